This is an optimization exercise on Yosys and OpenROAD, whose aim is small area, not a production implementation.
Where RTL was checked, it was by simulation tests only, not by an equivalence proof against the original.
Runs are listed by start time; runs that overlapped did not see each other's results, and the first one shown may already differ from the original design.
Not every run is shown, and edits may drop behaviour that the tests do not exercise.
The RTL of runs 10 and 15 was laid out without a check of its function.
No driver is modelled on the clock port, so clocking that relies on it looks cheaper here than on a real chip.
Power is estimated from default activity; no workload was simulated.

## flow/config.mk

```make
export PLATFORM = sky130hd
export DESIGN_NAME = ALU_top
export DESIGN_NICKNAME = ALU_top
export VERILOG_FILES = /design/flow/design.v
export SDC_FILE = /design/flow/constraint.sdc
export NUM_CORES = 4
export LEC_CHECK = 0
export CAP_MARGIN = 20
export CORE_MARGIN = 2
export CORE_UTILIZATION = 40
export SLEW_MARGIN = 20
```

## flow/constraint.sdc

```tcl
create_clock -name core_clock -period 4.5 [get_ports {clk}]
set_input_delay 0.9000 -clock core_clock [delete_from_list [all_inputs] [get_ports {clk}]]
set_output_delay 0.9000 -clock core_clock [all_outputs]
set_load 0.01 [all_outputs]
```

## flow/run.sh

```bash
#!/bin/bash
# synth_recipe.tcl (not shown) runs the flow's synth.tcl, then flattens the netlist and writes it again
# the make line also repeats each setting of config.mk as NAME=value (left out here)
make -C /OpenROAD-flow-scripts/flow DESIGN_CONFIG=/design/flow/config.mk WORK_HOME=/design/flow/orfs CLKGATE_MAP_FILE= SYNTH_SCRIPT=/design/flow/synth_recipe.tcl finish
```

## flow/design.v

```verilog
`timescale 1ns / 1ps
module ALU_top(
    input clk,
    input [31:0] a,
    input [31:0] b,
    input [3:0] f,
    output reg [31:0] y,
    output reg [3:0] zero
    );
    reg  [31:0] a_r, b_r;
    reg  [3:0]  f_r;
    wire [31:0] y_c;
    wire [3:0]  zero_c;
    ALU u_alu(.a(a_r), .b(b_r), .f(f_r), .y(y_c), .zero(zero_c));
    always @(posedge clk) begin
        a_r  <= a;
        b_r  <= b;
        f_r  <= f;
        y    <= y_c;
        zero <= zero_c;
    end
endmodule

`timescale 1ns / 1ps
module ALU(
   input signed [31:0] a, b,
   input [3:0] f,
   output signed [31:0] y,
   output [3:0] zero
   );
   reg signed [31:0] result;
   always @ (*)
   case (f)
   0: result = a & b;
   1: result = a | b;
   2: result = a + b;
   3: result = a ^ b;
   4: result = a & ~b;
   5: result = a | ~b;
   6: result = a + ~b + 1;
   7: result = (a < b) ? 1 : 0;
   default: result = 0;
   endcase
   assign zero = (y == 0) ? 1 : 0;
   assign y = result;
endmodule
```

==> impl_metrics.json, run 1 <==
{
  "synth_edf_count": 0,
  "critPathKind": "reg2reg",
  "slew_violations": 0,
  "ys_async_sr_fraction_pct": 0,
  "htree_num_levels": 3,
  "dp_hpwl_um": 19000,
  "cts_sinks": 101,
  "setup_violations": 0,
  "min_period_ns": 3.92,
  "overflow": 0,
  "ant_nets": 0,
  "ys_types": 89,
  "port_buffers": 101,
  "end_kind": "register",
  "drt_iter0_markers": 673,
  "first_pass_iters": 7,
  "synth_top_area_share_pct": 26.9,
  "cts-root-buf": "clkbuf_16",
  "chipWidth_um": 141,
  "track_usage_pct": 25.5,
  "clock_skew_ns": 0.0109,
  "ys_ff_latch": 101,
  "clock_path_buffers": 2,
  "final_area_mm2": 0.00900,
  "synth_most_common_cell": "dfxtp_1",
  "num_rows": 50,
  "slew_headroom_pct": 47.4,
  "syn-cell-area_mm2": 0.00753,
  "cap_violations": 0,
  "cp_data_required_time_ns": 4.79,
  "ios": 105,
  "die-area_mm2": 0.0199,
  "vias_per_cell": 6.03,
  "tns_ns": 0,
  "r2r_slack_ns": 0.58,
  "vias": 7525,
  "final.period_utilization_pct": 87.0,
  "yosys-top-cells-count": "dfxtp_1, a21oi_1, nand2_1, nor2_1, ha_1",
  "clk_latency_ns": 0.37,
  "nets": 1143,
  "leakage_nw": 3.69,
  "avgSynthCellArea_um2": 8.03,
  "powerDensity_mw_per_mm2": 300,
  "initial_core_util_pct": 40.5,
  "critPathMaxFanout": 6,
  "synth.area.top_cells": "dfxtp_1, ha_1, a21oi_1, nand2_1, nor2_1",
  "rsz0062_at_grt": "false",
  "utilization_pct": 48.4,
  "post_cts_resized": 0,
  "tritoncts": "done",
  "hold_path_class": "reg2reg",
  "avgRoutedWirePerCell_um": 20.2,
  "syn2layout_area_growth_pct": 19.5,
  "clk_transition_reported_paths_ns": 0.08,
  "remaining_drc_errors": 0,
  "peakVddDrop_mv": 0.184,
  "post-cts-setup-buffers": 0,
  "outcome": "no timing/DRC/antenna violations",
  "globalplace.congestion": 0.942,
  "place_area_mm2": 0.00869,
  "post-synth-top-area-cell": "dfxtp_1",
  "layout-drive-gt1-share_pct": 6.80,
  "fp.dieH_um": 141,
  "cts_hold_buf": 0,
  "yosys_warnings": 2,
  "drt_wl_total_um": 25200,
  "numCtsBuffers": 9,
  "grt_first_pass_wirelength_um": 39600,
  "start_kind": "register",
  "worst_slew_pin_slew_ns": 0.788,
  "hold_viol": 0,
  "n_antenna_cell": 0,
  "grt_antenna_before_repair": 0,
  "ys.flop_type": "dfxtp_1",
  "ys_seq_area_share_pct": 26.9,
  "grt_pass1_vias": 7241,
  "fmax_mhz": 255,
  "grt_max_degree": 50,
  "totalPowerFinal_mw": 2.70,
  "synth_cells": 937,
  "holdWs_ns": 0.699,
  "arrival_ns": 4.20,
  "fp.coreArea_mm2": 0.0186
}
-- critical path, cell delays in order, from the launching register on --
cell       delay, ns
dfxtp_1         0.34
inv_1           0.07
ha_1            0.23
fa_1            0.38
and2b_1         0.26
o2111ai_1       0.27
a211oi_2        0.51
o21a_1          0.29
xnor2_1         0.14
o221ai_1        0.23
nor4_2          0.19
nand4b_1        0.14
nor4b_2         0.42
nand4_1         0.19
nor4_2          0.15
-- worst paths after layout --
| kind | start | endpoint | depth (start not counted) |
|---|---|---|---|
| setup / recovery | a_r[0] | zero[0] | 14 |
| hold / removal | a_r[3] | y[3] | 2 |
| setup reg to reg | a_r[0] | zero[0] | 14 |
| hold reg to reg | a_r[3] | y[3] | 2 |
-- state kept, by name (all words and copies together), names as in the netlist --
name  count
b_r      32
y        32
zero      1
a_r      32
f_r       4
-- logic make-up after synthesis --
family	synth area share, %
and+or+nand+nor	18.2
DFF	26.9
AOI/OAI and AO/OA	28.3
adders and majority gates	14.1
other	0.0498
muxes	1.06
xor gates and xnor gates	4.66
buffers and inverters	6.80
-- stage by stage --
step                worst slack (ns)  std cells
CTS                            0.644       1248
detailed placement             0.685       1232
finish                         0.584       1248
floorplan                       1.35        939
global route                   0.301       1248
global placement               0.656       1232
-- per-layer routing --
metal,GRT usage [%],vias to the layer above,routed length (µm)
li1,-,3546,-
met1,33.2,3549,11100
met2,40.4,355,11400
met3,5.60,75,1900
met4,11.3,0,877
met5,0,-,0
-- placed cells by master (no fill, tap or decap), types with 9 or more instances in the layout --
| master | instances |
|---|---|
| nor2_1 | 69 |
| nor3_1 | 19 |
| nand2_1 | 85 |
| nor2b_1 | 12 |
| nor4_1 | 9 |
| o211ai_1 | 15 |
| a31oi_1 | 14 |
| buf_4 | 14 |
| maj3_1 | 23 |
| o21ai_0 | 43 |
| xnor2_1 | 12 |
| clkdlybuf4s50_1 | 101 |
| nand2b_1 | 13 |
| o31ai_1 | 11 |
| a21o_1 | 12 |
| o21a_1 | 11 |
| ha_1 | 63 |
| xor2_1 | 28 |
| dfxtp_1 | 99 |
| a21oi_1 | 86 |
| nand4_1 | 11 |
| o21bai_1 | 9 |
| inv_1 | 59 |
| clkbuf_16 | 9 |
| nand3_1 | 19 |
-- area by class of cell --
cell class              instances  area, µm²
flip-flops and latches        101       2020
multi-input cells             719       5000
fillers                      1817       9580
inverters                      62        233
repair buffers                116       1140
clock inverters                 6       68.8
well taps                     234        293
clock buffers                  10        239
-- where the power goes --
group          internal, mW  switching [mW]
sequential            0.964          0.0481
clock                 0.407           0.388
combinational         0.375           0.515
total                  1.75           0.951
==> inputs of run 2 (changes only) <==
==> flow/design.v (replaced) <==
`timescale 1ns / 1ps
module ALU_top(
    input clk,
    input [31:0] a,
    input [31:0] b,
    input [3:0] f,
    output reg [31:0] y,
    output reg [3:0] zero
    );
    reg  [31:0] a_r, b_r;
    reg  [3:0]  f_r;
    wire [31:0] y_c;
    wire [3:0]  zero_c;
    ALU u_alu(.a(a_r), .b(b_r), .f(f_r), .y(y_c), .zero(zero_c));
    always @(posedge clk) begin
        a_r  <= a;
        b_r  <= b;
        f_r  <= f;
        y    <= y_c;
        zero <= zero_c;
    end
endmodule

`timescale 1ns / 1ps
module ALU(
   input signed [31:0] a, b,
   input [3:0] f,
   output signed [31:0] y,
   output [3:0] zero
   );
   wire bb0, p0, g0, bb1, pn1, gn1, bb2, p2, g2, bb3, pn3, gn3, bb4, p4, g4, bb5, pn5, gn5, sn0, ln0, yb0, cn1, s1, l1, y1, c2, sn2, ln2, y2, cn3, s3, l3, y3, c4, sn4, ln4, y4, cn5, s5, l5, y5, c6, bb6, p6, g6, bb7, pn7, gn7, bb8, p8, g8, bb9, pn9, gn9, bb10, p10, g10, bb11, pn11, gn11, bb12, p12, g12, bb13, pn13, gn13, sn6, ln6, y6, cn7, s7, l7, y7, c8, sn8, ln8, y8, cn9, s9, l9, y9, c10, sn10, ln10, y10, cn11, s11, l11, y11, c12, sn12, ln12, y12, cn13, s13, l13, y13, gx6, G6_7, Gn6_8, G6_9, Gn6_10, G6_11, Gn6_12, G6_13, Px6, Pw6, P6, Cn14, bb14, pn14, gn14, bb15, p15, g15, bb16, pn16, gn16, bb17, p17, g17, bb18, pn18, gn18, bb19, p19, g19, s14, l14, y14, c15, sn15, ln15, y15, cn16, s16, l16, y16, c17, sn17, ln17, y17, cn18, s18, l18, y18, c19, sn19, ln19, y19, gx14, Gn14_15, G14_16, Gn14_17, G14_18, Gn14_19, Px14, Pw14, Pn14, C20, bb20, p20, g20, bb21, pn21, gn21, bb22, p22, g22, bb23, pn23, gn23, bb24, p24, g24, sn20, ln20, y20, cn21, s21, l21, y21, c22, sn22, ln22, y22, cn23, s23, l23, y23, c24, sn24, ln24, y24, gx20, G20_21, Gn20_22, G20_23, Gn20_24, Px20, Pw20, P20, Cn25, bb25, pn25, gn25, bb26, p26, g26, bb27, pn27, gn27, bb28, p28, g28, s25, l25, y25, c26, sn26, ln26, y26, cn27, s27, l27, y27, c28, sn28, ln28, y28, gx25, Gn25_26, G25_27, Gn25_28, Px25, Pw25, Pn25, C29, bb29, p29, g29, bb30, pn30, gn30, bb31, p31, g31, sn29, ln29, y29, cn30, s30, l30, y30, c31, sn31, ln31, y31, cn32, slt, y0, z0, z1, z2, z3, z4, z5, z6, z7, m1, m2, zr;
   wire nkill, f0n, F1, F1n, F1b, F1nb, S7;
   alu_ctrl u_ctrl (.f(f), .nkill(nkill), .f0n(f0n), .F1(F1), .F1n(F1n), .F1b(F1b), .F1nb(F1nb), .S7(S7));
   g_xor2 u_bb0 (.a(b[0]), .b(f[2]), .y(bb0));
   g_xor2 u_p0 (.a(a[0]), .b(bb0), .y(p0));
   g_and3 u_g0 (.a(a[0]), .b(bb0), .c(nkill), .y(g0));
   g_xor2 u_bb1 (.a(b[1]), .b(f[2]), .y(bb1));
   g_xnor2 u_pn1 (.a(a[1]), .b(bb1), .y(pn1));
   g_nand3 u_gn1 (.a(a[1]), .b(bb1), .c(nkill), .y(gn1));
   g_xor2 u_bb2 (.a(b[2]), .b(f[2]), .y(bb2));
   g_xor2 u_p2 (.a(a[2]), .b(bb2), .y(p2));
   g_and3 u_g2 (.a(a[2]), .b(bb2), .c(nkill), .y(g2));
   g_xor2 u_bb3 (.a(b[3]), .b(f[2]), .y(bb3));
   g_xnor2 u_pn3 (.a(a[3]), .b(bb3), .y(pn3));
   g_nand3 u_gn3 (.a(a[3]), .b(bb3), .c(nkill), .y(gn3));
   g_xor2 u_bb4 (.a(b[4]), .b(f[2]), .y(bb4));
   g_xor2 u_p4 (.a(a[4]), .b(bb4), .y(p4));
   g_and3 u_g4 (.a(a[4]), .b(bb4), .c(nkill), .y(g4));
   g_xor2 u_bb5 (.a(b[5]), .b(f[2]), .y(bb5));
   g_xnor2 u_pn5 (.a(a[5]), .b(bb5), .y(pn5));
   g_nand3 u_gn5 (.a(a[5]), .b(bb5), .c(nkill), .y(gn5));
   g_xnor2 u_sn0 (.a(p0), .b(f[2]), .y(sn0));
   g_a21oi u_ln0 (.a1(f[0]), .a2(p0), .b1(g0), .y(ln0));
   g_o22ai u_yb0 (.a1(F1b), .a2(sn0), .b1(F1nb), .b2(ln0), .y(yb0));
   g_a21oi u_cn1 (.a1(p0), .a2(f[2]), .b1(g0), .y(cn1));
   g_xor2 u_s1 (.a(pn1), .b(cn1), .y(s1));
   g_o21ai u_l1 (.a1(f0n), .a2(pn1), .b1(gn1), .y(l1));
   g_a22o u_y1 (.a1(F1), .a2(s1), .b1(F1n), .b2(l1), .y(y1));
   g_o21ai u_c2 (.a1(pn1), .a2(cn1), .b1(gn1), .y(c2));
   g_xnor2 u_sn2 (.a(p2), .b(c2), .y(sn2));
   g_a21oi u_ln2 (.a1(f[0]), .a2(p2), .b1(g2), .y(ln2));
   g_o22ai u_y2 (.a1(F1b), .a2(sn2), .b1(F1nb), .b2(ln2), .y(y2));
   g_a21oi u_cn3 (.a1(p2), .a2(c2), .b1(g2), .y(cn3));
   g_xor2 u_s3 (.a(pn3), .b(cn3), .y(s3));
   g_o21ai u_l3 (.a1(f0n), .a2(pn3), .b1(gn3), .y(l3));
   g_a22o u_y3 (.a1(F1), .a2(s3), .b1(F1n), .b2(l3), .y(y3));
   g_o21ai u_c4 (.a1(pn3), .a2(cn3), .b1(gn3), .y(c4));
   g_xnor2 u_sn4 (.a(p4), .b(c4), .y(sn4));
   g_a21oi u_ln4 (.a1(f[0]), .a2(p4), .b1(g4), .y(ln4));
   g_o22ai u_y4 (.a1(F1b), .a2(sn4), .b1(F1nb), .b2(ln4), .y(y4));
   g_a21oi u_cn5 (.a1(p4), .a2(c4), .b1(g4), .y(cn5));
   g_xor2 u_s5 (.a(pn5), .b(cn5), .y(s5));
   g_o21ai u_l5 (.a1(f0n), .a2(pn5), .b1(gn5), .y(l5));
   g_a22o u_y5 (.a1(F1), .a2(s5), .b1(F1n), .b2(l5), .y(y5));
   g_o21ai u_c6 (.a1(pn5), .a2(cn5), .b1(gn5), .y(c6));
   g_xor2 u_bb6 (.a(b[6]), .b(f[2]), .y(bb6));
   g_xor2 u_p6 (.a(a[6]), .b(bb6), .y(p6));
   g_and3 u_g6 (.a(a[6]), .b(bb6), .c(nkill), .y(g6));
   g_xor2 u_bb7 (.a(b[7]), .b(f[2]), .y(bb7));
   g_xnor2 u_pn7 (.a(a[7]), .b(bb7), .y(pn7));
   g_nand3 u_gn7 (.a(a[7]), .b(bb7), .c(nkill), .y(gn7));
   g_xor2 u_bb8 (.a(b[8]), .b(f[2]), .y(bb8));
   g_xor2 u_p8 (.a(a[8]), .b(bb8), .y(p8));
   g_and3 u_g8 (.a(a[8]), .b(bb8), .c(nkill), .y(g8));
   g_xor2 u_bb9 (.a(b[9]), .b(f[2]), .y(bb9));
   g_xnor2 u_pn9 (.a(a[9]), .b(bb9), .y(pn9));
   g_nand3 u_gn9 (.a(a[9]), .b(bb9), .c(nkill), .y(gn9));
   g_xor2 u_bb10 (.a(b[10]), .b(f[2]), .y(bb10));
   g_xor2 u_p10 (.a(a[10]), .b(bb10), .y(p10));
   g_and3 u_g10 (.a(a[10]), .b(bb10), .c(nkill), .y(g10));
   g_xor2 u_bb11 (.a(b[11]), .b(f[2]), .y(bb11));
   g_xnor2 u_pn11 (.a(a[11]), .b(bb11), .y(pn11));
   g_nand3 u_gn11 (.a(a[11]), .b(bb11), .c(nkill), .y(gn11));
   g_xor2 u_bb12 (.a(b[12]), .b(f[2]), .y(bb12));
   g_xor2 u_p12 (.a(a[12]), .b(bb12), .y(p12));
   g_and3 u_g12 (.a(a[12]), .b(bb12), .c(nkill), .y(g12));
   g_xor2 u_bb13 (.a(b[13]), .b(f[2]), .y(bb13));
   g_xnor2 u_pn13 (.a(a[13]), .b(bb13), .y(pn13));
   g_nand3 u_gn13 (.a(a[13]), .b(bb13), .c(nkill), .y(gn13));
   g_xnor2 u_sn6 (.a(p6), .b(c6), .y(sn6));
   g_a21oi u_ln6 (.a1(f[0]), .a2(p6), .b1(g6), .y(ln6));
   g_o22ai u_y6 (.a1(F1b), .a2(sn6), .b1(F1nb), .b2(ln6), .y(y6));
   g_a21oi u_cn7 (.a1(p6), .a2(c6), .b1(g6), .y(cn7));
   g_xor2 u_s7 (.a(pn7), .b(cn7), .y(s7));
   g_o21ai u_l7 (.a1(f0n), .a2(pn7), .b1(gn7), .y(l7));
   g_a22o u_y7 (.a1(F1), .a2(s7), .b1(F1n), .b2(l7), .y(y7));
   g_o21ai u_c8 (.a1(pn7), .a2(cn7), .b1(gn7), .y(c8));
   g_xnor2 u_sn8 (.a(p8), .b(c8), .y(sn8));
   g_a21oi u_ln8 (.a1(f[0]), .a2(p8), .b1(g8), .y(ln8));
   g_o22ai u_y8 (.a1(F1b), .a2(sn8), .b1(F1nb), .b2(ln8), .y(y8));
   g_a21oi u_cn9 (.a1(p8), .a2(c8), .b1(g8), .y(cn9));
   g_xor2 u_s9 (.a(pn9), .b(cn9), .y(s9));
   g_o21ai u_l9 (.a1(f0n), .a2(pn9), .b1(gn9), .y(l9));
   g_a22o u_y9 (.a1(F1), .a2(s9), .b1(F1n), .b2(l9), .y(y9));
   g_o21ai u_c10 (.a1(pn9), .a2(cn9), .b1(gn9), .y(c10));
   g_xnor2 u_sn10 (.a(p10), .b(c10), .y(sn10));
   g_a21oi u_ln10 (.a1(f[0]), .a2(p10), .b1(g10), .y(ln10));
   g_o22ai u_y10 (.a1(F1b), .a2(sn10), .b1(F1nb), .b2(ln10), .y(y10));
   g_a21oi u_cn11 (.a1(p10), .a2(c10), .b1(g10), .y(cn11));
   g_xor2 u_s11 (.a(pn11), .b(cn11), .y(s11));
   g_o21ai u_l11 (.a1(f0n), .a2(pn11), .b1(gn11), .y(l11));
   g_a22o u_y11 (.a1(F1), .a2(s11), .b1(F1n), .b2(l11), .y(y11));
   g_o21ai u_c12 (.a1(pn11), .a2(cn11), .b1(gn11), .y(c12));
   g_xnor2 u_sn12 (.a(p12), .b(c12), .y(sn12));
   g_a21oi u_ln12 (.a1(f[0]), .a2(p12), .b1(g12), .y(ln12));
   g_o22ai u_y12 (.a1(F1b), .a2(sn12), .b1(F1nb), .b2(ln12), .y(y12));
   g_a21oi u_cn13 (.a1(p12), .a2(c12), .b1(g12), .y(cn13));
   g_xor2 u_s13 (.a(pn13), .b(cn13), .y(s13));
   g_o21ai u_l13 (.a1(f0n), .a2(pn13), .b1(gn13), .y(l13));
   g_a22o u_y13 (.a1(F1), .a2(s13), .b1(F1n), .b2(l13), .y(y13));
   g_nand3 u_gx6 (.a(a[6]), .b(bb6), .c(nkill), .y(gx6));
   g_o21ai u_G6_7 (.a1(pn7), .a2(gx6), .b1(gn7), .y(G6_7));
   g_a21oi u_Gn6_8 (.a1(p8), .a2(G6_7), .b1(g8), .y(Gn6_8));
   g_o21ai u_G6_9 (.a1(pn9), .a2(Gn6_8), .b1(gn9), .y(G6_9));
   g_a21oi u_Gn6_10 (.a1(p10), .a2(G6_9), .b1(g10), .y(Gn6_10));
   g_o21ai u_G6_11 (.a1(pn11), .a2(Gn6_10), .b1(gn11), .y(G6_11));
   g_a21oi u_Gn6_12 (.a1(p12), .a2(G6_11), .b1(g12), .y(Gn6_12));
   g_o21ai u_G6_13 (.a1(pn13), .a2(Gn6_12), .b1(gn13), .y(G6_13));
   g_nand4 u_Px6 (.a(p6), .b(p8), .c(p10), .d(p12), .y(Px6));
   g_nor4 u_Pw6 (.a(pn7), .b(pn9), .c(pn11), .d(pn13), .y(Pw6));
   g_nor2b u_P6 (.a(Px6), .bn(Pw6), .y(P6));
   g_a21oi u_Cn14 (.a1(P6), .a2(c6), .b1(G6_13), .y(Cn14));
   g_xor2 u_bb14 (.a(b[14]), .b(f[2]), .y(bb14));
   g_xnor2 u_pn14 (.a(a[14]), .b(bb14), .y(pn14));
   g_nand3 u_gn14 (.a(a[14]), .b(bb14), .c(nkill), .y(gn14));
   g_xor2 u_bb15 (.a(b[15]), .b(f[2]), .y(bb15));
   g_xor2 u_p15 (.a(a[15]), .b(bb15), .y(p15));
   g_and3 u_g15 (.a(a[15]), .b(bb15), .c(nkill), .y(g15));
   g_xor2 u_bb16 (.a(b[16]), .b(f[2]), .y(bb16));
   g_xnor2 u_pn16 (.a(a[16]), .b(bb16), .y(pn16));
   g_nand3 u_gn16 (.a(a[16]), .b(bb16), .c(nkill), .y(gn16));
   g_xor2 u_bb17 (.a(b[17]), .b(f[2]), .y(bb17));
   g_xor2 u_p17 (.a(a[17]), .b(bb17), .y(p17));
   g_and3 u_g17 (.a(a[17]), .b(bb17), .c(nkill), .y(g17));
   g_xor2 u_bb18 (.a(b[18]), .b(f[2]), .y(bb18));
   g_xnor2 u_pn18 (.a(a[18]), .b(bb18), .y(pn18));
   g_nand3 u_gn18 (.a(a[18]), .b(bb18), .c(nkill), .y(gn18));
   g_xor2 u_bb19 (.a(b[19]), .b(f[2]), .y(bb19));
   g_xor2 u_p19 (.a(a[19]), .b(bb19), .y(p19));
   g_and3 u_g19 (.a(a[19]), .b(bb19), .c(nkill), .y(g19));
   g_xor2 u_s14 (.a(pn14), .b(Cn14), .y(s14));
   g_o21ai u_l14 (.a1(f0n), .a2(pn14), .b1(gn14), .y(l14));
   g_a22o u_y14 (.a1(F1), .a2(s14), .b1(F1n), .b2(l14), .y(y14));
   g_o21ai u_c15 (.a1(pn14), .a2(Cn14), .b1(gn14), .y(c15));
   g_xnor2 u_sn15 (.a(p15), .b(c15), .y(sn15));
   g_a21oi u_ln15 (.a1(f[0]), .a2(p15), .b1(g15), .y(ln15));
   g_o22ai u_y15 (.a1(F1b), .a2(sn15), .b1(F1nb), .b2(ln15), .y(y15));
   g_a21oi u_cn16 (.a1(p15), .a2(c15), .b1(g15), .y(cn16));
   g_xor2 u_s16 (.a(pn16), .b(cn16), .y(s16));
   g_o21ai u_l16 (.a1(f0n), .a2(pn16), .b1(gn16), .y(l16));
   g_a22o u_y16 (.a1(F1), .a2(s16), .b1(F1n), .b2(l16), .y(y16));
   g_o21ai u_c17 (.a1(pn16), .a2(cn16), .b1(gn16), .y(c17));
   g_xnor2 u_sn17 (.a(p17), .b(c17), .y(sn17));
   g_a21oi u_ln17 (.a1(f[0]), .a2(p17), .b1(g17), .y(ln17));
   g_o22ai u_y17 (.a1(F1b), .a2(sn17), .b1(F1nb), .b2(ln17), .y(y17));
   g_a21oi u_cn18 (.a1(p17), .a2(c17), .b1(g17), .y(cn18));
   g_xor2 u_s18 (.a(pn18), .b(cn18), .y(s18));
   g_o21ai u_l18 (.a1(f0n), .a2(pn18), .b1(gn18), .y(l18));
   g_a22o u_y18 (.a1(F1), .a2(s18), .b1(F1n), .b2(l18), .y(y18));
   g_o21ai u_c19 (.a1(pn18), .a2(cn18), .b1(gn18), .y(c19));
   g_xnor2 u_sn19 (.a(p19), .b(c19), .y(sn19));
   g_a21oi u_ln19 (.a1(f[0]), .a2(p19), .b1(g19), .y(ln19));
   g_o22ai u_y19 (.a1(F1b), .a2(sn19), .b1(F1nb), .b2(ln19), .y(y19));
   g_and3 u_gx14 (.a(a[14]), .b(bb14), .c(nkill), .y(gx14));
   g_a21oi u_Gn14_15 (.a1(p15), .a2(gx14), .b1(g15), .y(Gn14_15));
   g_o21ai u_G14_16 (.a1(pn16), .a2(Gn14_15), .b1(gn16), .y(G14_16));
   g_a21oi u_Gn14_17 (.a1(p17), .a2(G14_16), .b1(g17), .y(Gn14_17));
   g_o21ai u_G14_18 (.a1(pn18), .a2(Gn14_17), .b1(gn18), .y(G14_18));
   g_a21oi u_Gn14_19 (.a1(p19), .a2(G14_18), .b1(g19), .y(Gn14_19));
   g_nand3 u_Px14 (.a(p15), .b(p17), .c(p19), .y(Px14));
   g_nor3 u_Pw14 (.a(pn14), .b(pn16), .c(pn18), .y(Pw14));
   g_nand2b u_Pn14 (.an(Px14), .b(Pw14), .y(Pn14));
   g_o21ai u_C20 (.a1(Pn14), .a2(Cn14), .b1(Gn14_19), .y(C20));
   g_xor2 u_bb20 (.a(b[20]), .b(f[2]), .y(bb20));
   g_xor2 u_p20 (.a(a[20]), .b(bb20), .y(p20));
   g_and3 u_g20 (.a(a[20]), .b(bb20), .c(nkill), .y(g20));
   g_xor2 u_bb21 (.a(b[21]), .b(f[2]), .y(bb21));
   g_xnor2 u_pn21 (.a(a[21]), .b(bb21), .y(pn21));
   g_nand3 u_gn21 (.a(a[21]), .b(bb21), .c(nkill), .y(gn21));
   g_xor2 u_bb22 (.a(b[22]), .b(f[2]), .y(bb22));
   g_xor2 u_p22 (.a(a[22]), .b(bb22), .y(p22));
   g_and3 u_g22 (.a(a[22]), .b(bb22), .c(nkill), .y(g22));
   g_xor2 u_bb23 (.a(b[23]), .b(f[2]), .y(bb23));
   g_xnor2 u_pn23 (.a(a[23]), .b(bb23), .y(pn23));
   g_nand3 u_gn23 (.a(a[23]), .b(bb23), .c(nkill), .y(gn23));
   g_xor2 u_bb24 (.a(b[24]), .b(f[2]), .y(bb24));
   g_xor2 u_p24 (.a(a[24]), .b(bb24), .y(p24));
   g_and3 u_g24 (.a(a[24]), .b(bb24), .c(nkill), .y(g24));
   g_xnor2 u_sn20 (.a(p20), .b(C20), .y(sn20));
   g_a21oi u_ln20 (.a1(f[0]), .a2(p20), .b1(g20), .y(ln20));
   g_o22ai u_y20 (.a1(F1b), .a2(sn20), .b1(F1nb), .b2(ln20), .y(y20));
   g_a21oi u_cn21 (.a1(p20), .a2(C20), .b1(g20), .y(cn21));
   g_xor2 u_s21 (.a(pn21), .b(cn21), .y(s21));
   g_o21ai u_l21 (.a1(f0n), .a2(pn21), .b1(gn21), .y(l21));
   g_a22o u_y21 (.a1(F1), .a2(s21), .b1(F1n), .b2(l21), .y(y21));
   g_o21ai u_c22 (.a1(pn21), .a2(cn21), .b1(gn21), .y(c22));
   g_xnor2 u_sn22 (.a(p22), .b(c22), .y(sn22));
   g_a21oi u_ln22 (.a1(f[0]), .a2(p22), .b1(g22), .y(ln22));
   g_o22ai u_y22 (.a1(F1b), .a2(sn22), .b1(F1nb), .b2(ln22), .y(y22));
   g_a21oi u_cn23 (.a1(p22), .a2(c22), .b1(g22), .y(cn23));
   g_xor2 u_s23 (.a(pn23), .b(cn23), .y(s23));
   g_o21ai u_l23 (.a1(f0n), .a2(pn23), .b1(gn23), .y(l23));
   g_a22o u_y23 (.a1(F1), .a2(s23), .b1(F1n), .b2(l23), .y(y23));
   g_o21ai u_c24 (.a1(pn23), .a2(cn23), .b1(gn23), .y(c24));
   g_xnor2 u_sn24 (.a(p24), .b(c24), .y(sn24));
   g_a21oi u_ln24 (.a1(f[0]), .a2(p24), .b1(g24), .y(ln24));
   g_o22ai u_y24 (.a1(F1b), .a2(sn24), .b1(F1nb), .b2(ln24), .y(y24));
   g_nand3 u_gx20 (.a(a[20]), .b(bb20), .c(nkill), .y(gx20));
   g_o21ai u_G20_21 (.a1(pn21), .a2(gx20), .b1(gn21), .y(G20_21));
   g_a21oi u_Gn20_22 (.a1(p22), .a2(G20_21), .b1(g22), .y(Gn20_22));
   g_o21ai u_G20_23 (.a1(pn23), .a2(Gn20_22), .b1(gn23), .y(G20_23));
   g_a21oi u_Gn20_24 (.a1(p24), .a2(G20_23), .b1(g24), .y(Gn20_24));
   g_nand3 u_Px20 (.a(p20), .b(p22), .c(p24), .y(Px20));
   g_nor2 u_Pw20 (.a(pn21), .b(pn23), .y(Pw20));
   g_nor2b u_P20 (.a(Px20), .bn(Pw20), .y(P20));
   g_a21boi u_Cn25 (.a1(P20), .a2(C20), .b1n(Gn20_24), .y(Cn25));
   g_xor2 u_bb25 (.a(b[25]), .b(f[2]), .y(bb25));
   g_xnor2 u_pn25 (.a(a[25]), .b(bb25), .y(pn25));
   g_nand3 u_gn25 (.a(a[25]), .b(bb25), .c(nkill), .y(gn25));
   g_xor2 u_bb26 (.a(b[26]), .b(f[2]), .y(bb26));
   g_xor2 u_p26 (.a(a[26]), .b(bb26), .y(p26));
   g_and3 u_g26 (.a(a[26]), .b(bb26), .c(nkill), .y(g26));
   g_xor2 u_bb27 (.a(b[27]), .b(f[2]), .y(bb27));
   g_xnor2 u_pn27 (.a(a[27]), .b(bb27), .y(pn27));
   g_nand3 u_gn27 (.a(a[27]), .b(bb27), .c(nkill), .y(gn27));
   g_xor2 u_bb28 (.a(b[28]), .b(f[2]), .y(bb28));
   g_xor2 u_p28 (.a(a[28]), .b(bb28), .y(p28));
   g_and3 u_g28 (.a(a[28]), .b(bb28), .c(nkill), .y(g28));
   g_xor2 u_s25 (.a(pn25), .b(Cn25), .y(s25));
   g_o21ai u_l25 (.a1(f0n), .a2(pn25), .b1(gn25), .y(l25));
   g_a22o u_y25 (.a1(F1), .a2(s25), .b1(F1n), .b2(l25), .y(y25));
   g_o21ai u_c26 (.a1(pn25), .a2(Cn25), .b1(gn25), .y(c26));
   g_xnor2 u_sn26 (.a(p26), .b(c26), .y(sn26));
   g_a21oi u_ln26 (.a1(f[0]), .a2(p26), .b1(g26), .y(ln26));
   g_o22ai u_y26 (.a1(F1b), .a2(sn26), .b1(F1nb), .b2(ln26), .y(y26));
   g_a21oi u_cn27 (.a1(p26), .a2(c26), .b1(g26), .y(cn27));
   g_xor2 u_s27 (.a(pn27), .b(cn27), .y(s27));
   g_o21ai u_l27 (.a1(f0n), .a2(pn27), .b1(gn27), .y(l27));
   g_a22o u_y27 (.a1(F1), .a2(s27), .b1(F1n), .b2(l27), .y(y27));
   g_o21ai u_c28 (.a1(pn27), .a2(cn27), .b1(gn27), .y(c28));
   g_xnor2 u_sn28 (.a(p28), .b(c28), .y(sn28));
   g_a21oi u_ln28 (.a1(f[0]), .a2(p28), .b1(g28), .y(ln28));
   g_o22ai u_y28 (.a1(F1b), .a2(sn28), .b1(F1nb), .b2(ln28), .y(y28));
   g_and3 u_gx25 (.a(a[25]), .b(bb25), .c(nkill), .y(gx25));
   g_a21oi u_Gn25_26 (.a1(p26), .a2(gx25), .b1(g26), .y(Gn25_26));
   g_o21ai u_G25_27 (.a1(pn27), .a2(Gn25_26), .b1(gn27), .y(G25_27));
   g_a21oi u_Gn25_28 (.a1(p28), .a2(G25_27), .b1(g28), .y(Gn25_28));
   g_nand2 u_Px25 (.a(p26), .b(p28), .y(Px25));
   g_nor2 u_Pw25 (.a(pn25), .b(pn27), .y(Pw25));
   g_nand2b u_Pn25 (.an(Px25), .b(Pw25), .y(Pn25));
   g_o21ai u_C29 (.a1(Pn25), .a2(Cn25), .b1(Gn25_28), .y(C29));
   g_xor2 u_bb29 (.a(b[29]), .b(f[2]), .y(bb29));
   g_xor2 u_p29 (.a(a[29]), .b(bb29), .y(p29));
   g_and3 u_g29 (.a(a[29]), .b(bb29), .c(nkill), .y(g29));
   g_xor2 u_bb30 (.a(b[30]), .b(f[2]), .y(bb30));
   g_xnor2 u_pn30 (.a(a[30]), .b(bb30), .y(pn30));
   g_nand3 u_gn30 (.a(a[30]), .b(bb30), .c(nkill), .y(gn30));
   g_xor2 u_bb31 (.a(b[31]), .b(f[2]), .y(bb31));
   g_xor2 u_p31 (.a(a[31]), .b(bb31), .y(p31));
   g_and3 u_g31 (.a(a[31]), .b(bb31), .c(nkill), .y(g31));
   g_xnor2 u_sn29 (.a(p29), .b(C29), .y(sn29));
   g_a21oi u_ln29 (.a1(f[0]), .a2(p29), .b1(g29), .y(ln29));
   g_o22ai u_y29 (.a1(F1b), .a2(sn29), .b1(F1nb), .b2(ln29), .y(y29));
   g_a21oi u_cn30 (.a1(p29), .a2(C29), .b1(g29), .y(cn30));
   g_xor2 u_s30 (.a(pn30), .b(cn30), .y(s30));
   g_o21ai u_l30 (.a1(f0n), .a2(pn30), .b1(gn30), .y(l30));
   g_a22o u_y30 (.a1(F1), .a2(s30), .b1(F1n), .b2(l30), .y(y30));
   g_o21ai u_c31 (.a1(pn30), .a2(cn30), .b1(gn30), .y(c31));
   g_xnor2 u_sn31 (.a(p31), .b(c31), .y(sn31));
   g_a21oi u_ln31 (.a1(f[0]), .a2(p31), .b1(g31), .y(ln31));
   g_o22ai u_y31 (.a1(F1b), .a2(sn31), .b1(F1nb), .b2(ln31), .y(y31));
   g_a21oi u_cn32 (.a1(p31), .a2(c31), .b1(g31), .y(cn32));
   g_xnor2 u_slt (.a(p31), .b(cn32), .y(slt));
   g_a21o u_y0 (.a1(S7), .a2(slt), .b1(yb0), .y(y0));
   g_nor4 u_z0 (.a(y1), .b(y2), .c(y3), .d(y4), .y(z0));
   g_nor4 u_z1 (.a(y5), .b(y6), .c(y7), .d(y8), .y(z1));
   g_nor4 u_z2 (.a(y9), .b(y10), .c(y11), .d(y12), .y(z2));
   g_nor4 u_z3 (.a(y13), .b(y14), .c(y15), .d(y16), .y(z3));
   g_nor4 u_z4 (.a(y17), .b(y18), .c(y19), .d(y20), .y(z4));
   g_nor4 u_z5 (.a(y21), .b(y22), .c(y23), .d(y24), .y(z5));
   g_nor4 u_z6 (.a(y25), .b(y26), .c(y27), .d(y28), .y(z6));
   g_nor2 u_z7 (.a(y29), .b(y30), .y(z7));
   g_nand4 u_m1 (.a(z0), .b(z1), .c(z2), .d(z3), .y(m1));
   g_nand4 u_m2 (.a(z4), .b(z5), .c(z6), .d(z7), .y(m2));
   g_nor4 u_zr (.a(m1), .b(m2), .c(y31), .d(y0), .y(zr));
   assign y = {y31, y30, y29, y28, y27, y26, y25, y24, y23, y22, y21, y20, y19, y18, y17, y16, y15, y14, y13, y12, y11, y10, y9, y8, y7, y6, y5, y4, y3, y2, y1, y0};
   assign zero = {3'b000, zr};
endmodule
module alu_ctrl(input [3:0] f, output nkill, f0n, F1, F1n, F1b, F1nb, S7);
   wire en = ~f[3] & ~(f[2] & f[1] & f[0]);
   assign nkill = ~(~f[2] & f[1] & f[0]);
   assign f0n = ~f[0];
   assign F1 = f[1] & en;
   assign F1n = ~f[1] & en;
   assign F1b = ~(f[1] & en);
   assign F1nb = ~(~f[1] & en);
   assign S7 = ~f[3] & f[2] & f[1] & f[0];
endmodule
module g_a21boi(input a1, a2, b1n, output y);
   assign y = ~((a1 & a2) | ~b1n);
endmodule
module g_a21o(input a1, a2, b1, output y);
   assign y = (a1 & a2) | b1;
endmodule
module g_a21oi(input a1, a2, b1, output y);
   assign y = ~((a1 & a2) | b1);
endmodule
module g_a22o(input a1, a2, b1, b2, output y);
   assign y = (a1 & a2) | (b1 & b2);
endmodule
module g_and3(input a, b, c, output y);
   assign y = ~(~a | ~b | ~c);
endmodule
module g_nand2(input a, b, output y);
   assign y = ~(a & b);
endmodule
module g_nand2b(input an, b, output y);
   assign y = ~(~an & b);
endmodule
module g_nand3(input a, b, c, output y);
   assign y = ~(a & b & c);
endmodule
module g_nand4(input a, b, c, d, output y);
   assign y = ~(a & b & c & d);
endmodule
module g_nor2(input a, b, output y);
   assign y = ~(a | b);
endmodule
module g_nor2b(input a, bn, output y);
   assign y = ~(a | ~bn);
endmodule
module g_nor3(input a, b, c, output y);
   assign y = ~(a | b | c);
endmodule
module g_nor4(input a, b, c, d, output y);
   assign y = ~(a | b | c | d);
endmodule
module g_o21ai(input a1, a2, b1, output y);
   assign y = ~((a1 | a2) & b1);
endmodule
module g_o22ai(input a1, a2, b1, b2, output y);
   assign y = ~((a1 | a2) & (b1 | b2));
endmodule
module g_xnor2(input a, b, output y);
   assign y = (a & b) | (~a & ~b);
endmodule
module g_xor2(input a, b, output y);
   assign y = (a & ~b) | (~a & b);
endmodule
--- a/flow/config.mk
+++ b/flow/config.mk
@@ -9,3 +9,5 @@
 export CORE_MARGIN = 2
 export CORE_UTILIZATION = 40
 export SLEW_MARGIN = 20
+export SYNTH_HIERARCHICAL = 1
+export SYNTH_MINIMUM_KEEP_SIZE = 1
==> run 2 against run 1 <==
Effect of this change:
- still clean
- combinational power down about 30%
- final cell count down 48%
- clock-buffer cell count unchanged
- critical path depth up 6
- non-clock buffer count down 5
- critical path type unchanged
==> impl_metrics.json, run 2 <==
{
  "outcome": "no timing/DRC/antenna violations",
  "gr-usage-met2_pct": 29.8,
  "grt_first_pass_wirelength_um": 15700,
  "synth.area.top_cells": "dfxtp_1, xor2_1, a21oi_2, xnor2_1, o21ai_1",
  "grt_antenna_before_repair": 0,
  "multi_input_area_mm2": 0.00219,
  "cap_violations": 0,
  "switching_share_pct": 30.2,
  "globalplace.congestion": 0.862,
  "path_common_cell": "a21oi_2",
  "track_usage_pct": 17.8,
  "clk_transition_reported_paths_ns": 0.10,
  "cp_data_required_time_ns": 4.79,
  "cts_sinks": 101,
  "vias": 3189,
  "worst_slew_pin_slew_ns": 0.791,
  "leakage_nw": 2.16,
  "tritoncts": "done",
  "vias_per_cell": 4.92,
  "layout_commonest_cell": "clkdlybuf4s50_1",
  "layout-drive-gt1-share_pct": 18.8,
  "peakVddDrop_mv": 0.201,
  "busiest_layer": "met2",
  "start_kind": "register",
  "pwr-share-comb_pct": 28.0,
  "post-synth-top-area-cell": "dfxtp_1",
  "synth_edf_count": 0,
  "critPathKind": "reg2reg",
  "final_cell_mix": "clkdlybuf4s50_1, dfxtp_1, xor2_1",
  "setup_violations": 0,
  "path_buf_inv": 1,
  "grt_pass1_vias": 3217,
  "ys_seq_area_share_pct": 48.4,
  "numCtsBuffers": 9,
  "ff2ff_path_depth": 20,
  "crit_family": "compound AO/OA/AOI/OAI gates",
  "ys_async_sr_fraction_pct": 0,
  "first_pass_iters": 4,
  "r2r_slack_ns": 0.31,
  "clk_latency_ns": 0.37,
  "slew_headroom_pct": 47.2,
  "chipWidth_um": 106,
  "min_path_cells": 3,
  "clock_skew_ns": 0.0122,
  "utilization_pct": 55.7,
  "clock_path_buffers": 2,
  "overflow": 0,
  "syn2layout_area_growth_pct": 36.2,
  "final.period_utilization_pct": 93.1,
  "tns_ns": 0,
  "cp_slowest_cell": "dfxtp_4",
  "clock_power_share_pct": 27.3,
  "htree_num_levels": 3,
  "crit_end": "zero[0]",
  "cp.depth": 20,
  "fp.coreArea_mm2": 0.0102,
  "slew_violations": 0,
  "port_buffers": 101,
  "synth_most_common_cell": "dfxtp_1",
  "cp_slowest_stage_delay_ns": 0.46,
  "cts-root-buf": "clkbuf_8",
  "ios": 105,
  "synth_cells": 386,
  "r2r_end": "zero[0]",
  "intPower_mw": 1.56,
  "num_rows": 37,
  "r2r_start": "f_r[2]",
  "hold_path_class": "reg2reg",
  "drt_iter0_markers": 84,
  "drt_wl_total_um": 9750,
  "n_antenna_cell": 0,
  "grt_max_degree": 21,
  "ys.flop_type": "dfxtp_1",
  "nets": 576,
  "yosys-top-cells-count": "dfxtp_1, xor2_1, a21oi_2, o21ai_1, xnor2_1",
  "arrival_ns": 4.48,
  "ys_types": 25,
  "ys_ff_latch": 101,
  "p_seq_share_pct": 44.7,
  "dp_hpwl_um": 7270,
  "fp.dieH_um": 106,
  "reg.largest.list": "a_r x32, b_r x32, y x32",
  "fillers": 917,
  "hold_viol": 0,
  "remaining_drc_errors": 0,
  "end_kind": "register",
  "die-area_mm2": 0.0113,
  "fmax_mhz": 239,
  "grtUsageMet1_pct": 23.0,
  "avgSynthCellArea_um2": 10.8,
  "avgRoutedWirePerCell_um": 15.1,
  "powerDensity_mw_per_mm2": 391,
  "seq_area_mm2": 0.00203,
  "p_sw_uw": 673,
  "ant_nets": 0,
  "synth_top_area_share_pct": 48.4,
  "critPathMaxFanout": 11,
  "yosys_warnings": 7,
  "grt_util_met3_pct": 3.86,
  "syn-cell-area_mm2": 0.00418,
  "rsz0062_at_grt": "false",
  "crit_chain": "buf_4 > xor2_1 > xnor2_1 > o21ai_2 > a21oi_2 > o21ai_1 > a21oi_2 > o21ai_2 > a21oi_2 > o21ai_2 > a21oi_2 > o21ai_2 > a21oi_2 > o21ai_2 > a21oi_2 > xor2_1 > a22o_1 > nor4_2 > nand4_1 > nor4_2",
  "startpoint": "f_r[2]",
  "min_period_ns": 4.19,
  "initial_core_util_pct": 40.9
}
## run 2: cell types whose count changed after synthesis, sizes merged, moves of 18 or more
cell / change
maj3: -23
nor2: -66
nand2: -83
ha: -63
nor3: -18
inv: -59
buf: -29
a21oi: -46
clkbuf: -25
xnor2: +21
xor2: +36
## run 2: power by group through the flow
stage | logic [mW] | registers (mW) | clock network (mW)
2_1_floorplan | 0.379 | 1.04 | 0
3_3_place_gp | 0.611 | 1.02 | 0
3_5_place_dp | 0.615 | 1.02 | 0
6_report | 0.624 | 0.996 | 0.608
4_1_cts | 0.618 | 0.997 | 0.628
5_1_grt | 0.679 | 1.00 | 0.658
## run 2: worst register-to-register path: stages (launching register included)
cell and delay [ns]:
dfxtp_4 0.46, buf_4 0.21, xor2_1 0.22, xnor2_1 0.17, o21ai_2 0.19, a21oi_2 0.09, o21ai_1 0.25, a21oi_2 0.11
o21ai_2 0.24, a21oi_2 0.11, o21ai_2 0.20, a21oi_2 0.09, o21ai_2 0.22, a21oi_2 0.10, o21ai_2 0.20, a21oi_2 0.08
xor2_1 0.18, a22o_1 0.25, nor4_2 0.26, nand4_1 0.20, nor4_2 0.28
## run 2: timing repair
| item | CTS | global route |
|---|---|---|
| gates resized for setup | 0 | 6 |
| endpoints found under the setup margin | 0 | 1 |
| buffers inserted | 0 | 2 |
| hold buffers | 0 | 0 |
## run 2: worst min-delay path by stage
stage / slack [ns] / endpoint / start
finish: 0.75 / y[30] / a_r[30]
global route: 0.79 / y[30] / a_r[30]
CTS: 0.74 / y[30] / a_r[30]
detailed placement: 0.70 / y[30] / a_r[30]
global placement: 0.71 / y[30] / a_r[30]
floorplan: 0.64 / y[30] / a_r[30]
## run 2: logic make-up after synthesis
group | after synthesis | share of synthesized area [%]
AND/OR/NAND/NOR | 65 | 10.7
AO/OA/AOI/OAI | 117 | 19.8
buffers and inverters | 5 | 0.718
XOR/XNOR | 97 | 20.3
flip-flops | 101 | 48.4
other | 1 | 0.0897
## run 2: final cells by class
class	instances	area share (%)
multi-input combinational	282	38.5
timing repair buffer	111	19.1
clock buffer	10	2.42
clock inverter	6	1.34
sequential	101	35.6
tap	136	2.99
inverter	2	0.132
## run 2: routing by layer
metal | up-vias | share of wire, %
met5 | - | 0
met4 | 0 | 1.1
met3 | 9 | 4.0
met2 | 84 | 47
met1 | 1480 | 48
li1 | 1616 | -
## run 2: through the flow
stage               setup slack, ns  power (mW)  std cells  hold slack, ns  area, µm²
global route                 0.0106        2.34        648           0.791       5700
floorplan                    0.0287        1.42        388           0.641       4210
global placement              0.358        1.63        630           0.707       5430
detailed placement            0.172        1.63        630           0.697       5430
finish                        0.309        2.23        648           0.745       5700
CTS                           0.160        2.24        646           0.735       5650
## run 2: Yosys stat by module, one instance, submodules excluded, a selection
module    times used  cell area [µm²]  flops+latches
g_a21boi           1             11.3              0
g_xnor2           33             8.76              0
g_a21o             1             7.51              0
g_nor2b            2             13.8              0
g_o22ai           17             6.26              0
ALU_top            1             2050            101
g_xor2            64             8.76              0
g_nand2b           2             6.26              0
==> inputs of run 3 (changes only) <==
==> flow/design.v (replaced) <==
`timescale 1ns / 1ps
module ALU_top(
    input clk,
    input [31:0] a,
    input [31:0] b,
    input [3:0] f,
    output reg [31:0] y,
    output reg [3:0] zero
    );
    reg  [31:0] a_r, b_r;
    reg  [3:0]  f_r;
    wire [31:0] y_c;
    wire [3:0]  zero_c;
    ALU u_alu(.a(a_r), .b(b_r), .f(f_r), .y(y_c), .zero(zero_c));
    always @(posedge clk) begin
        a_r  <= a;
        b_r  <= b;
        f_r  <= f;
        y    <= y_c;
        zero <= zero_c;
    end
endmodule

`timescale 1ns / 1ps
module ALU(
   input signed [31:0] a, b,
   input [3:0] f,
   output signed [31:0] y,
   output [3:0] zero
   );
   wire bb0, p0, g0, bb1, pn1, gn1, bb2, p2, g2, bb3, pn3, gn3, bb4, p4, g4, bb5, pn5, gn5, qn0, yb0, cn1, l1, q1, y1, c2, qn2, y2, cn3, l3, q3, y3, c4, qn4, y4, cn5, l5, q5, y5, c6, bb6, p6, g6, bb7, pn7, gn7, bb8, p8, g8, bb9, pn9, gn9, bb10, p10, g10, bb11, pn11, gn11, bb12, p12, g12, bb13, pn13, gn13, qn6, y6, cn7, l7, q7, y7, c8, qn8, y8, cn9, l9, q9, y9, c10, qn10, y10, cn11, l11, q11, y11, c12, qn12, y12, cn13, l13, q13, y13, gx6, G6_7, Gn6_8, G6_9, Gn6_10, G6_11, Gn6_12, G6_13, Px6, Pw6, P6, Cn14, bb14, pn14, gn14, bb15, p15, g15, bb16, pn16, gn16, bb17, p17, g17, bb18, pn18, gn18, bb19, p19, g19, l14, q14, y14, c15, qn15, y15, cn16, l16, q16, y16, c17, qn17, y17, cn18, l18, q18, y18, c19, qn19, y19, gx14, Gn14_15, G14_16, Gn14_17, G14_18, Gn14_19, Px14, Pw14, Pn14, C20, bb20, p20, g20, bb21, pn21, gn21, bb22, p22, g22, bb23, pn23, gn23, bb24, p24, g24, qn20, y20, cn21, l21, q21, y21, c22, qn22, y22, cn23, l23, q23, y23, c24, qn24, y24, gx20, G20_21, Gn20_22, G20_23, Gn20_24, Px20, Pw20, P20, Cn25, bb25, pn25, gn25, bb26, p26, g26, bb27, pn27, gn27, bb28, p28, g28, l25, q25, y25, c26, qn26, y26, cn27, l27, q27, y27, c28, qn28, y28, gx25, Gn25_26, G25_27, Gn25_28, Px25, Pw25, Pn25, C29, bb29, p29, g29, bb30, pn30, gn30, bb31, p31, g31, qn29, y29, cn30, l30, q30, y30, c31, qn31, y31, cn32, slt, y0, z0, z1, z2, z3, z4, z5, z6, z7, m1, m2, zr;
   wire K1, K2, K3, K1n, K2n, K3n, S7;
   alu_ctrl u_ctrl (.f(f), .K1(K1), .K2(K2), .K3(K3), .K1n(K1n), .K2n(K2n), .K3n(K3n), .S7(S7));
   g_xor2 u_bb0 (.a(b[0]), .b(f[2]), .y(bb0));
   g_xor2 u_p0 (.a(a[0]), .b(bb0), .y(p0));
   g_and2 u_g0 (.a(a[0]), .b(bb0), .y(g0));
   g_xor2 u_bb1 (.a(b[1]), .b(f[2]), .y(bb1));
   g_xnor2 u_pn1 (.a(a[1]), .b(bb1), .y(pn1));
   g_nand2 u_gn1 (.a(a[1]), .b(bb1), .y(gn1));
   g_xor2 u_bb2 (.a(b[2]), .b(f[2]), .y(bb2));
   g_xor2 u_p2 (.a(a[2]), .b(bb2), .y(p2));
   g_and2 u_g2 (.a(a[2]), .b(bb2), .y(g2));
   g_xor2 u_bb3 (.a(b[3]), .b(f[2]), .y(bb3));
   g_xnor2 u_pn3 (.a(a[3]), .b(bb3), .y(pn3));
   g_nand2 u_gn3 (.a(a[3]), .b(bb3), .y(gn3));
   g_xor2 u_bb4 (.a(b[4]), .b(f[2]), .y(bb4));
   g_xor2 u_p4 (.a(a[4]), .b(bb4), .y(p4));
   g_and2 u_g4 (.a(a[4]), .b(bb4), .y(g4));
   g_xor2 u_bb5 (.a(b[5]), .b(f[2]), .y(bb5));
   g_xnor2 u_pn5 (.a(a[5]), .b(bb5), .y(pn5));
   g_nand2 u_gn5 (.a(a[5]), .b(bb5), .y(gn5));
   g_a222oi u_qn0 (.a1(K1), .a2(f[2]), .b1(K2), .b2(g0), .c1(K3), .c2(p0), .y(qn0));
   g_xnor2 u_yb0 (.a(p0), .b(qn0), .y(yb0));
   g_a21oi u_cn1 (.a1(p0), .a2(f[2]), .b1(g0), .y(cn1));
   g_o22ai u_l1 (.a1(K2n), .a2(gn1), .b1(K3n), .b2(pn1), .y(l1));
   g_o21bai u_q1 (.a1(K1n), .a2(cn1), .b1n(l1), .y(q1));
   g_xnor2 u_y1 (.a(pn1), .b(q1), .y(y1));
   g_o21ai u_c2 (.a1(pn1), .a2(cn1), .b1(gn1), .y(c2));
   g_a222oi u_qn2 (.a1(K1), .a2(c2), .b1(K2), .b2(g2), .c1(K3), .c2(p2), .y(qn2));
   g_xnor2 u_y2 (.a(p2), .b(qn2), .y(y2));
   g_a21oi u_cn3 (.a1(p2), .a2(c2), .b1(g2), .y(cn3));
   g_o22ai u_l3 (.a1(K2n), .a2(gn3), .b1(K3n), .b2(pn3), .y(l3));
   g_o21bai u_q3 (.a1(K1n), .a2(cn3), .b1n(l3), .y(q3));
   g_xnor2 u_y3 (.a(pn3), .b(q3), .y(y3));
   g_o21ai u_c4 (.a1(pn3), .a2(cn3), .b1(gn3), .y(c4));
   g_a222oi u_qn4 (.a1(K1), .a2(c4), .b1(K2), .b2(g4), .c1(K3), .c2(p4), .y(qn4));
   g_xnor2 u_y4 (.a(p4), .b(qn4), .y(y4));
   g_a21oi u_cn5 (.a1(p4), .a2(c4), .b1(g4), .y(cn5));
   g_o22ai u_l5 (.a1(K2n), .a2(gn5), .b1(K3n), .b2(pn5), .y(l5));
   g_o21bai u_q5 (.a1(K1n), .a2(cn5), .b1n(l5), .y(q5));
   g_xnor2 u_y5 (.a(pn5), .b(q5), .y(y5));
   g_o21ai u_c6 (.a1(pn5), .a2(cn5), .b1(gn5), .y(c6));
   g_xor2 u_bb6 (.a(b[6]), .b(f[2]), .y(bb6));
   g_xor2 u_p6 (.a(a[6]), .b(bb6), .y(p6));
   g_and2 u_g6 (.a(a[6]), .b(bb6), .y(g6));
   g_xor2 u_bb7 (.a(b[7]), .b(f[2]), .y(bb7));
   g_xnor2 u_pn7 (.a(a[7]), .b(bb7), .y(pn7));
   g_nand2 u_gn7 (.a(a[7]), .b(bb7), .y(gn7));
   g_xor2 u_bb8 (.a(b[8]), .b(f[2]), .y(bb8));
   g_xor2 u_p8 (.a(a[8]), .b(bb8), .y(p8));
   g_and2 u_g8 (.a(a[8]), .b(bb8), .y(g8));
   g_xor2 u_bb9 (.a(b[9]), .b(f[2]), .y(bb9));
   g_xnor2 u_pn9 (.a(a[9]), .b(bb9), .y(pn9));
   g_nand2 u_gn9 (.a(a[9]), .b(bb9), .y(gn9));
   g_xor2 u_bb10 (.a(b[10]), .b(f[2]), .y(bb10));
   g_xor2 u_p10 (.a(a[10]), .b(bb10), .y(p10));
   g_and2 u_g10 (.a(a[10]), .b(bb10), .y(g10));
   g_xor2 u_bb11 (.a(b[11]), .b(f[2]), .y(bb11));
   g_xnor2 u_pn11 (.a(a[11]), .b(bb11), .y(pn11));
   g_nand2 u_gn11 (.a(a[11]), .b(bb11), .y(gn11));
   g_xor2 u_bb12 (.a(b[12]), .b(f[2]), .y(bb12));
   g_xor2 u_p12 (.a(a[12]), .b(bb12), .y(p12));
   g_and2 u_g12 (.a(a[12]), .b(bb12), .y(g12));
   g_xor2 u_bb13 (.a(b[13]), .b(f[2]), .y(bb13));
   g_xnor2 u_pn13 (.a(a[13]), .b(bb13), .y(pn13));
   g_nand2 u_gn13 (.a(a[13]), .b(bb13), .y(gn13));
   g_a222oi u_qn6 (.a1(K1), .a2(c6), .b1(K2), .b2(g6), .c1(K3), .c2(p6), .y(qn6));
   g_xnor2 u_y6 (.a(p6), .b(qn6), .y(y6));
   g_a21oi u_cn7 (.a1(p6), .a2(c6), .b1(g6), .y(cn7));
   g_o22ai u_l7 (.a1(K2n), .a2(gn7), .b1(K3n), .b2(pn7), .y(l7));
   g_o21bai u_q7 (.a1(K1n), .a2(cn7), .b1n(l7), .y(q7));
   g_xnor2 u_y7 (.a(pn7), .b(q7), .y(y7));
   g_o21ai u_c8 (.a1(pn7), .a2(cn7), .b1(gn7), .y(c8));
   g_a222oi u_qn8 (.a1(K1), .a2(c8), .b1(K2), .b2(g8), .c1(K3), .c2(p8), .y(qn8));
   g_xnor2 u_y8 (.a(p8), .b(qn8), .y(y8));
   g_a21oi u_cn9 (.a1(p8), .a2(c8), .b1(g8), .y(cn9));
   g_o22ai u_l9 (.a1(K2n), .a2(gn9), .b1(K3n), .b2(pn9), .y(l9));
   g_o21bai u_q9 (.a1(K1n), .a2(cn9), .b1n(l9), .y(q9));
   g_xnor2 u_y9 (.a(pn9), .b(q9), .y(y9));
   g_o21ai u_c10 (.a1(pn9), .a2(cn9), .b1(gn9), .y(c10));
   g_a222oi u_qn10 (.a1(K1), .a2(c10), .b1(K2), .b2(g10), .c1(K3), .c2(p10), .y(qn10));
   g_xnor2 u_y10 (.a(p10), .b(qn10), .y(y10));
   g_a21oi u_cn11 (.a1(p10), .a2(c10), .b1(g10), .y(cn11));
   g_o22ai u_l11 (.a1(K2n), .a2(gn11), .b1(K3n), .b2(pn11), .y(l11));
   g_o21bai u_q11 (.a1(K1n), .a2(cn11), .b1n(l11), .y(q11));
   g_xnor2 u_y11 (.a(pn11), .b(q11), .y(y11));
   g_o21ai u_c12 (.a1(pn11), .a2(cn11), .b1(gn11), .y(c12));
   g_a222oi u_qn12 (.a1(K1), .a2(c12), .b1(K2), .b2(g12), .c1(K3), .c2(p12), .y(qn12));
   g_xnor2 u_y12 (.a(p12), .b(qn12), .y(y12));
   g_a21oi u_cn13 (.a1(p12), .a2(c12), .b1(g12), .y(cn13));
   g_o22ai u_l13 (.a1(K2n), .a2(gn13), .b1(K3n), .b2(pn13), .y(l13));
   g_o21bai u_q13 (.a1(K1n), .a2(cn13), .b1n(l13), .y(q13));
   g_xnor2 u_y13 (.a(pn13), .b(q13), .y(y13));
   g_nand2 u_gx6 (.a(a[6]), .b(bb6), .y(gx6));
   g_o21ai u_G6_7 (.a1(pn7), .a2(gx6), .b1(gn7), .y(G6_7));
   g_a21oi u_Gn6_8 (.a1(p8), .a2(G6_7), .b1(g8), .y(Gn6_8));
   g_o21ai u_G6_9 (.a1(pn9), .a2(Gn6_8), .b1(gn9), .y(G6_9));
   g_a21oi u_Gn6_10 (.a1(p10), .a2(G6_9), .b1(g10), .y(Gn6_10));
   g_o21ai u_G6_11 (.a1(pn11), .a2(Gn6_10), .b1(gn11), .y(G6_11));
   g_a21oi u_Gn6_12 (.a1(p12), .a2(G6_11), .b1(g12), .y(Gn6_12));
   g_o21ai u_G6_13 (.a1(pn13), .a2(Gn6_12), .b1(gn13), .y(G6_13));
   g_nand4 u_Px6 (.a(p6), .b(p8), .c(p10), .d(p12), .y(Px6));
   g_nor4 u_Pw6 (.a(pn7), .b(pn9), .c(pn11), .d(pn13), .y(Pw6));
   g_nor2b u_P6 (.a(Px6), .bn(Pw6), .y(P6));
   g_a21oi u_Cn14 (.a1(P6), .a2(c6), .b1(G6_13), .y(Cn14));
   g_xor2 u_bb14 (.a(b[14]), .b(f[2]), .y(bb14));
   g_xnor2 u_pn14 (.a(a[14]), .b(bb14), .y(pn14));
   g_nand2 u_gn14 (.a(a[14]), .b(bb14), .y(gn14));
   g_xor2 u_bb15 (.a(b[15]), .b(f[2]), .y(bb15));
   g_xor2 u_p15 (.a(a[15]), .b(bb15), .y(p15));
   g_and2 u_g15 (.a(a[15]), .b(bb15), .y(g15));
   g_xor2 u_bb16 (.a(b[16]), .b(f[2]), .y(bb16));
   g_xnor2 u_pn16 (.a(a[16]), .b(bb16), .y(pn16));
   g_nand2 u_gn16 (.a(a[16]), .b(bb16), .y(gn16));
   g_xor2 u_bb17 (.a(b[17]), .b(f[2]), .y(bb17));
   g_xor2 u_p17 (.a(a[17]), .b(bb17), .y(p17));
   g_and2 u_g17 (.a(a[17]), .b(bb17), .y(g17));
   g_xor2 u_bb18 (.a(b[18]), .b(f[2]), .y(bb18));
   g_xnor2 u_pn18 (.a(a[18]), .b(bb18), .y(pn18));
   g_nand2 u_gn18 (.a(a[18]), .b(bb18), .y(gn18));
   g_xor2 u_bb19 (.a(b[19]), .b(f[2]), .y(bb19));
   g_xor2 u_p19 (.a(a[19]), .b(bb19), .y(p19));
   g_and2 u_g19 (.a(a[19]), .b(bb19), .y(g19));
   g_o22ai u_l14 (.a1(K2n), .a2(gn14), .b1(K3n), .b2(pn14), .y(l14));
   g_o21bai u_q14 (.a1(K1n), .a2(Cn14), .b1n(l14), .y(q14));
   g_xnor2 u_y14 (.a(pn14), .b(q14), .y(y14));
   g_o21ai u_c15 (.a1(pn14), .a2(Cn14), .b1(gn14), .y(c15));
   g_a222oi u_qn15 (.a1(K1), .a2(c15), .b1(K2), .b2(g15), .c1(K3), .c2(p15), .y(qn15));
   g_xnor2 u_y15 (.a(p15), .b(qn15), .y(y15));
   g_a21oi u_cn16 (.a1(p15), .a2(c15), .b1(g15), .y(cn16));
   g_o22ai u_l16 (.a1(K2n), .a2(gn16), .b1(K3n), .b2(pn16), .y(l16));
   g_o21bai u_q16 (.a1(K1n), .a2(cn16), .b1n(l16), .y(q16));
   g_xnor2 u_y16 (.a(pn16), .b(q16), .y(y16));
   g_o21ai u_c17 (.a1(pn16), .a2(cn16), .b1(gn16), .y(c17));
   g_a222oi u_qn17 (.a1(K1), .a2(c17), .b1(K2), .b2(g17), .c1(K3), .c2(p17), .y(qn17));
   g_xnor2 u_y17 (.a(p17), .b(qn17), .y(y17));
   g_a21oi u_cn18 (.a1(p17), .a2(c17), .b1(g17), .y(cn18));
   g_o22ai u_l18 (.a1(K2n), .a2(gn18), .b1(K3n), .b2(pn18), .y(l18));
   g_o21bai u_q18 (.a1(K1n), .a2(cn18), .b1n(l18), .y(q18));
   g_xnor2 u_y18 (.a(pn18), .b(q18), .y(y18));
   g_o21ai u_c19 (.a1(pn18), .a2(cn18), .b1(gn18), .y(c19));
   g_a222oi u_qn19 (.a1(K1), .a2(c19), .b1(K2), .b2(g19), .c1(K3), .c2(p19), .y(qn19));
   g_xnor2 u_y19 (.a(p19), .b(qn19), .y(y19));
   g_and2 u_gx14 (.a(a[14]), .b(bb14), .y(gx14));
   g_a21oi u_Gn14_15 (.a1(p15), .a2(gx14), .b1(g15), .y(Gn14_15));
   g_o21ai u_G14_16 (.a1(pn16), .a2(Gn14_15), .b1(gn16), .y(G14_16));
   g_a21oi u_Gn14_17 (.a1(p17), .a2(G14_16), .b1(g17), .y(Gn14_17));
   g_o21ai u_G14_18 (.a1(pn18), .a2(Gn14_17), .b1(gn18), .y(G14_18));
   g_a21oi u_Gn14_19 (.a1(p19), .a2(G14_18), .b1(g19), .y(Gn14_19));
   g_nand3 u_Px14 (.a(p15), .b(p17), .c(p19), .y(Px14));
   g_nor3 u_Pw14 (.a(pn14), .b(pn16), .c(pn18), .y(Pw14));
   g_nand2b u_Pn14 (.an(Px14), .b(Pw14), .y(Pn14));
   g_o21ai u_C20 (.a1(Pn14), .a2(Cn14), .b1(Gn14_19), .y(C20));
   g_xor2 u_bb20 (.a(b[20]), .b(f[2]), .y(bb20));
   g_xor2 u_p20 (.a(a[20]), .b(bb20), .y(p20));
   g_and2 u_g20 (.a(a[20]), .b(bb20), .y(g20));
   g_xor2 u_bb21 (.a(b[21]), .b(f[2]), .y(bb21));
   g_xnor2 u_pn21 (.a(a[21]), .b(bb21), .y(pn21));
   g_nand2 u_gn21 (.a(a[21]), .b(bb21), .y(gn21));
   g_xor2 u_bb22 (.a(b[22]), .b(f[2]), .y(bb22));
   g_xor2 u_p22 (.a(a[22]), .b(bb22), .y(p22));
   g_and2 u_g22 (.a(a[22]), .b(bb22), .y(g22));
   g_xor2 u_bb23 (.a(b[23]), .b(f[2]), .y(bb23));
   g_xnor2 u_pn23 (.a(a[23]), .b(bb23), .y(pn23));
   g_nand2 u_gn23 (.a(a[23]), .b(bb23), .y(gn23));
   g_xor2 u_bb24 (.a(b[24]), .b(f[2]), .y(bb24));
   g_xor2 u_p24 (.a(a[24]), .b(bb24), .y(p24));
   g_and2 u_g24 (.a(a[24]), .b(bb24), .y(g24));
   g_a222oi u_qn20 (.a1(K1), .a2(C20), .b1(K2), .b2(g20), .c1(K3), .c2(p20), .y(qn20));
   g_xnor2 u_y20 (.a(p20), .b(qn20), .y(y20));
   g_a21oi u_cn21 (.a1(p20), .a2(C20), .b1(g20), .y(cn21));
   g_o22ai u_l21 (.a1(K2n), .a2(gn21), .b1(K3n), .b2(pn21), .y(l21));
   g_o21bai u_q21 (.a1(K1n), .a2(cn21), .b1n(l21), .y(q21));
   g_xnor2 u_y21 (.a(pn21), .b(q21), .y(y21));
   g_o21ai u_c22 (.a1(pn21), .a2(cn21), .b1(gn21), .y(c22));
   g_a222oi u_qn22 (.a1(K1), .a2(c22), .b1(K2), .b2(g22), .c1(K3), .c2(p22), .y(qn22));
   g_xnor2 u_y22 (.a(p22), .b(qn22), .y(y22));
   g_a21oi u_cn23 (.a1(p22), .a2(c22), .b1(g22), .y(cn23));
   g_o22ai u_l23 (.a1(K2n), .a2(gn23), .b1(K3n), .b2(pn23), .y(l23));
   g_o21bai u_q23 (.a1(K1n), .a2(cn23), .b1n(l23), .y(q23));
   g_xnor2 u_y23 (.a(pn23), .b(q23), .y(y23));
   g_o21ai u_c24 (.a1(pn23), .a2(cn23), .b1(gn23), .y(c24));
   g_a222oi u_qn24 (.a1(K1), .a2(c24), .b1(K2), .b2(g24), .c1(K3), .c2(p24), .y(qn24));
   g_xnor2 u_y24 (.a(p24), .b(qn24), .y(y24));
   g_nand2 u_gx20 (.a(a[20]), .b(bb20), .y(gx20));
   g_o21ai u_G20_21 (.a1(pn21), .a2(gx20), .b1(gn21), .y(G20_21));
   g_a21oi u_Gn20_22 (.a1(p22), .a2(G20_21), .b1(g22), .y(Gn20_22));
   g_o21ai u_G20_23 (.a1(pn23), .a2(Gn20_22), .b1(gn23), .y(G20_23));
   g_a21oi u_Gn20_24 (.a1(p24), .a2(G20_23), .b1(g24), .y(Gn20_24));
   g_nand3 u_Px20 (.a(p20), .b(p22), .c(p24), .y(Px20));
   g_nor2 u_Pw20 (.a(pn21), .b(pn23), .y(Pw20));
   g_nor2b u_P20 (.a(Px20), .bn(Pw20), .y(P20));
   g_a21boi u_Cn25 (.a1(P20), .a2(C20), .b1n(Gn20_24), .y(Cn25));
   g_xor2 u_bb25 (.a(b[25]), .b(f[2]), .y(bb25));
   g_xnor2 u_pn25 (.a(a[25]), .b(bb25), .y(pn25));
   g_nand2 u_gn25 (.a(a[25]), .b(bb25), .y(gn25));
   g_xor2 u_bb26 (.a(b[26]), .b(f[2]), .y(bb26));
   g_xor2 u_p26 (.a(a[26]), .b(bb26), .y(p26));
   g_and2 u_g26 (.a(a[26]), .b(bb26), .y(g26));
   g_xor2 u_bb27 (.a(b[27]), .b(f[2]), .y(bb27));
   g_xnor2 u_pn27 (.a(a[27]), .b(bb27), .y(pn27));
   g_nand2 u_gn27 (.a(a[27]), .b(bb27), .y(gn27));
   g_xor2 u_bb28 (.a(b[28]), .b(f[2]), .y(bb28));
   g_xor2 u_p28 (.a(a[28]), .b(bb28), .y(p28));
   g_and2 u_g28 (.a(a[28]), .b(bb28), .y(g28));
   g_o22ai u_l25 (.a1(K2n), .a2(gn25), .b1(K3n), .b2(pn25), .y(l25));
   g_o21bai u_q25 (.a1(K1n), .a2(Cn25), .b1n(l25), .y(q25));
   g_xnor2 u_y25 (.a(pn25), .b(q25), .y(y25));
   g_o21ai u_c26 (.a1(pn25), .a2(Cn25), .b1(gn25), .y(c26));
   g_a222oi u_qn26 (.a1(K1), .a2(c26), .b1(K2), .b2(g26), .c1(K3), .c2(p26), .y(qn26));
   g_xnor2 u_y26 (.a(p26), .b(qn26), .y(y26));
   g_a21oi u_cn27 (.a1(p26), .a2(c26), .b1(g26), .y(cn27));
   g_o22ai u_l27 (.a1(K2n), .a2(gn27), .b1(K3n), .b2(pn27), .y(l27));
   g_o21bai u_q27 (.a1(K1n), .a2(cn27), .b1n(l27), .y(q27));
   g_xnor2 u_y27 (.a(pn27), .b(q27), .y(y27));
   g_o21ai u_c28 (.a1(pn27), .a2(cn27), .b1(gn27), .y(c28));
   g_a222oi u_qn28 (.a1(K1), .a2(c28), .b1(K2), .b2(g28), .c1(K3), .c2(p28), .y(qn28));
   g_xnor2 u_y28 (.a(p28), .b(qn28), .y(y28));
   g_and2 u_gx25 (.a(a[25]), .b(bb25), .y(gx25));
   g_a21oi u_Gn25_26 (.a1(p26), .a2(gx25), .b1(g26), .y(Gn25_26));
   g_o21ai u_G25_27 (.a1(pn27), .a2(Gn25_26), .b1(gn27), .y(G25_27));
   g_a21oi u_Gn25_28 (.a1(p28), .a2(G25_27), .b1(g28), .y(Gn25_28));
   g_nand2 u_Px25 (.a(p26), .b(p28), .y(Px25));
   g_nor2 u_Pw25 (.a(pn25), .b(pn27), .y(Pw25));
   g_nand2b u_Pn25 (.an(Px25), .b(Pw25), .y(Pn25));
   g_o21ai u_C29 (.a1(Pn25), .a2(Cn25), .b1(Gn25_28), .y(C29));
   g_xor2 u_bb29 (.a(b[29]), .b(f[2]), .y(bb29));
   g_xor2 u_p29 (.a(a[29]), .b(bb29), .y(p29));
   g_and2 u_g29 (.a(a[29]), .b(bb29), .y(g29));
   g_xor2 u_bb30 (.a(b[30]), .b(f[2]), .y(bb30));
   g_xnor2 u_pn30 (.a(a[30]), .b(bb30), .y(pn30));
   g_nand2 u_gn30 (.a(a[30]), .b(bb30), .y(gn30));
   g_xor2 u_bb31 (.a(b[31]), .b(f[2]), .y(bb31));
   g_xor2 u_p31 (.a(a[31]), .b(bb31), .y(p31));
   g_and2 u_g31 (.a(a[31]), .b(bb31), .y(g31));
   g_a222oi u_qn29 (.a1(K1), .a2(C29), .b1(K2), .b2(g29), .c1(K3), .c2(p29), .y(qn29));
   g_xnor2 u_y29 (.a(p29), .b(qn29), .y(y29));
   g_a21oi u_cn30 (.a1(p29), .a2(C29), .b1(g29), .y(cn30));
   g_o22ai u_l30 (.a1(K2n), .a2(gn30), .b1(K3n), .b2(pn30), .y(l30));
   g_o21bai u_q30 (.a1(K1n), .a2(cn30), .b1n(l30), .y(q30));
   g_xnor2 u_y30 (.a(pn30), .b(q30), .y(y30));
   g_o21ai u_c31 (.a1(pn30), .a2(cn30), .b1(gn30), .y(c31));
   g_a222oi u_qn31 (.a1(K1), .a2(c31), .b1(K2), .b2(g31), .c1(K3), .c2(p31), .y(qn31));
   g_xnor2 u_y31 (.a(p31), .b(qn31), .y(y31));
   g_a21oi u_cn32 (.a1(p31), .a2(c31), .b1(g31), .y(cn32));
   g_xnor2 u_slt (.a(p31), .b(cn32), .y(slt));
   g_a21o u_y0 (.a1(S7), .a2(slt), .b1(yb0), .y(y0));
   g_nor4 u_z0 (.a(y1), .b(y2), .c(y3), .d(y4), .y(z0));
   g_nor4 u_z1 (.a(y5), .b(y6), .c(y7), .d(y8), .y(z1));
   g_nor4 u_z2 (.a(y9), .b(y10), .c(y11), .d(y12), .y(z2));
   g_nor4 u_z3 (.a(y13), .b(y14), .c(y15), .d(y16), .y(z3));
   g_nor4 u_z4 (.a(y17), .b(y18), .c(y19), .d(y20), .y(z4));
   g_nor4 u_z5 (.a(y21), .b(y22), .c(y23), .d(y24), .y(z5));
   g_nor4 u_z6 (.a(y25), .b(y26), .c(y27), .d(y28), .y(z6));
   g_nor2 u_z7 (.a(y29), .b(y30), .y(z7));
   g_nand4 u_m1 (.a(z0), .b(z1), .c(z2), .d(z3), .y(m1));
   g_nand4 u_m2 (.a(z4), .b(z5), .c(z6), .d(z7), .y(m2));
   g_nor4 u_zr (.a(m1), .b(m2), .c(y31), .d(y0), .y(zr));
   assign y = {y31, y30, y29, y28, y27, y26, y25, y24, y23, y22, y21, y20, y19, y18, y17, y16, y15, y14, y13, y12, y11, y10, y9, y8, y7, y6, y5, y4, y3, y2, y1, y0};
   assign zero = {3'b000, zr};
endmodule
module alu_ctrl(input [3:0] f, output K1, K2, K3, K1n, K2n, K3n, S7);
   assign K1 = ~f[3] & f[1] & ~f[0];
   assign K2 = ~f[3] & ~f[1];
   assign K3 = f[3] | (~f[1] & ~f[0]) | (f[2] & f[1] & f[0]);
   assign K1n = ~(~f[3] & f[1] & ~f[0]);
   assign K2n = ~(~f[3] & ~f[1]);
   assign K3n = ~(f[3] | (~f[1] & ~f[0]) | (f[2] & f[1] & f[0]));
   assign S7 = ~f[3] & f[2] & f[1] & f[0];
endmodule
module g_a21boi(input a1, a2, b1n, output y);
   assign y = ~((a1 & a2) | ~b1n);
endmodule
module g_a21o(input a1, a2, b1, output y);
   assign y = (a1 & a2) | b1;
endmodule
module g_a21oi(input a1, a2, b1, output y);
   assign y = ~((a1 & a2) | b1);
endmodule
module g_a222oi(input a1, a2, b1, b2, c1, c2, output y);
   assign y = ~((a1 & a2) | (b1 & b2) | (c1 & c2));
endmodule
module g_and2(input a, b, output y);
   assign y = ~(~a | ~b);
endmodule
module g_nand2(input a, b, output y);
   assign y = ~(a & b);
endmodule
module g_nand2b(input an, b, output y);
   assign y = ~(~an & b);
endmodule
module g_nand3(input a, b, c, output y);
   assign y = ~(a & b & c);
endmodule
module g_nand4(input a, b, c, d, output y);
   assign y = ~(a & b & c & d);
endmodule
module g_nor2(input a, b, output y);
   assign y = ~(a | b);
endmodule
module g_nor2b(input a, bn, output y);
   assign y = ~(a | ~bn);
endmodule
module g_nor3(input a, b, c, output y);
   assign y = ~(a | b | c);
endmodule
module g_nor4(input a, b, c, d, output y);
   assign y = ~(a | b | c | d);
endmodule
module g_o21ai(input a1, a2, b1, output y);
   assign y = ~((a1 | a2) & b1);
endmodule
module g_o21bai(input a1, a2, b1n, output y);
   assign y = ~((a1 | a2) & ~b1n);
endmodule
module g_o22ai(input a1, a2, b1, b2, output y);
   assign y = ~((a1 | a2) & (b1 | b2));
endmodule
module g_xnor2(input a, b, output y);
   assign y = (a & b) | (~a & ~b);
endmodule
module g_xor2(input a, b, output y);
   assign y = (a & ~b) | (~a & b);
endmodule
==> flow/flow/run.sh (new file) <==
#!/bin/bash
# The standard layout (standard.sh), with these changes:
#  - synthesis maps to the x1 (or x0) size of every cell: the platform's
#    don't-use list plus the larger sizes (flow/synth_dont_use.txt); ABC
#    otherwise upsizes the one-gate modules for a load they do not have.
#    Placement and timing repair may still use every size;
#  - the port buffers are the smallest buffer cell (buf_1);
#  - clock tree: clkbuf_4 buffers and no dummy loads.
# Each step's output goes to a log file of its own here; ORFS's own logs are
# under orfs/logs.
set -euo pipefail
bash standard.sh synth "DONT_USE_CELLS=$(cat flow/synth_dont_use.txt)" > synth.log 2>&1
export BUFFER_PORTS_ARGS="-buffer_cell sky130_fd_sc_hd__buf_1"
export CTS_ARGS="-sink_clustering_enable -repair_clock_nets -dont_use_dummy_load -buf_list sky130_fd_sc_hd__clkbuf_4"
bash standard.sh > layout.log 2>&1
==> flow/flow/synth_dont_use.txt (new file) <==
sky130_fd_sc_hd__probe_p_8 sky130_fd_sc_hd__probec_p_8 sky130_fd_sc_hd__lpflow_bleeder_1 sky130_fd_sc_hd__lpflow_clkbufkapwr_1 sky130_fd_sc_hd__lpflow_clkbufkapwr_16 sky130_fd_sc_hd__lpflow_clkbufkapwr_2 sky130_fd_sc_hd__lpflow_clkbufkapwr_4 sky130_fd_sc_hd__lpflow_clkbufkapwr_8 sky130_fd_sc_hd__lpflow_clkinvkapwr_1 sky130_fd_sc_hd__lpflow_clkinvkapwr_16 sky130_fd_sc_hd__lpflow_clkinvkapwr_2 sky130_fd_sc_hd__lpflow_clkinvkapwr_4 sky130_fd_sc_hd__lpflow_clkinvkapwr_8 sky130_fd_sc_hd__lpflow_decapkapwr_12 sky130_fd_sc_hd__lpflow_decapkapwr_3 sky130_fd_sc_hd__lpflow_decapkapwr_4 sky130_fd_sc_hd__lpflow_decapkapwr_6 sky130_fd_sc_hd__lpflow_decapkapwr_8 sky130_fd_sc_hd__lpflow_inputiso0n_1 sky130_fd_sc_hd__lpflow_inputiso0p_1 sky130_fd_sc_hd__lpflow_inputiso1n_1 sky130_fd_sc_hd__lpflow_inputiso1p_1 sky130_fd_sc_hd__lpflow_inputisolatch_1 sky130_fd_sc_hd__lpflow_isobufsrc_1 sky130_fd_sc_hd__lpflow_isobufsrc_16 sky130_fd_sc_hd__lpflow_isobufsrc_2 sky130_fd_sc_hd__lpflow_isobufsrc_4 sky130_fd_sc_hd__lpflow_isobufsrc_8 sky130_fd_sc_hd__lpflow_isobufsrckapwr_16 sky130_fd_sc_hd__lpflow_lsbuf_lh_hl_isowell_tap_1 sky130_fd_sc_hd__lpflow_lsbuf_lh_hl_isowell_tap_2 sky130_fd_sc_hd__lpflow_lsbuf_lh_hl_isowell_tap_4 sky130_fd_sc_hd__lpflow_lsbuf_lh_isowell_4 sky130_fd_sc_hd__lpflow_lsbuf_lh_isowell_tap_1 sky130_fd_sc_hd__lpflow_lsbuf_lh_isowell_tap_2 sky130_fd_sc_hd__lpflow_lsbuf_lh_isowell_tap_4 sky130_fd_sc_hd__fill_1 sky130_fd_sc_hd__fill_2 sky130_fd_sc_hd__fill_4 sky130_fd_sc_hd__fill_8 sky130_fd_sc_hd__a2111o_2 sky130_fd_sc_hd__a2111o_4 sky130_fd_sc_hd__a2111oi_2 sky130_fd_sc_hd__a2111oi_4 sky130_fd_sc_hd__a211o_2 sky130_fd_sc_hd__a211o_4 sky130_fd_sc_hd__a211oi_2 sky130_fd_sc_hd__a211oi_4 sky130_fd_sc_hd__a21bo_2 sky130_fd_sc_hd__a21bo_4 sky130_fd_sc_hd__a21boi_2 sky130_fd_sc_hd__a21boi_4 sky130_fd_sc_hd__a21o_2 sky130_fd_sc_hd__a21o_4 sky130_fd_sc_hd__a21oi_2 sky130_fd_sc_hd__a21oi_4 sky130_fd_sc_hd__a221o_2 sky130_fd_sc_hd__a221o_4 sky130_fd_sc_hd__a221oi_2 sky130_fd_sc_hd__a221oi_4 sky130_fd_sc_hd__a22o_2 sky130_fd_sc_hd__a22o_4 sky130_fd_sc_hd__a22oi_2 sky130_fd_sc_hd__a22oi_4 sky130_fd_sc_hd__a2bb2o_2 sky130_fd_sc_hd__a2bb2o_4 sky130_fd_sc_hd__a2bb2oi_2 sky130_fd_sc_hd__a2bb2oi_4 sky130_fd_sc_hd__a311o_2 sky130_fd_sc_hd__a311o_4 sky130_fd_sc_hd__a311oi_2 sky130_fd_sc_hd__a311oi_4 sky130_fd_sc_hd__a31o_2 sky130_fd_sc_hd__a31o_4 sky130_fd_sc_hd__a31oi_2 sky130_fd_sc_hd__a31oi_4 sky130_fd_sc_hd__a32o_2 sky130_fd_sc_hd__a32o_4 sky130_fd_sc_hd__a32oi_2 sky130_fd_sc_hd__a32oi_4 sky130_fd_sc_hd__a41o_2 sky130_fd_sc_hd__a41o_4 sky130_fd_sc_hd__a41oi_2 sky130_fd_sc_hd__a41oi_4 sky130_fd_sc_hd__and2_2 sky130_fd_sc_hd__and2_4 sky130_fd_sc_hd__and2b_2 sky130_fd_sc_hd__and2b_4 sky130_fd_sc_hd__and3_2 sky130_fd_sc_hd__and3_4 sky130_fd_sc_hd__and3b_2 sky130_fd_sc_hd__and3b_4 sky130_fd_sc_hd__and4_2 sky130_fd_sc_hd__and4_4 sky130_fd_sc_hd__and4b_2 sky130_fd_sc_hd__and4b_4 sky130_fd_sc_hd__and4bb_2 sky130_fd_sc_hd__and4bb_4 sky130_fd_sc_hd__buf_12 sky130_fd_sc_hd__buf_16 sky130_fd_sc_hd__buf_2 sky130_fd_sc_hd__buf_4 sky130_fd_sc_hd__buf_6 sky130_fd_sc_hd__buf_8 sky130_fd_sc_hd__bufbuf_16 sky130_fd_sc_hd__bufbuf_8 sky130_fd_sc_hd__bufinv_16 sky130_fd_sc_hd__bufinv_8 sky130_fd_sc_hd__clkbuf_16 sky130_fd_sc_hd__clkbuf_2 sky130_fd_sc_hd__clkbuf_4 sky130_fd_sc_hd__clkbuf_8 sky130_fd_sc_hd__clkdlybuf4s15_2 sky130_fd_sc_hd__clkdlybuf4s18_2 sky130_fd_sc_hd__clkdlybuf4s25_2 sky130_fd_sc_hd__clkdlybuf4s50_2 sky130_fd_sc_hd__clkinv_16 sky130_fd_sc_hd__clkinv_2 sky130_fd_sc_hd__clkinv_4 sky130_fd_sc_hd__clkinv_8 sky130_fd_sc_hd__clkinvlp_2 sky130_fd_sc_hd__clkinvlp_4 sky130_fd_sc_hd__decap_12 sky130_fd_sc_hd__decap_3 sky130_fd_sc_hd__decap_4 sky130_fd_sc_hd__decap_6 sky130_fd_sc_hd__decap_8 sky130_fd_sc_hd__dfbbn_2 sky130_fd_sc_hd__dfrbp_2 sky130_fd_sc_hd__dfrtp_2 sky130_fd_sc_hd__dfrtp_4 sky130_fd_sc_hd__dfsbp_2 sky130_fd_sc_hd__dfstp_2 sky130_fd_sc_hd__dfstp_4 sky130_fd_sc_hd__dfxbp_2 sky130_fd_sc_hd__dfxtp_2 sky130_fd_sc_hd__dfxtp_4 sky130_fd_sc_hd__diode_2 sky130_fd_sc_hd__dlclkp_2 sky130_fd_sc_hd__dlclkp_4 sky130_fd_sc_hd__dlrbn_2 sky130_fd_sc_hd__dlrbp_2 sky130_fd_sc_hd__dlrtn_2 sky130_fd_sc_hd__dlrtn_4 sky130_fd_sc_hd__dlrtp_2 sky130_fd_sc_hd__dlrtp_4 sky130_fd_sc_hd__dlxbn_2 sky130_fd_sc_hd__dlxtn_2 sky130_fd_sc_hd__dlxtn_4 sky130_fd_sc_hd__ebufn_2 sky130_fd_sc_hd__ebufn_4 sky130_fd_sc_hd__ebufn_8 sky130_fd_sc_hd__einvn_2 sky130_fd_sc_hd__einvn_4 sky130_fd_sc_hd__einvn_8 sky130_fd_sc_hd__einvp_2 sky130_fd_sc_hd__einvp_4 sky130_fd_sc_hd__einvp_8 sky130_fd_sc_hd__fa_2 sky130_fd_sc_hd__fa_4 sky130_fd_sc_hd__ha_2 sky130_fd_sc_hd__ha_4 sky130_fd_sc_hd__inv_12 sky130_fd_sc_hd__inv_16 sky130_fd_sc_hd__inv_2 sky130_fd_sc_hd__inv_4 sky130_fd_sc_hd__inv_6 sky130_fd_sc_hd__inv_8 sky130_fd_sc_hd__maj3_2 sky130_fd_sc_hd__maj3_4 sky130_fd_sc_hd__mux2_2 sky130_fd_sc_hd__mux2_4 sky130_fd_sc_hd__mux2_8 sky130_fd_sc_hd__mux2i_2 sky130_fd_sc_hd__mux2i_4 sky130_fd_sc_hd__mux4_2 sky130_fd_sc_hd__mux4_4 sky130_fd_sc_hd__nand2_2 sky130_fd_sc_hd__nand2_4 sky130_fd_sc_hd__nand2_8 sky130_fd_sc_hd__nand2b_2 sky130_fd_sc_hd__nand2b_4 sky130_fd_sc_hd__nand3_2 sky130_fd_sc_hd__nand3_4 sky130_fd_sc_hd__nand3b_2 sky130_fd_sc_hd__nand3b_4 sky130_fd_sc_hd__nand4_2 sky130_fd_sc_hd__nand4_4 sky130_fd_sc_hd__nand4b_2 sky130_fd_sc_hd__nand4b_4 sky130_fd_sc_hd__nand4bb_2 sky130_fd_sc_hd__nand4bb_4 sky130_fd_sc_hd__nor2_2 sky130_fd_sc_hd__nor2_4 sky130_fd_sc_hd__nor2_8 sky130_fd_sc_hd__nor2b_2 sky130_fd_sc_hd__nor2b_4 sky130_fd_sc_hd__nor3_2 sky130_fd_sc_hd__nor3_4 sky130_fd_sc_hd__nor3b_2 sky130_fd_sc_hd__nor3b_4 sky130_fd_sc_hd__nor4_2 sky130_fd_sc_hd__nor4_4 sky130_fd_sc_hd__nor4b_2 sky130_fd_sc_hd__nor4b_4 sky130_fd_sc_hd__nor4bb_2 sky130_fd_sc_hd__nor4bb_4 sky130_fd_sc_hd__o2111a_2 sky130_fd_sc_hd__o2111a_4 sky130_fd_sc_hd__o2111ai_2 sky130_fd_sc_hd__o2111ai_4 sky130_fd_sc_hd__o211a_2 sky130_fd_sc_hd__o211a_4 sky130_fd_sc_hd__o211ai_2 sky130_fd_sc_hd__o211ai_4 sky130_fd_sc_hd__o21a_2 sky130_fd_sc_hd__o21a_4 sky130_fd_sc_hd__o21ai_2 sky130_fd_sc_hd__o21ai_4 sky130_fd_sc_hd__o21ba_2 sky130_fd_sc_hd__o21ba_4 sky130_fd_sc_hd__o21bai_2 sky130_fd_sc_hd__o21bai_4 sky130_fd_sc_hd__o221a_2 sky130_fd_sc_hd__o221a_4 sky130_fd_sc_hd__o221ai_2 sky130_fd_sc_hd__o221ai_4 sky130_fd_sc_hd__o22a_2 sky130_fd_sc_hd__o22a_4 sky130_fd_sc_hd__o22ai_2 sky130_fd_sc_hd__o22ai_4 sky130_fd_sc_hd__o2bb2a_2 sky130_fd_sc_hd__o2bb2a_4 sky130_fd_sc_hd__o2bb2ai_2 sky130_fd_sc_hd__o2bb2ai_4 sky130_fd_sc_hd__o311a_2 sky130_fd_sc_hd__o311a_4 sky130_fd_sc_hd__o311ai_2 sky130_fd_sc_hd__o311ai_4 sky130_fd_sc_hd__o31a_2 sky130_fd_sc_hd__o31a_4 sky130_fd_sc_hd__o31ai_2 sky130_fd_sc_hd__o31ai_4 sky130_fd_sc_hd__o32a_2 sky130_fd_sc_hd__o32a_4 sky130_fd_sc_hd__o32ai_2 sky130_fd_sc_hd__o32ai_4 sky130_fd_sc_hd__o41a_2 sky130_fd_sc_hd__o41a_4 sky130_fd_sc_hd__o41ai_2 sky130_fd_sc_hd__o41ai_4 sky130_fd_sc_hd__or2_2 sky130_fd_sc_hd__or2_4 sky130_fd_sc_hd__or2b_2 sky130_fd_sc_hd__or2b_4 sky130_fd_sc_hd__or3_2 sky130_fd_sc_hd__or3_4 sky130_fd_sc_hd__or3b_2 sky130_fd_sc_hd__or3b_4 sky130_fd_sc_hd__or4_2 sky130_fd_sc_hd__or4_4 sky130_fd_sc_hd__or4b_2 sky130_fd_sc_hd__or4b_4 sky130_fd_sc_hd__or4bb_2 sky130_fd_sc_hd__or4bb_4 sky130_fd_sc_hd__sdfbbn_2 sky130_fd_sc_hd__sdfrbp_2 sky130_fd_sc_hd__sdfrtp_2 sky130_fd_sc_hd__sdfrtp_4 sky130_fd_sc_hd__sdfsbp_2 sky130_fd_sc_hd__sdfstp_2 sky130_fd_sc_hd__sdfstp_4 sky130_fd_sc_hd__sdfxbp_2 sky130_fd_sc_hd__sdfxtp_2 sky130_fd_sc_hd__sdfxtp_4 sky130_fd_sc_hd__sdlclkp_2 sky130_fd_sc_hd__sdlclkp_4 sky130_fd_sc_hd__sedfxbp_2 sky130_fd_sc_hd__sedfxtp_2 sky130_fd_sc_hd__sedfxtp_4 sky130_fd_sc_hd__xnor2_2 sky130_fd_sc_hd__xnor2_4 sky130_fd_sc_hd__xnor3_2 sky130_fd_sc_hd__xnor3_4 sky130_fd_sc_hd__xor2_2 sky130_fd_sc_hd__xor2_4 sky130_fd_sc_hd__xor3_2 sky130_fd_sc_hd__xor3_4
==> flow/standard.sh (new file) <==
#!/bin/bash
# synth_recipe.tcl (not shown) runs the flow's synth.tcl, then flattens the netlist and writes it again
# the make line also repeats each setting of config.mk as NAME=value (left out here)
make -C /OpenROAD-flow-scripts/flow DESIGN_CONFIG=/design/flow/config.mk WORK_HOME=/design/flow/orfs CLKGATE_MAP_FILE= SYNTH_SCRIPT=/design/flow/synth_recipe.tcl "${@:-finish}"
--- a/flow/config.mk
+++ b/flow/config.mk
@@ -7,7 +7,7 @@
 export LEC_CHECK = 0
 export CAP_MARGIN = 20
 export CORE_MARGIN = 2
-export CORE_UTILIZATION = 40
+export CORE_UTILIZATION = 70
 export SLEW_MARGIN = 20
 export SYNTH_HIERARCHICAL = 1
 export SYNTH_MINIMUM_KEEP_SIZE = 1
removed: flow/run.sh
==> run 3 against run 2 <==
Effect of this change:
- the run now fails in synthesis (1_2_yosys)
==> impl_metrics.json, run 3 <==
{
  "outcome": "stopped before the end",
  "haltStage": "synthesis (1_2_yosys)",
  "error": "ERROR: TCL interpreter returned an error: The step that buffers pass-through wires placed cells that are on DONT_USE_CELLS: 3 sky130_fd_sc_hd__buf_4 (a module's cells ...",
  "yosys_warnings": 1
}
==> inputs of run 4 (changes only) <==
==> flow/flow/run.sh (replaced) <==
#!/bin/bash
# The standard layout (standard.sh), with these changes:
#  - synthesis maps to the x1 (or x0) size of every cell: the platform's
#    don't-use list plus the larger sizes (flow/synth_dont_use.txt); ABC
#    otherwise upsizes the one-gate modules for a load they do not have.
#    Placement and timing repair may still use every size;
#  - the port buffers are the smallest buffer cell (buf_1);
#  - clock tree: clkbuf_8 buffers and no dummy loads.
# Each step's output goes to a log file of its own here; ORFS's own logs are
# under orfs/logs.
set -euo pipefail
bash standard.sh synth "DONT_USE_CELLS=$(cat flow/synth_dont_use.txt)" > synth.log 2>&1
export BUFFER_PORTS_ARGS="-buffer_cell sky130_fd_sc_hd__buf_1"
export CTS_ARGS="-sink_clustering_enable -repair_clock_nets -dont_use_dummy_load -buf_list sky130_fd_sc_hd__clkbuf_8"
bash standard.sh > layout.log 2>&1
--- a/flow/config.mk
+++ b/flow/config.mk
@@ -7,7 +7,7 @@
 export LEC_CHECK = 0
 export CAP_MARGIN = 20
 export CORE_MARGIN = 2
-export CORE_UTILIZATION = 70
+export CORE_UTILIZATION = 40
 export SLEW_MARGIN = 20
 export SYNTH_HIERARCHICAL = 1
 export SYNTH_MINIMUM_KEEP_SIZE = 1
==> run 4 against run 3 <==
Effect of this change:
- the flow again stops in synthesis (1_2_yosys)
==> impl_metrics.json, run 4 <==
{
  "outcome": "stopped before the end",
  "yosys_warnings": 1,
  "error": "ERROR: TCL interpreter returned an error: The step that buffers pass-through wires placed cells that are on DONT_USE_CELLS: 3 sky130_fd_sc_hd__buf_4 (a module's cells ...",
  "haltStage": "synthesis (1_2_yosys)"
}
==> inputs of run 5 (changes only) <==
==> flow/flow/synth_dont_use.txt (replaced) <==
sky130_fd_sc_hd__probe_p_8 sky130_fd_sc_hd__probec_p_8 sky130_fd_sc_hd__lpflow_bleeder_1 sky130_fd_sc_hd__lpflow_clkbufkapwr_1 sky130_fd_sc_hd__lpflow_clkbufkapwr_16 sky130_fd_sc_hd__lpflow_clkbufkapwr_2 sky130_fd_sc_hd__lpflow_clkbufkapwr_4 sky130_fd_sc_hd__lpflow_clkbufkapwr_8 sky130_fd_sc_hd__lpflow_clkinvkapwr_1 sky130_fd_sc_hd__lpflow_clkinvkapwr_16 sky130_fd_sc_hd__lpflow_clkinvkapwr_2 sky130_fd_sc_hd__lpflow_clkinvkapwr_4 sky130_fd_sc_hd__lpflow_clkinvkapwr_8 sky130_fd_sc_hd__lpflow_decapkapwr_12 sky130_fd_sc_hd__lpflow_decapkapwr_3 sky130_fd_sc_hd__lpflow_decapkapwr_4 sky130_fd_sc_hd__lpflow_decapkapwr_6 sky130_fd_sc_hd__lpflow_decapkapwr_8 sky130_fd_sc_hd__lpflow_inputiso0n_1 sky130_fd_sc_hd__lpflow_inputiso0p_1 sky130_fd_sc_hd__lpflow_inputiso1n_1 sky130_fd_sc_hd__lpflow_inputiso1p_1 sky130_fd_sc_hd__lpflow_inputisolatch_1 sky130_fd_sc_hd__lpflow_isobufsrc_1 sky130_fd_sc_hd__lpflow_isobufsrc_16 sky130_fd_sc_hd__lpflow_isobufsrc_2 sky130_fd_sc_hd__lpflow_isobufsrc_4 sky130_fd_sc_hd__lpflow_isobufsrc_8 sky130_fd_sc_hd__lpflow_isobufsrckapwr_16 sky130_fd_sc_hd__lpflow_lsbuf_lh_hl_isowell_tap_1 sky130_fd_sc_hd__lpflow_lsbuf_lh_hl_isowell_tap_2 sky130_fd_sc_hd__lpflow_lsbuf_lh_hl_isowell_tap_4 sky130_fd_sc_hd__lpflow_lsbuf_lh_isowell_4 sky130_fd_sc_hd__lpflow_lsbuf_lh_isowell_tap_1 sky130_fd_sc_hd__lpflow_lsbuf_lh_isowell_tap_2 sky130_fd_sc_hd__lpflow_lsbuf_lh_isowell_tap_4 sky130_fd_sc_hd__a2111o_2 sky130_fd_sc_hd__a2111o_4 sky130_fd_sc_hd__a2111oi_2 sky130_fd_sc_hd__a2111oi_4 sky130_fd_sc_hd__a211o_2 sky130_fd_sc_hd__a211o_4 sky130_fd_sc_hd__a211oi_2 sky130_fd_sc_hd__a211oi_4 sky130_fd_sc_hd__a21bo_2 sky130_fd_sc_hd__a21bo_4 sky130_fd_sc_hd__a21boi_2 sky130_fd_sc_hd__a21boi_4 sky130_fd_sc_hd__a21o_2 sky130_fd_sc_hd__a21o_4 sky130_fd_sc_hd__a21oi_2 sky130_fd_sc_hd__a21oi_4 sky130_fd_sc_hd__a221o_2 sky130_fd_sc_hd__a221o_4 sky130_fd_sc_hd__a221oi_2 sky130_fd_sc_hd__a221oi_4 sky130_fd_sc_hd__a22o_2 sky130_fd_sc_hd__a22o_4 sky130_fd_sc_hd__a22oi_2 sky130_fd_sc_hd__a22oi_4 sky130_fd_sc_hd__a2bb2o_2 sky130_fd_sc_hd__a2bb2o_4 sky130_fd_sc_hd__a2bb2oi_2 sky130_fd_sc_hd__a2bb2oi_4 sky130_fd_sc_hd__a311o_2 sky130_fd_sc_hd__a311o_4 sky130_fd_sc_hd__a311oi_2 sky130_fd_sc_hd__a311oi_4 sky130_fd_sc_hd__a31o_2 sky130_fd_sc_hd__a31o_4 sky130_fd_sc_hd__a31oi_2 sky130_fd_sc_hd__a31oi_4 sky130_fd_sc_hd__a32o_2 sky130_fd_sc_hd__a32o_4 sky130_fd_sc_hd__a32oi_2 sky130_fd_sc_hd__a32oi_4 sky130_fd_sc_hd__a41o_2 sky130_fd_sc_hd__a41o_4 sky130_fd_sc_hd__a41oi_2 sky130_fd_sc_hd__a41oi_4 sky130_fd_sc_hd__and2_2 sky130_fd_sc_hd__and2_4 sky130_fd_sc_hd__and2b_2 sky130_fd_sc_hd__and2b_4 sky130_fd_sc_hd__and3_2 sky130_fd_sc_hd__and3_4 sky130_fd_sc_hd__and3b_2 sky130_fd_sc_hd__and3b_4 sky130_fd_sc_hd__and4_2 sky130_fd_sc_hd__and4_4 sky130_fd_sc_hd__and4b_2 sky130_fd_sc_hd__and4b_4 sky130_fd_sc_hd__and4bb_2 sky130_fd_sc_hd__and4bb_4 sky130_fd_sc_hd__buf_12 sky130_fd_sc_hd__buf_16 sky130_fd_sc_hd__buf_2 sky130_fd_sc_hd__buf_6 sky130_fd_sc_hd__buf_8 sky130_fd_sc_hd__bufbuf_16 sky130_fd_sc_hd__bufbuf_8 sky130_fd_sc_hd__bufinv_16 sky130_fd_sc_hd__bufinv_8 sky130_fd_sc_hd__clkbuf_16 sky130_fd_sc_hd__clkbuf_2 sky130_fd_sc_hd__clkbuf_4 sky130_fd_sc_hd__clkbuf_8 sky130_fd_sc_hd__clkdlybuf4s15_2 sky130_fd_sc_hd__clkdlybuf4s18_2 sky130_fd_sc_hd__clkdlybuf4s25_2 sky130_fd_sc_hd__clkdlybuf4s50_2 sky130_fd_sc_hd__clkinv_16 sky130_fd_sc_hd__clkinv_2 sky130_fd_sc_hd__clkinv_4 sky130_fd_sc_hd__clkinv_8 sky130_fd_sc_hd__clkinvlp_2 sky130_fd_sc_hd__clkinvlp_4 sky130_fd_sc_hd__decap_12 sky130_fd_sc_hd__decap_3 sky130_fd_sc_hd__decap_4 sky130_fd_sc_hd__decap_6 sky130_fd_sc_hd__decap_8 sky130_fd_sc_hd__dfbbn_2 sky130_fd_sc_hd__dfrbp_2 sky130_fd_sc_hd__dfrtp_2 sky130_fd_sc_hd__dfrtp_4 sky130_fd_sc_hd__dfsbp_2 sky130_fd_sc_hd__dfstp_2 sky130_fd_sc_hd__dfstp_4 sky130_fd_sc_hd__dfxbp_2 sky130_fd_sc_hd__dfxtp_2 sky130_fd_sc_hd__dfxtp_4 sky130_fd_sc_hd__diode_2 sky130_fd_sc_hd__dlclkp_2 sky130_fd_sc_hd__dlclkp_4 sky130_fd_sc_hd__dlrbn_2 sky130_fd_sc_hd__dlrbp_2 sky130_fd_sc_hd__dlrtn_2 sky130_fd_sc_hd__dlrtn_4 sky130_fd_sc_hd__dlrtp_2 sky130_fd_sc_hd__dlrtp_4 sky130_fd_sc_hd__dlxbn_2 sky130_fd_sc_hd__dlxtn_2 sky130_fd_sc_hd__dlxtn_4 sky130_fd_sc_hd__ebufn_2 sky130_fd_sc_hd__ebufn_4 sky130_fd_sc_hd__ebufn_8 sky130_fd_sc_hd__einvn_2 sky130_fd_sc_hd__einvn_4 sky130_fd_sc_hd__einvn_8 sky130_fd_sc_hd__einvp_2 sky130_fd_sc_hd__einvp_4 sky130_fd_sc_hd__einvp_8 sky130_fd_sc_hd__fa_2 sky130_fd_sc_hd__fa_4 sky130_fd_sc_hd__ha_2 sky130_fd_sc_hd__ha_4 sky130_fd_sc_hd__inv_12 sky130_fd_sc_hd__inv_16 sky130_fd_sc_hd__inv_2 sky130_fd_sc_hd__inv_4 sky130_fd_sc_hd__inv_6 sky130_fd_sc_hd__inv_8 sky130_fd_sc_hd__maj3_2 sky130_fd_sc_hd__maj3_4 sky130_fd_sc_hd__mux2_2 sky130_fd_sc_hd__mux2_4 sky130_fd_sc_hd__mux2_8 sky130_fd_sc_hd__mux2i_2 sky130_fd_sc_hd__mux2i_4 sky130_fd_sc_hd__mux4_2 sky130_fd_sc_hd__mux4_4 sky130_fd_sc_hd__nand2_2 sky130_fd_sc_hd__nand2_4 sky130_fd_sc_hd__nand2_8 sky130_fd_sc_hd__nand2b_2 sky130_fd_sc_hd__nand2b_4 sky130_fd_sc_hd__nand3_2 sky130_fd_sc_hd__nand3_4 sky130_fd_sc_hd__nand3b_2 sky130_fd_sc_hd__nand3b_4 sky130_fd_sc_hd__nand4_2 sky130_fd_sc_hd__nand4_4 sky130_fd_sc_hd__nand4b_2 sky130_fd_sc_hd__nand4b_4 sky130_fd_sc_hd__nand4bb_2 sky130_fd_sc_hd__nand4bb_4 sky130_fd_sc_hd__nor2_2 sky130_fd_sc_hd__nor2_4 sky130_fd_sc_hd__nor2_8 sky130_fd_sc_hd__nor2b_2 sky130_fd_sc_hd__nor2b_4 sky130_fd_sc_hd__nor3_2 sky130_fd_sc_hd__nor3_4 sky130_fd_sc_hd__nor3b_2 sky130_fd_sc_hd__nor3b_4 sky130_fd_sc_hd__nor4_2 sky130_fd_sc_hd__nor4_4 sky130_fd_sc_hd__nor4b_2 sky130_fd_sc_hd__nor4b_4 sky130_fd_sc_hd__nor4bb_2 sky130_fd_sc_hd__nor4bb_4 sky130_fd_sc_hd__o2111a_2 sky130_fd_sc_hd__o2111a_4 sky130_fd_sc_hd__o2111ai_2 sky130_fd_sc_hd__o2111ai_4 sky130_fd_sc_hd__o211a_2 sky130_fd_sc_hd__o211a_4 sky130_fd_sc_hd__o211ai_2 sky130_fd_sc_hd__o211ai_4 sky130_fd_sc_hd__o21a_2 sky130_fd_sc_hd__o21a_4 sky130_fd_sc_hd__o21ai_2 sky130_fd_sc_hd__o21ai_4 sky130_fd_sc_hd__o21ba_2 sky130_fd_sc_hd__o21ba_4 sky130_fd_sc_hd__o21bai_2 sky130_fd_sc_hd__o21bai_4 sky130_fd_sc_hd__o221a_2 sky130_fd_sc_hd__o221a_4 sky130_fd_sc_hd__o221ai_2 sky130_fd_sc_hd__o221ai_4 sky130_fd_sc_hd__o22a_2 sky130_fd_sc_hd__o22a_4 sky130_fd_sc_hd__o22ai_2 sky130_fd_sc_hd__o22ai_4 sky130_fd_sc_hd__o2bb2a_2 sky130_fd_sc_hd__o2bb2a_4 sky130_fd_sc_hd__o2bb2ai_2 sky130_fd_sc_hd__o2bb2ai_4 sky130_fd_sc_hd__o311a_2 sky130_fd_sc_hd__o311a_4 sky130_fd_sc_hd__o311ai_2 sky130_fd_sc_hd__o311ai_4 sky130_fd_sc_hd__o31a_2 sky130_fd_sc_hd__o31a_4 sky130_fd_sc_hd__o31ai_2 sky130_fd_sc_hd__o31ai_4 sky130_fd_sc_hd__o32a_2 sky130_fd_sc_hd__o32a_4 sky130_fd_sc_hd__o32ai_2 sky130_fd_sc_hd__o32ai_4 sky130_fd_sc_hd__o41a_2 sky130_fd_sc_hd__o41a_4 sky130_fd_sc_hd__o41ai_2 sky130_fd_sc_hd__o41ai_4 sky130_fd_sc_hd__or2_2 sky130_fd_sc_hd__or2_4 sky130_fd_sc_hd__or2b_2 sky130_fd_sc_hd__or2b_4 sky130_fd_sc_hd__or3_2 sky130_fd_sc_hd__or3_4 sky130_fd_sc_hd__or3b_2 sky130_fd_sc_hd__or3b_4 sky130_fd_sc_hd__or4_2 sky130_fd_sc_hd__or4_4 sky130_fd_sc_hd__or4b_2 sky130_fd_sc_hd__or4b_4 sky130_fd_sc_hd__or4bb_2 sky130_fd_sc_hd__or4bb_4 sky130_fd_sc_hd__sdfbbn_2 sky130_fd_sc_hd__sdfrbp_2 sky130_fd_sc_hd__sdfrtp_2 sky130_fd_sc_hd__sdfrtp_4 sky130_fd_sc_hd__sdfsbp_2 sky130_fd_sc_hd__sdfstp_2 sky130_fd_sc_hd__sdfstp_4 sky130_fd_sc_hd__sdfxbp_2 sky130_fd_sc_hd__sdfxtp_2 sky130_fd_sc_hd__sdfxtp_4 sky130_fd_sc_hd__sdlclkp_2 sky130_fd_sc_hd__sdlclkp_4 sky130_fd_sc_hd__sedfxbp_2 sky130_fd_sc_hd__sedfxtp_2 sky130_fd_sc_hd__sedfxtp_4 sky130_fd_sc_hd__xnor2_2 sky130_fd_sc_hd__xnor2_4 sky130_fd_sc_hd__xnor3_2 sky130_fd_sc_hd__xnor3_4 sky130_fd_sc_hd__xor2_2 sky130_fd_sc_hd__xor2_4 sky130_fd_sc_hd__xor3_2 sky130_fd_sc_hd__xor3_4
==> run 5 against run 4 <==
Effect of this change:
- the run now finishes clean
==> impl_metrics.json, run 5 <==
{
  "outcome": "no timing/DRC/antenna violations",
  "grt_first_pass_wirelength_um": 12800,
  "clock_path_buffers": 2,
  "layout_commonest_cell": "buf_1",
  "ys_types": 27,
  "avgRoutedWirePerCell_um": 14.2,
  "tritoncts": "done",
  "fillers": 945,
  "yosys_warnings": 7,
  "setup_violations": 0,
  "hold_path_class": "in2reg",
  "r2r_start": "f_r[2]",
  "post-synth-top-area-cell": "dfxtp_1",
  "yosys-top-cells-count": "dfxtp_1, xor2_1, xnor2_1, a21oi_1, o21ai_1",
  "overflow": 0,
  "clk_latency_ns": 0.36,
  "wl_met3_um": 596,
  "cts_sinks": 101,
  "worst_slew_pin_slew_ns": 0.733,
  "tns_ns": 0,
  "drt_wl_total_um": 8720,
  "post-cts-setup-buffers": 0,
  "grt_max_degree": 20,
  "syn2layout_area_growth_pct": 19.1,
  "dp_hpwl_um": 6360,
  "end_kind": "register",
  "cap_violations": 0,
  "synth_cells": 369,
  "globalplace.congestion": 0.848,
  "layout-drive-gt1-share_pct": 4.76,
  "clk_transition_reported_paths_ns": 0.09,
  "die-area_mm2": 0.0106,
  "startpoint": "f_r[2]",
  "leakage_nw": 1.69,
  "wl_met1_um": 3960,
  "crit_end": "zero[0]",
  "grt_antenna_before_repair": 0,
  "remaining_drc_errors": 0,
  "first_pass_iters": 8,
  "avgSynthCellArea_um2": 10.6,
  "place_area_mm2": 0.00448,
  "critPathKind": "reg2reg",
  "pre_cts_slack_ns": 0.164,
  "fmax_mhz": 244,
  "num_rows": 36,
  "slew_violations": 0,
  "vias_per_cell": 5.01,
  "track_usage_pct": 15.9,
  "ys_ff_latch": 101,
  "powerDensity_mw_per_mm2": 443,
  "numCtsBuffers": 9,
  "final_cell_mix": "buf_1, dfxtp_1, xor2_1",
  "top_layer": "met4",
  "slew_headroom_pct": 51.1,
  "min_path_cells": 1,
  "nets": 554,
  "ys.flop_type": "dfxtp_1",
  "fp.coreArea_mm2": 0.00964,
  "htree_num_levels": 3,
  "critPathMaxFanout": 9,
  "rsz0062_at_grt": "false",
  "grt_pass1_vias": 2790,
  "fin_ws_ns": 0.399,
  "chipWidth_um": 103,
  "ys_seq_area_share_pct": 51.8,
  "synth.area.top_cells": "dfxtp_1, xor2_1, xnor2_1, a222oi_1, a21oi_1",
  "reg.largest.list": "a_r x32, b_r x32, y x32",
  "wl_met2_um": 4090,
  "hold_start": "a[30]",
  "n_antenna_cell": 0,
  "synth_edf_count": 0,
  "synth_top_area_share_pct": 51.8,
  "port_buffers": 101,
  "syn-cell-area_mm2": 0.00390,
  "final_area_mm2": 0.00465,
  "clock_skew_ns": 0.0287,
  "start_kind": "register",
  "fp.dieH_um": 103,
  "hold_viol": 0,
  "vias": 3086,
  "ant_nets": 0,
  "min_period_ns": 4.10,
  "ys_async_sr_fraction_pct": 0,
  "ios": 105,
  "arrival_ns": 4.37,
  "utilization_pct": 48.3,
  "r2r_end": "zero[0]",
  "final.period_utilization_pct": 91.1,
  "cp_data_required_time_ns": 4.77,
  "r2r_slack_ns": 0.40,
  "synth_most_common_cell": "dfxtp_1",
  "initial_core_util_pct": 40.5,
  "ff2ff_path_depth": 19,
  "cts-root-buf": "clkbuf_8",
  "drt_iter0_markers": 213,
  "peakVddDrop_mv": 0.194
}
run 5: cell type report:
cell class              instances  area, µm²  share of cell area [%]
well taps                     133        166                    3.58
inverters                       2       7.51                   0.161
flip-flops and latches        101       2030                    43.5
clock buffers                   9        124                    2.66
repair buffers                106        420                    9.04
multi-input cells             265       1910                    41.0
run 5: critical path, cell delays in order, from the launching register on:
cell and delay [ns]:
dfxtp_4 0.39, xor2_1 0.18, xor2_1 0.20, a21oi_1 0.21, o21ai_1 0.11, a21oi_1 0.20, o21ai_1 0.11, a21oi_1 0.19
o21ai_1 0.16, a21oi_1 0.20, o21ai_1 0.13, a21oi_1 0.21, o21ai_1 0.12, a21oi_1 0.19, o21ai_1 0.12, a222oi_1 0.44
xnor2_1 0.18, nor4_2 0.24, nand4_1 0.17, nor4_1 0.28
run 5: power by group:
group / total (mW) / internal, mW / switching [mW]
sequential: 1.07 / 1.02 / 0.0451
combinational: 0.564 / 0.227 / 0.337
clock: 0.431 / 0.180 / 0.251
run 5: cells by family (layout without fill, tap and decap cells):
group / Yosys count / count (layout) / share of synthesized area, %
other: 1 / 3 / 0.0960
flip-flops: 101 / 101 / 51.8
AO/OA/AOI/OAI: 99 / 99 / 16.4
buffers and inverters: 5 / 117 / 0.769
AND/OR/NAND/NOR: 66 / 66 / 9.16
XOR/XNOR: 97 / 97 / 21.8
run 5: routing by layer:
layer / global-route usage [%] / up-vias
met5: 0 / -
met4: 4.55 / 0
met2: 26.1 / 115
met1: 20.3 / 1432
met3: 4.75 / 4
li1: - / 1535
run 5: what timing repair did:
item                                   CTS  global route
hold buffers                             0             0
endpoints found under the hold margin    0             0
setup endpoints to repair                0             1
resized for setup                        0             8
run 5: worst min-delay path by stage:
stage	end	slack, ns
4_1_cts	a_r[30]	0.62
5_1_grt	a_r[30]	0.61
6_report	a_r[30]	0.63
2_1_floorplan	y[2]	0.59
3_3_place_gp	y[28]	0.64
3_5_place_dp	y[2]	0.63
run 5: modules after synthesis (local to each module, per instance), excerpt:
module | times used | cell area [µm²]
g_o21ai | 25 | 5.00
g_xor2 | 49 | 8.76
g_a222oi | 17 | 10.0
g_nand2b | 2 | 6.26
g_nand3 | 2 | 5.00
g_nand4 | 3 | 6.26
g_nor2b | 2 | 6.26
ALU_top | 1 | 2050
g_xnor2 | 48 | 8.76
g_and2 | 19 | 6.26
g_nor3 | 1 | 5.00
alu_ctrl | 1 | 52.6
g_nand2 | 18 | 3.75
run 5: stage by stage:
step | std cells | hold slack (ns) | power [mW]
floorplan | 371 | 0.592 | 1.47
global placement | 607 | 0.639 | 1.63
detailed placement | 607 | 0.635 | 1.64
CTS | 616 | 0.617 | 2.07
global route | 616 | 0.607 | 2.18
finish | 616 | 0.626 | 2.06
==> inputs of run 6 (changes only) <==
--- a/flow/config.mk
+++ b/flow/config.mk
@@ -7,7 +7,7 @@
 export LEC_CHECK = 0
 export CAP_MARGIN = 20
 export CORE_MARGIN = 2
-export CORE_UTILIZATION = 40
+export CORE_UTILIZATION = 70
 export SLEW_MARGIN = 20
 export SYNTH_HIERARCHICAL = 1
 export SYNTH_MINIMUM_KEEP_SIZE = 1
==> run 6 against run 5 <==
Effect of this change:
- still clean
- sequential cell count stayed put
- worst hold slack better by 0.0029 ns
- clock-buffer cell count stayed put
- worst setup slack worse by 0.19 ns
- fmax is 4.5% lower
- highest routed layer unchanged
==> impl_metrics.json, run 6 <==
{
  "final_cell_mix": "buf_1, dfxtp_1, xor2_1",
  "ys.flop_type": "dfxtp_1",
  "crit_end": "zero[0]",
  "avgSynthCellArea_um2": 10.6,
  "peakVddDrop_mv": 0.285,
  "totalPowerFinal_mw": 2.08,
  "cts-root-buf": "clkbuf_8",
  "layout-drive-gt1-share_pct": 5.18,
  "tritoncts": "done",
  "ys_types": 27,
  "numCtsBuffers": 9,
  "ys_seq_area_share_pct": 51.8,
  "port_buffers": 101,
  "die-area_mm2": 0.00619,
  "leakage_nw": 1.70,
  "initial_core_util_pct": 71.8,
  "remaining_drc_errors": 0,
  "outcome": "no timing/DRC/antenna violations",
  "num_rows": 27,
  "yosys_warnings": 7,
  "r2r_end": "zero[0]",
  "post_cts_resized": 0,
  "clock_skew_ns": 0.0127,
  "cap_violations": 0,
  "synth_most_common_cell": "dfxtp_1",
  "hold_viol": 0,
  "r2r_slack_ns": 0.21,
  "slew_headroom_pct": 50.8,
  "end_kind": "register",
  "first_pass_iters": 6,
  "startpoint": "f_r[2]",
  "clk_latency_ns": 0.35,
  "htree_num_levels": 3,
  "clk_transition_reported_paths_ns": 0.08,
  "place_area_mm2": 0.00441,
  "drt_iter0_markers": 357,
  "cp_slowest_stage_delay_ns": 0.43,
  "arrival_ns": 4.56,
  "dp_hpwl_um": 6230,
  "layout_commonest_cell": "buf_1",
  "r2r_start": "f_r[2]",
  "avgRoutedWirePerCell_um": 16.2,
  "path_buf_inv": 0,
  "fp.coreArea_mm2": 0.00544,
  "synth_cells": 369,
  "reg.largest.list": "a_r x32, b_r x32, y x32",
  "cp_data_required_time_ns": 4.76,
  "syn-cell-area_mm2": 0.00390,
  "globalplace.congestion": 0.853,
  "yosys-top-cells-count": "dfxtp_1, xor2_1, xnor2_1, a21oi_1, o21ai_1",
  "hold_path_class": "in2reg",
  "post-cts-setup-buffers": 0,
  "ys_async_sr_fraction_pct": 0,
  "track_usage_pct": 29.0,
  "post-synth-top-area-cell": "dfxtp_1",
  "final.period_utilization_pct": 95.4,
  "slew_violations": 0,
  "syn2layout_area_growth_pct": 17.3,
  "nets": 554,
  "crit_chain": "xor2_1 > xor2_1 > a21oi_1 > o21ai_1 > a21oi_1 > o21ai_1 > a21oi_1 > o21ai_2 > a21oi_1 > o21ai_1 > a21oi_1 > o21ai_1 > a21oi_1 > o21ai_1 > a222oi_1 > xnor2_1 > nor4_2 > nand4_1 > nor4_1",
  "worst_slew_pin_slew_ns": 0.733,
  "cts_hold_buf": 0,
  "n_antenna_cell": 0,
  "setup_violations": 0,
  "chipWidth_um": 78.7,
  "crit_family": "compound AO/OA/AOI/OAI gates",
  "fp.dieH_um": 78.7,
  "cp.depth": 19,
  "ff2ff_path_depth": 19,
  "start_kind": "register",
  "grt_first_pass_wirelength_um": 13900,
  "synth_edf_count": 0,
  "vias_per_cell": 5.93,
  "min_period_ns": 4.29,
  "final_area_mm2": 0.00458,
  "path_common_cell": "a21oi_1",
  "ys_ff_latch": 101,
  "cp_slowest_cell": "dfxtp_4",
  "clock_path_buffers": 2,
  "cts_sinks": 101,
  "ios": 105,
  "synth.area.top_cells": "dfxtp_1, xor2_1, xnor2_1, a222oi_1, a21oi_1",
  "grt_antenna_before_repair": 0,
  "powerDensity_mw_per_mm2": 455,
  "synth_top_area_share_pct": 51.8,
  "vias": 3292,
  "ant_nets": 0,
  "grt_max_degree": 19,
  "critPathKind": "reg2reg",
  "drt_wl_total_um": 9010,
  "critPathMaxFanout": 9,
  "overflow": 0,
  "grt_pass1_vias": 3108,
  "fmax_mhz": 233
}
[run 6: cell counts after synthesis]
Identical to the previous run, type by type.
[run 6: logic make-up (layout without fill, tap and decap cells)]
kind of cell	Yosys count	after routing	synth area share, %
xor+xnor	97	97	21.8
simple gates	66	66	9.16
buf+inv	5	117	0.769
compound gates	99	99	16.4
flops	101	101	51.8
other cells	1	3	0.0960
[run 6: area by class of cell]
| cell class | instances | area (µm²) |
|---|---|---|
| Sequential cell | 101 | 2030 |
| Multi-Input combinational cell | 265 | 1920 |
| Fill cell | 334 | 860 |
| Timing Repair Buffer | 106 | 417 |
| Clock buffer | 9 | 124 |
| Tap cell | 72 | 90.1 |
| Inverter | 2 | 7.51 |
[run 6: per-stage QoR]
| stage | std cells | util, % | setup TNS, ns | hold slack [ns] | setup slack [ns] |
|---|---|---|---|---|---|
| 2_1_floorplan | 371 | - | 0 | 0.592 | 0.473 |
| 3_3_place_gp | 546 | 81.0 | 0 | 0.614 | 0.477 |
| 3_5_place_dp | 546 | 81.0 | 0 | 0.637 | 0.279 |
| 4_1_cts | 555 | 83.3 | 0 | 0.616 | 0.172 |
| 5_1_grt | 555 | 84.2 | -0.0861 | 0.607 | -0.0861 |
| 6_report | 555 | 84.2 | 0 | 0.629 | 0.208 |
[run 6: worst register-to-register path: stages, from the launching register on]
cell and delay, ns:
dfxtp_4 0.43, xor2_1 0.20, xor2_1 0.13, a21oi_1 0.23, o21ai_1 0.12, a21oi_1 0.19
o21ai_1 0.13, a21oi_1 0.25, o21ai_2 0.13, a21oi_1 0.19, o21ai_1 0.12, a21oi_1 0.27
o21ai_1 0.16, a21oi_1 0.19, o21ai_1 0.12, a222oi_1 0.42, xnor2_1 0.19, nor4_2 0.33
nand4_1 0.13, nor4_1 0.26
[run 6: routing by layer]
layer / track usage (%) / share of wire (%)
met5: 0 / 0
met4: 10.2 / 2.5
met3: 8.30 / 8.5
met2: 52.0 / 51
met1: 33.0 / 37
[run 6: worst min path at each step]
stage	depth (start not counted)	slack, ns	end	from
6_report	1	0.63	a_r[25]	a[25]
5_1_grt	1	0.61	a_r[27]	a[27]
4_1_cts	1	0.62	a_r[26]	a[26]
3_5_place_dp	2	0.64	y[4]	a_r[4]
3_3_place_gp	2	0.61	y[29]	a_r[29]
2_1_floorplan	2	0.59	y[2]	a_r[2]
[run 6: Yosys stat by module (local to each module, per instance), a selection]
module    copies in the design  area [µm²]
ALU_top                      1        2050
alu_ctrl                     1        52.6
g_a21boi                     1        7.51
g_a222oi                    17        10.0
g_and2                      19        6.26
g_nand2                     18        3.75
g_nand2b                     2        6.26
g_nand4                      3        6.26
g_nor2                       3        3.75
g_nor2b                      2        6.26
g_nor3                       1        5.00
g_nor4                       9        6.26
g_o21ai                     25        5.00
g_o21bai                    15        7.51
g_xnor2                     48        8.76
[run 6: where the power goes]
group	switching (mW)	internal, mW
clock network	0.250	0.180
logic	0.356	0.228
registers	0.0491	1.02
total	0.655	1.43
==> inputs of run 7 (changes only) <==
==> flow/flow/run.sh (replaced) <==
#!/bin/bash
# The standard layout (standard.sh), with these changes:
#  - synthesis maps to the x1 (or x0) size of every cell: the platform's
#    don't-use list plus the larger sizes (flow/synth_dont_use.txt); ABC
#    otherwise upsizes the one-gate modules for a load they do not have.
#    Placement and timing repair may still use every size;
#  - the port buffers are the smallest buffer cell (buf_1);
#  - clock tree: clkbuf_4 buffers and no dummy loads, then each clock buffer
#    is sized to the smallest clkbuf that keeps the slew at the flip-flop
#    clock pins under 120 ps (flow/clk_size.tcl).
# Each step's output goes to a log file of its own here; ORFS's own logs are
# under orfs/logs.
set -euo pipefail
R=orfs/results/sky130hd/ALU_top/base
bash standard.sh synth "DONT_USE_CELLS=$(cat flow/synth_dont_use.txt)" > synth.log 2>&1
export BUFFER_PORTS_ARGS="-buffer_cell sky130_fd_sc_hd__buf_1"
export CTS_ARGS="-sink_clustering_enable -repair_clock_nets -dont_use_dummy_load -buf_list sky130_fd_sc_hd__clkbuf_4"
bash standard.sh cts > place_cts.log 2>&1
ODB_IN=$R/4_cts.odb ODB_OUT=$R/4_cts.odb SDC_IN=$R/4_cts.sdc \
  LIB=$FLOW_HOME/platforms/sky130hd/lib/sky130_fd_sc_hd__tt_025C_1v80.lib \
  PLATFORM_DIR=$FLOW_HOME/platforms/sky130hd CLK_SLEW_TARGET=0.120 CLK_ROOT_SLEW_TARGET=0.25 \
  openroad -no_splash -exit flow/clk_size.tcl > clk_size.log 2>&1
bash standard.sh > route_finish.log 2>&1
==> flow/flow/clk_size.tcl (new file) <==
# Sizes each clock buffer to the smallest clkbuf that keeps the slew at the
# pins it drives under a target, leaves first, then re-legalizes placement.
read_db $::env(ODB_IN)
read_liberty $::env(LIB)
read_sdc $::env(SDC_IN)
source $::env(PLATFORM_DIR)/setRC.tcl
set_propagated_clock [all_clocks]
estimate_parasitics -placement
set target $::env(CLK_SLEW_TARGET)
set sizes {sky130_fd_sc_hd__clkbuf_1 sky130_fd_sc_hd__clkbuf_2 sky130_fd_sc_hd__clkbuf_4 sky130_fd_sc_hd__clkbuf_8 sky130_fd_sc_hd__clkbuf_16}
proc load_slew {inst} {
  set mx 0
  set out [get_pins -of_objects [get_cells $inst] -filter "direction == output"]
  set net [get_nets -of_objects $out]
  foreach p [get_pins -of_objects $net -filter "direction == input"] {
    set s [get_property $p slew_max]
    if {$s > $mx} { set mx $s }
  }
  return $mx
}
proc drives_flops {inst} {
  set out [get_pins -of_objects [get_cells $inst] -filter "direction == output"]
  set net [get_nets -of_objects $out]
  foreach p [get_pins -of_objects $net -filter "direction == input"] {
    if {[string match *CLK [get_full_name $p]]} { return 1 }
  }
  return 0
}
set bufs {}
foreach i [get_cells -hierarchical *] {
  if {[string match *clkbuf* [get_property $i ref_name]]} { lappend bufs [get_full_name $i] }
}
set leaves {}; set others {}
foreach b $bufs { if {[drives_flops $b]} { lappend leaves $b } else { lappend others $b } }
foreach pass {1 2} {
  foreach b [concat $leaves $others] {
    set t [expr {[lsearch $leaves $b] >= 0 ? $target : $::env(CLK_ROOT_SLEW_TARGET)}]
    foreach s $sizes {
      replace_cell [get_cells $b] [get_lib_cells */$s]
      estimate_parasitics -placement
      if {[load_slew $b] <= $t} { break }
    }
    puts "clock buffer $b: [get_property [get_cells $b] ref_name] slew [load_slew $b]"
  }
}
detailed_placement
check_placement
estimate_parasitics -placement
set mx 0
foreach p [get_pins -hierarchical */CLK] { set s [get_property $p slew_max]; if {$s > $mx} {set mx $s} }
puts "max flop clock slew $mx"
write_db $::env(ODB_OUT)
--- a/flow/config.mk
+++ b/flow/config.mk
@@ -7,7 +7,7 @@
 export LEC_CHECK = 0
 export CAP_MARGIN = 20
 export CORE_MARGIN = 2
-export CORE_UTILIZATION = 70
+export CORE_UTILIZATION = 40
 export SLEW_MARGIN = 20
 export SYNTH_HIERARCHICAL = 1
 export SYNTH_MINIMUM_KEEP_SIZE = 1
==> run 7 against run 6 <==
Effect of this change:
- still clean on timing, DRC and antenna
- synthesized area is the same
- register-to-register slack gained 0.13 ns
- combinational power shrank 3%
- worst setup slack gained 0.13 ns
- largest cell class unchanged
- worst hold slack lost 0.068 ns
- critical path depth is the same
- die area grew 71%
- fmax grew 3.1%
- first-iteration DRC count shrank 55%
==> impl_metrics.json, run 7 <==
{
  "outcome": "no timing/DRC/antenna violations",
  "post-cts-setup-buffers": 0,
  "overflow": 0,
  "ys.flop_type": "dfxtp_1",
  "fin_ws_ns": 0.336,
  "hold_start": "b[13]",
  "synth_cells": 369,
  "cts_hold_buf": 0,
  "final_cell_mix": "buf_1, dfxtp_1, xor2_1",
  "drt_wl_total_um": 8730,
  "multi_input_area_mm2": 0.00191,
  "peakVddDrop_mv": 0.184,
  "synth_most_common_cell": "dfxtp_1",
  "hold_end": "b_r[13]",
  "critPathMaxFanout": 9,
  "post-synth-top-area-cell": "dfxtp_1",
  "numCtsBuffers": 9,
  "grt_pass1_vias": 2800,
  "clk_latency_ns": 0.42,
  "arrival_ns": 4.49,
  "fillers": 949,
  "synth_top_area_share_pct": 51.8,
  "n_antenna_cell": 0,
  "die-area_mm2": 0.0106,
  "pwr-share-comb_pct": 28.0,
  "clock_path_buffers": 2,
  "avgSynthCellArea_um2": 10.6,
  "syn-cell-area_mm2": 0.00390,
  "tritoncts": "done",
  "fp.dieH_um": 103,
  "clk_transition_reported_paths_ns": 0.10,
  "chipWidth_um": 103,
  "reg.largest.list": "a_r x32, b_r x32, y x32",
  "hold_viol": 0,
  "grt_first_pass_wirelength_um": 13000,
  "slew_violations": 0,
  "switching_share_pct": 31.2,
  "p_seq_share_pct": 52.8,
  "grt_max_degree": 20,
  "critPathKind": "reg2reg",
  "intPower_mw": 1.39,
  "p_sw_uw": 630,
  "min_path_cells": 1,
  "port_buffers": 101,
  "dp_hpwl_um": 6360,
  "cap_violations": 0,
  "remaining_drc_errors": 0,
  "yosys_warnings": 7,
  "r2r_slack_ns": 0.34,
  "num_rows": 36,
  "first_pass_iters": 6,
  "ant_nets": 0,
  "syn2layout_area_growth_pct": 18.5,
  "ys_seq_area_share_pct": 51.8,
  "globalplace.congestion": 0.848,
  "r2r_start": "f_r[2]",
  "layout_commonest_cell": "buf_1",
  "yosys-top-cells-count": "dfxtp_1, xor2_1, xnor2_1, a21oi_1, o21ai_1",
  "cts_sinks": 101,
  "initial_core_util_pct": 40.5,
  "clock_skew_ns": 0.0302,
  "htree_num_levels": 3,
  "slew_headroom_pct": 51.8,
  "leakage_nw": 1.68,
  "ios": 105,
  "avgRoutedWirePerCell_um": 14.2,
  "ff2ff_path_depth": 19,
  "layout-drive-gt1-share_pct": 4.76,
  "totalPowerFinal_mw": 2.02,
  "synth.area.top_cells": "dfxtp_1, xor2_1, xnor2_1, a222oi_1, a21oi_1",
  "r2r_end": "zero[0]",
  "clock_power_share_pct": 19.2,
  "powerDensity_mw_per_mm2": 436,
  "nets": 554,
  "vias": 3077,
  "hold_path_class": "in2reg",
  "pre_cts_slack_ns": 0.164,
  "setup_violations": 0,
  "cts-root-buf": "clkbuf_4",
  "post_cts_resized": 0,
  "ys_async_sr_fraction_pct": 0,
  "vias_per_cell": 5.00,
  "ys_types": 27,
  "start_kind": "register",
  "seq_area_mm2": 0.00203,
  "final.period_utilization_pct": 92.5,
  "worst_slew_pin_slew_ns": 0.723,
  "fp.coreArea_mm2": 0.00964,
  "ys_ff_latch": 101,
  "min_period_ns": 4.16,
  "cp_data_required_time_ns": 4.82,
  "synth_edf_count": 0,
  "track_usage_pct": 15.9,
  "holdWs_ns": 0.561,
  "tns_ns": 0,
  "end_kind": "register",
  "fmax_mhz": 240,
  "grt_antenna_before_repair": 0,
  "drt_iter0_markers": 161
}
## run 7: cell counts after synthesis
No cell type changed its count.
## run 7: routing by layer
| layer | global-route usage (%) | wire length [µm] |
|---|---|---|
| met5 | 0 | 0 |
| met1 | 20.6 | 3880 |
| met2 | 26.3 | 4050 |
| met4 | 5.36 | 117 |
| met3 | 3.73 | 678 |
## run 7: per-module statistics from Yosys, one instance, submodules excluded, excerpt
module,flip-flops and latches,area [µm²],cells,copies in the design
g_nor4,0,6.26,1,9
g_nand2b,0,6.26,1,2
g_xnor2,0,8.76,1,48
g_o21ai,0,5.00,1,25
g_a21oi,0,5.00,1,25
g_nand3,0,5.00,1,2
alu_ctrl,0,52.6,9,1
g_a21boi,0,7.51,1,1
g_o21bai,0,7.51,1,15
g_and2,0,6.26,1,19
g_nand2,0,3.75,1,18
g_xor2,0,8.76,1,49
g_nor2,0,3.75,1,3
ALU_top,101,2050,105,1
## run 7: kinds of logic (layout without fill, tap and decap cells)
kind of cell | count (synthesis) | in the layout | share of synthesized area [%]
and+or+nand+nor | 66 | 66 | 9.16
AOI/OAI and AO/OA | 99 | 99 | 16.4
DFF | 101 | 101 | 51.8
xor gates and xnor gates | 97 | 97 | 21.8
other | 1 | 3 | 0.0960
buffers and inverters | 5 | 117 | 0.769
## run 7: worst max-delay path by stage
stage / from / endpoint / slack, ns / depth (start not counted)
2_1_floorplan: f_r[2] / zero[0] / 0.47 / 20
3_3_place_gp: f_r[2] / zero[0] / 0.33 / 20
3_5_place_dp: f_r[2] / zero[0] / 0.16 / 20
4_1_cts: f_r[2] / zero[0] / 0.13 / 20
5_1_grt: f_r[2] / zero[0] / -0.003 / 19
6_report: f_r[2] / zero[0] / 0.34 / 19
## run 7: worst max-delay path, stage by stage, from the launching register on
cell	delay (ns)
dfxtp_4	0.39
xor2_1	0.18
xor2_1	0.19
a21oi_1	0.21
o21ai_1	0.11
a21oi_1	0.19
o21ai_1	0.11
a21oi_1	0.20
o21ai_1	0.17
a21oi_2	0.21
o21ai_1	0.13
a21oi_1	0.22
o21ai_1	0.13
a21oi_1	0.20
o21ai_1	0.10
a222oi_1	0.40
xnor2_1	0.16
nor4_2	0.34
nand4_1	0.15
nor4_1	0.28
## run 7: metrics by stage
step                      std cells  cell area [µm²]  util [%]
final                           616             4630      48.0
after global routing            616             4630      48.0
after CTS                       616             4550      47.2
after detailed placement        607             4480      46.5
after global placement          607             4480      46.5
after floorplan                 371             3910         -
## run 7: cell type report
cell class,count,share of cell area (%)
Sequential cell,101,43.8
Multi-Input combinational cell,265,41.2
Timing Repair Buffer,106,9.09
Tap cell,133,3.60
Clock buffer,9,2.14
Inverter,2,0.162
## run 7: power by group through the flow
stage	combinational, mW	clock (mW)	sequential (mW)
final	0.565	0.387	1.07
after floorplan	0.331	0	1.14
after global routing	0.621	0.439	1.08
after global placement	0.547	0	1.09
after detailed placement	0.549	0	1.09
after CTS	0.553	0.353	1.07
==> inputs of run 8 (changes only) <==
--- a/flow/config.mk
+++ b/flow/config.mk
@@ -7,7 +7,7 @@
 export LEC_CHECK = 0
 export CAP_MARGIN = 20
 export CORE_MARGIN = 2
-export CORE_UTILIZATION = 40
+export CORE_UTILIZATION = 70
 export SLEW_MARGIN = 20
 export SYNTH_HIERARCHICAL = 1
 export SYNTH_MINIMUM_KEEP_SIZE = 1
==> run 8 against run 7 <==
Effect of this change:
- cell area decreased by 1.8%
- clock-buffer cell count unchanged
- sequential share of layout area increased by 0.80 points
- worst hold slack worse by 0.020 ns
- still clean on timing, DRC and antenna
- critical endpoint unchanged
- worst setup slack lost 0.021 ns
- largest power group unchanged
- power grew 0.39%
- sequential power barely moved
- die area fell by 41%
==> impl_metrics.json, run 8 <==
{
  "avgSynthCellArea_um2": 10.6,
  "cp_data_required_time_ns": 4.82,
  "outcome": "no timing/DRC/antenna violations",
  "cts_hold_buf": 0,
  "htree_num_levels": 3,
  "cap_violations": 0,
  "port_buffers": 101,
  "leakage_nw": 1.68,
  "first_pass_iters": 6,
  "cts-root-buf": "clkbuf_4",
  "fmax_mhz": 239,
  "cts_sinks": 101,
  "synth.area.top_cells": "dfxtp_1, xor2_1, xnor2_1, a222oi_1, a21oi_1",
  "grt_first_pass_wirelength_um": 13800,
  "hold_viol": 0,
  "chipWidth_um": 78.7,
  "hold_end": "a_r[19]",
  "r2r_start": "f_r[2]",
  "final_cell_mix": "buf_1, dfxtp_1, xor2_1",
  "critPathMaxFanout": 9,
  "ys_seq_area_share_pct": 51.8,
  "synth_most_common_cell": "dfxtp_1",
  "remaining_drc_errors": 0,
  "vias": 3265,
  "ys_ff_latch": 101,
  "numCtsBuffers": 9,
  "slew_violations": 0,
  "tns_ns": 0,
  "fp.dieH_um": 78.7,
  "hold_path_class": "in2reg",
  "syn-cell-area_mm2": 0.00390,
  "powerDensity_mw_per_mm2": 446,
  "grt_antenna_before_repair": 0,
  "final_area_mm2": 0.00454,
  "clk_latency_ns": 0.44,
  "post-synth-top-area-cell": "dfxtp_1",
  "end_kind": "register",
  "critPathKind": "reg2reg",
  "r2r_slack_ns": 0.31,
  "setup_violations": 0,
  "ys_async_sr_fraction_pct": 0,
  "fp.coreArea_mm2": 0.00544,
  "grt_max_degree": 19,
  "dp_hpwl_um": 6230,
  "yosys-top-cells-count": "dfxtp_1, xor2_1, xnor2_1, a21oi_1, o21ai_1",
  "peakVddDrop_mv": 0.327,
  "slew_headroom_pct": 51.5,
  "tritoncts": "done",
  "final.period_utilization_pct": 93.0,
  "ios": 105,
  "track_usage_pct": 28.8,
  "drt_iter0_markers": 321,
  "layout_commonest_cell": "buf_1",
  "r2r_end": "zero[0]",
  "min_path_cells": 1,
  "clock_path_buffers": 2,
  "n_antenna_cell": 0,
  "reg.largest.list": "a_r x32, b_r x32, y x32",
  "ys_types": 27,
  "ff2ff_path_depth": 19,
  "clock_skew_ns": 0.0347,
  "vias_per_cell": 5.88,
  "syn2layout_area_growth_pct": 16.4,
  "yosys_warnings": 7,
  "hold_start": "a[19]",
  "drt_wl_total_um": 8770,
  "clk_transition_reported_paths_ns": 0.11,
  "worst_slew_pin_slew_ns": 0.723,
  "initial_core_util_pct": 71.8,
  "rsz0062_at_grt": "false",
  "synth_edf_count": 0,
  "avgRoutedWirePerCell_um": 15.8,
  "fin_ws_ns": 0.315,
  "synth_top_area_share_pct": 51.8,
  "globalplace.congestion": 0.853,
  "start_kind": "register",
  "pre_cts_slack_ns": 0.279,
  "grt_pass1_vias": 3136,
  "post-cts-setup-buffers": 0,
  "place_area_mm2": 0.00441,
  "ant_nets": 0,
  "arrival_ns": 4.50,
  "min_period_ns": 4.19,
  "layout-drive-gt1-share_pct": 4.97,
  "die-area_mm2": 0.00619,
  "num_rows": 27,
  "synth_cells": 369,
  "overflow": 0,
  "ys.flop_type": "dfxtp_1",
  "utilization_pct": 83.6,
  "nets": 554
}
[run 8: changes by cell type in the layout (fill, tap and decap cells not counted)]
cell      change
a21boi_1      -1
a21boi_2      +1
buf_4         +1
buf_6         -1
clkbuf_4      +1
clkbuf_8      -1
xnor2_1       -1
xnor2_2       +1
xor2_1        +1
xor2_2        -1
[run 8: cell type report]
type	instances	area, µm²
multi-input cells	265	1910
flip-flops and latches	101	2030
fillers	338	895
repair buffers	106	417
well taps	72	90.1
clock buffers	9	92.6
inverters	2	7.51
[run 8: worst max path at each step]
stage | start | to | slack (ns)
finish | f_r[2] | zero[0] | 0.31
global route | f_r[2] | zero[0] | 0.009
CTS | f_r[2] | zero[0] | 0.25
detailed placement | f_r[2] | zero[0] | 0.28
global placement | f_r[2] | zero[0] | 0.48
floorplan | f_r[2] | zero[0] | 0.47
[run 8: layer usage]
layer / up-vias / routed length [µm] / global-route usage, %
li1: 1541 / - / -
met1: 1511 / 3320 / 32.2
met2: 183 / 4530 / 52.1
met3: 30 / 698 / 8.07
met4: 0 / 219 / 10.7
met5: - / 0 / 0
[run 8: logic make-up after synthesis]
logic type | share of synthesized area, %
flops | 51.8
compound gates | 16.4
xor+xnor | 21.8
simple gates | 9.16
buf+inv | 0.769
other cells | 0.0960
[run 8: critical path: stages, from the launching register on]
cell and delay [ns]:
dfxtp_4 0.41, xor2_1 0.18, xor2_1 0.20, a21oi_1 0.23
o21ai_1 0.12, a21oi_1 0.18, o21ai_1 0.12, a21oi_1 0.20
o21ai_1 0.16, a21oi_1 0.20, o21ai_1 0.11, a21oi_1 0.17
o21ai_1 0.13, a21oi_1 0.18, o21ai_1 0.12, a222oi_1 0.40
xnor2_1 0.16, nor4_1 0.38, nand4_1 0.14, nor4_1 0.26
[run 8: timing repair]
action | 4_1_cts | 5_1_grt
setup endpoints to repair | 0 | 1
resized for setup | 0 | 8
hold endpoints to repair | 0 | 0
[run 8: Yosys stat by module (local to each module, per instance), a selection]
module,cells,times used,cell area [µm²]
g_xnor2,1,48,8.76
g_nor2,1,3,3.75
g_nor3,1,1,5.00
g_a21o,1,1,7.51
ALU_top,105,1,2050
g_nand3,1,2,5.00
g_o21ai,1,25,5.00
g_and2,1,19,6.26
g_a222oi,1,17,10.0
g_a21boi,1,1,7.51
alu_ctrl,9,1,52.6
[run 8: through the flow]
stage | hold WS (ns) | std cells | power (mW)
2_1_floorplan | 0.592 | 371 | 1.47
3_3_place_gp | 0.614 | 546 | 1.62
3_5_place_dp | 0.637 | 546 | 1.64
4_1_cts | 0.517 | 555 | 1.97
5_1_grt | 0.501 | 555 | 2.13
6_report | 0.542 | 555 | 2.03
[run 8: report_power, final]
group	leakage [nW]	internal (mW)	total (mW)	switching (mW)
registers	0.852	1.02	1.07	0.0487
clock network	0.0518	0.131	0.379	0.248
logic	0.778	0.228	0.577	0.350
==> inputs of run 9 (changes only) <==
--- a/flow/config.mk
+++ b/flow/config.mk
@@ -5,9 +5,9 @@
 export SDC_FILE = /design/flow/constraint.sdc
 export NUM_CORES = 4
 export LEC_CHECK = 0
-export CAP_MARGIN = 20
+export CAP_MARGIN = 0
 export CORE_MARGIN = 2
 export CORE_UTILIZATION = 70
-export SLEW_MARGIN = 20
+export SLEW_MARGIN = 0
 export SYNTH_HIERARCHICAL = 1
 export SYNTH_MINIMUM_KEEP_SIZE = 1
==> run 9 against run 8 <==
Effect of this change:
- clock skew is the same
- cell area stayed put
- synthesized area unchanged
- die area did not move
- worst hold slack stayed put
==> impl_metrics.json, run 9 <==
{
  "layout_commonest_cell": "buf_1",
  "chipWidth_um": 78.7,
  "grt_pass1_vias": 3136,
  "cp_slowest_stage_delay_ns": 0.41,
  "syn-cell-area_mm2": 0.00390,
  "path_buf_inv": 0,
  "synth.area.top_cells": "dfxtp_1, xor2_1, xnor2_1, a222oi_1, a21oi_1",
  "slew_headroom_pct": 51.5,
  "htree_num_levels": 3,
  "wl_met1_um": 3320,
  "ys_ff_latch": 101,
  "cp_slowest_cell": "dfxtp_4",
  "avgRoutedWirePerCell_um": 15.8,
  "overflow": 0,
  "fillers": 338,
  "dp_hpwl_um": 6230,
  "fp.dieH_um": 78.7,
  "min_period_ns": 4.19,
  "outcome": "no timing/DRC/antenna violations",
  "cp_data_required_time_ns": 4.82,
  "hold_path_class": "in2reg",
  "ys.flop_type": "dfxtp_1",
  "synth_top_area_share_pct": 51.8,
  "final_cell_mix": "buf_1, dfxtp_1, xor2_1",
  "fmax_mhz": 239,
  "cap_violations": 0,
  "layout-drive-gt1-share_pct": 4.97,
  "powerDensity_mw_per_mm2": 446,
  "end_kind": "register",
  "globalplace.congestion": 0.853,
  "peakVddDrop_mv": 0.327,
  "grt_antenna_before_repair": 0,
  "initial_core_util_pct": 71.8,
  "nets": 554,
  "n_antenna_cell": 0,
  "port_buffers": 101,
  "yosys_warnings": 7,
  "leakage_nw": 1.68,
  "clock_path_buffers": 2,
  "fp.coreArea_mm2": 0.00544,
  "rsz0062_at_grt": "false",
  "synth_most_common_cell": "dfxtp_1",
  "vias": 3265,
  "start_kind": "register",
  "numCtsBuffers": 9,
  "syn2layout_area_growth_pct": 16.4,
  "num_rows": 27,
  "top_layer": "met4",
  "cts_hold_buf": 0,
  "grt_first_pass_wirelength_um": 13800,
  "vias_per_cell": 5.88,
  "placedCellCount": 546,
  "crit_chain": "xor2_1 > xor2_1 > a21oi_1 > o21ai_1 > a21oi_1 > o21ai_1 > a21oi_1 > o21ai_1 > a21oi_1 > o21ai_1 > a21oi_1 > o21ai_1 > a21oi_1 > o21ai_1 > a222oi_1 > xnor2_1 > nor4_1 > nand4_1 > nor4_1",
  "utilization_pct": 83.6,
  "hold_viol": 0,
  "pre_cts_slack_ns": 0.279,
  "reg.largest.list": "a_r x32, b_r x32, y x32",
  "fin_ws_ns": 0.315,
  "clk_transition_reported_paths_ns": 0.11,
  "ys_seq_area_share_pct": 51.8,
  "stdcell_count": 555,
  "ys_async_sr_fraction_pct": 0,
  "critPathKind": "reg2reg",
  "clk_latency_ns": 0.44,
  "wl_met2_um": 4530,
  "crit_family": "compound AO/OA/AOI/OAI gates",
  "tritoncts": "done",
  "ant_nets": 0,
  "ys_types": 27,
  "ios": 105,
  "wl_met3_um": 698,
  "post-synth-top-area-cell": "dfxtp_1",
  "clock_skew_ns": 0.0347,
  "final.period_utilization_pct": 93.0,
  "cts-root-buf": "clkbuf_4",
  "slew_violations": 0,
  "synth_edf_count": 0,
  "track_usage_pct": 28.8,
  "synth_cells": 369,
  "arrival_ns": 4.50,
  "grt_max_degree": 19,
  "post-cts-setup-buffers": 0,
  "first_pass_iters": 6,
  "die-area_mm2": 0.00619,
  "cts_sinks": 101,
  "tns_ns": 0,
  "setup_violations": 0,
  "yosys-top-cells-count": "dfxtp_1, xor2_1, xnor2_1, a21oi_1, o21ai_1",
  "remaining_drc_errors": 0,
  "totalPowerFinal_mw": 2.03,
  "drt_iter0_markers": 321,
  "drt_wl_total_um": 8770,
  "worst_slew_pin_slew_ns": 0.723,
  "avgSynthCellArea_um2": 10.6,
  "critPathMaxFanout": 9
}
## run 9: cell counts in the layout (fill, tap and decap cells not counted)
No cell type changed its count.
## run 9: area by class of cell
class	count	area (µm²)	area share, %
inverter	2	7.51	0.165
timing repair buffer	106	417	9.17
multi-input combinational	265	1910	42.1
tap	72	90.1	1.98
sequential	101	2030	44.6
clock buffer	9	92.6	2.04
## run 9: per-module statistics from Yosys, one instance, submodules excluded, a selection
module	cell area, µm²	cells	flip-flops and latches
g_a21o	7.51	1	0
g_o21ai	5.00	1	0
g_xnor2	8.76	1	0
g_o21bai	7.51	1	0
g_a21boi	7.51	1	0
g_and2	6.26	1	0
alu_ctrl	52.6	9	0
g_xor2	8.76	1	0
g_nand2b	6.26	1	0
g_a21oi	5.00	1	0
g_a222oi	10.0	1	0
g_nor4	6.26	1	0
g_nand2	3.75	1	0
g_nor2b	6.26	1	0
g_nand4	6.26	1	0
g_nor2	3.75	1	0
## run 9: what timing repair did
item	in CTS	in global routing
gates resized for setup	0	8
setup endpoints to repair	0	1
endpoints found under the hold margin	0	0
## run 9: cells by family after synthesis
logic type      after synthesis  share of synthesized area (%)
flops                       101                           51.8
simple gates                 66                           9.16
other cells                   1                         0.0960
compound gates               99                           16.4
xor+xnor                     97                           21.8
buf+inv                       5                          0.769
## run 9: stage by stage
| stage | hold slack, ns | cell area [µm²] |
|---|---|---|
| 3_5_place_dp | 0.637 | 4410 |
| 4_1_cts | 0.517 | 4480 |
| 5_1_grt | 0.501 | 4540 |
| 2_1_floorplan | 0.592 | 3910 |
| 6_report | 0.542 | 4540 |
| 3_3_place_gp | 0.614 | 4410 |
## run 9: worst paths after layout
check / start / endpoint / slack, ns / cells past startpoint
worst min register to register: a_r[24] / y[24] / 0.65 / 2
worst max-delay path: f_r[2] / zero[0] / 0.31 / 19
worst min-delay path: a[19] / a_r[19] / 0.54 / 1
worst max register to register: f_r[2] / zero[0] / 0.31 / 19
## run 9: worst reg2reg max path, cell delays in order (launching register included)
cell and delay, ns:
dfxtp_4 0.41, xor2_1 0.18, xor2_1 0.20, a21oi_1 0.23, o21ai_1 0.12, a21oi_1 0.18, o21ai_1 0.12, a21oi_1 0.20
o21ai_1 0.16, a21oi_1 0.20, o21ai_1 0.11, a21oi_1 0.17, o21ai_1 0.13, a21oi_1 0.18, o21ai_1 0.12, a222oi_1 0.41
xnor2_1 0.16, nor4_1 0.38, nand4_1 0.14, nor4_1 0.26
## run 9: power by group
part / internal, mW / leakage [nW] / switching [mW]
Sequential: 1.02 / 0.852 / 0.0487
Clock: 0.131 / 0.0518 / 0.248
Combinational: 0.228 / 0.778 / 0.350
Total: 1.38 / 1.68 / 0.647
## run 9: metal layers
| metal | global-route usage, % | vias to the layer above |
|---|---|---|
| met5 | 0 | - |
| met4 | 10.7 | 0 |
| met3 | 8.07 | 30 |
| met2 | 52.1 | 183 |
| met1 | 32.2 | 1511 |
| li1 | - | 1541 |
==> inputs of run 10 (changes only) <==
==> flow/design.v (replaced) <==
`timescale 1ns / 1ps
module ALU_top(
    input clk,
    input [31:0] a,
    input [31:0] b,
    input [3:0] f,
    output reg [31:0] y,
    output reg [3:0] zero
    );
    reg  [31:0] a_r, b_r;
    reg  [3:0]  f_r;
    wire [31:0] y_c;
    wire [3:0]  zero_c;
    ALU u_alu(.a(a_r), .b(b_r), .f(f_r), .y(y_c), .zero(zero_c));
    always @(posedge clk) begin
        a_r  <= a;
        b_r  <= b;
        f_r  <= f;
        y    <= y_c;
        zero <= zero_c;
    end
endmodule

`timescale 1ns / 1ps
module ALU(
   input signed [31:0] a, b,
   input [3:0] f,
   output signed [31:0] y,
   output [3:0] zero
   );
   wire bb0, p0, g0, bb1, pn1, gn1, bb2, p2, g2, bb3, pn3, gn3, bb4, p4, g4, bb5, pn5, gn5, bb6, p6, g6, qn0, yb0, cn1, l1, q1, y1, c2, qn2, y2, cn3, l3, q3, y3, c4, qn4, y4, cn5, l5, q5, y5, c6, qn6, y6, cn7, bb7, pn7, gn7, bb8, p8, g8, bb9, pn9, gn9, bb10, p10, g10, bb11, pn11, gn11, bb12, p12, g12, bb13, pn13, gn13, bb14, p14, g14, l7, q7, y7, c8, qn8, y8, cn9, l9, q9, y9, c10, qn10, y10, cn11, l11, q11, y11, c12, qn12, y12, cn13, l13, q13, y13, c14, qn14, y14, gx7, Gn7_8, G7_9, Gn7_10, G7_11, Gn7_12, G7_13, Gn7_14, Px7, Pw7, Pn7, C15, bb15, p15, g15, bb16, pn16, gn16, bb17, p17, g17, bb18, pn18, gn18, bb19, p19, g19, bb20, pn20, gn20, bb21, p21, g21, qn15, y15, cn16, l16, q16, y16, c17, qn17, y17, cn18, l18, q18, y18, c19, qn19, y19, cn20, l20, q20, y20, c21, qn21, y21, gx15, G15_16, Gn15_17, G15_18, Gn15_19, G15_20, Gn15_21, Px15, Pw15, P15, Cn22, bb22, pn22, gn22, bb23, p23, g23, bb24, pn24, gn24, bb25, p25, g25, bb26, pn26, gn26, bb27, p27, g27, l22, q22, y22, c23, qn23, y23, cn24, l24, q24, y24, c25, qn25, y25, cn26, l26, q26, y26, c27, qn27, y27, gx22, Gn22_23, G22_24, Gn22_25, G22_26, Gn22_27, Px22, Pw22, Pn22, C28, bb28, p28, g28, bb29, pn29, gn29, bb30, p30, g30, bb31, pn31, gn31, qn28, y28, cn29, l29, q29, y29, c30, qn30, y30, cn31, l31, q31, y31, c32, slt, y0, zf0, zf1, zf2, zf3, zf4, zf5, zf6, zf7, zf8, zf9, zf10, zn0, zn1, zn2, zr;
   wire K1, K2, K3, K1n, K2n, K3n, S7;
   alu_ctrl u_ctrl (.f(f), .K1(K1), .K2(K2), .K3(K3), .K1n(K1n), .K2n(K2n), .K3n(K3n), .S7(S7));
   g_xor2 u_bb0 (.a(b[0]), .b(f[2]), .y(bb0));
   g_xor2 u_p0 (.a(a[0]), .b(bb0), .y(p0));
   g_and2 u_g0 (.a(a[0]), .b(bb0), .y(g0));
   g_xor2 u_bb1 (.a(b[1]), .b(f[2]), .y(bb1));
   g_xnor2 u_pn1 (.a(a[1]), .b(bb1), .y(pn1));
   g_nand2 u_gn1 (.a(a[1]), .b(bb1), .y(gn1));
   g_xor2 u_bb2 (.a(b[2]), .b(f[2]), .y(bb2));
   g_xor2 u_p2 (.a(a[2]), .b(bb2), .y(p2));
   g_and2 u_g2 (.a(a[2]), .b(bb2), .y(g2));
   g_xor2 u_bb3 (.a(b[3]), .b(f[2]), .y(bb3));
   g_xnor2 u_pn3 (.a(a[3]), .b(bb3), .y(pn3));
   g_nand2 u_gn3 (.a(a[3]), .b(bb3), .y(gn3));
   g_xor2 u_bb4 (.a(b[4]), .b(f[2]), .y(bb4));
   g_xor2 u_p4 (.a(a[4]), .b(bb4), .y(p4));
   g_and2 u_g4 (.a(a[4]), .b(bb4), .y(g4));
   g_xor2 u_bb5 (.a(b[5]), .b(f[2]), .y(bb5));
   g_xnor2 u_pn5 (.a(a[5]), .b(bb5), .y(pn5));
   g_nand2 u_gn5 (.a(a[5]), .b(bb5), .y(gn5));
   g_xor2 u_bb6 (.a(b[6]), .b(f[2]), .y(bb6));
   g_xor2 u_p6 (.a(a[6]), .b(bb6), .y(p6));
   g_and2 u_g6 (.a(a[6]), .b(bb6), .y(g6));
   g_a222oi u_qn0 (.a1(K1), .a2(f[2]), .b1(K2), .b2(g0), .c1(K3), .c2(p0), .y(qn0));
   g_xnor2 u_yb0 (.a(p0), .b(qn0), .y(yb0));
   g_a21oi u_cn1 (.a1(p0), .a2(f[2]), .b1(g0), .y(cn1));
   g_o22ai u_l1 (.a1(K2n), .a2(gn1), .b1(K3n), .b2(pn1), .y(l1));
   g_o21bai u_q1 (.a1(K1n), .a2(cn1), .b1n(l1), .y(q1));
   g_xnor2 u_y1 (.a(pn1), .b(q1), .y(y1));
   g_o21ai u_c2 (.a1(pn1), .a2(cn1), .b1(gn1), .y(c2));
   g_a222oi u_qn2 (.a1(K1), .a2(c2), .b1(K2), .b2(g2), .c1(K3), .c2(p2), .y(qn2));
   g_xnor2 u_y2 (.a(p2), .b(qn2), .y(y2));
   g_a21oi u_cn3 (.a1(p2), .a2(c2), .b1(g2), .y(cn3));
   g_o22ai u_l3 (.a1(K2n), .a2(gn3), .b1(K3n), .b2(pn3), .y(l3));
   g_o21bai u_q3 (.a1(K1n), .a2(cn3), .b1n(l3), .y(q3));
   g_xnor2 u_y3 (.a(pn3), .b(q3), .y(y3));
   g_o21ai u_c4 (.a1(pn3), .a2(cn3), .b1(gn3), .y(c4));
   g_a222oi u_qn4 (.a1(K1), .a2(c4), .b1(K2), .b2(g4), .c1(K3), .c2(p4), .y(qn4));
   g_xnor2 u_y4 (.a(p4), .b(qn4), .y(y4));
   g_a21oi u_cn5 (.a1(p4), .a2(c4), .b1(g4), .y(cn5));
   g_o22ai u_l5 (.a1(K2n), .a2(gn5), .b1(K3n), .b2(pn5), .y(l5));
   g_o21bai u_q5 (.a1(K1n), .a2(cn5), .b1n(l5), .y(q5));
   g_xnor2 u_y5 (.a(pn5), .b(q5), .y(y5));
   g_o21ai u_c6 (.a1(pn5), .a2(cn5), .b1(gn5), .y(c6));
   g_a222oi u_qn6 (.a1(K1), .a2(c6), .b1(K2), .b2(g6), .c1(K3), .c2(p6), .y(qn6));
   g_xnor2 u_y6 (.a(p6), .b(qn6), .y(y6));
   g_a21oi u_cn7 (.a1(p6), .a2(c6), .b1(g6), .y(cn7));
   g_xor2 u_bb7 (.a(b[7]), .b(f[2]), .y(bb7));
   g_xnor2 u_pn7 (.a(a[7]), .b(bb7), .y(pn7));
   g_nand2 u_gn7 (.a(a[7]), .b(bb7), .y(gn7));
   g_xor2 u_bb8 (.a(b[8]), .b(f[2]), .y(bb8));
   g_xor2 u_p8 (.a(a[8]), .b(bb8), .y(p8));
   g_and2 u_g8 (.a(a[8]), .b(bb8), .y(g8));
   g_xor2 u_bb9 (.a(b[9]), .b(f[2]), .y(bb9));
   g_xnor2 u_pn9 (.a(a[9]), .b(bb9), .y(pn9));
   g_nand2 u_gn9 (.a(a[9]), .b(bb9), .y(gn9));
   g_xor2 u_bb10 (.a(b[10]), .b(f[2]), .y(bb10));
   g_xor2 u_p10 (.a(a[10]), .b(bb10), .y(p10));
   g_and2 u_g10 (.a(a[10]), .b(bb10), .y(g10));
   g_xor2 u_bb11 (.a(b[11]), .b(f[2]), .y(bb11));
   g_xnor2 u_pn11 (.a(a[11]), .b(bb11), .y(pn11));
   g_nand2 u_gn11 (.a(a[11]), .b(bb11), .y(gn11));
   g_xor2 u_bb12 (.a(b[12]), .b(f[2]), .y(bb12));
   g_xor2 u_p12 (.a(a[12]), .b(bb12), .y(p12));
   g_and2 u_g12 (.a(a[12]), .b(bb12), .y(g12));
   g_xor2 u_bb13 (.a(b[13]), .b(f[2]), .y(bb13));
   g_xnor2 u_pn13 (.a(a[13]), .b(bb13), .y(pn13));
   g_nand2 u_gn13 (.a(a[13]), .b(bb13), .y(gn13));
   g_xor2 u_bb14 (.a(b[14]), .b(f[2]), .y(bb14));
   g_xor2 u_p14 (.a(a[14]), .b(bb14), .y(p14));
   g_and2 u_g14 (.a(a[14]), .b(bb14), .y(g14));
   g_o22ai u_l7 (.a1(K2n), .a2(gn7), .b1(K3n), .b2(pn7), .y(l7));
   g_o21bai u_q7 (.a1(K1n), .a2(cn7), .b1n(l7), .y(q7));
   g_xnor2 u_y7 (.a(pn7), .b(q7), .y(y7));
   g_o21ai u_c8 (.a1(pn7), .a2(cn7), .b1(gn7), .y(c8));
   g_a222oi u_qn8 (.a1(K1), .a2(c8), .b1(K2), .b2(g8), .c1(K3), .c2(p8), .y(qn8));
   g_xnor2 u_y8 (.a(p8), .b(qn8), .y(y8));
   g_a21oi u_cn9 (.a1(p8), .a2(c8), .b1(g8), .y(cn9));
   g_o22ai u_l9 (.a1(K2n), .a2(gn9), .b1(K3n), .b2(pn9), .y(l9));
   g_o21bai u_q9 (.a1(K1n), .a2(cn9), .b1n(l9), .y(q9));
   g_xnor2 u_y9 (.a(pn9), .b(q9), .y(y9));
   g_o21ai u_c10 (.a1(pn9), .a2(cn9), .b1(gn9), .y(c10));
   g_a222oi u_qn10 (.a1(K1), .a2(c10), .b1(K2), .b2(g10), .c1(K3), .c2(p10), .y(qn10));
   g_xnor2 u_y10 (.a(p10), .b(qn10), .y(y10));
   g_a21oi u_cn11 (.a1(p10), .a2(c10), .b1(g10), .y(cn11));
   g_o22ai u_l11 (.a1(K2n), .a2(gn11), .b1(K3n), .b2(pn11), .y(l11));
   g_o21bai u_q11 (.a1(K1n), .a2(cn11), .b1n(l11), .y(q11));
   g_xnor2 u_y11 (.a(pn11), .b(q11), .y(y11));
   g_o21ai u_c12 (.a1(pn11), .a2(cn11), .b1(gn11), .y(c12));
   g_a222oi u_qn12 (.a1(K1), .a2(c12), .b1(K2), .b2(g12), .c1(K3), .c2(p12), .y(qn12));
   g_xnor2 u_y12 (.a(p12), .b(qn12), .y(y12));
   g_a21oi u_cn13 (.a1(p12), .a2(c12), .b1(g12), .y(cn13));
   g_o22ai u_l13 (.a1(K2n), .a2(gn13), .b1(K3n), .b2(pn13), .y(l13));
   g_o21bai u_q13 (.a1(K1n), .a2(cn13), .b1n(l13), .y(q13));
   g_xnor2 u_y13 (.a(pn13), .b(q13), .y(y13));
   g_o21ai u_c14 (.a1(pn13), .a2(cn13), .b1(gn13), .y(c14));
   g_a222oi u_qn14 (.a1(K1), .a2(c14), .b1(K2), .b2(g14), .c1(K3), .c2(p14), .y(qn14));
   g_xnor2 u_y14 (.a(p14), .b(qn14), .y(y14));
   g_and2 u_gx7 (.a(a[7]), .b(bb7), .y(gx7));
   g_a21oi u_Gn7_8 (.a1(p8), .a2(gx7), .b1(g8), .y(Gn7_8));
   g_o21ai u_G7_9 (.a1(pn9), .a2(Gn7_8), .b1(gn9), .y(G7_9));
   g_a21oi u_Gn7_10 (.a1(p10), .a2(G7_9), .b1(g10), .y(Gn7_10));
   g_o21ai u_G7_11 (.a1(pn11), .a2(Gn7_10), .b1(gn11), .y(G7_11));
   g_a21oi u_Gn7_12 (.a1(p12), .a2(G7_11), .b1(g12), .y(Gn7_12));
   g_o21ai u_G7_13 (.a1(pn13), .a2(Gn7_12), .b1(gn13), .y(G7_13));
   g_a21oi u_Gn7_14 (.a1(p14), .a2(G7_13), .b1(g14), .y(Gn7_14));
   g_nand4 u_Px7 (.a(p8), .b(p10), .c(p12), .d(p14), .y(Px7));
   g_nor4 u_Pw7 (.a(pn7), .b(pn9), .c(pn11), .d(pn13), .y(Pw7));
   g_nand2b u_Pn7 (.an(Px7), .b(Pw7), .y(Pn7));
   g_o21ai u_C15 (.a1(Pn7), .a2(cn7), .b1(Gn7_14), .y(C15));
   g_xor2 u_bb15 (.a(b[15]), .b(f[2]), .y(bb15));
   g_xor2 u_p15 (.a(a[15]), .b(bb15), .y(p15));
   g_and2 u_g15 (.a(a[15]), .b(bb15), .y(g15));
   g_xor2 u_bb16 (.a(b[16]), .b(f[2]), .y(bb16));
   g_xnor2 u_pn16 (.a(a[16]), .b(bb16), .y(pn16));
   g_nand2 u_gn16 (.a(a[16]), .b(bb16), .y(gn16));
   g_xor2 u_bb17 (.a(b[17]), .b(f[2]), .y(bb17));
   g_xor2 u_p17 (.a(a[17]), .b(bb17), .y(p17));
   g_and2 u_g17 (.a(a[17]), .b(bb17), .y(g17));
   g_xor2 u_bb18 (.a(b[18]), .b(f[2]), .y(bb18));
   g_xnor2 u_pn18 (.a(a[18]), .b(bb18), .y(pn18));
   g_nand2 u_gn18 (.a(a[18]), .b(bb18), .y(gn18));
   g_xor2 u_bb19 (.a(b[19]), .b(f[2]), .y(bb19));
   g_xor2 u_p19 (.a(a[19]), .b(bb19), .y(p19));
   g_and2 u_g19 (.a(a[19]), .b(bb19), .y(g19));
   g_xor2 u_bb20 (.a(b[20]), .b(f[2]), .y(bb20));
   g_xnor2 u_pn20 (.a(a[20]), .b(bb20), .y(pn20));
   g_nand2 u_gn20 (.a(a[20]), .b(bb20), .y(gn20));
   g_xor2 u_bb21 (.a(b[21]), .b(f[2]), .y(bb21));
   g_xor2 u_p21 (.a(a[21]), .b(bb21), .y(p21));
   g_and2 u_g21 (.a(a[21]), .b(bb21), .y(g21));
   g_a222oi u_qn15 (.a1(K1), .a2(C15), .b1(K2), .b2(g15), .c1(K3), .c2(p15), .y(qn15));
   g_xnor2 u_y15 (.a(p15), .b(qn15), .y(y15));
   g_a21oi u_cn16 (.a1(p15), .a2(C15), .b1(g15), .y(cn16));
   g_o22ai u_l16 (.a1(K2n), .a2(gn16), .b1(K3n), .b2(pn16), .y(l16));
   g_o21bai u_q16 (.a1(K1n), .a2(cn16), .b1n(l16), .y(q16));
   g_xnor2 u_y16 (.a(pn16), .b(q16), .y(y16));
   g_o21ai u_c17 (.a1(pn16), .a2(cn16), .b1(gn16), .y(c17));
   g_a222oi u_qn17 (.a1(K1), .a2(c17), .b1(K2), .b2(g17), .c1(K3), .c2(p17), .y(qn17));
   g_xnor2 u_y17 (.a(p17), .b(qn17), .y(y17));
   g_a21oi u_cn18 (.a1(p17), .a2(c17), .b1(g17), .y(cn18));
   g_o22ai u_l18 (.a1(K2n), .a2(gn18), .b1(K3n), .b2(pn18), .y(l18));
   g_o21bai u_q18 (.a1(K1n), .a2(cn18), .b1n(l18), .y(q18));
   g_xnor2 u_y18 (.a(pn18), .b(q18), .y(y18));
   g_o21ai u_c19 (.a1(pn18), .a2(cn18), .b1(gn18), .y(c19));
   g_a222oi u_qn19 (.a1(K1), .a2(c19), .b1(K2), .b2(g19), .c1(K3), .c2(p19), .y(qn19));
   g_xnor2 u_y19 (.a(p19), .b(qn19), .y(y19));
   g_a21oi u_cn20 (.a1(p19), .a2(c19), .b1(g19), .y(cn20));
   g_o22ai u_l20 (.a1(K2n), .a2(gn20), .b1(K3n), .b2(pn20), .y(l20));
   g_o21bai u_q20 (.a1(K1n), .a2(cn20), .b1n(l20), .y(q20));
   g_xnor2 u_y20 (.a(pn20), .b(q20), .y(y20));
   g_o21ai u_c21 (.a1(pn20), .a2(cn20), .b1(gn20), .y(c21));
   g_a222oi u_qn21 (.a1(K1), .a2(c21), .b1(K2), .b2(g21), .c1(K3), .c2(p21), .y(qn21));
   g_xnor2 u_y21 (.a(p21), .b(qn21), .y(y21));
   g_nand2 u_gx15 (.a(a[15]), .b(bb15), .y(gx15));
   g_o21ai u_G15_16 (.a1(pn16), .a2(gx15), .b1(gn16), .y(G15_16));
   g_a21oi u_Gn15_17 (.a1(p17), .a2(G15_16), .b1(g17), .y(Gn15_17));
   g_o21ai u_G15_18 (.a1(pn18), .a2(Gn15_17), .b1(gn18), .y(G15_18));
   g_a21oi u_Gn15_19 (.a1(p19), .a2(G15_18), .b1(g19), .y(Gn15_19));
   g_o21ai u_G15_20 (.a1(pn20), .a2(Gn15_19), .b1(gn20), .y(G15_20));
   g_a21oi u_Gn15_21 (.a1(p21), .a2(G15_20), .b1(g21), .y(Gn15_21));
   g_nand4 u_Px15 (.a(p15), .b(p17), .c(p19), .d(p21), .y(Px15));
   g_nor3 u_Pw15 (.a(pn16), .b(pn18), .c(pn20), .y(Pw15));
   g_nor2b u_P15 (.a(Px15), .bn(Pw15), .y(P15));
   g_a21boi u_Cn22 (.a1(P15), .a2(C15), .b1n(Gn15_21), .y(Cn22));
   g_xor2 u_bb22 (.a(b[22]), .b(f[2]), .y(bb22));
   g_xnor2 u_pn22 (.a(a[22]), .b(bb22), .y(pn22));
   g_nand2 u_gn22 (.a(a[22]), .b(bb22), .y(gn22));
   g_xor2 u_bb23 (.a(b[23]), .b(f[2]), .y(bb23));
   g_xor2 u_p23 (.a(a[23]), .b(bb23), .y(p23));
   g_and2 u_g23 (.a(a[23]), .b(bb23), .y(g23));
   g_xor2 u_bb24 (.a(b[24]), .b(f[2]), .y(bb24));
   g_xnor2 u_pn24 (.a(a[24]), .b(bb24), .y(pn24));
   g_nand2 u_gn24 (.a(a[24]), .b(bb24), .y(gn24));
   g_xor2 u_bb25 (.a(b[25]), .b(f[2]), .y(bb25));
   g_xor2 u_p25 (.a(a[25]), .b(bb25), .y(p25));
   g_and2 u_g25 (.a(a[25]), .b(bb25), .y(g25));
   g_xor2 u_bb26 (.a(b[26]), .b(f[2]), .y(bb26));
   g_xnor2 u_pn26 (.a(a[26]), .b(bb26), .y(pn26));
   g_nand2 u_gn26 (.a(a[26]), .b(bb26), .y(gn26));
   g_xor2 u_bb27 (.a(b[27]), .b(f[2]), .y(bb27));
   g_xor2 u_p27 (.a(a[27]), .b(bb27), .y(p27));
   g_and2 u_g27 (.a(a[27]), .b(bb27), .y(g27));
   g_o22ai u_l22 (.a1(K2n), .a2(gn22), .b1(K3n), .b2(pn22), .y(l22));
   g_o21bai u_q22 (.a1(K1n), .a2(Cn22), .b1n(l22), .y(q22));
   g_xnor2 u_y22 (.a(pn22), .b(q22), .y(y22));
   g_o21ai u_c23 (.a1(pn22), .a2(Cn22), .b1(gn22), .y(c23));
   g_a222oi u_qn23 (.a1(K1), .a2(c23), .b1(K2), .b2(g23), .c1(K3), .c2(p23), .y(qn23));
   g_xnor2 u_y23 (.a(p23), .b(qn23), .y(y23));
   g_a21oi u_cn24 (.a1(p23), .a2(c23), .b1(g23), .y(cn24));
   g_o22ai u_l24 (.a1(K2n), .a2(gn24), .b1(K3n), .b2(pn24), .y(l24));
   g_o21bai u_q24 (.a1(K1n), .a2(cn24), .b1n(l24), .y(q24));
   g_xnor2 u_y24 (.a(pn24), .b(q24), .y(y24));
   g_o21ai u_c25 (.a1(pn24), .a2(cn24), .b1(gn24), .y(c25));
   g_a222oi u_qn25 (.a1(K1), .a2(c25), .b1(K2), .b2(g25), .c1(K3), .c2(p25), .y(qn25));
   g_xnor2 u_y25 (.a(p25), .b(qn25), .y(y25));
   g_a21oi u_cn26 (.a1(p25), .a2(c25), .b1(g25), .y(cn26));
   g_o22ai u_l26 (.a1(K2n), .a2(gn26), .b1(K3n), .b2(pn26), .y(l26));
   g_o21bai u_q26 (.a1(K1n), .a2(cn26), .b1n(l26), .y(q26));
   g_xnor2 u_y26 (.a(pn26), .b(q26), .y(y26));
   g_o21ai u_c27 (.a1(pn26), .a2(cn26), .b1(gn26), .y(c27));
   g_a222oi u_qn27 (.a1(K1), .a2(c27), .b1(K2), .b2(g27), .c1(K3), .c2(p27), .y(qn27));
   g_xnor2 u_y27 (.a(p27), .b(qn27), .y(y27));
   g_and2 u_gx22 (.a(a[22]), .b(bb22), .y(gx22));
   g_a21oi u_Gn22_23 (.a1(p23), .a2(gx22), .b1(g23), .y(Gn22_23));
   g_o21ai u_G22_24 (.a1(pn24), .a2(Gn22_23), .b1(gn24), .y(G22_24));
   g_a21oi u_Gn22_25 (.a1(p25), .a2(G22_24), .b1(g25), .y(Gn22_25));
   g_o21ai u_G22_26 (.a1(pn26), .a2(Gn22_25), .b1(gn26), .y(G22_26));
   g_a21oi u_Gn22_27 (.a1(p27), .a2(G22_26), .b1(g27), .y(Gn22_27));
   g_nand3 u_Px22 (.a(p23), .b(p25), .c(p27), .y(Px22));
   g_nor3 u_Pw22 (.a(pn22), .b(pn24), .c(pn26), .y(Pw22));
   g_nand2b u_Pn22 (.an(Px22), .b(Pw22), .y(Pn22));
   g_o21ai u_C28 (.a1(Pn22), .a2(Cn22), .b1(Gn22_27), .y(C28));
   g_xor2 u_bb28 (.a(b[28]), .b(f[2]), .y(bb28));
   g_xor2 u_p28 (.a(a[28]), .b(bb28), .y(p28));
   g_and2 u_g28 (.a(a[28]), .b(bb28), .y(g28));
   g_xor2 u_bb29 (.a(b[29]), .b(f[2]), .y(bb29));
   g_xnor2 u_pn29 (.a(a[29]), .b(bb29), .y(pn29));
   g_nand2 u_gn29 (.a(a[29]), .b(bb29), .y(gn29));
   g_xor2 u_bb30 (.a(b[30]), .b(f[2]), .y(bb30));
   g_xor2 u_p30 (.a(a[30]), .b(bb30), .y(p30));
   g_and2 u_g30 (.a(a[30]), .b(bb30), .y(g30));
   g_xor2 u_bb31 (.a(b[31]), .b(f[2]), .y(bb31));
   g_xnor2 u_pn31 (.a(a[31]), .b(bb31), .y(pn31));
   g_nand2 u_gn31 (.a(a[31]), .b(bb31), .y(gn31));
   g_a222oi u_qn28 (.a1(K1), .a2(C28), .b1(K2), .b2(g28), .c1(K3), .c2(p28), .y(qn28));
   g_xnor2 u_y28 (.a(p28), .b(qn28), .y(y28));
   g_a21oi u_cn29 (.a1(p28), .a2(C28), .b1(g28), .y(cn29));
   g_o22ai u_l29 (.a1(K2n), .a2(gn29), .b1(K3n), .b2(pn29), .y(l29));
   g_o21bai u_q29 (.a1(K1n), .a2(cn29), .b1n(l29), .y(q29));
   g_xnor2 u_y29 (.a(pn29), .b(q29), .y(y29));
   g_o21ai u_c30 (.a1(pn29), .a2(cn29), .b1(gn29), .y(c30));
   g_a222oi u_qn30 (.a1(K1), .a2(c30), .b1(K2), .b2(g30), .c1(K3), .c2(p30), .y(qn30));
   g_xnor2 u_y30 (.a(p30), .b(qn30), .y(y30));
   g_a21oi u_cn31 (.a1(p30), .a2(c30), .b1(g30), .y(cn31));
   g_o22ai u_l31 (.a1(K2n), .a2(gn31), .b1(K3n), .b2(pn31), .y(l31));
   g_o21bai u_q31 (.a1(K1n), .a2(cn31), .b1n(l31), .y(q31));
   g_xnor2 u_y31 (.a(pn31), .b(q31), .y(y31));
   g_o21ai u_c32 (.a1(pn31), .a2(cn31), .b1(gn31), .y(c32));
   g_xnor2 u_slt (.a(pn31), .b(c32), .y(slt));
   g_a21o u_y0 (.a1(S7), .a2(slt), .b1(yb0), .y(y0));
   g_nor2 u_zf0 (.a(y21), .b(y27), .y(zf0));
   g_nor2 u_zf1 (.a(y14), .b(y20), .y(zf1));
   g_nor2 u_zf2 (.a(y26), .b(y31), .y(zf2));
   g_nor2 u_zf3 (.a(y13), .b(y19), .y(zf3));
   g_nor2 u_zf4 (.a(y25), .b(y30), .y(zf4));
   g_nor3 u_zf5 (.a(y12), .b(y18), .c(y24), .y(zf5));
   g_nor3 u_zf6 (.a(y29), .b(y11), .c(y17), .y(zf6));
   g_nor3 u_zf7 (.a(y23), .b(y28), .c(y10), .y(zf7));
   g_nor4 u_zf8 (.a(y16), .b(y22), .c(y9), .d(y15), .y(zf8));
   g_nor4 u_zf9 (.a(y8), .b(y7), .c(y6), .d(y5), .y(zf9));
   g_nor4 u_zf10 (.a(y4), .b(y3), .c(y2), .d(y1), .y(zf10));
   g_nand4 u_zn0 (.a(zf0), .b(zf1), .c(zf2), .d(zf3), .y(zn0));
   g_nand4 u_zn1 (.a(zf4), .b(zf5), .c(zf6), .d(zf7), .y(zn1));
   g_nand3 u_zn2 (.a(zf8), .b(zf9), .c(zf10), .y(zn2));
   g_nor4 u_zr (.a(y0), .b(zn0), .c(zn1), .d(zn2), .y(zr));
   assign y = {y31, y30, y29, y28, y27, y26, y25, y24, y23, y22, y21, y20, y19, y18, y17, y16, y15, y14, y13, y12, y11, y10, y9, y8, y7, y6, y5, y4, y3, y2, y1, y0};
   assign zero = {3'b000, zr};
endmodule
module alu_ctrl(input [3:0] f, output K1, K2, K3, K1n, K2n, K3n, S7);
   assign K1 = ~f[3] & f[1] & ~f[0];
   assign K2 = ~f[3] & ~f[1];
   assign K3 = f[3] | (~f[1] & ~f[0]) | (f[2] & f[1] & f[0]);
   assign K1n = ~(~f[3] & f[1] & ~f[0]);
   assign K2n = ~(~f[3] & ~f[1]);
   assign K3n = ~(f[3] | (~f[1] & ~f[0]) | (f[2] & f[1] & f[0]));
   assign S7 = ~f[3] & f[2] & f[1] & f[0];
endmodule
module g_a21boi(input a1, a2, b1n, output y);
   assign y = ~((a1 & a2) | ~b1n);
endmodule
module g_a21o(input a1, a2, b1, output y);
   assign y = (a1 & a2) | b1;
endmodule
module g_a21oi(input a1, a2, b1, output y);
   assign y = ~((a1 & a2) | b1);
endmodule
module g_a222oi(input a1, a2, b1, b2, c1, c2, output y);
   assign y = ~((a1 & a2) | (b1 & b2) | (c1 & c2));
endmodule
module g_and2(input a, b, output y);
   assign y = ~(~a | ~b);
endmodule
module g_nand2(input a, b, output y);
   assign y = ~(a & b);
endmodule
module g_nand2b(input an, b, output y);
   assign y = ~(~an & b);
endmodule
module g_nand3(input a, b, c, output y);
   assign y = ~(a & b & c);
endmodule
module g_nand4(input a, b, c, d, output y);
   assign y = ~(a & b & c & d);
endmodule
module g_nor2(input a, b, output y);
   assign y = ~(a | b);
endmodule
module g_nor2b(input a, bn, output y);
   assign y = ~(a | ~bn);
endmodule
module g_nor3(input a, b, c, output y);
   assign y = ~(a | b | c);
endmodule
module g_nor4(input a, b, c, d, output y);
   assign y = ~(a | b | c | d);
endmodule
module g_o21ai(input a1, a2, b1, output y);
   assign y = ~((a1 | a2) & b1);
endmodule
module g_o21bai(input a1, a2, b1n, output y);
   assign y = ~((a1 | a2) & ~b1n);
endmodule
module g_o22ai(input a1, a2, b1, b2, output y);
   assign y = ~((a1 | a2) & (b1 | b2));
endmodule
module g_xnor2(input a, b, output y);
   assign y = (a & b) | (~a & ~b);
endmodule
module g_xor2(input a, b, output y);
   assign y = (a & ~b) | (~a & b);
endmodule
--- a/flow/config.mk
+++ b/flow/config.mk
@@ -5,9 +5,9 @@
 export SDC_FILE = /design/flow/constraint.sdc
 export NUM_CORES = 4
 export LEC_CHECK = 0
-export CAP_MARGIN = 0
+export CAP_MARGIN = 20
 export CORE_MARGIN = 2
 export CORE_UTILIZATION = 70
-export SLEW_MARGIN = 0
+export SLEW_MARGIN = 20
 export SYNTH_HIERARCHICAL = 1
 export SYNTH_MINIMUM_KEEP_SIZE = 1
==> run 10 against run 9 <==
Effect of this change:
- worst hold slack worse by 0.0054 ns
- non-clock buffer count is 2 lower
- register-to-register slack worse by 0.17 ns
- die area is 0.24% lower
- largest cell class unchanged
- highest routed layer unchanged
==> impl_metrics.json, run 10 <==
{
  "startpoint": "f_r[2]",
  "pwr-share-comb_pct": 28.9,
  "crit_end": "zero[0]",
  "cp_slowest_stage_delay_ns": 0.42,
  "ys_async_sr_fraction_pct": 0,
  "fp.coreArea_mm2": 0.00544,
  "critPathMaxFanout": 5,
  "ys_types": 27,
  "synth.area.top_cells": "dfxtp_1, xor2_1, xnor2_1, a222oi_1, o21ai_1",
  "busiest_layer": "met2",
  "first_pass_iters": 7,
  "tritoncts": "done",
  "holdWs_ns": 0.536,
  "remaining_drc_errors": 0,
  "cp_data_required_time_ns": 4.86,
  "numCtsBuffers": 9,
  "path_common_cell": "o21ai_1",
  "worst_slew_pin_slew_ns": 0.901,
  "port_buffers": 101,
  "cp.depth": 20,
  "arrival_ns": 4.71,
  "syn2layout_area_growth_pct": 18.0,
  "final.period_utilization_pct": 96.7,
  "fmax_mhz": 230,
  "drt_wl_total_um": 9620,
  "ant_nets": 0,
  "grt_pass1_vias": 3195,
  "leakage_nw": 1.68,
  "avgRoutedWirePerCell_um": 17.4,
  "gr-usage-met2_pct": 52.3,
  "fillers": 312,
  "cts_sinks": 101,
  "vias_per_cell": 6.03,
  "synth_cells": 368,
  "avgSynthCellArea_um2": 10.6,
  "intPower_mw": 1.39,
  "r2r_start": "f_r[2]",
  "placedCellCount": 543,
  "final_area_mm2": 0.00460,
  "r2r_end": "zero[0]",
  "grt_util_met3_pct": 8.28,
  "chipWidth_um": 78.6,
  "synth_top_area_share_pct": 51.9,
  "hold_path_class": "in2reg",
  "globalplace.congestion": 0.949,
  "fp.dieH_um": 78.6,
  "slew_headroom_pct": 39.8,
  "min_period_ns": 4.35,
  "n_antenna_cell": 0,
  "crit_family": "compound AO/OA/AOI/OAI gates",
  "ys_seq_area_share_pct": 51.9,
  "powerDensity_mw_per_mm2": 450,
  "syn-cell-area_mm2": 0.00389,
  "path_buf_inv": 0,
  "clock_path_buffers": 2,
  "cts-root-buf": "clkbuf_4",
  "switching_share_pct": 32.6,
  "grt_first_pass_wirelength_um": 14200,
  "grtUsageMet1_pct": 32.9,
  "synth_most_common_cell": "dfxtp_1",
  "hold_viol": 0,
  "pre_cts_slack_ns": 0.235,
  "r2r_slack_ns": 0.15,
  "ys.flop_type": "dfxtp_1",
  "crit_chain": "xor2_1 > xnor2_1 > o21ai_1 > a21oi_2 > o21ai_1 > a21oi_2 > o21ai_1 > a21oi_2 > o21ai_1 > a21oi_2 > o21ai_1 > a21oi_1 > o21ai_1 > a21oi_2 > o21ai_1 > a222oi_1 > xnor2_1 > nor2_1 > nand4_1 > nor4_2",
  "die-area_mm2": 0.00618,
  "start_kind": "register",
  "cap_violations": 0,
  "overflow": 0,
  "clk_transition_reported_paths_ns": 0.11,
  "stdcell_count": 552,
  "initial_core_util_pct": 71.6,
  "dp_hpwl_um": 6720,
  "outcome": "no timing/DRC/antenna violations",
  "setup_violations": 0,
  "ios": 105,
  "min_path_cells": 1,
  "critPathKind": "reg2reg",
  "cp_slowest_cell": "a222oi_1",
  "place_area_mm2": 0.00439,
  "end_kind": "register",
  "track_usage_pct": 30.0,
  "post-cts-setup-buffers": 0,
  "drt_iter0_markers": 345,
  "nets": 551,
  "yosys_warnings": 7,
  "htree_num_levels": 3,
  "tns_ns": 0,
  "clk_latency_ns": 0.44,
  "grt_antenna_before_repair": 0,
  "reg.largest.list": "a_r x32, b_r x32, y x32",
  "slew_violations": 0,
  "layout_commonest_cell": "buf_1",
  "clock_skew_ns": 0.0332,
  "grt_max_degree": 19,
  "totalPowerFinal_mw": 2.07,
  "yosys-top-cells-count": "dfxtp_1, xor2_1, xnor2_1, o21ai_1, a21oi_1",
  "ff2ff_path_depth": 20,
  "utilization_pct": 84.5,
  "synth_edf_count": 0,
  "num_rows": 27,
  "final_cell_mix": "buf_1, dfxtp_1, xnor2_1",
  "clock_power_share_pct": 19.0,
  "vias": 3331,
  "fin_ws_ns": 0.149,
  "ys_ff_latch": 101,
  "p_seq_share_pct": 52.1,
  "p_sw_uw": 675,
  "post-synth-top-area-cell": "dfxtp_1",
  "layout-drive-gt1-share_pct": 6.67,
  "peakVddDrop_mv": 0.347
}
run 10: changes by cell type after synthesis:
cell / change
nor2_1: +2
a21oi_1: -1
nand4_1: +1
nor4_1: -4
nor2b_1: -1
nand2_1: -2
nor3_1: +4
run 10: layout make-up:
class / instances / area (µm²) / share of cell area, %
multi-input cells: 264 / 1970 / 42.8
repair buffers: 104 / 409 / 8.90
flip-flops and latches: 101 / 2020 / 44.0
clock buffers: 9 / 98.8 / 2.15
well taps: 72 / 90.1 / 1.96
inverters: 2 / 7.51 / 0.163
run 10: logic make-up (layout without fill, tap and decap cells):
kind of cell | after synthesis | count (layout) | synth area share, %
buffers and inverters | 5 | 115 | 0.771
other | 1 | 3 | 0.0963
AO/OA/AOI/OAI | 98 | 98 | 16.4
flip-flops | 101 | 101 | 51.9
AND/OR/NAND/NOR | 66 | 66 | 9.06
XOR/XNOR | 97 | 97 | 21.8
run 10: worst min-delay path by stage:
stage	startpoint	end	slack (ns)
after CTS	b[2]	b_r[2]	0.52
after global placement	a_r[30]	y[30]	0.63
final	b[16]	b_r[16]	0.54
after global routing	a[15]	a_r[15]	0.50
after detailed placement	a_r[6]	y[6]	0.63
after floorplan	a_r[2]	y[2]	0.59
run 10: per-module statistics from Yosys, one instance, submodules excluded, excerpt:
module	area [µm²]	cells	flops+latches	copies in the design
g_a21oi	5.00	1	0	24
g_xnor2	8.76	1	0	48
g_o21ai	5.00	1	0	25
g_nand2	3.75	1	0	16
g_a222oi	10.0	1	0	17
alu_ctrl	52.6	9	0	1
ALU_top	2050	105	101	1
g_xor2	8.76	1	0	49
g_nand4	6.26	1	0	4
g_o21bai	7.51	1	0	15
g_nand3	5.00	1	0	2
g_nor4	6.26	1	0	5
g_nor2b	6.26	1	0	1
run 10: timing repair:
| action | 4_1_cts | 5_1_grt |
|---|---|---|
| endpoints found under the setup margin | 0 | 1 |
| hold buffers | 0 | 0 |
| gates resized for setup | 0 | 20 |
| endpoints found under the hold margin | 0 | 0 |
run 10: layer usage:
metal  vias up  wire length [µm]
li1       1521                 -
met1      1546              3470
met2       228              4890
met3        36               976
met4         0               280
met5         -                 0
run 10: power groups by stage:
stage | Clock [mW] | Combinational (mW) | Sequential (mW)
6_report | 0.393 | 0.598 | 1.08
5_1_grt | 0.431 | 0.642 | 1.09
4_1_cts | 0.344 | 0.563 | 1.07
3_5_place_dp | 0 | 0.560 | 1.09
3_3_place_gp | 0 | 0.544 | 1.09
2_1_floorplan | 0 | 0.332 | 1.14
==> inputs of run 11 (changes only) <==
==> flow/design.v (replaced) <==
`timescale 1ns / 1ps
module ALU_top(
    input clk,
    input [31:0] a,
    input [31:0] b,
    input [3:0] f,
    output reg [31:0] y,
    output reg [3:0] zero
    );
    reg  [31:0] a_r, b_r;
    reg  [3:0]  f_r;
    wire [31:0] y_c;
    wire [3:0]  zero_c;
    ALU u_alu(.a(a_r), .b(b_r), .f(f_r), .y(y_c), .zero(zero_c));
    always @(posedge clk) begin
        a_r  <= a;
        b_r  <= b;
        f_r  <= f;
        y    <= y_c;
        zero <= zero_c;
    end
endmodule

`timescale 1ns / 1ps
module ALU(
   input signed [31:0] a, b,
   input [3:0] f,
   output signed [31:0] y,
   output [3:0] zero
   );
   wire bb0, p0, g0, bb1, pn1, gn1, bb2, p2, g2, bb3, pn3, gn3, bb4, p4, g4, bb5, pn5, gn5, qn0, yb0, cn1, l1, q1, y1, c2, qn2, y2, cn3, l3, q3, y3, c4, qn4, y4, cn5, l5, q5, y5, c6, bb6, p6, g6, bb7, pn7, gn7, bb8, p8, g8, bb9, pn9, gn9, bb10, p10, g10, bb11, pn11, gn11, bb12, p12, g12, bb13, pn13, gn13, qn6, y6, cn7, l7, q7, y7, c8, qn8, y8, cn9, l9, q9, y9, c10, qn10, y10, cn11, l11, q11, y11, c12, qn12, y12, cn13, l13, q13, y13, gx6, G6_7, Gn6_8, G6_9, Gn6_10, G6_11, Gn6_12, G6_13, Px6, Pw6, P6, Cn14, bb14, pn14, gn14, bb15, p15, g15, bb16, pn16, gn16, bb17, p17, g17, bb18, pn18, gn18, bb19, p19, g19, l14, q14, y14, c15, qn15, y15, cn16, l16, q16, y16, c17, qn17, y17, cn18, l18, q18, y18, c19, qn19, y19, gx14, Gn14_15, G14_16, Gn14_17, G14_18, Gn14_19, Px14, Pw14, Pn14, C20, bb20, p20, g20, bb21, pn21, gn21, bb22, p22, g22, bb23, pn23, gn23, bb24, p24, g24, qn20, y20, cn21, l21, q21, y21, c22, qn22, y22, cn23, l23, q23, y23, c24, qn24, y24, gx20, G20_21, Gn20_22, G20_23, Gn20_24, Px20, Pw20, P20, Cn25, bb25, pn25, gn25, bb26, p26, g26, bb27, pn27, gn27, bb28, p28, g28, l25, q25, y25, c26, qn26, y26, cn27, l27, q27, y27, c28, qn28, y28, gx25, Gn25_26, G25_27, Gn25_28, Px25, Pw25, Pn25, C29, bb29, p29, g29, bb30, pn30, gn30, bb31, p31, g31, qn29, y29, cn30, l30, q30, y30, c31, qn31, y31, cn32, slt, y0, zf0, zf1, zf2, zf3, zf4, zf5, zf6, zf7, zf8, zf9, zf10, zn0, zn1, zn2, zr;
   wire K1, K2, K3, K1n, K2n, K3n, S7;
   alu_ctrl u_ctrl (.f(f), .K1(K1), .K2(K2), .K3(K3), .K1n(K1n), .K2n(K2n), .K3n(K3n), .S7(S7));
   g_xor2 u_bb0 (.a(b[0]), .b(f[2]), .y(bb0));
   g_xor2 u_p0 (.a(a[0]), .b(bb0), .y(p0));
   g_and2 u_g0 (.a(a[0]), .b(bb0), .y(g0));
   g_xor2 u_bb1 (.a(b[1]), .b(f[2]), .y(bb1));
   g_xnor2 u_pn1 (.a(a[1]), .b(bb1), .y(pn1));
   g_nand2 u_gn1 (.a(a[1]), .b(bb1), .y(gn1));
   g_xor2 u_bb2 (.a(b[2]), .b(f[2]), .y(bb2));
   g_xor2 u_p2 (.a(a[2]), .b(bb2), .y(p2));
   g_and2 u_g2 (.a(a[2]), .b(bb2), .y(g2));
   g_xor2 u_bb3 (.a(b[3]), .b(f[2]), .y(bb3));
   g_xnor2 u_pn3 (.a(a[3]), .b(bb3), .y(pn3));
   g_nand2 u_gn3 (.a(a[3]), .b(bb3), .y(gn3));
   g_xor2 u_bb4 (.a(b[4]), .b(f[2]), .y(bb4));
   g_xor2 u_p4 (.a(a[4]), .b(bb4), .y(p4));
   g_and2 u_g4 (.a(a[4]), .b(bb4), .y(g4));
   g_xor2 u_bb5 (.a(b[5]), .b(f[2]), .y(bb5));
   g_xnor2 u_pn5 (.a(a[5]), .b(bb5), .y(pn5));
   g_nand2 u_gn5 (.a(a[5]), .b(bb5), .y(gn5));
   g_a222oi u_qn0 (.a1(K1), .a2(f[2]), .b1(K2), .b2(g0), .c1(K3), .c2(p0), .y(qn0));
   g_xnor2 u_yb0 (.a(p0), .b(qn0), .y(yb0));
   g_a21oi u_cn1 (.a1(p0), .a2(f[2]), .b1(g0), .y(cn1));
   g_o22ai u_l1 (.a1(K2n), .a2(gn1), .b1(K3n), .b2(pn1), .y(l1));
   g_o21bai u_q1 (.a1(K1n), .a2(cn1), .b1n(l1), .y(q1));
   g_xnor2 u_y1 (.a(pn1), .b(q1), .y(y1));
   g_o21ai u_c2 (.a1(pn1), .a2(cn1), .b1(gn1), .y(c2));
   g_a222oi u_qn2 (.a1(K1), .a2(c2), .b1(K2), .b2(g2), .c1(K3), .c2(p2), .y(qn2));
   g_xnor2 u_y2 (.a(p2), .b(qn2), .y(y2));
   g_a21oi u_cn3 (.a1(p2), .a2(c2), .b1(g2), .y(cn3));
   g_o22ai u_l3 (.a1(K2n), .a2(gn3), .b1(K3n), .b2(pn3), .y(l3));
   g_o21bai u_q3 (.a1(K1n), .a2(cn3), .b1n(l3), .y(q3));
   g_xnor2 u_y3 (.a(pn3), .b(q3), .y(y3));
   g_o21ai u_c4 (.a1(pn3), .a2(cn3), .b1(gn3), .y(c4));
   g_a222oi u_qn4 (.a1(K1), .a2(c4), .b1(K2), .b2(g4), .c1(K3), .c2(p4), .y(qn4));
   g_xnor2 u_y4 (.a(p4), .b(qn4), .y(y4));
   g_a21oi u_cn5 (.a1(p4), .a2(c4), .b1(g4), .y(cn5));
   g_o22ai u_l5 (.a1(K2n), .a2(gn5), .b1(K3n), .b2(pn5), .y(l5));
   g_o21bai u_q5 (.a1(K1n), .a2(cn5), .b1n(l5), .y(q5));
   g_xnor2 u_y5 (.a(pn5), .b(q5), .y(y5));
   g_o21ai u_c6 (.a1(pn5), .a2(cn5), .b1(gn5), .y(c6));
   g_xor2 u_bb6 (.a(b[6]), .b(f[2]), .y(bb6));
   g_xor2 u_p6 (.a(a[6]), .b(bb6), .y(p6));
   g_and2 u_g6 (.a(a[6]), .b(bb6), .y(g6));
   g_xor2 u_bb7 (.a(b[7]), .b(f[2]), .y(bb7));
   g_xnor2 u_pn7 (.a(a[7]), .b(bb7), .y(pn7));
   g_nand2 u_gn7 (.a(a[7]), .b(bb7), .y(gn7));
   g_xor2 u_bb8 (.a(b[8]), .b(f[2]), .y(bb8));
   g_xor2 u_p8 (.a(a[8]), .b(bb8), .y(p8));
   g_and2 u_g8 (.a(a[8]), .b(bb8), .y(g8));
   g_xor2 u_bb9 (.a(b[9]), .b(f[2]), .y(bb9));
   g_xnor2 u_pn9 (.a(a[9]), .b(bb9), .y(pn9));
   g_nand2 u_gn9 (.a(a[9]), .b(bb9), .y(gn9));
   g_xor2 u_bb10 (.a(b[10]), .b(f[2]), .y(bb10));
   g_xor2 u_p10 (.a(a[10]), .b(bb10), .y(p10));
   g_and2 u_g10 (.a(a[10]), .b(bb10), .y(g10));
   g_xor2 u_bb11 (.a(b[11]), .b(f[2]), .y(bb11));
   g_xnor2 u_pn11 (.a(a[11]), .b(bb11), .y(pn11));
   g_nand2 u_gn11 (.a(a[11]), .b(bb11), .y(gn11));
   g_xor2 u_bb12 (.a(b[12]), .b(f[2]), .y(bb12));
   g_xor2 u_p12 (.a(a[12]), .b(bb12), .y(p12));
   g_and2 u_g12 (.a(a[12]), .b(bb12), .y(g12));
   g_xor2 u_bb13 (.a(b[13]), .b(f[2]), .y(bb13));
   g_xnor2 u_pn13 (.a(a[13]), .b(bb13), .y(pn13));
   g_nand2 u_gn13 (.a(a[13]), .b(bb13), .y(gn13));
   g_a222oi u_qn6 (.a1(K1), .a2(c6), .b1(K2), .b2(g6), .c1(K3), .c2(p6), .y(qn6));
   g_xnor2 u_y6 (.a(p6), .b(qn6), .y(y6));
   g_a21oi u_cn7 (.a1(p6), .a2(c6), .b1(g6), .y(cn7));
   g_o22ai u_l7 (.a1(K2n), .a2(gn7), .b1(K3n), .b2(pn7), .y(l7));
   g_o21bai u_q7 (.a1(K1n), .a2(cn7), .b1n(l7), .y(q7));
   g_xnor2 u_y7 (.a(pn7), .b(q7), .y(y7));
   g_o21ai u_c8 (.a1(pn7), .a2(cn7), .b1(gn7), .y(c8));
   g_a222oi u_qn8 (.a1(K1), .a2(c8), .b1(K2), .b2(g8), .c1(K3), .c2(p8), .y(qn8));
   g_xnor2 u_y8 (.a(p8), .b(qn8), .y(y8));
   g_a21oi u_cn9 (.a1(p8), .a2(c8), .b1(g8), .y(cn9));
   g_o22ai u_l9 (.a1(K2n), .a2(gn9), .b1(K3n), .b2(pn9), .y(l9));
   g_o21bai u_q9 (.a1(K1n), .a2(cn9), .b1n(l9), .y(q9));
   g_xnor2 u_y9 (.a(pn9), .b(q9), .y(y9));
   g_o21ai u_c10 (.a1(pn9), .a2(cn9), .b1(gn9), .y(c10));
   g_a222oi u_qn10 (.a1(K1), .a2(c10), .b1(K2), .b2(g10), .c1(K3), .c2(p10), .y(qn10));
   g_xnor2 u_y10 (.a(p10), .b(qn10), .y(y10));
   g_a21oi u_cn11 (.a1(p10), .a2(c10), .b1(g10), .y(cn11));
   g_o22ai u_l11 (.a1(K2n), .a2(gn11), .b1(K3n), .b2(pn11), .y(l11));
   g_o21bai u_q11 (.a1(K1n), .a2(cn11), .b1n(l11), .y(q11));
   g_xnor2 u_y11 (.a(pn11), .b(q11), .y(y11));
   g_o21ai u_c12 (.a1(pn11), .a2(cn11), .b1(gn11), .y(c12));
   g_a222oi u_qn12 (.a1(K1), .a2(c12), .b1(K2), .b2(g12), .c1(K3), .c2(p12), .y(qn12));
   g_xnor2 u_y12 (.a(p12), .b(qn12), .y(y12));
   g_a21oi u_cn13 (.a1(p12), .a2(c12), .b1(g12), .y(cn13));
   g_o22ai u_l13 (.a1(K2n), .a2(gn13), .b1(K3n), .b2(pn13), .y(l13));
   g_o21bai u_q13 (.a1(K1n), .a2(cn13), .b1n(l13), .y(q13));
   g_xnor2 u_y13 (.a(pn13), .b(q13), .y(y13));
   g_nand2 u_gx6 (.a(a[6]), .b(bb6), .y(gx6));
   g_o21ai u_G6_7 (.a1(pn7), .a2(gx6), .b1(gn7), .y(G6_7));
   g_a21oi u_Gn6_8 (.a1(p8), .a2(G6_7), .b1(g8), .y(Gn6_8));
   g_o21ai u_G6_9 (.a1(pn9), .a2(Gn6_8), .b1(gn9), .y(G6_9));
   g_a21oi u_Gn6_10 (.a1(p10), .a2(G6_9), .b1(g10), .y(Gn6_10));
   g_o21ai u_G6_11 (.a1(pn11), .a2(Gn6_10), .b1(gn11), .y(G6_11));
   g_a21oi u_Gn6_12 (.a1(p12), .a2(G6_11), .b1(g12), .y(Gn6_12));
   g_o21ai u_G6_13 (.a1(pn13), .a2(Gn6_12), .b1(gn13), .y(G6_13));
   g_nand4 u_Px6 (.a(p6), .b(p8), .c(p10), .d(p12), .y(Px6));
   g_nor4 u_Pw6 (.a(pn7), .b(pn9), .c(pn11), .d(pn13), .y(Pw6));
   g_nor2b u_P6 (.a(Px6), .bn(Pw6), .y(P6));
   g_a21oi u_Cn14 (.a1(P6), .a2(c6), .b1(G6_13), .y(Cn14));
   g_xor2 u_bb14 (.a(b[14]), .b(f[2]), .y(bb14));
   g_xnor2 u_pn14 (.a(a[14]), .b(bb14), .y(pn14));
   g_nand2 u_gn14 (.a(a[14]), .b(bb14), .y(gn14));
   g_xor2 u_bb15 (.a(b[15]), .b(f[2]), .y(bb15));
   g_xor2 u_p15 (.a(a[15]), .b(bb15), .y(p15));
   g_and2 u_g15 (.a(a[15]), .b(bb15), .y(g15));
   g_xor2 u_bb16 (.a(b[16]), .b(f[2]), .y(bb16));
   g_xnor2 u_pn16 (.a(a[16]), .b(bb16), .y(pn16));
   g_nand2 u_gn16 (.a(a[16]), .b(bb16), .y(gn16));
   g_xor2 u_bb17 (.a(b[17]), .b(f[2]), .y(bb17));
   g_xor2 u_p17 (.a(a[17]), .b(bb17), .y(p17));
   g_and2 u_g17 (.a(a[17]), .b(bb17), .y(g17));
   g_xor2 u_bb18 (.a(b[18]), .b(f[2]), .y(bb18));
   g_xnor2 u_pn18 (.a(a[18]), .b(bb18), .y(pn18));
   g_nand2 u_gn18 (.a(a[18]), .b(bb18), .y(gn18));
   g_xor2 u_bb19 (.a(b[19]), .b(f[2]), .y(bb19));
   g_xor2 u_p19 (.a(a[19]), .b(bb19), .y(p19));
   g_and2 u_g19 (.a(a[19]), .b(bb19), .y(g19));
   g_o22ai u_l14 (.a1(K2n), .a2(gn14), .b1(K3n), .b2(pn14), .y(l14));
   g_o21bai u_q14 (.a1(K1n), .a2(Cn14), .b1n(l14), .y(q14));
   g_xnor2 u_y14 (.a(pn14), .b(q14), .y(y14));
   g_o21ai u_c15 (.a1(pn14), .a2(Cn14), .b1(gn14), .y(c15));
   g_a222oi u_qn15 (.a1(K1), .a2(c15), .b1(K2), .b2(g15), .c1(K3), .c2(p15), .y(qn15));
   g_xnor2 u_y15 (.a(p15), .b(qn15), .y(y15));
   g_a21oi u_cn16 (.a1(p15), .a2(c15), .b1(g15), .y(cn16));
   g_o22ai u_l16 (.a1(K2n), .a2(gn16), .b1(K3n), .b2(pn16), .y(l16));
   g_o21bai u_q16 (.a1(K1n), .a2(cn16), .b1n(l16), .y(q16));
   g_xnor2 u_y16 (.a(pn16), .b(q16), .y(y16));
   g_o21ai u_c17 (.a1(pn16), .a2(cn16), .b1(gn16), .y(c17));
   g_a222oi u_qn17 (.a1(K1), .a2(c17), .b1(K2), .b2(g17), .c1(K3), .c2(p17), .y(qn17));
   g_xnor2 u_y17 (.a(p17), .b(qn17), .y(y17));
   g_a21oi u_cn18 (.a1(p17), .a2(c17), .b1(g17), .y(cn18));
   g_o22ai u_l18 (.a1(K2n), .a2(gn18), .b1(K3n), .b2(pn18), .y(l18));
   g_o21bai u_q18 (.a1(K1n), .a2(cn18), .b1n(l18), .y(q18));
   g_xnor2 u_y18 (.a(pn18), .b(q18), .y(y18));
   g_o21ai u_c19 (.a1(pn18), .a2(cn18), .b1(gn18), .y(c19));
   g_a222oi u_qn19 (.a1(K1), .a2(c19), .b1(K2), .b2(g19), .c1(K3), .c2(p19), .y(qn19));
   g_xnor2 u_y19 (.a(p19), .b(qn19), .y(y19));
   g_and2 u_gx14 (.a(a[14]), .b(bb14), .y(gx14));
   g_a21oi u_Gn14_15 (.a1(p15), .a2(gx14), .b1(g15), .y(Gn14_15));
   g_o21ai u_G14_16 (.a1(pn16), .a2(Gn14_15), .b1(gn16), .y(G14_16));
   g_a21oi u_Gn14_17 (.a1(p17), .a2(G14_16), .b1(g17), .y(Gn14_17));
   g_o21ai u_G14_18 (.a1(pn18), .a2(Gn14_17), .b1(gn18), .y(G14_18));
   g_a21oi u_Gn14_19 (.a1(p19), .a2(G14_18), .b1(g19), .y(Gn14_19));
   g_nand3 u_Px14 (.a(p15), .b(p17), .c(p19), .y(Px14));
   g_nor3 u_Pw14 (.a(pn14), .b(pn16), .c(pn18), .y(Pw14));
   g_nand2b u_Pn14 (.an(Px14), .b(Pw14), .y(Pn14));
   g_o21ai u_C20 (.a1(Pn14), .a2(Cn14), .b1(Gn14_19), .y(C20));
   g_xor2 u_bb20 (.a(b[20]), .b(f[2]), .y(bb20));
   g_xor2 u_p20 (.a(a[20]), .b(bb20), .y(p20));
   g_and2 u_g20 (.a(a[20]), .b(bb20), .y(g20));
   g_xor2 u_bb21 (.a(b[21]), .b(f[2]), .y(bb21));
   g_xnor2 u_pn21 (.a(a[21]), .b(bb21), .y(pn21));
   g_nand2 u_gn21 (.a(a[21]), .b(bb21), .y(gn21));
   g_xor2 u_bb22 (.a(b[22]), .b(f[2]), .y(bb22));
   g_xor2 u_p22 (.a(a[22]), .b(bb22), .y(p22));
   g_and2 u_g22 (.a(a[22]), .b(bb22), .y(g22));
   g_xor2 u_bb23 (.a(b[23]), .b(f[2]), .y(bb23));
   g_xnor2 u_pn23 (.a(a[23]), .b(bb23), .y(pn23));
   g_nand2 u_gn23 (.a(a[23]), .b(bb23), .y(gn23));
   g_xor2 u_bb24 (.a(b[24]), .b(f[2]), .y(bb24));
   g_xor2 u_p24 (.a(a[24]), .b(bb24), .y(p24));
   g_and2 u_g24 (.a(a[24]), .b(bb24), .y(g24));
   g_a222oi u_qn20 (.a1(K1), .a2(C20), .b1(K2), .b2(g20), .c1(K3), .c2(p20), .y(qn20));
   g_xnor2 u_y20 (.a(p20), .b(qn20), .y(y20));
   g_a21oi u_cn21 (.a1(p20), .a2(C20), .b1(g20), .y(cn21));
   g_o22ai u_l21 (.a1(K2n), .a2(gn21), .b1(K3n), .b2(pn21), .y(l21));
   g_o21bai u_q21 (.a1(K1n), .a2(cn21), .b1n(l21), .y(q21));
   g_xnor2 u_y21 (.a(pn21), .b(q21), .y(y21));
   g_o21ai u_c22 (.a1(pn21), .a2(cn21), .b1(gn21), .y(c22));
   g_a222oi u_qn22 (.a1(K1), .a2(c22), .b1(K2), .b2(g22), .c1(K3), .c2(p22), .y(qn22));
   g_xnor2 u_y22 (.a(p22), .b(qn22), .y(y22));
   g_a21oi u_cn23 (.a1(p22), .a2(c22), .b1(g22), .y(cn23));
   g_o22ai u_l23 (.a1(K2n), .a2(gn23), .b1(K3n), .b2(pn23), .y(l23));
   g_o21bai u_q23 (.a1(K1n), .a2(cn23), .b1n(l23), .y(q23));
   g_xnor2 u_y23 (.a(pn23), .b(q23), .y(y23));
   g_o21ai u_c24 (.a1(pn23), .a2(cn23), .b1(gn23), .y(c24));
   g_a222oi u_qn24 (.a1(K1), .a2(c24), .b1(K2), .b2(g24), .c1(K3), .c2(p24), .y(qn24));
   g_xnor2 u_y24 (.a(p24), .b(qn24), .y(y24));
   g_nand2 u_gx20 (.a(a[20]), .b(bb20), .y(gx20));
   g_o21ai u_G20_21 (.a1(pn21), .a2(gx20), .b1(gn21), .y(G20_21));
   g_a21oi u_Gn20_22 (.a1(p22), .a2(G20_21), .b1(g22), .y(Gn20_22));
   g_o21ai u_G20_23 (.a1(pn23), .a2(Gn20_22), .b1(gn23), .y(G20_23));
   g_a21oi u_Gn20_24 (.a1(p24), .a2(G20_23), .b1(g24), .y(Gn20_24));
   g_nand3 u_Px20 (.a(p20), .b(p22), .c(p24), .y(Px20));
   g_nor2 u_Pw20 (.a(pn21), .b(pn23), .y(Pw20));
   g_nor2b u_P20 (.a(Px20), .bn(Pw20), .y(P20));
   g_a21boi u_Cn25 (.a1(P20), .a2(C20), .b1n(Gn20_24), .y(Cn25));
   g_xor2 u_bb25 (.a(b[25]), .b(f[2]), .y(bb25));
   g_xnor2 u_pn25 (.a(a[25]), .b(bb25), .y(pn25));
   g_nand2 u_gn25 (.a(a[25]), .b(bb25), .y(gn25));
   g_xor2 u_bb26 (.a(b[26]), .b(f[2]), .y(bb26));
   g_xor2 u_p26 (.a(a[26]), .b(bb26), .y(p26));
   g_and2 u_g26 (.a(a[26]), .b(bb26), .y(g26));
   g_xor2 u_bb27 (.a(b[27]), .b(f[2]), .y(bb27));
   g_xnor2 u_pn27 (.a(a[27]), .b(bb27), .y(pn27));
   g_nand2 u_gn27 (.a(a[27]), .b(bb27), .y(gn27));
   g_xor2 u_bb28 (.a(b[28]), .b(f[2]), .y(bb28));
   g_xor2 u_p28 (.a(a[28]), .b(bb28), .y(p28));
   g_and2 u_g28 (.a(a[28]), .b(bb28), .y(g28));
   g_o22ai u_l25 (.a1(K2n), .a2(gn25), .b1(K3n), .b2(pn25), .y(l25));
   g_o21bai u_q25 (.a1(K1n), .a2(Cn25), .b1n(l25), .y(q25));
   g_xnor2 u_y25 (.a(pn25), .b(q25), .y(y25));
   g_o21ai u_c26 (.a1(pn25), .a2(Cn25), .b1(gn25), .y(c26));
   g_a222oi u_qn26 (.a1(K1), .a2(c26), .b1(K2), .b2(g26), .c1(K3), .c2(p26), .y(qn26));
   g_xnor2 u_y26 (.a(p26), .b(qn26), .y(y26));
   g_a21oi u_cn27 (.a1(p26), .a2(c26), .b1(g26), .y(cn27));
   g_o22ai u_l27 (.a1(K2n), .a2(gn27), .b1(K3n), .b2(pn27), .y(l27));
   g_o21bai u_q27 (.a1(K1n), .a2(cn27), .b1n(l27), .y(q27));
   g_xnor2 u_y27 (.a(pn27), .b(q27), .y(y27));
   g_o21ai u_c28 (.a1(pn27), .a2(cn27), .b1(gn27), .y(c28));
   g_a222oi u_qn28 (.a1(K1), .a2(c28), .b1(K2), .b2(g28), .c1(K3), .c2(p28), .y(qn28));
   g_xnor2 u_y28 (.a(p28), .b(qn28), .y(y28));
   g_and2 u_gx25 (.a(a[25]), .b(bb25), .y(gx25));
   g_a21oi u_Gn25_26 (.a1(p26), .a2(gx25), .b1(g26), .y(Gn25_26));
   g_o21ai u_G25_27 (.a1(pn27), .a2(Gn25_26), .b1(gn27), .y(G25_27));
   g_a21oi u_Gn25_28 (.a1(p28), .a2(G25_27), .b1(g28), .y(Gn25_28));
   g_nand2 u_Px25 (.a(p26), .b(p28), .y(Px25));
   g_nor2 u_Pw25 (.a(pn25), .b(pn27), .y(Pw25));
   g_nand2b u_Pn25 (.an(Px25), .b(Pw25), .y(Pn25));
   g_o21ai u_C29 (.a1(Pn25), .a2(Cn25), .b1(Gn25_28), .y(C29));
   g_xor2 u_bb29 (.a(b[29]), .b(f[2]), .y(bb29));
   g_xor2 u_p29 (.a(a[29]), .b(bb29), .y(p29));
   g_and2 u_g29 (.a(a[29]), .b(bb29), .y(g29));
   g_xor2 u_bb30 (.a(b[30]), .b(f[2]), .y(bb30));
   g_xnor2 u_pn30 (.a(a[30]), .b(bb30), .y(pn30));
   g_nand2 u_gn30 (.a(a[30]), .b(bb30), .y(gn30));
   g_xor2 u_bb31 (.a(b[31]), .b(f[2]), .y(bb31));
   g_xor2 u_p31 (.a(a[31]), .b(bb31), .y(p31));
   g_and2 u_g31 (.a(a[31]), .b(bb31), .y(g31));
   g_a222oi u_qn29 (.a1(K1), .a2(C29), .b1(K2), .b2(g29), .c1(K3), .c2(p29), .y(qn29));
   g_xnor2 u_y29 (.a(p29), .b(qn29), .y(y29));
   g_a21oi u_cn30 (.a1(p29), .a2(C29), .b1(g29), .y(cn30));
   g_o22ai u_l30 (.a1(K2n), .a2(gn30), .b1(K3n), .b2(pn30), .y(l30));
   g_o21bai u_q30 (.a1(K1n), .a2(cn30), .b1n(l30), .y(q30));
   g_xnor2 u_y30 (.a(pn30), .b(q30), .y(y30));
   g_o21ai u_c31 (.a1(pn30), .a2(cn30), .b1(gn30), .y(c31));
   g_a222oi u_qn31 (.a1(K1), .a2(c31), .b1(K2), .b2(g31), .c1(K3), .c2(p31), .y(qn31));
   g_xnor2 u_y31 (.a(p31), .b(qn31), .y(y31));
   g_a21oi u_cn32 (.a1(p31), .a2(c31), .b1(g31), .y(cn32));
   g_xnor2 u_slt (.a(p31), .b(cn32), .y(slt));
   g_a21o u_y0 (.a1(S7), .a2(slt), .b1(yb0), .y(y0));
   g_nor2 u_zf0 (.a(y19), .b(y24), .y(zf0));
   g_nor2 u_zf1 (.a(y28), .b(y31), .y(zf1));
   g_nor2 u_zf2 (.a(y13), .b(y18), .y(zf2));
   g_nor2 u_zf3 (.a(y23), .b(y27), .y(zf3));
   g_nor2 u_zf4 (.a(y30), .b(y12), .y(zf4));
   g_nor3 u_zf5 (.a(y17), .b(y22), .c(y26), .y(zf5));
   g_nor3 u_zf6 (.a(y29), .b(y11), .c(y16), .y(zf6));
   g_nor3 u_zf7 (.a(y21), .b(y25), .c(y10), .y(zf7));
   g_nor4 u_zf8 (.a(y15), .b(y20), .c(y9), .d(y14), .y(zf8));
   g_nor4 u_zf9 (.a(y8), .b(y7), .c(y6), .d(y5), .y(zf9));
   g_nor4 u_zf10 (.a(y4), .b(y3), .c(y2), .d(y1), .y(zf10));
   g_nand4 u_zn0 (.a(zf0), .b(zf1), .c(zf2), .d(zf3), .y(zn0));
   g_nand4 u_zn1 (.a(zf4), .b(zf5), .c(zf6), .d(zf7), .y(zn1));
   g_nand3 u_zn2 (.a(zf8), .b(zf9), .c(zf10), .y(zn2));
   g_nor4 u_zr (.a(y0), .b(zn0), .c(zn1), .d(zn2), .y(zr));
   assign y = {y31, y30, y29, y28, y27, y26, y25, y24, y23, y22, y21, y20, y19, y18, y17, y16, y15, y14, y13, y12, y11, y10, y9, y8, y7, y6, y5, y4, y3, y2, y1, y0};
   assign zero = {3'b000, zr};
endmodule
module alu_ctrl(input [3:0] f, output K1, K2, K3, K1n, K2n, K3n, S7);
   assign K1 = ~f[3] & f[1] & ~f[0];
   assign K2 = ~f[3] & ~f[1];
   assign K3 = f[3] | (~f[1] & ~f[0]) | (f[2] & f[1] & f[0]);
   assign K1n = ~(~f[3] & f[1] & ~f[0]);
   assign K2n = ~(~f[3] & ~f[1]);
   assign K3n = ~(f[3] | (~f[1] & ~f[0]) | (f[2] & f[1] & f[0]));
   assign S7 = ~f[3] & f[2] & f[1] & f[0];
endmodule
module g_a21boi(input a1, a2, b1n, output y);
   assign y = ~((a1 & a2) | ~b1n);
endmodule
module g_a21o(input a1, a2, b1, output y);
   assign y = (a1 & a2) | b1;
endmodule
module g_a21oi(input a1, a2, b1, output y);
   assign y = ~((a1 & a2) | b1);
endmodule
module g_a222oi(input a1, a2, b1, b2, c1, c2, output y);
   assign y = ~((a1 & a2) | (b1 & b2) | (c1 & c2));
endmodule
module g_and2(input a, b, output y);
   assign y = ~(~a | ~b);
endmodule
module g_nand2(input a, b, output y);
   assign y = ~(a & b);
endmodule
module g_nand2b(input an, b, output y);
   assign y = ~(~an & b);
endmodule
module g_nand3(input a, b, c, output y);
   assign y = ~(a & b & c);
endmodule
module g_nand4(input a, b, c, d, output y);
   assign y = ~(a & b & c & d);
endmodule
module g_nor2(input a, b, output y);
   assign y = ~(a | b);
endmodule
module g_nor2b(input a, bn, output y);
   assign y = ~(a | ~bn);
endmodule
module g_nor3(input a, b, c, output y);
   assign y = ~(a | b | c);
endmodule
module g_nor4(input a, b, c, d, output y);
   assign y = ~(a | b | c | d);
endmodule
module g_o21ai(input a1, a2, b1, output y);
   assign y = ~((a1 | a2) & b1);
endmodule
module g_o21bai(input a1, a2, b1n, output y);
   assign y = ~((a1 | a2) & ~b1n);
endmodule
module g_o22ai(input a1, a2, b1, b2, output y);
   assign y = ~((a1 | a2) & (b1 | b2));
endmodule
module g_xnor2(input a, b, output y);
   assign y = (a & b) | (~a & ~b);
endmodule
module g_xor2(input a, b, output y);
   assign y = (a & ~b) | (~a & b);
endmodule
==> run 11 against run 10 <==
Effect of this change:
- sequential power about the same
- routed wire length is 11% lower
- cell area shrank 1.8%
- worst setup slack better by 0.26 ns
- combinational power down 3.5%
- synthesized area increased by 0.51%
- sequential cell count unchanged
- clock power is 7.4% lower
- clock-buffer cell count unchanged
- largest cell class unchanged
- register-to-register slack gained 0.26 ns
- non-clock buffer count stayed put
==> impl_metrics.json, run 11 <==
{
  "track_usage_pct": 28.2,
  "hold_path_class": "in2reg",
  "overflow": 0,
  "fmax_mhz": 245,
  "hold_start": "b[2]",
  "tritoncts": "done",
  "cts_hold_buf": 0,
  "outcome": "no timing/DRC/antenna violations",
  "hold_end": "b_r[2]",
  "ys_seq_area_share_pct": 51.6,
  "final.period_utilization_pct": 90.8,
  "worst_slew_pin_slew_ns": 1.07,
  "drt_wl_total_um": 8550,
  "post_cts_resized": 0,
  "yosys-top-cells-count": "dfxtp_1, xor2_1, xnor2_1, a21oi_1, o21ai_1",
  "synth_cells": 373,
  "setup_violations": 0,
  "grt_max_degree": 18,
  "clk_transition_reported_paths_ns": 0.12,
  "numCtsBuffers": 9,
  "n_antenna_cell": 0,
  "dp_hpwl_um": 6320,
  "syn2layout_area_growth_pct": 15.3,
  "peakVddDrop_mv": 0.325,
  "synth.area.top_cells": "dfxtp_1, xor2_1, xnor2_1, a222oi_1, a21oi_1",
  "ios": 105,
  "leakage_nw": 1.67,
  "grt_pass1_vias": 3126,
  "r2r_end": "zero[0]",
  "avgRoutedWirePerCell_um": 15.3,
  "placedCellCount": 548,
  "final_cell_mix": "buf_1, dfxtp_1, xnor2_1",
  "ys.flop_type": "dfxtp_1",
  "ys_ff_latch": 101,
  "clock_path_buffers": 2,
  "hold_viol": 0,
  "cts-root-buf": "clkbuf_4",
  "ant_nets": 0,
  "r2r_slack_ns": 0.41,
  "cts_sinks": 101,
  "num_rows": 27,
  "avgSynthCellArea_um2": 10.5,
  "yosys_warnings": 7,
  "critPathMaxFanout": 13,
  "post-synth-top-area-cell": "dfxtp_1",
  "r2r_start": "f_r[2]",
  "fillers": 364,
  "fp.dieH_um": 78.8,
  "slew_violations": 0,
  "drt_iter0_markers": 299,
  "fp.coreArea_mm2": 0.00544,
  "layout-drive-gt1-share_pct": 3.92,
  "syn-cell-area_mm2": 0.00392,
  "initial_core_util_pct": 72.0,
  "layout_commonest_cell": "buf_1",
  "critPathKind": "reg2reg",
  "crit_chain": "xor2_2 > xor2_2 > a21oi_1 > o21ai_1 > a21oi_1 > o21ai_1 > a21oi_1 > o21ai_1 > a21oi_1 > o21ai_1 > a21oi_1 > o21ai_1 > a21oi_1 > o21ai_1 > a222oi_1 > xnor2_1 > nor2_1 > nand4_1 > nor4_1",
  "synth_most_common_cell": "dfxtp_1",
  "pre_cts_slack_ns": 0.338,
  "ys_async_sr_fraction_pct": 0,
  "synth_edf_count": 0,
  "chipWidth_um": 78.8,
  "crit_family": "compound AO/OA/AOI/OAI gates",
  "slew_headroom_pct": 28.6,
  "rsz0062_at_grt": "false",
  "ys_types": 27,
  "powerDensity_mw_per_mm2": 445,
  "vias_per_cell": 5.74,
  "clk_latency_ns": 0.43,
  "cp_slowest_stage_delay_ns": 0.47,
  "utilization_pct": 83.0,
  "cap_violations": 0,
  "first_pass_iters": 7,
  "fin_ws_ns": 0.413,
  "die-area_mm2": 0.00621,
  "ff2ff_path_depth": 19,
  "clock_skew_ns": 0.0343,
  "cp_slowest_cell": "dfxtp_4",
  "path_buf_inv": 0,
  "post-cts-setup-buffers": 0,
  "globalplace.congestion": 0.927,
  "min_period_ns": 4.09,
  "vias": 3197,
  "stdcell_count": 557,
  "start_kind": "register",
  "synth_top_area_share_pct": 51.6,
  "min_path_cells": 1,
  "grt_antenna_before_repair": 0,
  "nets": 556,
  "reg.largest.list": "a_r x32, b_r x32, y x32",
  "htree_num_levels": 3,
  "remaining_drc_errors": 0,
  "tns_ns": 0,
  "port_buffers": 101,
  "grt_first_pass_wirelength_um": 13500,
  "arrival_ns": 4.44,
  "cp_data_required_time_ns": 4.85,
  "end_kind": "register"
}
## run 11: cell types whose count changed after synthesis
cell	delta
nand3_1	+1
a21oi_1	+1
nor3_1	-1
nor2_1	+2
nor2b_1	+1
nand4_1	-1
nand2_1	+2
## run 11: report_power, final
group	switching, mW	total, mW	internal, mW
Clock	0.242	0.364	0.122
Combinational	0.351	0.577	0.226
Sequential	0.0450	1.07	1.02
Total	0.638	2.01	1.37
## run 11: logic make-up after synthesis
kind of cell,Yosys count,share of synthesized area (%)
DFF,101,51.6
other,1,0.0958
buffers and inverters,5,0.767
and+or+nand+nor,70,9.40
AOI/OAI and AO/OA,99,16.4
xor gates and xnor gates,97,21.7
## run 11: per-layer routing
metal  part of all wire, %  vias up  GRT usage (%)  wire length (µm)
li1                      -     1540              -                 -
met1                    38     1446           32.3              3240
met2                    51      183           48.7              4370
met3                   8.3       28           6.14               707
met4                   2.7        0           15.8               232
met5                     0        -              0                 0
## run 11: layout make-up
type                            count  area (µm²)  area share, %
Clock buffer                        9        86.3           1.91
Sequential cell                   101        2030           44.9
Timing Repair Buffer              104         402           8.90
Tap cell                           72        90.1           2.00
Inverter                            2        7.51          0.166
Multi-Input combinational cell    269        1900           42.2
## run 11: worst max-delay path by stage
stage,start,to,cells after the start
3_5_place_dp,f_r[2],zero[0],19
6_report,f_r[2],zero[0],19
3_3_place_gp,f_r[2],zero[0],20
4_1_cts,f_r[2],zero[0],19
5_1_grt,f_r[2],zero[0],19
2_1_floorplan,f_r[2],zero[0],20
## run 11: worst reg2reg max path, delay by kind of cell (launching register included)
| family | cells | cell delay [ns] |
|---|---|---|
| compound gates | 13 | 2.64 |
| flops | 1 | 0.47 |
| simple gates | 3 | 0.40 |
| xor+xnor | 3 | 0.53 |
## run 11: Yosys stat by module (local to each module, per instance), excerpt
module	cell area, µm²	cells inside
g_o21ai	5.00	1
g_nor2b	6.26	1
g_a21oi	5.00	1
g_nor3	5.00	1
g_nand3	5.00	1
g_nor2	3.75	1
ALU_top	2050	105
g_nor4	6.26	1
g_a21boi	7.51	1
## run 11: stage by stage
stage | area [µm²] | total power, mW | hold slack [ns]
after floorplan | 3920 | 1.47 | 0.592
after CTS | 4470 | 1.97 | 0.528
after global routing | 4510 | 2.10 | 0.511
final | 4510 | 2.01 | 0.547
after detailed placement | 4400 | 1.65 | 0.645
after global placement | 4400 | 1.63 | 0.622
==> inputs of run 12 (changes only) <==
--- a/flow/config.mk
+++ b/flow/config.mk
@@ -7,7 +7,7 @@
 export LEC_CHECK = 0
 export CAP_MARGIN = 20
 export CORE_MARGIN = 2
-export CORE_UTILIZATION = 70
+export CORE_UTILIZATION = 80
 export SLEW_MARGIN = 20
 export SYNTH_HIERARCHICAL = 1
 export SYNTH_MINIMUM_KEEP_SIZE = 1
==> run 12 against run 11 <==
Effect of this change:
- synthesized cell count unchanged
- synthesized area unchanged
- the flow now stops in global routing (5_1_grt)
==> impl_metrics.json, run 12 <==
{
  "htree_num_levels": 3,
  "cts-root-buf": "clkbuf_4",
  "syn-cell-area_mm2": 0.00392,
  "dp_hpwl_um": 7650,
  "synth_xor_area_share_pct": 21.7,
  "synth_cells": 373,
  "yosys-top-cells-count": "dfxtp_1, xor2_1, xnor2_1, a21oi_1, o21ai_1",
  "place_area_mm2": 0.00440,
  "numCtsBuffers": 9,
  "synth.area.top_cells": "dfxtp_1, xor2_1, xnor2_1, a222oi_1, a21oi_1",
  "worst_path_end_type": "register data pin",
  "ys_ff_latch": 101,
  "grt_max_degree": 18,
  "ios": 105,
  "outcome": "stopped before the end",
  "globalplace.congestion": 0.905,
  "placedCellCount": 543,
  "synth_compound_area_share_pct": 16.4,
  "ys.flop_type": "dfxtp_1",
  "fp.dieH_um": 74.0,
  "synthMuxAreaShare_pct": 0,
  "chipWidth_um": 74.0,
  "synth_most_common_cell": "dfxtp_1",
  "synth_simple_gate_area_share_pct": 9.40,
  "track_usage_pct": 95.6,
  "ys_types": 27,
  "synth_edf_count": 0,
  "synth_top_area_share_pct": 51.6,
  "num_rows": 25,
  "cts_hold_buf": 0,
  "synthAdderAreaFrac_pct": 0,
  "post-synth-top-area-cell": "dfxtp_1",
  "ys_async_sr_fraction_pct": 0,
  "ys_seq_area_share_pct": 51.6,
  "synth_top_family_by_area": "XOR/XNOR gates",
  "overflow": 446,
  "port_buffers": 101,
  "pre_cts_slack_ns": 0.113,
  "yosys_warnings": 7,
  "cts_sinks": 101,
  "clock_path_buffers": 2,
  "initial_core_util_pct": 82.9,
  "avgSynthCellArea_um2": 10.5,
  "grt-worst-endpoint": "zero[0]$_DFF_P_/D",
  "haltStage": "global routing (5_1_grt)",
  "error": "[ERROR GRT-0232] Routing congestion too high. Check the congestion heatmap in the GUI."
}
-- run 12: logic make-up after synthesis --
logic type	Yosys count
other cells	1
xor+xnor	97
compound gates	99
buf+inv	5
simple gates	70
flops	101
-- run 12: power by group through the flow --
stage	logic [mW]	registers, mW	clock network, mW
after floorplan	0.335	1.14	0
after CTS	0.610	1.08	0.342
after global placement	0.541	1.09	0
after detailed placement	0.572	1.09	0
-- run 12: timing repair --
action                                 in CTS
setup buffers                               3
resized for setup                           3
endpoints found under the hold margin       0
setup endpoints to repair                   1
-- run 12: metrics by stage --
stage	util (%)	total power, mW
after floorplan	-	1.47
after global placement	93.1	1.63
after detailed placement	93.1	1.66
after CTS	95.3	2.03
-- run 12: worst max path at each step --
stage                 from      end  slack, ns  depth (start not counted)
floorplan           f_r[2]  zero[0]       0.12                         20
global placement    f_r[2]  zero[0]       0.57                         19
detailed placement  f_r[2]  zero[0]       0.11                         19
CTS                 f_r[2]  zero[0]      0.007                         19
-- run 12: per-layer routing --
| layer | GRT usage [%] | overflow |
|---|---|---|
| met1 | 84.6 | 3 |
| met2 | 128 | 304 |
| met3 | 65.0 | 8 |
| met4 | 119 | 131 |
| met5 | 8.33 | 0 |
-- run 12: per-module statistics from Yosys (local to each module, per instance), a selection --
module	cell area, µm²	flops+latches	copies in the design
g_o22ai	6.26	0	15
g_xnor2	8.76	0	48
g_nand2b	6.26	0	2
alu_ctrl	52.6	0	1
g_a21o	7.51	0	1
g_nand3	5.00	0	3
g_nor2	3.75	0	7
g_nor2b	6.26	0	2
==> inputs of run 13 (changes only) <==
--- a/flow/config.mk
+++ b/flow/config.mk
@@ -7,7 +7,7 @@
 export LEC_CHECK = 0
 export CAP_MARGIN = 20
 export CORE_MARGIN = 2
-export CORE_UTILIZATION = 80
+export CORE_UTILIZATION = 55
 export SLEW_MARGIN = 20
 export SYNTH_HIERARCHICAL = 1
 export SYNTH_MINIMUM_KEEP_SIZE = 1
==> run 13 against run 12 <==
Effect of this change:
- now clean on timing, DRC and antenna
- synthesized cell count unchanged
- synthesized area unchanged
==> impl_metrics.json, run 13 <==
{
  "ys_async_sr_fraction_pct": 0,
  "cts_sinks": 101,
  "cap_violations": 0,
  "rsz0062_at_grt": "false",
  "startpoint": "f_r[2]",
  "vias_per_cell": 5.39,
  "crit_end": "zero[0]",
  "avgRoutedWirePerCell_um": 14.8,
  "hold_viol": 0,
  "final.period_utilization_pct": 90.5,
  "clock_skew_ns": 0.0350,
  "fmax_mhz": 246,
  "layout-drive-gt1-share_pct": 3.90,
  "nets": 558,
  "cp_slowest_cell": "dfxtp_2",
  "powerDensity_mw_per_mm2": 443,
  "ys_seq_area_share_pct": 51.6,
  "cp_slowest_stage_delay_ns": 0.47,
  "synth.area.top_cells": "dfxtp_1, xor2_1, xnor2_1, a222oi_1, a21oi_1",
  "yosys-top-cells-count": "dfxtp_1, xor2_1, xnor2_1, a21oi_1, o21ai_1",
  "ant_nets": 0,
  "synth_edf_count": 0,
  "r2r_end": "zero[0]",
  "fin_ws_ns": 0.428,
  "arrival_ns": 4.41,
  "synth_top_area_share_pct": 51.6,
  "outcome": "no timing/DRC/antenna violations",
  "layout_commonest_cell": "buf_1",
  "clock_path_buffers": 2,
  "syn-cell-area_mm2": 0.00392,
  "end_kind": "register",
  "holdWs_ns": 0.545,
  "ys_types": 27,
  "fp.coreArea_mm2": 0.00683,
  "critPathMaxFanout": 9,
  "tns_ns": 0,
  "remaining_drc_errors": 0,
  "utilization_pct": 66.6,
  "globalplace.congestion": 0.817,
  "start_kind": "register",
  "syn2layout_area_growth_pct": 16.2,
  "initial_core_util_pct": 57.3,
  "stdcell_count": 583,
  "chipWidth_um": 88.4,
  "worst_slew_pin_slew_ns": 0.756,
  "hold_start": "a[30]",
  "fp.dieH_um": 88.4,
  "dp_hpwl_um": 6330,
  "grt_pass1_vias": 3000,
  "peakVddDrop_mv": 0.248,
  "htree_num_levels": 3,
  "track_usage_pct": 22.8,
  "grt_max_degree": 19,
  "yosys_warnings": 7,
  "final_area_mm2": 0.00455,
  "grt_antenna_before_repair": 0,
  "crit_chain": "xor2_1 > xor2_1 > a21oi_1 > o21ai_1 > a21oi_1 > o21ai_1 > a21oi_1 > o21ai_2 > a21oi_2 > o21ai_1 > a21boi_1 > o21ai_1 > a21oi_1 > o21ai_1 > a222oi_1 > xnor2_1 > nor2_1 > nand4_1 > nor4_1",
  "setup_violations": 0,
  "drt_wl_total_um": 8640,
  "first_pass_iters": 8,
  "r2r_slack_ns": 0.43,
  "tritoncts": "done",
  "n_antenna_cell": 0,
  "post-synth-top-area-cell": "dfxtp_1",
  "min_period_ns": 4.07,
  "ff2ff_path_depth": 19,
  "critPathKind": "reg2reg",
  "drt_iter0_markers": 209,
  "clk_transition_reported_paths_ns": 0.11,
  "slew_violations": 0,
  "port_buffers": 101,
  "final_cell_mix": "buf_1, dfxtp_1, xor2_1",
  "cp_data_required_time_ns": 4.84,
  "grt_first_pass_wirelength_um": 13600,
  "cts-root-buf": "clkbuf_4",
  "leakage_nw": 1.68,
  "vias": 3143,
  "slew_headroom_pct": 49.6,
  "path_common_cell": "o21ai_1",
  "num_rows": 30,
  "totalPowerFinal_mw": 2.02,
  "overflow": 0,
  "synth_most_common_cell": "dfxtp_1",
  "avgSynthCellArea_um2": 10.5,
  "clk_latency_ns": 0.44,
  "place_area_mm2": 0.00445,
  "r2r_start": "f_r[2]",
  "reg.largest.list": "a_r x32, b_r x32, y x32",
  "hold_path_class": "in2reg",
  "pre_cts_slack_ns": 0.409,
  "ios": 105,
  "placedCellCount": 574,
  "numCtsBuffers": 9,
  "fillers": 602,
  "ys_ff_latch": 101,
  "synth_cells": 373,
  "ys.flop_type": "dfxtp_1",
  "die-area_mm2": 0.00781
}
-- run 13: cell counts after synthesis --
Identical to the previous run, type by type.
-- run 13: logic make-up (layout without fill, tap and decap cells) --
logic type,Yosys count,after routing,share of synthesized area (%)
other,1,3,0.0958
AOI/OAI and AO/OA,99,99,16.4
buffers and inverters,5,117,0.767
and+or+nand+nor,70,70,9.40
xor gates and xnor gates,97,97,21.7
DFF,101,101,51.6
-- run 13: routing by layer --
metal / wire length (µm) / global-route usage (%) / up-vias
met5: 0 / 0 / -
met4: 105 / 8.40 / 0
met3: 655 / 6.81 / 9
met2: 4250 / 39.4 / 131
met1: 3630 / 26.7 / 1453
li1: - / - / 1550
-- run 13: area by class of cell --
class	count	area, µm²	area share [%]
Inverter	2	7.51	0.165
Multi-Input combinational cell	269	1890	41.5
Tap cell	96	120	2.64
Clock buffer	9	92.6	2.04
Sequential cell	101	2020	44.5
Timing Repair Buffer	106	417	9.16
-- run 13: worst max-delay path: cells and delay by family, from the launching register on --
| family | cells | cell delay (ns) |
|---|---|---|
| AO/OA/AOI/OAI | 13 | 2.46 |
| XOR/XNOR | 3 | 0.57 |
| AND/OR/NAND/NOR | 3 | 0.47 |
| flip-flops | 1 | 0.47 |
-- run 13: what timing repair did --
action / CTS / global route
gates resized for setup: 0 / 2
hold buffers: 0 / 0
buffers inserted: 0 / 0
endpoints found under the hold margin: 0 / 0
setup endpoints to repair: 0 / 1
-- run 13: where the power goes --
group	internal, mW	switching (mW)
clock network	0.131	0.245
registers	1.02	0.0437
logic	0.226	0.349
-- run 13: worst min-delay path by stage --
stage / to / slack [ns] / cells after the start
after floorplan: y[2] / 0.59 / 2
after global placement: y[4] / 0.64 / 2
after detailed placement: y[4] / 0.64 / 2
after CTS: b_r[7] / 0.51 / 1
after global routing: a_r[25] / 0.50 / 1
final: a_r[30] / 0.55 / 1
-- run 13: Yosys stat by module (local to each module, per instance), excerpt --
module | flops+latches | times used | area (µm²)
g_nor2b | 0 | 2 | 6.26
g_nor3 | 0 | 4 | 5.00
g_o22ai | 0 | 15 | 6.26
g_xnor2 | 0 | 48 | 8.76
g_xor2 | 0 | 49 | 8.76
g_nor2 | 0 | 7 | 3.75
g_a21oi | 0 | 25 | 5.00
g_nand4 | 0 | 3 | 6.26
ALU_top | 101 | 1 | 2050
g_nand3 | 0 | 3 | 5.00
g_nand2b | 0 | 2 | 6.26
g_a21o | 0 | 1 | 7.51
g_nand2 | 0 | 18 | 3.75
g_o21ai | 0 | 25 | 5.00
==> inputs of run 14 (changes only) <==
--- a/flow/design.v
+++ b/flow/design.v
@@ -32,20 +32,17 @@
    wire K1, K2, K3, K1n, K2n, K3n, S7;
    alu_ctrl u_ctrl (.f(f), .K1(K1), .K2(K2), .K3(K3), .K1n(K1n), .K2n(K2n), .K3n(K3n), .S7(S7));
    g_xor2 u_bb0 (.a(b[0]), .b(f[2]), .y(bb0));
-   g_xor2 u_p0 (.a(a[0]), .b(bb0), .y(p0));
-   g_and2 u_g0 (.a(a[0]), .b(bb0), .y(g0));
+   g_ha u_p0 (.a(a[0]), .b(bb0), .s(p0), .c(g0));
    g_xor2 u_bb1 (.a(b[1]), .b(f[2]), .y(bb1));
    g_xnor2 u_pn1 (.a(a[1]), .b(bb1), .y(pn1));
    g_nand2 u_gn1 (.a(a[1]), .b(bb1), .y(gn1));
    g_xor2 u_bb2 (.a(b[2]), .b(f[2]), .y(bb2));
-   g_xor2 u_p2 (.a(a[2]), .b(bb2), .y(p2));
-   g_and2 u_g2 (.a(a[2]), .b(bb2), .y(g2));
+   g_ha u_p2 (.a(a[2]), .b(bb2), .s(p2), .c(g2));
    g_xor2 u_bb3 (.a(b[3]), .b(f[2]), .y(bb3));
    g_xnor2 u_pn3 (.a(a[3]), .b(bb3), .y(pn3));
    g_nand2 u_gn3 (.a(a[3]), .b(bb3), .y(gn3));
    g_xor2 u_bb4 (.a(b[4]), .b(f[2]), .y(bb4));
-   g_xor2 u_p4 (.a(a[4]), .b(bb4), .y(p4));
-   g_and2 u_g4 (.a(a[4]), .b(bb4), .y(g4));
+   g_ha u_p4 (.a(a[4]), .b(bb4), .s(p4), .c(g4));
    g_xor2 u_bb5 (.a(b[5]), .b(f[2]), .y(bb5));
    g_xnor2 u_pn5 (.a(a[5]), .b(bb5), .y(pn5));
    g_nand2 u_gn5 (.a(a[5]), .b(bb5), .y(gn5));
@@ -71,26 +68,22 @@
    g_xnor2 u_y5 (.a(pn5), .b(q5), .y(y5));
    g_o21ai u_c6 (.a1(pn5), .a2(cn5), .b1(gn5), .y(c6));
    g_xor2 u_bb6 (.a(b[6]), .b(f[2]), .y(bb6));
-   g_xor2 u_p6 (.a(a[6]), .b(bb6), .y(p6));
-   g_and2 u_g6 (.a(a[6]), .b(bb6), .y(g6));
+   g_ha u_p6 (.a(a[6]), .b(bb6), .s(p6), .c(g6));
    g_xor2 u_bb7 (.a(b[7]), .b(f[2]), .y(bb7));
    g_xnor2 u_pn7 (.a(a[7]), .b(bb7), .y(pn7));
    g_nand2 u_gn7 (.a(a[7]), .b(bb7), .y(gn7));
    g_xor2 u_bb8 (.a(b[8]), .b(f[2]), .y(bb8));
-   g_xor2 u_p8 (.a(a[8]), .b(bb8), .y(p8));
-   g_and2 u_g8 (.a(a[8]), .b(bb8), .y(g8));
+   g_ha u_p8 (.a(a[8]), .b(bb8), .s(p8), .c(g8));
    g_xor2 u_bb9 (.a(b[9]), .b(f[2]), .y(bb9));
    g_xnor2 u_pn9 (.a(a[9]), .b(bb9), .y(pn9));
    g_nand2 u_gn9 (.a(a[9]), .b(bb9), .y(gn9));
    g_xor2 u_bb10 (.a(b[10]), .b(f[2]), .y(bb10));
-   g_xor2 u_p10 (.a(a[10]), .b(bb10), .y(p10));
-   g_and2 u_g10 (.a(a[10]), .b(bb10), .y(g10));
+   g_ha u_p10 (.a(a[10]), .b(bb10), .s(p10), .c(g10));
    g_xor2 u_bb11 (.a(b[11]), .b(f[2]), .y(bb11));
    g_xnor2 u_pn11 (.a(a[11]), .b(bb11), .y(pn11));
    g_nand2 u_gn11 (.a(a[11]), .b(bb11), .y(gn11));
    g_xor2 u_bb12 (.a(b[12]), .b(f[2]), .y(bb12));
-   g_xor2 u_p12 (.a(a[12]), .b(bb12), .y(p12));
-   g_and2 u_g12 (.a(a[12]), .b(bb12), .y(g12));
+   g_ha u_p12 (.a(a[12]), .b(bb12), .s(p12), .c(g12));
    g_xor2 u_bb13 (.a(b[13]), .b(f[2]), .y(bb13));
    g_xnor2 u_pn13 (.a(a[13]), .b(bb13), .y(pn13));
    g_nand2 u_gn13 (.a(a[13]), .b(bb13), .y(gn13));
@@ -137,20 +130,17 @@
    g_xnor2 u_pn14 (.a(a[14]), .b(bb14), .y(pn14));
    g_nand2 u_gn14 (.a(a[14]), .b(bb14), .y(gn14));
    g_xor2 u_bb15 (.a(b[15]), .b(f[2]), .y(bb15));
-   g_xor2 u_p15 (.a(a[15]), .b(bb15), .y(p15));
-   g_and2 u_g15 (.a(a[15]), .b(bb15), .y(g15));
+   g_ha u_p15 (.a(a[15]), .b(bb15), .s(p15), .c(g15));
    g_xor2 u_bb16 (.a(b[16]), .b(f[2]), .y(bb16));
    g_xnor2 u_pn16 (.a(a[16]), .b(bb16), .y(pn16));
    g_nand2 u_gn16 (.a(a[16]), .b(bb16), .y(gn16));
    g_xor2 u_bb17 (.a(b[17]), .b(f[2]), .y(bb17));
-   g_xor2 u_p17 (.a(a[17]), .b(bb17), .y(p17));
-   g_and2 u_g17 (.a(a[17]), .b(bb17), .y(g17));
+   g_ha u_p17 (.a(a[17]), .b(bb17), .s(p17), .c(g17));
    g_xor2 u_bb18 (.a(b[18]), .b(f[2]), .y(bb18));
    g_xnor2 u_pn18 (.a(a[18]), .b(bb18), .y(pn18));
    g_nand2 u_gn18 (.a(a[18]), .b(bb18), .y(gn18));
    g_xor2 u_bb19 (.a(b[19]), .b(f[2]), .y(bb19));
-   g_xor2 u_p19 (.a(a[19]), .b(bb19), .y(p19));
-   g_and2 u_g19 (.a(a[19]), .b(bb19), .y(g19));
+   g_ha u_p19 (.a(a[19]), .b(bb19), .s(p19), .c(g19));
    g_o22ai u_l14 (.a1(K2n), .a2(gn14), .b1(K3n), .b2(pn14), .y(l14));
    g_o21bai u_q14 (.a1(K1n), .a2(Cn14), .b1n(l14), .y(q14));
    g_xnor2 u_y14 (.a(pn14), .b(q14), .y(y14));
@@ -182,20 +172,17 @@
    g_nand2b u_Pn14 (.an(Px14), .b(Pw14), .y(Pn14));
    g_o21ai u_C20 (.a1(Pn14), .a2(Cn14), .b1(Gn14_19), .y(C20));
    g_xor2 u_bb20 (.a(b[20]), .b(f[2]), .y(bb20));
-   g_xor2 u_p20 (.a(a[20]), .b(bb20), .y(p20));
-   g_and2 u_g20 (.a(a[20]), .b(bb20), .y(g20));
+   g_ha u_p20 (.a(a[20]), .b(bb20), .s(p20), .c(g20));
    g_xor2 u_bb21 (.a(b[21]), .b(f[2]), .y(bb21));
    g_xnor2 u_pn21 (.a(a[21]), .b(bb21), .y(pn21));
    g_nand2 u_gn21 (.a(a[21]), .b(bb21), .y(gn21));
    g_xor2 u_bb22 (.a(b[22]), .b(f[2]), .y(bb22));
-   g_xor2 u_p22 (.a(a[22]), .b(bb22), .y(p22));
-   g_and2 u_g22 (.a(a[22]), .b(bb22), .y(g22));
+   g_ha u_p22 (.a(a[22]), .b(bb22), .s(p22), .c(g22));
    g_xor2 u_bb23 (.a(b[23]), .b(f[2]), .y(bb23));
    g_xnor2 u_pn23 (.a(a[23]), .b(bb23), .y(pn23));
    g_nand2 u_gn23 (.a(a[23]), .b(bb23), .y(gn23));
    g_xor2 u_bb24 (.a(b[24]), .b(f[2]), .y(bb24));
-   g_xor2 u_p24 (.a(a[24]), .b(bb24), .y(p24));
-   g_and2 u_g24 (.a(a[24]), .b(bb24), .y(g24));
+   g_ha u_p24 (.a(a[24]), .b(bb24), .s(p24), .c(g24));
    g_a222oi u_qn20 (.a1(K1), .a2(C20), .b1(K2), .b2(g20), .c1(K3), .c2(p20), .y(qn20));
    g_xnor2 u_y20 (.a(p20), .b(qn20), .y(y20));
    g_a21oi u_cn21 (.a1(p20), .a2(C20), .b1(g20), .y(cn21));
@@ -225,14 +212,12 @@
    g_xnor2 u_pn25 (.a(a[25]), .b(bb25), .y(pn25));
    g_nand2 u_gn25 (.a(a[25]), .b(bb25), .y(gn25));
    g_xor2 u_bb26 (.a(b[26]), .b(f[2]), .y(bb26));
-   g_xor2 u_p26 (.a(a[26]), .b(bb26), .y(p26));
-   g_and2 u_g26 (.a(a[26]), .b(bb26), .y(g26));
+   g_ha u_p26 (.a(a[26]), .b(bb26), .s(p26), .c(g26));
    g_xor2 u_bb27 (.a(b[27]), .b(f[2]), .y(bb27));
    g_xnor2 u_pn27 (.a(a[27]), .b(bb27), .y(pn27));
    g_nand2 u_gn27 (.a(a[27]), .b(bb27), .y(gn27));
    g_xor2 u_bb28 (.a(b[28]), .b(f[2]), .y(bb28));
-   g_xor2 u_p28 (.a(a[28]), .b(bb28), .y(p28));
-   g_and2 u_g28 (.a(a[28]), .b(bb28), .y(g28));
+   g_ha u_p28 (.a(a[28]), .b(bb28), .s(p28), .c(g28));
    g_o22ai u_l25 (.a1(K2n), .a2(gn25), .b1(K3n), .b2(pn25), .y(l25));
    g_o21bai u_q25 (.a1(K1n), .a2(Cn25), .b1n(l25), .y(q25));
    g_xnor2 u_y25 (.a(pn25), .b(q25), .y(y25));
@@ -255,14 +240,12 @@
    g_nand2b u_Pn25 (.an(Px25), .b(Pw25), .y(Pn25));
    g_o21ai u_C29 (.a1(Pn25), .a2(Cn25), .b1(Gn25_28), .y(C29));
    g_xor2 u_bb29 (.a(b[29]), .b(f[2]), .y(bb29));
-   g_xor2 u_p29 (.a(a[29]), .b(bb29), .y(p29));
-   g_and2 u_g29 (.a(a[29]), .b(bb29), .y(g29));
+   g_ha u_p29 (.a(a[29]), .b(bb29), .s(p29), .c(g29));
    g_xor2 u_bb30 (.a(b[30]), .b(f[2]), .y(bb30));
    g_xnor2 u_pn30 (.a(a[30]), .b(bb30), .y(pn30));
    g_nand2 u_gn30 (.a(a[30]), .b(bb30), .y(gn30));
    g_xor2 u_bb31 (.a(b[31]), .b(f[2]), .y(bb31));
-   g_xor2 u_p31 (.a(a[31]), .b(bb31), .y(p31));
-   g_and2 u_g31 (.a(a[31]), .b(bb31), .y(g31));
+   g_ha u_p31 (.a(a[31]), .b(bb31), .s(p31), .c(g31));
    g_a222oi u_qn29 (.a1(K1), .a2(C29), .b1(K2), .b2(g29), .c1(K3), .c2(p29), .y(qn29));
    g_xnor2 u_y29 (.a(p29), .b(qn29), .y(y29));
    g_a21oi u_cn30 (.a1(p29), .a2(C29), .b1(g29), .y(cn30));
@@ -317,6 +300,10 @@
 module g_and2(input a, b, output y);
    assign y = ~(~a | ~b);
 endmodule
+module g_ha(input a, b, output s, c);
+   assign s = a ^ b;
+   assign c = a & b;
+endmodule
 module g_nand2(input a, b, output y);
    assign y = ~(a & b);
 endmodule
--- a/flow/config.mk
+++ b/flow/config.mk
@@ -7,7 +7,7 @@
 export LEC_CHECK = 0
 export CAP_MARGIN = 20
 export CORE_MARGIN = 2
-export CORE_UTILIZATION = 55
+export CORE_UTILIZATION = 70
 export SLEW_MARGIN = 20
 export SYNTH_HIERARCHICAL = 1
 export SYNTH_MINIMUM_KEEP_SIZE = 1
==> run 14 against run 13 <==
Effect of this change:
- core utilization rose by 16 points
- global-route usage rose by 5.5 points
- worst hold slack got worse by 0.0067 ns
- fmax fell by 3.3%
- register-to-register slack got worse by 0.14 ns
- power fell by 0.42%
- non-clock buffer count fell by 1
- first-iteration DRC count rose by 47%
- final cell count fell by 7.2%
- largest cell class unchanged
==> impl_metrics.json, run 14 <==
{
  "clock_path_buffers": 2,
  "drt_wl_total_um": 8670,
  "overflow": 0,
  "crit_chain": "buf_6 > xor2_1 > ha_1 > a21oi_1 > o21ai_1 > a21oi_1 > o21ai_1 > a21oi_1 > o21ai_1 > a21boi_2 > o21ai_1 > a21oi_1 > o21ai_1 > a222oi_1 > xnor2_1 > nor2_1 > nand4_1 > nor4_1",
  "num_rows": 27,
  "remaining_drc_errors": 0,
  "pre_cts_slack_ns": 0.301,
  "ant_nets": 0,
  "grt_antenna_before_repair": 0,
  "synth_edf_count": 0,
  "cts_sinks": 101,
  "cp_slowest_stage_delay_ns": 0.44,
  "slew_violations": 0,
  "worst_slew_pin_slew_ns": 0.698,
  "fp.dieH_um": 78.4,
  "cap_violations": 0,
  "r2r_end": "zero[0]",
  "dp_hpwl_um": 6210,
  "yosys-top-cells-count": "dfxtp_1, xnor2_1, xor2_1, a21oi_1, o21ai_1",
  "vias_per_cell": 6.00,
  "syn-cell-area_mm2": 0.00387,
  "post-cts-setup-buffers": 0,
  "peakVddDrop_mv": 0.325,
  "synth_cells": 356,
  "post-synth-top-area-cell": "dfxtp_1",
  "ys_async_sr_fraction_pct": 0,
  "clk_transition_reported_paths_ns": 0.12,
  "path_common_cell": "o21ai_1",
  "clk_latency_ns": 0.44,
  "hold_end": "b_r[27]",
  "ys_ff_latch": 101,
  "post_cts_resized": 0,
  "die-area_mm2": 0.00614,
  "leakage_nw": 1.69,
  "fp.coreArea_mm2": 0.00544,
  "port_buffers": 101,
  "first_pass_iters": 6,
  "startpoint": "f_r[2]",
  "nets": 557,
  "critPathMaxFanout": 21,
  "layout_commonest_cell": "buf_1",
  "rsz0062_at_grt": "false",
  "ys_types": 28,
  "outcome": "no timing/DRC/antenna violations",
  "fillers": 352,
  "cts_hold_buf": 0,
  "yosys_warnings": 7,
  "hold_path_class": "in2reg",
  "slew_headroom_pct": 53.5,
  "fin_ws_ns": 0.289,
  "min_period_ns": 4.21,
  "synth.area.top_cells": "dfxtp_1, xnor2_1, xor2_1, ha_1, a222oi_1",
  "tns_ns": 0,
  "path_buf_inv": 1,
  "syn2layout_area_growth_pct": 15.4,
  "ios": 105,
  "hold_viol": 0,
  "start_kind": "register",
  "ys.flop_type": "dfxtp_1",
  "cp_slowest_cell": "a222oi_1",
  "clock_skew_ns": 0.0332,
  "fmax_mhz": 237,
  "tritoncts": "done",
  "r2r_start": "f_r[2]",
  "setup_violations": 0,
  "avgSynthCellArea_um2": 10.9,
  "critPathKind": "reg2reg",
  "globalplace.congestion": 0.860,
  "reg.largest.list": "a_r x32, b_r x32, y x32",
  "synth_most_common_cell": "dfxtp_1",
  "cp_data_required_time_ns": 4.84,
  "min_path_cells": 1,
  "n_antenna_cell": 0,
  "ff2ff_path_depth": 18,
  "layout-drive-gt1-share_pct": 3.84,
  "grt_pass1_vias": 2967,
  "powerDensity_mw_per_mm2": 449,
  "r2r_slack_ns": 0.29,
  "ys_seq_area_share_pct": 52.2,
  "track_usage_pct": 28.3,
  "chipWidth_um": 78.4,
  "synth_top_area_share_pct": 52.2,
  "drt_iter0_markers": 308,
  "initial_core_util_pct": 71.2,
  "numCtsBuffers": 9,
  "crit_family": "compound AO/OA/AOI/OAI gates",
  "grt_first_pass_wirelength_um": 13400,
  "grt_max_degree": 22,
  "arrival_ns": 4.55,
  "end_kind": "register",
  "final.period_utilization_pct": 93.6,
  "hold_start": "b[27]",
  "final_cell_mix": "buf_1, dfxtp_1, xnor2_1",
  "htree_num_levels": 3,
  "vias": 3244,
  "avgRoutedWirePerCell_um": 16.0,
  "cts-root-buf": "clkbuf_4"
}
==> run 14: layout make-up <==
class                   count  area [µm²]  area share (%)
multi-input cells         252        1850            41.4
well taps                  72        90.1            2.02
repair buffers            105         413            9.24
clock buffers               9        86.3            1.93
flip-flops and latches    101        2020            45.3
inverters                   2        7.51           0.168
==> run 14: stage by stage <==
step	instance area (µm²)	std cells	utilization [%]	total power [mW]	hold slack (ns)
final	4470	541	82.2	2.01	0.539
after global routing	4470	541	82.2	2.11	0.492
after CTS	4440	541	81.6	1.97	0.521
after detailed placement	4370	532	80.3	1.64	0.647
after global placement	4370	532	80.3	1.63	0.644
after floorplan	3880	358	-	1.47	0.588
==> run 14: worst reg2reg max path: cells and delay by family (launching register included) <==
kind                       cells  cell delay, ns
AOI/OAI and AO/OA             11            2.20
xor gates and xnor gates       2            0.34
and+or+nand+nor                3            0.58
DFF                            1            0.43
adders and majority gates      1            0.29
buffers and inverters          1            0.29
==> run 14: cells by family (layout without fill, tap and decap cells) <==
| kind of cell | count (synthesis) | count (layout) | share of synthesized area [%] |
|---|---|---|---|
| buffers and inverters | 5 | 116 | 0.775 |
| AO/OA/AOI/OAI | 99 | 99 | 16.6 |
| XOR/XNOR | 80 | 80 | 18.1 |
| AND/OR/NAND/NOR | 53 | 53 | 6.75 |
| adder cells (fa/ha/maj) | 17 | 17 | 5.49 |
| flip-flops | 101 | 101 | 52.2 |
| other | 1 | 3 | 0.0968 |
==> run 14: how the worst max path moves through the flow <==
| stage | to | depth (start not counted) | slack, ns |
|---|---|---|---|
| 4_1_cts | zero[0] | 18 | 0.22 |
| 3_5_place_dp | zero[0] | 18 | 0.30 |
| 5_1_grt | zero[0] | 19 | 0.03 |
| 2_1_floorplan | zero[0] | 19 | 0.07 |
| 3_3_place_gp | zero[0] | 18 | 0.56 |
| 6_report | zero[0] | 18 | 0.29 |
==> run 14: Yosys stat by module (local to each module, per instance), a selection <==
module    cells  area, µm²
g_a21boi      1       7.51
g_o21bai      1       7.51
g_nor3        1       5.00
g_nor2b       1       6.26
g_nand4       1       6.26
g_nand2       1       3.75
g_and2        1       6.26
g_a21oi       1       5.00
g_nand2b      1       6.26
g_a21o        1       7.51
alu_ctrl      9       52.6
g_xor2        1       8.76
g_ha          1       12.5
g_nor2        1       3.75
g_nor4        1       6.26
==> run 14: layer usage <==
layer	track usage, %	wire (µm)	up-vias	share of wire (%)
met5	0	0	-	0
met4	11.2	212	0	2.4
met3	7.93	708	28	8.2
met2	48.7	4300	203	50
met1	33.4	3450	1497	40
li1	-	-	1516	-
==> run 14: where the power goes <==
| group | switching (mW) | leakage, nW | internal (mW) |
|---|---|---|---|
| clock | 0.243 | 0.0492 | 0.122 |
| combinational | 0.344 | 0.790 | 0.233 |
| sequential | 0.0449 | 0.852 | 1.02 |
| total | 0.632 | 1.69 | 1.38 |
==> inputs of run 15 (changes only) <==
--- a/flow/design.v
+++ b/flow/design.v
@@ -28,7 +28,7 @@
    output signed [31:0] y,
    output [3:0] zero
    );
-   wire bb0, p0, g0, bb1, pn1, gn1, bb2, p2, g2, bb3, pn3, gn3, bb4, p4, g4, bb5, pn5, gn5, qn0, yb0, cn1, l1, q1, y1, c2, qn2, y2, cn3, l3, q3, y3, c4, qn4, y4, cn5, l5, q5, y5, c6, bb6, p6, g6, bb7, pn7, gn7, bb8, p8, g8, bb9, pn9, gn9, bb10, p10, g10, bb11, pn11, gn11, bb12, p12, g12, bb13, pn13, gn13, qn6, y6, cn7, l7, q7, y7, c8, qn8, y8, cn9, l9, q9, y9, c10, qn10, y10, cn11, l11, q11, y11, c12, qn12, y12, cn13, l13, q13, y13, gx6, G6_7, Gn6_8, G6_9, Gn6_10, G6_11, Gn6_12, G6_13, Px6, Pw6, P6, Cn14, bb14, pn14, gn14, bb15, p15, g15, bb16, pn16, gn16, bb17, p17, g17, bb18, pn18, gn18, bb19, p19, g19, l14, q14, y14, c15, qn15, y15, cn16, l16, q16, y16, c17, qn17, y17, cn18, l18, q18, y18, c19, qn19, y19, gx14, Gn14_15, G14_16, Gn14_17, G14_18, Gn14_19, Px14, Pw14, Pn14, C20, bb20, p20, g20, bb21, pn21, gn21, bb22, p22, g22, bb23, pn23, gn23, bb24, p24, g24, qn20, y20, cn21, l21, q21, y21, c22, qn22, y22, cn23, l23, q23, y23, c24, qn24, y24, gx20, G20_21, Gn20_22, G20_23, Gn20_24, Px20, Pw20, P20, Cn25, bb25, pn25, gn25, bb26, p26, g26, bb27, pn27, gn27, bb28, p28, g28, l25, q25, y25, c26, qn26, y26, cn27, l27, q27, y27, c28, qn28, y28, gx25, Gn25_26, G25_27, Gn25_28, Px25, Pw25, Pn25, C29, bb29, p29, g29, bb30, pn30, gn30, bb31, p31, g31, qn29, y29, cn30, l30, q30, y30, c31, qn31, y31, cn32, slt, y0, zf0, zf1, zf2, zf3, zf4, zf5, zf6, zf7, zf8, zf9, zf10, zn0, zn1, zn2, zr;
+   wire bb0, p0, g0, bb1, pn1, gn1, bb2, p2, g2, bb3, pn3, gn3, bb4, p4, g4, bb5, pn5, gn5, qn0, yb0, cn1, l1, q1, y1, c2, qn2, y2, cn3, l3, q3, y3, c4, qn4, y4, cn5, l5, q5, y5, c6, bb6, p6, g6, bb7, pn7, gn7, bb8, p8, g8, bb9, pn9, gn9, bb10, p10, g10, bb11, pn11, gn11, bb12, p12, g12, qn6, y6, cn7, l7, q7, y7, c8, qn8, y8, cn9, l9, q9, y9, c10, qn10, y10, cn11, l11, q11, y11, c12, qn12, y12, gx6, G6_7, Gn6_8, G6_9, Gn6_10, G6_11, Gn6_12, Px6, Pw6, P6, Cn13, bb13, pn13, gn13, bb14, p14, g14, bb15, pn15, gn15, bb16, p16, g16, bb17, pn17, gn17, bb18, p18, g18, l13, q13, y13, c14, qn14, y14, cn15, l15, q15, y15, c16, qn16, y16, cn17, l17, q17, y17, c18, qn18, y18, gx13, Gn13_14, G13_15, Gn13_16, G13_17, Gn13_18, Px13, Pw13, Pn13, C19, bb19, p19, g19, bb20, pn20, gn20, bb21, p21, g21, bb22, pn22, gn22, bb23, p23, g23, bb24, pn24, gn24, qn19, y19, cn20, l20, q20, y20, c21, qn21, y21, cn22, l22, q22, y22, c23, qn23, y23, cn24, l24, q24, y24, gx19, G19_20, Gn19_21, G19_22, Gn19_23, G19_24, Px19, Pw19, P19, Cn25, bb25, pn25, gn25, bb26, p26, g26, bb27, pn27, gn27, bb28, p28, g28, l25, q25, y25, c26, qn26, y26, cn27, l27, q27, y27, c28, qn28, y28, gx25, Gn25_26, G25_27, Gn25_28, Px25, Pw25, Pn25, C29, bb29, p29, g29, bb30, pn30, gn30, bb31, p31, g31, qn29, y29, cn30, l30, q30, y30, c31, qn31, y31, cn32, slt, y0, zf0, zf1, zf2, zf3, zf4, zf5, zf6, zf7, zf8, zf9, zf10, zn0, zn1, zn2, zr;
    wire K1, K2, K3, K1n, K2n, K3n, S7;
    alu_ctrl u_ctrl (.f(f), .K1(K1), .K2(K2), .K3(K3), .K1n(K1n), .K2n(K2n), .K3n(K3n), .S7(S7));
    g_xor2 u_bb0 (.a(b[0]), .b(f[2]), .y(bb0));
@@ -84,9 +84,6 @@
    g_nand2 u_gn11 (.a(a[11]), .b(bb11), .y(gn11));
    g_xor2 u_bb12 (.a(b[12]), .b(f[2]), .y(bb12));
    g_ha u_p12 (.a(a[12]), .b(bb12), .s(p12), .c(g12));
-   g_xor2 u_bb13 (.a(b[13]), .b(f[2]), .y(bb13));
-   g_xnor2 u_pn13 (.a(a[13]), .b(bb13), .y(pn13));
-   g_nand2 u_gn13 (.a(a[13]), .b(bb13), .y(gn13));
    g_a222oi u_qn6 (.a1(K1), .a2(c6), .b1(K2), .b2(g6), .c1(K3), .c2(p6), .y(qn6));
    g_xnor2 u_y6 (.a(p6), .b(qn6), .y(y6));
    g_a21oi u_cn7 (.a1(p6), .a2(c6), .b1(g6), .y(cn7));
@@ -110,10 +107,6 @@
    g_o21ai u_c12 (.a1(pn11), .a2(cn11), .b1(gn11), .y(c12));
    g_a222oi u_qn12 (.a1(K1), .a2(c12), .b1(K2), .b2(g12), .c1(K3), .c2(p12), .y(qn12));
    g_xnor2 u_y12 (.a(p12), .b(qn12), .y(y12));
-   g_a21oi u_cn13 (.a1(p12), .a2(c12), .b1(g12), .y(cn13));
-   g_o22ai u_l13 (.a1(K2n), .a2(gn13), .b1(K3n), .b2(pn13), .y(l13));
-   g_o21bai u_q13 (.a1(K1n), .a2(cn13), .b1n(l13), .y(q13));
-   g_xnor2 u_y13 (.a(pn13), .b(q13), .y(y13));
    g_nand2 u_gx6 (.a(a[6]), .b(bb6), .y(gx6));
    g_o21ai u_G6_7 (.a1(pn7), .a2(gx6), .b1(gn7), .y(G6_7));
    g_a21oi u_Gn6_8 (.a1(p8), .a2(G6_7), .b1(g8), .y(Gn6_8));
@@ -121,93 +114,100 @@
    g_a21oi u_Gn6_10 (.a1(p10), .a2(G6_9), .b1(g10), .y(Gn6_10));
    g_o21ai u_G6_11 (.a1(pn11), .a2(Gn6_10), .b1(gn11), .y(G6_11));
    g_a21oi u_Gn6_12 (.a1(p12), .a2(G6_11), .b1(g12), .y(Gn6_12));
-   g_o21ai u_G6_13 (.a1(pn13), .a2(Gn6_12), .b1(gn13), .y(G6_13));
    g_nand4 u_Px6 (.a(p6), .b(p8), .c(p10), .d(p12), .y(Px6));
-   g_nor4 u_Pw6 (.a(pn7), .b(pn9), .c(pn11), .d(pn13), .y(Pw6));
+   g_nor3 u_Pw6 (.a(pn7), .b(pn9), .c(pn11), .y(Pw6));
    g_nor2b u_P6 (.a(Px6), .bn(Pw6), .y(P6));
-   g_a21oi u_Cn14 (.a1(P6), .a2(c6), .b1(G6_13), .y(Cn14));
+   g_a21boi u_Cn13 (.a1(P6), .a2(c6), .b1n(Gn6_12), .y(Cn13));
+   g_xor2 u_bb13 (.a(b[13]), .b(f[2]), .y(bb13));
+   g_xnor2 u_pn13 (.a(a[13]), .b(bb13), .y(pn13));
+   g_nand2 u_gn13 (.a(a[13]), .b(bb13), .y(gn13));
    g_xor2 u_bb14 (.a(b[14]), .b(f[2]), .y(bb14));
-   g_xnor2 u_pn14 (.a(a[14]), .b(bb14), .y(pn14));
-   g_nand2 u_gn14 (.a(a[14]), .b(bb14), .y(gn14));
+   g_ha u_p14 (.a(a[14]), .b(bb14), .s(p14), .c(g14));
    g_xor2 u_bb15 (.a(b[15]), .b(f[2]), .y(bb15));
-   g_ha u_p15 (.a(a[15]), .b(bb15), .s(p15), .c(g15));
+   g_xnor2 u_pn15 (.a(a[15]), .b(bb15), .y(pn15));
+   g_nand2 u_gn15 (.a(a[15]), .b(bb15), .y(gn15));
    g_xor2 u_bb16 (.a(b[16]), .b(f[2]), .y(bb16));
-   g_xnor2 u_pn16 (.a(a[16]), .b(bb16), .y(pn16));
-   g_nand2 u_gn16 (.a(a[16]), .b(bb16), .y(gn16));
+   g_ha u_p16 (.a(a[16]), .b(bb16), .s(p16), .c(g16));
    g_xor2 u_bb17 (.a(b[17]), .b(f[2]), .y(bb17));
-   g_ha u_p17 (.a(a[17]), .b(bb17), .s(p17), .c(g17));
+   g_xnor2 u_pn17 (.a(a[17]), .b(bb17), .y(pn17));
+   g_nand2 u_gn17 (.a(a[17]), .b(bb17), .y(gn17));
    g_xor2 u_bb18 (.a(b[18]), .b(f[2]), .y(bb18));
-   g_xnor2 u_pn18 (.a(a[18]), .b(bb18), .y(pn18));
-   g_nand2 u_gn18 (.a(a[18]), .b(bb18), .y(gn18));
+   g_ha u_p18 (.a(a[18]), .b(bb18), .s(p18), .c(g18));
+   g_o22ai u_l13 (.a1(K2n), .a2(gn13), .b1(K3n), .b2(pn13), .y(l13));
+   g_o21bai u_q13 (.a1(K1n), .a2(Cn13), .b1n(l13), .y(q13));
+   g_xnor2 u_y13 (.a(pn13), .b(q13), .y(y13));
+   g_o21ai u_c14 (.a1(pn13), .a2(Cn13), .b1(gn13), .y(c14));
+   g_a222oi u_qn14 (.a1(K1), .a2(c14), .b1(K2), .b2(g14), .c1(K3), .c2(p14), .y(qn14));
+   g_xnor2 u_y14 (.a(p14), .b(qn14), .y(y14));
+   g_a21oi u_cn15 (.a1(p14), .a2(c14), .b1(g14), .y(cn15));
+   g_o22ai u_l15 (.a1(K2n), .a2(gn15), .b1(K3n), .b2(pn15), .y(l15));
+   g_o21bai u_q15 (.a1(K1n), .a2(cn15), .b1n(l15), .y(q15));
+   g_xnor2 u_y15 (.a(pn15), .b(q15), .y(y15));
+   g_o21ai u_c16 (.a1(pn15), .a2(cn15), .b1(gn15), .y(c16));
+   g_a222oi u_qn16 (.a1(K1), .a2(c16), .b1(K2), .b2(g16), .c1(K3), .c2(p16), .y(qn16));
+   g_xnor2 u_y16 (.a(p16), .b(qn16), .y(y16));
+   g_a21oi u_cn17 (.a1(p16), .a2(c16), .b1(g16), .y(cn17));
+   g_o22ai u_l17 (.a1(K2n), .a2(gn17), .b1(K3n), .b2(pn17), .y(l17));
+   g_o21bai u_q17 (.a1(K1n), .a2(cn17), .b1n(l17), .y(q17));
+   g_xnor2 u_y17 (.a(pn17), .b(q17), .y(y17));
+   g_o21ai u_c18 (.a1(pn17), .a2(cn17), .b1(gn17), .y(c18));
+   g_a222oi u_qn18 (.a1(K1), .a2(c18), .b1(K2), .b2(g18), .c1(K3), .c2(p18), .y(qn18));
+   g_xnor2 u_y18 (.a(p18), .b(qn18), .y(y18));
+   g_and2 u_gx13 (.a(a[13]), .b(bb13), .y(gx13));
+   g_a21oi u_Gn13_14 (.a1(p14), .a2(gx13), .b1(g14), .y(Gn13_14));
+   g_o21ai u_G13_15 (.a1(pn15), .a2(Gn13_14), .b1(gn15), .y(G13_15));
+   g_a21oi u_Gn13_16 (.a1(p16), .a2(G13_15), .b1(g16), .y(Gn13_16));
+   g_o21ai u_G13_17 (.a1(pn17), .a2(Gn13_16), .b1(gn17), .y(G13_17));
+   g_a21oi u_Gn13_18 (.a1(p18), .a2(G13_17), .b1(g18), .y(Gn13_18));
+   g_nand3 u_Px13 (.a(p14), .b(p16), .c(p18), .y(Px13));
+   g_nor3 u_Pw13 (.a(pn13), .b(pn15), .c(pn17), .y(Pw13));
+   g_nand2b u_Pn13 (.an(Px13), .b(Pw13), .y(Pn13));
+   g_o21ai u_C19 (.a1(Pn13), .a2(Cn13), .b1(Gn13_18), .y(C19));
    g_xor2 u_bb19 (.a(b[19]), .b(f[2]), .y(bb19));
    g_ha u_p19 (.a(a[19]), .b(bb19), .s(p19), .c(g19));
-   g_o22ai u_l14 (.a1(K2n), .a2(gn14), .b1(K3n), .b2(pn14), .y(l14));
-   g_o21bai u_q14 (.a1(K1n), .a2(Cn14), .b1n(l14), .y(q14));
-   g_xnor2 u_y14 (.a(pn14), .b(q14), .y(y14));
-   g_o21ai u_c15 (.a1(pn14), .a2(Cn14), .b1(gn14), .y(c15));
-   g_a222oi u_qn15 (.a1(K1), .a2(c15), .b1(K2), .b2(g15), .c1(K3), .c2(p15), .y(qn15));
-   g_xnor2 u_y15 (.a(p15), .b(qn15), .y(y15));
-   g_a21oi u_cn16 (.a1(p15), .a2(c15), .b1(g15), .y(cn16));
-   g_o22ai u_l16 (.a1(K2n), .a2(gn16), .b1(K3n), .b2(pn16), .y(l16));
-   g_o21bai u_q16 (.a1(K1n), .a2(cn16), .b1n(l16), .y(q16));
-   g_xnor2 u_y16 (.a(pn16), .b(q16), .y(y16));
-   g_o21ai u_c17 (.a1(pn16), .a2(cn16), .b1(gn16), .y(c17));
-   g_a222oi u_qn17 (.a1(K1), .a2(c17), .b1(K2), .b2(g17), .c1(K3), .c2(p17), .y(qn17));
-   g_xnor2 u_y17 (.a(p17), .b(qn17), .y(y17));
-   g_a21oi u_cn18 (.a1(p17), .a2(c17), .b1(g17), .y(cn18));
-   g_o22ai u_l18 (.a1(K2n), .a2(gn18), .b1(K3n), .b2(pn18), .y(l18));
-   g_o21bai u_q18 (.a1(K1n), .a2(cn18), .b1n(l18), .y(q18));
-   g_xnor2 u_y18 (.a(pn18), .b(q18), .y(y18));
-   g_o21ai u_c19 (.a1(pn18), .a2(cn18), .b1(gn18), .y(c19));
-   g_a222oi u_qn19 (.a1(K1), .a2(c19), .b1(K2), .b2(g19), .c1(K3), .c2(p19), .y(qn19));
-   g_xnor2 u_y19 (.a(p19), .b(qn19), .y(y19));
-   g_and2 u_gx14 (.a(a[14]), .b(bb14), .y(gx14));
-   g_a21oi u_Gn14_15 (.a1(p15), .a2(gx14), .b1(g15), .y(Gn14_15));
-   g_o21ai u_G14_16 (.a1(pn16), .a2(Gn14_15), .b1(gn16), .y(G14_16));
-   g_a21oi u_Gn14_17 (.a1(p17), .a2(G14_16), .b1(g17), .y(Gn14_17));
-   g_o21ai u_G14_18 (.a1(pn18), .a2(Gn14_17), .b1(gn18), .y(G14_18));
-   g_a21oi u_Gn14_19 (.a1(p19), .a2(G14_18), .b1(g19), .y(Gn14_19));
-   g_nand3 u_Px14 (.a(p15), .b(p17), .c(p19), .y(Px14));
-   g_nor3 u_Pw14 (.a(pn14), .b(pn16), .c(pn18), .y(Pw14));
-   g_nand2b u_Pn14 (.an(Px14), .b(Pw14), .y(Pn14));
-   g_o21ai u_C20 (.a1(Pn14), .a2(Cn14), .b1(Gn14_19), .y(C20));
    g_xor2 u_bb20 (.a(b[20]), .b(f[2]), .y(bb20));
-   g_ha u_p20 (.a(a[20]), .b(bb20), .s(p20), .c(g20));
+   g_xnor2 u_pn20 (.a(a[20]), .b(bb20), .y(pn20));
+   g_nand2 u_gn20 (.a(a[20]), .b(bb20), .y(gn20));
    g_xor2 u_bb21 (.a(b[21]), .b(f[2]), .y(bb21));
-   g_xnor2 u_pn21 (.a(a[21]), .b(bb21), .y(pn21));
-   g_nand2 u_gn21 (.a(a[21]), .b(bb21), .y(gn21));
+   g_ha u_p21 (.a(a[21]), .b(bb21), .s(p21), .c(g21));
    g_xor2 u_bb22 (.a(b[22]), .b(f[2]), .y(bb22));
-   g_ha u_p22 (.a(a[22]), .b(bb22), .s(p22), .c(g22));
+   g_xnor2 u_pn22 (.a(a[22]), .b(bb22), .y(pn22));
+   g_nand2 u_gn22 (.a(a[22]), .b(bb22), .y(gn22));
    g_xor2 u_bb23 (.a(b[23]), .b(f[2]), .y(bb23));
-   g_xnor2 u_pn23 (.a(a[23]), .b(bb23), .y(pn23));
-   g_nand2 u_gn23 (.a(a[23]), .b(bb23), .y(gn23));
+   g_ha u_p23 (.a(a[23]), .b(bb23), .s(p23), .c(g23));
    g_xor2 u_bb24 (.a(b[24]), .b(f[2]), .y(bb24));
-   g_ha u_p24 (.a(a[24]), .b(bb24), .s(p24), .c(g24));
-   g_a222oi u_qn20 (.a1(K1), .a2(C20), .b1(K2), .b2(g20), .c1(K3), .c2(p20), .y(qn20));
-   g_xnor2 u_y20 (.a(p20), .b(qn20), .y(y20));
-   g_a21oi u_cn21 (.a1(p20), .a2(C20), .b1(g20), .y(cn21));
-   g_o22ai u_l21 (.a1(K2n), .a2(gn21), .b1(K3n), .b2(pn21), .y(l21));
-   g_o21bai u_q21 (.a1(K1n), .a2(cn21), .b1n(l21), .y(q21));
-   g_xnor2 u_y21 (.a(pn21), .b(q21), .y(y21));
-   g_o21ai u_c22 (.a1(pn21), .a2(cn21), .b1(gn21), .y(c22));
-   g_a222oi u_qn22 (.a1(K1), .a2(c22), .b1(K2), .b2(g22), .c1(K3), .c2(p22), .y(qn22));
-   g_xnor2 u_y22 (.a(p22), .b(qn22), .y(y22));
-   g_a21oi u_cn23 (.a1(p22), .a2(c22), .b1(g22), .y(cn23));
-   g_o22ai u_l23 (.a1(K2n), .a2(gn23), .b1(K3n), .b2(pn23), .y(l23));
-   g_o21bai u_q23 (.a1(K1n), .a2(cn23), .b1n(l23), .y(q23));
-   g_xnor2 u_y23 (.a(pn23), .b(q23), .y(y23));
-   g_o21ai u_c24 (.a1(pn23), .a2(cn23), .b1(gn23), .y(c24));
-   g_a222oi u_qn24 (.a1(K1), .a2(c24), .b1(K2), .b2(g24), .c1(K3), .c2(p24), .y(qn24));
-   g_xnor2 u_y24 (.a(p24), .b(qn24), .y(y24));
-   g_nand2 u_gx20 (.a(a[20]), .b(bb20), .y(gx20));
-   g_o21ai u_G20_21 (.a1(pn21), .a2(gx20), .b1(gn21), .y(G20_21));
-   g_a21oi u_Gn20_22 (.a1(p22), .a2(G20_21), .b1(g22), .y(Gn20_22));
-   g_o21ai u_G20_23 (.a1(pn23), .a2(Gn20_22), .b1(gn23), .y(G20_23));
-   g_a21oi u_Gn20_24 (.a1(p24), .a2(G20_23), .b1(g24), .y(Gn20_24));
-   g_nand3 u_Px20 (.a(p20), .b(p22), .c(p24), .y(Px20));
-   g_nor2 u_Pw20 (.a(pn21), .b(pn23), .y(Pw20));
-   g_nor2b u_P20 (.a(Px20), .bn(Pw20), .y(P20));
-   g_a21boi u_Cn25 (.a1(P20), .a2(C20), .b1n(Gn20_24), .y(Cn25));
+   g_xnor2 u_pn24 (.a(a[24]), .b(bb24), .y(pn24));
+   g_nand2 u_gn24 (.a(a[24]), .b(bb24), .y(gn24));
+   g_a222oi u_qn19 (.a1(K1), .a2(C19), .b1(K2), .b2(g19), .c1(K3), .c2(p19), .y(qn19));
+   g_xnor2 u_y19 (.a(p19), .b(qn19), .y(y19));
+   g_a21oi u_cn20 (.a1(p19), .a2(C19), .b1(g19), .y(cn20));
+   g_o22ai u_l20 (.a1(K2n), .a2(gn20), .b1(K3n), .b2(pn20), .y(l20));
+   g_o21bai u_q20 (.a1(K1n), .a2(cn20), .b1n(l20), .y(q20));
+   g_xnor2 u_y20 (.a(pn20), .b(q20), .y(y20));
+   g_o21ai u_c21 (.a1(pn20), .a2(cn20), .b1(gn20), .y(c21));
+   g_a222oi u_qn21 (.a1(K1), .a2(c21), .b1(K2), .b2(g21), .c1(K3), .c2(p21), .y(qn21));
+   g_xnor2 u_y21 (.a(p21), .b(qn21), .y(y21));
+   g_a21oi u_cn22 (.a1(p21), .a2(c21), .b1(g21), .y(cn22));
+   g_o22ai u_l22 (.a1(K2n), .a2(gn22), .b1(K3n), .b2(pn22), .y(l22));
+   g_o21bai u_q22 (.a1(K1n), .a2(cn22), .b1n(l22), .y(q22));
+   g_xnor2 u_y22 (.a(pn22), .b(q22), .y(y22));
+   g_o21ai u_c23 (.a1(pn22), .a2(cn22), .b1(gn22), .y(c23));
+   g_a222oi u_qn23 (.a1(K1), .a2(c23), .b1(K2), .b2(g23), .c1(K3), .c2(p23), .y(qn23));
+   g_xnor2 u_y23 (.a(p23), .b(qn23), .y(y23));
+   g_a21oi u_cn24 (.a1(p23), .a2(c23), .b1(g23), .y(cn24));
+   g_o22ai u_l24 (.a1(K2n), .a2(gn24), .b1(K3n), .b2(pn24), .y(l24));
+   g_o21bai u_q24 (.a1(K1n), .a2(cn24), .b1n(l24), .y(q24));
+   g_xnor2 u_y24 (.a(pn24), .b(q24), .y(y24));
+   g_nand2 u_gx19 (.a(a[19]), .b(bb19), .y(gx19));
+   g_o21ai u_G19_20 (.a1(pn20), .a2(gx19), .b1(gn20), .y(G19_20));
+   g_a21oi u_Gn19_21 (.a1(p21), .a2(G19_20), .b1(g21), .y(Gn19_21));
+   g_o21ai u_G19_22 (.a1(pn22), .a2(Gn19_21), .b1(gn22), .y(G19_22));
+   g_a21oi u_Gn19_23 (.a1(p23), .a2(G19_22), .b1(g23), .y(Gn19_23));
+   g_o21ai u_G19_24 (.a1(pn24), .a2(Gn19_23), .b1(gn24), .y(G19_24));
+   g_nand3 u_Px19 (.a(p19), .b(p21), .c(p23), .y(Px19));
+   g_nor3 u_Pw19 (.a(pn20), .b(pn22), .c(pn24), .y(Pw19));
+   g_nor2b u_P19 (.a(Px19), .bn(Pw19), .y(P19));
+   g_a21oi u_Cn25 (.a1(P19), .a2(C19), .b1(G19_24), .y(Cn25));
    g_xor2 u_bb25 (.a(b[25]), .b(f[2]), .y(bb25));
    g_xnor2 u_pn25 (.a(a[25]), .b(bb25), .y(pn25));
    g_nand2 u_gn25 (.a(a[25]), .b(bb25), .y(gn25));
@@ -258,16 +258,16 @@
    g_a21oi u_cn32 (.a1(p31), .a2(c31), .b1(g31), .y(cn32));
    g_xnor2 u_slt (.a(p31), .b(cn32), .y(slt));
    g_a21o u_y0 (.a1(S7), .a2(slt), .b1(yb0), .y(y0));
-   g_nor2 u_zf0 (.a(y19), .b(y24), .y(zf0));
-   g_nor2 u_zf1 (.a(y28), .b(y31), .y(zf1));
-   g_nor2 u_zf2 (.a(y13), .b(y18), .y(zf2));
-   g_nor2 u_zf3 (.a(y23), .b(y27), .y(zf3));
-   g_nor2 u_zf4 (.a(y30), .b(y12), .y(zf4));
-   g_nor3 u_zf5 (.a(y17), .b(y22), .c(y26), .y(zf5));
-   g_nor3 u_zf6 (.a(y29), .b(y11), .c(y16), .y(zf6));
-   g_nor3 u_zf7 (.a(y21), .b(y25), .c(y10), .y(zf7));
-   g_nor4 u_zf8 (.a(y15), .b(y20), .c(y9), .d(y14), .y(zf8));
-   g_nor4 u_zf9 (.a(y8), .b(y7), .c(y6), .d(y5), .y(zf9));
+   g_nor2 u_zf0 (.a(y24), .b(y18), .y(zf0));
+   g_nor2 u_zf1 (.a(y23), .b(y28), .y(zf1));
+   g_nor2 u_zf2 (.a(y31), .b(y12), .y(zf2));
+   g_nor2 u_zf3 (.a(y17), .b(y22), .y(zf3));
+   g_nor2 u_zf4 (.a(y27), .b(y30), .y(zf4));
+   g_nor3 u_zf5 (.a(y11), .b(y16), .c(y21), .y(zf5));
+   g_nor3 u_zf6 (.a(y26), .b(y29), .c(y10), .y(zf6));
+   g_nor3 u_zf7 (.a(y15), .b(y20), .c(y25), .y(zf7));
+   g_nor4 u_zf8 (.a(y9), .b(y14), .c(y19), .d(y8), .y(zf8));
+   g_nor4 u_zf9 (.a(y13), .b(y7), .c(y6), .d(y5), .y(zf9));
    g_nor4 u_zf10 (.a(y4), .b(y3), .c(y2), .d(y1), .y(zf10));
    g_nand4 u_zn0 (.a(zf0), .b(zf1), .c(zf2), .d(zf3), .y(zn0));
    g_nand4 u_zn1 (.a(zf4), .b(zf5), .c(zf6), .d(zf7), .y(zn1));
==> run 15 against run 14 <==
Effect of this change:
- still clean
- non-clock buffer count unchanged
- die area unchanged
- cell area up 0.25%
- fmax up 0.74%
- routed wire length up 0.42%
- first-iteration DRC count up 6.8%
- sequential share of layout area down 0.058 points
- global-route usage up 0.90 points
- sequential power about the same
- worst hold slack better by 0.0024 ns
==> impl_metrics.json, run 15 <==
{
  "num_rows": 27,
  "cts-root-buf": "clkbuf_4",
  "start_kind": "register",
  "htree_num_levels": 3,
  "syn2layout_area_growth_pct": 15.7,
  "holdWs_ns": 0.541,
  "place_area_mm2": 0.00437,
  "syn-cell-area_mm2": 0.00387,
  "overflow": 0,
  "remaining_drc_errors": 0,
  "synth_edf_count": 0,
  "ys_ff_latch": 101,
  "yosys-top-cells-count": "dfxtp_1, xnor2_1, xor2_1, a21oi_1, o21ai_1",
  "globalplace.congestion": 0.885,
  "cp_slowest_stage_delay_ns": 0.48,
  "vias": 3206,
  "grt_max_degree": 20,
  "critPathKind": "reg2reg",
  "final_cell_mix": "buf_1, dfxtp_1, xnor2_1",
  "peakVddDrop_mv": 0.358,
  "fin_ws_ns": 0.320,
  "hold_viol": 0,
  "tns_ns": 0,
  "r2r_start": "f_r[2]",
  "drt_wl_total_um": 8710,
  "min_period_ns": 4.18,
  "synth_cells": 356,
  "outcome": "no timing/DRC/antenna violations",
  "avgSynthCellArea_um2": 10.9,
  "avgRoutedWirePerCell_um": 16.1,
  "post-cts-setup-buffers": 0,
  "ios": 105,
  "grt_first_pass_wirelength_um": 13600,
  "ff2ff_path_depth": 19,
  "pre_cts_slack_ns": 0.252,
  "final_area_mm2": 0.00448,
  "fp.coreArea_mm2": 0.00544,
  "tritoncts": "done",
  "yosys_warnings": 7,
  "numCtsBuffers": 9,
  "ys.flop_type": "dfxtp_1",
  "startpoint": "f_r[2]",
  "cp.depth": 19,
  "powerDensity_mw_per_mm2": 452,
  "vias_per_cell": 5.93,
  "ys_seq_area_share_pct": 52.2,
  "arrival_ns": 4.51,
  "layout-drive-gt1-share_pct": 4.26,
  "path_common_cell": "o21ai_1",
  "dp_hpwl_um": 6440,
  "drt_iter0_markers": 329,
  "fmax_mhz": 239,
  "critPathMaxFanout": 10,
  "hold_start": "b[24]",
  "post-synth-top-area-cell": "dfxtp_1",
  "cap_violations": 0,
  "track_usage_pct": 29.2,
  "utilization_pct": 82.4,
  "slew_violations": 0,
  "hold_path_class": "in2reg",
  "cts_sinks": 101,
  "end_kind": "register",
  "cp_data_required_time_ns": 4.83,
  "n_antenna_cell": 0,
  "initial_core_util_pct": 71.2,
  "fillers": 375,
  "die-area_mm2": 0.00614,
  "clk_transition_reported_paths_ns": 0.10,
  "leakage_nw": 1.69,
  "clock_path_buffers": 2,
  "clk_latency_ns": 0.44,
  "worst_slew_pin_slew_ns": 0.698,
  "layout_commonest_cell": "buf_1",
  "synth_most_common_cell": "dfxtp_1",
  "ys_types": 28,
  "synth_top_area_share_pct": 52.2,
  "slew_headroom_pct": 53.5,
  "clock_skew_ns": 0.0246,
  "final.period_utilization_pct": 92.9,
  "reg.largest.list": "a_r x32, b_r x32, y x32",
  "setup_violations": 0,
  "path_buf_inv": 0,
  "grt_pass1_vias": 2990,
  "crit_chain": "xor2_1 > ha_1 > a21oi_2 > o21ai_1 > a21oi_1 > o21ai_1 > a21oi_1 > o21ai_1 > a21boi_2 > o21ai_1 > a21oi_1 > o21ai_1 > a21oi_1 > o21ai_1 > a222oi_1 > xnor2_1 > nor2_1 > nand4_1 > nor4_2",
  "chipWidth_um": 78.4,
  "min_path_cells": 1,
  "nets": 557,
  "synth.area.top_cells": "dfxtp_1, xnor2_1, xor2_1, ha_1, a222oi_1",
  "ys_async_sr_fraction_pct": 0,
  "cts_hold_buf": 0,
  "first_pass_iters": 5,
  "ant_nets": 0,
  "grt_antenna_before_repair": 0,
  "cp_slowest_cell": "a222oi_1",
  "port_buffers": 101,
  "crit_family": "compound AO/OA/AOI/OAI gates",
  "fp.dieH_um": 78.4
}
run 15: cell families after synthesis:
kind of cell               after synthesis  synth area share (%)
AOI/OAI and AO/OA                       99                  16.6
xor gates and xnor gates                80                  18.1
adders and majority gates               17                  5.49
buffers and inverters                    5                 0.775
DFF                                    101                  52.2
other                                    1                0.0968
and+or+nand+nor                         53                  6.75
run 15: through the flow:
step / std cells / power, mW
after floorplan: 358 / 1.47
after global placement: 532 / 1.63
after detailed placement: 532 / 1.65
after CTS: 541 / 1.98
after global routing: 541 / 2.12
final: 541 / 2.03
run 15: area by class of cell:
type | instances | area (µm²) | share of cell area, %
sequential | 101 | 2030 | 45.2
multi-input combinational | 252 | 1860 | 41.4
timing repair buffer | 105 | 409 | 9.13
clock buffer | 9 | 92.6 | 2.07
tap | 72 | 90.1 | 2.01
inverter | 2 | 7.51 | 0.168
run 15: report_power, final:
| part | switching [mW] | internal, mW | leakage, nW |
|---|---|---|---|
| registers | 0.0460 | 1.02 | 0.852 |
| clock network | 0.249 | 0.131 | 0.0518 |
| logic | 0.346 | 0.233 | 0.783 |
| total | 0.641 | 1.39 | 1.69 |
run 15: Yosys stat by module, one instance, submodules excluded, a selection:
module	cells	flip-flops and latches
g_a21boi	1	0
g_nor2b	1	0
g_nor3	1	0
g_nor4	1	0
g_o21ai	1	0
g_o21bai	1	0
g_xor2	1	0
run 15: repair_timing:
action,in CTS,in global routing
hold endpoints to repair,0,0
resized for setup,0,5
endpoints found under the setup margin,0,1
run 15: routing by layer:
layer / vias up / part of all wire (%) / track usage, %
met4: 0 / 2.5 / 13.7
li1: 1510 / - / -
met3: 25 / 9.1 / 7.82
met5: - / 0 / 0
met2: 178 / 48 / 48.2
met1: 1493 / 41 / 35.6
run 15: worst paths after layout:
kind              endpoint  slack [ns]
hold reg to reg      y[31]        0.67
setup reg to reg   zero[0]        0.32
setup / recovery   zero[0]        0.32
hold / removal     b_r[24]        0.54
==> inputs of run 16 (changes only) <==
==> flow/design.v (replaced) <==
`timescale 1ns / 1ps
module ALU_top(
    input clk,
    input [31:0] a,
    input [31:0] b,
    input [3:0] f,
    output reg [31:0] y,
    output reg [3:0] zero
    );
    reg  [31:0] a_r, b_r;
    reg  [3:0]  f_r;
    wire [31:0] y_c;
    wire [3:0]  zero_c;
    ALU u_alu(.a(a_r), .b(b_r), .f(f_r), .y(y_c), .zero(zero_c));
    always @(posedge clk) begin
        a_r  <= a;
        b_r  <= b;
        f_r  <= f;
        y    <= y_c;
        zero <= zero_c;
    end
endmodule

`timescale 1ns / 1ps
module ALU(
   input signed [31:0] a, b,
   input [3:0] f,
   output signed [31:0] y,
   output [3:0] zero
   );
   wire bb0, p0, g0, bb1, pn1, gn1, bb2, p2, g2, bb3, pn3, gn3, bb4, p4, g4, bb5, pn5, gn5, bb6, p6, g6, qn0, yb0, cn1, l1, q1, y1, c2, qn2, y2, cn3, l3, q3, y3, c4, qn4, y4, cn5, l5, q5, y5, c6, qn6, y6, cn7, bb7, pn7, gn7, bb8, p8, g8, bb9, pn9, gn9, bb10, p10, g10, bb11, pn11, gn11, bb12, p12, g12, bb13, pn13, gn13, l7, q7, y7, c8, qn8, y8, cn9, l9, q9, y9, c10, qn10, y10, cn11, l11, q11, y11, c12, qn12, y12, cn13, l13, q13, y13, gx7, Gn7_8, G7_9, Gn7_10, G7_11, Gn7_12, G7_13, Px7, Pw7, Pn7, C14, bb14, p14, g14, bb15, pn15, gn15, bb16, p16, g16, bb17, pn17, gn17, bb18, p18, g18, bb19, pn19, gn19, qn14, y14, cn15, l15, q15, y15, c16, qn16, y16, cn17, l17, q17, y17, c18, qn18, y18, cn19, l19, q19, y19, gx14, G14_15, Gn14_16, G14_17, Gn14_18, G14_19, Px14, Pw14, P14, Cn20, bb20, pn20, gn20, bb21, p21, g21, bb22, pn22, gn22, bb23, p23, g23, bb24, pn24, gn24, l20, q20, y20, c21, qn21, y21, cn22, l22, q22, y22, c23, qn23, y23, cn24, l24, q24, y24, gx20, Gn20_21, G20_22, Gn20_23, G20_24, Px20, Pw20, Pn20, C25, bb25, p25, g25, bb26, pn26, gn26, bb27, p27, g27, bb28, pn28, gn28, qn25, y25, cn26, l26, q26, y26, c27, qn27, y27, cn28, l28, q28, y28, gx25, G25_26, Gn25_27, G25_28, Px25, Pw25, P25, Cn29, bb29, pn29, gn29, bb30, p30, g30, bb31, pn31, gn31, l29, q29, y29, c30, qn30, y30, cn31, l31, q31, y31, c32, slt, y0, zf0, zf1, zf2, zf3, zf4, zf5, zf6, zf7, zf8, zf9, zf10, zn0, zn1, zn2, zr;
   wire K1, K2, K3, K1n, K2n, K3n, S7;
   alu_ctrl u_ctrl (.f(f), .K1(K1), .K2(K2), .K3(K3), .K1n(K1n), .K2n(K2n), .K3n(K3n), .S7(S7));
   g_xor2 u_bb0 (.a(b[0]), .b(f[2]), .y(bb0));
   g_ha u_p0 (.a(a[0]), .b(bb0), .s(p0), .c(g0));
   g_xor2 u_bb1 (.a(b[1]), .b(f[2]), .y(bb1));
   g_xnor2 u_pn1 (.a(a[1]), .b(bb1), .y(pn1));
   g_nand2 u_gn1 (.a(a[1]), .b(bb1), .y(gn1));
   g_xor2 u_bb2 (.a(b[2]), .b(f[2]), .y(bb2));
   g_ha u_p2 (.a(a[2]), .b(bb2), .s(p2), .c(g2));
   g_xor2 u_bb3 (.a(b[3]), .b(f[2]), .y(bb3));
   g_xnor2 u_pn3 (.a(a[3]), .b(bb3), .y(pn3));
   g_nand2 u_gn3 (.a(a[3]), .b(bb3), .y(gn3));
   g_xor2 u_bb4 (.a(b[4]), .b(f[2]), .y(bb4));
   g_ha u_p4 (.a(a[4]), .b(bb4), .s(p4), .c(g4));
   g_xor2 u_bb5 (.a(b[5]), .b(f[2]), .y(bb5));
   g_xnor2 u_pn5 (.a(a[5]), .b(bb5), .y(pn5));
   g_nand2 u_gn5 (.a(a[5]), .b(bb5), .y(gn5));
   g_xor2 u_bb6 (.a(b[6]), .b(f[2]), .y(bb6));
   g_ha u_p6 (.a(a[6]), .b(bb6), .s(p6), .c(g6));
   g_a222oi u_qn0 (.a1(K1), .a2(f[2]), .b1(K2), .b2(g0), .c1(K3), .c2(p0), .y(qn0));
   g_xnor2 u_yb0 (.a(p0), .b(qn0), .y(yb0));
   g_a21oi u_cn1 (.a1(p0), .a2(f[2]), .b1(g0), .y(cn1));
   g_o22ai u_l1 (.a1(K2n), .a2(gn1), .b1(K3n), .b2(pn1), .y(l1));
   g_o21bai u_q1 (.a1(K1n), .a2(cn1), .b1n(l1), .y(q1));
   g_xnor2 u_y1 (.a(pn1), .b(q1), .y(y1));
   g_o21ai u_c2 (.a1(pn1), .a2(cn1), .b1(gn1), .y(c2));
   g_a222oi u_qn2 (.a1(K1), .a2(c2), .b1(K2), .b2(g2), .c1(K3), .c2(p2), .y(qn2));
   g_xnor2 u_y2 (.a(p2), .b(qn2), .y(y2));
   g_a21oi u_cn3 (.a1(p2), .a2(c2), .b1(g2), .y(cn3));
   g_o22ai u_l3 (.a1(K2n), .a2(gn3), .b1(K3n), .b2(pn3), .y(l3));
   g_o21bai u_q3 (.a1(K1n), .a2(cn3), .b1n(l3), .y(q3));
   g_xnor2 u_y3 (.a(pn3), .b(q3), .y(y3));
   g_o21ai u_c4 (.a1(pn3), .a2(cn3), .b1(gn3), .y(c4));
   g_a222oi u_qn4 (.a1(K1), .a2(c4), .b1(K2), .b2(g4), .c1(K3), .c2(p4), .y(qn4));
   g_xnor2 u_y4 (.a(p4), .b(qn4), .y(y4));
   g_a21oi u_cn5 (.a1(p4), .a2(c4), .b1(g4), .y(cn5));
   g_o22ai u_l5 (.a1(K2n), .a2(gn5), .b1(K3n), .b2(pn5), .y(l5));
   g_o21bai u_q5 (.a1(K1n), .a2(cn5), .b1n(l5), .y(q5));
   g_xnor2 u_y5 (.a(pn5), .b(q5), .y(y5));
   g_o21ai u_c6 (.a1(pn5), .a2(cn5), .b1(gn5), .y(c6));
   g_a222oi u_qn6 (.a1(K1), .a2(c6), .b1(K2), .b2(g6), .c1(K3), .c2(p6), .y(qn6));
   g_xnor2 u_y6 (.a(p6), .b(qn6), .y(y6));
   g_a21oi u_cn7 (.a1(p6), .a2(c6), .b1(g6), .y(cn7));
   g_xor2 u_bb7 (.a(b[7]), .b(f[2]), .y(bb7));
   g_xnor2 u_pn7 (.a(a[7]), .b(bb7), .y(pn7));
   g_nand2 u_gn7 (.a(a[7]), .b(bb7), .y(gn7));
   g_xor2 u_bb8 (.a(b[8]), .b(f[2]), .y(bb8));
   g_ha u_p8 (.a(a[8]), .b(bb8), .s(p8), .c(g8));
   g_xor2 u_bb9 (.a(b[9]), .b(f[2]), .y(bb9));
   g_xnor2 u_pn9 (.a(a[9]), .b(bb9), .y(pn9));
   g_nand2 u_gn9 (.a(a[9]), .b(bb9), .y(gn9));
   g_xor2 u_bb10 (.a(b[10]), .b(f[2]), .y(bb10));
   g_ha u_p10 (.a(a[10]), .b(bb10), .s(p10), .c(g10));
   g_xor2 u_bb11 (.a(b[11]), .b(f[2]), .y(bb11));
   g_xnor2 u_pn11 (.a(a[11]), .b(bb11), .y(pn11));
   g_nand2 u_gn11 (.a(a[11]), .b(bb11), .y(gn11));
   g_xor2 u_bb12 (.a(b[12]), .b(f[2]), .y(bb12));
   g_ha u_p12 (.a(a[12]), .b(bb12), .s(p12), .c(g12));
   g_xor2 u_bb13 (.a(b[13]), .b(f[2]), .y(bb13));
   g_xnor2 u_pn13 (.a(a[13]), .b(bb13), .y(pn13));
   g_nand2 u_gn13 (.a(a[13]), .b(bb13), .y(gn13));
   g_o22ai u_l7 (.a1(K2n), .a2(gn7), .b1(K3n), .b2(pn7), .y(l7));
   g_o21bai u_q7 (.a1(K1n), .a2(cn7), .b1n(l7), .y(q7));
   g_xnor2 u_y7 (.a(pn7), .b(q7), .y(y7));
   g_o21ai u_c8 (.a1(pn7), .a2(cn7), .b1(gn7), .y(c8));
   g_a222oi u_qn8 (.a1(K1), .a2(c8), .b1(K2), .b2(g8), .c1(K3), .c2(p8), .y(qn8));
   g_xnor2 u_y8 (.a(p8), .b(qn8), .y(y8));
   g_a21oi u_cn9 (.a1(p8), .a2(c8), .b1(g8), .y(cn9));
   g_o22ai u_l9 (.a1(K2n), .a2(gn9), .b1(K3n), .b2(pn9), .y(l9));
   g_o21bai u_q9 (.a1(K1n), .a2(cn9), .b1n(l9), .y(q9));
   g_xnor2 u_y9 (.a(pn9), .b(q9), .y(y9));
   g_o21ai u_c10 (.a1(pn9), .a2(cn9), .b1(gn9), .y(c10));
   g_a222oi u_qn10 (.a1(K1), .a2(c10), .b1(K2), .b2(g10), .c1(K3), .c2(p10), .y(qn10));
   g_xnor2 u_y10 (.a(p10), .b(qn10), .y(y10));
   g_a21oi u_cn11 (.a1(p10), .a2(c10), .b1(g10), .y(cn11));
   g_o22ai u_l11 (.a1(K2n), .a2(gn11), .b1(K3n), .b2(pn11), .y(l11));
   g_o21bai u_q11 (.a1(K1n), .a2(cn11), .b1n(l11), .y(q11));
   g_xnor2 u_y11 (.a(pn11), .b(q11), .y(y11));
   g_o21ai u_c12 (.a1(pn11), .a2(cn11), .b1(gn11), .y(c12));
   g_a222oi u_qn12 (.a1(K1), .a2(c12), .b1(K2), .b2(g12), .c1(K3), .c2(p12), .y(qn12));
   g_xnor2 u_y12 (.a(p12), .b(qn12), .y(y12));
   g_a21oi u_cn13 (.a1(p12), .a2(c12), .b1(g12), .y(cn13));
   g_o22ai u_l13 (.a1(K2n), .a2(gn13), .b1(K3n), .b2(pn13), .y(l13));
   g_o21bai u_q13 (.a1(K1n), .a2(cn13), .b1n(l13), .y(q13));
   g_xnor2 u_y13 (.a(pn13), .b(q13), .y(y13));
   g_and2 u_gx7 (.a(a[7]), .b(bb7), .y(gx7));
   g_a21oi u_Gn7_8 (.a1(p8), .a2(gx7), .b1(g8), .y(Gn7_8));
   g_o21ai u_G7_9 (.a1(pn9), .a2(Gn7_8), .b1(gn9), .y(G7_9));
   g_a21oi u_Gn7_10 (.a1(p10), .a2(G7_9), .b1(g10), .y(Gn7_10));
   g_o21ai u_G7_11 (.a1(pn11), .a2(Gn7_10), .b1(gn11), .y(G7_11));
   g_a21oi u_Gn7_12 (.a1(p12), .a2(G7_11), .b1(g12), .y(Gn7_12));
   g_o21ai u_G7_13 (.a1(pn13), .a2(Gn7_12), .b1(gn13), .y(G7_13));
   g_nand3 u_Px7 (.a(p8), .b(p10), .c(p12), .y(Px7));
   g_nor4 u_Pw7 (.a(pn7), .b(pn9), .c(pn11), .d(pn13), .y(Pw7));
   g_nand2b u_Pn7 (.an(Px7), .b(Pw7), .y(Pn7));
   g_o21bai u_C14 (.a1(Pn7), .a2(cn7), .b1n(G7_13), .y(C14));
   g_xor2 u_bb14 (.a(b[14]), .b(f[2]), .y(bb14));
   g_ha u_p14 (.a(a[14]), .b(bb14), .s(p14), .c(g14));
   g_xor2 u_bb15 (.a(b[15]), .b(f[2]), .y(bb15));
   g_xnor2 u_pn15 (.a(a[15]), .b(bb15), .y(pn15));
   g_nand2 u_gn15 (.a(a[15]), .b(bb15), .y(gn15));
   g_xor2 u_bb16 (.a(b[16]), .b(f[2]), .y(bb16));
   g_ha u_p16 (.a(a[16]), .b(bb16), .s(p16), .c(g16));
   g_xor2 u_bb17 (.a(b[17]), .b(f[2]), .y(bb17));
   g_xnor2 u_pn17 (.a(a[17]), .b(bb17), .y(pn17));
   g_nand2 u_gn17 (.a(a[17]), .b(bb17), .y(gn17));
   g_xor2 u_bb18 (.a(b[18]), .b(f[2]), .y(bb18));
   g_ha u_p18 (.a(a[18]), .b(bb18), .s(p18), .c(g18));
   g_xor2 u_bb19 (.a(b[19]), .b(f[2]), .y(bb19));
   g_xnor2 u_pn19 (.a(a[19]), .b(bb19), .y(pn19));
   g_nand2 u_gn19 (.a(a[19]), .b(bb19), .y(gn19));
   g_a222oi u_qn14 (.a1(K1), .a2(C14), .b1(K2), .b2(g14), .c1(K3), .c2(p14), .y(qn14));
   g_xnor2 u_y14 (.a(p14), .b(qn14), .y(y14));
   g_a21oi u_cn15 (.a1(p14), .a2(C14), .b1(g14), .y(cn15));
   g_o22ai u_l15 (.a1(K2n), .a2(gn15), .b1(K3n), .b2(pn15), .y(l15));
   g_o21bai u_q15 (.a1(K1n), .a2(cn15), .b1n(l15), .y(q15));
   g_xnor2 u_y15 (.a(pn15), .b(q15), .y(y15));
   g_o21ai u_c16 (.a1(pn15), .a2(cn15), .b1(gn15), .y(c16));
   g_a222oi u_qn16 (.a1(K1), .a2(c16), .b1(K2), .b2(g16), .c1(K3), .c2(p16), .y(qn16));
   g_xnor2 u_y16 (.a(p16), .b(qn16), .y(y16));
   g_a21oi u_cn17 (.a1(p16), .a2(c16), .b1(g16), .y(cn17));
   g_o22ai u_l17 (.a1(K2n), .a2(gn17), .b1(K3n), .b2(pn17), .y(l17));
   g_o21bai u_q17 (.a1(K1n), .a2(cn17), .b1n(l17), .y(q17));
   g_xnor2 u_y17 (.a(pn17), .b(q17), .y(y17));
   g_o21ai u_c18 (.a1(pn17), .a2(cn17), .b1(gn17), .y(c18));
   g_a222oi u_qn18 (.a1(K1), .a2(c18), .b1(K2), .b2(g18), .c1(K3), .c2(p18), .y(qn18));
   g_xnor2 u_y18 (.a(p18), .b(qn18), .y(y18));
   g_a21oi u_cn19 (.a1(p18), .a2(c18), .b1(g18), .y(cn19));
   g_o22ai u_l19 (.a1(K2n), .a2(gn19), .b1(K3n), .b2(pn19), .y(l19));
   g_o21bai u_q19 (.a1(K1n), .a2(cn19), .b1n(l19), .y(q19));
   g_xnor2 u_y19 (.a(pn19), .b(q19), .y(y19));
   g_nand2 u_gx14 (.a(a[14]), .b(bb14), .y(gx14));
   g_o21ai u_G14_15 (.a1(pn15), .a2(gx14), .b1(gn15), .y(G14_15));
   g_a21oi u_Gn14_16 (.a1(p16), .a2(G14_15), .b1(g16), .y(Gn14_16));
   g_o21ai u_G14_17 (.a1(pn17), .a2(Gn14_16), .b1(gn17), .y(G14_17));
   g_a21oi u_Gn14_18 (.a1(p18), .a2(G14_17), .b1(g18), .y(Gn14_18));
   g_o21ai u_G14_19 (.a1(pn19), .a2(Gn14_18), .b1(gn19), .y(G14_19));
   g_nand3 u_Px14 (.a(p14), .b(p16), .c(p18), .y(Px14));
   g_nor3 u_Pw14 (.a(pn15), .b(pn17), .c(pn19), .y(Pw14));
   g_nor2b u_P14 (.a(Px14), .bn(Pw14), .y(P14));
   g_a21oi u_Cn20 (.a1(P14), .a2(C14), .b1(G14_19), .y(Cn20));
   g_xor2 u_bb20 (.a(b[20]), .b(f[2]), .y(bb20));
   g_xnor2 u_pn20 (.a(a[20]), .b(bb20), .y(pn20));
   g_nand2 u_gn20 (.a(a[20]), .b(bb20), .y(gn20));
   g_xor2 u_bb21 (.a(b[21]), .b(f[2]), .y(bb21));
   g_ha u_p21 (.a(a[21]), .b(bb21), .s(p21), .c(g21));
   g_xor2 u_bb22 (.a(b[22]), .b(f[2]), .y(bb22));
   g_xnor2 u_pn22 (.a(a[22]), .b(bb22), .y(pn22));
   g_nand2 u_gn22 (.a(a[22]), .b(bb22), .y(gn22));
   g_xor2 u_bb23 (.a(b[23]), .b(f[2]), .y(bb23));
   g_ha u_p23 (.a(a[23]), .b(bb23), .s(p23), .c(g23));
   g_xor2 u_bb24 (.a(b[24]), .b(f[2]), .y(bb24));
   g_xnor2 u_pn24 (.a(a[24]), .b(bb24), .y(pn24));
   g_nand2 u_gn24 (.a(a[24]), .b(bb24), .y(gn24));
   g_o22ai u_l20 (.a1(K2n), .a2(gn20), .b1(K3n), .b2(pn20), .y(l20));
   g_o21bai u_q20 (.a1(K1n), .a2(Cn20), .b1n(l20), .y(q20));
   g_xnor2 u_y20 (.a(pn20), .b(q20), .y(y20));
   g_o21ai u_c21 (.a1(pn20), .a2(Cn20), .b1(gn20), .y(c21));
   g_a222oi u_qn21 (.a1(K1), .a2(c21), .b1(K2), .b2(g21), .c1(K3), .c2(p21), .y(qn21));
   g_xnor2 u_y21 (.a(p21), .b(qn21), .y(y21));
   g_a21oi u_cn22 (.a1(p21), .a2(c21), .b1(g21), .y(cn22));
   g_o22ai u_l22 (.a1(K2n), .a2(gn22), .b1(K3n), .b2(pn22), .y(l22));
   g_o21bai u_q22 (.a1(K1n), .a2(cn22), .b1n(l22), .y(q22));
   g_xnor2 u_y22 (.a(pn22), .b(q22), .y(y22));
   g_o21ai u_c23 (.a1(pn22), .a2(cn22), .b1(gn22), .y(c23));
   g_a222oi u_qn23 (.a1(K1), .a2(c23), .b1(K2), .b2(g23), .c1(K3), .c2(p23), .y(qn23));
   g_xnor2 u_y23 (.a(p23), .b(qn23), .y(y23));
   g_a21oi u_cn24 (.a1(p23), .a2(c23), .b1(g23), .y(cn24));
   g_o22ai u_l24 (.a1(K2n), .a2(gn24), .b1(K3n), .b2(pn24), .y(l24));
   g_o21bai u_q24 (.a1(K1n), .a2(cn24), .b1n(l24), .y(q24));
   g_xnor2 u_y24 (.a(pn24), .b(q24), .y(y24));
   g_and2 u_gx20 (.a(a[20]), .b(bb20), .y(gx20));
   g_a21oi u_Gn20_21 (.a1(p21), .a2(gx20), .b1(g21), .y(Gn20_21));
   g_o21ai u_G20_22 (.a1(pn22), .a2(Gn20_21), .b1(gn22), .y(G20_22));
   g_a21oi u_Gn20_23 (.a1(p23), .a2(G20_22), .b1(g23), .y(Gn20_23));
   g_o21ai u_G20_24 (.a1(pn24), .a2(Gn20_23), .b1(gn24), .y(G20_24));
   g_nand2 u_Px20 (.a(p21), .b(p23), .y(Px20));
   g_nor3 u_Pw20 (.a(pn20), .b(pn22), .c(pn24), .y(Pw20));
   g_nand2b u_Pn20 (.an(Px20), .b(Pw20), .y(Pn20));
   g_o21bai u_C25 (.a1(Pn20), .a2(Cn20), .b1n(G20_24), .y(C25));
   g_xor2 u_bb25 (.a(b[25]), .b(f[2]), .y(bb25));
   g_ha u_p25 (.a(a[25]), .b(bb25), .s(p25), .c(g25));
   g_xor2 u_bb26 (.a(b[26]), .b(f[2]), .y(bb26));
   g_xnor2 u_pn26 (.a(a[26]), .b(bb26), .y(pn26));
   g_nand2 u_gn26 (.a(a[26]), .b(bb26), .y(gn26));
   g_xor2 u_bb27 (.a(b[27]), .b(f[2]), .y(bb27));
   g_ha u_p27 (.a(a[27]), .b(bb27), .s(p27), .c(g27));
   g_xor2 u_bb28 (.a(b[28]), .b(f[2]), .y(bb28));
   g_xnor2 u_pn28 (.a(a[28]), .b(bb28), .y(pn28));
   g_nand2 u_gn28 (.a(a[28]), .b(bb28), .y(gn28));
   g_a222oi u_qn25 (.a1(K1), .a2(C25), .b1(K2), .b2(g25), .c1(K3), .c2(p25), .y(qn25));
   g_xnor2 u_y25 (.a(p25), .b(qn25), .y(y25));
   g_a21oi u_cn26 (.a1(p25), .a2(C25), .b1(g25), .y(cn26));
   g_o22ai u_l26 (.a1(K2n), .a2(gn26), .b1(K3n), .b2(pn26), .y(l26));
   g_o21bai u_q26 (.a1(K1n), .a2(cn26), .b1n(l26), .y(q26));
   g_xnor2 u_y26 (.a(pn26), .b(q26), .y(y26));
   g_o21ai u_c27 (.a1(pn26), .a2(cn26), .b1(gn26), .y(c27));
   g_a222oi u_qn27 (.a1(K1), .a2(c27), .b1(K2), .b2(g27), .c1(K3), .c2(p27), .y(qn27));
   g_xnor2 u_y27 (.a(p27), .b(qn27), .y(y27));
   g_a21oi u_cn28 (.a1(p27), .a2(c27), .b1(g27), .y(cn28));
   g_o22ai u_l28 (.a1(K2n), .a2(gn28), .b1(K3n), .b2(pn28), .y(l28));
   g_o21bai u_q28 (.a1(K1n), .a2(cn28), .b1n(l28), .y(q28));
   g_xnor2 u_y28 (.a(pn28), .b(q28), .y(y28));
   g_nand2 u_gx25 (.a(a[25]), .b(bb25), .y(gx25));
   g_o21ai u_G25_26 (.a1(pn26), .a2(gx25), .b1(gn26), .y(G25_26));
   g_a21oi u_Gn25_27 (.a1(p27), .a2(G25_26), .b1(g27), .y(Gn25_27));
   g_o21ai u_G25_28 (.a1(pn28), .a2(Gn25_27), .b1(gn28), .y(G25_28));
   g_nand2 u_Px25 (.a(p25), .b(p27), .y(Px25));
   g_nor2 u_Pw25 (.a(pn26), .b(pn28), .y(Pw25));
   g_nor2b u_P25 (.a(Px25), .bn(Pw25), .y(P25));
   g_a21oi u_Cn29 (.a1(P25), .a2(C25), .b1(G25_28), .y(Cn29));
   g_xor2 u_bb29 (.a(b[29]), .b(f[2]), .y(bb29));
   g_xnor2 u_pn29 (.a(a[29]), .b(bb29), .y(pn29));
   g_nand2 u_gn29 (.a(a[29]), .b(bb29), .y(gn29));
   g_xor2 u_bb30 (.a(b[30]), .b(f[2]), .y(bb30));
   g_ha u_p30 (.a(a[30]), .b(bb30), .s(p30), .c(g30));
   g_xor2 u_bb31 (.a(b[31]), .b(f[2]), .y(bb31));
   g_xnor2 u_pn31 (.a(a[31]), .b(bb31), .y(pn31));
   g_nand2 u_gn31 (.a(a[31]), .b(bb31), .y(gn31));
   g_o22ai u_l29 (.a1(K2n), .a2(gn29), .b1(K3n), .b2(pn29), .y(l29));
   g_o21bai u_q29 (.a1(K1n), .a2(Cn29), .b1n(l29), .y(q29));
   g_xnor2 u_y29 (.a(pn29), .b(q29), .y(y29));
   g_o21ai u_c30 (.a1(pn29), .a2(Cn29), .b1(gn29), .y(c30));
   g_a222oi u_qn30 (.a1(K1), .a2(c30), .b1(K2), .b2(g30), .c1(K3), .c2(p30), .y(qn30));
   g_xnor2 u_y30 (.a(p30), .b(qn30), .y(y30));
   g_a21oi u_cn31 (.a1(p30), .a2(c30), .b1(g30), .y(cn31));
   g_o22ai u_l31 (.a1(K2n), .a2(gn31), .b1(K3n), .b2(pn31), .y(l31));
   g_o21bai u_q31 (.a1(K1n), .a2(cn31), .b1n(l31), .y(q31));
   g_xnor2 u_y31 (.a(pn31), .b(q31), .y(y31));
   g_o21ai u_c32 (.a1(pn31), .a2(cn31), .b1(gn31), .y(c32));
   g_xnor2 u_slt (.a(pn31), .b(c32), .y(slt));
   g_a21o u_y0 (.a1(S7), .a2(slt), .b1(yb0), .y(y0));
   g_nor2 u_zf0 (.a(y13), .b(y19), .y(zf0));
   g_nor2 u_zf1 (.a(y24), .b(y28), .y(zf1));
   g_nor2 u_zf2 (.a(y31), .b(y12), .y(zf2));
   g_nor2 u_zf3 (.a(y18), .b(y23), .y(zf3));
   g_nor2 u_zf4 (.a(y27), .b(y30), .y(zf4));
   g_nor3 u_zf5 (.a(y11), .b(y17), .c(y22), .y(zf5));
   g_nor3 u_zf6 (.a(y26), .b(y29), .c(y10), .y(zf6));
   g_nor3 u_zf7 (.a(y16), .b(y21), .c(y25), .y(zf7));
   g_nor4 u_zf8 (.a(y9), .b(y15), .c(y20), .d(y8), .y(zf8));
   g_nor4 u_zf9 (.a(y14), .b(y7), .c(y6), .d(y5), .y(zf9));
   g_nor4 u_zf10 (.a(y4), .b(y3), .c(y2), .d(y1), .y(zf10));
   g_nand4 u_zn0 (.a(zf0), .b(zf1), .c(zf2), .d(zf3), .y(zn0));
   g_nand4 u_zn1 (.a(zf4), .b(zf5), .c(zf6), .d(zf7), .y(zn1));
   g_nand3 u_zn2 (.a(zf8), .b(zf9), .c(zf10), .y(zn2));
   g_nor4 u_zr (.a(y0), .b(zn0), .c(zn1), .d(zn2), .y(zr));
   assign y = {y31, y30, y29, y28, y27, y26, y25, y24, y23, y22, y21, y20, y19, y18, y17, y16, y15, y14, y13, y12, y11, y10, y9, y8, y7, y6, y5, y4, y3, y2, y1, y0};
   assign zero = {3'b000, zr};
endmodule
module alu_ctrl(input [3:0] f, output K1, K2, K3, K1n, K2n, K3n, S7);
   assign K1 = ~f[3] & f[1] & ~f[0];
   assign K2 = ~f[3] & ~f[1];
   assign K3 = f[3] | (~f[1] & ~f[0]) | (f[2] & f[1] & f[0]);
   assign K1n = ~(~f[3] & f[1] & ~f[0]);
   assign K2n = ~(~f[3] & ~f[1]);
   assign K3n = ~(f[3] | (~f[1] & ~f[0]) | (f[2] & f[1] & f[0]));
   assign S7 = ~f[3] & f[2] & f[1] & f[0];
endmodule
module g_a21o(input a1, a2, b1, output y);
   assign y = (a1 & a2) | b1;
endmodule
module g_a21oi(input a1, a2, b1, output y);
   assign y = ~((a1 & a2) | b1);
endmodule
module g_a222oi(input a1, a2, b1, b2, c1, c2, output y);
   assign y = ~((a1 & a2) | (b1 & b2) | (c1 & c2));
endmodule
module g_and2(input a, b, output y);
   assign y = ~(~a | ~b);
endmodule
module g_ha(input a, b, output s, c);
   assign s = a ^ b;
   assign c = a & b;
endmodule
module g_nand2(input a, b, output y);
   assign y = ~(a & b);
endmodule
module g_nand2b(input an, b, output y);
   assign y = ~(~an & b);
endmodule
module g_nand3(input a, b, c, output y);
   assign y = ~(a & b & c);
endmodule
module g_nand4(input a, b, c, d, output y);
   assign y = ~(a & b & c & d);
endmodule
module g_nor2(input a, b, output y);
   assign y = ~(a | b);
endmodule
module g_nor2b(input a, bn, output y);
   assign y = ~(a | ~bn);
endmodule
module g_nor3(input a, b, c, output y);
   assign y = ~(a | b | c);
endmodule
module g_nor4(input a, b, c, d, output y);
   assign y = ~(a | b | c | d);
endmodule
module g_o21ai(input a1, a2, b1, output y);
   assign y = ~((a1 | a2) & b1);
endmodule
module g_o21bai(input a1, a2, b1n, output y);
   assign y = ~((a1 | a2) & ~b1n);
endmodule
module g_o22ai(input a1, a2, b1, b2, output y);
   assign y = ~((a1 | a2) & (b1 | b2));
endmodule
module g_xnor2(input a, b, output y);
   assign y = (a & b) | (~a & ~b);
endmodule
module g_xor2(input a, b, output y);
   assign y = (a & ~b) | (~a & b);
endmodule
==> run 16 against run 15 <==
Effect of this change:
- cell area decreased by 0.28%
- synthesized cell count is 0.84% higher
- first-iteration DRC count shrank 23%
- final cell count up 0.37%
- core utilization is 0.23 points lower
- power decreased by 0.32%
- largest power group unchanged
==> impl_metrics.json, run 16 <==
{
  "port_buffers": 101,
  "cap_violations": 0,
  "synth_most_common_cell": "dfxtp_1",
  "final_cell_mix": "buf_1, dfxtp_1, xnor2_1",
  "clk_transition_reported_paths_ns": 0.12,
  "synth_top_area_share_pct": 52.2,
  "slew_violations": 0,
  "ant_nets": 0,
  "track_usage_pct": 27.5,
  "gr-usage-met2_pct": 43.4,
  "tns_ns": 0,
  "final.period_utilization_pct": 90.3,
  "synth.area.top_cells": "dfxtp_1, xnor2_1, xor2_1, ha_1, a222oi_1",
  "fp.dieH_um": 78.4,
  "pwr-share-comb_pct": 28.3,
  "cts_sinks": 101,
  "hold_path_class": "in2reg",
  "numCtsBuffers": 9,
  "yosys-top-cells-count": "dfxtp_1, xnor2_1, xor2_1, a21oi_1, o21ai_1",
  "drt_wl_total_um": 8300,
  "outcome": "no timing/DRC/antenna violations",
  "end_kind": "register",
  "vias_per_cell": 5.77,
  "cp_slowest_cell": "dfxtp_2",
  "cp.depth": 20,
  "layout-drive-gt1-share_pct": 3.61,
  "first_pass_iters": 8,
  "grt_pass1_vias": 2895,
  "globalplace.congestion": 0.910,
  "nets": 557,
  "arrival_ns": 4.40,
  "grt_util_met3_pct": 8.28,
  "chipWidth_um": 78.4,
  "hold_viol": 0,
  "multi_input_area_mm2": 0.00185,
  "syn2layout_area_growth_pct": 15.3,
  "pre_cts_slack_ns": 0.488,
  "tritoncts": "done",
  "switching_share_pct": 31.4,
  "initial_core_util_pct": 71.3,
  "clock_path_buffers": 2,
  "start_kind": "register",
  "fin_ws_ns": 0.435,
  "grt_first_pass_wirelength_um": 13000,
  "grtUsageMet1_pct": 35.2,
  "ios": 105,
  "overflow": 0,
  "drt_iter0_markers": 252,
  "p_seq_share_pct": 52.9,
  "die-area_mm2": 0.00615,
  "busiest_layer": "met2",
  "reg.largest.list": "a_r x32, b_r x32, y x32",
  "htree_num_levels": 3,
  "fp.coreArea_mm2": 0.00544,
  "ys.flop_type": "dfxtp_1",
  "ys_ff_latch": 101,
  "slew_headroom_pct": 28.2,
  "cp_slowest_stage_delay_ns": 0.37,
  "clock_power_share_pct": 18.8,
  "clk_latency_ns": 0.44,
  "critPathKind": "reg2reg",
  "min_path_cells": 1,
  "intPower_mw": 1.39,
  "path_common_cell": "a21oi_1",
  "layout_commonest_cell": "buf_1",
  "grt_antenna_before_repair": 0,
  "remaining_drc_errors": 0,
  "peakVddDrop_mv": 0.287,
  "fmax_mhz": 246,
  "p_sw_uw": 634,
  "seq_area_mm2": 0.00202,
  "setup_violations": 0,
  "num_rows": 27,
  "dp_hpwl_um": 5910,
  "crit_family": "compound AO/OA/AOI/OAI gates",
  "avgRoutedWirePerCell_um": 15.3,
  "n_antenna_cell": 0,
  "powerDensity_mw_per_mm2": 452,
  "vias": 3133,
  "post-synth-top-area-cell": "dfxtp_1",
  "syn-cell-area_mm2": 0.00388,
  "synth_edf_count": 0,
  "ys_types": 27,
  "avgSynthCellArea_um2": 10.8,
  "path_buf_inv": 1,
  "worst_slew_pin_slew_ns": 1.07,
  "min_period_ns": 4.06,
  "synth_cells": 359,
  "ff2ff_path_depth": 20,
  "clock_skew_ns": 0.0375,
  "crit_chain": "buf_4 > xor2_1 > xnor2_1 > o21ai_1 > a21oi_1 > o21ai_1 > a21oi_1 > o21ai_1 > a21oi_2 > o21bai_1 > a21oi_1 > o21bai_2 > a21oi_1 > o21ai_1 > a21oi_1 > o21bai_1 > xnor2_1 > nor2_1 > nand4_1 > nor4_1",
  "cp_data_required_time_ns": 4.84,
  "cts-root-buf": "clkbuf_4",
  "leakage_nw": 1.68,
  "ys_async_sr_fraction_pct": 0,
  "critPathMaxFanout": 14,
  "ys_seq_area_share_pct": 52.2,
  "grt_max_degree": 22,
  "cts_hold_buf": 0,
  "yosys_warnings": 7,
  "fillers": 360
}
-- run 16: cell type report --
type	instances	area share, %
clock buffer	9	2.07
timing repair buffer	104	9.07
multi-input combinational	255	41.4
tap	72	2.02
inverter	2	0.168
sequential	101	45.3
-- run 16: worst register-to-register path: cells and delay by family (launching register included) --
| family | cells | cell delay [ns] |
|---|---|---|
| compound gates | 13 | 2.20 |
| xor+xnor | 3 | 0.62 |
| buf+inv | 1 | 0.24 |
| flops | 1 | 0.37 |
| simple gates | 3 | 0.54 |
-- run 16: logic make-up (layout without fill, tap and decap cells) --
group,Yosys count,in the layout,share of synthesized area [%]
other cells,1,3,0.0967
simple gates,55,55,6.91
fa+ha+maj,15,15,4.84
compound gates,100,100,16.7
buf+inv,5,115,0.775
xor+xnor,82,82,18.5
flops,101,101,52.2
-- run 16: final timing paths --
path,end,startpoint,slack [ns]
max reg2reg,zero[0],f_r[2],0.44
min reg2reg,y[4],a_r[4],0.66
min,a_r[7],a[7],0.54
max,zero[0],f_r[2],0.44
-- run 16: metrics by stage --
stage | instances | hold WS (ns) | utilization (%) | cell area, µm² | power [mW]
after floorplan | 361 | 0.588 | - | 3880 | 1.47
after global placement | 534 | 0.618 | 80.2 | 4360 | 1.63
after detailed placement | 534 | 0.623 | 80.2 | 4360 | 1.64
after CTS | 543 | 0.515 | 81.5 | 4430 | 1.97
after global routing | 543 | 0.498 | 82.1 | 4470 | 2.13
final | 543 | 0.539 | 82.1 | 4470 | 2.02
-- run 16: repair_timing --
| item | in CTS | in global routing |
|---|---|---|
| setup buffers | 0 | 0 |
| resized for setup | 0 | 3 |
| setup endpoints to repair | 0 | 1 |
-- run 16: modules after synthesis, one instance, submodules excluded, a selection --
module,cells,flops+latches
g_nand2,1,0
g_nor3,1,0
g_xnor2,1,0
g_a222oi,1,0
g_ha,1,0
g_nor2b,1,0
g_o21ai,1,0
g_nand4,1,0
ALU_top,105,101
-- run 16: power by group through the flow --
stage,sequential [mW],combinational [mW],clock (mW)
2_1_floorplan,1.14,0.336,0
3_3_place_gp,1.09,0.545,0
3_5_place_dp,1.09,0.557,0
4_1_cts,1.07,0.560,0.341
5_1_grt,1.08,0.623,0.425
6_report,1.07,0.572,0.380
-- run 16: routing by layer --
layer,vias up,share of wire [%]
li1,1519,-
met1,1428,42
met2,161,47
met3,25,8.2
met4,0,2.6
met5,-,0

[static timing again, ports no longer ideal]
In the flow no input, the clock included, has a driving cell. The finished layouts below were timed again as built, in two steps. Step 1 assumes that a clkbuf_16 drives the clock port and a buf_2 every other input. Step 2, shift: input delay + t, output delay - t, t = (earliest + latest rising clock arrival at the registers) / 2. This alone moves slack from input paths to output paths. a / b / c = ideal / step 1 / step 2; a / b = the first two.
run	shift t [ns]	setup slack, ns	worst setup path at the end	pins driven straight from the clock port
run 1	0.409	0.584 / 0.584 / 0.584	register to register	1
run 2	0.398	0.309 / 0.309 / 0.309	register to register	1
run 5	0.372	0.399 / 0.399 / 0.399	register to register	1
run 6	0.377	0.208 / 0.208 / 0.208	register to register	1
run 7	0.437	0.336 / 0.336 / 0.336	register to register	1
run 8	0.448	0.315 / 0.315 / 0.315	register to register	1
run 9	0.448	0.315 / 0.315 / 0.315	register to register	1
run 10	0.454	0.149 / 0.149 / 0.149	register to register	1
run 11	0.443	0.413 / 0.413 / 0.413	register to register	1
run 13	0.453	0.428 / 0.428 / 0.428	register to register	1
run 14	0.452	0.289 / 0.289 / 0.289	register to register	1
run 15	0.456	0.320 / 0.320 / 0.320	register to register	1
run 16	0.449	0.435 / 0.435 / 0.435	register to register	1
After both steps every run listed still meets setup and hold.
